This design comes from an exercise in tuning for small area and a short achievable clock period on the open sky130 flow, not from production work. RTL that was checked went through simulation tests only; none was proved equivalent to the original. The runs stand in the order in which they began. Some may have run side by side, so a run need not build on the results above it, and the first need not be the original design. Not every run is shown, and edits may drop behaviour that the tests do not exercise. Only the layout flow was run in runs 3 to 10, 12, 19 to 21, 29, 32 and 33; the RTL was not checked for function there.

## constraint.sdc

```tcl
create_clock -name core_clock -period 8.0 [get_ports {clk}]
set_input_delay 1.6000 -clock core_clock [delete_from_list [all_inputs] [get_ports {clk}]]
set_output_delay 1.6000 -clock core_clock [all_outputs]
set_load 0.01 [all_outputs]
```

## run.sh

```bash
#!/bin/bash
# synth_recipe.tcl (not shown) runs the flow's synth.tcl, then flattens the netlist and writes it again
# the make line also repeats each setting of config.mk as NAME=value (left out here)
make -C /OpenROAD-flow-scripts/flow DESIGN_CONFIG=/design/flow/config.mk WORK_HOME=/design/flow/orfs CLKGATE_MAP_FILE= SYNTH_SCRIPT=/design/flow/synth_recipe.tcl finish
```

## config.mk

```make
export PLATFORM = sky130hd
export DESIGN_NAME = ROTATING_VECTORING
export DESIGN_NICKNAME = ROTATING_VECTORING
export VERILOG_FILES = /design/flow/design.v
export SDC_FILE = /design/flow/constraint.sdc
export NUM_CORES = 4
export LEC_CHECK = 0
export CAP_MARGIN = 20
export CORE_MARGIN = 2
export CORE_UTILIZATION = 40
export SLEW_MARGIN = 20
```

## design.v

```verilog
module ROTATING_VECTORING(clk,xi,yi,xf,yf);
 input clk;
 input [15:0]xi,yi; 
 output [15:0] xf,yf;
 wire [15:0]theta,norm;
 VECTORING first(clk,xi,yi,theta,norm);
 ROTATING second(xi,yi,theta,xf,yf,clk);
endmodule
module ROTATING(x0, y0, theta, xf, yf, clk);
  input clk;
  input [15:0] x0, y0;
  input [15:0] theta;
  output [15:0] xf, yf;
  wire [15:0] xi [0:7]; 
  wire [15:0] yi [0:7];
  reg [2:0] stage;
  wire [15:0] outangle [0:7];
  cordics r0(clk, 3'd0, x0, y0, theta, 16'd45_00, 16'd0, xi[0], yi[0], outangle[0]);
  cordics r1(clk, 3'd1, xi[0], yi[0], theta, 16'd26_57, outangle[0], xi[1], yi[1], outangle[1]);
  cordics r2(clk, 3'd2, xi[1], yi[1], theta, 16'd14_04, outangle[1], xi[2], yi[2], outangle[2]); 
  cordics r3(clk, 3'd3, xi[2], yi[2], theta, 16'd7_13, outangle[2], xi[3], yi[3], outangle[3]);
  cordics r4(clk, 3'd4, xi[3], yi[3], theta, 16'd3_58, outangle[3], xi[4], yi[4], outangle[4]);  
  cordics r5(clk, 3'd5, xi[4], yi[4], theta, 16'd1_79, outangle[4], xi[5], yi[5], outangle[5]);
  cordics r6(clk, 3'd6, xi[5], yi[5], theta, 16'd89, outangle[5], xi[6], yi[6], outangle[6]);
  cordics r7(clk, 3'd7, xi[6], yi[6], theta, 16'd44, outangle[6], xi[7], yi[7], outangle[7]);
  assign xf = xi[7];
  assign yf = yi[7];
endmodule
module cordics(clk,stage,xi,yi,theta,uangle,inangle,xf,yf,outangle);
 input clk;
 input [2:0] stage;
 input [15:0] xi,yi,theta,inangle,uangle;
 output reg [15:0] xf,yf,outangle;
 always @(posedge clk)begin
   if((inangle)>theta)begin                                    
    case({xi[15],yi[15]})
       2'b00 : begin
          xf <= xi+(yi>>stage);
            yf <= yi - (xi>>stage);
       end
       2'b01 : begin
          xf <= xi-((16'hffff-yi+1)>>stage);
          yf <= -(16'hffff-yi+1) - (xi>>stage);
       end 
      2'b10 : begin
          xf <= -(16'hffff-xi+1)+(yi>>stage);
          yf <= yi +((16'hffff-xi+1)>>stage);
       end
      2'b11 : begin 
          xf <= -(16'hffff-xi+1)-((16'hffff-yi+1)>>stage);
          yf <= -(16'hffff-yi+1) + ((16'hffff-xi+1)>>stage);
       end
    endcase
    outangle <= inangle-uangle;
   end
   else begin 
    case({xi[15],yi[15]})
       2'b00 : begin                                         
          xf <= xi-(yi>>stage);
          yf <= yi + (xi>>stage);
        end
       2'b01 : begin
            xf <= xi + ((16'hffff-yi+1)>>stage);
            yf <= -(16'hffff-yi+1) + (xi>>stage);
        end 
       2'b10 : begin
          xf <= -((16'hffff-xi+1))-(yi>>stage);
          yf <= yi - ((16'hffff-xi+1)>>stage);
        end 
       2'b11 : begin
          xf <= -(16'hffff-xi+1)+((16'hffff-yi+1)>>stage);
          yf <= -(16'hffff-yi+1) - ((16'hffff-xi+1)>>stage);
        end
    endcase
         outangle <= inangle+uangle;
   end
  end
endmodule
module VECTORING(clk, xi, yi, theta, norm);
input clk;
input [15:0] xi, yi;
output [15:0] theta, norm;
reg [2:0] stage;
wire [15:0] x [0:7];
wire [15:0] y [0:7];
wire [15:0] outangle [0:7];
   cordicvec v0(clk,3'd0,xi,yi,16'd0,x[0],y[0],outangle[0],16'd45_00);
   cordicvec v1(clk,3'd1,x[0],y[0],outangle[0],x[1],y[1],outangle[1],16'd26_57); 
   cordicvec v2(clk,3'd2,x[1],y[1],outangle[1],x[2],y[2],outangle[2],16'd14_04);
   cordicvec v3(clk,3'd3,x[2],y[2],outangle[2],x[3],y[3],outangle[3],16'd7_13);
   cordicvec v4(clk,3'd4,x[3],y[3],outangle[3],x[4],y[4],outangle[4],16'd3_58); 
   cordicvec v5(clk,3'd5,x[4],y[4],outangle[4],x[5],y[5],outangle[5],16'd1_79); 
   cordicvec v6(clk,3'd6,x[5],y[5],outangle[5],x[6],y[6],outangle[6],16'd89);
   cordicvec v7(clk,3'd7,x[6],y[6],outangle[6],x[7],y[7],outangle[7],16'd44); 
    assign norm = x[7];
    assign theta = outangle[7];
endmodule
module cordicvec (clk, stage, xi, yi, inangle, xf, yf, outangle, uangle);
input clk;
input [2:0] stage;
input [15:0] xi, yi, inangle, uangle;
output reg [15:0] xf, yf, outangle;
 always @(posedge clk)
 begin
  if (yi[15])
   begin
   case({xi[15],yi[15]})
       2'b00 : begin                               
          xf <= xi-(yi>>stage);
          yf <= yi + (xi>>stage);
        end
       2'b01 : begin
            xf <= xi + ((16'hffff-yi+1)>>stage);
            yf <= -(16'hffff-yi+1) + (xi>>stage);
        end 
       2'b10 : begin
          xf <= -((16'hffff-xi+1))-(yi>>stage);
          yf <= yi - ((16'hffff-xi+1)>>stage);
        end 
       2'b11 : begin
          xf <= -(16'hffff-xi+1)+((16'hffff-yi+1)>>stage);
          yf <= -(16'hffff-yi+1) - ((16'hffff-xi+1)>>stage);
        end
    endcase
         outangle <= inangle-uangle;
   end
     else begin                                     
    case({xi[15],yi[15]})
       2'b00 : begin
          xf <= xi+(yi>>stage);
            yf <= yi - (xi>>stage);
       end
       2'b01 : begin
          xf <= xi-((16'hffff-yi+1)>>stage);
          yf <= -(16'hffff-yi+1) - (xi>>stage);
       end 
      2'b10 : begin
          xf <= -(16'hffff-xi+1)+(yi>>stage);
          yf <= yi +((16'hffff-xi+1)>>stage);
       end
      2'b11 : begin 
          xf <= -(16'hffff-xi+1)-((16'hffff-yi+1)>>stage);
          yf <= -(16'hffff-yi+1) + ((16'hffff-xi+1)>>stage);
       end
    endcase
    outangle <= inangle+uangle;
   end
 end
 endmodule
```

==> results of run 1 <==
-- cell type report --
cell class / instances / area (sq um)
Fill cell: 30000 / 166000
Multi-Input combinational cell: 13200 / 95200
Inverter: 1376 / 5160
Antenna cell: 2 / 5.00
Clock inverter: 46 / 551
Timing Repair Buffer: 160 / 1360
Clock buffer: 114 / 2410
Sequential cell: 630 / 12600
Tap cell: 3781 / 4730
-- through the flow --
step                      cell area, sq um  utilization [%]  instances  setup WS, ns  hold WS [ns]
final                               122000             42.4      19300          1.78         0.330
after global routing                122000             42.4      19300          1.49         0.336
after CTS                           122000             42.4      19300          1.90         0.331
after detailed placement            119000             41.3      19100          1.10         0.314
after global placement              119000             41.3      19100          1.07         0.311
after floorplan                     116000                -      15900          2.20         0.310
-- worst max-delay path by stage --
stage                     start  slack, ns  cells after the start              end
after CTS                 yi[5]       1.90                     16  first.v0.yf[15]
after global placement    yi[5]       1.07                     18  first.v0.yf[15]
after global routing      xi[1]       1.49                     20  first.v0.xf[15]
after detailed placement  yi[5]       1.10                     16  first.v0.yf[15]
after floorplan           yi[4]       2.20                     17  first.v0.yf[15]
final                     yi[5]       1.78                     16  first.v0.yf[15]
-- metal layers --
metal	global-route usage, %	up-vias	wire (um)
met5	0	-	0
li1	-	53600	-
met2	40.1	2537	164000
met3	1.91	506	15500
met1	29.9	49500	159000
met4	6.41	0	9760
-- critical path, stage by stage --
cell	delay, ns
clkdlybuf4s50_1	0.68
or4_1	0.71
nor4_2	0.54
nand3_1	0.21
xnor2_2	0.38
inv_1	0.24
nor4_1	0.37
xnor2_1	0.17
ha_1	0.44
nor2_1	0.08
and3_1	0.19
a2111oi_0	0.49
xnor2_1	0.12
a21oi_1	0.16
a31oi_1	0.12
a221o_1	0.35
-- layout by cell type (no fill, tap or decap), drive strengths merged, types with 142 or more instances in the layout --
master and instances:
a211oi 142, a21o 273, a21oi 1272, dfxtp 630, ha 1811, inv 1377, nand2 1434, nand2b 177
nand3 223, nor2 1458, nor2b 199, nor3 512, o21ai 810, o21bai 284, or3 211, xnor2 1567
xor2 798
-- logic make-up (layout without fill, tap and decap cells) --
family	count (synthesis)	after routing	synth area share (%)
other	1	3	0.00324
xor gates and xnor gates	2365	2365	17.9
muxes	233	233	2.52
DFF	630	630	10.9
buffers and inverters	2072	1696	6.79
adders and majority gates	1919	1919	21.5
and+or+nand+nor	4844	4844	19.5
AOI/OAI and AO/OA	3819	3819	20.8
==> impl_metrics.json, run 1 <==
{
  "die_y_um": 542,
  "synth_area_sq_um": 116000,
  "syn_avg_cell_area_sq_um": 7.28,
  "worst_setup_path_end_kind": "flip-flop",
  "row_count": 197,
  "cts_setup_buffers": 0,
  "wl_um": 348000,
  "synth_area_leaders": "ha_1 20%, xnor2_1 12%, dfxtp_1 11%",
  "async_flop_share_pct": 0,
  "port_buffers": 64,
  "ys_types": 106,
  "fin_crit_ns": 6.22,
  "whs_path_depth": 0,
  "grt_pass1_vias": 101000,
  "r2r-start": "second.r1.xf[2]",
  "crit_path_max_fanout": 8,
  "drc_errors": 0,
  "ys_seq_elements": 630,
  "netlist_top_cells_count": "1,811 x ha_1, 1,566 x xnor2_1, 1,456 x nor2_1",
  "netlist_instances": 15900,
  "synth_area_leader_cell": "ha_1",
  "fin_skew_ns": 0.0542,
  "dieArea_sq_um": 293000,
  "hold_path.class": "reg2reg",
  "grt_max_degree": 79,
  "initial_utilization_pct": 40.2,
  "critical_path_class": "in2reg",
  "setup_tns_ns": 0,
  "grt_overflow": 0,
  "status": "no timing/DRC/antenna violations",
  "start_kind": "input port",
  "grt_pass1_wl_um": 551000,
  "setup_viol": 0,
  "cts_buffer_depth": 3,
  "gp_congestion": 0.947,
  "cts_sinks": 630,
  "yosysTopAreaCellShare_pct": 19.6,
  "whs_endpoint": "first.v2.outangle[1]",
  "cts-root-buf": "clkbuf_16",
  "tightest_slew_ns": 1.09,
  "rr_endpoint": "second.r2.xf[15]",
  "reg2reg_depth": 17,
  "drtPass1Iterations": 6,
  "rsz0062_at_grt": "no",
  "drt_first_iter_violations": 6604,
  "grtUsageTotal_pct": 22.9,
  "core-area_sq_um": 288000,
  "synth_most_common_cell": "ha_1",
  "worstPathArrival_ns": 6.84,
  "clk_pin_slew_ns": 0.06,
  "ys.flop_type": "dfxtp_1",
  "layout.nets": 17400,
  "relSlewSlack_pct": 27.4,
  "cts_buffers": 87,
  "hpwl_um": 283000,
  "syn_to_final_growth_pct": 5.55,
  "num_vias": 106000,
  "io_pins": 65,
  "fin_crit_sh_pct": 77.8,
  "vias_per_cell": 5.50,
  "ys_seq_area_share_pct": 10.9,
  "hold_viol_final": 0,
  "yosysWarnings": 4,
  "clk_latency_ns": 0.75,
  "regToRegSetupSlack_ns": 2.37,
  "min_from": "first.v1.outangle[1]",
  "synth_edf_count": 0,
  "max_cap_violations": 0,
  "tritoncts": "yes",
  "syn-num-nets": 17800,
  "layout-drive-gt1-share_pct": 3.55,
  "die_w_um": 542,
  "cts_resized": 0,
  "cts.hold.buffers_added": 0,
  "fmax_mhz": 161,
  "wire_per_inst_um": 18.0,
  "cts.htree.levels": 3,
  "critPathRequiredTime_ns": 8.62,
  "drv_slew": 0,
  "grt_antenna_before_repair": 6,
  "drtAntennaViolNets": 0
}
Power of run 1 is not shown: default switching activity piles up to over one toggle a cycle in this logic, so the estimate is an artifact.
==> run 2, diff against run 1 <==
==> design.v (replaced) <==
module ROTATING_VECTORING(clk, xi, yi, xf, yf);
  input clk;
  input [15:0] xi, yi;
  output [15:0] xf, yf;
  wire [15:0] theta;
  VECTORING first(.clk(clk), .x0(xi), .y0(yi), .theta(theta));
  ROTATING second(.clk(clk), .x0(xi), .y0(yi), .theta(theta), .xf(xf), .yf(yf));
endmodule
module tadd #(parameter S = 0) (a, b, plus, r);
  input [15:0] a, b;
  input plus;
  output [15:0] r;
  wire [15:0] sh;
  wire c;
  generate
    if (S == 0) begin : g0
      assign sh = b;
      assign c = 1'b0;
    end else begin : gs
      assign sh = {{S{b[15]}}, b[15:S]};
      assign c = b[15] & (|b[S-1:0]);
    end
  endgenerate
  assign r = a + (sh ^ {16{~plus}}) + {15'd0, c ^ ~plus};
endmodule
module ROTATING(clk, x0, y0, theta, xf, yf);
  input clk;
  input [15:0] x0, y0, theta;
  output [15:0] xf, yf;
  localparam [16*8-1:0] U = {16'd44, 16'd89, 16'd179, 16'd358, 16'd713, 16'd1404, 16'd2657, 16'd4500};
  wire [15:0] xs [0:8];
  wire [15:0] ys [0:8];
  wire [15:0] as [0:8];
  assign xs[0] = x0;
  assign ys[0] = y0;
  assign as[0] = 16'd0;
  genvar k;
  generate
    for (k = 0; k < 8; k = k + 1) begin : st
      wire d = as[k] > theta;
      wire [15:0] nx, ny;
      tadd #(k) ax(.a(xs[k]), .b(ys[k]), .plus(d), .r(nx));
      tadd #(k) ay(.a(ys[k]), .b(xs[k]), .plus(~d), .r(ny));
      reg [15:0] rx, ry, ra;
      always @(posedge clk) begin
        rx <= nx;
        ry <= ny;
        ra <= d ? as[k] - U[16*k +: 16] : as[k] + U[16*k +: 16];
      end
      assign xs[k+1] = rx;
      assign ys[k+1] = ry;
      assign as[k+1] = ra;
    end
  endgenerate
  assign xf = xs[8];
  assign yf = ys[8];
endmodule
module VECTORING(clk, x0, y0, theta);
  input clk;
  input [15:0] x0, y0;
  output [15:0] theta;
  localparam [16*8-1:0] U = {16'd44, 16'd89, 16'd179, 16'd358, 16'd713, 16'd1404, 16'd2657, 16'd4500};
  wire [15:0] xs [0:8];
  wire [15:0] ys [0:8];
  wire [15:0] as [0:8];
  assign xs[0] = x0;
  assign ys[0] = y0;
  assign as[0] = 16'd0;
  genvar k;
  generate
    for (k = 0; k < 8; k = k + 1) begin : st
      wire e = ys[k][15];
      wire [15:0] nx, ny;
      tadd #(k) ax(.a(xs[k]), .b(ys[k]), .plus(~e), .r(nx));
      tadd #(k) ay(.a(ys[k]), .b(xs[k]), .plus(e), .r(ny));
      reg [15:0] rx, ry, ra;
      always @(posedge clk) begin
        rx <= nx;
        ry <= ny;
        ra <= e ? as[k] - U[16*k +: 16] : as[k] + U[16*k +: 16];
      end
      assign xs[k+1] = rx;
      assign ys[k+1] = ry;
      assign as[k+1] = ra;
    end
  endgenerate
  assign theta = as[8];
endmodule
==> run 2 against run 1 <==
Effect of this change:
- still clean on timing, DRC and antenna
- area after synthesis is 64% lower
- final area is 62% lower
- worst hold slack worse by 0.0023 ns
- via count is 71% lower
- core utilization is 2.7 points higher
==> impl_metrics.json, run 2 <==
{
  "status": "no timing/DRC/antenna violations",
  "tritoncts": "yes",
  "num_vias": 30600,
  "layout.nets": 5398,
  "dieArea_sq_um": 107000,
  "cpPeakStageDelay_ns": 0.79,
  "die_y_um": 328,
  "wire_per_inst_um": 14.1,
  "initial_utilization_pct": 40.4,
  "io_pins": 65,
  "setup_tns_ns": 0,
  "syn_avg_cell_area_sq_um": 9.10,
  "cts_buffer_depth": 3,
  "drtPass1Iterations": 5,
  "fin_crit_ns": 5.65,
  "layout-drive-gt1-share_pct": 4.68,
  "synth_area_leader_cell": "dfxtp_1",
  "fin_crit_sh_pct": 70.6,
  "place_area_sq_um": 44200,
  "fill_cells": 9995,
  "final_area_sq_um": 46800,
  "netlist_top_cells_count": "632 x dfxtp_1, 604 x ha_1, 565 x xnor2_1",
  "crit_chain": "inv_1, ha_1, a21o_1, a21o_1, a21oi_1, o21ai_0, a21o_1, a211oi_4, buf_4, xor2_1, fa_1, fa_1, a21o_1, a21oi_1, o21ai_1, a21oi_1, o21bai_1, a211oi_1, o21ai_1, a31o_2, a21oi_1, xnor2_1",
  "drt_first_iter_violations": 1293,
  "cts_buffers": 75,
  "slowest_stage": "a211oi_4",
  "gp_congestion": 0.849,
  "fin_skew_ns": 0.0331,
  "clk_pin_slew_ns": 0.06,
  "syn_to_final_growth_pct": 11.5,
  "syn-num-nets": 5309,
  "ys_seq_area_share_pct": 30.2,
  "grt_antenna_before_repair": 1,
  "drc_errors": 0,
  "row_count": 118,
  "die_w_um": 328,
  "cts.htree.levels": 3,
  "crit_path_max_fanout": 16,
  "multi_input_area_sq_um": 27800,
  "ys_types": 90,
  "final_common_cell": "dfxtp_1",
  "core-area_sq_um": 104000,
  "fmax_mhz": 177,
  "wl_um": 86500,
  "cts.hold.buffers_added": 0,
  "netlist_instances": 4612,
  "grtUsageTotal_pct": 16.1,
  "grt_max_degree": 42,
  "hpwl_um": 69500,
  "worst_setup_path_end_kind": "flip-flop",
  "largest_reg_flops": 128,
  "rsz0062_at_grt": "no",
  "cts_setup_buffers": 0,
  "hold_path.class": "reg2reg",
  "critical_path_class": "reg2reg",
  "clk_latency_ns": 0.64,
  "async_flop_share_pct": 0,
  "yosysTopAreaCellShare_pct": 30.2,
  "ys_seq_elements": 632,
  "setup_viol": 0,
  "largestRegisters": "second.st.rx x128, second.st.ry x127, first.st.ra x107",
  "port_buffers": 64,
  "start_kind": "flip-flop",
  "cts-root-buf": "clkbuf_16",
  "vias_per_cell": 4.99,
  "synth_area_leaders": "dfxtp_1 30%, ha_1 18%, xnor2_1 12%",
  "final_cells": 6141,
  "dp.cells": 6004,
  "grt_pass1_vias": 30000,
  "critPathRequiredTime_ns": 8.57,
  "grt_overflow": 0,
  "drv_slew": 0,
  "tightest_slew_ns": 0.913,
  "synth_most_common_cell": "dfxtp_1",
  "cts_sinks": 632,
  "ys.flop_type": "dfxtp_1",
  "synth_edf_count": 0,
  "top_register": "second.st.rx",
  "synth_area_sq_um": 42000,
  "max_cap_violations": 0,
  "cts_resized": 0,
  "layout_common_cells": "627 x dfxtp_1, 604 x ha_1, 565 x xnor2_1",
  "worstPathArrival_ns": 6.22,
  "grt_pass1_wl_um": 146000,
  "drtAntennaViolNets": 0,
  "relSlewSlack_pct": 38.9,
  "diodes": 0,
  "yosysWarnings": 2,
  "register_area_sq_um": 12700,
  "hold_viol_final": 0
}
==> run 2: cell types whose count changed after synthesis, sizes merged, moves of 177 or more <==
| cell | before | now |
|---|---|---|
| a21oi | 1272 | 270 |
| ha | 1811 | 604 |
| nand2 | 1434 | 198 |
| xor2 | 798 | 238 |
| a21o | 273 | 71 |
| o21bai | 284 | 66 |
| xnor2 | 1567 | 565 |
| nor3 | 512 | 117 |
| o21ai | 810 | 261 |
| or3 | 211 | 34 |
| inv | 1369 | 333 |
| clkbuf | 588 | 31 |
| nor2 | 1458 | 384 |
==> run 2: area by class of cell <==
| type | count | area share (%) |
|---|---|---|
| Clock buffer | 90 | 4.24 |
| Multi-Input combinational cell | 3581 | 59.4 |
| Sequential cell | 632 | 27.1 |
| Timing Repair Buffer | 77 | 1.57 |
| Clock inverter | 47 | 1.33 |
| Tap cell | 1380 | 3.69 |
| Inverter | 334 | 2.69 |
==> run 2: cells by family (layout without fill, tap and decap cells) <==
group | Yosys count | after routing | share of synthesized area, %
compound gates | 1029 | 1029 | 16.1
flops | 632 | 632 | 30.2
mux | 8 | 8 | 0.194
xor+xnor | 803 | 803 | 16.8
buf+inv | 399 | 548 | 3.65
other cells | 1 | 1 | 0.00894
fa+ha+maj | 664 | 664 | 20.9
simple gates | 1076 | 1076 | 12.2
==> run 2: worst paths after layout <==
kind	start	end	slack [ns]	depth (start not counted)
hold / removal	first.st[1].ra[1]	first.st[2].ra[1]	0.33	0
setup / recovery	first.st[7].ra[9]	second.st[6].rx[14]	2.35	22
hold reg to reg	first.st[1].ra[1]	first.st[2].ra[1]	0.33	0
setup reg to reg	first.st[7].ra[9]	second.st[6].rx[14]	2.35	22
==> run 2: worst max-delay path: cells and delay by family, from the launching register on <==
family,cells,cell delay [ns]
flops,1,0.31
buf+inv,2,0.59
xor+xnor,2,0.24
compound gates,15,3.29
fa+ha+maj,3,1.16
==> run 2: per-stage QoR <==
stage               setup slack [ns]  utilization [%]  hold slack (ns)
finish                          2.35             45.1            0.328
global route                    1.94             45.1            0.329
CTS                             2.35             45.1            0.327
detailed placement              2.37             42.6            0.313
global placement                2.39             42.6            0.317
floorplan                       3.21                -            0.310
==> run 2: routing by layer <==
metal	GRT usage (%)	up-vias	share of wire (%)
li1	-	16300	-
met1	21.3	13900	49
met2	27.4	373	45
met3	2.03	122	2.9
met4	4.80	2	2.3
met5	0	-	0.018
Power of run 2 is left out for the same reason.
## Run 3: large edit since run 2, in outline
design.v: 88 -> 2555 lines; modules unchanged: 0
  ROTATING_VECTORING: edited, 8 -> 2555 lines, shown in part
  removed: tadd, ROTATING, VECTORING
==> module ROTATING_VECTORING, changes in run 3, first 22 of 2558 lines <==
@@ -2,7 +2,2554 @@
   input clk;
   input [15:0] xi, yi;
   output [15:0] xf, yf;
-  wire [15:0] theta;
-  VECTORING first(.clk(clk), .x0(xi), .y0(yi), .theta(theta));
-  ROTATING second(.clk(clk), .x0(xi), .y0(yi), .theta(theta), .xf(xf), .yf(yf));
+  function [15:0] add17;
+    input [16:0] a, b;
+    reg [16:0] s;
+    begin
+      s = a + b;
+      add17 = s[16:1];
+    end
+  endfunction
+  reg [15:0] t6;       
+  reg e7;              
+  wire [15:0] theta = e7 ? t6 - 16'd44 : t6 + 16'd44;
+  wire ad1_m = ~(1'b1);
+  wire ad1_p0 = xi[0] ^ (yi[0] ^ ad1_m);
+  wire ad1_p1 = xi[1] ^ (yi[1] ^ ad1_m);
+  wire ad1_p2 = xi[2] ^ (yi[2] ^ ad1_m);
--- a/config.mk
+++ b/config.mk
@@ -8,4 +8,5 @@
 export CAP_MARGIN = 20
 export CORE_MARGIN = 2
 export CORE_UTILIZATION = 40
+export SETUP_SLACK_MARGIN = 5
 export SLEW_MARGIN = 20
==> run 3 against run 2 <==
Effect of this change:
- still clean
- via count down 19%
- final area shrank 5.4%
- clock skew down 0.0094 ns
- area after synthesis down 16%
==> impl_metrics.json, run 3 <==
{
  "hpwl_um": 56600,
  "final_common_cell": "ha_1",
  "drc_errors": 0,
  "start_kind": "flip-flop",
  "drtAntennaViolNets": 0,
  "r2r-start": "ry6[0]",
  "hold_path.class": "reg2reg",
  "setup_viol": 0,
  "gp_congestion": 0.854,
  "synth_area_leader_cell": "dfxtp_1",
  "setup_tns_ns": 0,
  "min_from": "vE5[3]",
  "grt_overflow": 0,
  "row_count": 108,
  "syn-num-nets": 4332,
  "core-area_sq_um": 86900,
  "grt_pass1_wl_um": 127000,
  "die_w_um": 300,
  "clk_pin_slew_ns": 0.06,
  "tritoncts": "yes",
  "synth_most_common_cell": "ha_1",
  "layout.nets": 4619,
  "drv_slew": 0,
  "wire_per_inst_um": 15.3,
  "die_y_um": 300,
  "cts-root-buf": "clkbuf_16",
  "async_flop_share_pct": 0,
  "netlist_top_cells_count": "496 x ha_1, 488 x dfxtp_1, 435 x inv_1",
  "clk_latency_ns": 0.63,
  "fin_skew_ns": 0.0237,
  "relSlewSlack_pct": 35.1,
  "drtPass1Iterations": 5,
  "status": "no timing/DRC/antenna violations",
  "wl_met2_um": 38000,
  "syn_avg_cell_area_sq_um": 9.84,
  "max_cap_violations": 0,
  "syn_to_final_growth_pct": 25.9,
  "cts_buffers": 55,
  "initial_utilization_pct": 40.5,
  "grt_max_degree": 58,
  "rsz0062_at_grt": "yes",
  "cts_sinks": 488,
  "crit_path_max_fanout": 2,
  "vias_per_cell": 4.89,
  "yosysTopAreaCellShare_pct": 27.8,
  "hold_viol_final": 0,
  "num_vias": 24800,
  "synth_area_leaders": "dfxtp_1 28%, ha_1 18%, fa_1 13%",
  "crit_start": "ry6[0]",
  "io_pins": 65,
  "critPathRequiredTime_ns": 8.56,
  "netlist_instances": 3571,
  "worstPathArrival_ns": 4.51,
  "tightest_slew_ns": 0.969,
  "cts.htree.levels": 2,
  "drt_first_iter_violations": 1045,
  "fin_crit_ns": 3.95,
  "layout_common_cells": "463 x ha_1, 431 x dfxtp_1, 378 x inv_1",
  "critical_path_class": "reg2reg",
  "routed.top_layer": "met4",
  "worst_setup_path_end_kind": "flip-flop",
  "diodes": 0,
  "grt_pass1_vias": 25100,
  "grt_antenna_before_repair": 0,
  "dieArea_sq_um": 90300,
  "fin_crit_sh_pct": 49.3,
  "ys_seq_area_share_pct": 27.8,
  "ys_types": 67,
  "synth_area_sq_um": 35200,
  "ys_seq_elements": 488,
  "cts_buffer_depth": 3,
  "fmax_mhz": 253,
  "grtUsageTotal_pct": 17.1,
  "ys.flop_type": "dfxtp_1",
  "port_buffers": 64,
  "layout-drive-gt1-share_pct": 25.1,
  "yosysWarnings": 1,
  "synth_edf_count": 0,
  "wl_um": 77500,
  "dr_wl_met3_um": 2430,
  "wl_met1_um": 35100
}
-- run 3: cell count changes after synthesis, moves of 62 or more --
cell and change:
nor2_1 -259, o21ai_1 -99, xnor2_1 -278, nand3_1 -62, dfxtp_1 -144, nor2b_1 -65
inv_1 +108, nor3_1 -88, a21oi_1 -107, fa_1 +172, a21o_1 +74, ha_1 -108
-- run 3: metal layers --
layer  vias to the layer above  GRT usage [%]
met1                     11700           22.0
li1                      12600              -
met4                         0           4.74
met3                       111           2.01
met2                       367           30.2
met5                         -              0
-- run 3: path summary, 6_finish.rpt --
check             cells past startpoint  slack [ns]       to
setup / recovery                     15        4.05  rx7[14]
hold / removal                        0        0.32   vE6[3]
setup reg to reg                     15        4.05  rx7[14]
hold reg to reg                       0        0.32   vE6[3]
-- run 3: cell families after synthesis --
group | Yosys count | share of synthesized area, %
fa+ha+maj | 729 | 30.9
xor+xnor | 542 | 13.5
mux | 52 | 1.65
buf+inv | 553 | 5.94
flops | 488 | 27.8
simple gates | 483 | 6.57
compound gates | 724 | 13.7
-- run 3: timing repair --
action / 4_1_cts / 5_1_grt
buffers inserted: 177 / 75
setup endpoints to repair: 309 / 252
hold buffers: 0 / 0
gates cloned: 6 / 0
gates resized for setup: 435 / 211
pin swaps: 216 / 191
-- run 3: final cells by class --
type	count	area [sq um]
clock buffers	78	1610
clock inverters	25	274
fillers	7686	42600
inverters	438	1690
multi-input cells	2530	26000
flip-flops and latches	488	9900
well taps	1155	1450
repair buffers	345	3340
-- run 3: per-stage QoR --
stage	instances	setup slack, ns	hold WS (ns)	cell area [sq um]	utilization, %
floorplan	3571	4.01	0.310	36400	-
global placement	4698	2.97	0.311	37900	43.6
detailed placement	4698	2.91	0.312	37900	43.6
CTS	4984	3.96	0.326	42700	49.2
global route	5059	3.90	0.332	44200	50.9
finish	5059	4.05	0.321	44200	50.9
-- run 3: critical path: stages (launching register included) --
cell     delay [ns]
dfxtp_2        0.32
or4_4          0.53
o31ai_4        0.21
xnor2_2        0.15
fa_2           0.23
inv_2          0.04
fa_2           0.34
a21o_1         0.18
a21o_1         0.20
a21o_1         0.20
o311a_1        0.32
a311o_2        0.37
o31ai_4        0.19
o21a_1         0.15
fa_1           0.42
inv_1          0.06
Power of run 3 is left out for the same reason.
==> run 4, diff against run 3 <==
--- a/config.mk
+++ b/config.mk
@@ -8,5 +8,4 @@
 export CAP_MARGIN = 20
 export CORE_MARGIN = 2
 export CORE_UTILIZATION = 40
-export SETUP_SLACK_MARGIN = 5
 export SLEW_MARGIN = 20
==> run 4 against run 3 <==
Effect of this change:
- clock skew increased by 0.00071 ns
- synthesized cell count unchanged
- flip-flop and latch count unchanged
- die area unchanged
- final area decreased by 12%
- register-to-register slack got worse by 0.66 ns
- final cell count decreased by 5.1%
- critical path type unchanged
- worst setup slack got worse by 0.66 ns
- still clean
- core utilization decreased by 6.2 points
- area after synthesis unchanged
- wire length decreased by 8.0%
- first-iteration DRC count increased by 8.1%
==> impl_metrics.json, run 4 <==
{
  "grt_overflow": 0,
  "synth_edf_count": 0,
  "tightest_slew_ns": 1.00,
  "port_buffers": 64,
  "worst-path-buf-inv": 3,
  "grt_max_degree": 58,
  "drc_errors": 0,
  "hold_viol_final": 0,
  "die_y_um": 300,
  "synth_most_common_cell": "ha_1",
  "cts_buffer_depth": 3,
  "netlist_top_cells_count": "496 x ha_1, 488 x dfxtp_1, 435 x inv_1",
  "yosysWarnings": 1,
  "critPathRequiredTime_ns": 8.56,
  "final_common_cell": "ha_1",
  "fin_ws_ns": 3.39,
  "syn_avg_cell_area_sq_um": 9.84,
  "relSlewSlack_pct": 32.8,
  "async_flop_share_pct": 0,
  "grt_pass1_wl_um": 120000,
  "synth_xor_area_share_pct": 13.5,
  "layout.nets": 4359,
  "crit_top_cell": "fa_1",
  "cts_resized": 0,
  "critical_path_class": "reg2reg",
  "synth_top_family_by_area": "adder cells",
  "initial_utilization_pct": 40.5,
  "drtAntennaViolNets": 0,
  "synth-simple-area-share_pct": 6.57,
  "max_cap_violations": 0,
  "gp_congestion": 0.848,
  "syn-num-nets": 4332,
  "vias_per_cell": 4.88,
  "io_pins": 65,
  "hold_path.class": "reg2reg",
  "num_vias": 23400,
  "drv_slew": 0,
  "place_area_sq_um": 37000,
  "worstPathArrival_ns": 5.17,
  "ys_seq_area_share_pct": 27.8,
  "crit_path_max_fanout": 38,
  "status": "no timing/DRC/antenna violations",
  "synth_area_sq_um": 35200,
  "clk_latency_ns": 0.62,
  "ys_types": 67,
  "synth-compound-area-share_pct": 13.7,
  "path_delay_family": "compound AO/OA/AOI/OAI gates",
  "drt_first_iter_violations": 1130,
  "whs_path_depth": 0,
  "synth_area_leader_cell": "dfxtp_1",
  "synthAdderAreaFrac_pct": 30.9,
  "final_cells": 4799,
  "grt_antenna_before_repair": 1,
  "cts_buffers": 55,
  "core-area_sq_um": 86900,
  "crit_chain": "nor2b_1, a21oi_4, buf_4, xnor2_1, fa_1, inv_1, fa_1, a21o_1, a311o_1, a21oi_1, o21bai_1, nand4_1, nand3_1, a41oi_1, fa_1, inv_1",
  "layout_common_cells": "496 x ha_1, 480 x dfxtp_1, 435 x inv_1",
  "cpPeakStageDelay_ns": 0.90,
  "fin_skew_ns": 0.0244,
  "cts.htree.levels": 2,
  "tritoncts": "yes",
  "grtUsageTotal_pct": 16.1,
  "wire_per_inst_um": 14.9,
  "fmax_mhz": 217,
  "die_w_um": 300,
  "dp.cells": 4696,
  "worst_setup_path_end_kind": "flip-flop",
  "reg2reg_depth": 16,
  "start_kind": "flip-flop",
  "ys_seq_elements": 488,
  "row_count": 108,
  "yosysTopAreaCellShare_pct": 27.8,
  "setup_viol": 0,
  "slowest_stage": "dfxtp_2",
  "dieArea_sq_um": 90300,
  "wl_um": 71300,
  "grt_pass1_vias": 23700,
  "clk_pin_slew_ns": 0.06,
  "setup_tns_ns": 0,
  "layout-drive-gt1-share_pct": 4.34,
  "critical_path_depth": 16,
  "syn_to_final_growth_pct": 10.6,
  "rsz0062_at_grt": "no",
  "cts-root-buf": "clkbuf_16",
  "cts_sinks": 488,
  "ys.flop_type": "dfxtp_1",
  "fin_crit_sh_pct": 57.6,
  "synthMuxAreaShare_pct": 1.65,
  "cts.hold.buffers_added": 0,
  "hpwl_um": 56900,
  "drtPass1Iterations": 5,
  "final_area_sq_um": 38900,
  "fin_crit_ns": 4.61,
  "synth_area_leaders": "dfxtp_1 28%, ha_1 18%, fa_1 13%",
  "cts_setup_buffers": 0,
  "netlist_instances": 3571,
  "place_ws_ns": 2.75,
  "fill_cells": 8251
}
## run 4: changes by cell type in the layout (fill, tap and decap cells not counted), moves of 43 or more
cell	previous run	this run
fa_2	143	0
buf_6	62	0
buf_4	193	21
inv_2	48	0
inv_1	378	435
dfxtp_1	431	480
xnor2_2	43	0
xnor2_1	232	287
fa_1	89	232
clkdlybuf4s50_1	14	64
## run 4: worst reg2reg max path: cells and delay by family (launching register included)
family                     cells  cell delay, ns
AOI/OAI and AO/OA              6            1.37
DFF                            1            0.90
adders and majority gates      3            1.05
buffers and inverters          3            0.53
xor gates and xnor gates       1            0.22
and+or+nand+nor                3            0.48
## run 4: worst paths after layout
path         startpoint  endpoint  slack (ns)
min reg2reg      vE5[0]    vE6[0]        0.33
max reg2reg         ve0   vy2[14]        3.39
min              vE5[0]    vE6[0]        0.33
max                 ve0   vy2[14]        3.39
## run 4: cells by family after synthesis
kind of cell | Yosys count
AOI/OAI and AO/OA | 724
xor gates and xnor gates | 542
adders and majority gates | 729
buffers and inverters | 553
DFF | 488
muxes | 52
and+or+nand+nor | 483
## run 4: through the flow
step | utilization (%) | hold slack (ns)
global route | 44.8 | 0.328
finish | 44.8 | 0.326
detailed placement | 42.6 | 0.312
CTS | 44.8 | 0.326
floorplan | - | 0.310
global placement | 42.6 | 0.310
## run 4: cell type report
class                      count  area (sq um)  share of cell area [%]
tap                         1155          1450                    3.72
clock buffer                  74          1570                    4.03
antenna                        1          2.50                 0.00643
timing repair buffer          85           798                    2.05
multi-input combinational   2530         23300                    59.9
sequential                   488          9780                    25.1
inverter                     438          1640                    4.23
clock inverter                28           345                   0.888
## run 4: layer usage
metal | part of all wire [%] | vias to the layer above | routed length [um] | global-route usage, %
met5 | 0 | - | 0 | 0
met4 | 2.4 | 0 | 1720 | 4.33
met3 | 3.3 | 85 | 2320 | 1.99
met2 | 47 | 367 | 33300 | 27.3
met1 | 48 | 11000 | 34000 | 21.7
li1 | - | 12000 | - | -
Power of run 4 is left out for the same reason.
==> run 5: too many edits to list; what changed since run 4 <==
design.v: 2555 -> 3175 lines; modules unchanged: 0
  ROTATING_VECTORING: edited, 2555 -> 3175 lines, shown in part
==> module ROTATING_VECTORING, changes in run 5, first 22 of 995 lines <==
@@ -2,17 +2,7 @@
   input clk;
   input [15:0] xi, yi;
   output [15:0] xf, yf;
-  function [15:0] add17;
-    input [16:0] a, b;
-    reg [16:0] s;
-    begin
-      s = a + b;
-      add17 = s[16:1];
-    end
-  endfunction
-  reg [15:0] t6;       
-  reg e7;              
-  wire [15:0] theta = e7 ? t6 - 16'd44 : t6 + 16'd44;
+  reg [7:0] E;
   wire ad1_m = ~(1'b1);
   wire ad1_p0 = xi[0] ^ (yi[0] ^ ad1_m);
   wire ad1_p1 = xi[1] ^ (yi[1] ^ ad1_m);
@@ -99,7 +89,6 @@
   wire ad1_g14_7 = ad1_g14_0 | (ad1_p14 & ad1_g13_6);
   wire ad1_pp14_7 = ad1_p14 & ad1_pp13_6;
--- a/config.mk
+++ b/config.mk
@@ -8,4 +8,5 @@
 export CAP_MARGIN = 20
 export CORE_MARGIN = 2
 export CORE_UTILIZATION = 40
+export SETUP_SLACK_MARGIN = 5
 export SLEW_MARGIN = 20
==> run 5 against run 4 <==
Effect of this change:
- clock-buffer cell count shrank 2
- wire length shrank 8.2%
- final area shrank 3.4%
- die area shrank 14%
- fmax grew 20%
- area after synthesis shrank 15%
- final cell count shrank 15%
- clock skew grew 0.0098 ns
- worst setup slack gained 0.76 ns
- critical path type unchanged
- critical endpoint is now xo[15]
- highest routed layer unchanged
==> impl_metrics.json, run 5 <==
{
  "status": "no timing/DRC/antenna violations",
  "cts.hold.buffers_added": 0,
  "fin_hold_ws_ns": 0.324,
  "tritoncts": "yes",
  "grt_pass1_wl_um": 107000,
  "synth_area_leader_cell": "dfxtp_1",
  "setup_tns_ns": 0,
  "crit_start": "ry7[3]",
  "min_from": "vE6[4]",
  "crit_path_max_fanout": 2,
  "syn-num-nets": 3412,
  "fin_crit_sh_pct": 48.1,
  "whs_endpoint": "E[4]",
  "yosysWarnings": 1,
  "layout-drive-gt1-share_pct": 24.9,
  "dieArea_sq_um": 77300,
  "clk_latency_ns": 0.61,
  "fin_skew_ns": 0.0342,
  "clk_pin_slew_ns": 0.06,
  "tightest_slew_ns": 0.869,
  "final_common_cell": "dfxtp_1",
  "worstPathArrival_ns": 4.34,
  "cts_buffer_depth": 3,
  "gp_congestion": 0.874,
  "synth_edf_count": 0,
  "drt_first_iter_violations": 746,
  "layout.nets": 3665,
  "start_kind": "flip-flop",
  "row_count": 100,
  "hpwl_um": 49700,
  "drtPass1Iterations": 5,
  "r2r-start": "ry7[3]",
  "ys_seq_elements": 481,
  "netlist_instances": 2807,
  "whs_path_depth": 0,
  "rr_endpoint": "xo[15]",
  "rsz0062_at_grt": "yes",
  "worst_setup_path_end_kind": "flip-flop",
  "cts-root-buf": "clkbuf_16",
  "io_pins": 65,
  "cts.htree.levels": 2,
  "drtAntennaViolNets": 0,
  "initial_utilization_pct": 40.3,
  "ys.flop_type": "dfxtp_1",
  "reg2reg_depth": 14,
  "ys_seq_area_share_pct": 32.1,
  "regToRegSetupSlack_ns": 4.15,
  "layout_common_cells": "433 x dfxtp_1, 333 x inv_1, 324 x ha_1",
  "synth_area_sq_um": 30000,
  "drc_errors": 0,
  "num_vias": 19700,
  "grtUsageTotal_pct": 16.9,
  "async_flop_share_pct": 0,
  "wl_um": 65400,
  "die_y_um": 278,
  "diodes": 0,
  "fill_cells": 6463,
  "hold_path.class": "reg2reg",
  "hold_viol_final": 0,
  "fmax_mhz": 260,
  "max_cap_violations": 0,
  "cts_sinks": 481,
  "vias_per_cell": 4.84,
  "grt_pass1_vias": 21600,
  "ys_types": 75,
  "synth_most_common_cell": "dfxtp_1",
  "grt_overflow": 0,
  "die_w_um": 278,
  "grt_antenna_before_repair": 0,
  "fin_crit_ns": 3.85,
  "grt_max_degree": 28,
  "yosysTopAreaCellShare_pct": 32.1,
  "cts_buffers": 53,
  "port_buffers": 64,
  "wire_per_inst_um": 16.1,
  "core-area_sq_um": 74400,
  "syn_to_final_growth_pct": 25.0,
  "synth_area_leaders": "dfxtp_1 32%, fa_1 15%, ha_1 14%",
  "netlist_top_cells_count": "481 x dfxtp_1, 381 x inv_1, 341 x ha_1",
  "drv_slew": 0,
  "critPathRequiredTime_ns": 8.49,
  "syn_avg_cell_area_sq_um": 10.7,
  "relSlewSlack_pct": 42.0,
  "setup_viol": 0,
  "critical_path_class": "reg2reg"
}
[run 5: changes by cell type after synthesis, sizes merged, moves of 33 or more]
cell	previous run	this run
a21oi	162	86
and2	35	2
clkbuf	77	18
ha	496	341
inv	435	385
nand2	139	81
nor2	124	53
o21ai	145	61
[run 5: how the worst max path moves through the flow]
| stage | end | slack [ns] |
|---|---|---|
| final | xo[15] | 4.15 |
| after global routing | xo[15] | 4.05 |
| after CTS | rx7[14] | 4.11 |
| after detailed placement | vx2[13] | 3.29 |
| after global placement | vx2[13] | 3.34 |
| after floorplan | ry1[15] | 4.38 |
[run 5: per-stage QoR]
stage / instance area, sq um / setup slack, ns / cells / utilization [%]
6_report: 37500 / 4.15 / 4069 / 50.4
5_1_grt: 37500 / 4.05 / 4069 / 50.4
3_5_place_dp: 32300 / 3.29 / 3788 / 43.4
2_1_floorplan: 30900 / 4.38 / 2807 / -
4_1_cts: 36600 / 4.11 / 4017 / 49.1
3_3_place_gp: 32300 / 3.34 / 3788 / 43.4
[run 5: worst max-delay path: stages, from the launching register on]
cell and delay [ns]:
dfxtp_2 0.32, or4_4 0.54, o41ai_4 0.28, xnor2_2 0.15
fa_2 0.35, inv_2 0.06, fa_2 0.19, a21o_1 0.11
a21o_1 0.20, a2111oi_4 0.11, or3_4 0.41, a211o_1 0.29
o21a_1 0.21, fa_1 0.38, xnor2_1 0.14
[run 5: area by class of cell]
type	count	area (sq um)	share of cell area, %
Clock buffer	72	1520	4.05
Tap cell	969	1210	3.23
Multi-Input combinational cell	1879	20700	55.2
Sequential cell	481	9730	25.9
Clock inverter	23	377	1.00
Inverter	385	1470	3.91
Timing Repair Buffer	260	2530	6.74
[run 5: cells by family (layout without fill, tap and decap cells)]
kind of cell | count (synthesis) | in the layout | synth area share (%)
fa+ha+maj | 580 | 580 | 29.9
xor+xnor | 522 | 522 | 15.2
flops | 481 | 481 | 32.1
compound gates | 458 | 459 | 11.2
buf+inv | 448 | 740 | 5.81
simple gates | 292 | 292 | 4.89
mux | 26 | 26 | 0.925
[run 5: metal layers]
| metal | up-vias | wire (um) | GRT usage [%] |
|---|---|---|---|
| met5 | - | 0 | 0 |
| met1 | 9466 | 26000 | 18.7 |
| met2 | 341 | 33600 | 31.2 |
| met4 | 0 | 4120 | 9.72 |
| met3 | 176 | 1730 | 2.13 |
| li1 | 9720 | - | - |
[run 5: repair_timing]
item,in CTS,in global routing
endpoints found under the setup margin,295,223
resized for setup,372,167
pin swaps,181,129
cloned,7,0
setup buffers,127,52
Power of run 5 is left out for the same reason.
==> run 6, diff against run 5 <==
--- a/config.mk
+++ b/config.mk
@@ -8,5 +8,4 @@
 export CAP_MARGIN = 20
 export CORE_MARGIN = 2
 export CORE_UTILIZATION = 40
-export SETUP_SLACK_MARGIN = 5
 export SLEW_MARGIN = 20
==> run 6 against run 5 <==
Effect of this change:
- register-to-register slack worse by 0.77 ns
- flip-flop and latch count unchanged
- via count down 6.0%
- critical endpoint is now vx2[13]
- largest cell class unchanged
==> impl_metrics.json, run 6 <==
{
  "final_cells": 3885,
  "drc_errors": 0,
  "drtPass1Iterations": 5,
  "ys_types": 75,
  "regToRegSetupSlack_ns": 3.37,
  "worstPathArrival_ns": 5.11,
  "ys_seq_elements": 481,
  "wl_um": 59200,
  "crit_path_max_fanout": 38,
  "layout.nets": 3480,
  "max_cap_violations": 0,
  "clk_latency_ns": 0.60,
  "fin_crit_ns": 4.63,
  "worst_setup_path_end_kind": "flip-flop",
  "netlist_top_cells_count": "481 x dfxtp_1, 381 x inv_1, 341 x ha_1",
  "diodes": 0,
  "critical_path_class": "reg2reg",
  "drv_slew": 0,
  "die_w_um": 278,
  "gp_congestion": 0.879,
  "drt_first_iter_violations": 573,
  "grt_max_degree": 39,
  "grt_pass1_wl_um": 100000,
  "ys_seq_area_share_pct": 32.1,
  "cts-root-buf": "clkbuf_16",
  "fmax_mhz": 216,
  "fin_util_pct": 45.1,
  "cts_sinks": 481,
  "cts_buffer_depth": 3,
  "status": "no timing/DRC/antenna violations",
  "tritoncts": "yes",
  "fin_crit_sh_pct": 57.8,
  "yosysWarnings": 1,
  "grt_pass1_vias": 20300,
  "fin_skew_ns": 0.0299,
  "cts.htree.levels": 2,
  "drtAntennaViolNets": 0,
  "hold_path.class": "reg2reg",
  "grtUsageTotal_pct": 15.7,
  "yosysTopAreaCellShare_pct": 32.1,
  "port_buffers": 64,
  "synth_edf_count": 0,
  "critPathRequiredTime_ns": 8.48,
  "setup_tns_ns": 0,
  "die_y_um": 278,
  "ys.flop_type": "dfxtp_1",
  "synth_area_leaders": "dfxtp_1 32%, fa_1 15%, ha_1 14%",
  "cts.hold.buffers_added": 0,
  "grt_antenna_before_repair": 0,
  "syn-num-nets": 3412,
  "synth_area_leader_cell": "dfxtp_1",
  "cts_resized": 0,
  "synth_most_common_cell": "dfxtp_1",
  "cts_buffers": 54,
  "setup_viol": 0,
  "initial_utilization_pct": 40.3,
  "vias_per_cell": 4.77,
  "io_pins": 65,
  "core-area_sq_um": 74400,
  "rsz0062_at_grt": "no",
  "tightest_slew_ns": 1.11,
  "wire_per_inst_um": 15.2,
  "async_flop_share_pct": 0,
  "synth_area_sq_um": 30000,
  "relSlewSlack_pct": 25.9,
  "syn_to_final_growth_pct": 11.8,
  "dieArea_sq_um": 77300,
  "num_vias": 18500,
  "hold_viol_final": 0,
  "dp.cells": 3788,
  "grt_overflow": 0,
  "row_count": 100,
  "start_kind": "flip-flop",
  "layout-drive-gt1-share_pct": 5.42,
  "hpwl_um": 48900,
  "clk_pin_slew_ns": 0.06,
  "fill_cells": 6886,
  "final_common_cell": "dfxtp_1",
  "netlist_instances": 2807,
  "layout_common_cells": "478 x dfxtp_1, 381 x inv_1, 341 x ha_1",
  "syn_avg_cell_area_sq_um": 10.7,
  "cts_setup_buffers": 0
}
## run 6: cell counts after synthesis
Identical to the previous run, type by type.
## run 6: through the flow
stage	setup slack [ns]	instance area [sq um]	hold WS (ns)
finish	3.37	33600	0.321
global route	3.06	33600	0.328
CTS	3.34	33600	0.323
detailed placement	3.22	31700	0.312
global placement	3.38	31700	0.310
floorplan	4.19	30000	0.310
## run 6: logic make-up (layout without fill, tap and decap cells)
logic type                 count (synthesis)  count (layout)  share of synthesized area, %
AOI/OAI and AO/OA                        458             458                          11.2
xor gates and xnor gates                 522             522                          15.2
adders and majority gates                580             580                          29.9
muxes                                     26              26                         0.925
and+or+nand+nor                          292             292                          4.89
DFF                                      481             481                          32.1
buffers and inverters                    448             557                          5.81
## run 6: layer usage
| metal | track usage [%] | vias to the layer above | share of wire [%] |
|---|---|---|---|
| li1 | - | 9334 | - |
| met4 | 6.65 | 0 | 4.1 |
| met3 | 1.94 | 138 | 2.6 |
| met5 | 0 | - | 0 |
| met1 | 17.7 | 8776 | 42 |
| met2 | 29.6 | 269 | 52 |
## run 6: path summary, 6_finish.rpt
check	startpoint	to	cells past startpoint
hold / removal	vE5[3]	vE6[3]	0
setup reg to reg	ve0	vx2[13]	15
hold reg to reg	vE5[3]	vE6[3]	0
setup / recovery	ve0	vx2[13]	15
## run 6: critical path: stages, from the launching register on
cell,delay (ns)
dfxtp_2,0.31
buf_4,0.41
nor2b_1,0.16
a21oi_4,0.86
xor2_1,0.26
fa_1,0.20
inv_1,0.05
fa_1,0.39
a21o_1,0.19
a21o_1,0.23
a2111oi_4,0.42
nor2_1,0.11
nor4b_2,0.26
nor3_1,0.11
fa_1,0.38
xor2_1,0.16
## run 6: cell type report
cell class                      instances  area (sq um)  share of cell area [%]
Inverter                              385          1450                    4.31
Timing Repair Buffer                   75           723                    2.15
Multi-Input combinational cell       1878         18700                    55.6
Clock inverter                         23           368                    1.10
Sequential cell                       481          9630                    28.7
Clock buffer                           74          1530                    4.54
Tap cell                              969          1210                    3.61
Power of run 6 is left out for the same reason.
--- run 7: outline of the changes from run 6 ---
design.v: 3175 -> 3613 lines; modules unchanged: 0
  ROTATING_VECTORING: edited, 3175 -> 3613 lines, not shown
--- a/config.mk
+++ b/config.mk
@@ -8,4 +8,5 @@
 export CAP_MARGIN = 20
 export CORE_MARGIN = 2
 export CORE_UTILIZATION = 40
+export SETUP_SLACK_MARGIN = 5
 export SLEW_MARGIN = 20
==> run 7 against run 6 <==
Effect of this change:
- still clean on timing, DRC and antenna
- sequential share of layout area fell by 2.4 points
- final area grew 9.4%
- fmax grew 37%
- core utilization increased by 4.2 points
- highest routed layer unchanged
- clock skew shrank 0.015 ns
- critical path depth down 3
- critical endpoint is now vy2[15]
==> impl_metrics.json, run 7 <==
{
  "clk_latency_ns": 0.60,
  "fmax_mhz": 297,
  "synth_most_common_cell": "dfxtp_1",
  "cts.hold.buffers_added": 0,
  "synth_area_sq_um": 30200,
  "drtPass1Iterations": 5,
  "synth_area_leaders": "dfxtp_1 32%, ha_1 17%, xnor2_1 11%",
  "hold_viol_final": 0,
  "vias_per_cell": 5.02,
  "syn_avg_cell_area_sq_um": 9.48,
  "crit_path_max_fanout": 8,
  "setup_viol": 0,
  "async_flop_share_pct": 0,
  "gp_congestion": 0.845,
  "drc_errors": 0,
  "dieArea_sq_um": 77800,
  "final_common_cell": "dfxtp_1",
  "drtAntennaViolNets": 0,
  "cts-root-buf": "clkbuf_16",
  "port_buffers": 64,
  "yosysWarnings": 1,
  "critical_path_class": "reg2reg",
  "fin_crit_sh_pct": 42.1,
  "fin_crit_ns": 3.37,
  "tightest_slew_ns": 0.912,
  "reg2reg_depth": 12,
  "rsz0062_at_grt": "yes",
  "ys.flop_type": "dfxtp_1",
  "diodes": 0,
  "synth_edf_count": 0,
  "wire_per_inst_um": 15.1,
  "layout-drive-gt1-share_pct": 15.6,
  "whs_path_depth": 0,
  "grt_pass1_wl_um": 107000,
  "netlist_top_cells_count": "481 x dfxtp_1, 406 x ha_1, 382 x xnor2_1",
  "grtUsageTotal_pct": 16.6,
  "grt_antenna_before_repair": 0,
  "clk_pin_slew_ns": 0.06,
  "cts_buffers": 54,
  "min_from": "vE6[2]",
  "drt_first_iter_violations": 851,
  "max_cap_violations": 0,
  "synth_area_leader_cell": "dfxtp_1",
  "layout_common_cells": "465 x dfxtp_1, 382 x ha_1, 365 x xnor2_1",
  "syn_to_final_growth_pct": 21.6,
  "netlist_instances": 3187,
  "fin_skew_ns": 0.0154,
  "ys_types": 97,
  "grt_max_degree": 38,
  "relSlewSlack_pct": 39.0,
  "die_y_um": 279,
  "ys_seq_area_share_pct": 31.9,
  "status": "no timing/DRC/antenna violations",
  "worstPathArrival_ns": 3.85,
  "core-area_sq_um": 74600,
  "drv_slew": 0,
  "hold_path.class": "reg2reg",
  "ys_seq_elements": 481,
  "initial_utilization_pct": 40.5,
  "yosysTopAreaCellShare_pct": 31.9,
  "rr_endpoint": "vy2[15]",
  "r2r-start": "ve0",
  "row_count": 100,
  "start_kind": "flip-flop",
  "cts_sinks": 481,
  "whs_endpoint": "E[2]",
  "wl_um": 66400,
  "critPathRequiredTime_ns": 8.49,
  "hpwl_um": 48900,
  "setup_tns_ns": 0,
  "cts.htree.levels": 2,
  "die_w_um": 279,
  "layout.nets": 3860,
  "tritoncts": "yes",
  "num_vias": 22100,
  "grt_overflow": 0,
  "syn-num-nets": 3652,
  "cts_buffer_depth": 3,
  "worst_setup_path_end_kind": "flip-flop",
  "grt_pass1_vias": 21700,
  "regToRegSetupSlack_ns": 4.63,
  "io_pins": 65
}
run 7: worst max-delay path: stages (launching register included):
cell      delay, ns
dfxtp_4        0.38
buf_12         0.14
mux2_4         0.34
xnor2_4        0.14
ha_4           0.17
or4_4          0.54
o211ai_1       0.12
a21oi_2        0.08
o311ai_4       0.26
a41oi_2        0.17
o21a_1         0.24
o31a_1         0.34
a311o_1        0.32
run 7: cells by family after synthesis:
group           share of synthesized area [%]
fa+ha+maj                                19.0
xor+xnor                                 18.3
buf+inv                                  2.41
mux                                      1.54
simple gates                             13.3
flops                                    31.9
compound gates                           13.6
run 7: metrics by stage:
stage          util, %  instance area, sq um  cells  setup WS [ns]  hold WS (ns)
2_1_floorplan        -                 30700   3187           4.31         0.310
3_3_place_gp      43.1                 32200   4160           3.31         0.310
3_5_place_dp      43.1                 32200   4160           3.29         0.312
4_1_cts           47.6                 35500   4343           4.62         0.325
5_1_grt           49.3                 36700   4403           4.55         0.331
6_report          49.3                 36700   4403           4.63         0.325
run 7: routing by layer:
metal / up-vias / GRT usage [%] / part of all wire (%) / wire [um]
met3: 116 / 2.10 / 2.8 / 1850
met1: 10100 / 20.8 / 45 / 30200
met2: 299 / 29.4 / 49 / 32200
met4: 0 / 5.71 / 3.2 / 2150
met5: - / 0 / 0 / 0
li1: 11600 / - / - / -
run 7: final cells by class:
class / count / area, sq um
clock inverter: 21 / 256
sequential: 481 / 9660
fill: 6932 / 37800
tap: 969 / 1210
inverter: 119 / 514
timing repair buffer: 223 / 2240
clock buffer: 74 / 1570
multi-input combinational: 2516 / 21300
run 7: timing repair:
action | in CTS | in global routing
pin swaps | 83 | 97
endpoints found under the setup margin | 185 | 96
gates cloned | 6 | 2
gates resized for setup | 221 | 140
buffers inserted | 82 | 58
run 7: worst max path at each step:
stage          startpoint  endpoint  slack (ns)
2_1_floorplan       xi[2]   ry1[15]        4.31
3_3_place_gp        xi[0]   rx1[14]        3.31
3_5_place_dp        xi[0]   rx1[14]        3.29
4_1_cts             xi[0]   rx1[14]        4.62
5_1_grt               ve0   vy2[15]        4.55
6_report              ve0   vy2[15]        4.63
Power of run 7 is left out for the same reason.
==> run 8, diff against run 7 <==
==> design.v (replaced) <==
module ROTATING_VECTORING(clk, xi, yi, xf, yf);
  input clk;
  input [15:0] xi, yi;
  output [15:0] xf, yf;
  reg [7:0] E;
  wire ad1_m = ~(1'b1);
  wire [16:0] ad1_s = {xi, 1'b1} + {(yi[15] ^ ad1_m), (yi[14] ^ ad1_m), (yi[13] ^ ad1_m), (yi[12] ^ ad1_m), (yi[11] ^ ad1_m), (yi[10] ^ ad1_m), (yi[9] ^ ad1_m), (yi[8] ^ ad1_m), (yi[7] ^ ad1_m), (yi[6] ^ ad1_m), (yi[5] ^ ad1_m), (yi[4] ^ ad1_m), (yi[3] ^ ad1_m), (yi[2] ^ ad1_m), (yi[1] ^ ad1_m), (yi[0] ^ ad1_m), (1'b0 ^ ad1_m)};
  wire [15:0] ad1 = ad1_s[16:1];
  wire ad2_m = ~(1'b0);
  wire [16:0] ad2_s = {xi, 1'b1} + {(yi[15] ^ ad2_m), (yi[14] ^ ad2_m), (yi[13] ^ ad2_m), (yi[12] ^ ad2_m), (yi[11] ^ ad2_m), (yi[10] ^ ad2_m), (yi[9] ^ ad2_m), (yi[8] ^ ad2_m), (yi[7] ^ ad2_m), (yi[6] ^ ad2_m), (yi[5] ^ ad2_m), (yi[4] ^ ad2_m), (yi[3] ^ ad2_m), (yi[2] ^ ad2_m), (yi[1] ^ ad2_m), (yi[0] ^ ad2_m), (1'b0 ^ ad2_m)};
  wire [15:0] ad2 = ad2_s[16:1];
  wire ad3_m = ~(1'b0);
  wire [16:0] ad3_s = {yi, 1'b1} + {(xi[15] ^ ad3_m), (xi[14] ^ ad3_m), (xi[13] ^ ad3_m), (xi[12] ^ ad3_m), (xi[11] ^ ad3_m), (xi[10] ^ ad3_m), (xi[9] ^ ad3_m), (xi[8] ^ ad3_m), (xi[7] ^ ad3_m), (xi[6] ^ ad3_m), (xi[5] ^ ad3_m), (xi[4] ^ ad3_m), (xi[3] ^ ad3_m), (xi[2] ^ ad3_m), (xi[1] ^ ad3_m), (xi[0] ^ ad3_m), (1'b0 ^ ad3_m)};
  wire [15:0] ad3 = ad3_s[16:1];
  wire dn1;
  wire c0_new_n10;
  wire c0_new_n11;
  wire c0_new_n12;
  wire c0_new_n13;
  wire c0_new_n14;
  wire c0_new_n15;
  wire c0_new_n16;
  wire c0_new_n17;
  wire c0_new_n18;
  wire c0_new_n19;
  wire c0_new_n20;
  wire c0_new_n21;
  wire c0_new_n22;
  wire c0_new_n23;
  wire c0_new_n24;
  wire c0_new_n25;
  wire c0_new_n26;
  wire c0_new_n27;
  wire c0_new_n28;
  wire c0_new_n29;
  wire c0_new_n30;
  wire c0_new_n31;
  wire c0_new_n32;
  wire c0_new_n33;
  wire c0_new_n34;
  wire c0_new_n35;
  assign c0_new_n10 = (~E[2] & ~E[3]);
  assign c0_new_n11 = (E[0] & ~E[1]);
  assign c0_new_n12 = (c0_new_n10 & c0_new_n11);
  assign c0_new_n13 = (~E[0] & E[1]);
  assign c0_new_n14 = (E[3] & ~E[6]);
  assign c0_new_n15 = (~E[7] & c0_new_n14);
  assign c0_new_n16 = (c0_new_n13 & c0_new_n15);
  assign c0_new_n17 = (~c0_new_n12 & ~c0_new_n16);
  assign c0_new_n18 = (E[6] & E[7]);
  assign c0_new_n19 = (~E[3] & ~E[5]);
  assign c0_new_n20 = (~c0_new_n18 & c0_new_n19);
  assign c0_new_n21 = (E[4] & ~c0_new_n20);
  assign c0_new_n22 = (~c0_new_n17 & ~c0_new_n21);
  assign c0_new_n23 = (E[2] & E[3]);
  assign c0_new_n24 = (E[4] & c0_new_n23);
  assign c0_new_n25 = (~E[4] & ~E[5]);
  assign c0_new_n26 = (c0_new_n10 & c0_new_n25);
  assign c0_new_n27 = (~c0_new_n24 & ~c0_new_n26);
  assign c0_new_n28 = (~E[6] & ~c0_new_n27);
  assign c0_new_n29 = (c0_new_n23 & ~c0_new_n25);
  assign c0_new_n30 = (c0_new_n13 & ~c0_new_n29);
  assign c0_new_n31 = (~E[0] & ~E[1]);
  assign c0_new_n32 = (E[5] & c0_new_n31);
  assign c0_new_n33 = (c0_new_n24 & c0_new_n32);
  assign c0_new_n34 = (~c0_new_n30 & ~c0_new_n33);
  assign c0_new_n35 = (~c0_new_n28 & ~c0_new_n34);
  assign dn1 = ~((~c0_new_n22 & ~c0_new_n35));
  reg [15:0] rx1, ry1, vn1;
  reg ve0;
  reg [1:1] rd1;    
  always @(posedge clk) begin
    rx1 <= ad2;
    ry1 <= ad1;
    vn1 <= ad3;
    ve0 <= yi[15];
    rd1 <= dn1;
  end
  wire [15:0] vx1 = ve0 ? rx1 : ry1;
  wire [15:0] vy1 = ve0 ? ry1 : vn1;
  wire ve1 = ve0 ? ry1[15] : vn1[15];
  wire ad4_m = ~(~ve1);
  wire [16:0] ad4_s = {vx1, 1'b1} + {(vy1[15] ^ ad4_m), (vy1[15] ^ ad4_m), (vy1[14] ^ ad4_m), (vy1[13] ^ ad4_m), (vy1[12] ^ ad4_m), (vy1[11] ^ ad4_m), (vy1[10] ^ ad4_m), (vy1[9] ^ ad4_m), (vy1[8] ^ ad4_m), (vy1[7] ^ ad4_m), (vy1[6] ^ ad4_m), (vy1[5] ^ ad4_m), (vy1[4] ^ ad4_m), (vy1[3] ^ ad4_m), (vy1[2] ^ ad4_m), (vy1[1] ^ ad4_m), ((vy1[15] & (|vy1[0:0])) ^ ad4_m)};
  wire [15:0] ad4 = ad4_s[16:1];
  wire ad5_m = ~(ve1);
  wire [16:0] ad5_s = {vy1, 1'b1} + {(vx1[15] ^ ad5_m), (vx1[15] ^ ad5_m), (vx1[14] ^ ad5_m), (vx1[13] ^ ad5_m), (vx1[12] ^ ad5_m), (vx1[11] ^ ad5_m), (vx1[10] ^ ad5_m), (vx1[9] ^ ad5_m), (vx1[8] ^ ad5_m), (vx1[7] ^ ad5_m), (vx1[6] ^ ad5_m), (vx1[5] ^ ad5_m), (vx1[4] ^ ad5_m), (vx1[3] ^ ad5_m), (vx1[2] ^ ad5_m), (vx1[1] ^ ad5_m), ((vx1[15] & (|vx1[0:0])) ^ ad5_m)};
  wire [15:0] ad5 = ad5_s[16:1];
  reg [15:0] vx2, vy2;
  reg [1:0] vE2;    
  always @(posedge clk) begin
    vx2 <= ad4;
    vy2 <= ad5;
    vE2 <= {ve1, ve0};
  end
  wire ve2 = vy2[15];
  wire ad6_m = ~(~ve2);
  wire [16:0] ad6_s = {vx2, 1'b1} + {(vy2[15] ^ ad6_m), (vy2[15] ^ ad6_m), (vy2[15] ^ ad6_m), (vy2[14] ^ ad6_m), (vy2[13] ^ ad6_m), (vy2[12] ^ ad6_m), (vy2[11] ^ ad6_m), (vy2[10] ^ ad6_m), (vy2[9] ^ ad6_m), (vy2[8] ^ ad6_m), (vy2[7] ^ ad6_m), (vy2[6] ^ ad6_m), (vy2[5] ^ ad6_m), (vy2[4] ^ ad6_m), (vy2[3] ^ ad6_m), (vy2[2] ^ ad6_m), ((vy2[15] & (|vy2[1:0])) ^ ad6_m)};
  wire [15:0] ad6 = ad6_s[16:1];
  wire ad7_m = ~(ve2);
  wire [16:0] ad7_s = {vy2, 1'b1} + {(vx2[15] ^ ad7_m), (vx2[15] ^ ad7_m), (vx2[15] ^ ad7_m), (vx2[14] ^ ad7_m), (vx2[13] ^ ad7_m), (vx2[12] ^ ad7_m), (vx2[11] ^ ad7_m), (vx2[10] ^ ad7_m), (vx2[9] ^ ad7_m), (vx2[8] ^ ad7_m), (vx2[7] ^ ad7_m), (vx2[6] ^ ad7_m), (vx2[5] ^ ad7_m), (vx2[4] ^ ad7_m), (vx2[3] ^ ad7_m), (vx2[2] ^ ad7_m), ((vx2[15] & (|vx2[1:0])) ^ ad7_m)};
  wire [15:0] ad7 = ad7_s[16:1];
  reg [15:0] vx3, vy3;
  reg [2:0] vE3;    
  always @(posedge clk) begin
    vx3 <= ad6;
    vy3 <= ad7;
    vE3 <= {ve2, vE2};
  end
  wire ve3 = vy3[15];
  wire ad8_m = ~(~ve3);
  wire [16:0] ad8_s = {vx3, 1'b1} + {(vy3[15] ^ ad8_m), (vy3[15] ^ ad8_m), (vy3[15] ^ ad8_m), (vy3[15] ^ ad8_m), (vy3[14] ^ ad8_m), (vy3[13] ^ ad8_m), (vy3[12] ^ ad8_m), (vy3[11] ^ ad8_m), (vy3[10] ^ ad8_m), (vy3[9] ^ ad8_m), (vy3[8] ^ ad8_m), (vy3[7] ^ ad8_m), (vy3[6] ^ ad8_m), (vy3[5] ^ ad8_m), (vy3[4] ^ ad8_m), (vy3[3] ^ ad8_m), ((vy3[15] & (|vy3[2:0])) ^ ad8_m)};
  wire [15:0] ad8 = ad8_s[16:1];
  wire ad9_m = ~(ve3);
  wire [16:0] ad9_s = {vy3, 1'b1} + {(vx3[15] ^ ad9_m), (vx3[15] ^ ad9_m), (vx3[15] ^ ad9_m), (vx3[15] ^ ad9_m), (vx3[14] ^ ad9_m), (vx3[13] ^ ad9_m), (vx3[12] ^ ad9_m), (vx3[11] ^ ad9_m), (vx3[10] ^ ad9_m), (vx3[9] ^ ad9_m), (vx3[8] ^ ad9_m), (vx3[7] ^ ad9_m), (vx3[6] ^ ad9_m), (vx3[5] ^ ad9_m), (vx3[4] ^ ad9_m), (vx3[3] ^ ad9_m), ((vx3[15] & (|vx3[2:0])) ^ ad9_m)};
  wire [15:0] ad9 = ad9_s[16:1];
  reg [15:0] vx4, vy4;
  reg [3:0] vE4;    
  always @(posedge clk) begin
    vx4 <= ad8;
    vy4 <= ad9;
    vE4 <= {ve3, vE3};
  end
  wire ve4 = vy4[15];
  wire ad10_m = ~(~ve4);
  wire [16:0] ad10_s = {vx4, 1'b1} + {(vy4[15] ^ ad10_m), (vy4[15] ^ ad10_m), (vy4[15] ^ ad10_m), (vy4[15] ^ ad10_m), (vy4[15] ^ ad10_m), (vy4[14] ^ ad10_m), (vy4[13] ^ ad10_m), (vy4[12] ^ ad10_m), (vy4[11] ^ ad10_m), (vy4[10] ^ ad10_m), (vy4[9] ^ ad10_m), (vy4[8] ^ ad10_m), (vy4[7] ^ ad10_m), (vy4[6] ^ ad10_m), (vy4[5] ^ ad10_m), (vy4[4] ^ ad10_m), ((vy4[15] & (|vy4[3:0])) ^ ad10_m)};
  wire [15:0] ad10 = ad10_s[16:1];
  wire ad11_m = ~(ve4);
  wire [16:0] ad11_s = {vy4, 1'b1} + {(vx4[15] ^ ad11_m), (vx4[15] ^ ad11_m), (vx4[15] ^ ad11_m), (vx4[15] ^ ad11_m), (vx4[15] ^ ad11_m), (vx4[14] ^ ad11_m), (vx4[13] ^ ad11_m), (vx4[12] ^ ad11_m), (vx4[11] ^ ad11_m), (vx4[10] ^ ad11_m), (vx4[9] ^ ad11_m), (vx4[8] ^ ad11_m), (vx4[7] ^ ad11_m), (vx4[6] ^ ad11_m), (vx4[5] ^ ad11_m), (vx4[4] ^ ad11_m), ((vx4[15] & (|vx4[3:0])) ^ ad11_m)};
  wire [15:0] ad11 = ad11_s[16:1];
  reg [15:0] vx5, vy5;
  reg [4:0] vE5;    
  always @(posedge clk) begin
    vx5 <= ad10;
    vy5 <= ad11;
    vE5 <= {ve4, vE4};
  end
  wire ve5 = vy5[15];
  wire ad12_m = ~(~ve5);
  wire [16:0] ad12_s = {vx5, 1'b1} + {(vy5[15] ^ ad12_m), (vy5[15] ^ ad12_m), (vy5[15] ^ ad12_m), (vy5[15] ^ ad12_m), (vy5[15] ^ ad12_m), (vy5[15] ^ ad12_m), (vy5[14] ^ ad12_m), (vy5[13] ^ ad12_m), (vy5[12] ^ ad12_m), (vy5[11] ^ ad12_m), (vy5[10] ^ ad12_m), (vy5[9] ^ ad12_m), (vy5[8] ^ ad12_m), (vy5[7] ^ ad12_m), (vy5[6] ^ ad12_m), (vy5[5] ^ ad12_m), ((vy5[15] & (|vy5[4:0])) ^ ad12_m)};
  wire [15:0] ad12 = ad12_s[16:1];
  wire ad13_m = ~(ve5);
  wire [16:0] ad13_s = {vy5, 1'b1} + {(vx5[15] ^ ad13_m), (vx5[15] ^ ad13_m), (vx5[15] ^ ad13_m), (vx5[15] ^ ad13_m), (vx5[15] ^ ad13_m), (vx5[15] ^ ad13_m), (vx5[14] ^ ad13_m), (vx5[13] ^ ad13_m), (vx5[12] ^ ad13_m), (vx5[11] ^ ad13_m), (vx5[10] ^ ad13_m), (vx5[9] ^ ad13_m), (vx5[8] ^ ad13_m), (vx5[7] ^ ad13_m), (vx5[6] ^ ad13_m), (vx5[5] ^ ad13_m), ((vx5[15] & (|vx5[4:0])) ^ ad13_m)};
  wire [15:0] ad13 = ad13_s[16:1];
  reg [15:0] vx6, vy6;
  reg [5:0] vE6;    
  always @(posedge clk) begin
    vx6 <= ad12;
    vy6 <= ad13;
    vE6 <= {ve5, vE5};
  end
  wire ve6 = vy6[15];
  wire ad14_m = ~(ve6);
  wire [16:0] ad14_s = {vy6, 1'b1} + {(vx6[15] ^ ad14_m), (vx6[15] ^ ad14_m), (vx6[15] ^ ad14_m), (vx6[15] ^ ad14_m), (vx6[15] ^ ad14_m), (vx6[15] ^ ad14_m), (vx6[15] ^ ad14_m), (vx6[14] ^ ad14_m), (vx6[13] ^ ad14_m), (vx6[12] ^ ad14_m), (vx6[11] ^ ad14_m), (vx6[10] ^ ad14_m), (vx6[9] ^ ad14_m), (vx6[8] ^ ad14_m), (vx6[7] ^ ad14_m), (vx6[6] ^ ad14_m), ((vx6[15] & (|vx6[5:0])) ^ ad14_m)};
  wire [15:0] ad14 = ad14_s[16:1];
  always @(posedge clk) E <= {ad14[15], ve6, vE6};
  wire ad15_m = ~(rd1[1]);
  wire [16:0] ad15_s = {rx1, 1'b1} + {(ry1[15] ^ ad15_m), (ry1[15] ^ ad15_m), (ry1[14] ^ ad15_m), (ry1[13] ^ ad15_m), (ry1[12] ^ ad15_m), (ry1[11] ^ ad15_m), (ry1[10] ^ ad15_m), (ry1[9] ^ ad15_m), (ry1[8] ^ ad15_m), (ry1[7] ^ ad15_m), (ry1[6] ^ ad15_m), (ry1[5] ^ ad15_m), (ry1[4] ^ ad15_m), (ry1[3] ^ ad15_m), (ry1[2] ^ ad15_m), (ry1[1] ^ ad15_m), ((ry1[15] & (|ry1[0:0])) ^ ad15_m)};
  wire [15:0] ad15 = ad15_s[16:1];
  wire ad16_m = ~(~rd1[1]);
  wire [16:0] ad16_s = {ry1, 1'b1} + {(rx1[15] ^ ad16_m), (rx1[15] ^ ad16_m), (rx1[14] ^ ad16_m), (rx1[13] ^ ad16_m), (rx1[12] ^ ad16_m), (rx1[11] ^ ad16_m), (rx1[10] ^ ad16_m), (rx1[9] ^ ad16_m), (rx1[8] ^ ad16_m), (rx1[7] ^ ad16_m), (rx1[6] ^ ad16_m), (rx1[5] ^ ad16_m), (rx1[4] ^ ad16_m), (rx1[3] ^ ad16_m), (rx1[2] ^ ad16_m), (rx1[1] ^ ad16_m), ((rx1[15] & (|rx1[0:0])) ^ ad16_m)};
  wire [15:0] ad16 = ad16_s[16:1];
  reg [15:0] rx2, ry2;
  wire dn2;
  wire c1_new_n11;
  wire c1_new_n12;
  wire c1_new_n13;
  wire c1_new_n14;
  wire c1_new_n15;
  wire c1_new_n16;
  wire c1_new_n17;
  wire c1_new_n18;
  wire c1_new_n19;
  wire c1_new_n20;
  wire c1_new_n21;
  wire c1_new_n22;
  wire c1_new_n23;
  wire c1_new_n24;
  wire c1_new_n25;
  wire c1_new_n26;
  wire c1_new_n27;
  assign c1_new_n11 = (~E[6] & ~E[7]);
  assign c1_new_n12 = (E[5] & ~c1_new_n11);
  assign c1_new_n13 = (~E[4] & ~c1_new_n12);
  assign c1_new_n14 = (E[1] & E[2]);
  assign c1_new_n15 = (E[3] & c1_new_n14);
  assign c1_new_n16 = (~c1_new_n13 & c1_new_n15);
  assign c1_new_n17 = (rd1[1] & ~c1_new_n14);
  assign c1_new_n18 = (~E[1] & ~E[2]);
  assign c1_new_n19 = (~E[0] & ~c1_new_n18);
  assign c1_new_n20 = (~c1_new_n17 & c1_new_n19);
  assign c1_new_n21 = (~c1_new_n16 & c1_new_n20);
  assign c1_new_n22 = (E[6] & E[7]);
  assign c1_new_n23 = (~E[5] & ~c1_new_n22);
  assign c1_new_n24 = (E[4] & ~c1_new_n23);
  assign c1_new_n25 = (E[0] & ~E[3]);
  assign c1_new_n26 = (c1_new_n18 & c1_new_n25);
  assign c1_new_n27 = (~c1_new_n24 & c1_new_n26);
  assign dn2 = ~((~c1_new_n21 & ~c1_new_n27));
  reg [2:1] rd2;
  always @(posedge clk) begin
    rx2 <= ad15;
    ry2 <= ad16;
    rd2 <= {dn2, rd1[1:1]};
  end
  wire ad17_m = ~(rd2[2]);
  wire [16:0] ad17_s = {rx2, 1'b1} + {(ry2[15] ^ ad17_m), (ry2[15] ^ ad17_m), (ry2[15] ^ ad17_m), (ry2[14] ^ ad17_m), (ry2[13] ^ ad17_m), (ry2[12] ^ ad17_m), (ry2[11] ^ ad17_m), (ry2[10] ^ ad17_m), (ry2[9] ^ ad17_m), (ry2[8] ^ ad17_m), (ry2[7] ^ ad17_m), (ry2[6] ^ ad17_m), (ry2[5] ^ ad17_m), (ry2[4] ^ ad17_m), (ry2[3] ^ ad17_m), (ry2[2] ^ ad17_m), ((ry2[15] & (|ry2[1:0])) ^ ad17_m)};
  wire [15:0] ad17 = ad17_s[16:1];
  wire ad18_m = ~(~rd2[2]);
  wire [16:0] ad18_s = {ry2, 1'b1} + {(rx2[15] ^ ad18_m), (rx2[15] ^ ad18_m), (rx2[15] ^ ad18_m), (rx2[14] ^ ad18_m), (rx2[13] ^ ad18_m), (rx2[12] ^ ad18_m), (rx2[11] ^ ad18_m), (rx2[10] ^ ad18_m), (rx2[9] ^ ad18_m), (rx2[8] ^ ad18_m), (rx2[7] ^ ad18_m), (rx2[6] ^ ad18_m), (rx2[5] ^ ad18_m), (rx2[4] ^ ad18_m), (rx2[3] ^ ad18_m), (rx2[2] ^ ad18_m), ((rx2[15] & (|rx2[1:0])) ^ ad18_m)};
  wire [15:0] ad18 = ad18_s[16:1];
  reg [15:0] rx3, ry3;
  wire dn3;
  wire c2_new_n12;
  wire c2_new_n13;
  wire c2_new_n14;
  wire c2_new_n15;
  wire c2_new_n16;
  wire c2_new_n17;
  wire c2_new_n18;
  wire c2_new_n19;
  wire c2_new_n20;
  wire c2_new_n21;
  wire c2_new_n22;
  wire c2_new_n23;
  wire c2_new_n24;
  wire c2_new_n25;
  wire c2_new_n26;
  wire c2_new_n27;
  wire c2_new_n28;
  wire c2_new_n29;
  wire c2_new_n30;
  wire c2_new_n31;
  wire c2_new_n32;
  wire c2_new_n33;
  wire c2_new_n34;
  wire c2_new_n35;
  wire c2_new_n36;
  assign c2_new_n12 = (E[5] & E[6]);
  assign c2_new_n13 = (~E[4] & ~c2_new_n12);
  assign c2_new_n14 = (E[5] & E[7]);
  assign c2_new_n15 = (c2_new_n13 & ~c2_new_n14);
  assign c2_new_n16 = (E[2] & E[3]);
  assign c2_new_n17 = (E[1] & c2_new_n16);
  assign c2_new_n18 = (~c2_new_n15 & c2_new_n17);
  assign c2_new_n19 = (~E[2] & ~E[3]);
  assign c2_new_n20 = (~rd2[2] & ~c2_new_n19);
  assign c2_new_n21 = (E[1] & ~rd2[1]);
  assign c2_new_n22 = (~c2_new_n16 & ~c2_new_n21);
  assign c2_new_n23 = (~c2_new_n20 & c2_new_n22);
  assign c2_new_n24 = (~E[1] & rd2[1]);
  assign c2_new_n25 = (~E[0] & ~c2_new_n24);
  assign c2_new_n26 = (~c2_new_n23 & c2_new_n25);
  assign c2_new_n27 = (~c2_new_n18 & c2_new_n26);
  assign c2_new_n28 = (E[6] & E[7]);
  assign c2_new_n29 = (~E[5] & ~c2_new_n28);
  assign c2_new_n30 = (E[4] & ~c2_new_n29);
  assign c2_new_n31 = (rd2[1] & rd2[2]);
  assign c2_new_n32 = (c2_new_n13 & c2_new_n31);
  assign c2_new_n33 = (E[0] & ~E[1]);
  assign c2_new_n34 = (c2_new_n19 & c2_new_n33);
  assign c2_new_n35 = (~c2_new_n32 & c2_new_n34);
  assign c2_new_n36 = (~c2_new_n30 & c2_new_n35);
  assign dn3 = ~((~c2_new_n27 & ~c2_new_n36));
  reg [3:1] rd3;
  always @(posedge clk) begin
    rx3 <= ad17;
    ry3 <= ad18;
    rd3 <= {dn3, rd2[2:1]};
  end
  wire ad19_m = ~(rd3[3]);
  wire [16:0] ad19_s = {rx3, 1'b1} + {(ry3[15] ^ ad19_m), (ry3[15] ^ ad19_m), (ry3[15] ^ ad19_m), (ry3[15] ^ ad19_m), (ry3[14] ^ ad19_m), (ry3[13] ^ ad19_m), (ry3[12] ^ ad19_m), (ry3[11] ^ ad19_m), (ry3[10] ^ ad19_m), (ry3[9] ^ ad19_m), (ry3[8] ^ ad19_m), (ry3[7] ^ ad19_m), (ry3[6] ^ ad19_m), (ry3[5] ^ ad19_m), (ry3[4] ^ ad19_m), (ry3[3] ^ ad19_m), ((ry3[15] & (|ry3[2:0])) ^ ad19_m)};
  wire [15:0] ad19 = ad19_s[16:1];
  wire ad20_m = ~(~rd3[3]);
  wire [16:0] ad20_s = {ry3, 1'b1} + {(rx3[15] ^ ad20_m), (rx3[15] ^ ad20_m), (rx3[15] ^ ad20_m), (rx3[15] ^ ad20_m), (rx3[14] ^ ad20_m), (rx3[13] ^ ad20_m), (rx3[12] ^ ad20_m), (rx3[11] ^ ad20_m), (rx3[10] ^ ad20_m), (rx3[9] ^ ad20_m), (rx3[8] ^ ad20_m), (rx3[7] ^ ad20_m), (rx3[6] ^ ad20_m), (rx3[5] ^ ad20_m), (rx3[4] ^ ad20_m), (rx3[3] ^ ad20_m), ((rx3[15] & (|rx3[2:0])) ^ ad20_m)};
  wire [15:0] ad20 = ad20_s[16:1];
  reg [15:0] rx4, ry4;
  wire dn4;
  wire c3_new_n13;
  wire c3_new_n14;
  wire c3_new_n15;
  wire c3_new_n16;
  wire c3_new_n17;
  wire c3_new_n18;
  wire c3_new_n19;
  wire c3_new_n20;
  wire c3_new_n21;
  wire c3_new_n22;
  wire c3_new_n23;
  wire c3_new_n24;
  wire c3_new_n25;
  wire c3_new_n26;
  wire c3_new_n27;
  wire c3_new_n28;
  wire c3_new_n29;
  wire c3_new_n30;
  wire c3_new_n31;
  wire c3_new_n32;
  wire c3_new_n33;
  wire c3_new_n34;
  wire c3_new_n35;
  wire c3_new_n36;
  wire c3_new_n37;
  wire c3_new_n38;
  wire c3_new_n39;
  wire c3_new_n40;
  wire c3_new_n41;
  wire c3_new_n42;
  wire c3_new_n43;
  wire c3_new_n44;
  wire c3_new_n45;
  wire c3_new_n46;
  wire c3_new_n47;
  wire c3_new_n48;
  wire c3_new_n49;
  wire c3_new_n50;
  wire c3_new_n51;
  wire c3_new_n52;
  assign c3_new_n13 = (E[1] & E[2]);
  assign c3_new_n14 = (E[3] & c3_new_n13);
  assign c3_new_n15 = (~E[0] & ~E[4]);
  assign c3_new_n16 = (c3_new_n14 & c3_new_n15);
  assign c3_new_n17 = (~E[6] & c3_new_n16);
  assign c3_new_n18 = (~E[1] & ~E[2]);
  assign c3_new_n19 = (~E[3] & c3_new_n18);
  assign c3_new_n20 = (E[0] & c3_new_n19);
  assign c3_new_n21 = (~E[5] & c3_new_n20);
  assign c3_new_n22 = (~c3_new_n17 & ~c3_new_n21);
  assign c3_new_n23 = (~E[7] & ~c3_new_n22);
  assign c3_new_n24 = (E[5] & E[6]);
  assign c3_new_n25 = (c3_new_n19 & ~c3_new_n24);
  assign c3_new_n26 = (rd3[2] & rd3[3]);
  assign c3_new_n27 = (rd3[1] & c3_new_n26);
  assign c3_new_n28 = (~c3_new_n16 & c3_new_n27);
  assign c3_new_n29 = (~c3_new_n25 & c3_new_n28);
  assign c3_new_n30 = (E[3] & E[4]);
  assign c3_new_n31 = (rd3[3] & ~c3_new_n30);
  assign c3_new_n32 = (~E[2] & rd3[2]);
  assign c3_new_n33 = (~E[3] & ~E[4]);
  assign c3_new_n34 = (~c3_new_n32 & ~c3_new_n33);
  assign c3_new_n35 = (~c3_new_n31 & c3_new_n34);
  assign c3_new_n36 = (E[1] & ~rd3[1]);
  assign c3_new_n37 = (E[2] & ~rd3[2]);
  assign c3_new_n38 = (~E[1] & rd3[1]);
  assign c3_new_n39 = (~c3_new_n37 & ~c3_new_n38);
  assign c3_new_n40 = (~c3_new_n36 & c3_new_n39);
  assign c3_new_n41 = (~c3_new_n35 & c3_new_n40);
  assign c3_new_n42 = (~c3_new_n26 & c3_new_n38);
  assign c3_new_n43 = (~E[0] & ~c3_new_n14);
  assign c3_new_n44 = (~c3_new_n42 & c3_new_n43);
  assign c3_new_n45 = (~c3_new_n41 & c3_new_n44);
  assign c3_new_n46 = (~E[5] & c3_new_n16);
  assign c3_new_n47 = (~E[5] & ~E[6]);
  assign c3_new_n48 = (E[4] & ~c3_new_n47);
  assign c3_new_n49 = (c3_new_n20 & ~c3_new_n48);
  assign c3_new_n50 = (~c3_new_n46 & ~c3_new_n49);
  assign c3_new_n51 = (~c3_new_n45 & c3_new_n50);
  assign c3_new_n52 = (~c3_new_n29 & c3_new_n51);
  assign dn4 = ~((~c3_new_n23 & c3_new_n52));
  reg [4:1] rd4;
  always @(posedge clk) begin
    rx4 <= ad19;
    ry4 <= ad20;
    rd4 <= {dn4, rd3[3:1]};
  end
  wire ad21_m = ~(rd4[4]);
  wire [16:0] ad21_s = {rx4, 1'b1} + {(ry4[15] ^ ad21_m), (ry4[15] ^ ad21_m), (ry4[15] ^ ad21_m), (ry4[15] ^ ad21_m), (ry4[15] ^ ad21_m), (ry4[14] ^ ad21_m), (ry4[13] ^ ad21_m), (ry4[12] ^ ad21_m), (ry4[11] ^ ad21_m), (ry4[10] ^ ad21_m), (ry4[9] ^ ad21_m), (ry4[8] ^ ad21_m), (ry4[7] ^ ad21_m), (ry4[6] ^ ad21_m), (ry4[5] ^ ad21_m), (ry4[4] ^ ad21_m), ((ry4[15] & (|ry4[3:0])) ^ ad21_m)};
  wire [15:0] ad21 = ad21_s[16:1];
  wire ad22_m = ~(~rd4[4]);
  wire [16:0] ad22_s = {ry4, 1'b1} + {(rx4[15] ^ ad22_m), (rx4[15] ^ ad22_m), (rx4[15] ^ ad22_m), (rx4[15] ^ ad22_m), (rx4[15] ^ ad22_m), (rx4[14] ^ ad22_m), (rx4[13] ^ ad22_m), (rx4[12] ^ ad22_m), (rx4[11] ^ ad22_m), (rx4[10] ^ ad22_m), (rx4[9] ^ ad22_m), (rx4[8] ^ ad22_m), (rx4[7] ^ ad22_m), (rx4[6] ^ ad22_m), (rx4[5] ^ ad22_m), (rx4[4] ^ ad22_m), ((rx4[15] & (|rx4[3:0])) ^ ad22_m)};
  wire [15:0] ad22 = ad22_s[16:1];
  reg [15:0] rx5, ry5;
  wire dn5;
  wire c4_new_n14;
  wire c4_new_n15;
  wire c4_new_n16;
  wire c4_new_n17;
  wire c4_new_n18;
  wire c4_new_n19;
  wire c4_new_n20;
  wire c4_new_n21;
  wire c4_new_n22;
  wire c4_new_n23;
  wire c4_new_n24;
  wire c4_new_n25;
  wire c4_new_n26;
  wire c4_new_n27;
  wire c4_new_n28;
  wire c4_new_n29;
  wire c4_new_n30;
  wire c4_new_n31;
  wire c4_new_n32;
  wire c4_new_n33;
  wire c4_new_n34;
  wire c4_new_n35;
  wire c4_new_n36;
  wire c4_new_n37;
  wire c4_new_n38;
  wire c4_new_n39;
  wire c4_new_n40;
  wire c4_new_n41;
  wire c4_new_n42;
  wire c4_new_n43;
  wire c4_new_n44;
  wire c4_new_n45;
  wire c4_new_n46;
  wire c4_new_n47;
  wire c4_new_n48;
  wire c4_new_n49;
  wire c4_new_n50;
  wire c4_new_n51;
  wire c4_new_n52;
  wire c4_new_n53;
  wire c4_new_n54;
  wire c4_new_n55;
  wire c4_new_n56;
  wire c4_new_n57;
  wire c4_new_n58;
  wire c4_new_n59;
  wire c4_new_n60;
  wire c4_new_n61;
  wire c4_new_n62;
  wire c4_new_n63;
  wire c4_new_n64;
  wire c4_new_n65;
  wire c4_new_n66;
  wire c4_new_n67;
  wire c4_new_n68;
  wire c4_new_n69;
  wire c4_new_n70;
  wire c4_new_n71;
  wire c4_new_n72;
  wire c4_new_n73;
  wire c4_new_n74;
  wire c4_new_n75;
  wire c4_new_n76;
  wire c4_new_n77;
  wire c4_new_n78;
  wire c4_new_n79;
  assign c4_new_n14 = (rd4[1] & rd4[2]);
  assign c4_new_n15 = (rd4[3] & c4_new_n14);
  assign c4_new_n16 = (E[0] & ~E[1]);
  assign c4_new_n17 = (~E[2] & c4_new_n16);
  assign c4_new_n18 = (~E[5] & ~E[6]);
  assign c4_new_n19 = (c4_new_n17 & ~c4_new_n18);
  assign c4_new_n20 = (~E[3] & c4_new_n19);
  assign c4_new_n21 = (E[1] & E[2]);
  assign c4_new_n22 = (~E[0] & c4_new_n21);
  assign c4_new_n23 = (E[3] & c4_new_n22);
  assign c4_new_n24 = (~E[5] & c4_new_n23);
  assign c4_new_n25 = (~c4_new_n20 & ~c4_new_n24);
  assign c4_new_n26 = (~c4_new_n15 & ~c4_new_n25);
  assign c4_new_n27 = (c4_new_n17 & c4_new_n18);
  assign c4_new_n28 = (rd4[4] & c4_new_n15);
  assign c4_new_n29 = (E[2] & E[5]);
  assign c4_new_n30 = (c4_new_n28 & ~c4_new_n29);
  assign c4_new_n31 = (~c4_new_n27 & c4_new_n30);
  assign c4_new_n32 = (~c4_new_n26 & ~c4_new_n31);
  assign c4_new_n33 = (~E[4] & ~c4_new_n32);
  assign c4_new_n34 = (~E[1] & rd4[1]);
  assign c4_new_n35 = (~E[2] & rd4[2]);
  assign c4_new_n36 = (~E[0] & ~c4_new_n35);
  assign c4_new_n37 = (~c4_new_n34 & c4_new_n36);
  assign c4_new_n38 = (E[4] & ~rd4[4]);
  assign c4_new_n39 = (rd4[3] & ~c4_new_n38);
  assign c4_new_n40 = (~c4_new_n21 & ~c4_new_n39);
  assign c4_new_n41 = (c4_new_n37 & c4_new_n40);
  assign c4_new_n42 = (E[4] & E[5]);
  assign c4_new_n43 = (c4_new_n22 & ~c4_new_n42);
  assign c4_new_n44 = (~E[4] & ~E[5]);
  assign c4_new_n45 = (c4_new_n28 & ~c4_new_n44);
  assign c4_new_n46 = (~c4_new_n43 & c4_new_n45);
  assign c4_new_n47 = (~c4_new_n41 & ~c4_new_n46);
  assign c4_new_n48 = (E[3] & ~c4_new_n47);
  assign c4_new_n49 = (E[2] & ~rd4[2]);
  assign c4_new_n50 = (~E[1] & ~c4_new_n49);
  assign c4_new_n51 = (~E[0] & ~rd4[1]);
  assign c4_new_n52 = (~c4_new_n21 & c4_new_n51);
  assign c4_new_n53 = (~c4_new_n50 & c4_new_n52);
  assign c4_new_n54 = (~E[3] & c4_new_n27);
  assign c4_new_n55 = (E[5] & c4_new_n37);
  assign c4_new_n56 = (~c4_new_n54 & ~c4_new_n55);
  assign c4_new_n57 = (~E[3] & rd4[3]);
  assign c4_new_n58 = (~E[4] & rd4[4]);
  assign c4_new_n59 = (~c4_new_n57 & ~c4_new_n58);
  assign c4_new_n60 = (~c4_new_n23 & c4_new_n59);
  assign c4_new_n61 = (~c4_new_n56 & c4_new_n60);
  assign c4_new_n62 = (~c4_new_n53 & ~c4_new_n61);
  assign c4_new_n63 = (~c4_new_n48 & c4_new_n62);
  assign c4_new_n64 = (~E[5] & c4_new_n20);
  assign c4_new_n65 = (~E[4] & ~E[6]);
  assign c4_new_n66 = (c4_new_n23 & c4_new_n65);
  assign c4_new_n67 = (~c4_new_n64 & ~c4_new_n66);
  assign c4_new_n68 = (~E[7] & ~c4_new_n44);
  assign c4_new_n69 = (~c4_new_n67 & c4_new_n68);
  assign c4_new_n70 = (~c4_new_n22 & ~c4_new_n27);
  assign c4_new_n71 = (~c4_new_n14 & ~c4_new_n70);
  assign c4_new_n72 = (~c4_new_n19 & c4_new_n28);
  assign c4_new_n73 = (~rd4[3] & c4_new_n38);
  assign c4_new_n74 = (c4_new_n37 & c4_new_n73);
  assign c4_new_n75 = (~c4_new_n72 & ~c4_new_n74);
  assign c4_new_n76 = (~c4_new_n71 & c4_new_n75);
  assign c4_new_n77 = (~E[3] & ~c4_new_n76);
  assign c4_new_n78 = (~c4_new_n69 & ~c4_new_n77);
  assign c4_new_n79 = (c4_new_n63 & c4_new_n78);
  assign dn5 = ~((~c4_new_n33 & c4_new_n79));
  reg [5:1] rd5;
  always @(posedge clk) begin
    rx5 <= ad21;
    ry5 <= ad22;
    rd5 <= {dn5, rd4[4:1]};
  end
  wire ad23_m = ~(rd5[5]);
  wire [16:0] ad23_s = {rx5, 1'b1} + {(ry5[15] ^ ad23_m), (ry5[15] ^ ad23_m), (ry5[15] ^ ad23_m), (ry5[15] ^ ad23_m), (ry5[15] ^ ad23_m), (ry5[15] ^ ad23_m), (ry5[14] ^ ad23_m), (ry5[13] ^ ad23_m), (ry5[12] ^ ad23_m), (ry5[11] ^ ad23_m), (ry5[10] ^ ad23_m), (ry5[9] ^ ad23_m), (ry5[8] ^ ad23_m), (ry5[7] ^ ad23_m), (ry5[6] ^ ad23_m), (ry5[5] ^ ad23_m), ((ry5[15] & (|ry5[4:0])) ^ ad23_m)};
  wire [15:0] ad23 = ad23_s[16:1];
  wire ad24_m = ~(~rd5[5]);
  wire [16:0] ad24_s = {ry5, 1'b1} + {(rx5[15] ^ ad24_m), (rx5[15] ^ ad24_m), (rx5[15] ^ ad24_m), (rx5[15] ^ ad24_m), (rx5[15] ^ ad24_m), (rx5[15] ^ ad24_m), (rx5[14] ^ ad24_m), (rx5[13] ^ ad24_m), (rx5[12] ^ ad24_m), (rx5[11] ^ ad24_m), (rx5[10] ^ ad24_m), (rx5[9] ^ ad24_m), (rx5[8] ^ ad24_m), (rx5[7] ^ ad24_m), (rx5[6] ^ ad24_m), (rx5[5] ^ ad24_m), ((rx5[15] & (|rx5[4:0])) ^ ad24_m)};
  wire [15:0] ad24 = ad24_s[16:1];
  reg [15:0] rx6, ry6;
  wire dn6;
  wire c5_new_n15;
  wire c5_new_n16;
  wire c5_new_n17;
  wire c5_new_n18;
  wire c5_new_n19;
  wire c5_new_n20;
  wire c5_new_n21;
  wire c5_new_n22;
  wire c5_new_n23;
  wire c5_new_n24;
  wire c5_new_n25;
  wire c5_new_n26;
  wire c5_new_n27;
  wire c5_new_n28;
  wire c5_new_n29;
  wire c5_new_n30;
  wire c5_new_n31;
  wire c5_new_n32;
  wire c5_new_n33;
  wire c5_new_n34;
  wire c5_new_n35;
  wire c5_new_n36;
  wire c5_new_n37;
  wire c5_new_n38;
  wire c5_new_n39;
  wire c5_new_n40;
  wire c5_new_n41;
  wire c5_new_n42;
  wire c5_new_n43;
  wire c5_new_n44;
  wire c5_new_n45;
  wire c5_new_n46;
  wire c5_new_n47;
  wire c5_new_n48;
  wire c5_new_n49;
  wire c5_new_n50;
  wire c5_new_n51;
  wire c5_new_n52;
  wire c5_new_n53;
  wire c5_new_n54;
  wire c5_new_n55;
  wire c5_new_n56;
  wire c5_new_n57;
  wire c5_new_n58;
  wire c5_new_n59;
  wire c5_new_n60;
  wire c5_new_n61;
  wire c5_new_n62;
  wire c5_new_n63;
  wire c5_new_n64;
  wire c5_new_n65;
  wire c5_new_n66;
  wire c5_new_n67;
  wire c5_new_n68;
  wire c5_new_n69;
  wire c5_new_n70;
  wire c5_new_n71;
  wire c5_new_n72;
  wire c5_new_n73;
  wire c5_new_n74;
  wire c5_new_n75;
  wire c5_new_n76;
  wire c5_new_n77;
  wire c5_new_n78;
  wire c5_new_n79;
  wire c5_new_n80;
  wire c5_new_n81;
  wire c5_new_n82;
  wire c5_new_n83;
  assign c5_new_n15 = (~E[4] & rd5[4]);
  assign c5_new_n16 = (~E[5] & rd5[5]);
  assign c5_new_n17 = (E[6] & ~c5_new_n16);
  assign c5_new_n18 = (E[4] & ~rd5[4]);
  assign c5_new_n19 = (E[5] & ~rd5[5]);
  assign c5_new_n20 = (~c5_new_n18 & ~c5_new_n19);
  assign c5_new_n21 = (~c5_new_n17 & c5_new_n20);
  assign c5_new_n22 = (~c5_new_n15 & ~c5_new_n21);
  assign c5_new_n23 = (~rd5[4] & ~rd5[5]);
  assign c5_new_n24 = (rd5[1] & ~c5_new_n23);
  assign c5_new_n25 = (c5_new_n22 & c5_new_n24);
  assign c5_new_n26 = (~E[6] & ~E[7]);
  assign c5_new_n27 = (E[5] & ~c5_new_n26);
  assign c5_new_n28 = (~E[4] & ~c5_new_n27);
  assign c5_new_n29 = (~E[0] & E[1]);
  assign c5_new_n30 = (~c5_new_n28 & c5_new_n29);
  assign c5_new_n31 = (~c5_new_n25 & ~c5_new_n30);
  assign c5_new_n32 = (E[2] & E[3]);
  assign c5_new_n33 = (~c5_new_n31 & c5_new_n32);
  assign c5_new_n34 = (~E[1] & ~rd5[1]);
  assign c5_new_n35 = (~c5_new_n33 & ~c5_new_n34);
  assign c5_new_n36 = (~E[2] & rd5[2]);
  assign c5_new_n37 = (E[2] & ~rd5[2]);
  assign c5_new_n38 = (~E[3] & rd5[3]);
  assign c5_new_n39 = (E[3] & ~rd5[3]);
  assign c5_new_n40 = (~c5_new_n22 & ~c5_new_n39);
  assign c5_new_n41 = (~c5_new_n38 & ~c5_new_n40);
  assign c5_new_n42 = (~c5_new_n37 & ~c5_new_n41);
  assign c5_new_n43 = (~c5_new_n36 & ~c5_new_n42);
  assign c5_new_n44 = (~c5_new_n35 & ~c5_new_n43);
  assign c5_new_n45 = (~E[1] & ~E[2]);
  assign c5_new_n46 = (c5_new_n15 & c5_new_n16);
  assign c5_new_n47 = (E[3] & ~c5_new_n46);
  assign c5_new_n48 = (c5_new_n45 & ~c5_new_n47);
  assign c5_new_n49 = (rd5[1] & ~c5_new_n48);
  assign c5_new_n50 = (E[0] & ~c5_new_n49);
  assign c5_new_n51 = (~c5_new_n44 & ~c5_new_n50);
  assign c5_new_n52 = (E[4] & ~E[5]);
  assign c5_new_n53 = (E[6] & E[7]);
  assign c5_new_n54 = (c5_new_n52 & c5_new_n53);
  assign c5_new_n55 = (E[4] & E[5]);
  assign c5_new_n56 = (rd5[4] & c5_new_n55);
  assign c5_new_n57 = (E[0] & ~E[3]);
  assign c5_new_n58 = (~c5_new_n56 & c5_new_n57);
  assign c5_new_n59 = (~c5_new_n54 & c5_new_n58);
  assign c5_new_n60 = (~c5_new_n51 & ~c5_new_n59);
  assign c5_new_n61 = (rd5[2] & rd5[3]);
  assign c5_new_n62 = (c5_new_n24 & c5_new_n61);
  assign c5_new_n63 = (rd5[2] & c5_new_n46);
  assign c5_new_n64 = (~E[1] & ~c5_new_n63);
  assign c5_new_n65 = (~c5_new_n43 & ~c5_new_n64);
  assign c5_new_n66 = (E[6] & c5_new_n37);
  assign c5_new_n67 = (c5_new_n39 & c5_new_n55);
  assign c5_new_n68 = (c5_new_n66 & c5_new_n67);
  assign c5_new_n69 = (~E[4] & c5_new_n61);
  assign c5_new_n70 = (c5_new_n57 & ~c5_new_n69);
  assign c5_new_n71 = (~E[1] & ~c5_new_n70);
  assign c5_new_n72 = (~c5_new_n68 & c5_new_n71);
  assign c5_new_n73 = (~c5_new_n65 & ~c5_new_n72);
  assign c5_new_n74 = (rd5[1] & ~c5_new_n73);
  assign c5_new_n75 = (c5_new_n45 & ~c5_new_n55);
  assign c5_new_n76 = (~E[2] & ~E[6]);
  assign c5_new_n77 = (c5_new_n38 & c5_new_n76);
  assign c5_new_n78 = (c5_new_n63 & c5_new_n77);
  assign c5_new_n79 = (~E[0] & ~c5_new_n78);
  assign c5_new_n80 = (~c5_new_n75 & ~c5_new_n79);
  assign c5_new_n81 = (~c5_new_n33 & ~c5_new_n80);
  assign c5_new_n82 = (~c5_new_n74 & c5_new_n81);
  assign c5_new_n83 = (~c5_new_n62 & ~c5_new_n82);
  assign dn6 = (~c5_new_n60 & ~c5_new_n83);
  reg [6:1] rd6;
  always @(posedge clk) begin
    rx6 <= ad23;
    ry6 <= ad24;
    rd6 <= {dn6, rd5[5:1]};
  end
  wire ad25_m = ~(rd6[6]);
  wire [16:0] ad25_s = {rx6, 1'b1} + {(ry6[15] ^ ad25_m), (ry6[15] ^ ad25_m), (ry6[15] ^ ad25_m), (ry6[15] ^ ad25_m), (ry6[15] ^ ad25_m), (ry6[15] ^ ad25_m), (ry6[15] ^ ad25_m), (ry6[14] ^ ad25_m), (ry6[13] ^ ad25_m), (ry6[12] ^ ad25_m), (ry6[11] ^ ad25_m), (ry6[10] ^ ad25_m), (ry6[9] ^ ad25_m), (ry6[8] ^ ad25_m), (ry6[7] ^ ad25_m), (ry6[6] ^ ad25_m), ((ry6[15] & (|ry6[5:0])) ^ ad25_m)};
  wire [15:0] ad25 = ad25_s[16:1];
  wire ad26_m = ~(~rd6[6]);
  wire [16:0] ad26_s = {ry6, 1'b1} + {(rx6[15] ^ ad26_m), (rx6[15] ^ ad26_m), (rx6[15] ^ ad26_m), (rx6[15] ^ ad26_m), (rx6[15] ^ ad26_m), (rx6[15] ^ ad26_m), (rx6[15] ^ ad26_m), (rx6[14] ^ ad26_m), (rx6[13] ^ ad26_m), (rx6[12] ^ ad26_m), (rx6[11] ^ ad26_m), (rx6[10] ^ ad26_m), (rx6[9] ^ ad26_m), (rx6[8] ^ ad26_m), (rx6[7] ^ ad26_m), (rx6[6] ^ ad26_m), ((rx6[15] & (|rx6[5:0])) ^ ad26_m)};
  wire [15:0] ad26 = ad26_s[16:1];
  reg [15:0] rx7, ry7;
  wire dn7;
  wire c6_new_n16;
  wire c6_new_n17;
  wire c6_new_n18;
  wire c6_new_n19;
  wire c6_new_n20;
  wire c6_new_n21;
  wire c6_new_n22;
  wire c6_new_n23;
  wire c6_new_n24;
  wire c6_new_n25;
  wire c6_new_n26;
  wire c6_new_n27;
  wire c6_new_n28;
  wire c6_new_n29;
  wire c6_new_n30;
  wire c6_new_n31;
  wire c6_new_n32;
  wire c6_new_n33;
  wire c6_new_n34;
  wire c6_new_n35;
  wire c6_new_n36;
  wire c6_new_n37;
  wire c6_new_n38;
  wire c6_new_n39;
  wire c6_new_n40;
  wire c6_new_n41;
  wire c6_new_n42;
  wire c6_new_n43;
  wire c6_new_n44;
  wire c6_new_n45;
  wire c6_new_n46;
  wire c6_new_n47;
  wire c6_new_n48;
  wire c6_new_n49;
  wire c6_new_n50;
  wire c6_new_n51;
  wire c6_new_n52;
  wire c6_new_n53;
  wire c6_new_n54;
  wire c6_new_n55;
  wire c6_new_n56;
  wire c6_new_n57;
  wire c6_new_n58;
  wire c6_new_n59;
  wire c6_new_n60;
  wire c6_new_n61;
  wire c6_new_n62;
  wire c6_new_n63;
  wire c6_new_n64;
  wire c6_new_n65;
  wire c6_new_n66;
  wire c6_new_n67;
  wire c6_new_n68;
  wire c6_new_n69;
  wire c6_new_n70;
  wire c6_new_n71;
  wire c6_new_n72;
  wire c6_new_n73;
  wire c6_new_n74;
  wire c6_new_n75;
  wire c6_new_n76;
  wire c6_new_n77;
  wire c6_new_n78;
  wire c6_new_n79;
  wire c6_new_n80;
  wire c6_new_n81;
  wire c6_new_n82;
  wire c6_new_n83;
  wire c6_new_n84;
  wire c6_new_n85;
  wire c6_new_n86;
  wire c6_new_n87;
  wire c6_new_n88;
  wire c6_new_n89;
  wire c6_new_n90;
  wire c6_new_n91;
  wire c6_new_n92;
  wire c6_new_n93;
  wire c6_new_n94;
  assign c6_new_n16 = (E[2] & ~rd6[2]);
  assign c6_new_n17 = (~E[3] & rd6[3]);
  assign c6_new_n18 = (E[5] & ~rd6[5]);
  assign c6_new_n19 = (E[6] & E[7]);
  assign c6_new_n20 = (~E[6] & ~E[7]);
  assign c6_new_n21 = (~rd6[6] & ~c6_new_n20);
  assign c6_new_n22 = (~c6_new_n19 & ~c6_new_n21);
  assign c6_new_n23 = (~c6_new_n18 & c6_new_n22);
  assign c6_new_n24 = (~E[4] & rd6[4]);
  assign c6_new_n25 = (~E[5] & rd6[5]);
  assign c6_new_n26 = (~c6_new_n24 & ~c6_new_n25);
  assign c6_new_n27 = (~c6_new_n23 & c6_new_n26);
  assign c6_new_n28 = (E[3] & ~rd6[3]);
  assign c6_new_n29 = (E[4] & ~rd6[4]);
  assign c6_new_n30 = (~c6_new_n28 & ~c6_new_n29);
  assign c6_new_n31 = (~c6_new_n27 & c6_new_n30);
  assign c6_new_n32 = (~c6_new_n17 & ~c6_new_n31);
  assign c6_new_n33 = (~c6_new_n16 & ~c6_new_n32);
  assign c6_new_n34 = (~E[2] & rd6[2]);
  assign c6_new_n35 = (~E[1] & rd6[1]);
  assign c6_new_n36 = (~c6_new_n34 & ~c6_new_n35);
  assign c6_new_n37 = (~c6_new_n33 & c6_new_n36);
  assign c6_new_n38 = (rd6[6] & c6_new_n20);
  assign c6_new_n39 = (~c6_new_n18 & c6_new_n38);
  assign c6_new_n40 = (~rd6[6] & c6_new_n19);
  assign c6_new_n41 = (c6_new_n25 & ~c6_new_n40);
  assign c6_new_n42 = (~c6_new_n39 & ~c6_new_n41);
  assign c6_new_n43 = (c6_new_n24 & ~c6_new_n42);
  assign c6_new_n44 = (c6_new_n34 & c6_new_n43);
  assign c6_new_n45 = (E[2] & ~E[4]);
  assign c6_new_n46 = (E[5] & c6_new_n45);
  assign c6_new_n47 = (~c6_new_n44 & ~c6_new_n46);
  assign c6_new_n48 = (E[0] & c6_new_n40);
  assign c6_new_n49 = (~rd6[4] & ~rd6[5]);
  assign c6_new_n50 = (c6_new_n16 & c6_new_n28);
  assign c6_new_n51 = (c6_new_n49 & c6_new_n50);
  assign c6_new_n52 = (~c6_new_n22 & c6_new_n51);
  assign c6_new_n53 = (~c6_new_n48 & ~c6_new_n52);
  assign c6_new_n54 = (E[5] & ~c6_new_n53);
  assign c6_new_n55 = (E[4] & ~c6_new_n38);
  assign c6_new_n56 = (rd6[2] & rd6[3]);
  assign c6_new_n57 = (~c6_new_n55 & c6_new_n56);
  assign c6_new_n58 = (E[0] & ~c6_new_n57);
  assign c6_new_n59 = (~c6_new_n54 & ~c6_new_n58);
  assign c6_new_n60 = (c6_new_n47 & ~c6_new_n59);
  assign c6_new_n61 = (~E[0] & ~E[1]);
  assign c6_new_n62 = (~rd6[1] & ~c6_new_n61);
  assign c6_new_n63 = (~c6_new_n60 & ~c6_new_n62);
  assign c6_new_n64 = (~c6_new_n37 & c6_new_n63);
  assign c6_new_n65 = (~E[5] & ~c6_new_n19);
  assign c6_new_n66 = (E[4] & ~c6_new_n65);
  assign c6_new_n67 = (~E[3] & ~c6_new_n66);
  assign c6_new_n68 = (~E[1] & ~E[2]);
  assign c6_new_n69 = (~c6_new_n67 & c6_new_n68);
  assign c6_new_n70 = (rd6[1] & ~c6_new_n49);
  assign c6_new_n71 = (c6_new_n56 & c6_new_n70);
  assign c6_new_n72 = (~c6_new_n68 & ~c6_new_n71);
  assign c6_new_n73 = (~c6_new_n69 & ~c6_new_n72);
  assign c6_new_n74 = (c6_new_n17 & c6_new_n25);
  assign c6_new_n75 = (c6_new_n22 & c6_new_n74);
  assign c6_new_n76 = (~c6_new_n47 & c6_new_n75);
  assign c6_new_n77 = (~E[0] & ~c6_new_n76);
  assign c6_new_n78 = (E[5] & ~c6_new_n20);
  assign c6_new_n79 = (~E[4] & ~c6_new_n78);
  assign c6_new_n80 = (E[1] & E[2]);
  assign c6_new_n81 = (E[3] & c6_new_n80);
  assign c6_new_n82 = (~c6_new_n79 & c6_new_n81);
  assign c6_new_n83 = (c6_new_n77 & ~c6_new_n82);
  assign c6_new_n84 = (~c6_new_n73 & ~c6_new_n83);
  assign c6_new_n85 = (~c6_new_n64 & ~c6_new_n84);
  assign c6_new_n86 = (c6_new_n18 & c6_new_n40);
  assign c6_new_n87 = (~E[3] & ~c6_new_n86);
  assign c6_new_n88 = (~c6_new_n43 & ~c6_new_n87);
  assign c6_new_n89 = (~rd6[4] & c6_new_n42);
  assign c6_new_n90 = (c6_new_n69 & ~c6_new_n89);
  assign c6_new_n91 = (~c6_new_n88 & c6_new_n90);
  assign c6_new_n92 = (~c6_new_n77 & ~c6_new_n91);
  assign c6_new_n93 = (~c6_new_n83 & ~c6_new_n92);
  assign c6_new_n94 = (c6_new_n71 & ~c6_new_n93);
  assign dn7 = ~((~c6_new_n85 & ~c6_new_n94));
  reg [7:7] rd7;
  always @(posedge clk) begin
    rx7 <= ad25;
    ry7 <= ad26;
    rd7 <= dn7;
  end
  wire ad27_m = ~(rd7[7]);
  wire [16:0] ad27_s = {rx7, 1'b1} + {(ry7[15] ^ ad27_m), (ry7[15] ^ ad27_m), (ry7[15] ^ ad27_m), (ry7[15] ^ ad27_m), (ry7[15] ^ ad27_m), (ry7[15] ^ ad27_m), (ry7[15] ^ ad27_m), (ry7[15] ^ ad27_m), (ry7[14] ^ ad27_m), (ry7[13] ^ ad27_m), (ry7[12] ^ ad27_m), (ry7[11] ^ ad27_m), (ry7[10] ^ ad27_m), (ry7[9] ^ ad27_m), (ry7[8] ^ ad27_m), (ry7[7] ^ ad27_m), ((ry7[15] & (|ry7[6:0])) ^ ad27_m)};
  wire [15:0] ad27 = ad27_s[16:1];
  wire ad28_m = ~(~rd7[7]);
  wire [16:0] ad28_s = {ry7, 1'b1} + {(rx7[15] ^ ad28_m), (rx7[15] ^ ad28_m), (rx7[15] ^ ad28_m), (rx7[15] ^ ad28_m), (rx7[15] ^ ad28_m), (rx7[15] ^ ad28_m), (rx7[15] ^ ad28_m), (rx7[15] ^ ad28_m), (rx7[14] ^ ad28_m), (rx7[13] ^ ad28_m), (rx7[12] ^ ad28_m), (rx7[11] ^ ad28_m), (rx7[10] ^ ad28_m), (rx7[9] ^ ad28_m), (rx7[8] ^ ad28_m), (rx7[7] ^ ad28_m), ((rx7[15] & (|rx7[6:0])) ^ ad28_m)};
  wire [15:0] ad28 = ad28_s[16:1];
  reg [15:0] xo, yo;
  always @(posedge clk) begin
    xo <= ad27;
    yo <= ad28;
  end
  assign xf = xo;
  assign yf = yo;
endmodule
==> run 8 against run 7 <==
Effect of this change:
- critical path type unchanged
- area after synthesis increased by 5.2%
- clock-buffer cell count increased by 1
- fmax increased by 5.6%
- final cell count increased by 10%
- synthesized cell count increased by 8.7%
- critical endpoint is now yo[15]
- highest routed layer unchanged
==> impl_metrics.json, run 8 <==
{
  "status": "no timing/DRC/antenna violations",
  "core-area_sq_um": 78900,
  "tightest_slew_ns": 0.779,
  "syn_avg_cell_area_sq_um": 9.18,
  "clk_pin_slew_ns": 0.06,
  "drv_slew": 0,
  "dieArea_sq_um": 81800,
  "tritoncts": "yes",
  "async_flop_share_pct": 0,
  "syn_to_final_growth_pct": 24.6,
  "critPathRequiredTime_ns": 8.52,
  "crit_chain": "or4_4, o21a_1, xor2_1, fa_2, a21o_1, a21oi_2, nor2b_1, o21a_1, o311a_1, nor3_2, o31ai_1, a21oi_1, xor2_1",
  "slowest_stage": "or4_4",
  "layout_common_cells": "450 x dfxtp_1, 403 x xnor2_1, 381 x ha_1",
  "io_pins": 65,
  "die_y_um": 286,
  "yosysWarnings": 1,
  "hpwl_um": 54700,
  "fmax_mhz": 314,
  "final_common_cell": "dfxtp_1",
  "clk_latency_ns": 0.61,
  "crit_path_max_fanout": 2,
  "diodes": 0,
  "gp_congestion": 0.874,
  "worst-path-buf-inv": 0,
  "synth_most_common_cell": "dfxtp_1",
  "grt_antenna_before_repair": 0,
  "critical_path_class": "reg2reg",
  "cts.htree.levels": 2,
  "synth_area_leader_cell": "dfxtp_1",
  "grt_pass1_wl_um": 117000,
  "fin_crit_sh_pct": 39.9,
  "netlist_instances": 3464,
  "worstPathArrival_ns": 3.71,
  "wl_um": 75100,
  "rsz0062_at_grt": "yes",
  "ys_seq_area_share_pct": 30.3,
  "initial_utilization_pct": 40.3,
  "yosysTopAreaCellShare_pct": 30.3,
  "synth_area_sq_um": 31800,
  "num_vias": 24700,
  "drc_errors": 0,
  "cts_buffer_depth": 3,
  "fin_crit_ns": 3.19,
  "start_kind": "flip-flop",
  "port_buffers": 64,
  "ys_seq_elements": 481,
  "drt_first_iter_violations": 1133,
  "max_cap_violations": 0,
  "cts_sinks": 481,
  "row_count": 103,
  "grt_max_degree": 36,
  "cts-root-buf": "clkbuf_16",
  "worst_setup_path_end_kind": "flip-flop",
  "dp.cells": 4518,
  "setup_tns_ns": 0,
  "wire_per_inst_um": 15.5,
  "grtUsageTotal_pct": 17.2,
  "synth_area_leaders": "dfxtp_1 30%, ha_1 16%, xnor2_1 12%",
  "die_w_um": 286,
  "hold_viol_final": 0,
  "vias_per_cell": 5.09,
  "netlist_top_cells_count": "481 x dfxtp_1, 420 x xnor2_1, 405 x ha_1",
  "grt_overflow": 0,
  "ys_types": 83,
  "syn-num-nets": 3929,
  "final_cells": 4842,
  "layout.nets": 4213,
  "drtPass1Iterations": 6,
  "cpPeakStageDelay_ns": 0.53,
  "grt_pass1_vias": 23700,
  "relSlewSlack_pct": 48.0,
  "ys.flop_type": "dfxtp_1",
  "hold_path.class": "reg2reg",
  "fin_skew_ns": 0.0207,
  "cts_buffers": 55,
  "path_delay_family": "compound AO/OA/AOI/OAI gates",
  "setup_viol": 0,
  "layout-drive-gt1-share_pct": 18.4,
  "synth_edf_count": 0,
  "drtAntennaViolNets": 0
}
==> run 8: final timing paths <==
kind	end	startpoint	cells after the start	slack, ns
max	yo[15]	rx7[2]	13	4.81
min	vE6[3]	vE5[3]	0	0.33
max reg2reg	yo[15]	rx7[2]	13	4.81
min reg2reg	vE6[3]	vE5[3]	0	0.33
==> run 8: kinds of logic after synthesis <==
logic type	share of synthesized area (%)
AOI/OAI and AO/OA	18.2
xor gates and xnor gates	19.1
adders and majority gates	17.8
buffers and inverters	2.72
DFF	30.3
muxes	1.24
and+or+nand+nor	10.8
==> run 8: per-layer routing <==
metal / up-vias / part of all wire, % / global-route usage (%)
li1: 12800 / - / -
met1: 11300 / 44 / 20.7
met2: 420 / 49 / 30.8
met3: 153 / 3.1 / 1.93
met4: 0 / 4.0 / 7.24
met5: - / 0 / 0
==> run 8: cell type report <==
type | instances | area (sq um)
Sequential cell | 481 | 9700
Clock inverter | 26 | 390
Clock buffer | 75 | 1580
Tap cell | 1050 | 1310
Multi-Input combinational cell | 2753 | 23100
Fill cell | 7327 | 39300
Timing Repair Buffer | 300 | 2880
Inverter | 157 | 641
==> run 8: worst reg2reg max path, stage by stage, from the launching register on <==
cell     delay [ns]
dfxtp_2        0.33
or4_4          0.53
o21a_1         0.21
xor2_1         0.16
fa_2           0.36
a21o_1         0.18
a21oi_2        0.17
nor2b_1        0.07
o21a_1         0.19
o311a_1        0.33
nor3_2         0.16
o31ai_1        0.11
a21oi_1        0.15
xor2_1         0.18
==> run 8: per-stage QoR <==
step	setup slack, ns	cell area, sq um	hold slack, ns	utilization [%]
2_1_floorplan	4.62	32200	0.310	-
3_3_place_gp	3.59	33900	0.310	43.0
3_5_place_dp	3.54	33900	0.312	43.0
4_1_cts	4.80	37500	0.326	47.5
5_1_grt	4.66	39600	0.330	50.2
6_report	4.81	39600	0.325	50.2
==> run 8: timing repair <==
item	4_1_cts	5_1_grt
hold endpoints to repair	0	0
pin swaps	88	182
buffers inserted	102	109
setup endpoints to repair	168	114
gates resized for setup	243	239
hold buffers	0	0
gates cloned	5	7
Power of run 8 is left out for the same reason.
==> run 9, diff against run 8 <==
==> design.v: back to that of run 7 <==
--- a/config.mk
+++ b/config.mk
@@ -7,6 +7,6 @@
 export LEC_CHECK = 0
 export CAP_MARGIN = 20
 export CORE_MARGIN = 2
-export CORE_UTILIZATION = 40
+export CORE_UTILIZATION = 60
 export SETUP_SLACK_MARGIN = 5
 export SLEW_MARGIN = 20
==> run 9 against run 8 <==
Effect of this change:
- core utilization rose by 23 points
- clock skew fell by 0.0045 ns
- first-iteration DRC count shrank 0.26%
- wire length fell by 3.0%
- clock-buffer cell count down 11
- synthesized cell count fell by 8.0%
- area after synthesis shrank 4.9%
- via count shrank 5.3%
- critical path type is now in2reg
- highest routed layer unchanged
==> impl_metrics.json, run 9 <==
{
  "fin_crit_sh_pct": 42.1,
  "synth_most_common_cell": "dfxtp_1",
  "tightest_slew_ns": 0.977,
  "gp_congestion": 0.920,
  "cpPeakStageDelay_ns": 0.48,
  "die_y_um": 228,
  "drt_first_iter_violations": 1130,
  "fin_hold_ws_ns": 0.309,
  "layout.nets": 3874,
  "grt_antenna_before_repair": 0,
  "syn-num-nets": 3652,
  "status": "no timing/DRC/antenna violations",
  "clk_latency_ns": 0.60,
  "worst-path-buf-inv": 1,
  "ys_seq_area_share_pct": 31.9,
  "crit_top_cell": "a21oi_2",
  "slowest_stage": "or4b_1",
  "layout-drive-gt1-share_pct": 15.9,
  "hold_path.class": "reg2reg",
  "initial_utilization_pct": 60.5,
  "cts-root-buf": "clkbuf_16",
  "register_area_sq_um": 9660,
  "grt_max_degree": 38,
  "drv_slew": 0,
  "max_cap_violations": 0,
  "num_vias": 23300,
  "fmax_mhz": 297,
  "cts.hold.buffers_added": 0,
  "critPathRequiredTime_ns": 8.54,
  "setup_viol": 0,
  "cts.htree.levels": 2,
  "grt_pass1_vias": 23500,
  "wire_per_inst_um": 17.7,
  "cts_sinks": 481,
  "fin_ws_ns": 4.63,
  "fin_crit_ns": 3.37,
  "drtPass1Iterations": 6,
  "diodes": 0,
  "hpwl_um": 52800,
  "setup_tns_ns": 0,
  "final_common_cell": "dfxtp_1",
  "cts_buffer_depth": 3,
  "rsz0062_at_grt": "yes",
  "clk_pin_slew_ns": 0.06,
  "ys_types": 97,
  "syn_to_final_growth_pct": 20.5,
  "path_delay_family": "compound AO/OA/AOI/OAI gates",
  "core-area_sq_um": 50000,
  "grt_pass1_wl_um": 115000,
  "grtUsageTotal_pct": 26.4,
  "grt_overflow": 0,
  "crit_chain": "buf_12, ha_4, fa_2, a21oi_2, o21ai_1, a21oi_2, nor2_1, o21a_1, o311ai_4, a31oi_2, or4b_1, nand3_1",
  "fin_skew_ns": 0.0162,
  "die_w_um": 228,
  "synth_area_leaders": "dfxtp_1 32%, ha_1 17%, xnor2_1 11%",
  "cts_buffers": 52,
  "final_area_sq_um": 36400,
  "worstPathArrival_ns": 3.91,
  "drc_errors": 0,
  "ys_seq_elements": 481,
  "syn_avg_cell_area_sq_um": 9.48,
  "fill_cells": 3696,
  "netlist_top_cells_count": "481 x dfxtp_1, 406 x ha_1, 382 x xnor2_1",
  "synth_area_leader_cell": "dfxtp_1",
  "synth_area_sq_um": 30200,
  "vias_per_cell": 5.66,
  "layout_common_cells": "467 x dfxtp_1, 382 x ha_1, 369 x xnor2_1",
  "relSlewSlack_pct": 34.6,
  "multi_input_area_sq_um": 21200,
  "port_buffers": 64,
  "hold_viol_final": 0,
  "synth_edf_count": 0,
  "worst_setup_path_end_kind": "flip-flop",
  "io_pins": 65,
  "place_ws_ns": 3.30,
  "ys.flop_type": "dfxtp_1",
  "tritoncts": "yes",
  "netlist_instances": 3187,
  "yosysWarnings": 1,
  "drtAntennaViolNets": 0,
  "critical_path_class": "in2reg",
  "async_flop_share_pct": 0,
  "row_count": 82,
  "crit_path_max_fanout": 2,
  "wl_um": 72900,
  "yosysTopAreaCellShare_pct": 31.9,
  "start_kind": "input port",
  "place_area_sq_um": 31800,
  "dieArea_sq_um": 52200
}
-- run 9: final cells by class --
| cell class | count | area share, % |
|---|---|---|
| clock buffer | 64 | 3.86 |
| clock inverter | 32 | 1.19 |
| inverter | 119 | 1.42 |
| multi-input combinational | 2516 | 58.3 |
| sequential | 481 | 26.5 |
| tap | 672 | 2.31 |
| timing repair buffer | 239 | 6.39 |
-- run 9: per-stage QoR --
stage / util, % / instances
floorplan: - / 3187
global placement: 63.7 / 3864
detailed placement: 63.7 / 3864
CTS: 69.7 / 4031
global route: 72.9 / 4123
finish: 72.9 / 4123
-- run 9: metal layers --
metal / track usage (%) / vias up / share of wire (%)
li1: - / 11700 / -
met5: 0 / - / 0
met4: 11.6 / 0 / 4.3
met3: 3.52 / 178 / 3.4
met1: 31.2 / 11000 / 43
met2: 47.7 / 466 / 50
-- run 9: final timing paths --
path / endpoint / slack, ns / startpoint / depth (start not counted)
worst max register to register: vy2[15] / 4.64 / ve0 / 12
worst max-delay path: rx1[14] / 4.63 / xi[0] / 12
worst min-delay path: vE6[3] / 0.31 / vE5[3] / 0
worst min register to register: vE6[3] / 0.31 / vE5[3] / 0
-- run 9: cell families (layout without fill, tap and decap cells) --
| group | Yosys count | in the layout | share of synthesized area (%) |
|---|---|---|---|
| buffers and inverters | 190 | 454 | 2.41 |
| muxes | 41 | 41 | 1.54 |
| adders and majority gates | 445 | 445 | 19.0 |
| DFF | 481 | 481 | 31.9 |
| xor gates and xnor gates | 631 | 631 | 18.3 |
| and+or+nand+nor | 803 | 803 | 13.3 |
| AOI/OAI and AO/OA | 596 | 596 | 13.6 |
-- run 9: timing repair --
| item | 4_1_cts | 5_1_grt |
|---|---|---|
| endpoints found under the hold margin | 0 | 0 |
| pin swaps | 83 | 115 |
| buffers inserted | 68 | 87 |
| gates cloned | 3 | 5 |
| setup endpoints to repair | 189 | 118 |
| resized for setup | 211 | 142 |
Power of run 9 is left out for the same reason.
## Run 10: large edit since run 9, in outline
design.v: 3613 -> 3485 lines; modules unchanged: 0
  ROTATING_VECTORING: edited, 3613 -> 3485 lines, not shown
--- a/config.mk
+++ b/config.mk
@@ -5,8 +5,9 @@
 export SDC_FILE = /design/flow/constraint.sdc
 export NUM_CORES = 4
 export LEC_CHECK = 0
+export ABC_AREA = 1
 export CAP_MARGIN = 20
 export CORE_MARGIN = 2
-export CORE_UTILIZATION = 60
+export CORE_UTILIZATION = 40
 export SETUP_SLACK_MARGIN = 5
 export SLEW_MARGIN = 20
==> run 10 against run 9 <==
Effect of this change:
- worst setup slack better by 0.43 ns
- fmax grew 15%
- final cell count increased by 36%
- critical path depth shrank 1
- non-clock buffer count down 147
- synthesized cell count grew 38%
- via count up 16%
- global-route usage down 8.5 points
- worst hold slack gained 0.0079 ns
- area after synthesis increased by 11%
- highest routed layer unchanged
- core utilization down 28 points
- die area is 65% higher
==> impl_metrics.json, run 10 <==
{
  "netlist_instances": 4386,
  "path_delay_family": "compound AO/OA/AOI/OAI gates",
  "cts.hold.buffers_added": 0,
  "dieArea_sq_um": 85900,
  "cts_buffer_depth": 3,
  "fin_util_pct": 45.3,
  "rsz0062_at_grt": "yes",
  "critPathRequiredTime_ns": 8.50,
  "hpwl_um": 63500,
  "die_y_um": 293,
  "routed.top_layer": "met4",
  "ys_seq_area_share_pct": 28.5,
  "whs_path_depth": 0,
  "num_vias": 27200,
  "cts_sinks": 476,
  "rr_endpoint": "vx2[12]",
  "synth_area_sq_um": 33400,
  "max_cap_violations": 0,
  "status": "no timing/DRC/antenna violations",
  "whs_endpoint": "E[4]",
  "clk_pin_slew_ns": 0.06,
  "grt_pass1_wl_um": 127000,
  "regToRegSetupSlack_ns": 5.12,
  "drt_first_iter_violations": 1240,
  "grt_overflow": 0,
  "final_common_cell": "nand2_1",
  "dr_wl_met3_um": 2430,
  "crit_top_cell": "nand2_1",
  "crit_start": "yi[4]",
  "diodes": 0,
  "grt_pass1_vias": 26000,
  "io_pins": 65,
  "slowest_stage": "clkdlybuf4s50_1",
  "cts.htree.levels": 2,
  "wl_met1_um": 33000,
  "reg2reg_depth": 11,
  "gp_congestion": 0.894,
  "grtUsageTotal_pct": 17.9,
  "wl_met2_um": 38400,
  "synth_area_leaders": "dfxtp_1 28%, ha_1 15%, xor2_1 11%",
  "synth_edf_count": 0,
  "drtAntennaViolNets": 0,
  "syn_to_final_growth_pct": 12.7,
  "grt_max_degree": 36,
  "synth_area_leader_cell": "dfxtp_1",
  "synth_most_common_cell": "nand2_1",
  "tightest_slew_ns": 0.778,
  "syn_avg_cell_area_sq_um": 7.63,
  "wl_um": 77500,
  "fill_cells": 8304,
  "layout_common_cells": "825 x nand2_1, 502 x inv_1, 473 x dfxtp_1",
  "cts-root-buf": "clkbuf_16",
  "netlist_top_cells_count": "830 x nand2_1, 506 x inv_1, 476 x dfxtp_1",
  "setup_viol": 0,
  "die_w_um": 293,
  "tritoncts": "yes",
  "core-area_sq_um": 83200,
  "start_kind": "input port",
  "grt_antenna_before_repair": 0,
  "dp.cells": 5471,
  "final_cells": 5592,
  "fin_crit_sh_pct": 36.7,
  "ys.flop_type": "dfxtp_1",
  "worst-path-buf-inv": 2,
  "row_count": 106,
  "hold_viol_final": 0,
  "setup_tns_ns": 0,
  "relSlewSlack_pct": 46.6,
  "worstPathArrival_ns": 3.43,
  "async_flop_share_pct": 0,
  "initial_utilization_pct": 40.2,
  "fmax_mhz": 341,
  "min_from": "vE6[4]",
  "r2r-start": "ve0",
  "cts_buffers": 56,
  "fin_crit_ns": 2.93,
  "yosysTopAreaCellShare_pct": 28.5,
  "ys_types": 58,
  "vias_per_cell": 4.86,
  "wire_per_inst_um": 13.9,
  "cpPeakStageDelay_ns": 0.48,
  "yosysWarnings": 1,
  "hold_path.class": "reg2reg",
  "fin_skew_ns": 0.0387,
  "clk_latency_ns": 0.62,
  "drv_slew": 0,
  "syn-num-nets": 4836,
  "worst_setup_path_end_kind": "flip-flop",
  "crit_path_max_fanout": 8,
  "drtPass1Iterations": 5,
  "critical_path_class": "in2reg",
  "ys_seq_elements": 476,
  "port_buffers": 64,
  "crit_chain": "clkdlybuf4s50_1, inv_1, ha_4, a21oi_2, o21ai_1, a21oi_4, o21ai_2, a21oi_2, nand2_1, nand2_1, nand2_1",
  "layout-drive-gt1-share_pct": 5.12,
  "layout.nets": 4917,
  "drc_errors": 0
}
-- run 10: cell types whose count changed after synthesis, sizes merged, moves of 31 or more --
cell,delta
a21oi,+153
and3,-46
inv,+400
mux2,-31
nand2,+737
nand2b,-33
nand3,+283
nand4,+106
nor2b,-38
nor3,-44
o21a,-63
xnor2,-174
xor2,+159
-- run 10: metrics by stage --
step	instance area (sq um)	hold slack, ns	worst slack (ns)
5_1_grt	37700	0.316	4.96
2_1_floorplan	33500	0.310	4.98
3_3_place_gp	35300	0.311	4.05
4_1_cts	37400	0.312	4.94
6_report	37700	0.317	5.07
3_5_place_dp	35300	0.312	4.05
-- run 10: final cells by class --
| class | instances | area [sq um] | share of cell area [%] |
|---|---|---|---|
| clock inverters | 28 | 422 | 1.12 |
| multi-input cells | 3315 | 22000 | 58.3 |
| flip-flops and latches | 476 | 9540 | 25.3 |
| repair buffers | 92 | 833 | 2.21 |
| well taps | 1080 | 1350 | 3.59 |
| clock buffers | 75 | 1580 | 4.20 |
| inverters | 526 | 1980 | 5.25 |
-- run 10: per-layer routing --
metal  vias to the layer above  GRT usage [%]
met2                       477           33.2
li1                      14600              -
met3                       165           2.20
met4                         0           8.33
met5                         -              0
met1                     11900           20.3
-- run 10: worst max-delay path by stage --
stage	endpoint	slack [ns]	cells after the start
6_report	rx1[13]	5.07	11
3_3_place_gp	rx1[14]	4.05	12
3_5_place_dp	rx1[14]	4.05	12
4_1_cts	ry1[10]	4.94	10
5_1_grt	rx1[13]	4.96	11
2_1_floorplan	ry1[10]	4.98	10
-- run 10: cell families after synthesis --
logic type | after synthesis | share of synthesized area (%)
simple gates | 1676 | 21.7
xor+xnor | 616 | 16.2
buf+inv | 595 | 6.91
fa+ha+maj | 417 | 16.2
flops | 476 | 28.5
compound gates | 604 | 10.5
mux | 2 | 0.0636
-- run 10: repair_timing --
item	4_1_cts	5_1_grt
buffers inserted	3	15
gates resized for setup	58	52
endpoints found under the setup margin	85	36
endpoints found under the hold margin	0	0
pin swaps	3	15
-- run 10: worst reg2reg max path: cells and delay by family (launching register included) --
family	cells	cell delay (ns)
AO/OA/AOI/OAI	4	0.96
XOR/XNOR	2	0.43
adder cells (fa/ha/maj)	1	0.29
buffers and inverters	1	0.22
flip-flops	1	0.49
AND/OR/NAND/NOR	3	0.40
Power of run 10 is left out for the same reason.
## Run 11: large edit since run 10, in outline
design.v: 3485 -> 3617 lines; modules unchanged: 0
  ROTATING_VECTORING: edited, 3485 -> 3617 lines, not shown
==> run 11 against run 10 <==
Effect of this change:
- final cell count is 2.8% higher
- via count increased by 1.7%
- die area is 2.1% higher
- area after synthesis rose by 2.1%
- critical path depth fell by 1
- global-route usage about the same
- final area up 1.6%
- first-iteration DRC count is 2.7% higher
- flip-flop and latch count unchanged
- clock skew fell by 0.010 ns
==> impl_metrics.json, run 11 <==
{
  "reg2reg_depth": 11,
  "min_from": "vE6[0]",
  "synth_area_leaders": "dfxtp_1 28%, ha_1 15%, xor2_1 10%",
  "crit_chain": "clkdlybuf4s50_1, inv_1, ha_4, nand2_1, inv_1, a21oi_1, or2_2, nand3_1, a21oi_1, xnor2_1",
  "ys_seq_elements": 476,
  "critPathRequiredTime_ns": 8.48,
  "tritoncts": "yes",
  "whs_endpoint": "E[0]",
  "wl_um": 78300,
  "regToRegSetupSlack_ns": 5.15,
  "rr_endpoint": "ry3[9]",
  "diodes": 0,
  "path_delay_family": "buffers and inverters",
  "worst-path-buf-inv": 3,
  "die_w_um": 296,
  "drc_errors": 0,
  "cts_buffer_depth": 3,
  "status": "no timing/DRC/antenna violations",
  "synthAdderAreaFrac_pct": 16.4,
  "fill_cells": 8590,
  "cts.htree.levels": 2,
  "grt_max_degree": 61,
  "max_cap_violations": 0,
  "crit_path_max_fanout": 12,
  "fin_crit_ns": 2.92,
  "hold_path.class": "reg2reg",
  "whs_path_depth": 0,
  "synth-simple-area-share_pct": 22.1,
  "worstPathArrival_ns": 3.41,
  "grt_overflow": 0,
  "rsz0062_at_grt": "yes",
  "synth_top_family_by_area": "simple AND/OR/NAND/NOR gates",
  "drt_first_iter_violations": 1274,
  "grt_pass1_vias": 26500,
  "core-area_sq_um": 84900,
  "grtUsageTotal_pct": 17.9,
  "fin_skew_ns": 0.0287,
  "hpwl_um": 64400,
  "synth_xor_area_share_pct": 15.7,
  "syn_avg_cell_area_sq_um": 7.61,
  "cts-root-buf": "clkbuf_16",
  "fin_crit_sh_pct": 36.5,
  "layout-drive-gt1-share_pct": 5.39,
  "row_count": 107,
  "clk_pin_slew_ns": 0.06,
  "async_flop_share_pct": 0,
  "critical_path_class": "in2reg",
  "synth-compound-area-share_pct": 10.6,
  "synthMuxAreaShare_pct": 0.0330,
  "synth_most_common_cell": "nand2_1",
  "cpPeakStageDelay_ns": 0.50,
  "yosysTopAreaCellShare_pct": 27.9,
  "clk_latency_ns": 0.62,
  "r2r-start": "rd2[2]",
  "netlist_top_cells_count": "879 x nand2_1, 548 x inv_1, 476 x dfxtp_1",
  "fin_util_pct": 45.1,
  "hold_viol_final": 0,
  "port_buffers": 64,
  "ys.flop_type": "dfxtp_1",
  "gp_congestion": 0.889,
  "layout_common_cells": "873 x nand2_1, 543 x inv_1, 473 x dfxtp_1",
  "final_cells": 5749,
  "setup_tns_ns": 0,
  "grt_antenna_before_repair": 0,
  "netlist_instances": 4487,
  "grt_pass1_wl_um": 130000,
  "synth_edf_count": 0,
  "synth_area_sq_um": 34100,
  "drtAntennaViolNets": 0,
  "syn-num-nets": 4952,
  "syn_to_final_growth_pct": 12.1,
  "yosysWarnings": 1,
  "vias_per_cell": 4.81,
  "die_y_um": 296,
  "relSlewSlack_pct": 47.8,
  "final_common_cell": "nand2_1",
  "layout.nets": 5024,
  "ys_seq_area_share_pct": 27.9,
  "cts_sinks": 476,
  "wire_per_inst_um": 13.6,
  "ys_types": 60,
  "tightest_slew_ns": 0.783,
  "cts_buffers": 55,
  "setup_viol": 0,
  "io_pins": 65,
  "dieArea_sq_um": 87700,
  "num_vias": 27600,
  "start_kind": "input port",
  "slowest_stage": "clkdlybuf4s50_1",
  "drtPass1Iterations": 5,
  "fmax_mhz": 342,
  "worst_setup_path_end_kind": "flip-flop",
  "synth_area_leader_cell": "dfxtp_1",
  "drv_slew": 0,
  "dp.cells": 5637,
  "initial_utilization_pct": 40.2
}
-- run 11: changes by cell type after synthesis, sizes merged, moves of 5 or more --
cell / before / now
a31oi: 21 / 26
buf: 52 / 63
clkbuf: 17 / 8
ha: 391 / 406
inv: 518 / 559
nand2: 837 / 888
nand3: 355 / 338
nand4: 119 / 132
nor2: 273 / 263
o21ai: 114 / 126
xnor2: 208 / 213
xor2: 408 / 394
-- run 11: layer usage --
| layer | global-route usage [%] | routed length, um |
|---|---|---|
| met5 | 0 | 0 |
| met4 | 6.49 | 2690 |
| met3 | 1.83 | 2310 |
| met1 | 21.4 | 35400 |
| met2 | 32.8 | 38000 |
-- run 11: layout make-up --
cell class	instances	area (sq um)	share of cell area, %
clock buffers	70	1520	3.98
clock inverters	33	434	1.13
inverters	564	2120	5.54
multi-input cells	3376	22400	58.6
flip-flops and latches	476	9530	24.9
well taps	1144	1430	3.74
repair buffers	86	798	2.08
-- run 11: kinds of logic after synthesis --
group                      after synthesis
buffers and inverters                  635
DFF                                    476
xor gates and xnor gates               607
and+or+nand+nor                       1716
AOI/OAI and AO/OA                      620
adders and majority gates              432
muxes                                    1
-- run 11: through the flow --
stage	worst slack (ns)	instance area (sq um)	hold WS, ns
3_5_place_dp	4.03	36000	0.312
2_1_floorplan	4.98	34200	0.310
4_1_cts	5.00	38100	0.319
6_report	5.08	38300	0.309
3_3_place_gp	4.05	36000	0.311
5_1_grt	4.98	38300	0.323
-- run 11: how the worst max path moves through the flow --
stage / cells after the start / slack (ns) / from / endpoint
after global routing: 13 / 4.98 / xi[4] / ry1[15]
after detailed placement: 10 / 4.03 / xi[1] / rx1[9]
final: 10 / 5.08 / xi[9] / rx1[14]
after floorplan: 10 / 4.98 / xi[0] / ry1[10]
after CTS: 10 / 5.00 / xi[9] / rx1[14]
after global placement: 10 / 4.05 / xi[1] / rx1[13]
-- run 11: repair_timing --
action	CTS	global route
endpoints found under the setup margin	75	42
gates resized for setup	66	43
setup buffers	3	6
pin swaps	5	14
hold buffers	0	0
Power of run 11 is left out for the same reason.
==> run 12: too many edits to list; what changed since run 11 <==
design.v: 3617 -> 3317 lines; modules unchanged: 0
  ROTATING_VECTORING: edited, 3617 -> 3317 lines, not shown
==> run 12 against run 11 <==
Effect of this change:
- critical path type is now reg2reg
- register-to-register slack worse by 0.36 ns
- area after synthesis down 14%
- flip-flop and latch count unchanged
- first-iteration DRC count down 49%
- synthesized cell count down 33%
- still clean on timing, DRC and antenna
- global-route usage down 2.1 points
==> impl_metrics.json, run 12 <==
{
  "syn_avg_cell_area_sq_um": 9.87,
  "num_vias": 19500,
  "start_kind": "flip-flop",
  "cts_sinks": 476,
  "status": "no timing/DRC/antenna violations",
  "diodes": 0,
  "slowest_stage": "o21ai_0",
  "syn_to_final_growth_pct": 23.0,
  "critical_path_depth": 12,
  "layout-drive-gt1-share_pct": 19.6,
  "io_pins": 65,
  "vias_per_cell": 4.65,
  "r2r-start": "ve0",
  "core-area_sq_um": 73000,
  "tritoncts": "yes",
  "cts_buffers": 53,
  "crit_chain": "buf_6, o21ai_0, xor2_1, ha_1, a21o_1, a221oi_1, nand2_2, a31oi_4, o21ai_2, a21boi_2, fa_2, inv_1",
  "drtPass1Iterations": 5,
  "gp_congestion": 0.880,
  "hpwl_um": 45500,
  "synth_most_common_cell": "inv_1",
  "final_common_cell": "inv_1",
  "grt_max_degree": 32,
  "tightest_slew_ns": 0.904,
  "fin_util_pct": 49.7,
  "max_cap_violations": 0,
  "place_area_sq_um": 31200,
  "cts.htree.levels": 2,
  "fin_crit_sh_pct": 40.1,
  "fmax_mhz": 311,
  "worst-path-buf-inv": 2,
  "ys_seq_elements": 476,
  "dp.cells": 3960,
  "hold_viol_final": 0,
  "setup_viol": 0,
  "wl_um": 59900,
  "final_cells": 4206,
  "drv_slew": 0,
  "layout.nets": 3793,
  "relSlewSlack_pct": 39.1,
  "cpPeakStageDelay_ns": 0.58,
  "critical_path_class": "reg2reg",
  "wire_per_inst_um": 14.2,
  "drc_errors": 0,
  "synth_area_leader_cell": "dfxtp_1",
  "row_count": 99,
  "ys_seq_area_share_pct": 32.3,
  "rr_endpoint": "vy2[14]",
  "path_delay_family": "compound AO/OA/AOI/OAI gates",
  "cts_buffer_depth": 3,
  "port_buffers": 64,
  "crit_path_max_fanout": 16,
  "reg2reg_depth": 12,
  "drtAntennaViolNets": 0,
  "clk_pin_slew_ns": 0.06,
  "setup_tns_ns": 0,
  "critPathRequiredTime_ns": 8.54,
  "drt_first_iter_violations": 652,
  "initial_utilization_pct": 40.4,
  "grt_pass1_vias": 19900,
  "grt_pass1_wl_um": 97500,
  "netlist_top_cells_count": "488 x inv_1, 476 x dfxtp_1, 347 x ha_1",
  "ys.flop_type": "dfxtp_1",
  "fin_skew_ns": 0.0286,
  "fin_crit_ns": 3.21,
  "synth_area_sq_um": 29500,
  "netlist_instances": 2990,
  "layout_common_cells": "461 x inv_1, 440 x dfxtp_1, 331 x ha_1",
  "die_w_um": 276,
  "grtUsageTotal_pct": 15.8,
  "synth_edf_count": 0,
  "cts-root-buf": "clkbuf_16",
  "rsz0062_at_grt": "yes",
  "worstPathArrival_ns": 3.75,
  "clk_latency_ns": 0.62,
  "synth_area_leaders": "dfxtp_1 32%, ha_1 15%, fa_1 14%",
  "yosysTopAreaCellShare_pct": 32.3,
  "ys_types": 52,
  "grt_antenna_before_repair": 0,
  "yosysWarnings": 1,
  "grt_overflow": 0,
  "worst_setup_path_end_kind": "flip-flop",
  "whs_path_depth": 0,
  "final_area_sq_um": 36300,
  "die_y_um": 276,
  "whs_endpoint": "vE5[0]",
  "hold_path.class": "reg2reg",
  "cts.hold.buffers_added": 0,
  "syn-num-nets": 3580,
  "async_flop_share_pct": 0,
  "regToRegSetupSlack_ns": 4.79,
  "dieArea_sq_um": 76000,
  "min_from": "vE4[0]"
}
-- run 12: cell types whose count changed in the layout (fill, tap and decap cells not counted), sizes merged, moves of 30 or more --
cell    change
fa        +184
nor2      -182
ha         -59
inv        -71
nand4     -104
nand2     -623
a21oi     -179
buf       +128
o21bai     -36
nor3       -70
nand3     -280
xor2       -99
o21ai      -30
-- run 12: timing repair --
action                     4_1_cts  5_1_grt
setup endpoints to repair      198      148
cloned                           3        4
setup buffers                   79       61
gates resized for setup        276      212
pin swaps                       55      112
-- run 12: worst max path at each step --
stage	slack (ns)	startpoint	endpoint
after floorplan	4.84	xi[0]	ry1[14]
after global placement	3.77	ve0	vy2[14]
after detailed placement	3.77	ve0	vy2[15]
after CTS	4.81	rx6[3]	ry7[14]
after global routing	4.68	rx6[3]	ry7[14]
final	4.79	ve0	vy2[14]
-- run 12: metrics by stage --
step	setup slack (ns)	hold slack [ns]
3_3_place_gp	3.77	0.310
2_1_floorplan	4.84	0.310
4_1_cts	4.81	0.316
6_report	4.79	0.310
3_5_place_dp	3.77	0.314
5_1_grt	4.68	0.328
-- run 12: cell families (layout without fill, tap and decap cells) --
kind of cell | count (synthesis) | after routing | synth area share (%)
simple gates | 453 | 453 | 6.55
fa+ha+maj | 557 | 557 | 29.0
flops | 476 | 476 | 32.3
buf+inv | 555 | 811 | 7.44
compound gates | 415 | 416 | 8.91
xor+xnor | 534 | 534 | 15.8
-- run 12: cell type report --
class	instances	area, sq um
well taps	959	1200
inverters	492	1860
fillers	6528	36700
multi-input cells	1960	19400
repair buffers	220	2160
flip-flops and latches	476	9590
clock inverters	35	636
clock buffers	64	1440
-- run 12: per-layer routing --
layer / global-route usage, % / vias to the layer above / share of wire [%]
met5: 0 / - / 0
met4: 6.73 / 0 / 3.9
met3: 1.98 / 127 / 3.0
met2: 28.8 / 294 / 51
met1: 18.6 / 9124 / 42
li1: - / 9992 / -
Power of run 12 is left out for the same reason.
## Run 13: large edit since run 12, in outline
design.v: 3317 -> 3617 lines; modules unchanged: 0
  ROTATING_VECTORING: edited, 3317 -> 3617 lines, not shown
==> run 13 against run 12 <==
Effect of this change:
- register-to-register slack improved by 0.25 ns
- core utilization decreased by 3.1 points
- global-route usage decreased by 0.49 points
- die area increased by 3.8%
- largest cell class unchanged
- via count increased by 10%
- non-clock buffer count decreased by 91
- fmax increased by 8.3%
- final cell count increased by 11%
- worst hold slack improved by 0.010 ns
- synthesized cell count increased by 17%
==> impl_metrics.json, run 13 <==
{
  "row_count": 101,
  "worst_setup_path_end_kind": "flip-flop",
  "grt_antenna_before_repair": 0,
  "layout-drive-gt1-share_pct": 10.3,
  "drv_slew": 0,
  "cts.hold.buffers_added": 0,
  "rsz0062_at_grt": "yes",
  "die_y_um": 281,
  "final_area_sq_um": 35400,
  "relSlewSlack_pct": 54.3,
  "layout_common_cells": "538 x nand2_1, 460 x dfxtp_1, 375 x inv_1",
  "place_area_sq_um": 32300,
  "hold_path.class": "reg2reg",
  "drt_first_iter_violations": 838,
  "ys_seq_area_share_pct": 31.1,
  "crit_path_max_fanout": 3,
  "synth_area_sq_um": 30600,
  "setup_viol": 0,
  "synth_edf_count": 0,
  "syn-num-nets": 4000,
  "regToRegSetupSlack_ns": 5.04,
  "gp_congestion": 0.913,
  "cts_buffers": 53,
  "clk_pin_slew_ns": 0.06,
  "grt_pass1_wl_um": 100000,
  "whs_path_depth": 0,
  "grt_overflow": 0,
  "crit_start": "rx5[3]",
  "tritoncts": "yes",
  "final_cells": 4683,
  "reg2reg_depth": 14,
  "fill_cells": 7257,
  "crit_chain": "or4_4, o21ai_4, xor2_2, fa_2, inv_2, fa_2, nand3_2, nand2_2, nand3_2, nand2_2, nand3_2, nand2_4, fa_2, xor2_1",
  "ys_seq_elements": 476,
  "ys.flop_type": "dfxtp_1",
  "grtUsageTotal_pct": 15.3,
  "netlist_top_cells_count": "550 x nand2_1, 476 x dfxtp_1, 380 x inv_1",
  "drc_errors": 0,
  "cts_sinks": 476,
  "drtPass1Iterations": 6,
  "setup_tns_ns": 0,
  "port_buffers": 64,
  "dieArea_sq_um": 78900,
  "core-area_sq_um": 75900,
  "hpwl_um": 48300,
  "final_common_cell": "nand2_1",
  "synth_area_leaders": "dfxtp_1 31%, ha_1 15%, xor2_1 9.6%",
  "critical_path_class": "reg2reg",
  "num_vias": 21500,
  "cts_buffer_depth": 3,
  "r2r-start": "rx5[3]",
  "fin_skew_ns": 0.0344,
  "ys_types": 59,
  "cts.htree.levels": 2,
  "async_flop_share_pct": 0,
  "whs_endpoint": "E[0]",
  "grt_max_degree": 36,
  "min_from": "vE6[0]",
  "yosysTopAreaCellShare_pct": 31.1,
  "grt_pass1_vias": 21100,
  "initial_utilization_pct": 40.4,
  "diodes": 0,
  "wire_per_inst_um": 13.0,
  "multi_input_area_sq_um": 19900,
  "wl_um": 60700,
  "synth_most_common_cell": "nand2_1",
  "io_pins": 65,
  "netlist_instances": 3487,
  "cpPeakStageDelay_ns": 0.54,
  "vias_per_cell": 4.60,
  "fin_crit_ns": 2.96,
  "critPathRequiredTime_ns": 8.49,
  "max_cap_violations": 0,
  "syn_avg_cell_area_sq_um": 8.79,
  "dp.cells": 4533,
  "worstPathArrival_ns": 3.45,
  "start_kind": "flip-flop",
  "hold_viol_final": 0,
  "yosysWarnings": 1,
  "die_w_um": 281,
  "cts-root-buf": "clkbuf_16",
  "register_area_sq_um": 9560,
  "fin_hold_ws_ns": 0.320,
  "tightest_slew_ns": 0.683,
  "synth_area_leader_cell": "dfxtp_1",
  "fmax_mhz": 337,
  "syn_to_final_growth_pct": 15.5,
  "rr_endpoint": "ry6[9]",
  "slowest_stage": "or4_4",
  "clk_latency_ns": 0.61,
  "status": "no timing/DRC/antenna violations",
  "drtAntennaViolNets": 0,
  "fin_crit_sh_pct": 37.0,
  "layout.nets": 4123
}
[run 13: changes by cell type after synthesis, moves of 17 or more]
cell / previous run / this run
a221oi_1: 23 / 1
nand3_1: 58 / 223
xor2_1: 295 / 335
a21oi_1: 124 / 245
a21boi_0: 2 / 19
o21bai_1: 5 / 33
nor2_1: 75 / 167
nand4_1: 28 / 7
fa_1: 210 / 123
inv_1: 488 / 380
a21boi_1: 17 / 0
nand2_1: 264 / 550
nand2_2: 0 / 37
a31oi_1: 51 / 8
[run 13: final cells by class]
class | count | area share (%)
well taps | 1030 | 3.64
clock buffers | 69 | 4.20
repair buffers | 129 | 3.77
flip-flops and latches | 476 | 27.0
clock inverters | 29 | 1.04
inverters | 392 | 4.19
multi-input cells | 2558 | 56.2
[run 13: per-layer routing]
metal  vias to the layer above  wire [um]  global-route usage (%)
met2                       279      29000                    27.0
li1                      11500          -                       -
met5                         -          0                       0
met4                         0       1810                    5.35
met3                       106       1750                    2.05
met1                      9591      28200                    19.1
[run 13: how the worst max path moves through the flow]
stage / to / depth (start not counted)
4_1_cts: vy2[8] / 13
3_3_place_gp: vy2[8] / 15
2_1_floorplan: ry1[10] / 10
5_1_grt: ry6[9] / 14
3_5_place_dp: vy2[8] / 16
6_report: ry6[9] / 14
[run 13: cells by family (layout without fill, tap and decap cells)]
kind of cell | after synthesis | in the layout | share of synthesized area [%]
compound gates | 477 | 477 | 9.59
xor+xnor | 562 | 562 | 16.1
fa+ha+maj | 480 | 480 | 22.6
buf+inv | 453 | 619 | 6.02
flops | 476 | 476 | 31.1
mux | 1 | 1 | 0.0367
simple gates | 1038 | 1038 | 14.6
[run 13: timing repair]
item	in CTS	in global routing
endpoints found under the setup margin	102	91
gates resized for setup	102	127
buffers inserted	15	31
cloned	1	5
pin swaps	22	39
[run 13: critical path: cells and delay by family (launching register included)]
family	cells	cell delay, ns
adders and majority gates	3	0.99
and+or+nand+nor	7	0.97
xor gates and xnor gates	2	0.34
DFF	1	0.32
AOI/OAI and AO/OA	1	0.18
buffers and inverters	1	0.04
[run 13: through the flow]
stage,utilization [%],worst slack [ns]
global route,46.6,4.91
detailed placement,42.6,4.09
CTS,45.5,4.92
floorplan,-,5.00
global placement,42.6,4.16
finish,46.6,5.04
Power of run 13 is left out for the same reason.
==> run 14, diff against run 13 <==
--- a/config.mk
+++ b/config.mk
@@ -11,3 +11,4 @@
 export CORE_UTILIZATION = 40
 export SETUP_SLACK_MARGIN = 5
 export SLEW_MARGIN = 20
+export TNS_END_PERCENT = 0
==> run 14 against run 13 <==
Effect of this change:
- critical path depth fell by 13
- core utilization fell by 0.64 points
- final cell count fell by 0.45%
- via count fell by 1.3%
- critical endpoint is now yf[12]
- highest routed layer unchanged
- still clean
- fmax fell by 3.1%
- worst hold slack got worse by 0.012 ns
- first-iteration DRC count fell by 2.0%
- global-route usage fell by 0.11 points
- wire length fell by 1.6%
- sequential share of layout area rose by 0.32 points
- clock skew fell by 0.0091 ns
- die area did not move
==> impl_metrics.json, run 14 <==
{
  "status": "no timing/DRC/antenna violations",
  "layout-drive-gt1-share_pct": 8.15,
  "die_y_um": 281,
  "critPathRequiredTime_ns": 6.40,
  "cts_sinks": 476,
  "io_pins": 65,
  "async_flop_share_pct": 0,
  "max_cap_violations": 0,
  "ys_seq_area_share_pct": 31.1,
  "use_met3_pct": 1.83,
  "fin_crit_ns": 3.06,
  "register_area_sq_um": 9540,
  "worst_setup_path_end_kind": "primary output",
  "drtPass1Iterations": 7,
  "crit_chain": "clkdlybuf4s50_1",
  "wire_per_inst_um": 12.8,
  "reg2reg_depth": 14,
  "rr_endpoint": "vy2[8]",
  "hold_viol_final": 0,
  "cts.htree.levels": 2,
  "multi_input_area_sq_um": 19600,
  "fmax_mhz": 327,
  "worst-path-buf-inv": 1,
  "ys.flop_type": "dfxtp_1",
  "clk_pin_slew_ns": 0.06,
  "setup_tns_ns": 0,
  "crit_path_max_fanout": 1,
  "wl_um": 59700,
  "synth_area_sq_um": 30600,
  "fill_cells": 7341,
  "grtUsageTotal_pct": 15.2,
  "grt_max_degree": 36,
  "netlist_instances": 3487,
  "grtUsageMet1_pct": 19.0,
  "setup_viol": 0,
  "layout_common_cells": "545 x nand2_1, 470 x dfxtp_1, 379 x inv_1",
  "core-area_sq_um": 75900,
  "r2r-start": "ve0",
  "cts_buffer_depth": 3,
  "fin_crit_sh_pct": 38.2,
  "num_vias": 21200,
  "critical_path_class": "reg2out",
  "relSlewSlack_pct": 55.1,
  "syn_avg_cell_area_sq_um": 8.79,
  "tritoncts": "yes",
  "grt_pass1_wl_um": 99500,
  "whs_endpoint": "E[0]",
  "gr-usage-met2_pct": 26.9,
  "cpPeakStageDelay_ns": 0.53,
  "slowest_stage": "clkdlybuf4s50_1",
  "synth_area_leader_cell": "dfxtp_1",
  "tightest_slew_ns": 0.671,
  "rsz0062_at_grt": "yes",
  "min_from": "vE6[0]",
  "ys_seq_elements": 476,
  "diodes": 0,
  "final_common_cell": "nand2_1",
  "grt_antenna_before_repair": 0,
  "drc_errors": 0,
  "layout.nets": 4101,
  "drt_first_iter_violations": 821,
  "dieArea_sq_um": 78900,
  "worstPathArrival_ns": 1.46,
  "row_count": 101,
  "grt_overflow": 0,
  "clk_latency_ns": 0.61,
  "die_w_um": 281,
  "vias_per_cell": 4.56,
  "fin_skew_ns": 0.0254,
  "regToRegSetupSlack_ns": 5.01,
  "hpwl_um": 48300,
  "syn-num-nets": 4000,
  "start_kind": "flip-flop",
  "cts-root-buf": "clkbuf_16",
  "synth_most_common_cell": "nand2_1",
  "netlist_top_cells_count": "550 x nand2_1, 476 x dfxtp_1, 380 x inv_1",
  "whs_path_depth": 0,
  "cts.hold.buffers_added": 0,
  "port_buffers": 64,
  "drv_slew": 0,
  "hold_path.class": "reg2reg",
  "grt_pass1_vias": 20700,
  "syn_to_final_growth_pct": 13.9,
  "synth_edf_count": 0,
  "busiest_layer": "met2",
  "gp_congestion": 0.898,
  "ys_types": 59,
  "yosysTopAreaCellShare_pct": 31.1,
  "drtAntennaViolNets": 0,
  "yosysWarnings": 1,
  "path_delay_family": "buffers and inverters",
  "initial_utilization_pct": 40.4,
  "synth_area_leaders": "dfxtp_1 31%, ha_1 15%, xor2_1 9.6%",
  "cts_buffers": 53
}
==> run 14: cell count changes in the layout (fill, tap and decap cells not counted), sizes merged <==
cell / previous run / this run
buf: 59 / 38
bufbuf: 1 / 2
bufinv: 7 / 6
clkbuf: 74 / 80
clkdlybuf4s50: 26 / 59
clkinv: 18 / 13
dlygate4sd2: 36 / 1
dlymetal6s2s: 2 / 4
inv: 393 / 392
==> run 14: how the worst max path moves through the flow <==
stage	startpoint	to	slack [ns]	cells after the start
finish	yo[12]	yf[12]	4.94	1
global route	rx5[1]	ry6[9]	4.85	14
CTS	yo[12]	yf[12]	4.87	1
floorplan	yi[0]	vn1[12]	4.95	8
global placement	xi[1]	ry1[10]	4.22	10
detailed placement	xi[1]	ry1[10]	4.18	10
==> run 14: cell families after synthesis <==
| kind of cell | Yosys count | synth area share [%] |
|---|---|---|
| and+or+nand+nor | 1038 | 14.6 |
| AOI/OAI and AO/OA | 477 | 9.59 |
| xor gates and xnor gates | 562 | 16.1 |
| DFF | 476 | 31.1 |
| buffers and inverters | 453 | 6.02 |
| adders and majority gates | 480 | 22.6 |
| muxes | 1 | 0.0367 |
==> run 14: what timing repair did <==
item	4_1_cts	5_1_grt
cloned	2	3
endpoints found under the hold margin	0	0
buffers inserted	2	22
pin swaps	1	15
gates resized for setup	23	84
endpoints found under the setup margin	103	158
==> run 14: area by class of cell <==
class	count	area share (%)
multi-input combinational	2558	56.0
clock inverter	22	0.853
sequential	476	27.3
timing repair buffer	107	3.36
inverter	392	4.23
tap	1030	3.69
clock buffer	77	4.55
==> run 14: through the flow <==
step / hold slack [ns] / area, sq um / cells / setup slack, ns / util (%)
after floorplan: 0.310 / 30700 / 3487 / 4.95 / -
after global placement: 0.311 / 32300 / 4534 / 4.22 / 42.6
after detailed placement: 0.312 / 32300 / 4534 / 4.18 / 42.6
after CTS: 0.308 / 34400 / 4637 / 4.87 / 45.3
after global routing: 0.316 / 34900 / 4662 / 4.85 / 46.0
final: 0.308 / 34900 / 4662 / 4.94 / 46.0
==> run 14: routing by layer <==
| metal | vias to the layer above | wire, um |
|---|---|---|
| li1 | 11500 | - |
| met1 | 9444 | 27900 |
| met2 | 211 | 28700 |
| met3 | 98 | 1440 |
| met4 | 0 | 1650 |
| met5 | - | 0 |
==> run 14: worst reg2reg max path, delay by kind of cell, from the launching register on <==
family / cells / cell delay, ns
simple gates: 5 / 0.43
fa+ha+maj: 3 / 1.02
compound gates: 3 / 0.66
flops: 1 / 0.35
buf+inv: 2 / 0.21
xor+xnor: 1 / 0.19
Power of run 14 is left out for the same reason.
--- run 15: outline of the changes from run 14 ---
design.v: 3617 -> 3485 lines; modules unchanged: 0
  ROTATING_VECTORING: edited, 3617 -> 3485 lines, not shown
--- a/config.mk
+++ b/config.mk
@@ -11,4 +11,3 @@
 export CORE_UTILIZATION = 40
 export SETUP_SLACK_MARGIN = 5
 export SLEW_MARGIN = 20
-export TNS_END_PERCENT = 0
==> run 15 against run 14 <==
Effect of this change:
- sequential share of layout area increased by 0.074 points
- global-route usage up 0.53 points
- clock skew grew 0.0012 ns
- non-clock buffer count is 20 higher
- critical path depth increased by 13
- wire length increased by 1.7%
- final area hardly changed
- worst setup slack improved by 0.068 ns
- via count up 0.81%
- clock-buffer cell count down 11
==> impl_metrics.json, run 15 <==
{
  "relSlewSlack_pct": 49.2,
  "ys_seq_area_share_pct": 31.7,
  "row_count": 100,
  "clk_latency_ns": 0.61,
  "grtUsageTotal_pct": 15.7,
  "reg2reg_depth": 14,
  "setup_viol": 0,
  "syn_avg_cell_area_sq_um": 8.73,
  "cts_buffer_depth": 3,
  "gp_congestion": 0.895,
  "slowest_stage": "or4_4",
  "regToRegSetupSlack_ns": 5.01,
  "die_y_um": 278,
  "crit_chain": "or4_4, o21ai_2, xor2_1, fa_2, inv_2, fa_2, nand3_2, nand2_2, nand3_2, nand2_2, nand3_2, nand2_4, fa_2, xor2_1",
  "netlist_instances": 3443,
  "synth_most_common_cell": "nand2_1",
  "ys.flop_type": "dfxtp_1",
  "grt_antenna_before_repair": 0,
  "max_cap_violations": 0,
  "drt_first_iter_violations": 799,
  "core-area_sq_um": 74400,
  "diodes": 0,
  "final_area_sq_um": 34900,
  "cts_sinks": 476,
  "layout_common_cells": "555 x nand2_1, 460 x dfxtp_1, 351 x inv_1",
  "ys_types": 47,
  "critPathRequiredTime_ns": 8.49,
  "syn_to_final_growth_pct": 16.1,
  "synth_area_leader_cell": "dfxtp_1",
  "io_pins": 65,
  "ys_seq_elements": 476,
  "drtPass1Iterations": 5,
  "setup_tns_ns": 0,
  "syn-num-nets": 3941,
  "drtAntennaViolNets": 0,
  "clk_pin_slew_ns": 0.06,
  "grt_max_degree": 36,
  "place_area_sq_um": 31700,
  "start_kind": "flip-flop",
  "initial_utilization_pct": 40.4,
  "async_flop_share_pct": 0,
  "vias_per_cell": 4.68,
  "synth_area_sq_um": 30000,
  "grt_overflow": 0,
  "fin_util_pct": 46.9,
  "cpPeakStageDelay_ns": 0.53,
  "cts.htree.levels": 2,
  "num_vias": 21400,
  "synth_edf_count": 0,
  "drv_slew": 0,
  "worstPathArrival_ns": 3.48,
  "tightest_slew_ns": 0.754,
  "cts_buffers": 53,
  "whs_path_depth": 0,
  "critical_path_class": "reg2reg",
  "yosysTopAreaCellShare_pct": 31.7,
  "synth_area_leaders": "dfxtp_1 32%, ha_1 14%, xor2_1 9.9%",
  "fin_crit_ns": 2.99,
  "hold_path.class": "reg2reg",
  "dieArea_sq_um": 77300,
  "layout.nets": 4065,
  "rsz0062_at_grt": "yes",
  "yosysWarnings": 1,
  "layout-drive-gt1-share_pct": 9.95,
  "hpwl_um": 48300,
  "port_buffers": 64,
  "fill_cells": 7119,
  "wire_per_inst_um": 13.3,
  "cts-root-buf": "clkbuf_16",
  "drc_errors": 0,
  "tritoncts": "yes",
  "register_area_sq_um": 9560,
  "fmax_mhz": 334,
  "final_common_cell": "nand2_1",
  "multi_input_area_sq_um": 19500,
  "status": "no timing/DRC/antenna violations",
  "netlist_top_cells_count": "587 x nand2_1, 476 x dfxtp_1, 363 x inv_1",
  "fin_skew_ns": 0.0266,
  "grt_pass1_wl_um": 102000,
  "crit_path_max_fanout": 4,
  "wl_um": 60800,
  "fin_crit_sh_pct": 37.4,
  "grt_pass1_vias": 21100,
  "die_w_um": 278,
  "worst_setup_path_end_kind": "flip-flop",
  "hold_viol_final": 0
}
## run 15: cell count changes after synthesis, sizes merged, moves of 3 or more
cell,change
a21oi,-20
nor3,+6
inv,-21
a31oi,+4
ha,-14
o21bai,-3
buf,-4
nor2,+11
o21a,+3
o21ai,-10
xor2,+4
## run 15: layout make-up
| type | instances | area share [%] |
|---|---|---|
| Clock buffer | 66 | 4.23 |
| Clock inverter | 31 | 1.29 |
| Inverter | 370 | 3.98 |
| Multi-Input combinational cell | 2539 | 56.0 |
| Sequential cell | 476 | 27.4 |
| Tap cell | 969 | 3.47 |
| Timing Repair Buffer | 127 | 3.64 |
## run 15: cells by family after synthesis
kind of cell / after synthesis / synth area share (%)
and+or+nand+nor: 1056 / 14.6
AOI/OAI and AO/OA: 453 / 9.16
DFF: 476 / 31.7
adders and majority gates: 465 / 22.4
xor gates and xnor gates: 564 / 16.4
muxes: 1 / 0.0375
buffers and inverters: 428 / 5.62
## run 15: metrics by stage
step,cells,hold WS (ns),setup slack (ns)
after global placement,4431,0.310,4.07
after detailed placement,4431,0.312,4.00
after CTS,4552,0.327,4.97
after global routing,4578,0.334,4.90
after floorplan,3443,0.310,4.96
final,4578,0.325,5.01
## run 15: path summary, 6_finish.rpt
path                             start      to
worst min-delay path            vE6[4]    E[4]
worst min register to register  vE6[4]    E[4]
worst max-delay path            rx5[1]  ry6[9]
worst max register to register  rx5[1]  ry6[9]
## run 15: critical path, delay by kind of cell (launching register included)
| kind | cells | cell delay [ns] |
|---|---|---|
| AND/OR/NAND/NOR | 7 | 0.97 |
| buffers and inverters | 1 | 0.04 |
| XOR/XNOR | 2 | 0.36 |
| flip-flops | 1 | 0.33 |
| adder cells (fa/ha/maj) | 3 | 1.02 |
| AO/OA/AOI/OAI | 1 | 0.16 |
## run 15: routing by layer
layer / up-vias / GRT usage, % / share of wire (%) / wire length (um)
li1: 11400 / - / - / -
met1: 9566 / 19.0 / 44 / 26900
met2: 335 / 28.5 / 49 / 29800
met3: 124 / 2.06 / 3.3 / 1980
met4: 0 / 5.50 / 3.5 / 2110
met5: - / 0 / 0 / 0
## run 15: timing repair
action	in CTS	in global routing
pin swaps	24	40
hold buffers	0	0
endpoints found under the setup margin	132	94
buffers inserted	22	24
resized for setup	127	129
endpoints found under the hold margin	0	0
gates cloned	2	2
Power of run 15 is left out for the same reason.
==> run 16, diff against run 15 <==
==> design.v: back to that of run 13 <==
--- a/config.mk
+++ b/config.mk
@@ -8,6 +8,6 @@
 export ABC_AREA = 1
 export CAP_MARGIN = 20
 export CORE_MARGIN = 2
-export CORE_UTILIZATION = 40
+export CORE_UTILIZATION = 55
 export SETUP_SLACK_MARGIN = 5
 export SLEW_MARGIN = 20
==> run 16 against run 15 <==
Effect of this change:
- global-route usage increased by 7.0 points
- register-to-register slack barely moved
- critical path depth is the same
==> impl_metrics.json, run 16 <==
{
  "r2r-start": "ry5[0]",
  "layout-drive-gt1-share_pct": 9.93,
  "io_pins": 65,
  "drv_slew": 0,
  "critical_path_class": "reg2reg",
  "cpPeakStageDelay_ns": 0.54,
  "row_count": 86,
  "rsz0062_at_grt": "yes",
  "cts_sinks": 476,
  "grtUsageTotal_pct": 22.8,
  "tritoncts": "yes",
  "yosysWarnings": 1,
  "worst-path-buf-inv": 1,
  "wl_um": 64800,
  "crit_start": "ry5[0]",
  "drc_errors": 0,
  "hpwl_um": 52200,
  "syn-num-nets": 4000,
  "fin_crit_sh_pct": 37.2,
  "slowest_stage": "or4_4",
  "wire_per_inst_um": 14.7,
  "netlist_top_cells_count": "550 x nand2_1, 476 x dfxtp_1, 380 x inv_1",
  "initial_utilization_pct": 55.6,
  "die_w_um": 240,
  "synth_area_leader_cell": "dfxtp_1",
  "synth_edf_count": 0,
  "cts.htree.levels": 2,
  "layout_common_cells": "539 x nand2_1, 462 x dfxtp_1, 374 x inv_1",
  "drtPass1Iterations": 7,
  "max_cap_violations": 0,
  "synth_area_leaders": "dfxtp_1 31%, ha_1 15%, xor2_1 9.6%",
  "worst_setup_path_end_kind": "flip-flop",
  "cts_buffers": 53,
  "ys.flop_type": "dfxtp_1",
  "dieArea_sq_um": 57600,
  "syn_to_final_growth_pct": 13.8,
  "port_buffers": 64,
  "grt_antenna_before_repair": 0,
  "grt_overflow": 0,
  "core-area_sq_um": 55100,
  "setup_viol": 0,
  "cts.hold.buffers_added": 0,
  "vias_per_cell": 5.07,
  "clk_pin_slew_ns": 0.06,
  "netlist_instances": 3487,
  "drtAntennaViolNets": 0,
  "final_common_cell": "nand2_1",
  "ys_types": 59,
  "die_y_um": 240,
  "diodes": 0,
  "num_vias": 22300,
  "setup_tns_ns": 0,
  "start_kind": "flip-flop",
  "min_from": "vE6[0]",
  "cts-root-buf": "clkbuf_16",
  "fin_skew_ns": 0.0220,
  "hold_path.class": "reg2reg",
  "syn_avg_cell_area_sq_um": 8.79,
  "layout.nets": 4117,
  "critPathRequiredTime_ns": 8.48,
  "synth_area_sq_um": 30600,
  "async_flop_share_pct": 0,
  "yosysTopAreaCellShare_pct": 31.1,
  "hold_viol_final": 0,
  "drt_first_iter_violations": 963,
  "grt_pass1_wl_um": 107000,
  "relSlewSlack_pct": 53.8,
  "tightest_slew_ns": 0.691,
  "fmax_mhz": 336,
  "fill_cells": 4739,
  "path_delay_family": "simple AND/OR/NAND/NOR gates",
  "ys_seq_area_share_pct": 31.1,
  "worstPathArrival_ns": 3.45,
  "crit_chain": "or4_4, o21ai_4, xor2_2, fa_2, inv_2, fa_2, nand3_2, nand2_2, nand3_2, nand2_2, nand3_2, nand2_4, fa_2, xor2_1",
  "crit_path_max_fanout": 5,
  "synth_most_common_cell": "nand2_1",
  "grt_max_degree": 32,
  "grt_pass1_vias": 22200,
  "clk_latency_ns": 0.61,
  "status": "no timing/DRC/antenna violations",
  "fin_crit_ns": 2.98,
  "ys_seq_elements": 476,
  "gp_congestion": 0.864,
  "cts_buffer_depth": 3
}
-- run 16: changes by cell type after synthesis, sizes merged, moves of 3 or more --
cell	delta
xor2	-4
nor2	-11
o21ai	+10
nor3	-6
buf	+4
a31oi	-4
inv	+21
o21bai	+3
o21a	-3
ha	+14
a21oi	+20
-- run 16: kinds of logic (layout without fill, tap and decap cells) --
| logic type | after synthesis | after routing | synth area share, % |
|---|---|---|---|
| xor gates and xnor gates | 562 | 562 | 16.1 |
| adders and majority gates | 480 | 480 | 22.6 |
| buffers and inverters | 453 | 612 | 6.02 |
| and+or+nand+nor | 1038 | 1038 | 14.6 |
| muxes | 1 | 1 | 0.0367 |
| AOI/OAI and AO/OA | 477 | 478 | 9.59 |
| DFF | 476 | 476 | 31.1 |
-- run 16: final cells by class --
cell class              instances  area, sq um  share of cell area, %
clock inverters                24          253                  0.724
inverters                     392         1490                   4.26
multi-input cells            2559        19900                   57.1
clock buffers                  74         1520                   4.34
repair buffers                122         1220                   3.49
well taps                     748          936                   2.68
flip-flops and latches        476         9560                   27.4
-- run 16: per-layer routing --
layer	share of wire [%]	vias up	track usage (%)	wire [um]
met4	2.9	0	7.85	1910
met3	3.1	119	2.95	2030
met2	49	353	40.5	32000
li1	-	11500	-	-
met1	45	10300	28.3	28900
met5	0	-	0	0
-- run 16: what timing repair did --
action	4_1_cts	5_1_grt
hold endpoints to repair	0	0
setup buffers	15	29
cloned	3	1
resized for setup	106	115
setup endpoints to repair	115	84
pin swaps	16	39
-- run 16: final timing paths --
kind | endpoint | slack [ns] | cells past startpoint
worst max-delay path | rx6[9] | 5.02 | 14
worst min-delay path | E[0] | 0.32 | 0
worst max register to register | rx6[9] | 5.02 | 14
worst min register to register | E[0] | 0.32 | 0
-- run 16: metrics by stage --
| stage | hold slack, ns | cells | util (%) | instance area [sq um] | setup slack, ns |
|---|---|---|---|---|---|
| 2_1_floorplan | 0.310 | 3487 | - | 30700 | 5.00 |
| 3_3_place_gp | 0.311 | 4249 | 58.0 | 32000 | 4.12 |
| 3_5_place_dp | 0.312 | 4249 | 58.0 | 32000 | 4.00 |
| 4_1_cts | 0.325 | 4365 | 62.0 | 34100 | 4.97 |
| 5_1_grt | 0.321 | 4395 | 63.3 | 34900 | 4.83 |
| 6_report | 0.320 | 4395 | 63.3 | 34900 | 5.02 |
Power of run 16 is left out for the same reason.
==> run 17, diff against run 16 <==
==> design.v: back to that of run 15 <==
==> flow/run.sh (new file) <==
#!/bin/bash
# The standard layout, with timing repair aimed at a 2.7 ns clock (setup margin 5.3 ns
# on the design's 8 ns clock); constraints and clock period are the design's.
set -euo pipefail
bash standard.sh SETUP_SLACK_MARGIN=5.3 finish > standard.log 2>&1
==> standard.sh (new file) <==
#!/bin/bash
# synth_recipe.tcl (not shown) runs the flow's synth.tcl, then flattens the netlist and writes it again
# the make line also repeats each setting of config.mk as NAME=value (left out here)
make -C /OpenROAD-flow-scripts/flow DESIGN_CONFIG=/design/flow/config.mk WORK_HOME=/design/flow/orfs CLKGATE_MAP_FILE= SYNTH_SCRIPT=/design/flow/synth_recipe.tcl "${@:-finish}"
--- a/config.mk
+++ b/config.mk
@@ -8,6 +8,6 @@
 export ABC_AREA = 1
 export CAP_MARGIN = 20
 export CORE_MARGIN = 2
-export CORE_UTILIZATION = 55
+export CORE_UTILIZATION = 40
 export SETUP_SLACK_MARGIN = 5
 export SLEW_MARGIN = 20
removed: run.sh
==> run 17 against run 16 <==
Effect of this change:
- register-to-register slack improved by 0.17 ns
- final area rose by 5.9%
- core utilization fell by 14 points
- largest cell class unchanged
- global-route usage fell by 6.5 points
- fmax rose by 6.0%
- clock skew rose by 0.014 ns
- first-iteration DRC count fell by 3.7%
- still clean on timing, DRC and antenna
- clock-buffer cell count fell by 5
==> impl_metrics.json, run 17 <==
{
  "status": "no timing/DRC/antenna violations",
  "syn_to_final_growth_pct": 23.0,
  "final_common_cell": "nand2_1",
  "layout-drive-gt1-share_pct": 21.6,
  "drtPass1Iterations": 5,
  "synth_area_sq_um": 30000,
  "drtAntennaViolNets": 0,
  "hpwl_um": 48300,
  "cpPeakStageDelay_ns": 0.55,
  "syn_avg_cell_area_sq_um": 8.73,
  "num_vias": 21900,
  "fin_crit_ns": 2.81,
  "grtUsageTotal_pct": 16.3,
  "grt_pass1_vias": 21800,
  "crit_path_max_fanout": 2,
  "grt_max_degree": 31,
  "fmax_mhz": 356,
  "ys_seq_area_share_pct": 31.7,
  "critPathRequiredTime_ns": 8.48,
  "tritoncts": "yes",
  "fin_skew_ns": 0.0355,
  "ys_seq_elements": 476,
  "critical_path_class": "reg2reg",
  "die_w_um": 278,
  "wl_um": 63600,
  "setup_tns_ns": 0,
  "synth_area_leader_cell": "dfxtp_1",
  "dieArea_sq_um": 77300,
  "tightest_slew_ns": 0.655,
  "worstPathArrival_ns": 3.28,
  "diodes": 0,
  "worst-path-buf-inv": 1,
  "vias_per_cell": 4.67,
  "netlist_top_cells_count": "587 x nand2_1, 476 x dfxtp_1, 363 x inv_1",
  "layout.nets": 4175,
  "synth_area_leaders": "dfxtp_1 32%, ha_1 14%, xor2_1 9.9%",
  "cts_buffers": 52,
  "die_y_um": 278,
  "setup_viol": 0,
  "netlist_instances": 3443,
  "hold_path.class": "reg2reg",
  "core-area_sq_um": 74400,
  "synth_edf_count": 0,
  "clk_pin_slew_ns": 0.06,
  "fin_hold_ws_ns": 0.317,
  "cts.hold.buffers_added": 0,
  "clk_latency_ns": 0.60,
  "drc_errors": 0,
  "syn-num-nets": 3941,
  "regToRegSetupSlack_ns": 5.19,
  "cts_buffer_depth": 3,
  "crit_chain": "or4_4, o21ai_4, xnor2_2, fa_2, inv_2, fa_2, nand3_2, nand2_2, nand3_2, nand2_2, nand2_2, a21oi_4, fa_2",
  "cts.htree.levels": 2,
  "layout_common_cells": "481 x nand2_1, 430 x dfxtp_1, 329 x xor2_1",
  "ys_types": 47,
  "fin_crit_sh_pct": 35.1,
  "worst_setup_path_end_kind": "flip-flop",
  "start_kind": "flip-flop",
  "drt_first_iter_violations": 927,
  "synth_most_common_cell": "nand2_1",
  "grt_overflow": 0,
  "relSlewSlack_pct": 56.2,
  "gp_congestion": 0.864,
  "wire_per_inst_um": 13.6,
  "yosysWarnings": 1,
  "rsz0062_at_grt": "yes",
  "path_delay_family": "adder cells",
  "yosysTopAreaCellShare_pct": 31.7,
  "row_count": 100,
  "ys.flop_type": "dfxtp_1",
  "cts-root-buf": "clkbuf_16",
  "initial_utilization_pct": 40.4,
  "port_buffers": 64,
  "slowest_stage": "or4_4",
  "grt_pass1_wl_um": 105000,
  "hold_viol_final": 0,
  "io_pins": 65,
  "max_cap_violations": 0,
  "async_flop_share_pct": 0,
  "cts_sinks": 476,
  "grt_antenna_before_repair": 0,
  "drv_slew": 0
}
[run 17: logic make-up (layout without fill, tap and decap cells)]
logic type / Yosys count / count (layout) / synth area share, %
AND/OR/NAND/NOR: 1056 / 1056 / 14.6
XOR/XNOR: 564 / 564 / 16.4
flip-flops: 476 / 476 / 31.7
adder cells (fa/ha/maj): 465 / 465 / 22.4
AO/OA/AOI/OAI: 453 / 453 / 9.16
buffers and inverters: 428 / 701 / 5.62
multiplexers: 1 / 1 / 0.0375
[run 17: final timing paths]
| kind | from | end | depth (start not counted) |
|---|---|---|---|
| worst max register to register | vx5[1] | vy6[8] | 13 |
| worst max-delay path | vx5[1] | vy6[8] | 13 |
| worst min-delay path | vE6[2] | E[2] | 0 |
| worst min register to register | vE6[2] | E[2] | 0 |
[run 17: cell type report]
class                   count  area [sq um]
fillers                  6939         37500
multi-input cells        2539         20900
flip-flops and latches    476          9630
repair buffers            238          2090
inverters                 370          1460
clock buffers              69          1440
well taps                 969          1210
clock inverters            24           233
[run 17: per-stage QoR]
stage	setup WS (ns)	area, sq um	utilization (%)	std cells
after floorplan	5.02	30800	-	3443
after global placement	4.10	32300	43.4	4428
after detailed placement	4.05	32300	43.4	4428
after CTS	5.11	35800	48.1	4642
after global routing	5.05	36900	49.6	4685
final	5.19	36900	49.6	4685
[run 17: routing by layer]
layer	share of wire (%)	track usage, %
met1	45	20.1
met2	49	29.5
met3	2.9	2.20
met4	2.6	4.71
met5	0	0
[run 17: timing repair]
action / 4_1_cts / 5_1_grt
setup buffers: 117 / 41
gates cloned: 4 / 2
pin swaps: 117 / 115
resized for setup: 434 / 222
setup endpoints to repair: 272 / 191
Power of run 17 is left out for the same reason.
==> run 18, diff against run 17 <==
==> run.sh (new file) <==
#!/bin/bash
# synth_recipe.tcl (not shown) runs the flow's synth.tcl, then flattens the netlist and writes it again
# the make line also repeats each setting of config.mk as NAME=value (left out here)
make -C /OpenROAD-flow-scripts/flow DESIGN_CONFIG=/design/flow/config.mk WORK_HOME=/design/flow/orfs CLKGATE_MAP_FILE= SYNTH_SCRIPT=/design/flow/synth_recipe.tcl finish
--- a/config.mk
+++ b/config.mk
@@ -9,5 +9,6 @@
 export CAP_MARGIN = 20
 export CORE_MARGIN = 2
 export CORE_UTILIZATION = 40
+export PLACE_DENSITY = 0.75
 export SETUP_SLACK_MARGIN = 5
 export SLEW_MARGIN = 20
removed: flow/run.sh
removed: standard.sh
==> run 18 against run 17 <==
Effect of this change:
- wire length is 2.1% lower
- first-iteration DRC count is 4.6% lower
- area after synthesis unchanged
- final area fell by 6.0%
==> impl_metrics.json, run 18 <==
{
  "io_pins": 65,
  "cts_buffer_depth": 3,
  "fmax_mhz": 336,
  "tightest_slew_ns": 0.707,
  "drtAntennaViolNets": 0,
  "rsz0062_at_grt": "yes",
  "diodes": 0,
  "ys_seq_elements": 476,
  "synth_xor_area_share_pct": 16.4,
  "grtUsageTotal_pct": 15.6,
  "yosysTopAreaCellShare_pct": 31.7,
  "syn_avg_cell_area_sq_um": 8.73,
  "fin_util_pct": 46.7,
  "relSlewSlack_pct": 52.3,
  "synth_top_family_by_area": "adder cells",
  "layout_common_cells": "556 x nand2_1, 460 x dfxtp_1, 352 x inv_1",
  "grt_max_degree": 31,
  "wire_per_inst_um": 13.6,
  "ys_types": 47,
  "clk_pin_slew_ns": 0.06,
  "synth-simple-area-share_pct": 14.6,
  "hpwl_um": 47900,
  "max_cap_violations": 0,
  "critical_path_class": "reg2reg",
  "layout-drive-gt1-share_pct": 9.51,
  "place_ws_ns": 4.07,
  "synth_most_common_cell": "nand2_1",
  "layout.nets": 4063,
  "grt_overflow": 0,
  "grt_pass1_vias": 21800,
  "cts_sinks": 476,
  "start_kind": "flip-flop",
  "fin_crit_ns": 2.97,
  "hold_viol_final": 0,
  "die_y_um": 278,
  "gp_congestion": 0.908,
  "worstPathArrival_ns": 3.48,
  "setup_viol": 0,
  "critPathRequiredTime_ns": 8.51,
  "tritoncts": "yes",
  "grt_pass1_wl_um": 102000,
  "die_w_um": 278,
  "async_flop_share_pct": 0,
  "num_vias": 22200,
  "synth_edf_count": 0,
  "synth_area_sq_um": 30000,
  "syn-num-nets": 3941,
  "cts.hold.buffers_added": 0,
  "worst_setup_path_end_kind": "flip-flop",
  "port_buffers": 64,
  "whs_path_depth": 0,
  "drt_first_iter_violations": 884,
  "netlist_top_cells_count": "587 x nand2_1, 476 x dfxtp_1, 363 x inv_1",
  "initial_utilization_pct": 40.4,
  "drtPass1Iterations": 6,
  "cts.htree.levels": 2,
  "synthMuxAreaShare_pct": 0.0375,
  "final_common_cell": "nand2_1",
  "cts_buffers": 53,
  "hold_path.class": "reg2reg",
  "ys_seq_area_share_pct": 31.7,
  "status": "no timing/DRC/antenna violations",
  "row_count": 100,
  "setup_tns_ns": 0,
  "place_area_sq_um": 31700,
  "fin_ws_ns": 5.03,
  "drc_errors": 0,
  "reg2reg_depth": 14,
  "synthAdderAreaFrac_pct": 22.4,
  "grt_antenna_before_repair": 0,
  "cts-root-buf": "clkbuf_16",
  "crit_path_max_fanout": 3,
  "ys.flop_type": "dfxtp_1",
  "syn_to_final_growth_pct": 15.6,
  "clk_latency_ns": 0.63,
  "fin_crit_sh_pct": 37.2,
  "core-area_sq_um": 74400,
  "dieArea_sq_um": 77300,
  "synth_area_leader_cell": "dfxtp_1",
  "drv_slew": 0,
  "final_area_sq_um": 34700,
  "vias_per_cell": 4.86,
  "fin_skew_ns": 0.0252,
  "netlist_instances": 3443,
  "synth_area_leaders": "dfxtp_1 32%, ha_1 14%, xor2_1 9.9%",
  "yosysWarnings": 1,
  "synth-compound-area-share_pct": 9.16,
  "wl_um": 62300
}
-- run 18: through the flow --
stage	hold slack [ns]	instances
final	0.321	4576
after floorplan	0.310	3443
after global placement	0.310	4429
after detailed placement	0.312	4429
after CTS	0.323	4543
after global routing	0.327	4576
-- run 18: path summary, 6_finish.rpt --
| path | start | end | slack, ns |
|---|---|---|---|
| min reg2reg | vE4[2] | vE5[2] | 0.32 |
| max | ry5[1] | rx6[9] | 5.03 |
| min | vE4[2] | vE5[2] | 0.32 |
| max reg2reg | ry5[1] | rx6[9] | 5.03 |
-- run 18: final cells by class --
| cell class | instances | area [sq um] |
|---|---|---|
| Clock buffer | 70 | 1500 |
| Clock inverter | 27 | 298 |
| Fill cell | 6847 | 39700 |
| Inverter | 370 | 1390 |
| Multi-Input combinational cell | 2540 | 19600 |
| Sequential cell | 476 | 9560 |
| Tap cell | 969 | 1210 |
| Timing Repair Buffer | 124 | 1220 |
-- run 18: critical path: stages (launching register included) --
cell     delay (ns)
dfxtp_2        0.32
or4_4          0.54
o21ai_4        0.15
xor2_2         0.19
fa_2           0.23
inv_2          0.04
fa_2           0.40
nand3_2        0.08
nand2_2        0.06
nand3_2        0.09
nand2_4        0.07
nand3_4        0.08
nand2_4        0.06
fa_2           0.39
xor2_1         0.16
-- run 18: logic make-up after synthesis --
group,after synthesis
adder cells (fa/ha/maj),465
AO/OA/AOI/OAI,453
AND/OR/NAND/NOR,1056
buffers and inverters,428
multiplexers,1
XOR/XNOR,564
flip-flops,476
-- run 18: repair_timing --
action | in CTS | in global routing
resized for setup | 111 | 143
endpoints found under the setup margin | 132 | 102
pin swaps | 12 | 45
setup buffers | 14 | 32
cloned | 3 | 1
endpoints found under the hold margin | 0 | 0
-- run 18: per-layer routing --
metal  wire length (um)  track usage (%)  part of all wire (%)  vias to the layer above
met2              31700             29.7                    51                      424
li1                   -                -                     -                    11400
met5                  0                0                     0                        -
met1              26100             17.6                    42                    10200
met4               2450             6.14                   3.9                        0
met3               2060             1.96                   3.3                      146
Power of run 18 is left out for the same reason.
==> run 19, diff against run 18 <==
--- a/design.v
+++ b/design.v
@@ -38,100 +38,66 @@
   wire ad1_g15_0 = xi[15] & (yi[15] ^ ad1_m);
   wire ad1_g1_1 = ad1_g1_0 | (ad1_p1 & ad1_g0_0);
   wire ad1_pp1_1 = ad1_p1 & ad1_p0;
-  wire ad1_g2_1 = ad1_g2_0 | (ad1_p2 & ad1_g1_0);
-  wire ad1_pp2_1 = ad1_p2 & ad1_p1;
   wire ad1_g3_1 = ad1_g3_0 | (ad1_p3 & ad1_g2_0);
   wire ad1_pp3_1 = ad1_p3 & ad1_p2;
-  wire ad1_g4_1 = ad1_g4_0 | (ad1_p4 & ad1_g3_0);
-  wire ad1_pp4_1 = ad1_p4 & ad1_p3;
   wire ad1_g5_1 = ad1_g5_0 | (ad1_p5 & ad1_g4_0);
   wire ad1_pp5_1 = ad1_p5 & ad1_p4;
-  wire ad1_g6_1 = ad1_g6_0 | (ad1_p6 & ad1_g5_0);
-  wire ad1_pp6_1 = ad1_p6 & ad1_p5;
   wire ad1_g7_1 = ad1_g7_0 | (ad1_p7 & ad1_g6_0);
   wire ad1_pp7_1 = ad1_p7 & ad1_p6;
-  wire ad1_g8_1 = ad1_g8_0 | (ad1_p8 & ad1_g7_0);
-  wire ad1_pp8_1 = ad1_p8 & ad1_p7;
   wire ad1_g9_1 = ad1_g9_0 | (ad1_p9 & ad1_g8_0);
   wire ad1_pp9_1 = ad1_p9 & ad1_p8;
-  wire ad1_g10_1 = ad1_g10_0 | (ad1_p10 & ad1_g9_0);
-  wire ad1_pp10_1 = ad1_p10 & ad1_p9;
   wire ad1_g11_1 = ad1_g11_0 | (ad1_p11 & ad1_g10_0);
   wire ad1_pp11_1 = ad1_p11 & ad1_p10;
-  wire ad1_g12_1 = ad1_g12_0 | (ad1_p12 & ad1_g11_0);
-  wire ad1_pp12_1 = ad1_p12 & ad1_p11;
   wire ad1_g13_1 = ad1_g13_0 | (ad1_p13 & ad1_g12_0);
   wire ad1_pp13_1 = ad1_p13 & ad1_p12;
-  wire ad1_g14_1 = ad1_g14_0 | (ad1_p14 & ad1_g13_0);
-  wire ad1_pp14_1 = ad1_p14 & ad1_p13;
   wire ad1_g15_1 = ad1_g15_0 | (ad1_p15 & ad1_g14_0);
   wire ad1_pp15_1 = ad1_p15 & ad1_p14;
-  wire ad1_g2_2 = ad1_g2_1 | (ad1_pp2_1 & ad1_g0_0);
-  wire ad1_pp2_2 = ad1_pp2_1 & ad1_p0;
+  wire ad1_g2_2 = ad1_g2_0 | (ad1_p2 & ad1_g1_1);
+  wire ad1_pp2_2 = ad1_p2 & ad1_pp1_1;
   wire ad1_g3_2 = ad1_g3_1 | (ad1_pp3_1 & ad1_g1_1);
   wire ad1_pp3_2 = ad1_pp3_1 & ad1_pp1_1;
-  wire ad1_g4_2 = ad1_g4_1 | (ad1_pp4_1 & ad1_g2_1);
-  wire ad1_pp4_2 = ad1_pp4_1 & ad1_pp2_1;
-  wire ad1_g5_2 = ad1_g5_1 | (ad1_pp5_1 & ad1_g3_1);
-  wire ad1_pp5_2 = ad1_pp5_1 & ad1_pp3_1;
-  wire ad1_g6_2 = ad1_g6_1 | (ad1_pp6_1 & ad1_g4_1);
-  wire ad1_pp6_2 = ad1_pp6_1 & ad1_pp4_1;
+  wire ad1_g6_2 = ad1_g6_0 | (ad1_p6 & ad1_g5_1);
+  wire ad1_pp6_2 = ad1_p6 & ad1_pp5_1;
   wire ad1_g7_2 = ad1_g7_1 | (ad1_pp7_1 & ad1_g5_1);
   wire ad1_pp7_2 = ad1_pp7_1 & ad1_pp5_1;
-  wire ad1_g8_2 = ad1_g8_1 | (ad1_pp8_1 & ad1_g6_1);
-  wire ad1_pp8_2 = ad1_pp8_1 & ad1_pp6_1;
-  wire ad1_g9_2 = ad1_g9_1 | (ad1_pp9_1 & ad1_g7_1);
-  wire ad1_pp9_2 = ad1_pp9_1 & ad1_pp7_1;
-  wire ad1_g10_2 = ad1_g10_1 | (ad1_pp10_1 & ad1_g8_1);
-  wire ad1_pp10_2 = ad1_pp10_1 & ad1_pp8_1;
+  wire ad1_g10_2 = ad1_g10_0 | (ad1_p10 & ad1_g9_1);
+  wire ad1_pp10_2 = ad1_p10 & ad1_pp9_1;
   wire ad1_g11_2 = ad1_g11_1 | (ad1_pp11_1 & ad1_g9_1);
   wire ad1_pp11_2 = ad1_pp11_1 & ad1_pp9_1;
-  wire ad1_g12_2 = ad1_g12_1 | (ad1_pp12_1 & ad1_g10_1);
-  wire ad1_pp12_2 = ad1_pp12_1 & ad1_pp10_1;
-  wire ad1_g13_2 = ad1_g13_1 | (ad1_pp13_1 & ad1_g11_1);
-  wire ad1_pp13_2 = ad1_pp13_1 & ad1_pp11_1;
-  wire ad1_g14_2 = ad1_g14_1 | (ad1_pp14_1 & ad1_g12_1);
-  wire ad1_pp14_2 = ad1_pp14_1 & ad1_pp12_1;
+  wire ad1_g14_2 = ad1_g14_0 | (ad1_p14 & ad1_g13_1);
+  wire ad1_pp14_2 = ad1_p14 & ad1_pp13_1;
   wire ad1_g15_2 = ad1_g15_1 | (ad1_pp15_1 & ad1_g13_1);
   wire ad1_pp15_2 = ad1_pp15_1 & ad1_pp13_1;
-  wire ad1_g4_3 = ad1_g4_2 | (ad1_pp4_2 & ad1_g0_0);
-  wire ad1_pp4_3 = ad1_pp4_2 & ad1_p0;
-  wire ad1_g5_3 = ad1_g5_2 | (ad1_pp5_2 & ad1_g1_1);
-  wire ad1_pp5_3 = ad1_pp5_2 & ad1_pp1_1;
-  wire ad1_g6_3 = ad1_g6_2 | (ad1_pp6_2 & ad1_g2_2);
-  wire ad1_pp6_3 = ad1_pp6_2 & ad1_pp2_2;
+  wire ad1_g4_3 = ad1_g4_0 | (ad1_p4 & ad1_g3_2);
+  wire ad1_pp4_3 = ad1_p4 & ad1_pp3_2;
+  wire ad1_g5_3 = ad1_g5_1 | (ad1_pp5_1 & ad1_g3_2);
+  wire ad1_pp5_3 = ad1_pp5_1 & ad1_pp3_2;
+  wire ad1_g6_3 = ad1_g6_2 | (ad1_pp6_2 & ad1_g3_2);
+  wire ad1_pp6_3 = ad1_pp6_2 & ad1_pp3_2;
   wire ad1_g7_3 = ad1_g7_2 | (ad1_pp7_2 & ad1_g3_2);
   wire ad1_pp7_3 = ad1_pp7_2 & ad1_pp3_2;
-  wire ad1_g8_3 = ad1_g8_2 | (ad1_pp8_2 & ad1_g4_2);
-  wire ad1_pp8_3 = ad1_pp8_2 & ad1_pp4_2;
-  wire ad1_g9_3 = ad1_g9_2 | (ad1_pp9_2 & ad1_g5_2);
-  wire ad1_pp9_3 = ad1_pp9_2 & ad1_pp5_2;
-  wire ad1_g10_3 = ad1_g10_2 | (ad1_pp10_2 & ad1_g6_2);
-  wire ad1_pp10_3 = ad1_pp10_2 & ad1_pp6_2;
-  wire ad1_g11_3 = ad1_g11_2 | (ad1_pp11_2 & ad1_g7_2);
-  wire ad1_pp11_3 = ad1_pp11_2 & ad1_pp7_2;
-  wire ad1_g12_3 = ad1_g12_2 | (ad1_pp12_2 & ad1_g8_2);
-  wire ad1_pp12_3 = ad1_pp12_2 & ad1_pp8_2;
-  wire ad1_g13_3 = ad1_g13_2 | (ad1_pp13_2 & ad1_g9_2);
-  wire ad1_pp13_3 = ad1_pp13_2 & ad1_pp9_2;
-  wire ad1_g14_3 = ad1_g14_2 | (ad1_pp14_2 & ad1_g10_2);
-  wire ad1_pp14_3 = ad1_pp14_2 & ad1_pp10_2;
+  wire ad1_g12_3 = ad1_g12_0 | (ad1_p12 & ad1_g11_2);
+  wire ad1_pp12_3 = ad1_p12 & ad1_pp11_2;
+  wire ad1_g13_3 = ad1_g13_1 | (ad1_pp13_1 & ad1_g11_2);
+  wire ad1_pp13_3 = ad1_pp13_1 & ad1_pp11_2;
+  wire ad1_g14_3 = ad1_g14_2 | (ad1_pp14_2 & ad1_g11_2);
+  wire ad1_pp14_3 = ad1_pp14_2 & ad1_pp11_2;
   wire ad1_g15_3 = ad1_g15_2 | (ad1_pp15_2 & ad1_g11_2);
   wire ad1_pp15_3 = ad1_pp15_2 & ad1_pp11_2;
-  wire ad1_g8_4 = ad1_g8_3 | (ad1_pp8_3 & ad1_g0_0);
-  wire ad1_pp8_4 = ad1_pp8_3 & ad1_p0;
-  wire ad1_g9_4 = ad1_g9_3 | (ad1_pp9_3 & ad1_g1_1);
-  wire ad1_pp9_4 = ad1_pp9_3 & ad1_pp1_1;
-  wire ad1_g10_4 = ad1_g10_3 | (ad1_pp10_3 & ad1_g2_2);
-  wire ad1_pp10_4 = ad1_pp10_3 & ad1_pp2_2;
-  wire ad1_g11_4 = ad1_g11_3 | (ad1_pp11_3 & ad1_g3_2);
-  wire ad1_pp11_4 = ad1_pp11_3 & ad1_pp3_2;
-  wire ad1_g12_4 = ad1_g12_3 | (ad1_pp12_3 & ad1_g4_3);
-  wire ad1_pp12_4 = ad1_pp12_3 & ad1_pp4_3;
-  wire ad1_g13_4 = ad1_g13_3 | (ad1_pp13_3 & ad1_g5_3);
-  wire ad1_pp13_4 = ad1_pp13_3 & ad1_pp5_3;
-  wire ad1_g14_4 = ad1_g14_3 | (ad1_pp14_3 & ad1_g6_3);
-  wire ad1_pp14_4 = ad1_pp14_3 & ad1_pp6_3;
+  wire ad1_g8_4 = ad1_g8_0 | (ad1_p8 & ad1_g7_3);
+  wire ad1_pp8_4 = ad1_p8 & ad1_pp7_3;
+  wire ad1_g9_4 = ad1_g9_1 | (ad1_pp9_1 & ad1_g7_3);
+  wire ad1_pp9_4 = ad1_pp9_1 & ad1_pp7_3;
+  wire ad1_g10_4 = ad1_g10_2 | (ad1_pp10_2 & ad1_g7_3);
+  wire ad1_pp10_4 = ad1_pp10_2 & ad1_pp7_3;
+  wire ad1_g11_4 = ad1_g11_2 | (ad1_pp11_2 & ad1_g7_3);
+  wire ad1_pp11_4 = ad1_pp11_2 & ad1_pp7_3;
+  wire ad1_g12_4 = ad1_g12_3 | (ad1_pp12_3 & ad1_g7_3);
+  wire ad1_pp12_4 = ad1_pp12_3 & ad1_pp7_3;
+  wire ad1_g13_4 = ad1_g13_3 | (ad1_pp13_3 & ad1_g7_3);
+  wire ad1_pp13_4 = ad1_pp13_3 & ad1_pp7_3;
+  wire ad1_g14_4 = ad1_g14_3 | (ad1_pp14_3 & ad1_g7_3);
+  wire ad1_pp14_4 = ad1_pp14_3 & ad1_pp7_3;
   wire ad1_g15_4 = ad1_g15_3 | (ad1_pp15_3 & ad1_g7_3);
   wire ad1_pp15_4 = ad1_pp15_3 & ad1_pp7_3;
   wire [15:0] ad1 = {(ad1_p15 ^ ad1_g14_4), (ad1_p14 ^ ad1_g13_4), (ad1_p13 ^ ad1_g12_4), (ad1_p12 ^ ad1_g11_4), (ad1_p11 ^ ad1_g10_4), (ad1_p10 ^ ad1_g9_4), (ad1_p9 ^ ad1_g8_4), (ad1_p8 ^ ad1_g7_3), (ad1_p7 ^ ad1_g6_3), (ad1_p6 ^ ad1_g5_3), (ad1_p5 ^ ad1_g4_3), (ad1_p4 ^ ad1_g3_2), (ad1_p3 ^ ad1_g2_2), (ad1_p2 ^ ad1_g1_1), (ad1_p1 ^ ad1_g0_0), (ad1_p0 ^ (1'b0 ^ ad1_m))};
@@ -169,100 +135,66 @@
   wire dx_g15_0 = xi[15] & ~yi[15];
   wire dx_g1_1 = dx_g1_0 | (dx_p1 & dx_g0_0);
   wire dx_pp1_1 = dx_p1 & dx_p0;
-  wire dx_g2_1 = dx_g2_0 | (dx_p2 & dx_g1_0);
-  wire dx_pp2_1 = dx_p2 & dx_p1;
   wire dx_g3_1 = dx_g3_0 | (dx_p3 & dx_g2_0);
   wire dx_pp3_1 = dx_p3 & dx_p2;
-  wire dx_g4_1 = dx_g4_0 | (dx_p4 & dx_g3_0);
-  wire dx_pp4_1 = dx_p4 & dx_p3;
   wire dx_g5_1 = dx_g5_0 | (dx_p5 & dx_g4_0);
   wire dx_pp5_1 = dx_p5 & dx_p4;
-  wire dx_g6_1 = dx_g6_0 | (dx_p6 & dx_g5_0);
-  wire dx_pp6_1 = dx_p6 & dx_p5;
   wire dx_g7_1 = dx_g7_0 | (dx_p7 & dx_g6_0);
   wire dx_pp7_1 = dx_p7 & dx_p6;
-  wire dx_g8_1 = dx_g8_0 | (dx_p8 & dx_g7_0);
-  wire dx_pp8_1 = dx_p8 & dx_p7;
   wire dx_g9_1 = dx_g9_0 | (dx_p9 & dx_g8_0);
   wire dx_pp9_1 = dx_p9 & dx_p8;
-  wire dx_g10_1 = dx_g10_0 | (dx_p10 & dx_g9_0);
-  wire dx_pp10_1 = dx_p10 & dx_p9;
   wire dx_g11_1 = dx_g11_0 | (dx_p11 & dx_g10_0);
   wire dx_pp11_1 = dx_p11 & dx_p10;
-  wire dx_g12_1 = dx_g12_0 | (dx_p12 & dx_g11_0);
-  wire dx_pp12_1 = dx_p12 & dx_p11;
   wire dx_g13_1 = dx_g13_0 | (dx_p13 & dx_g12_0);
   wire dx_pp13_1 = dx_p13 & dx_p12;
-  wire dx_g14_1 = dx_g14_0 | (dx_p14 & dx_g13_0);
-  wire dx_pp14_1 = dx_p14 & dx_p13;
   wire dx_g15_1 = dx_g15_0 | (dx_p15 & dx_g14_0);
   wire dx_pp15_1 = dx_p15 & dx_p14;
-  wire dx_g2_2 = dx_g2_1 | (dx_pp2_1 & dx_g0_0);
-  wire dx_pp2_2 = dx_pp2_1 & dx_p0;
+  wire dx_g2_2 = dx_g2_0 | (dx_p2 & dx_g1_1);
+  wire dx_pp2_2 = dx_p2 & dx_pp1_1;
   wire dx_g3_2 = dx_g3_1 | (dx_pp3_1 & dx_g1_1);
   wire dx_pp3_2 = dx_pp3_1 & dx_pp1_1;
-  wire dx_g4_2 = dx_g4_1 | (dx_pp4_1 & dx_g2_1);
-  wire dx_pp4_2 = dx_pp4_1 & dx_pp2_1;
-  wire dx_g5_2 = dx_g5_1 | (dx_pp5_1 & dx_g3_1);
-  wire dx_pp5_2 = dx_pp5_1 & dx_pp3_1;
-  wire dx_g6_2 = dx_g6_1 | (dx_pp6_1 & dx_g4_1);
-  wire dx_pp6_2 = dx_pp6_1 & dx_pp4_1;
+  wire dx_g6_2 = dx_g6_0 | (dx_p6 & dx_g5_1);
+  wire dx_pp6_2 = dx_p6 & dx_pp5_1;
   wire dx_g7_2 = dx_g7_1 | (dx_pp7_1 & dx_g5_1);
   wire dx_pp7_2 = dx_pp7_1 & dx_pp5_1;
-  wire dx_g8_2 = dx_g8_1 | (dx_pp8_1 & dx_g6_1);
-  wire dx_pp8_2 = dx_pp8_1 & dx_pp6_1;
-  wire dx_g9_2 = dx_g9_1 | (dx_pp9_1 & dx_g7_1);
-  wire dx_pp9_2 = dx_pp9_1 & dx_pp7_1;
-  wire dx_g10_2 = dx_g10_1 | (dx_pp10_1 & dx_g8_1);
-  wire dx_pp10_2 = dx_pp10_1 & dx_pp8_1;
+  wire dx_g10_2 = dx_g10_0 | (dx_p10 & dx_g9_1);
+  wire dx_pp10_2 = dx_p10 & dx_pp9_1;
   wire dx_g11_2 = dx_g11_1 | (dx_pp11_1 & dx_g9_1);
   wire dx_pp11_2 = dx_pp11_1 & dx_pp9_1;
-  wire dx_g12_2 = dx_g12_1 | (dx_pp12_1 & dx_g10_1);
-  wire dx_pp12_2 = dx_pp12_1 & dx_pp10_1;
-  wire dx_g13_2 = dx_g13_1 | (dx_pp13_1 & dx_g11_1);
-  wire dx_pp13_2 = dx_pp13_1 & dx_pp11_1;
-  wire dx_g14_2 = dx_g14_1 | (dx_pp14_1 & dx_g12_1);
-  wire dx_pp14_2 = dx_pp14_1 & dx_pp12_1;
+  wire dx_g14_2 = dx_g14_0 | (dx_p14 & dx_g13_1);
+  wire dx_pp14_2 = dx_p14 & dx_pp13_1;
   wire dx_g15_2 = dx_g15_1 | (dx_pp15_1 & dx_g13_1);
   wire dx_pp15_2 = dx_pp15_1 & dx_pp13_1;
-  wire dx_g4_3 = dx_g4_2 | (dx_pp4_2 & dx_g0_0);
-  wire dx_pp4_3 = dx_pp4_2 & dx_p0;
-  wire dx_g5_3 = dx_g5_2 | (dx_pp5_2 & dx_g1_1);
-  wire dx_pp5_3 = dx_pp5_2 & dx_pp1_1;
-  wire dx_g6_3 = dx_g6_2 | (dx_pp6_2 & dx_g2_2);
-  wire dx_pp6_3 = dx_pp6_2 & dx_pp2_2;
+  wire dx_g4_3 = dx_g4_0 | (dx_p4 & dx_g3_2);
+  wire dx_pp4_3 = dx_p4 & dx_pp3_2;
+  wire dx_g5_3 = dx_g5_1 | (dx_pp5_1 & dx_g3_2);
+  wire dx_pp5_3 = dx_pp5_1 & dx_pp3_2;
+  wire dx_g6_3 = dx_g6_2 | (dx_pp6_2 & dx_g3_2);
+  wire dx_pp6_3 = dx_pp6_2 & dx_pp3_2;
   wire dx_g7_3 = dx_g7_2 | (dx_pp7_2 & dx_g3_2);
   wire dx_pp7_3 = dx_pp7_2 & dx_pp3_2;
-  wire dx_g8_3 = dx_g8_2 | (dx_pp8_2 & dx_g4_2);
-  wire dx_pp8_3 = dx_pp8_2 & dx_pp4_2;
-  wire dx_g9_3 = dx_g9_2 | (dx_pp9_2 & dx_g5_2);
-  wire dx_pp9_3 = dx_pp9_2 & dx_pp5_2;
-  wire dx_g10_3 = dx_g10_2 | (dx_pp10_2 & dx_g6_2);
-  wire dx_pp10_3 = dx_pp10_2 & dx_pp6_2;
-  wire dx_g11_3 = dx_g11_2 | (dx_pp11_2 & dx_g7_2);
-  wire dx_pp11_3 = dx_pp11_2 & dx_pp7_2;
-  wire dx_g12_3 = dx_g12_2 | (dx_pp12_2 & dx_g8_2);
-  wire dx_pp12_3 = dx_pp12_2 & dx_pp8_2;
-  wire dx_g13_3 = dx_g13_2 | (dx_pp13_2 & dx_g9_2);
-  wire dx_pp13_3 = dx_pp13_2 & dx_pp9_2;
-  wire dx_g14_3 = dx_g14_2 | (dx_pp14_2 & dx_g10_2);
-  wire dx_pp14_3 = dx_pp14_2 & dx_pp10_2;
+  wire dx_g12_3 = dx_g12_0 | (dx_p12 & dx_g11_2);
+  wire dx_pp12_3 = dx_p12 & dx_pp11_2;
+  wire dx_g13_3 = dx_g13_1 | (dx_pp13_1 & dx_g11_2);
+  wire dx_pp13_3 = dx_pp13_1 & dx_pp11_2;
+  wire dx_g14_3 = dx_g14_2 | (dx_pp14_2 & dx_g11_2);
+  wire dx_pp14_3 = dx_pp14_2 & dx_pp11_2;
   wire dx_g15_3 = dx_g15_2 | (dx_pp15_2 & dx_g11_2);
   wire dx_pp15_3 = dx_pp15_2 & dx_pp11_2;
-  wire dx_g8_4 = dx_g8_3 | (dx_pp8_3 & dx_g0_0);
-  wire dx_pp8_4 = dx_pp8_3 & dx_p0;
-  wire dx_g9_4 = dx_g9_3 | (dx_pp9_3 & dx_g1_1);
-  wire dx_pp9_4 = dx_pp9_3 & dx_pp1_1;
-  wire dx_g10_4 = dx_g10_3 | (dx_pp10_3 & dx_g2_2);
-  wire dx_pp10_4 = dx_pp10_3 & dx_pp2_2;
-  wire dx_g11_4 = dx_g11_3 | (dx_pp11_3 & dx_g3_2);
-  wire dx_pp11_4 = dx_pp11_3 & dx_pp3_2;
-  wire dx_g12_4 = dx_g12_3 | (dx_pp12_3 & dx_g4_3);
-  wire dx_pp12_4 = dx_pp12_3 & dx_pp4_3;
-  wire dx_g13_4 = dx_g13_3 | (dx_pp13_3 & dx_g5_3);
-  wire dx_pp13_4 = dx_pp13_3 & dx_pp5_3;
-  wire dx_g14_4 = dx_g14_3 | (dx_pp14_3 & dx_g6_3);
-  wire dx_pp14_4 = dx_pp14_3 & dx_pp6_3;
+  wire dx_g8_4 = dx_g8_0 | (dx_p8 & dx_g7_3);
+  wire dx_pp8_4 = dx_p8 & dx_pp7_3;
+  wire dx_g9_4 = dx_g9_1 | (dx_pp9_1 & dx_g7_3);
+  wire dx_pp9_4 = dx_pp9_1 & dx_pp7_3;
+  wire dx_g10_4 = dx_g10_2 | (dx_pp10_2 & dx_g7_3);
+  wire dx_pp10_4 = dx_pp10_2 & dx_pp7_3;
+  wire dx_g11_4 = dx_g11_2 | (dx_pp11_2 & dx_g7_3);
+  wire dx_pp11_4 = dx_pp11_2 & dx_pp7_3;
+  wire dx_g12_4 = dx_g12_3 | (dx_pp12_3 & dx_g7_3);
+  wire dx_pp12_4 = dx_pp12_3 & dx_pp7_3;
+  wire dx_g13_4 = dx_g13_3 | (dx_pp13_3 & dx_g7_3);
+  wire dx_pp13_4 = dx_pp13_3 & dx_pp7_3;
+  wire dx_g14_4 = dx_g14_3 | (dx_pp14_3 & dx_g7_3);
+  wire dx_pp14_4 = dx_pp14_3 & dx_pp7_3;
   wire dx_g15_4 = dx_g15_3 | (dx_pp15_3 & dx_g7_3);
   wire dx_pp15_4 = dx_pp15_3 & dx_pp7_3;
   wire [15:0] dx_0 = {(dx_p15 ^ dx_g14_4), (dx_p14 ^ dx_g13_4), (dx_p13 ^ dx_g12_4), (dx_p12 ^ dx_g11_4), (dx_p11 ^ dx_g10_4), (dx_p10 ^ dx_g9_4), (dx_p9 ^ dx_g8_4), (dx_p8 ^ dx_g7_3), (dx_p7 ^ dx_g6_3), (dx_p6 ^ dx_g5_3), (dx_p5 ^ dx_g4_3), (dx_p4 ^ dx_g3_2), (dx_p3 ^ dx_g2_2), (dx_p2 ^ dx_g1_1), (dx_p1 ^ dx_g0_0), dx_p0};
--- a/config.mk
+++ b/config.mk
@@ -9,6 +9,5 @@
 export CAP_MARGIN = 20
 export CORE_MARGIN = 2
 export CORE_UTILIZATION = 40
-export PLACE_DENSITY = 0.75
 export SETUP_SLACK_MARGIN = 5
 export SLEW_MARGIN = 20
==> run 19 against run 18 <==
Effect of this change:
- still clean
- die area hardly changed
- final area grew 0.68%
- core utilization grew 0.32 points
- sequential share of layout area is 0.19 points lower
- clock skew up 0.0061 ns
- critical endpoint is now rx1[9]
==> impl_metrics.json, run 19 <==
{
  "wl_um": 59400,
  "tightest_slew_ns": 0.659,
  "die_y_um": 278,
  "tritoncts": "yes",
  "synth_most_common_cell": "nand2_1",
  "fmax_mhz": 337,
  "io_pins": 65,
  "ys_seq_elements": 476,
  "layout_common_cells": "551 x nand2_1, 460 x dfxtp_1, 337 x inv_1",
  "relSlewSlack_pct": 55.9,
  "syn_avg_cell_area_sq_um": 8.83,
  "synth_edf_count": 0,
  "layout.nets": 4044,
  "cts_buffers": 54,
  "grtUsageTotal_pct": 15.1,
  "critical_path_class": "in2reg",
  "synth_area_leader_cell": "dfxtp_1",
  "status": "no timing/DRC/antenna violations",
  "grt_antenna_before_repair": 1,
  "setup_tns_ns": 0,
  "fin_skew_ns": 0.0314,
  "vias_per_cell": 4.60,
  "ys_seq_area_share_pct": 31.7,
  "crit_chain": "clkdlybuf4s50_1, ha_4, a21oi_4, nand2_2, nand2_4, nand2_8, fa_2, o21bai_4, xor2_1",
  "ys_types": 58,
  "netlist_instances": 3404,
  "yosysTopAreaCellShare_pct": 31.7,
  "core-area_sq_um": 74400,
  "crit_path_max_fanout": 5,
  "path_delay_family": "adder cells",
  "hold_viol_final": 0,
  "wire_per_inst_um": 13.1,
  "clk_pin_slew_ns": 0.06,
  "rsz0062_at_grt": "yes",
  "grt_pass1_vias": 20400,
  "slowest_stage": "clkdlybuf4s50_1",
  "setup_viol": 0,
  "drt_first_iter_violations": 820,
  "dieArea_sq_um": 77300,
  "initial_utilization_pct": 40.4,
  "worst-path-buf-inv": 1,
  "syn-num-nets": 3907,
  "grt_max_degree": 36,
  "start_kind": "input port",
  "final_common_cell": "nand2_1",
  "cts_buffer_depth": 3,
  "synth_area_sq_um": 30000,
  "worst_setup_path_end_kind": "flip-flop",
  "regToRegSetupSlack_ns": 5.03,
  "netlist_top_cells_count": "586 x nand2_1, 476 x dfxtp_1, 355 x inv_1",
  "gp_congestion": 0.853,
  "row_count": 100,
  "grt_overflow": 0,
  "max_cap_violations": 0,
  "layout-drive-gt1-share_pct": 10.9,
  "port_buffers": 64,
  "grt_pass1_wl_um": 98000,
  "cts-root-buf": "clkbuf_16",
  "cts.htree.levels": 2,
  "fin_crit_ns": 2.97,
  "yosysWarnings": 1,
  "fin_crit_sh_pct": 37.1,
  "cts_sinks": 476,
  "drc_errors": 0,
  "synth_area_leaders": "dfxtp_1 32%, ha_1 14%, xor2_1 9.2%",
  "drv_slew": 0,
  "num_vias": 21000,
  "ys.flop_type": "dfxtp_1",
  "worstPathArrival_ns": 3.46,
  "clk_latency_ns": 0.62,
  "async_flop_share_pct": 0,
  "critPathRequiredTime_ns": 8.49,
  "syn_to_final_growth_pct": 16.4,
  "drtAntennaViolNets": 0,
  "cpPeakStageDelay_ns": 0.53,
  "die_w_um": 278,
  "hpwl_um": 46600,
  "drtPass1Iterations": 5,
  "hold_path.class": "reg2reg"
}
==> run 19: cell types whose count changed in the layout (fill, tap and decap cells not counted), sizes merged, moves of 12 or more <==
cell	before	now
o21ai	62	48
xor2	340	316
clkdlybuf4s50	28	16
nor2	185	164
nand2	589	607
nand3	223	236
==> run 19: stage by stage <==
step           setup slack [ns]  instances  utilization [%]  cell area, sq um  hold WS [ns]
6_report                   5.03       4553             47.0             35000         0.320
5_1_grt                    4.92       4553             47.0             35000         0.334
2_1_floorplan              4.69       3404                -             30200         0.310
4_1_cts                    4.96       4512             45.9             34200         0.322
3_5_place_dp               3.73       4393             42.7             31800         0.312
3_3_place_gp               3.75       4393             42.7             31800         0.310
==> run 19: cells by family after synthesis <==
kind of cell | count (synthesis) | synth area share [%]
xor gates and xnor gates | 546 | 15.9
DFF | 476 | 31.7
and+or+nand+nor | 1058 | 15.1
buffers and inverters | 424 | 5.58
adders and majority gates | 470 | 22.8
muxes | 1 | 0.0375
AOI/OAI and AO/OA | 429 | 8.89
==> run 19: final cells by class <==
type                            count  area [sq um]
Inverter                          368          1410
Tap cell                          969          1210
Clock buffer                       68          1480
Fill cell                        7035         39500
Clock inverter                     30           479
Timing Repair Buffer              137          1380
Sequential cell                   476          9560
Multi-Input combinational cell   2504         19500
Antenna cell                        1          2.50
==> run 19: final timing paths <==
kind	start	end	depth (start not counted)
max	xi[6]	rx1[9]	9
min reg2reg	vE4[3]	vE5[3]	0
max reg2reg	vx5[3]	vy6[8]	13
min	vE4[3]	vE5[3]	0
==> run 19: worst reg2reg max path, stage by stage, from the launching register on <==
cell and delay, ns:
dfxtp_2 0.32, or4_4 0.54, o21ai_4 0.18, xnor2_2 0.10, fa_2 0.40, inv_2 0.07
fa_2 0.22, nand3_2 0.07, nand2_2 0.09, nand3_2 0.08, nand2_4 0.09, nand2_4 0.05
a21oi_4 0.17, fa_2 0.45
==> run 19: timing repair <==
| item | CTS | global route |
|---|---|---|
| pin swaps | 22 | 43 |
| setup buffers | 20 | 34 |
| resized for setup | 124 | 121 |
| hold buffers | 0 | 0 |
| setup endpoints to repair | 127 | 93 |
| gates cloned | 1 | 6 |
==> run 19: per-layer routing <==
layer	up-vias	track usage, %	share of wire, %
li1	11300	-	-
met1	9351	18.8	46
met2	230	27.2	49
met3	93	2.06	2.9
met4	0	4.21	2.3
met5	-	0	0
Power of run 19 is left out for the same reason.
==> run 20, diff against run 19 <==
--- a/design.v
+++ b/design.v
@@ -38,66 +38,100 @@
   wire ad1_g15_0 = xi[15] & (yi[15] ^ ad1_m);
   wire ad1_g1_1 = ad1_g1_0 | (ad1_p1 & ad1_g0_0);
   wire ad1_pp1_1 = ad1_p1 & ad1_p0;
+  wire ad1_g2_1 = ad1_g2_0 | (ad1_p2 & ad1_g1_0);
+  wire ad1_pp2_1 = ad1_p2 & ad1_p1;
   wire ad1_g3_1 = ad1_g3_0 | (ad1_p3 & ad1_g2_0);
   wire ad1_pp3_1 = ad1_p3 & ad1_p2;
+  wire ad1_g4_1 = ad1_g4_0 | (ad1_p4 & ad1_g3_0);
+  wire ad1_pp4_1 = ad1_p4 & ad1_p3;
   wire ad1_g5_1 = ad1_g5_0 | (ad1_p5 & ad1_g4_0);
   wire ad1_pp5_1 = ad1_p5 & ad1_p4;
+  wire ad1_g6_1 = ad1_g6_0 | (ad1_p6 & ad1_g5_0);
+  wire ad1_pp6_1 = ad1_p6 & ad1_p5;
   wire ad1_g7_1 = ad1_g7_0 | (ad1_p7 & ad1_g6_0);
   wire ad1_pp7_1 = ad1_p7 & ad1_p6;
+  wire ad1_g8_1 = ad1_g8_0 | (ad1_p8 & ad1_g7_0);
+  wire ad1_pp8_1 = ad1_p8 & ad1_p7;
   wire ad1_g9_1 = ad1_g9_0 | (ad1_p9 & ad1_g8_0);
   wire ad1_pp9_1 = ad1_p9 & ad1_p8;
+  wire ad1_g10_1 = ad1_g10_0 | (ad1_p10 & ad1_g9_0);
+  wire ad1_pp10_1 = ad1_p10 & ad1_p9;
   wire ad1_g11_1 = ad1_g11_0 | (ad1_p11 & ad1_g10_0);
   wire ad1_pp11_1 = ad1_p11 & ad1_p10;
+  wire ad1_g12_1 = ad1_g12_0 | (ad1_p12 & ad1_g11_0);
+  wire ad1_pp12_1 = ad1_p12 & ad1_p11;
   wire ad1_g13_1 = ad1_g13_0 | (ad1_p13 & ad1_g12_0);
   wire ad1_pp13_1 = ad1_p13 & ad1_p12;
+  wire ad1_g14_1 = ad1_g14_0 | (ad1_p14 & ad1_g13_0);
+  wire ad1_pp14_1 = ad1_p14 & ad1_p13;
   wire ad1_g15_1 = ad1_g15_0 | (ad1_p15 & ad1_g14_0);
   wire ad1_pp15_1 = ad1_p15 & ad1_p14;
-  wire ad1_g2_2 = ad1_g2_0 | (ad1_p2 & ad1_g1_1);
-  wire ad1_pp2_2 = ad1_p2 & ad1_pp1_1;
+  wire ad1_g2_2 = ad1_g2_1 | (ad1_pp2_1 & ad1_g0_0);
+  wire ad1_pp2_2 = ad1_pp2_1 & ad1_p0;
   wire ad1_g3_2 = ad1_g3_1 | (ad1_pp3_1 & ad1_g1_1);
   wire ad1_pp3_2 = ad1_pp3_1 & ad1_pp1_1;
-  wire ad1_g6_2 = ad1_g6_0 | (ad1_p6 & ad1_g5_1);
-  wire ad1_pp6_2 = ad1_p6 & ad1_pp5_1;
+  wire ad1_g4_2 = ad1_g4_1 | (ad1_pp4_1 & ad1_g2_1);
+  wire ad1_pp4_2 = ad1_pp4_1 & ad1_pp2_1;
+  wire ad1_g5_2 = ad1_g5_1 | (ad1_pp5_1 & ad1_g3_1);
+  wire ad1_pp5_2 = ad1_pp5_1 & ad1_pp3_1;
+  wire ad1_g6_2 = ad1_g6_1 | (ad1_pp6_1 & ad1_g4_1);
+  wire ad1_pp6_2 = ad1_pp6_1 & ad1_pp4_1;
   wire ad1_g7_2 = ad1_g7_1 | (ad1_pp7_1 & ad1_g5_1);
   wire ad1_pp7_2 = ad1_pp7_1 & ad1_pp5_1;
-  wire ad1_g10_2 = ad1_g10_0 | (ad1_p10 & ad1_g9_1);
-  wire ad1_pp10_2 = ad1_p10 & ad1_pp9_1;
+  wire ad1_g8_2 = ad1_g8_1 | (ad1_pp8_1 & ad1_g6_1);
+  wire ad1_pp8_2 = ad1_pp8_1 & ad1_pp6_1;
+  wire ad1_g9_2 = ad1_g9_1 | (ad1_pp9_1 & ad1_g7_1);
+  wire ad1_pp9_2 = ad1_pp9_1 & ad1_pp7_1;
+  wire ad1_g10_2 = ad1_g10_1 | (ad1_pp10_1 & ad1_g8_1);
+  wire ad1_pp10_2 = ad1_pp10_1 & ad1_pp8_1;
   wire ad1_g11_2 = ad1_g11_1 | (ad1_pp11_1 & ad1_g9_1);
   wire ad1_pp11_2 = ad1_pp11_1 & ad1_pp9_1;
-  wire ad1_g14_2 = ad1_g14_0 | (ad1_p14 & ad1_g13_1);
-  wire ad1_pp14_2 = ad1_p14 & ad1_pp13_1;
+  wire ad1_g12_2 = ad1_g12_1 | (ad1_pp12_1 & ad1_g10_1);
+  wire ad1_pp12_2 = ad1_pp12_1 & ad1_pp10_1;
+  wire ad1_g13_2 = ad1_g13_1 | (ad1_pp13_1 & ad1_g11_1);
+  wire ad1_pp13_2 = ad1_pp13_1 & ad1_pp11_1;
+  wire ad1_g14_2 = ad1_g14_1 | (ad1_pp14_1 & ad1_g12_1);
+  wire ad1_pp14_2 = ad1_pp14_1 & ad1_pp12_1;
   wire ad1_g15_2 = ad1_g15_1 | (ad1_pp15_1 & ad1_g13_1);
   wire ad1_pp15_2 = ad1_pp15_1 & ad1_pp13_1;
-  wire ad1_g4_3 = ad1_g4_0 | (ad1_p4 & ad1_g3_2);
-  wire ad1_pp4_3 = ad1_p4 & ad1_pp3_2;
-  wire ad1_g5_3 = ad1_g5_1 | (ad1_pp5_1 & ad1_g3_2);
-  wire ad1_pp5_3 = ad1_pp5_1 & ad1_pp3_2;
-  wire ad1_g6_3 = ad1_g6_2 | (ad1_pp6_2 & ad1_g3_2);
-  wire ad1_pp6_3 = ad1_pp6_2 & ad1_pp3_2;
+  wire ad1_g4_3 = ad1_g4_2 | (ad1_pp4_2 & ad1_g0_0);
+  wire ad1_pp4_3 = ad1_pp4_2 & ad1_p0;
+  wire ad1_g5_3 = ad1_g5_2 | (ad1_pp5_2 & ad1_g1_1);
+  wire ad1_pp5_3 = ad1_pp5_2 & ad1_pp1_1;
+  wire ad1_g6_3 = ad1_g6_2 | (ad1_pp6_2 & ad1_g2_2);
+  wire ad1_pp6_3 = ad1_pp6_2 & ad1_pp2_2;
   wire ad1_g7_3 = ad1_g7_2 | (ad1_pp7_2 & ad1_g3_2);
   wire ad1_pp7_3 = ad1_pp7_2 & ad1_pp3_2;
-  wire ad1_g12_3 = ad1_g12_0 | (ad1_p12 & ad1_g11_2);
-  wire ad1_pp12_3 = ad1_p12 & ad1_pp11_2;
-  wire ad1_g13_3 = ad1_g13_1 | (ad1_pp13_1 & ad1_g11_2);
-  wire ad1_pp13_3 = ad1_pp13_1 & ad1_pp11_2;
-  wire ad1_g14_3 = ad1_g14_2 | (ad1_pp14_2 & ad1_g11_2);
-  wire ad1_pp14_3 = ad1_pp14_2 & ad1_pp11_2;
+  wire ad1_g8_3 = ad1_g8_2 | (ad1_pp8_2 & ad1_g4_2);
+  wire ad1_pp8_3 = ad1_pp8_2 & ad1_pp4_2;
+  wire ad1_g9_3 = ad1_g9_2 | (ad1_pp9_2 & ad1_g5_2);
+  wire ad1_pp9_3 = ad1_pp9_2 & ad1_pp5_2;
+  wire ad1_g10_3 = ad1_g10_2 | (ad1_pp10_2 & ad1_g6_2);
+  wire ad1_pp10_3 = ad1_pp10_2 & ad1_pp6_2;
+  wire ad1_g11_3 = ad1_g11_2 | (ad1_pp11_2 & ad1_g7_2);
+  wire ad1_pp11_3 = ad1_pp11_2 & ad1_pp7_2;
+  wire ad1_g12_3 = ad1_g12_2 | (ad1_pp12_2 & ad1_g8_2);
+  wire ad1_pp12_3 = ad1_pp12_2 & ad1_pp8_2;
+  wire ad1_g13_3 = ad1_g13_2 | (ad1_pp13_2 & ad1_g9_2);
+  wire ad1_pp13_3 = ad1_pp13_2 & ad1_pp9_2;
+  wire ad1_g14_3 = ad1_g14_2 | (ad1_pp14_2 & ad1_g10_2);
+  wire ad1_pp14_3 = ad1_pp14_2 & ad1_pp10_2;
   wire ad1_g15_3 = ad1_g15_2 | (ad1_pp15_2 & ad1_g11_2);
   wire ad1_pp15_3 = ad1_pp15_2 & ad1_pp11_2;
-  wire ad1_g8_4 = ad1_g8_0 | (ad1_p8 & ad1_g7_3);
-  wire ad1_pp8_4 = ad1_p8 & ad1_pp7_3;
-  wire ad1_g9_4 = ad1_g9_1 | (ad1_pp9_1 & ad1_g7_3);
-  wire ad1_pp9_4 = ad1_pp9_1 & ad1_pp7_3;
-  wire ad1_g10_4 = ad1_g10_2 | (ad1_pp10_2 & ad1_g7_3);
-  wire ad1_pp10_4 = ad1_pp10_2 & ad1_pp7_3;
-  wire ad1_g11_4 = ad1_g11_2 | (ad1_pp11_2 & ad1_g7_3);
-  wire ad1_pp11_4 = ad1_pp11_2 & ad1_pp7_3;
-  wire ad1_g12_4 = ad1_g12_3 | (ad1_pp12_3 & ad1_g7_3);
-  wire ad1_pp12_4 = ad1_pp12_3 & ad1_pp7_3;
-  wire ad1_g13_4 = ad1_g13_3 | (ad1_pp13_3 & ad1_g7_3);
-  wire ad1_pp13_4 = ad1_pp13_3 & ad1_pp7_3;
-  wire ad1_g14_4 = ad1_g14_3 | (ad1_pp14_3 & ad1_g7_3);
-  wire ad1_pp14_4 = ad1_pp14_3 & ad1_pp7_3;
+  wire ad1_g8_4 = ad1_g8_3 | (ad1_pp8_3 & ad1_g0_0);
+  wire ad1_pp8_4 = ad1_pp8_3 & ad1_p0;
+  wire ad1_g9_4 = ad1_g9_3 | (ad1_pp9_3 & ad1_g1_1);
+  wire ad1_pp9_4 = ad1_pp9_3 & ad1_pp1_1;
+  wire ad1_g10_4 = ad1_g10_3 | (ad1_pp10_3 & ad1_g2_2);
+  wire ad1_pp10_4 = ad1_pp10_3 & ad1_pp2_2;
+  wire ad1_g11_4 = ad1_g11_3 | (ad1_pp11_3 & ad1_g3_2);
+  wire ad1_pp11_4 = ad1_pp11_3 & ad1_pp3_2;
+  wire ad1_g12_4 = ad1_g12_3 | (ad1_pp12_3 & ad1_g4_3);
+  wire ad1_pp12_4 = ad1_pp12_3 & ad1_pp4_3;
+  wire ad1_g13_4 = ad1_g13_3 | (ad1_pp13_3 & ad1_g5_3);
+  wire ad1_pp13_4 = ad1_pp13_3 & ad1_pp5_3;
+  wire ad1_g14_4 = ad1_g14_3 | (ad1_pp14_3 & ad1_g6_3);
+  wire ad1_pp14_4 = ad1_pp14_3 & ad1_pp6_3;
   wire ad1_g15_4 = ad1_g15_3 | (ad1_pp15_3 & ad1_g7_3);
   wire ad1_pp15_4 = ad1_pp15_3 & ad1_pp7_3;
   wire [15:0] ad1 = {(ad1_p15 ^ ad1_g14_4), (ad1_p14 ^ ad1_g13_4), (ad1_p13 ^ ad1_g12_4), (ad1_p12 ^ ad1_g11_4), (ad1_p11 ^ ad1_g10_4), (ad1_p10 ^ ad1_g9_4), (ad1_p9 ^ ad1_g8_4), (ad1_p8 ^ ad1_g7_3), (ad1_p7 ^ ad1_g6_3), (ad1_p6 ^ ad1_g5_3), (ad1_p5 ^ ad1_g4_3), (ad1_p4 ^ ad1_g3_2), (ad1_p3 ^ ad1_g2_2), (ad1_p2 ^ ad1_g1_1), (ad1_p1 ^ ad1_g0_0), (ad1_p0 ^ (1'b0 ^ ad1_m))};
@@ -135,66 +169,100 @@
   wire dx_g15_0 = xi[15] & ~yi[15];
   wire dx_g1_1 = dx_g1_0 | (dx_p1 & dx_g0_0);
   wire dx_pp1_1 = dx_p1 & dx_p0;
+  wire dx_g2_1 = dx_g2_0 | (dx_p2 & dx_g1_0);
+  wire dx_pp2_1 = dx_p2 & dx_p1;
   wire dx_g3_1 = dx_g3_0 | (dx_p3 & dx_g2_0);
   wire dx_pp3_1 = dx_p3 & dx_p2;
+  wire dx_g4_1 = dx_g4_0 | (dx_p4 & dx_g3_0);
+  wire dx_pp4_1 = dx_p4 & dx_p3;
   wire dx_g5_1 = dx_g5_0 | (dx_p5 & dx_g4_0);
   wire dx_pp5_1 = dx_p5 & dx_p4;
+  wire dx_g6_1 = dx_g6_0 | (dx_p6 & dx_g5_0);
+  wire dx_pp6_1 = dx_p6 & dx_p5;
   wire dx_g7_1 = dx_g7_0 | (dx_p7 & dx_g6_0);
   wire dx_pp7_1 = dx_p7 & dx_p6;
+  wire dx_g8_1 = dx_g8_0 | (dx_p8 & dx_g7_0);
+  wire dx_pp8_1 = dx_p8 & dx_p7;
   wire dx_g9_1 = dx_g9_0 | (dx_p9 & dx_g8_0);
   wire dx_pp9_1 = dx_p9 & dx_p8;
+  wire dx_g10_1 = dx_g10_0 | (dx_p10 & dx_g9_0);
+  wire dx_pp10_1 = dx_p10 & dx_p9;
   wire dx_g11_1 = dx_g11_0 | (dx_p11 & dx_g10_0);
   wire dx_pp11_1 = dx_p11 & dx_p10;
+  wire dx_g12_1 = dx_g12_0 | (dx_p12 & dx_g11_0);
+  wire dx_pp12_1 = dx_p12 & dx_p11;
   wire dx_g13_1 = dx_g13_0 | (dx_p13 & dx_g12_0);
   wire dx_pp13_1 = dx_p13 & dx_p12;
+  wire dx_g14_1 = dx_g14_0 | (dx_p14 & dx_g13_0);
+  wire dx_pp14_1 = dx_p14 & dx_p13;
   wire dx_g15_1 = dx_g15_0 | (dx_p15 & dx_g14_0);
   wire dx_pp15_1 = dx_p15 & dx_p14;
-  wire dx_g2_2 = dx_g2_0 | (dx_p2 & dx_g1_1);
-  wire dx_pp2_2 = dx_p2 & dx_pp1_1;
+  wire dx_g2_2 = dx_g2_1 | (dx_pp2_1 & dx_g0_0);
+  wire dx_pp2_2 = dx_pp2_1 & dx_p0;
   wire dx_g3_2 = dx_g3_1 | (dx_pp3_1 & dx_g1_1);
   wire dx_pp3_2 = dx_pp3_1 & dx_pp1_1;
-  wire dx_g6_2 = dx_g6_0 | (dx_p6 & dx_g5_1);
-  wire dx_pp6_2 = dx_p6 & dx_pp5_1;
+  wire dx_g4_2 = dx_g4_1 | (dx_pp4_1 & dx_g2_1);
+  wire dx_pp4_2 = dx_pp4_1 & dx_pp2_1;
+  wire dx_g5_2 = dx_g5_1 | (dx_pp5_1 & dx_g3_1);
+  wire dx_pp5_2 = dx_pp5_1 & dx_pp3_1;
+  wire dx_g6_2 = dx_g6_1 | (dx_pp6_1 & dx_g4_1);
+  wire dx_pp6_2 = dx_pp6_1 & dx_pp4_1;
   wire dx_g7_2 = dx_g7_1 | (dx_pp7_1 & dx_g5_1);
   wire dx_pp7_2 = dx_pp7_1 & dx_pp5_1;
-  wire dx_g10_2 = dx_g10_0 | (dx_p10 & dx_g9_1);
-  wire dx_pp10_2 = dx_p10 & dx_pp9_1;
+  wire dx_g8_2 = dx_g8_1 | (dx_pp8_1 & dx_g6_1);
+  wire dx_pp8_2 = dx_pp8_1 & dx_pp6_1;
+  wire dx_g9_2 = dx_g9_1 | (dx_pp9_1 & dx_g7_1);
+  wire dx_pp9_2 = dx_pp9_1 & dx_pp7_1;
+  wire dx_g10_2 = dx_g10_1 | (dx_pp10_1 & dx_g8_1);
+  wire dx_pp10_2 = dx_pp10_1 & dx_pp8_1;
   wire dx_g11_2 = dx_g11_1 | (dx_pp11_1 & dx_g9_1);
   wire dx_pp11_2 = dx_pp11_1 & dx_pp9_1;
-  wire dx_g14_2 = dx_g14_0 | (dx_p14 & dx_g13_1);
-  wire dx_pp14_2 = dx_p14 & dx_pp13_1;
+  wire dx_g12_2 = dx_g12_1 | (dx_pp12_1 & dx_g10_1);
+  wire dx_pp12_2 = dx_pp12_1 & dx_pp10_1;
+  wire dx_g13_2 = dx_g13_1 | (dx_pp13_1 & dx_g11_1);
+  wire dx_pp13_2 = dx_pp13_1 & dx_pp11_1;
+  wire dx_g14_2 = dx_g14_1 | (dx_pp14_1 & dx_g12_1);
+  wire dx_pp14_2 = dx_pp14_1 & dx_pp12_1;
   wire dx_g15_2 = dx_g15_1 | (dx_pp15_1 & dx_g13_1);
   wire dx_pp15_2 = dx_pp15_1 & dx_pp13_1;
-  wire dx_g4_3 = dx_g4_0 | (dx_p4 & dx_g3_2);
-  wire dx_pp4_3 = dx_p4 & dx_pp3_2;
-  wire dx_g5_3 = dx_g5_1 | (dx_pp5_1 & dx_g3_2);
-  wire dx_pp5_3 = dx_pp5_1 & dx_pp3_2;
-  wire dx_g6_3 = dx_g6_2 | (dx_pp6_2 & dx_g3_2);
-  wire dx_pp6_3 = dx_pp6_2 & dx_pp3_2;
+  wire dx_g4_3 = dx_g4_2 | (dx_pp4_2 & dx_g0_0);
+  wire dx_pp4_3 = dx_pp4_2 & dx_p0;
+  wire dx_g5_3 = dx_g5_2 | (dx_pp5_2 & dx_g1_1);
+  wire dx_pp5_3 = dx_pp5_2 & dx_pp1_1;
+  wire dx_g6_3 = dx_g6_2 | (dx_pp6_2 & dx_g2_2);
+  wire dx_pp6_3 = dx_pp6_2 & dx_pp2_2;
   wire dx_g7_3 = dx_g7_2 | (dx_pp7_2 & dx_g3_2);
   wire dx_pp7_3 = dx_pp7_2 & dx_pp3_2;
-  wire dx_g12_3 = dx_g12_0 | (dx_p12 & dx_g11_2);
-  wire dx_pp12_3 = dx_p12 & dx_pp11_2;
-  wire dx_g13_3 = dx_g13_1 | (dx_pp13_1 & dx_g11_2);
-  wire dx_pp13_3 = dx_pp13_1 & dx_pp11_2;
-  wire dx_g14_3 = dx_g14_2 | (dx_pp14_2 & dx_g11_2);
-  wire dx_pp14_3 = dx_pp14_2 & dx_pp11_2;
+  wire dx_g8_3 = dx_g8_2 | (dx_pp8_2 & dx_g4_2);
+  wire dx_pp8_3 = dx_pp8_2 & dx_pp4_2;
+  wire dx_g9_3 = dx_g9_2 | (dx_pp9_2 & dx_g5_2);
+  wire dx_pp9_3 = dx_pp9_2 & dx_pp5_2;
+  wire dx_g10_3 = dx_g10_2 | (dx_pp10_2 & dx_g6_2);
+  wire dx_pp10_3 = dx_pp10_2 & dx_pp6_2;
+  wire dx_g11_3 = dx_g11_2 | (dx_pp11_2 & dx_g7_2);
+  wire dx_pp11_3 = dx_pp11_2 & dx_pp7_2;
+  wire dx_g12_3 = dx_g12_2 | (dx_pp12_2 & dx_g8_2);
+  wire dx_pp12_3 = dx_pp12_2 & dx_pp8_2;
+  wire dx_g13_3 = dx_g13_2 | (dx_pp13_2 & dx_g9_2);
+  wire dx_pp13_3 = dx_pp13_2 & dx_pp9_2;
+  wire dx_g14_3 = dx_g14_2 | (dx_pp14_2 & dx_g10_2);
+  wire dx_pp14_3 = dx_pp14_2 & dx_pp10_2;
   wire dx_g15_3 = dx_g15_2 | (dx_pp15_2 & dx_g11_2);
   wire dx_pp15_3 = dx_pp15_2 & dx_pp11_2;
-  wire dx_g8_4 = dx_g8_0 | (dx_p8 & dx_g7_3);
-  wire dx_pp8_4 = dx_p8 & dx_pp7_3;
-  wire dx_g9_4 = dx_g9_1 | (dx_pp9_1 & dx_g7_3);
-  wire dx_pp9_4 = dx_pp9_1 & dx_pp7_3;
-  wire dx_g10_4 = dx_g10_2 | (dx_pp10_2 & dx_g7_3);
-  wire dx_pp10_4 = dx_pp10_2 & dx_pp7_3;
-  wire dx_g11_4 = dx_g11_2 | (dx_pp11_2 & dx_g7_3);
-  wire dx_pp11_4 = dx_pp11_2 & dx_pp7_3;
-  wire dx_g12_4 = dx_g12_3 | (dx_pp12_3 & dx_g7_3);
-  wire dx_pp12_4 = dx_pp12_3 & dx_pp7_3;
-  wire dx_g13_4 = dx_g13_3 | (dx_pp13_3 & dx_g7_3);
-  wire dx_pp13_4 = dx_pp13_3 & dx_pp7_3;
-  wire dx_g14_4 = dx_g14_3 | (dx_pp14_3 & dx_g7_3);
-  wire dx_pp14_4 = dx_pp14_3 & dx_pp7_3;
+  wire dx_g8_4 = dx_g8_3 | (dx_pp8_3 & dx_g0_0);
+  wire dx_pp8_4 = dx_pp8_3 & dx_p0;
+  wire dx_g9_4 = dx_g9_3 | (dx_pp9_3 & dx_g1_1);
+  wire dx_pp9_4 = dx_pp9_3 & dx_pp1_1;
+  wire dx_g10_4 = dx_g10_3 | (dx_pp10_3 & dx_g2_2);
+  wire dx_pp10_4 = dx_pp10_3 & dx_pp2_2;
+  wire dx_g11_4 = dx_g11_3 | (dx_pp11_3 & dx_g3_2);
+  wire dx_pp11_4 = dx_pp11_3 & dx_pp3_2;
+  wire dx_g12_4 = dx_g12_3 | (dx_pp12_3 & dx_g4_3);
+  wire dx_pp12_4 = dx_pp12_3 & dx_pp4_3;
+  wire dx_g13_4 = dx_g13_3 | (dx_pp13_3 & dx_g5_3);
+  wire dx_pp13_4 = dx_pp13_3 & dx_pp5_3;
+  wire dx_g14_4 = dx_g14_3 | (dx_pp14_3 & dx_g6_3);
+  wire dx_pp14_4 = dx_pp14_3 & dx_pp6_3;
   wire dx_g15_4 = dx_g15_3 | (dx_pp15_3 & dx_g7_3);
   wire dx_pp15_4 = dx_pp15_3 & dx_pp7_3;
   wire [15:0] dx_0 = {(dx_p15 ^ dx_g14_4), (dx_p14 ^ dx_g13_4), (dx_p13 ^ dx_g12_4), (dx_p12 ^ dx_g11_4), (dx_p11 ^ dx_g10_4), (dx_p10 ^ dx_g9_4), (dx_p9 ^ dx_g8_4), (dx_p8 ^ dx_g7_3), (dx_p7 ^ dx_g6_3), (dx_p6 ^ dx_g5_3), (dx_p5 ^ dx_g4_3), (dx_p4 ^ dx_g3_2), (dx_p3 ^ dx_g2_2), (dx_p2 ^ dx_g1_1), (dx_p1 ^ dx_g0_0), dx_p0};
@@ -256,12 +324,14 @@
   reg [15:0] rx1, ry1, vn1;
   reg ve0;
   reg [1:1] rd1;    
+  reg rq1;          
   always @(posedge clk) begin
     rx1 <= dx_1;
     ry1 <= ad1;
     vn1 <= (~dx_0);
     ve0 <= yi[15];
     rd1 <= dn1;
+    rq1 <= ~dn1;
   end
   wire [15:0] vx1 = ve0 ? rx1 : ry1;
   wire [15:0] vy1 = ve0 ? ry1 : vn1;
@@ -464,10 +534,12 @@
   wire [15:0] ad3 = {(ad3_p15 ^ ad3_g14_4), (ad3_p14 ^ ad3_g13_4), (ad3_p13 ^ ad3_g12_4), (ad3_p12 ^ ad3_g11_4), (ad3_p11 ^ ad3_g10_4), (ad3_p10 ^ ad3_g9_4), (ad3_p9 ^ ad3_g8_4), (ad3_p8 ^ ad3_g7_3), (ad3_p7 ^ ad3_g6_3), (ad3_p6 ^ ad3_g5_3), (ad3_p5 ^ ad3_g4_3), (ad3_p4 ^ ad3_g3_2), (ad3_p3 ^ ad3_g2_2), (ad3_p2 ^ ad3_g1_1), (ad3_p1 ^ ad3_g0_0), (ad3_p0 ^ ((vx1[15] & (|vx1[0:0])) ^ ad3_m))};
   reg [15:0] vx2, vy2;
   reg [1:0] vE2;    
+  reg vq2;    
   always @(posedge clk) begin
     vx2 <= ad2;
     vy2 <= ad3;
     vE2 <= {ve1, ve0};
+    vq2 <= ~ad3[15];
   end
   wire ve2 = vy2[15];
   wire ad4_m = ~(~ve2);
@@ -568,7 +640,7 @@
   wire ad4_g15_4 = ad4_g15_3 | (ad4_pp15_3 & ad4_g7_3);
   wire ad4_pp15_4 = ad4_pp15_3 & ad4_pp7_3;
   wire [15:0] ad4 = {(ad4_p15 ^ ad4_g14_4), (ad4_p14 ^ ad4_g13_4), (ad4_p13 ^ ad4_g12_4), (ad4_p12 ^ ad4_g11_4), (ad4_p11 ^ ad4_g10_4), (ad4_p10 ^ ad4_g9_4), (ad4_p9 ^ ad4_g8_4), (ad4_p8 ^ ad4_g7_3), (ad4_p7 ^ ad4_g6_3), (ad4_p6 ^ ad4_g5_3), (ad4_p5 ^ ad4_g4_3), (ad4_p4 ^ ad4_g3_2), (ad4_p3 ^ ad4_g2_2), (ad4_p2 ^ ad4_g1_1), (ad4_p1 ^ ad4_g0_0), (ad4_p0 ^ ((vy2[15] & (|vy2[1:0])) ^ ad4_m))};
-  wire ad5_m = ~(ve2);
+  wire ad5_m = ~(~vq2);
   wire ad5_p0 = vy2[0] ^ (vx2[2] ^ ad5_m);
   wire ad5_p1 = vy2[1] ^ (vx2[3] ^ ad5_m);
   wire ad5_p2 = vy2[2] ^ (vx2[4] ^ ad5_m);
@@ -668,10 +740,12 @@
   wire [15:0] ad5 = {(ad5_p15 ^ ad5_g14_4), (ad5_p14 ^ ad5_g13_4), (ad5_p13 ^ ad5_g12_4), (ad5_p12 ^ ad5_g11_4), (ad5_p11 ^ ad5_g10_4), (ad5_p10 ^ ad5_g9_4), (ad5_p9 ^ ad5_g8_4), (ad5_p8 ^ ad5_g7_3), (ad5_p7 ^ ad5_g6_3), (ad5_p6 ^ ad5_g5_3), (ad5_p5 ^ ad5_g4_3), (ad5_p4 ^ ad5_g3_2), (ad5_p3 ^ ad5_g2_2), (ad5_p2 ^ ad5_g1_1), (ad5_p1 ^ ad5_g0_0), (ad5_p0 ^ ((vx2[15] & (|vx2[1:0])) ^ ad5_m))};
   reg [15:0] vx3, vy3;
   reg [2:0] vE3;    
+  reg vq3;    
   always @(posedge clk) begin
     vx3 <= ad4;
     vy3 <= ad5;
     vE3 <= {ve2, vE2};
+    vq3 <= ~ad5[15];
   end
   wire ve3 = vy3[15];
   wire ad6_m = ~(~ve3);
@@ -772,7 +846,7 @@
   wire ad6_g15_4 = ad6_g15_3 | (ad6_pp15_3 & ad6_g7_3);
   wire ad6_pp15_4 = ad6_pp15_3 & ad6_pp7_3;
   wire [15:0] ad6 = {(ad6_p15 ^ ad6_g14_4), (ad6_p14 ^ ad6_g13_4), (ad6_p13 ^ ad6_g12_4), (ad6_p12 ^ ad6_g11_4), (ad6_p11 ^ ad6_g10_4), (ad6_p10 ^ ad6_g9_4), (ad6_p9 ^ ad6_g8_4), (ad6_p8 ^ ad6_g7_3), (ad6_p7 ^ ad6_g6_3), (ad6_p6 ^ ad6_g5_3), (ad6_p5 ^ ad6_g4_3), (ad6_p4 ^ ad6_g3_2), (ad6_p3 ^ ad6_g2_2), (ad6_p2 ^ ad6_g1_1), (ad6_p1 ^ ad6_g0_0), (ad6_p0 ^ ((vy3[15] & (|vy3[2:0])) ^ ad6_m))};
-  wire ad7_m = ~(ve3);
+  wire ad7_m = ~(~vq3);
   wire ad7_p0 = vy3[0] ^ (vx3[3] ^ ad7_m);
   wire ad7_p1 = vy3[1] ^ (vx3[4] ^ ad7_m);
   wire ad7_p2 = vy3[2] ^ (vx3[5] ^ ad7_m);
@@ -872,10 +946,12 @@
   wire [15:0] ad7 = {(ad7_p15 ^ ad7_g14_4), (ad7_p14 ^ ad7_g13_4), (ad7_p13 ^ ad7_g12_4), (ad7_p12 ^ ad7_g11_4), (ad7_p11 ^ ad7_g10_4), (ad7_p10 ^ ad7_g9_4), (ad7_p9 ^ ad7_g8_4), (ad7_p8 ^ ad7_g7_3), (ad7_p7 ^ ad7_g6_3), (ad7_p6 ^ ad7_g5_3), (ad7_p5 ^ ad7_g4_3), (ad7_p4 ^ ad7_g3_2), (ad7_p3 ^ ad7_g2_2), (ad7_p2 ^ ad7_g1_1), (ad7_p1 ^ ad7_g0_0), (ad7_p0 ^ ((vx3[15] & (|vx3[2:0])) ^ ad7_m))};
   reg [15:0] vx4, vy4;
   reg [3:0] vE4;    
+  reg vq4;    
   always @(posedge clk) begin
     vx4 <= ad6;
     vy4 <= ad7;
     vE4 <= {ve3, vE3};
+    vq4 <= ~ad7[15];
   end
   wire ve4 = vy4[15];
   wire ad8_m = ~(~ve4);
@@ -976,7 +1052,7 @@
   wire ad8_g15_4 = ad8_g15_3 | (ad8_pp15_3 & ad8_g7_3);
   wire ad8_pp15_4 = ad8_pp15_3 & ad8_pp7_3;
   wire [15:0] ad8 = {(ad8_p15 ^ ad8_g14_4), (ad8_p14 ^ ad8_g13_4), (ad8_p13 ^ ad8_g12_4), (ad8_p12 ^ ad8_g11_4), (ad8_p11 ^ ad8_g10_4), (ad8_p10 ^ ad8_g9_4), (ad8_p9 ^ ad8_g8_4), (ad8_p8 ^ ad8_g7_3), (ad8_p7 ^ ad8_g6_3), (ad8_p6 ^ ad8_g5_3), (ad8_p5 ^ ad8_g4_3), (ad8_p4 ^ ad8_g3_2), (ad8_p3 ^ ad8_g2_2), (ad8_p2 ^ ad8_g1_1), (ad8_p1 ^ ad8_g0_0), (ad8_p0 ^ ((vy4[15] & (|vy4[3:0])) ^ ad8_m))};
-  wire ad9_m = ~(ve4);
+  wire ad9_m = ~(~vq4);
   wire ad9_p0 = vy4[0] ^ (vx4[4] ^ ad9_m);
   wire ad9_p1 = vy4[1] ^ (vx4[5] ^ ad9_m);
   wire ad9_p2 = vy4[2] ^ (vx4[6] ^ ad9_m);
@@ -1076,10 +1152,12 @@
   wire [15:0] ad9 = {(ad9_p15 ^ ad9_g14_4), (ad9_p14 ^ ad9_g13_4), (ad9_p13 ^ ad9_g12_4), (ad9_p12 ^ ad9_g11_4), (ad9_p11 ^ ad9_g10_4), (ad9_p10 ^ ad9_g9_4), (ad9_p9 ^ ad9_g8_4), (ad9_p8 ^ ad9_g7_3), (ad9_p7 ^ ad9_g6_3), (ad9_p6 ^ ad9_g5_3), (ad9_p5 ^ ad9_g4_3), (ad9_p4 ^ ad9_g3_2), (ad9_p3 ^ ad9_g2_2), (ad9_p2 ^ ad9_g1_1), (ad9_p1 ^ ad9_g0_0), (ad9_p0 ^ ((vx4[15] & (|vx4[3:0])) ^ ad9_m))};
   reg [15:0] vx5, vy5;
   reg [4:0] vE5;    
+  reg vq5;    
   always @(posedge clk) begin
     vx5 <= ad8;
     vy5 <= ad9;
     vE5 <= {ve4, vE4};
+    vq5 <= ~ad9[15];
   end
   wire ve5 = vy5[15];
   wire ad10_m = ~(~ve5);
@@ -1180,7 +1258,7 @@
   wire ad10_g15_4 = ad10_g15_3 | (ad10_pp15_3 & ad10_g7_3);
   wire ad10_pp15_4 = ad10_pp15_3 & ad10_pp7_3;
   wire [15:0] ad10 = {(ad10_p15 ^ ad10_g14_4), (ad10_p14 ^ ad10_g13_4), (ad10_p13 ^ ad10_g12_4), (ad10_p12 ^ ad10_g11_4), (ad10_p11 ^ ad10_g10_4), (ad10_p10 ^ ad10_g9_4), (ad10_p9 ^ ad10_g8_4), (ad10_p8 ^ ad10_g7_3), (ad10_p7 ^ ad10_g6_3), (ad10_p6 ^ ad10_g5_3), (ad10_p5 ^ ad10_g4_3), (ad10_p4 ^ ad10_g3_2), (ad10_p3 ^ ad10_g2_2), (ad10_p2 ^ ad10_g1_1), (ad10_p1 ^ ad10_g0_0), (ad10_p0 ^ ((vy5[15] & (|vy5[4:0])) ^ ad10_m))};
-  wire ad11_m = ~(ve5);
+  wire ad11_m = ~(~vq5);
   wire ad11_p0 = vy5[0] ^ (vx5[5] ^ ad11_m);
   wire ad11_p1 = vy5[1] ^ (vx5[6] ^ ad11_m);
   wire ad11_p2 = vy5[2] ^ (vx5[7] ^ ad11_m);
@@ -1283,14 +1361,16 @@
   reg [15:0] vy6;
   wire [15:0] vx6 = {vx6h, 5'd0, vx6z};
   reg [5:0] vE6;    
+  reg vq6;    
   always @(posedge clk) begin
     vx6h <= ad10[15:6];
     vx6z <= |ad10[5:0];
     vy6 <= ad11;
     vE6 <= {ve5, vE5};
+    vq6 <= ~ad11[15];
   end
   wire ve6 = vy6[15];
-  wire ad12_m = ~(ve6);
+  wire ad12_m = ~(~vq6);
   wire ad12_p0 = vy6[0] ^ (vx6[6] ^ ad12_m);
   wire ad12_p1 = vy6[1] ^ (vx6[7] ^ ad12_m);
   wire ad12_p2 = vy6[2] ^ (vx6[8] ^ ad12_m);
@@ -1487,7 +1567,7 @@
   wire ad13_g15_4 = ad13_g15_3 | (ad13_pp15_3 & ad13_g7_3);
   wire ad13_pp15_4 = ad13_pp15_3 & ad13_pp7_3;
   wire [15:0] ad13 = {(ad13_p15 ^ ad13_g14_4), (ad13_p14 ^ ad13_g13_4), (ad13_p13 ^ ad13_g12_4), (ad13_p12 ^ ad13_g11_4), (ad13_p11 ^ ad13_g10_4), (ad13_p10 ^ ad13_g9_4), (ad13_p9 ^ ad13_g8_4), (ad13_p8 ^ ad13_g7_3), (ad13_p7 ^ ad13_g6_3), (ad13_p6 ^ ad13_g5_3), (ad13_p5 ^ ad13_g4_3), (ad13_p4 ^ ad13_g3_2), (ad13_p3 ^ ad13_g2_2), (ad13_p2 ^ ad13_g1_1), (ad13_p1 ^ ad13_g0_0), (ad13_p0 ^ ((ry1[15] & (|ry1[0:0])) ^ ad13_m))};
-  wire ad14_m = ~(~rd1[1]);
+  wire ad14_m = ~(rq1);
   wire ad14_p0 = ry1[0] ^ (rx1[1] ^ ad14_m);
   wire ad14_p1 = ry1[1] ^ (rx1[2] ^ ad14_m);
   wire ad14_p2 = ry1[2] ^ (rx1[3] ^ ad14_m);
@@ -1623,10 +1703,12 @@
   assign c1_new_n27 = (~c1_new_n24 & c1_new_n26);
   assign dn2 = ~((~c1_new_n21 & ~c1_new_n27));
   reg [2:1] rd2;
+  reg rq2;    
   always @(posedge clk) begin
     rx2 <= ad13;
     ry2 <= ad14;
     rd2 <= {dn2, rd1[1:1]};
+    rq2 <= ~dn2;
   end
   wire ad15_m = ~(rd2[2]);
   wire ad15_p0 = rx2[0] ^ (ry2[2] ^ ad15_m);
@@ -1726,7 +1808,7 @@
   wire ad15_g15_4 = ad15_g15_3 | (ad15_pp15_3 & ad15_g7_3);
   wire ad15_pp15_4 = ad15_pp15_3 & ad15_pp7_3;
   wire [15:0] ad15 = {(ad15_p15 ^ ad15_g14_4), (ad15_p14 ^ ad15_g13_4), (ad15_p13 ^ ad15_g12_4), (ad15_p12 ^ ad15_g11_4), (ad15_p11 ^ ad15_g10_4), (ad15_p10 ^ ad15_g9_4), (ad15_p9 ^ ad15_g8_4), (ad15_p8 ^ ad15_g7_3), (ad15_p7 ^ ad15_g6_3), (ad15_p6 ^ ad15_g5_3), (ad15_p5 ^ ad15_g4_3), (ad15_p4 ^ ad15_g3_2), (ad15_p3 ^ ad15_g2_2), (ad15_p2 ^ ad15_g1_1), (ad15_p1 ^ ad15_g0_0), (ad15_p0 ^ ((ry2[15] & (|ry2[1:0])) ^ ad15_m))};
-  wire ad16_m = ~(~rd2[2]);
+  wire ad16_m = ~(rq2);
   wire ad16_p0 = ry2[0] ^ (rx2[2] ^ ad16_m);
   wire ad16_p1 = ry2[1] ^ (rx2[3] ^ ad16_m);
   wire ad16_p2 = ry2[2] ^ (rx2[4] ^ ad16_m);
@@ -1878,10 +1960,12 @@
   assign c2_new_n36 = (~c2_new_n30 & c2_new_n35);
   assign dn3 = ~((~c2_new_n27 & ~c2_new_n36));
   reg [3:1] rd3;
+  reg rq3;    
   always @(posedge clk) begin
     rx3 <= ad15;
     ry3 <= ad16;
     rd3 <= {dn3, rd2[2:1]};
+    rq3 <= ~dn3;
   end
   wire ad17_m = ~(rd3[3]);
   wire ad17_p0 = rx3[0] ^ (ry3[3] ^ ad17_m);
@@ -1981,7 +2065,7 @@
   wire ad17_g15_4 = ad17_g15_3 | (ad17_pp15_3 & ad17_g7_3);
   wire ad17_pp15_4 = ad17_pp15_3 & ad17_pp7_3;
   wire [15:0] ad17 = {(ad17_p15 ^ ad17_g14_4), (ad17_p14 ^ ad17_g13_4), (ad17_p13 ^ ad17_g12_4), (ad17_p12 ^ ad17_g11_4), (ad17_p11 ^ ad17_g10_4), (ad17_p10 ^ ad17_g9_4), (ad17_p9 ^ ad17_g8_4), (ad17_p8 ^ ad17_g7_3), (ad17_p7 ^ ad17_g6_3), (ad17_p6 ^ ad17_g5_3), (ad17_p5 ^ ad17_g4_3), (ad17_p4 ^ ad17_g3_2), (ad17_p3 ^ ad17_g2_2), (ad17_p2 ^ ad17_g1_1), (ad17_p1 ^ ad17_g0_0), (ad17_p0 ^ ((ry3[15] & (|ry3[2:0])) ^ ad17_m))};
-  wire ad18_m = ~(~rd3[3]);
+  wire ad18_m = ~(rq3);
   wire ad18_p0 = ry3[0] ^ (rx3[3] ^ ad18_m);
   wire ad18_p1 = ry3[1] ^ (rx3[4] ^ ad18_m);
   wire ad18_p2 = ry3[2] ^ (rx3[5] ^ ad18_m);
@@ -2163,10 +2247,12 @@
   assign c3_new_n52 = (~c3_new_n29 & c3_new_n51);
   assign dn4 = ~((~c3_new_n23 & c3_new_n52));
   reg [4:1] rd4;
+  reg rq4;    
   always @(posedge clk) begin
     rx4 <= ad17;
     ry4 <= ad18;
     rd4 <= {dn4, rd3[3:1]};
+    rq4 <= ~dn4;
   end
   wire ad19_m = ~(rd4[4]);
   wire ad19_p0 = rx4[0] ^ (ry4[4] ^ ad19_m);
@@ -2266,7 +2352,7 @@
   wire ad19_g15_4 = ad19_g15_3 | (ad19_pp15_3 & ad19_g7_3);
   wire ad19_pp15_4 = ad19_pp15_3 & ad19_pp7_3;
   wire [15:0] ad19 = {(ad19_p15 ^ ad19_g14_4), (ad19_p14 ^ ad19_g13_4), (ad19_p13 ^ ad19_g12_4), (ad19_p12 ^ ad19_g11_4), (ad19_p11 ^ ad19_g10_4), (ad19_p10 ^ ad19_g9_4), (ad19_p9 ^ ad19_g8_4), (ad19_p8 ^ ad19_g7_3), (ad19_p7 ^ ad19_g6_3), (ad19_p6 ^ ad19_g5_3), (ad19_p5 ^ ad19_g4_3), (ad19_p4 ^ ad19_g3_2), (ad19_p3 ^ ad19_g2_2), (ad19_p2 ^ ad19_g1_1), (ad19_p1 ^ ad19_g0_0), (ad19_p0 ^ ((ry4[15] & (|ry4[3:0])) ^ ad19_m))};
-  wire ad20_m = ~(~rd4[4]);
+  wire ad20_m = ~(rq4);
   wire ad20_p0 = ry4[0] ^ (rx4[4] ^ ad20_m);
   wire ad20_p1 = ry4[1] ^ (rx4[5] ^ ad20_m);
   wire ad20_p2 = ry4[2] ^ (rx4[6] ^ ad20_m);
@@ -2500,10 +2586,12 @@
   assign c4_new_n79 = (c4_new_n63 & c4_new_n78);
   assign dn5 = ~((~c4_new_n33 & c4_new_n79));
   reg [5:1] rd5;
+  reg rq5;    
   always @(posedge clk) begin
     rx5 <= ad19;
     ry5 <= ad20;
     rd5 <= {dn5, rd4[4:1]};
+    rq5 <= ~dn5;
   end
   wire ad21_m = ~(rd5[5]);
   wire ad21_p0 = rx5[0] ^ (ry5[5] ^ ad21_m);
@@ -2603,7 +2691,7 @@
   wire ad21_g15_4 = ad21_g15_3 | (ad21_pp15_3 & ad21_g7_3);
   wire ad21_pp15_4 = ad21_pp15_3 & ad21_pp7_3;
   wire [15:0] ad21 = {(ad21_p15 ^ ad21_g14_4), (ad21_p14 ^ ad21_g13_4), (ad21_p13 ^ ad21_g12_4), (ad21_p12 ^ ad21_g11_4), (ad21_p11 ^ ad21_g10_4), (ad21_p10 ^ ad21_g9_4), (ad21_p9 ^ ad21_g8_4), (ad21_p8 ^ ad21_g7_3), (ad21_p7 ^ ad21_g6_3), (ad21_p6 ^ ad21_g5_3), (ad21_p5 ^ ad21_g4_3), (ad21_p4 ^ ad21_g3_2), (ad21_p3 ^ ad21_g2_2), (ad21_p2 ^ ad21_g1_1), (ad21_p1 ^ ad21_g0_0), (ad21_p0 ^ ((ry5[15] & (|ry5[4:0])) ^ ad21_m))};
-  wire ad22_m = ~(~rd5[5]);
+  wire ad22_m = ~(rq5);
   wire ad22_p0 = ry5[0] ^ (rx5[5] ^ ad22_m);
   wire ad22_p1 = ry5[1] ^ (rx5[6] ^ ad22_m);
   wire ad22_p2 = ry5[2] ^ (rx5[7] ^ ad22_m);
@@ -2843,10 +2931,12 @@
   assign c5_new_n83 = (~c5_new_n62 & ~c5_new_n82);
   assign dn6 = (~c5_new_n60 & ~c5_new_n83);
   reg [6:1] rd6;
+  reg rq6;    
   always @(posedge clk) begin
     rx6 <= ad21;
     ry6 <= ad22;
     rd6 <= {dn6, rd5[5:1]};
+    rq6 <= ~dn6;
   end
   wire ad23_m = ~(rd6[6]);
   wire ad23_p0 = rx6[0] ^ (ry6[6] ^ ad23_m);
@@ -2946,7 +3036,7 @@
   wire ad23_g15_4 = ad23_g15_3 | (ad23_pp15_3 & ad23_g7_3);
   wire ad23_pp15_4 = ad23_pp15_3 & ad23_pp7_3;
   wire [15:0] ad23 = {(ad23_p15 ^ ad23_g14_4), (ad23_p14 ^ ad23_g13_4), (ad23_p13 ^ ad23_g12_4), (ad23_p12 ^ ad23_g11_4), (ad23_p11 ^ ad23_g10_4), (ad23_p10 ^ ad23_g9_4), (ad23_p9 ^ ad23_g8_4), (ad23_p8 ^ ad23_g7_3), (ad23_p7 ^ ad23_g6_3), (ad23_p6 ^ ad23_g5_3), (ad23_p5 ^ ad23_g4_3), (ad23_p4 ^ ad23_g3_2), (ad23_p3 ^ ad23_g2_2), (ad23_p2 ^ ad23_g1_1), (ad23_p1 ^ ad23_g0_0), (ad23_p0 ^ ((ry6[15] & (|ry6[5:0])) ^ ad23_m))};
-  wire ad24_m = ~(~rd6[6]);
+  wire ad24_m = ~(rq6);
   wire ad24_p0 = ry6[0] ^ (rx6[6] ^ ad24_m);
   wire ad24_p1 = ry6[1] ^ (rx6[7] ^ ad24_m);
   wire ad24_p2 = ry6[2] ^ (rx6[8] ^ ad24_m);
@@ -3206,10 +3296,12 @@
   assign c6_new_n94 = (c6_new_n71 & ~c6_new_n93);
   assign dn7 = ~((~c6_new_n85 & ~c6_new_n94));
   reg [7:7] rd7;
+  reg rq7;    
   always @(posedge clk) begin
     rx7 <= ad23;
     ry7 <= ad24;
     rd7 <= dn7;
+    rq7 <= ~dn7;
   end
   wire ad25_m = ~(rd7[7]);
   wire ad25_p0 = rx7[0] ^ (ry7[7] ^ ad25_m);
@@ -3309,7 +3401,7 @@
   wire ad25_g15_4 = ad25_g15_3 | (ad25_pp15_3 & ad25_g7_3);
   wire ad25_pp15_4 = ad25_pp15_3 & ad25_pp7_3;
   wire [15:0] ad25 = {(ad25_p15 ^ ad25_g14_4), (ad25_p14 ^ ad25_g13_4), (ad25_p13 ^ ad25_g12_4), (ad25_p12 ^ ad25_g11_4), (ad25_p11 ^ ad25_g10_4), (ad25_p10 ^ ad25_g9_4), (ad25_p9 ^ ad25_g8_4), (ad25_p8 ^ ad25_g7_3), (ad25_p7 ^ ad25_g6_3), (ad25_p6 ^ ad25_g5_3), (ad25_p5 ^ ad25_g4_3), (ad25_p4 ^ ad25_g3_2), (ad25_p3 ^ ad25_g2_2), (ad25_p2 ^ ad25_g1_1), (ad25_p1 ^ ad25_g0_0), (ad25_p0 ^ ((ry7[15] & (|ry7[6:0])) ^ ad25_m))};
-  wire ad26_m = ~(~rd7[7]);
+  wire ad26_m = ~(rq7);
   wire ad26_p0 = ry7[0] ^ (rx7[7] ^ ad26_m);
   wire ad26_p1 = ry7[1] ^ (rx7[8] ^ ad26_m);
   wire ad26_p2 = ry7[2] ^ (rx7[9] ^ ad26_m);
==> run 20 against run 19 <==
Effect of this change:
- worst setup slack worse by 0.082 ns
- via count grew 4.1%
- die area rose by 2.3%
- final cell count rose by 3.9%
- fmax fell by 2.7%
- register-to-register slack worse by 0.08 ns
- first-iteration DRC count decreased by 11%
- core utilization is 0.34 points lower
- wire length grew 3.9%
- critical path type is now reg2reg
==> impl_metrics.json, run 20 <==
{
  "num_vias": 21800,
  "grt_pass1_wl_um": 102000,
  "yosysTopAreaCellShare_pct": 31.8,
  "vias_per_cell": 4.61,
  "ys_seq_elements": 488,
  "die_y_um": 281,
  "clk_pin_slew_ns": 0.06,
  "setup_viol": 0,
  "regToRegSetupSlack_ns": 4.95,
  "crit_start": "vx5[0]",
  "die_w_um": 281,
  "io_pins": 65,
  "crit_path_end": "vy6[9]",
  "hold_viol_final": 0,
  "drtAntennaViolNets": 0,
  "crit_path_max_fanout": 2,
  "diodes": 0,
  "cts_buffers": 53,
  "row_count": 101,
  "hold_path.class": "reg2reg",
  "hpwl_um": 49600,
  "layout_common_cells": "569 x nand2_1, 452 x dfxtp_1, 415 x inv_1",
  "cts_buffer_depth": 3,
  "synth_edf_count": 0,
  "final_cells": 4732,
  "core-area_sq_um": 76100,
  "relSlewSlack_pct": 40.9,
  "grt_pass1_vias": 21400,
  "synthAdderAreaFrac_pct": 21.9,
  "cts.htree.levels": 2,
  "fin_crit_ns": 3.05,
  "layout.nets": 4161,
  "worstPathArrival_ns": 3.52,
  "tritoncts": "yes",
  "initial_utilization_pct": 40.4,
  "ys_types": 48,
  "fin_skew_ns": 0.0182,
  "cts.hold.buffers_added": 0,
  "rsz0062_at_grt": "yes",
  "start_kind": "flip-flop",
  "r2r-start": "vx5[0]",
  "netlist_instances": 3542,
  "gp_congestion": 0.900,
  "wl_um": 61700,
  "dieArea_sq_um": 79100,
  "grtUsageTotal_pct": 15.6,
  "tightest_slew_ns": 0.880,
  "grt_overflow": 0,
  "worst_setup_path_end_kind": "flip-flop",
  "synth_area_sq_um": 30700,
  "synth_xor_area_share_pct": 16.6,
  "synthMuxAreaShare_pct": 0.0326,
  "wire_per_inst_um": 13.0,
  "synth-simple-area-share_pct": 14.4,
  "critical_path_class": "reg2reg",
  "fin_crit_sh_pct": 38.1,
  "yosysWarnings": 1,
  "port_buffers": 64,
  "status": "no timing/DRC/antenna violations",
  "cts-root-buf": "clkbuf_16",
  "max_cap_violations": 0,
  "synth_area_leaders": "dfxtp_1 32%, ha_1 14%, xor2_1 8.9%",
  "ys_seq_area_share_pct": 31.8,
  "async_flop_share_pct": 0,
  "ys.flop_type": "dfxtp_1",
  "synth_area_leader_cell": "dfxtp_1",
  "syn_avg_cell_area_sq_um": 8.68,
  "reg2reg_depth": 14,
  "grt_max_degree": 31,
  "synth-compound-area-share_pct": 8.91,
  "critPathRequiredTime_ns": 8.47,
  "drt_first_iter_violations": 727,
  "final_common_cell": "nand2_1",
  "synth_top_family_by_area": "adder cells",
  "clk_latency_ns": 0.60,
  "drc_errors": 0,
  "rr_endpoint": "vy6[9]",
  "layout-drive-gt1-share_pct": 10.3,
  "synth_most_common_cell": "nand2_1",
  "syn_to_final_growth_pct": 15.4,
  "netlist_top_cells_count": "607 x nand2_1, 488 x dfxtp_1, 429 x inv_1",
  "cts_sinks": 488,
  "drv_slew": 0,
  "fill_cells": 7377,
  "fin_hold_ws_ns": 0.321,
  "drtPass1Iterations": 8,
  "grt_antenna_before_repair": 0,
  "setup_tns_ns": 0,
  "syn-num-nets": 4040,
  "dp.cells": 4574,
  "fmax_mhz": 328
}
==> run 20: cell types whose count changed after synthesis, moves of 8 or more <==
cell,before,now
nor2_1,154,162
a31oi_1,5,14
nand2_1,586,607
inv_2,12,3
xnor2_1,230,270
dfxtp_1,476,488
nand2_2,17,3
inv_1,355,429
o21ai_0,40,55
==> run 20: worst min-delay path by stage <==
| stage | start | end | slack, ns | depth (start not counted) |
|---|---|---|---|---|
| after global placement | vE6[0] | E[0] | 0.31 | 0 |
| after global routing | vE6[2] | E[2] | 0.33 | 0 |
| final | vE4[1] | vE5[1] | 0.32 | 0 |
| after floorplan | vE6[0] | E[0] | 0.31 | 0 |
| after detailed placement | vE6[1] | E[1] | 0.31 | 0 |
| after CTS | vE4[1] | vE5[1] | 0.32 | 0 |
==> run 20: kinds of logic (layout without fill, tap and decap cells) <==
group | count (synthesis) | count (layout)
simple gates | 1062 | 1062
xor+xnor | 581 | 581
buf+inv | 497 | 657
flops | 488 | 488
fa+ha+maj | 465 | 465
compound gates | 448 | 448
mux | 1 | 1
==> run 20: repair_timing <==
action | in CTS | in global routing
pin swaps | 30 | 44
setup endpoints to repair | 185 | 133
setup buffers | 29 | 34
cloned | 1 | 0
gates resized for setup | 134 | 141
==> run 20: worst max-delay path, stage by stage, from the launching register on <==
cell      delay (ns)
dfxtp_1         0.31
or4_4           0.53
o21ai_2         0.13
xor2_1          0.09
fa_2            0.37
fa_2            0.34
nand3b_1        0.16
nand2_1         0.10
nand3_2         0.07
nand2_2         0.08
nand2_2         0.06
a21oi_4         0.14
inv_2           0.05
fa_1            0.37
xnor2_1         0.13
==> run 20: per-layer routing <==
layer	routed length, um	GRT usage [%]
met1	27400	18.7
met2	30100	28.2
met3	2090	2.18
met4	2080	5.99
met5	0	0
==> run 20: final cells by class <==
class / count / area (sq um) / share of cell area [%]
Tap cell: 1030 / 1290 / 3.63
Clock buffer: 66 / 1440 / 4.04
Sequential cell: 488 / 9850 / 27.8
Timing Repair Buffer: 131 / 1180 / 3.32
Multi-Input combinational cell: 2557 / 19800 / 55.7
Clock inverter: 28 / 358 / 1.01
Inverter: 432 / 1630 / 4.58
==> run 20: through the flow <==
step / area, sq um / util (%) / setup WS, ns
after floorplan: 30800 / - / 4.94
after global placement: 32400 / 42.6 / 3.90
after global routing: 35500 / 46.6 / 4.80
final: 35500 / 46.6 / 4.95
after detailed placement: 32400 / 42.6 / 3.86
after CTS: 34700 / 45.6 / 4.91
Power of run 20 is left out for the same reason.
==> run 21, diff against run 20 <==
--- a/config.mk
+++ b/config.mk
@@ -9,5 +9,6 @@
 export CAP_MARGIN = 20
 export CORE_MARGIN = 2
 export CORE_UTILIZATION = 40
+export PLACE_DENSITY = 0.75
 export SETUP_SLACK_MARGIN = 5
 export SLEW_MARGIN = 20
==> run 21 against run 20 <==
Effect of this change:
- still clean
- fmax down 3.4%
- worst setup slack got worse by 0.11 ns
- register-to-register slack worse by 0.11 ns
- area after synthesis unchanged
- via count up 3.6%
- critical path depth stayed put
- core utilization up 0.21 points
- final area increased by 0.46%
- worst hold slack worse by 0.0056 ns
- critical endpoint is now vy6[8]
- largest cell class unchanged
==> impl_metrics.json, run 21 <==
{
  "status": "no timing/DRC/antenna violations",
  "start_kind": "flip-flop",
  "cts-root-buf": "clkbuf_16",
  "fin_ws_ns": 4.84,
  "worst_setup_path_end_kind": "flip-flop",
  "grt_antenna_before_repair": 0,
  "r2r-start": "vx5[0]",
  "yosysTopAreaCellShare_pct": 31.8,
  "row_count": 101,
  "diodes": 0,
  "fill_cells": 7002,
  "drtPass1Iterations": 5,
  "synth_most_common_cell": "nand2_1",
  "grt_pass1_wl_um": 103000,
  "initial_utilization_pct": 40.4,
  "synth_edf_count": 0,
  "critical_path_class": "reg2reg",
  "core-area_sq_um": 76100,
  "syn-num-nets": 4040,
  "num_vias": 22600,
  "final_common_cell": "nand2_1",
  "drc_errors": 0,
  "io_pins": 65,
  "relSlewSlack_pct": 39.7,
  "crit_start": "vx5[0]",
  "fin_crit_sh_pct": 39.5,
  "grtUsageTotal_pct": 15.7,
  "fin_crit_ns": 3.16,
  "port_buffers": 64,
  "grt_overflow": 0,
  "cts.hold.buffers_added": 0,
  "synth_area_leader_cell": "dfxtp_1",
  "dieArea_sq_um": 79100,
  "setup_viol": 0,
  "synth_area_leaders": "dfxtp_1 32%, ha_1 14%, xor2_1 8.9%",
  "synth_area_sq_um": 30700,
  "hpwl_um": 49000,
  "layout-drive-gt1-share_pct": 10.6,
  "gp_congestion": 0.906,
  "cts_buffers": 53,
  "netlist_top_cells_count": "607 x nand2_1, 488 x dfxtp_1, 429 x inv_1",
  "async_flop_share_pct": 0,
  "layout.nets": 4173,
  "grt_pass1_vias": 22200,
  "drt_first_iter_violations": 945,
  "clk_pin_slew_ns": 0.06,
  "syn_to_final_growth_pct": 16.0,
  "syn_avg_cell_area_sq_um": 8.68,
  "min_from": "vE6[1]",
  "cts_buffer_depth": 3,
  "ys_seq_elements": 488,
  "place_ws_ns": 3.81,
  "ys_types": 48,
  "wire_per_inst_um": 13.3,
  "hold_viol_final": 0,
  "grt_max_degree": 32,
  "max_cap_violations": 0,
  "crit_path_max_fanout": 2,
  "cts_sinks": 488,
  "wl_um": 63200,
  "dp.cells": 4573,
  "ys_seq_area_share_pct": 31.8,
  "tritoncts": "yes",
  "die_w_um": 281,
  "die_y_um": 281,
  "hold_path.class": "reg2reg",
  "final_cells": 4749,
  "ys.flop_type": "dfxtp_1",
  "fmax_mhz": 317,
  "fin_skew_ns": 0.0226,
  "rsz0062_at_grt": "yes",
  "tightest_slew_ns": 0.898,
  "critPathRequiredTime_ns": 8.50,
  "drv_slew": 0,
  "yosysWarnings": 1,
  "cts.htree.levels": 2,
  "layout_common_cells": "570 x nand2_1, 453 x dfxtp_1, 419 x inv_1",
  "clk_latency_ns": 0.62,
  "netlist_instances": 3542,
  "vias_per_cell": 4.76,
  "drtAntennaViolNets": 0,
  "setup_tns_ns": 0,
  "worstPathArrival_ns": 3.66
}
==> run 21: cell types whose count changed in the layout (fill, tap and decap cells not counted), sizes merged <==
cell      change
buf          +12
bufbuf        -1
clkbuf        -1
clkinv        -2
clkinvlp      +4
inv           +4
o21ai         +1
==> run 21: final cells by class <==
cell class | count | area [sq um] | area share [%]
Timing Repair Buffer | 142 | 1240 | 3.49
Sequential cell | 488 | 9840 | 27.6
Inverter | 432 | 1630 | 4.56
Clock inverter | 34 | 449 | 1.26
Multi-Input combinational cell | 2558 | 19700 | 55.3
Clock buffer | 65 | 1470 | 4.13
Tap cell | 1030 | 1290 | 3.61
==> run 21: cells by family (layout without fill, tap and decap cells) <==
logic type / Yosys count / after routing / share of synthesized area [%]
and+or+nand+nor: 1062 / 1062 / 14.4
DFF: 488 / 488 / 31.8
xor gates and xnor gates: 581 / 581 / 16.6
adders and majority gates: 465 / 465 / 21.9
muxes: 1 / 1 / 0.0326
AOI/OAI and AO/OA: 448 / 449 / 8.91
buffers and inverters: 497 / 673 / 6.39
==> run 21: final timing paths <==
check	to	slack [ns]	cells after the start
worst max-delay path	vy6[8]	4.84	14
worst min-delay path	E[1]	0.32	0
worst max register to register	vy6[8]	4.84	14
worst min register to register	E[1]	0.32	0
==> run 21: critical path, stage by stage, from the launching register on <==
cell      delay (ns)
dfxtp_2         0.32
or4_4           0.53
o21ai_2         0.13
xor2_1          0.09
fa_2            0.37
fa_2            0.36
nand3b_1        0.18
nand2_2         0.09
nand3_2         0.06
nand2_2         0.10
nand2_2         0.07
a21oi_4         0.13
inv_2           0.05
fa_2            0.52
inv_1           0.03
==> run 21: per-stage QoR <==
stage / area [sq um] / hold slack (ns) / utilization [%]
after floorplan: 30800 / 0.310 / -
after global placement: 32400 / 0.311 / 42.6
after detailed placement: 32400 / 0.313 / 42.6
after CTS: 34700 / 0.324 / 45.6
after global routing: 35700 / 0.326 / 46.9
final: 35700 / 0.316 / 46.9
==> run 21: metal layers <==
layer | GRT usage [%] | vias up | wire length, um
li1 | - | 11700 | -
met1 | 18.5 | 10400 | 27200
met2 | 28.6 | 413 | 31500
met3 | 1.95 | 147 | 2120
met4 | 6.64 | 0 | 2450
met5 | 0 | - | 0
==> run 21: what timing repair did <==
action,4_1_cts,5_1_grt
gates resized for setup,102,164
setup buffers,23,53
setup endpoints to repair,185,118
pin swaps,15,50
cloned,1,0
Power of run 21 is left out for the same reason.
==> run 22, diff against run 21 <==
==> design.v: back to that of run 15 <==
--- a/config.mk
+++ b/config.mk
@@ -9,6 +9,8 @@
 export CAP_MARGIN = 20
 export CORE_MARGIN = 2
 export CORE_UTILIZATION = 40
+export CTS_BUF_LIST = sky130_fd_sc_hd__clkbuf_8
+export CTS_CLUSTER_SIZE = 30
 export PLACE_DENSITY = 0.75
 export SETUP_SLACK_MARGIN = 5
 export SLEW_MARGIN = 20
==> run 22 against run 21 <==
Effect of this change:
- worst hold slack got worse by 0.0050 ns
- wire length down 2.1%
- final cell count decreased by 2.6%
- worst setup slack better by 0.18 ns
- fmax increased by 6.2%
- die area down 2.2%
- area after synthesis down 2.3%
- final area down 2.7%
- global-route usage hardly changed
- still clean
- core utilization shrank 0.25 points
- critical endpoint is now rx6[9]
- non-clock buffer count shrank 27
==> impl_metrics.json, run 22 <==
{
  "netlist_top_cells_count": "587 x nand2_1, 476 x dfxtp_1, 363 x inv_1",
  "hpwl_um": 47900,
  "grt_pass1_vias": 22200,
  "hold_path.class": "reg2reg",
  "clk_latency_ns": 0.69,
  "hold_viol_final": 0,
  "start_kind": "flip-flop",
  "synth_area_sq_um": 30000,
  "cpPeakStageDelay_ns": 0.54,
  "rsz0062_at_grt": "yes",
  "grt_overflow": 0,
  "port_buffers": 64,
  "cts.hold.buffers_added": 0,
  "fin_crit_ns": 2.97,
  "layout_common_cells": "556 x nand2_1, 461 x dfxtp_1, 374 x inv_1",
  "max_cap_violations": 0,
  "yosysTopAreaCellShare_pct": 31.7,
  "num_vias": 22300,
  "syn-num-nets": 3941,
  "tritoncts": "yes",
  "setup_tns_ns": 0,
  "drv_slew": 0,
  "grtUsageTotal_pct": 15.7,
  "status": "no timing/DRC/antenna violations",
  "crit_chain": "or4_4, o21ai_4, xor2_2, fa_2, inv_2, fa_2, nand3_2, nand2_2, nand3_2, nand2_4, nand3_4, nand2_4, fa_2, xor2_1",
  "syn_avg_cell_area_sq_um": 8.73,
  "critical_path_class": "reg2reg",
  "fin_crit_sh_pct": 37.2,
  "ys.flop_type": "dfxtp_1",
  "tightest_slew_ns": 0.789,
  "fill_cells": 6900,
  "ys_seq_area_share_pct": 31.7,
  "synth_edf_count": 0,
  "synth_area_leaders": "dfxtp_1 32%, ha_1 14%, xor2_1 9.9%",
  "drt_first_iter_violations": 842,
  "ys_seq_elements": 476,
  "drtAntennaViolNets": 0,
  "drtPass1Iterations": 5,
  "synth_area_leader_cell": "dfxtp_1",
  "fin_skew_ns": 0.0477,
  "row_count": 100,
  "vias_per_cell": 4.82,
  "crit_top_cell": "fa_2",
  "layout.nets": 4086,
  "relSlewSlack_pct": 46.8,
  "netlist_instances": 3443,
  "dieArea_sq_um": 77300,
  "io_pins": 65,
  "cts_buffers": 85,
  "layout-drive-gt1-share_pct": 10.0,
  "yosysWarnings": 1,
  "synth_most_common_cell": "nand2_1",
  "cts.htree.levels": 3,
  "die_w_um": 278,
  "syn_to_final_growth_pct": 15.5,
  "wl_um": 61900,
  "async_flop_share_pct": 0,
  "worstPathArrival_ns": 3.53,
  "gp_congestion": 0.908,
  "worst_setup_path_end_kind": "flip-flop",
  "drc_errors": 0,
  "cts_buffer_depth": 3,
  "grt_antenna_before_repair": 1,
  "fmax_mhz": 336,
  "cts-root-buf": "clkbuf_8",
  "clk_pin_slew_ns": 0.06,
  "die_y_um": 278,
  "core-area_sq_um": 74400,
  "initial_utilization_pct": 40.4,
  "wire_per_inst_um": 13.4,
  "slowest_stage": "or4_4",
  "setup_viol": 0,
  "final_common_cell": "nand2_1",
  "cts_sinks": 476,
  "crit_path_max_fanout": 3,
  "critPathRequiredTime_ns": 8.56,
  "grt_pass1_wl_um": 102000,
  "grt_max_degree": 31,
  "ys_types": 47
}
==> run 22: changes by cell type after synthesis, sizes merged, moves of 5 or more <==
cell,delta
nor2,+19
xnor2,-46
inv,-62
clkbuf,-8
xor2,+29
nor3,+5
nand3,-5
dfxtp,-12
nand2,-21
==> run 22: cells by family (layout without fill, tap and decap cells) <==
group,count (synthesis),after routing,synth area share [%]
simple gates,1056,1056,14.6
xor+xnor,564,564,16.4
flops,476,476,31.7
fa+ha+maj,465,465,22.4
compound gates,453,454,9.16
buf+inv,428,641,5.62
mux,1,1,0.0375
other cells,0,1,0
==> run 22: cell type report <==
class                           instances  area, sq um  area share, %
Antenna cell                            1         2.50        0.00721
Clock buffer                          105         1450           4.16
Clock inverter                         51          484           1.40
Inverter                              370         1390           4.01
Multi-Input combinational cell       2540        19500           56.1
Sequential cell                       476         9560           27.6
Tap cell                              969         1210           3.49
Timing Repair Buffer                  115         1140           3.27
==> run 22: repair_timing <==
action / in CTS / in global routing
buffers inserted: 11 / 27
cloned: 3 / 0
gates resized for setup: 90 / 145
endpoints found under the hold margin: 0 / 0
pin swaps: 6 / 36
setup endpoints to repair: 110 / 92
==> run 22: through the flow <==
stage	utilization (%)	hold slack (ns)	area [sq um]	std cells	setup slack [ns]
2_1_floorplan	-	0.310	30100	3443	4.96
3_3_place_gp	42.6	0.310	31700	4429	4.06
3_5_place_dp	42.6	0.312	31700	4429	4.07
4_1_cts	45.6	0.314	34000	4599	5.00
5_1_grt	46.6	0.326	34700	4627	4.90
6_report	46.6	0.311	34700	4627	5.03
==> run 22: critical path: cells and delay by family, from the launching register on <==
family / cells / cell delay, ns
adder cells (fa/ha/maj): 3 / 1.02
flip-flops: 1 / 0.32
AO/OA/AOI/OAI: 1 / 0.17
XOR/XNOR: 2 / 0.35
buffers and inverters: 1 / 0.04
AND/OR/NAND/NOR: 7 / 0.99
==> run 22: final timing paths <==
| check | start | endpoint | slack [ns] | depth (start not counted) |
|---|---|---|---|---|
| setup / recovery | ry5[1] | rx6[9] | 5.03 | 14 |
| hold / removal | vE3[0] | vE4[0] | 0.31 | 0 |
| setup reg to reg | ry5[1] | rx6[9] | 5.03 | 14 |
| hold reg to reg | vE3[0] | vE4[0] | 0.31 | 0 |
==> run 22: layer usage <==
layer | track usage (%) | share of wire [%] | wire [um] | vias up
met5 | 0 | 0 | 0 | -
met3 | 2.53 | 3.5 | 2150 | 159
met4 | 7.03 | 4.0 | 2480 | 0
li1 | - | - | - | 11500
met1 | 17.4 | 42 | 25800 | 10200
met2 | 29.4 | 51 | 31400 | 426
Power of run 22 is left out for the same reason.
==> run 23, diff against run 22 <==
--- a/config.mk
+++ b/config.mk
@@ -9,7 +9,7 @@
 export CAP_MARGIN = 20
 export CORE_MARGIN = 2
 export CORE_UTILIZATION = 40
-export CTS_BUF_LIST = sky130_fd_sc_hd__clkbuf_8
+export CTS_CLUSTER_DIAMETER = 100
 export CTS_CLUSTER_SIZE = 30
 export PLACE_DENSITY = 0.75
 export SETUP_SLACK_MARGIN = 5
==> run 23 against run 22 <==
Effect of this change:
- flip-flop and latch count unchanged
- die area unchanged
- worst hold slack better by 0.022 ns
- fmax down 0.12%
- worst setup slack worse by 0.0037 ns
- final area down 2.7%
- first-iteration DRC count up 6.8%
- critical path type unchanged
- largest cell class unchanged
==> impl_metrics.json, run 23 <==
{
  "cts.htree.levels": 1,
  "status": "no timing/DRC/antenna violations",
  "fin_crit_ns": 2.98,
  "path_delay_family": "adder cells",
  "final_area_sq_um": 33700,
  "die_w_um": 278,
  "core-area_sq_um": 74400,
  "place_ws_ns": 4.07,
  "async_flop_share_pct": 0,
  "netlist_instances": 3443,
  "netlist_top_cells_count": "587 x nand2_1, 476 x dfxtp_1, 363 x inv_1",
  "fmax_mhz": 336,
  "syn-num-nets": 3941,
  "fill_cells": 7003,
  "cpPeakStageDelay_ns": 0.40,
  "gp_congestion": 0.908,
  "critPathRequiredTime_ns": 8.47,
  "grt_pass1_wl_um": 100000,
  "final_common_cell": "nand2_1",
  "crit_chain": "inv_2, nand2_2, o21ai_4, buf_4, xnor2_1, fa_1, inv_1, fa_1, nand3_1, nand2_1, nand3_1, nand2_1, nand3_1, nand2_2, fa_1, xor2_1",
  "hold_path.class": "reg2reg",
  "synth_area_leader_cell": "dfxtp_1",
  "setup_tns_ns": 0,
  "clk_pin_slew_ns": 0.12,
  "diodes": 0,
  "drt_first_iter_violations": 899,
  "layout_common_cells": "551 x nand2_1, 457 x dfxtp_1, 350 x inv_1",
  "yosysWarnings": 1,
  "max_cap_violations": 0,
  "wire_per_inst_um": 13.3,
  "synth-simple-area-share_pct": 14.6,
  "fin_ws_ns": 5.02,
  "synth_area_leaders": "dfxtp_1 32%, ha_1 14%, xor2_1 9.9%",
  "worst-path-buf-inv": 3,
  "tightest_slew_ns": 0.831,
  "drv_slew": 0,
  "num_vias": 21800,
  "drtPass1Iterations": 7,
  "grt_pass1_vias": 21600,
  "cts-root-buf": "clkbuf_16",
  "hpwl_um": 47900,
  "relSlewSlack_pct": 44.6,
  "die_y_um": 278,
  "row_count": 100,
  "register_area_sq_um": 9570,
  "grtUsageTotal_pct": 15.2,
  "critical_path_class": "reg2reg",
  "rr_endpoint": "vy2[9]",
  "cts_sinks": 476,
  "initial_utilization_pct": 40.4,
  "worstPathArrival_ns": 3.45,
  "multi_input_area_sq_um": 19600,
  "synth_most_common_cell": "nand2_1",
  "layout-drive-gt1-share_pct": 8.57,
  "worst_setup_path_end_kind": "flip-flop",
  "setup_viol": 0,
  "cts.hold.buffers_added": 0,
  "hold_viol_final": 0,
  "port_buffers": 64,
  "slowest_stage": "fa_1",
  "crit_path_max_fanout": 7,
  "syn_to_final_growth_pct": 12.3,
  "clk_latency_ns": 0.60,
  "drtAntennaViolNets": 0,
  "place_area_sq_um": 31700,
  "fin_hold_ws_ns": 0.333,
  "synth_top_family_by_area": "adder cells",
  "cts_buffers": 23,
  "regToRegSetupSlack_ns": 5.02,
  "ys_types": 47,
  "vias_per_cell": 4.83,
  "tritoncts": "yes",
  "yosysTopAreaCellShare_pct": 31.7,
  "layout.nets": 4032,
  "dieArea_sq_um": 77300,
  "min_from": "vE4[2]",
  "synth_xor_area_share_pct": 16.4,
  "fin_skew_ns": 0.0470,
  "syn_avg_cell_area_sq_um": 8.73,
  "cts_buffer_depth": 3,
  "whs_path_depth": 0,
  "start_kind": "flip-flop",
  "rsz0062_at_grt": "yes",
  "ys_seq_elements": 476,
  "fin_crit_sh_pct": 37.2,
  "grt_max_degree": 31,
  "synthMuxAreaShare_pct": 0.0375,
  "grt_overflow": 0,
  "whs_endpoint": "vE5[2]",
  "synthAdderAreaFrac_pct": 22.4,
  "ys.flop_type": "dfxtp_1",
  "wl_um": 60000,
  "synth_edf_count": 0,
  "synth-compound-area-share_pct": 9.16,
  "r2r-start": "ry1[15]",
  "grt_antenna_before_repair": 0,
  "drc_errors": 0,
  "ys_seq_area_share_pct": 31.7,
  "reg2reg_depth": 16,
  "synth_area_sq_um": 30000,
  "io_pins": 65
}
[run 23: layout make-up]
type / count / share of cell area (%)
inverters: 370 / 4.14
clock inverters: 12 / 0.564
multi-input cells: 2540 / 58.0
well taps: 969 / 3.59
clock buffers: 25 / 1.79
flip-flops and latches: 476 / 28.3
repair buffers: 123 / 3.58
[run 23: worst reg2reg max path, delay by kind of cell (launching register included)]
| kind | cells | cell delay [ns] |
|---|---|---|
| DFF | 1 | 0.39 |
| and+or+nand+nor | 7 | 0.67 |
| adders and majority gates | 3 | 0.99 |
| AOI/OAI and AO/OA | 1 | 0.13 |
| buffers and inverters | 3 | 0.38 |
| xor gates and xnor gates | 2 | 0.30 |
[run 23: cell families (layout without fill, tap and decap cells)]
family                     after synthesis  count (layout)
muxes                                    1               1
DFF                                    476             476
buffers and inverters                  428             530
AOI/OAI and AO/OA                      453             454
and+or+nand+nor                       1056            1056
adders and majority gates              465             465
xor gates and xnor gates               564             564
[run 23: how the worst max path moves through the flow]
stage	slack, ns	to	cells past startpoint	startpoint
after detailed placement	4.07	vy2[8]	15	ve0
final	5.02	vy2[9]	16	ry1[15]
after floorplan	4.96	ry3[9]	13	rd2[2]
after global routing	4.81	vx2[9]	16	ve0
after CTS	4.97	vy2[9]	16	rx1[15]
after global placement	4.06	rx1[15]	10	yi[10]
[run 23: metal layers]
layer	wire length, um	share of wire [%]	vias to the layer above	track usage (%)
li1	-	-	11300	-
met1	25700	43	10000	17.5
met2	30600	51	370	29.4
met3	1710	2.9	119	1.29
met4	1910	3.2	0	5.07
met5	0	0	-	0
[run 23: stage by stage]
step | util [%] | cells
2_1_floorplan | - | 3443
3_3_place_gp | 42.6 | 4429
3_5_place_dp | 42.6 | 4429
4_1_cts | 44.3 | 4490
5_1_grt | 45.3 | 4515
6_report | 45.3 | 4515
[run 23: what timing repair did]
action	4_1_cts	5_1_grt
pin swaps	18	43
gates cloned	3	0
setup endpoints to repair	135	99
resized for setup	123	143
buffers inserted	21	25
Power of run 23 is left out for the same reason.
==> run 24, diff against run 23 <==
--- a/config.mk
+++ b/config.mk
@@ -9,8 +9,7 @@
 export CAP_MARGIN = 20
 export CORE_MARGIN = 2
 export CORE_UTILIZATION = 40
-export CTS_CLUSTER_DIAMETER = 100
-export CTS_CLUSTER_SIZE = 30
+export CTS_CLUSTER_SIZE = 24
 export PLACE_DENSITY = 0.75
 export SETUP_SLACK_MARGIN = 5
 export SLEW_MARGIN = 20
==> run 24 against run 23 <==
Effect of this change:
- still clean
- via count is 1.8% higher
- die area did not move
- non-clock buffer count increased by 1
- fmax barely moved
- register-to-register slack about the same
- flip-flop and latch count unchanged
- final cell count grew 1.4%
- clock skew down 0.022 ns
- clock-buffer cell count rose by 45
- critical path type unchanged
==> impl_metrics.json, run 24 <==
{
  "status": "no timing/DRC/antenna violations",
  "async_flop_share_pct": 0,
  "relSlewSlack_pct": 52.3,
  "drt_first_iter_violations": 884,
  "synth_area_leader_cell": "dfxtp_1",
  "synth_most_common_cell": "nand2_1",
  "worst_setup_path_end_kind": "flip-flop",
  "yosysWarnings": 1,
  "cts.hold.buffers_added": 0,
  "critical_path_class": "reg2reg",
  "netlist_instances": 3443,
  "die_w_um": 278,
  "layout.nets": 4063,
  "crit_chain": "or4_4, o21ai_4, xor2_2, fa_2, inv_2, fa_2, nand3_2, nand2_2, nand3_2, nand2_4, nand3_4, nand2_4, fa_2, xor2_1",
  "ys.flop_type": "dfxtp_1",
  "rsz0062_at_grt": "yes",
  "hpwl_um": 47900,
  "wire_per_inst_um": 13.6,
  "crit_path_max_fanout": 3,
  "grt_pass1_wl_um": 102000,
  "core-area_sq_um": 74400,
  "hold_path.class": "reg2reg",
  "clk_latency_ns": 0.63,
  "cts_buffers": 53,
  "drv_slew": 0,
  "fin_hold_ws_ns": 0.321,
  "num_vias": 22200,
  "dieArea_sq_um": 77300,
  "fin_crit_ns": 2.97,
  "wl_um": 62300,
  "grt_overflow": 0,
  "die_y_um": 278,
  "row_count": 100,
  "fin_skew_ns": 0.0252,
  "crit_top_cell": "fa_2",
  "drtPass1Iterations": 6,
  "grt_antenna_before_repair": 0,
  "final_common_cell": "nand2_1",
  "cts.htree.levels": 2,
  "worst-path-buf-inv": 1,
  "grt_pass1_vias": 21800,
  "io_pins": 65,
  "vias_per_cell": 4.86,
  "syn_to_final_growth_pct": 15.6,
  "tightest_slew_ns": 0.707,
  "max_cap_violations": 0,
  "worstPathArrival_ns": 3.48,
  "clk_pin_slew_ns": 0.06,
  "drtAntennaViolNets": 0,
  "multi_input_area_sq_um": 19600,
  "start_kind": "flip-flop",
  "tritoncts": "yes",
  "yosysTopAreaCellShare_pct": 31.7,
  "cpPeakStageDelay_ns": 0.54,
  "port_buffers": 64,
  "path_delay_family": "adder cells",
  "grt_max_degree": 31,
  "netlist_top_cells_count": "587 x nand2_1, 476 x dfxtp_1, 363 x inv_1",
  "cts_buffer_depth": 3,
  "setup_tns_ns": 0,
  "ys_types": 47,
  "layout_common_cells": "556 x nand2_1, 460 x dfxtp_1, 352 x inv_1",
  "drc_errors": 0,
  "synth_area_sq_um": 30000,
  "critPathRequiredTime_ns": 8.51,
  "ys_seq_elements": 476,
  "slowest_stage": "or4_4",
  "register_area_sq_um": 9560,
  "cts-root-buf": "clkbuf_16",
  "layout-drive-gt1-share_pct": 9.51,
  "synth_edf_count": 0,
  "initial_utilization_pct": 40.4,
  "setup_viol": 0,
  "gp_congestion": 0.908,
  "fill_cells": 6847,
  "diodes": 0,
  "cts_sinks": 476,
  "syn_avg_cell_area_sq_um": 8.73,
  "hold_viol_final": 0,
  "ys_seq_area_share_pct": 31.7,
  "grtUsageTotal_pct": 15.6,
  "syn-num-nets": 3941,
  "fmax_mhz": 336,
  "fin_crit_sh_pct": 37.2,
  "synth_area_leaders": "dfxtp_1 32%, ha_1 14%, xor2_1 9.9%"
}
[run 24: cell counts after synthesis]
No cell type changed its count.
[run 24: worst paths after layout]
kind,from,endpoint,slack (ns),cells past startpoint
max,ry5[1],rx6[9],5.03,14
min,vE4[2],vE5[2],0.32,0
max reg2reg,ry5[1],rx6[9],5.03,14
min reg2reg,vE4[2],vE5[2],0.32,0
[run 24: kinds of logic (layout without fill, tap and decap cells)]
logic type	after synthesis	after routing	share of synthesized area, %
AOI/OAI and AO/OA	453	454	9.16
xor gates and xnor gates	564	564	16.4
adders and majority gates	465	465	22.4
buffers and inverters	428	591	5.62
DFF	476	476	31.7
muxes	1	1	0.0375
and+or+nand+nor	1056	1056	14.6
[run 24: timing repair]
action | 4_1_cts | 5_1_grt
pin swaps | 12 | 45
endpoints found under the setup margin | 132 | 102
buffers inserted | 14 | 32
cloned | 3 | 1
gates resized for setup | 111 | 143
[run 24: routing by layer]
metal  share of wire [%]  vias to the layer above  track usage [%]
li1                    -                    11400                -
met3                 3.3                      146             1.96
met1                  42                    10200             17.6
met5                   0                        -                0
met2                  51                      424             29.7
met4                 3.9                        0             6.14
[run 24: worst reg2reg max path, cell delays in order (launching register included)]
cell and delay, ns:
dfxtp_2 0.32, or4_4 0.54, o21ai_4 0.15, xor2_2 0.19, fa_2 0.23, inv_2 0.04
fa_2 0.40, nand3_2 0.08, nand2_2 0.06, nand3_2 0.09, nand2_4 0.07, nand3_4 0.08
nand2_4 0.06, fa_2 0.39, xor2_1 0.16
[run 24: stage by stage]
stage               setup WS (ns)  cell area [sq um]  utilization [%]  instances
finish                       5.03              34700             46.7       4576
floorplan                    4.96              30100                -       3443
detailed placement           4.07              31700             42.6       4429
global route                 4.82              34700             46.7       4576
global placement             4.06              31700             42.6       4429
CTS                          5.00              33900             45.5       4543
[run 24: cell type report]
| class | instances | share of cell area [%] |
|---|---|---|
| multi-input cells | 2540 | 56.3 |
| flip-flops and latches | 476 | 27.5 |
| clock buffers | 70 | 4.32 |
| inverters | 370 | 4.01 |
| repair buffers | 124 | 3.52 |
| well taps | 969 | 3.49 |
| clock inverters | 27 | 0.857 |
Power of run 24 is left out for the same reason.
==> run 25, diff against run 24 <==
--- a/config.mk
+++ b/config.mk
@@ -9,7 +9,8 @@
 export CAP_MARGIN = 20
 export CORE_MARGIN = 2
 export CORE_UTILIZATION = 40
-export CTS_CLUSTER_SIZE = 24
+export CTS_CLUSTER_DIAMETER = 80
+export CTS_CLUSTER_SIZE = 30
 export PLACE_DENSITY = 0.75
 export SETUP_SLACK_MARGIN = 5
 export SLEW_MARGIN = 20
==> run 25 against run 24 <==
Effect of this change:
- non-clock buffer count down 9
- sequential share of layout area up 0.74 points
- clock-buffer cell count down 42
- clock skew up 0.011 ns
- critical path type is now in2reg
- highest routed layer unchanged
==> impl_metrics.json, run 25 <==
{
  "status": "no timing/DRC/antenna violations",
  "final_common_cell": "nand2_1",
  "grt_pass1_vias": 21600,
  "wire_per_inst_um": 13.3,
  "cts-root-buf": "clkbuf_16",
  "netlist_top_cells_count": "587 x nand2_1, 476 x dfxtp_1, 363 x inv_1",
  "fin_crit_sh_pct": 37.0,
  "fmax_mhz": 337,
  "drt_first_iter_violations": 887,
  "grt_pass1_wl_um": 100000,
  "crit_path_max_fanout": 6,
  "rsz0062_at_grt": "yes",
  "io_pins": 65,
  "grt_antenna_before_repair": 0,
  "layout-drive-gt1-share_pct": 8.23,
  "crit_chain": "clkdlybuf4s50_1, ha_2, inv_2, nand2_1, nor3_1, nand4_1, nand3_2, a21oi_1, xor2_1",
  "netlist_instances": 3443,
  "fin_skew_ns": 0.0366,
  "fin_crit_ns": 2.96,
  "cts.htree.levels": 1,
  "layout.nets": 4028,
  "num_vias": 21900,
  "syn_avg_cell_area_sq_um": 8.73,
  "grt_overflow": 0,
  "die_w_um": 278,
  "final_cells": 4519,
  "clk_pin_slew_ns": 0.11,
  "synth_most_common_cell": "nand2_1",
  "yosysWarnings": 1,
  "max_cap_violations": 0,
  "diodes": 0,
  "cts.hold.buffers_added": 0,
  "layout_common_cells": "554 x nand2_1, 458 x dfxtp_1, 352 x inv_1",
  "yosysTopAreaCellShare_pct": 31.7,
  "tightest_slew_ns": 0.837,
  "worstPathArrival_ns": 3.48,
  "core-area_sq_um": 74400,
  "drv_slew": 0,
  "async_flop_share_pct": 0,
  "clk_latency_ns": 0.63,
  "start_kind": "input port",
  "ys_seq_area_share_pct": 31.7,
  "hold_viol_final": 0,
  "path_delay_family": "buffers and inverters",
  "relSlewSlack_pct": 44.2,
  "dp.cells": 4429,
  "drtAntennaViolNets": 0,
  "synth_area_leader_cell": "dfxtp_1",
  "worst_setup_path_end_kind": "flip-flop",
  "critical_path_class": "in2reg",
  "dieArea_sq_um": 77300,
  "critPathRequiredTime_ns": 8.51,
  "drtPass1Iterations": 5,
  "worst-path-buf-inv": 2,
  "grt_max_degree": 31,
  "vias_per_cell": 4.84,
  "synth_area_leaders": "dfxtp_1 32%, ha_1 14%, xor2_1 9.9%",
  "cts_sinks": 476,
  "r2r-start": "rx5[3]",
  "ys_types": 47,
  "setup_viol": 0,
  "hpwl_um": 47900,
  "row_count": 100,
  "slowest_stage": "clkdlybuf4s50_1",
  "min_from": "vE4[2]",
  "grtUsageTotal_pct": 15.3,
  "tritoncts": "yes",
  "setup_tns_ns": 0,
  "crit_start": "xi[7]",
  "syn-num-nets": 3941,
  "synth_edf_count": 0,
  "initial_utilization_pct": 40.4,
  "cts_buffer_depth": 3,
  "die_y_um": 278,
  "cpPeakStageDelay_ns": 0.52,
  "synth_area_sq_um": 30000,
  "hold_path.class": "reg2reg",
  "gp_congestion": 0.908,
  "wl_um": 60300,
  "ys.flop_type": "dfxtp_1",
  "cts_buffers": 27,
  "drc_errors": 0,
  "ys_seq_elements": 476,
  "syn_to_final_growth_pct": 12.6,
  "port_buffers": 64
}
-- run 25: layer usage --
metal	up-vias	wire length, um	global-route usage, %
met2	366	30700	29.4
met1	10000	25700	17.4
met3	119	1760	1.39
met5	-	0	0
li1	11300	-	-
met4	0	2120	5.21
-- run 25: cells by family after synthesis --
group	after synthesis	share of synthesized area (%)
AO/OA/AOI/OAI	453	9.16
adder cells (fa/ha/maj)	465	22.4
AND/OR/NAND/NOR	1056	14.6
XOR/XNOR	564	16.4
buffers and inverters	428	5.62
multiplexers	1	0.0375
flip-flops	476	31.7
-- run 25: timing repair --
action	CTS	global route
resized for setup	112	132
endpoints found under the setup margin	129	102
gates cloned	3	0
pin swaps	18	39
endpoints found under the hold margin	0	0
setup buffers	19	19
-- run 25: metrics by stage --
step | hold slack, ns | setup slack, ns | utilization [%] | instance area, sq um
2_1_floorplan | 0.310 | 4.96 | - | 30100
3_3_place_gp | 0.310 | 4.06 | 42.6 | 31700
3_5_place_dp | 0.312 | 4.07 | 42.6 | 31700
4_1_cts | 0.333 | 4.94 | 44.6 | 33200
5_1_grt | 0.338 | 4.82 | 45.4 | 33800
6_report | 0.328 | 5.04 | 45.4 | 33800
-- run 25: final timing paths --
kind                            cells past startpoint  slack, ns       to
worst max-delay path                                9       5.04  ry1[15]
worst min-delay path                                0       0.33   vE5[2]
worst max register to register                     14       5.04   ry6[9]
worst min register to register                      0       0.33   vE5[2]
-- run 25: worst register-to-register path, cell delays in order (launching register included) --
cell     delay, ns
dfxtp_2       0.33
or4_4         0.54
o21ai_4       0.18
xor2_2        0.18
fa_2          0.22
inv_2         0.04
fa_2          0.39
nand3_2       0.08
nand2_2       0.07
nand3_2       0.07
nand2_2       0.07
nand3_2       0.08
nand2_4       0.07
fa_2          0.39
xor2_1        0.14
-- run 25: cell type report --
class                           instances  area (sq um)
Clock buffer                           28           679
Clock inverter                         21           357
Fill cell                            7011         40600
Inverter                              370          1390
Multi-Input combinational cell       2540         19500
Sequential cell                       476          9560
Tap cell                              969          1210
Timing Repair Buffer                  115          1150
Power of run 25 is left out for the same reason.
==> run 26, diff against run 25 <==
--- a/config.mk
+++ b/config.mk
@@ -9,8 +9,8 @@
 export CAP_MARGIN = 20
 export CORE_MARGIN = 2
 export CORE_UTILIZATION = 40
-export CTS_CLUSTER_DIAMETER = 80
-export CTS_CLUSTER_SIZE = 30
+export CTS_CLUSTER_DIAMETER = 100
+export CTS_CLUSTER_SIZE = 24
 export PLACE_DENSITY = 0.75
 export SETUP_SLACK_MARGIN = 5
 export SLEW_MARGIN = 20
==> run 26 against run 25 <==
Effect of this change:
- highest routed layer unchanged
- area after synthesis unchanged
- global-route usage hardly changed
- first-iteration DRC count fell by 10%
- synthesized cell count unchanged
- clock-buffer cell count increased by 1
- non-clock buffer count increased by 8
- final cell count about the same
- still clean on timing, DRC and antenna
- clock skew is 0.013 ns lower
- critical endpoint is now ry6[9]
- via count hardly changed
- die area unchanged
- critical path depth is 5 higher
==> impl_metrics.json, run 26 <==
{
  "rsz0062_at_grt": "yes",
  "fill_cells": 6981,
  "netlist_top_cells_count": "587 x nand2_1, 476 x dfxtp_1, 363 x inv_1",
  "cts_buffers": 27,
  "fin_crit_sh_pct": 37.0,
  "syn_avg_cell_area_sq_um": 8.73,
  "synth_edf_count": 0,
  "drtAntennaViolNets": 0,
  "fmax_mhz": 337,
  "rr_endpoint": "ry6[9]",
  "grt_pass1_wl_um": 101000,
  "yosysTopAreaCellShare_pct": 31.7,
  "diodes": 0,
  "syn-num-nets": 3941,
  "vias_per_cell": 4.84,
  "hpwl_um": 47900,
  "row_count": 100,
  "reg2reg_depth": 14,
  "core-area_sq_um": 74400,
  "ys_seq_elements": 476,
  "fin_crit_ns": 2.96,
  "critPathRequiredTime_ns": 8.49,
  "ys_seq_area_share_pct": 31.7,
  "fin_util_pct": 45.3,
  "layout_common_cells": "553 x nand2_1, 458 x dfxtp_1, 352 x inv_1",
  "final_common_cell": "nand2_1",
  "drv_slew": 0,
  "grtUsageTotal_pct": 15.3,
  "cts.hold.buffers_added": 0,
  "ys_types": 47,
  "wire_per_inst_um": 13.4,
  "clk_latency_ns": 0.60,
  "regToRegSetupSlack_ns": 5.04,
  "tritoncts": "yes",
  "start_kind": "flip-flop",
  "drc_errors": 0,
  "synth_area_sq_um": 30000,
  "hold_path.class": "reg2reg",
  "ys.flop_type": "dfxtp_1",
  "wl_met1_um": 25600,
  "wl_met2_um": 31200,
  "netlist_instances": 3443,
  "grt_antenna_before_repair": 0,
  "gp_congestion": 0.908,
  "max_cap_violations": 0,
  "whs_endpoint": "vE5[2]",
  "cts_buffer_depth": 3,
  "die_w_um": 278,
  "grt_pass1_vias": 21700,
  "min_from": "vE4[2]",
  "clk_pin_slew_ns": 0.09,
  "hold_viol_final": 0,
  "cts-root-buf": "clkbuf_16",
  "drtPass1Iterations": 5,
  "drt_first_iter_violations": 796,
  "port_buffers": 64,
  "layout.nets": 4036,
  "synth_area_leaders": "dfxtp_1 32%, ha_1 14%, xor2_1 9.9%",
  "initial_utilization_pct": 40.4,
  "critical_path_class": "reg2reg",
  "synth_most_common_cell": "nand2_1",
  "yosysWarnings": 1,
  "layout-drive-gt1-share_pct": 8.26,
  "worst_setup_path_end_kind": "flip-flop",
  "cts_sinks": 476,
  "wl_um": 60400,
  "cts.htree.levels": 1,
  "setup_viol": 0,
  "dr_wl_met3_um": 1840,
  "tightest_slew_ns": 0.832,
  "setup_tns_ns": 0,
  "status": "no timing/DRC/antenna violations",
  "grt_overflow": 0,
  "syn_to_final_growth_pct": 12.2,
  "r2r-start": "rx5[3]",
  "io_pins": 65,
  "fin_skew_ns": 0.0236,
  "routed.top_layer": "met4",
  "grt_max_degree": 31,
  "num_vias": 21900,
  "async_flop_share_pct": 0,
  "synth_area_leader_cell": "dfxtp_1",
  "worstPathArrival_ns": 3.45,
  "fin_hold_ws_ns": 0.329,
  "die_y_um": 278,
  "crit_path_max_fanout": 2,
  "dieArea_sq_um": 77300,
  "whs_path_depth": 0,
  "relSlewSlack_pct": 44.5
}
[run 26: cell types whose count changed in the layout (fill, tap and decap cells not counted), moves of 4 or more]
cell / delta
a21oi_2: -4
buf_4: +8
clkinv_16: -5
clkinv_4: -5
a21oi_1: +4
[run 26: repair_timing]
item | CTS | global route
resized for setup | 115 | 134
setup buffers | 21 | 25
setup endpoints to repair | 132 | 98
pin swaps | 20 | 48
cloned | 3 | 0
[run 26: logic make-up (layout without fill, tap and decap cells)]
family,count (synthesis),after routing,synth area share [%]
xor gates and xnor gates,564,564,16.4
buffers and inverters,428,533,5.62
AOI/OAI and AO/OA,453,454,9.16
and+or+nand+nor,1056,1056,14.6
muxes,1,1,0.0375
DFF,476,476,31.7
adders and majority gates,465,465,22.4
[run 26: layout make-up]
class	instances	area (sq um)	area share, %
tap	969	1210	3.60
clock buffer	29	693	2.06
clock inverter	11	138	0.408
multi-input combinational	2540	19500	57.9
sequential	476	9560	28.4
inverter	370	1390	4.13
timing repair buffer	123	1210	3.60
[run 26: how the worst max path moves through the flow]
stage                 start       to  slack (ns)
CTS                  rx5[1]   ry6[9]        4.94
detailed placement      ve0   vy2[8]        4.07
finish               rx5[3]   ry6[9]        5.04
floorplan            rd2[2]   ry3[9]        4.96
global route        ry1[15]   vx2[9]        4.80
global placement     yi[10]  rx1[15]        4.06
[run 26: layer usage]
metal,up-vias,GRT usage [%]
met3,111,1.46
met2,357,29.8
met5,-,0
met4,0,4.62
li1,11400,-
met1,10100,17.5
[run 26: worst max-delay path: stages (launching register included)]
cell and delay (ns):
dfxtp_2 0.33, or4_4 0.54, o21ai_4 0.18, xor2_2 0.18
fa_2 0.22, inv_2 0.04, fa_2 0.39, nand3_2 0.08
nand2_2 0.07, nand3_2 0.07, nand2_2 0.07, nand3_2 0.08
nand2_4 0.07, fa_2 0.39, xor2_1 0.14
[run 26: stage by stage]
stage	area (sq um)	setup WS, ns	cells
floorplan	30100	4.96	3443
global placement	31700	4.06	4429
detailed placement	31700	4.07	4429
CTS	33000	4.94	4493
global route	33700	4.80	4518
finish	33700	5.04	4518
Power of run 26 is left out for the same reason.
==> run 27, diff against run 26 <==
--- a/config.mk
+++ b/config.mk
@@ -11,6 +11,6 @@
 export CORE_UTILIZATION = 40
 export CTS_CLUSTER_DIAMETER = 100
 export CTS_CLUSTER_SIZE = 24
-export PLACE_DENSITY = 0.75
+export PLACE_DENSITY = 0.85
 export SETUP_SLACK_MARGIN = 5
 export SLEW_MARGIN = 20
==> run 27 against run 26 <==
Effect of this change:
- final cell count hardly changed
- sequential share of layout area hardly changed
- clock skew is 0.0048 ns lower
- worst hold slack better by 0.0029 ns
- largest cell class unchanged
- via count is 1.7% higher
- final area hardly changed
- area after synthesis stayed put
- core utilization hardly changed
- critical endpoint is now vx2[9]
- non-clock buffer count is 6 higher
- critical path depth is 2 higher
- die area stayed put
==> impl_metrics.json, run 27 <==
{
  "die_y_um": 278,
  "syn-num-nets": 3941,
  "slowest_stage": "dfxtp_4",
  "netlist_top_cells_count": "587 x nand2_1, 476 x dfxtp_1, 363 x inv_1",
  "row_count": 100,
  "initial_utilization_pct": 40.4,
  "die_w_um": 278,
  "crit_path_max_fanout": 6,
  "syn_to_final_growth_pct": 12.2,
  "max_cap_violations": 0,
  "start_kind": "flip-flop",
  "clk_pin_slew_ns": 0.09,
  "drt_first_iter_violations": 1082,
  "port_buffers": 64,
  "cts_buffers": 25,
  "drtPass1Iterations": 5,
  "worst-path-buf-inv": 4,
  "yosysWarnings": 1,
  "setup_tns_ns": 0,
  "grt_overflow": 0,
  "fin_crit_sh_pct": 36.9,
  "cts_sinks": 476,
  "synth_edf_count": 0,
  "grt_pass1_wl_um": 101000,
  "worst_setup_path_end_kind": "flip-flop",
  "vias_per_cell": 4.92,
  "relSlewSlack_pct": 42.3,
  "status": "no timing/DRC/antenna violations",
  "layout.nets": 4040,
  "netlist_instances": 3443,
  "drc_errors": 0,
  "fmax_mhz": 338,
  "hold_path.class": "reg2reg",
  "fill_cells": 6681,
  "final_common_cell": "nand2_1",
  "num_vias": 22200,
  "synth_area_leader_cell": "dfxtp_1",
  "critPathRequiredTime_ns": 8.49,
  "synth_area_sq_um": 30000,
  "wl_um": 61200,
  "fin_ws_ns": 5.05,
  "multi_input_area_sq_um": 19600,
  "grtUsageTotal_pct": 15.3,
  "cts.htree.levels": 1,
  "ys_seq_area_share_pct": 31.7,
  "syn_avg_cell_area_sq_um": 8.73,
  "path_delay_family": "adder cells",
  "hpwl_um": 47800,
  "grt_max_degree": 31,
  "cts.hold.buffers_added": 0,
  "layout-drive-gt1-share_pct": 8.57,
  "place_ws_ns": 4.05,
  "clk_latency_ns": 0.59,
  "worstPathArrival_ns": 3.44,
  "fin_crit_ns": 2.95,
  "cts-root-buf": "clkbuf_16",
  "synth_area_leaders": "dfxtp_1 32%, ha_1 14%, xor2_1 9.9%",
  "crit_chain": "buf_4, o21ai_4, inv_2, buf_4, xor2_1, ha_1, nand3_1, nand3_2, nand3_1, nand2_2, nand2_1, nand2_1, o21a_4, inv_1, fa_1, xnor2_1",
  "ys.flop_type": "dfxtp_1",
  "drv_slew": 0,
  "grt_antenna_before_repair": 0,
  "gp_congestion": 0.956,
  "cpPeakStageDelay_ns": 0.38,
  "rsz0062_at_grt": "yes",
  "fin_skew_ns": 0.0188,
  "core-area_sq_um": 74400,
  "tightest_slew_ns": 0.865,
  "async_flop_share_pct": 0,
  "ys_seq_elements": 476,
  "register_area_sq_um": 9560,
  "grt_pass1_vias": 22100,
  "synth_most_common_cell": "nand2_1",
  "tritoncts": "yes",
  "ys_types": 47,
  "diodes": 0,
  "cts_buffer_depth": 3,
  "dieArea_sq_um": 77300,
  "setup_viol": 0,
  "hold_viol_final": 0,
  "drtAntennaViolNets": 0,
  "yosysTopAreaCellShare_pct": 31.7,
  "io_pins": 65,
  "wire_per_inst_um": 13.5,
  "layout_common_cells": "551 x nand2_1, 458 x dfxtp_1, 351 x inv_1",
  "critical_path_class": "reg2reg"
}
[run 27: cell counts after synthesis]
No cell type changed its count.
[run 27: routing by layer]
layer	wire, um	track usage (%)
met5	0	0
met4	2250	5.31
met3	2000	1.55
met2	31600	29.4
met1	25400	17.3
[run 27: cells by family (layout without fill, tap and decap cells)]
kind of cell / after synthesis / after routing / synth area share, %
and+or+nand+nor: 1056 / 1056 / 14.6
xor gates and xnor gates: 564 / 564 / 16.4
DFF: 476 / 476 / 31.7
adders and majority gates: 465 / 465 / 22.4
AOI/OAI and AO/OA: 453 / 454 / 9.16
buffers and inverters: 428 / 531 / 5.62
muxes: 1 / 1 / 0.0375
[run 27: timing repair]
| item | in CTS | in global routing |
|---|---|---|
| pin swaps | 19 | 48 |
| resized for setup | 122 | 153 |
| buffers inserted | 20 | 32 |
| setup endpoints to repair | 135 | 89 |
| gates cloned | 2 | 1 |
[run 27: cell type report]
| type | instances | share of cell area [%] |
|---|---|---|
| multi-input cells | 2540 | 58.1 |
| well taps | 969 | 3.60 |
| repair buffers | 129 | 3.71 |
| flip-flops and latches | 476 | 28.4 |
| clock buffers | 26 | 1.87 |
| clock inverters | 6 | 0.223 |
| inverters | 370 | 4.14 |
[run 27: path summary, 6_finish.rpt]
check	from	endpoint	slack, ns	cells past startpoint
max reg2reg	ve0	vx2[9]	5.05	16
max	ve0	vx2[9]	5.05	16
min	vE6[2]	E[2]	0.33	0
min reg2reg	vE6[2]	E[2]	0.33	0
[run 27: per-stage QoR]
stage | instance area, sq um | util, % | hold WS, ns | instances
2_1_floorplan | 30100 | - | 0.310 | 3443
3_3_place_gp | 31700 | 42.6 | 0.310 | 4429
3_5_place_dp | 31700 | 42.6 | 0.312 | 4429
4_1_cts | 32900 | 44.1 | 0.332 | 4483
5_1_grt | 33700 | 45.3 | 0.338 | 4516
6_report | 33700 | 45.3 | 0.332 | 4516
Power of run 27 is left out for the same reason.
==> run 28, diff against run 27 <==
--- a/config.mk
+++ b/config.mk
@@ -9,8 +9,9 @@
 export CAP_MARGIN = 20
 export CORE_MARGIN = 2
 export CORE_UTILIZATION = 40
+export CTS_BUF_LIST = sky130_fd_sc_hd__clkbuf_8 sky130_fd_sc_hd__clkbuf_16
 export CTS_CLUSTER_DIAMETER = 100
 export CTS_CLUSTER_SIZE = 24
-export PLACE_DENSITY = 0.85
+export PLACE_DENSITY = 0.75
 export SETUP_SLACK_MARGIN = 5
 export SLEW_MARGIN = 20
==> run 28 against run 27 <==
Effect of this change:
- clock-buffer cell count rose by 2
- die area did not move
- flip-flop and latch count did not move
- global-route usage about the same
- final area barely moved
- critical endpoint is now ry6[9]
- critical path type unchanged
- worst hold slack lost 0.0029 ns
- via count decreased by 1.7%
- core utilization hardly changed
- final cell count about the same
- largest cell class unchanged
==> impl_metrics.json, run 28 <==
{
  "hold_path.class": "reg2reg",
  "syn_avg_cell_area_sq_um": 8.73,
  "rsz0062_at_grt": "yes",
  "rr_endpoint": "ry6[9]",
  "final_common_cell": "nand2_1",
  "fin_skew_ns": 0.0235,
  "layout_common_cells": "553 x nand2_1, 458 x dfxtp_1, 353 x inv_1",
  "grt_antenna_before_repair": 0,
  "grtUsageTotal_pct": 15.3,
  "cts_buffers": 27,
  "status": "no timing/DRC/antenna violations",
  "start_kind": "flip-flop",
  "min_from": "vE4[2]",
  "clk_pin_slew_ns": 0.09,
  "initial_utilization_pct": 40.4,
  "num_vias": 21900,
  "wl_um": 60500,
  "grt_overflow": 0,
  "critPathRequiredTime_ns": 8.49,
  "cts-root-buf": "clkbuf_16",
  "r2r-start": "rx5[3]",
  "fin_crit_ns": 2.96,
  "drc_errors": 0,
  "ys.flop_type": "dfxtp_1",
  "die_y_um": 278,
  "dieArea_sq_um": 77300,
  "yosysTopAreaCellShare_pct": 31.7,
  "relSlewSlack_pct": 44.5,
  "whs_endpoint": "vE5[2]",
  "row_count": 100,
  "setup_tns_ns": 0,
  "drtPass1Iterations": 5,
  "worst_setup_path_end_kind": "flip-flop",
  "tightest_slew_ns": 0.832,
  "cpPeakStageDelay_ns": 0.54,
  "ys_seq_elements": 476,
  "wire_per_inst_um": 13.4,
  "max_cap_violations": 0,
  "fin_crit_sh_pct": 37.0,
  "io_pins": 65,
  "hold_viol_final": 0,
  "die_w_um": 278,
  "fin_ws_ns": 5.04,
  "async_flop_share_pct": 0,
  "netlist_top_cells_count": "587 x nand2_1, 476 x dfxtp_1, 363 x inv_1",
  "worstPathArrival_ns": 3.45,
  "fmax_mhz": 337,
  "crit_chain": "or4_4, o21ai_4, xor2_2, fa_2, inv_2, fa_2, nand3_2, nand2_2, nand3_2, nand2_2, nand3_2, nand2_4, fa_2, xor2_1",
  "drtAntennaViolNets": 0,
  "reg2reg_depth": 14,
  "crit_path_max_fanout": 2,
  "hpwl_um": 47900,
  "drt_first_iter_violations": 796,
  "cts_sinks": 476,
  "ys_seq_area_share_pct": 31.7,
  "slowest_stage": "or4_4",
  "synth_area_sq_um": 30000,
  "syn_to_final_growth_pct": 12.2,
  "grt_max_degree": 31,
  "syn-num-nets": 3941,
  "setup_viol": 0,
  "cts_buffer_depth": 3,
  "layout.nets": 4036,
  "core-area_sq_um": 74400,
  "cts.htree.levels": 1,
  "yosysWarnings": 1,
  "critical_path_class": "reg2reg",
  "ys_types": 47,
  "cts.hold.buffers_added": 0,
  "drv_slew": 0,
  "synth_edf_count": 0,
  "gp_congestion": 0.908,
  "netlist_instances": 3443,
  "synth_area_leaders": "dfxtp_1 32%, ha_1 14%, xor2_1 9.9%",
  "grt_pass1_vias": 21700,
  "diodes": 0,
  "port_buffers": 64,
  "place_ws_ns": 4.07,
  "grt_pass1_wl_um": 101000,
  "synth_most_common_cell": "nand2_1",
  "regToRegSetupSlack_ns": 5.04,
  "layout-drive-gt1-share_pct": 8.26,
  "tritoncts": "yes",
  "vias_per_cell": 4.84,
  "whs_path_depth": 0,
  "synth_area_leader_cell": "dfxtp_1",
  "clk_latency_ns": 0.61
}
## run 28: worst max path at each step
| stage | startpoint | slack, ns | endpoint |
|---|---|---|---|
| 2_1_floorplan | rd2[2] | 4.96 | ry3[9] |
| 3_3_place_gp | yi[10] | 4.06 | rx1[15] |
| 3_5_place_dp | ve0 | 4.07 | vy2[8] |
| 4_1_cts | rx5[1] | 4.94 | ry6[9] |
| 5_1_grt | ry1[15] | 4.80 | vx2[9] |
| 6_report | rx5[3] | 5.04 | ry6[9] |
## run 28: critical path: cells and delay by family, from the launching register on
family	cells	cell delay, ns
buffers and inverters	1	0.04
AND/OR/NAND/NOR	7	0.98
AO/OA/AOI/OAI	1	0.18
flip-flops	1	0.33
adder cells (fa/ha/maj)	3	1.00
XOR/XNOR	2	0.32
## run 28: kinds of logic after synthesis
group | synth area share [%]
compound gates | 9.16
mux | 0.0375
buf+inv | 5.62
fa+ha+maj | 22.4
simple gates | 14.6
xor+xnor | 16.4
flops | 31.7
## run 28: cell type report
| cell class | count | area, sq um |
|---|---|---|
| clock inverter | 12 | 141 |
| timing repair buffer | 123 | 1210 |
| multi-input combinational | 2540 | 19500 |
| inverter | 370 | 1390 |
| sequential | 476 | 9560 |
| clock buffer | 28 | 689 |
| fill | 6981 | 40700 |
| tap | 969 | 1210 |
## run 28: routing by layer
| layer | vias to the layer above | track usage, % | wire length (um) |
|---|---|---|---|
| met3 | 111 | 1.46 | 1790 |
| met2 | 345 | 29.8 | 31200 |
| met5 | - | 0 | 0 |
| met4 | 0 | 4.62 | 1810 |
| met1 | 10100 | 17.5 | 25600 |
| li1 | 11400 | - | - |
## run 28: stage by stage
| stage | utilization (%) | instances | hold WS, ns | instance area, sq um |
|---|---|---|---|---|
| floorplan | - | 3443 | 0.310 | 30100 |
| global placement | 42.6 | 4429 | 0.310 | 31700 |
| detailed placement | 42.6 | 4429 | 0.312 | 31700 |
| CTS | 44.3 | 4493 | 0.332 | 33000 |
| global route | 45.3 | 4518 | 0.337 | 33700 |
| finish | 45.3 | 4518 | 0.329 | 33700 |
## run 28: what timing repair did
action,in CTS,in global routing
buffers inserted,21,25
cloned,3,0
endpoints found under the hold margin,0,0
gates resized for setup,115,134
endpoints found under the setup margin,132,98
pin swaps,20,48
Power of run 28 is left out for the same reason.
==> run 29, diff against run 28 <==
==> design.v: back to that of run 19 <==
--- a/config.mk
+++ b/config.mk
@@ -9,7 +9,6 @@
 export CAP_MARGIN = 20
 export CORE_MARGIN = 2
 export CORE_UTILIZATION = 40
-export CTS_BUF_LIST = sky130_fd_sc_hd__clkbuf_8 sky130_fd_sc_hd__clkbuf_16
 export CTS_CLUSTER_DIAMETER = 100
 export CTS_CLUSTER_SIZE = 24
 export PLACE_DENSITY = 0.75
==> run 29 against run 28 <==
Effect of this change:
- area after synthesis is essentially flat
- fmax decreased by 0.74%
- final area down 0.17%
- worst setup slack got worse by 0.022 ns
- highest routed layer unchanged
- synthesized cell count shrank 1.1%
- sequential share of layout area increased by 0.052 points
- global-route usage shrank 0.74 points
- still clean on timing, DRC and antenna
- die area about the same
- wire length fell by 5.1%
- final cell count fell by 0.80%
- critical path type is now in2reg
- largest cell class unchanged
- register-to-register slack about the same
==> impl_metrics.json, run 29 <==
{
  "grt_overflow": 0,
  "hpwl_um": 45200,
  "final_common_cell": "nand2_1",
  "yosysWarnings": 1,
  "clk_pin_slew_ns": 0.10,
  "start_kind": "input port",
  "synth-simple-area-share_pct": 15.1,
  "synth_area_sq_um": 30000,
  "grt_pass1_vias": 20800,
  "ys.flop_type": "dfxtp_1",
  "crit_start": "xi[6]",
  "cts_buffer_depth": 3,
  "synth_top_family_by_area": "adder cells",
  "worst_setup_path_end_kind": "flip-flop",
  "syn_avg_cell_area_sq_um": 8.83,
  "num_vias": 21400,
  "initial_utilization_pct": 40.4,
  "tightest_slew_ns": 0.742,
  "yosysTopAreaCellShare_pct": 31.7,
  "fin_crit_sh_pct": 37.3,
  "vias_per_cell": 4.78,
  "reg2reg_depth": 14,
  "cts-root-buf": "clkbuf_16",
  "wl_um": 57400,
  "slowest_stage": "clkdlybuf4s50_1",
  "synth_xor_area_share_pct": 15.9,
  "critical_path_class": "in2reg",
  "synth_edf_count": 0,
  "fmax_mhz": 335,
  "path_delay_family": "adder cells",
  "dieArea_sq_um": 77300,
  "io_pins": 65,
  "ys_seq_area_share_pct": 31.7,
  "drt_first_iter_violations": 911,
  "rr_endpoint": "ry6[9]",
  "fin_crit_ns": 2.99,
  "setup_viol": 0,
  "gp_congestion": 0.890,
  "netlist_top_cells_count": "586 x nand2_1, 476 x dfxtp_1, 355 x inv_1",
  "worstPathArrival_ns": 3.46,
  "critPathRequiredTime_ns": 8.48,
  "synthAdderAreaFrac_pct": 22.8,
  "tritoncts": "yes",
  "layout-drive-gt1-share_pct": 9.37,
  "netlist_instances": 3404,
  "hold_viol_final": 0,
  "synth_area_leader_cell": "dfxtp_1",
  "synth_area_leaders": "dfxtp_1 32%, ha_1 14%, xor2_1 9.2%",
  "drv_slew": 0,
  "status": "no timing/DRC/antenna violations",
  "ys_seq_elements": 476,
  "fill_cells": 6835,
  "wire_per_inst_um": 12.8,
  "layout_common_cells": "559 x nand2_1, 455 x dfxtp_1, 337 x inv_1",
  "synth-compound-area-share_pct": 8.89,
  "cts_sinks": 476,
  "rsz0062_at_grt": "yes",
  "row_count": 100,
  "die_y_um": 278,
  "cts_buffers": 25,
  "ys_types": 58,
  "crit_path_max_fanout": 4,
  "synth_most_common_cell": "nand2_1",
  "setup_tns_ns": 0,
  "diodes": 0,
  "regToRegSetupSlack_ns": 5.04,
  "syn_to_final_growth_pct": 12.1,
  "async_flop_share_pct": 0,
  "layout.nets": 4012,
  "fin_skew_ns": 0.0208,
  "hold_path.class": "reg2reg",
  "crit_chain": "clkdlybuf4s50_1, ha_4, a21oi_4, nand2_2, nand2_4, nand2_8, fa_2, o21bai_1, xor2_1",
  "port_buffers": 64,
  "wl_met1_um": 24900,
  "grtUsageTotal_pct": 14.6,
  "core-area_sq_um": 74400,
  "cpPeakStageDelay_ns": 0.53,
  "synthMuxAreaShare_pct": 0.0375,
  "grt_pass1_wl_um": 96300,
  "cts.htree.levels": 1,
  "dr_wl_met3_um": 1830,
  "cts.hold.buffers_added": 0,
  "wl_met2_um": 28300,
  "relSlewSlack_pct": 50.0,
  "grt_antenna_before_repair": 0,
  "crit_path_end": "rx1[9]",
  "worst-path-buf-inv": 1,
  "drtPass1Iterations": 5,
  "max_cap_violations": 0,
  "syn-num-nets": 3907,
  "drtAntennaViolNets": 0,
  "critical_path_depth": 9,
  "routed.top_layer": "met4",
  "grt_max_degree": 32,
  "drc_errors": 0,
  "die_w_um": 278,
  "clk_latency_ns": 0.58,
  "r2r-start": "rx5[1]"
}
[run 29: repair_timing]
action	CTS	global route
cloned	2	2
gates resized for setup	126	130
setup endpoints to repair	144	71
buffers inserted	29	27
pin swaps	27	43
[run 29: per-stage QoR]
stage                     cell area (sq um)  hold slack, ns  cells  util, %  worst slack (ns)
after floorplan                       30200           0.310   3404        -              4.69
after global placement                31800           0.311   4391     42.7              3.78
after detailed placement              31800           0.312   4391     42.7              3.74
after CTS                             33000           0.329   4453     44.3              4.96
after global routing                  33700           0.340   4482     45.2              4.91
final                                 33700           0.331   4482     45.2              5.01
[run 29: kinds of logic after synthesis]
logic type               count (synthesis)
flip-flops                             476
buffers and inverters                  424
AND/OR/NAND/NOR                       1058
AO/OA/AOI/OAI                          429
adder cells (fa/ha/maj)                470
multiplexers                             1
XOR/XNOR                               546
[run 29: how the worst min path moves through the flow]
stage	endpoint	cells after the start	slack, ns	startpoint
final	E[5]	0	0.33	vE6[5]
after global routing	vE5[1]	0	0.34	vE4[1]
after CTS	E[4]	0	0.33	vE6[4]
after detailed placement	vE4[0]	0	0.31	vE3[0]
after global placement	vE5[2]	0	0.31	vE4[2]
after floorplan	E[0]	0	0.31	vE6[0]
[run 29: layout make-up]
class	count	area [sq um]	area share, %
clock buffers	25	626	1.86
clock inverters	6	92.6	0.275
inverters	368	1410	4.18
multi-input cells	2505	19500	57.8
flip-flops and latches	476	9570	28.4
well taps	969	1210	3.60
repair buffers	133	1290	3.83
[run 29: metal layers]
layer,vias to the layer above,global-route usage [%]
met4,0,5.52
met3,122,1.56
met2,375,27.0
li1,11200,-
met1,9755,17.2
met5,-,0
Power of run 29 is left out for the same reason.
==> run 30, diff against run 29 <==
==> design.v: back to that of run 15 <==
--- a/config.mk
+++ b/config.mk
@@ -8,7 +8,7 @@
 export ABC_AREA = 1
 export CAP_MARGIN = 20
 export CORE_MARGIN = 2
-export CORE_UTILIZATION = 40
+export CORE_UTILIZATION = 50
 export CTS_CLUSTER_DIAMETER = 100
 export CTS_CLUSTER_SIZE = 24
 export PLACE_DENSITY = 0.75
==> run 30 against run 29 <==
Effect of this change:
- still clean
- critical path depth is 5 higher
- synthesized cell count is 1.1% higher
- fmax shrank 0.25%
- largest cell class unchanged
==> impl_metrics.json, run 30 <==
{
  "grtUsageTotal_pct": 18.4,
  "cts.hold.buffers_added": 0,
  "row_count": 89,
  "status": "no timing/DRC/antenna violations",
  "fin_skew_ns": 0.0159,
  "setup_viol": 0,
  "final_common_cell": "nand2_1",
  "fin_crit_ns": 2.99,
  "gp_congestion": 0.901,
  "grt_max_degree": 36,
  "synth_area_leaders": "dfxtp_1 32%, ha_1 14%, xor2_1 9.9%",
  "ys.flop_type": "dfxtp_1",
  "rsz0062_at_grt": "yes",
  "yosysWarnings": 1,
  "synth_most_common_cell": "nand2_1",
  "fmax_mhz": 334,
  "critPathRequiredTime_ns": 8.47,
  "synth_edf_count": 0,
  "layout-drive-gt1-share_pct": 8.77,
  "die_y_um": 249,
  "start_kind": "flip-flop",
  "drtPass1Iterations": 5,
  "synth_area_leader_cell": "dfxtp_1",
  "drc_errors": 0,
  "drv_slew": 0,
  "cts-root-buf": "clkbuf_16",
  "layout_common_cells": "551 x nand2_1, 454 x dfxtp_1, 350 x inv_1",
  "fin_crit_sh_pct": 37.4,
  "diodes": 0,
  "grt_antenna_before_repair": 1,
  "crit_path_max_fanout": 5,
  "worstPathArrival_ns": 3.46,
  "grt_pass1_vias": 20800,
  "wl_um": 59600,
  "wire_per_inst_um": 13.8,
  "initial_utilization_pct": 50.7,
  "fin_ws_ns": 5.01,
  "hold_path.class": "reg2reg",
  "grt_pass1_wl_um": 97000,
  "max_cap_violations": 0,
  "cts_buffers": 25,
  "synthAdderAreaFrac_pct": 22.4,
  "drt_first_iter_violations": 986,
  "regToRegSetupSlack_ns": 5.01,
  "cts_sinks": 476,
  "fill_cells": 5187,
  "drtAntennaViolNets": 0,
  "synth_top_family_by_area": "adder cells",
  "syn_to_final_growth_pct": 11.7,
  "netlist_top_cells_count": "587 x nand2_1, 476 x dfxtp_1, 363 x inv_1",
  "async_flop_share_pct": 0,
  "tightest_slew_ns": 0.737,
  "critical_path_class": "reg2reg",
  "port_buffers": 64,
  "synth-compound-area-share_pct": 9.16,
  "ys_seq_elements": 476,
  "layout.nets": 4037,
  "place_ws_ns": 4.03,
  "grt_overflow": 0,
  "syn_avg_cell_area_sq_um": 8.73,
  "clk_latency_ns": 0.58,
  "syn-num-nets": 3941,
  "hpwl_um": 47000,
  "hold_viol_final": 0,
  "cts_buffer_depth": 3,
  "vias_per_cell": 5.02,
  "clk_pin_slew_ns": 0.09,
  "ys_seq_area_share_pct": 31.7,
  "tritoncts": "yes",
  "dieArea_sq_um": 62100,
  "io_pins": 65,
  "setup_tns_ns": 0,
  "netlist_instances": 3443,
  "core-area_sq_um": 59200,
  "cts.htree.levels": 1,
  "synthMuxAreaShare_pct": 0.0375,
  "synth_area_sq_um": 30000,
  "die_w_um": 249,
  "ys_types": 47,
  "worst_setup_path_end_kind": "flip-flop",
  "synth_xor_area_share_pct": 16.4,
  "num_vias": 21700,
  "synth-simple-area-share_pct": 14.6,
  "yosysTopAreaCellShare_pct": 31.7,
  "relSlewSlack_pct": 50.4
}
-- run 30: cell count changes in the layout (fill, tap and decap cells not counted), moves of 10 or more --
cell	before	now
clkdlybuf4s50_1	15	27
o21ai_0	30	42
xor2_1	312	338
inv_2	28	18
nand3_1	221	209
nor2_1	154	174
inv_1	337	350
-- run 30: area by class of cell --
type / count / area [sq um] / share of cell area [%]
clock inverter: 8 / 121 / 0.362
clock buffer: 25 / 626 / 1.86
multi-input combinational: 2540 / 19600 / 58.5
tap: 773 / 967 / 2.88
inverter: 370 / 1390 / 4.15
timing repair buffer: 126 / 1240 / 3.68
sequential: 476 / 9570 / 28.5
-- run 30: path summary, 6_finish.rpt --
| check | startpoint | end | depth (start not counted) |
|---|---|---|---|
| worst max register to register | rx5[1] | ry6[9] | 14 |
| worst min register to register | vE5[3] | vE6[3] | 0 |
| worst min-delay path | vE5[3] | vE6[3] | 0 |
| worst max-delay path | rx5[1] | ry6[9] | 14 |
-- run 30: metrics by stage --
| stage | cells | utilization, % | hold slack, ns | cell area [sq um] |
|---|---|---|---|---|
| floorplan | 3443 | - | 0.310 | 30100 |
| global placement | 4233 | 53.1 | 0.311 | 31500 |
| detailed placement | 4233 | 53.1 | 0.312 | 31500 |
| CTS | 4281 | 55.0 | 0.329 | 32600 |
| global route | 4318 | 56.6 | 0.338 | 33600 |
| finish | 4318 | 56.6 | 0.327 | 33600 |
-- run 30: logic make-up (layout without fill, tap and decap cells) --
group	Yosys count	count (layout)
flip-flops	476	476
adder cells (fa/ha/maj)	465	465
AND/OR/NAND/NOR	1056	1056
buffers and inverters	428	529
AO/OA/AOI/OAI	453	454
XOR/XNOR	564	564
multiplexers	1	1
-- run 30: critical path, cell delays in order, from the launching register on --
cell	delay, ns
dfxtp_2	0.34
or4_4	0.56
o21ai_4	0.18
xor2_2	0.18
fa_2	0.22
inv_2	0.04
fa_2	0.39
nand3_2	0.08
nand2_2	0.06
nand3_2	0.09
nand2_4	0.07
nand3_4	0.07
nand2_4	0.08
fa_2	0.40
xor2_1	0.14
-- run 30: per-layer routing --
layer	vias to the layer above	wire (um)	part of all wire [%]	global-route usage, %
met1	9870	25200	42	21.3
li1	11300	-	-	-
met5	-	13	0.022	0
met4	2	2360	4.0	7.06
met3	119	1730	2.9	1.59
met2	347	30200	51	34.8
-- run 30: timing repair --
action,4_1_cts,5_1_grt
gates cloned,2,2
setup buffers,13,35
resized for setup,124,163
endpoints found under the setup margin,127,101
endpoints found under the hold margin,0,0
pin swaps,17,45
Power of run 30 is left out for the same reason.
==> run 31, diff against run 30 <==
--- a/config.mk
+++ b/config.mk
@@ -8,9 +8,9 @@
 export ABC_AREA = 1
 export CAP_MARGIN = 20
 export CORE_MARGIN = 2
-export CORE_UTILIZATION = 50
-export CTS_CLUSTER_DIAMETER = 100
-export CTS_CLUSTER_SIZE = 24
+export CORE_UTILIZATION = 40
+export CTS_CLUSTER_DIAMETER = 120
+export CTS_CLUSTER_SIZE = 20
 export PLACE_DENSITY = 0.75
 export SETUP_SLACK_MARGIN = 5
 export SLEW_MARGIN = 20
==> run 31 against run 30 <==
Effect of this change:
- still clean on timing, DRC and antenna
- worst setup slack better by 0.052 ns
- core utilization fell by 11 points
- global-route usage shrank 3.2 points
- non-clock buffer count fell by 2
- die area increased by 25%
- first-iteration DRC count shrank 16%
- worst hold slack better by 0.0010 ns
- wire length rose by 1.1%
- critical path depth down 5
- via count up 0.93%
- final cell count is 4.5% higher
==> impl_metrics.json, run 31 <==
{
  "status": "no timing/DRC/antenna violations",
  "synth_area_sq_um": 30000,
  "dieArea_sq_um": 77300,
  "yosysTopAreaCellShare_pct": 31.7,
  "port_buffers": 64,
  "fin_skew_ns": 0.0418,
  "num_vias": 21900,
  "rsz0062_at_grt": "yes",
  "grt_antenna_before_repair": 0,
  "final_area_sq_um": 33700,
  "grt_pass1_wl_um": 100000,
  "tritoncts": "yes",
  "drc_errors": 0,
  "ys_seq_elements": 476,
  "worst-path-buf-inv": 2,
  "worst_setup_path_end_kind": "flip-flop",
  "critical_path_class": "in2reg",
  "ys.flop_type": "dfxtp_1",
  "relSlewSlack_pct": 46.9,
  "cts_buffer_depth": 3,
  "wire_per_inst_um": 13.3,
  "setup_viol": 0,
  "synth_edf_count": 0,
  "ys_seq_area_share_pct": 31.7,
  "cts_buffers": 28,
  "netlist_top_cells_count": "587 x nand2_1, 476 x dfxtp_1, 363 x inv_1",
  "crit_path_max_fanout": 6,
  "grt_pass1_vias": 21500,
  "final_common_cell": "nand2_1",
  "yosysWarnings": 1,
  "layout-drive-gt1-share_pct": 8.47,
  "hpwl_um": 47900,
  "cts_sinks": 476,
  "row_count": 100,
  "path_delay_family": "buffers and inverters",
  "cpPeakStageDelay_ns": 0.52,
  "gp_congestion": 0.908,
  "fin_crit_ns": 2.94,
  "fill_cells": 6991,
  "clk_pin_slew_ns": 0.09,
  "max_cap_violations": 0,
  "die_y_um": 278,
  "drt_first_iter_violations": 828,
  "initial_utilization_pct": 40.4,
  "vias_per_cell": 4.85,
  "fin_crit_sh_pct": 36.8,
  "synth_most_common_cell": "nand2_1",
  "grtUsageTotal_pct": 15.2,
  "cts-root-buf": "clkbuf_16",
  "netlist_instances": 3443,
  "start_kind": "input port",
  "place_area_sq_um": 31700,
  "setup_tns_ns": 0,
  "syn_to_final_growth_pct": 12.1,
  "wl_um": 60200,
  "grt_max_degree": 31,
  "tightest_slew_ns": 0.788,
  "hold_path.class": "reg2reg",
  "hold_viol_final": 0,
  "syn_avg_cell_area_sq_um": 8.73,
  "core-area_sq_um": 74400,
  "die_w_um": 278,
  "layout.nets": 4038,
  "cts.hold.buffers_added": 0,
  "ys_types": 47,
  "syn-num-nets": 3941,
  "fmax_mhz": 340,
  "crit_chain": "clkdlybuf4s50_1, ha_2, inv_2, nand2_1, nor3_1, nand4_1, nand3_2, a21oi_1, xor2_1",
  "worstPathArrival_ns": 3.45,
  "drv_slew": 0,
  "layout_common_cells": "549 x nand2_1, 459 x dfxtp_1, 351 x inv_1",
  "slowest_stage": "clkdlybuf4s50_1",
  "io_pins": 65,
  "clk_latency_ns": 0.61,
  "diodes": 0,
  "grt_overflow": 0,
  "critPathRequiredTime_ns": 8.51,
  "synth_area_leader_cell": "dfxtp_1",
  "async_flop_share_pct": 0,
  "drtPass1Iterations": 7,
  "drtAntennaViolNets": 0,
  "regToRegSetupSlack_ns": 5.06,
  "synth_area_leaders": "dfxtp_1 32%, ha_1 14%, xor2_1 9.9%",
  "cts.htree.levels": 1
}
==> run 31: changes by cell type in the layout (fill, tap and decap cells not counted), sizes merged, moves of 2 or more <==
cell	delta
bufinv	-2
dlygate4sd2	+3
clkinv	+2
inv	-4
==> run 31: what timing repair did <==
action / CTS / global route
gates resized for setup: 115 / 153
setup endpoints to repair: 130 / 105
pin swaps: 17 / 45
hold endpoints to repair: 0 / 0
setup buffers: 19 / 28
cloned: 3 / 0
==> run 31: routing by layer <==
metal  part of all wire, %  global-route usage (%)  up-vias
li1                      -                       -    11300
met1                    43                    17.5    10000
met2                    51                    29.4      365
met3                   2.9                    1.39      116
met4                   3.0                    4.68        0
met5                     0                       0        -
==> run 31: logic make-up after synthesis <==
logic type	count (synthesis)	share of synthesized area [%]
DFF	476	31.7
AOI/OAI and AO/OA	453	9.16
adders and majority gates	465	22.4
xor gates and xnor gates	564	16.4
and+or+nand+nor	1056	14.6
buffers and inverters	428	5.62
muxes	1	0.0375
==> run 31: cell type report <==
type / instances / area [sq um] / area share [%]
multi-input cells: 2540 / 19600 / 58.1
flip-flops and latches: 476 / 9560 / 28.4
inverters: 370 / 1400 / 4.14
well taps: 969 / 1210 / 3.60
repair buffers: 124 / 1200 / 3.55
clock buffers: 29 / 714 / 2.12
clock inverters: 3 / 41.3 / 0.123
==> run 31: path summary, 6_finish.rpt <==
path,startpoint,end,cells past startpoint
worst min register to register,vE4[2],vE5[2],0
worst min-delay path,vE4[2],vE5[2],0
worst max-delay path,xi[7],ry1[15],9
worst max register to register,rx5[3],ry6[9],14
==> run 31: per-stage QoR <==
stage	cells	hold slack, ns	util, %	setup slack (ns)
6_report	4511	0.328	45.3	5.06
5_1_grt	4511	0.335	45.3	4.93
4_1_cts	4483	0.330	44.2	5.00
3_5_place_dp	4429	0.312	42.6	4.07
3_3_place_gp	4429	0.310	42.6	4.06
2_1_floorplan	3443	0.310	-	4.96
Power of run 31 is left out for the same reason.
==> run 32, diff against run 31 <==
--- a/design.v
+++ b/design.v
@@ -736,7 +736,10 @@
   wire [15:0] ad5 = {(ad5_p15 ^ ad5_g14_4), (ad5_p14 ^ ad5_g13_4), (ad5_p13 ^ ad5_g12_4), (ad5_p12 ^ ad5_g11_4), (ad5_p11 ^ ad5_g10_4), (ad5_p10 ^ ad5_g9_4), (ad5_p9 ^ ad5_g8_4), (ad5_p8 ^ ad5_g7_3), (ad5_p7 ^ ad5_g6_3), (ad5_p6 ^ ad5_g5_3), (ad5_p5 ^ ad5_g4_3), (ad5_p4 ^ ad5_g3_2), (ad5_p3 ^ ad5_g2_2), (ad5_p2 ^ ad5_g1_1), (ad5_p1 ^ ad5_g0_0), (ad5_p0 ^ ((vx2[15] & (|vx2[1:0])) ^ ad5_m))};
   reg [15:0] vx3, vy3;
   reg [2:0] vE3;    
+  reg vzx3, vzy3;    
   always @(posedge clk) begin
+    vzx3 <= |ad4[2:0];
+    vzy3 <= |ad5[2:0];
     vx3 <= ad4;
     vy3 <= ad5;
     vE3 <= {ve2, vE2};
@@ -759,7 +762,7 @@
   wire ad6_p13 = vx3[13] ^ (vy3[15] ^ ad6_m);
   wire ad6_p14 = vx3[14] ^ (vy3[15] ^ ad6_m);
   wire ad6_p15 = vx3[15] ^ (vy3[15] ^ ad6_m);
-  wire ad6_g0_0 = (vx3[0] & (vy3[3] ^ ad6_m)) | (ad6_p0 & ((vy3[15] & (|vy3[2:0])) ^ ad6_m));
+  wire ad6_g0_0 = (vx3[0] & (vy3[3] ^ ad6_m)) | (ad6_p0 & ((vy3[15] & vzy3) ^ ad6_m));
   wire ad6_g1_0 = vx3[1] & (vy3[4] ^ ad6_m);
   wire ad6_g2_0 = vx3[2] & (vy3[5] ^ ad6_m);
   wire ad6_g3_0 = vx3[3] & (vy3[6] ^ ad6_m);
@@ -839,7 +842,7 @@
   wire ad6_pp14_4 = ad6_pp14_3 & ad6_pp7_3;
   wire ad6_g15_4 = ad6_g15_3 | (ad6_pp15_3 & ad6_g7_3);
   wire ad6_pp15_4 = ad6_pp15_3 & ad6_pp7_3;
-  wire [15:0] ad6 = {(ad6_p15 ^ ad6_g14_4), (ad6_p14 ^ ad6_g13_4), (ad6_p13 ^ ad6_g12_4), (ad6_p12 ^ ad6_g11_4), (ad6_p11 ^ ad6_g10_4), (ad6_p10 ^ ad6_g9_4), (ad6_p9 ^ ad6_g8_4), (ad6_p8 ^ ad6_g7_3), (ad6_p7 ^ ad6_g6_3), (ad6_p6 ^ ad6_g5_3), (ad6_p5 ^ ad6_g4_3), (ad6_p4 ^ ad6_g3_2), (ad6_p3 ^ ad6_g2_2), (ad6_p2 ^ ad6_g1_1), (ad6_p1 ^ ad6_g0_0), (ad6_p0 ^ ((vy3[15] & (|vy3[2:0])) ^ ad6_m))};
+  wire [15:0] ad6 = {(ad6_p15 ^ ad6_g14_4), (ad6_p14 ^ ad6_g13_4), (ad6_p13 ^ ad6_g12_4), (ad6_p12 ^ ad6_g11_4), (ad6_p11 ^ ad6_g10_4), (ad6_p10 ^ ad6_g9_4), (ad6_p9 ^ ad6_g8_4), (ad6_p8 ^ ad6_g7_3), (ad6_p7 ^ ad6_g6_3), (ad6_p6 ^ ad6_g5_3), (ad6_p5 ^ ad6_g4_3), (ad6_p4 ^ ad6_g3_2), (ad6_p3 ^ ad6_g2_2), (ad6_p2 ^ ad6_g1_1), (ad6_p1 ^ ad6_g0_0), (ad6_p0 ^ ((vy3[15] & vzy3) ^ ad6_m))};
   wire ad7_m = ~(ve3);
   wire ad7_p0 = vy3[0] ^ (vx3[3] ^ ad7_m);
   wire ad7_p1 = vy3[1] ^ (vx3[4] ^ ad7_m);
@@ -857,7 +860,7 @@
   wire ad7_p13 = vy3[13] ^ (vx3[15] ^ ad7_m);
   wire ad7_p14 = vy3[14] ^ (vx3[15] ^ ad7_m);
   wire ad7_p15 = vy3[15] ^ (vx3[15] ^ ad7_m);
-  wire ad7_g0_0 = (vy3[0] & (vx3[3] ^ ad7_m)) | (ad7_p0 & ((vx3[15] & (|vx3[2:0])) ^ ad7_m));
+  wire ad7_g0_0 = (vy3[0] & (vx3[3] ^ ad7_m)) | (ad7_p0 & ((vx3[15] & vzx3) ^ ad7_m));
   wire ad7_g1_0 = vy3[1] & (vx3[4] ^ ad7_m);
   wire ad7_g2_0 = vy3[2] & (vx3[5] ^ ad7_m);
   wire ad7_g3_0 = vy3[3] & (vx3[6] ^ ad7_m);
@@ -937,10 +940,13 @@
   wire ad7_pp14_4 = ad7_pp14_3 & ad7_pp7_3;
   wire ad7_g15_4 = ad7_g15_3 | (ad7_pp15_3 & ad7_g7_3);
   wire ad7_pp15_4 = ad7_pp15_3 & ad7_pp7_3;
-  wire [15:0] ad7 = {(ad7_p15 ^ ad7_g14_4), (ad7_p14 ^ ad7_g13_4), (ad7_p13 ^ ad7_g12_4), (ad7_p12 ^ ad7_g11_4), (ad7_p11 ^ ad7_g10_4), (ad7_p10 ^ ad7_g9_4), (ad7_p9 ^ ad7_g8_4), (ad7_p8 ^ ad7_g7_3), (ad7_p7 ^ ad7_g6_3), (ad7_p6 ^ ad7_g5_3), (ad7_p5 ^ ad7_g4_3), (ad7_p4 ^ ad7_g3_2), (ad7_p3 ^ ad7_g2_2), (ad7_p2 ^ ad7_g1_1), (ad7_p1 ^ ad7_g0_0), (ad7_p0 ^ ((vx3[15] & (|vx3[2:0])) ^ ad7_m))};
+  wire [15:0] ad7 = {(ad7_p15 ^ ad7_g14_4), (ad7_p14 ^ ad7_g13_4), (ad7_p13 ^ ad7_g12_4), (ad7_p12 ^ ad7_g11_4), (ad7_p11 ^ ad7_g10_4), (ad7_p10 ^ ad7_g9_4), (ad7_p9 ^ ad7_g8_4), (ad7_p8 ^ ad7_g7_3), (ad7_p7 ^ ad7_g6_3), (ad7_p6 ^ ad7_g5_3), (ad7_p5 ^ ad7_g4_3), (ad7_p4 ^ ad7_g3_2), (ad7_p3 ^ ad7_g2_2), (ad7_p2 ^ ad7_g1_1), (ad7_p1 ^ ad7_g0_0), (ad7_p0 ^ ((vx3[15] & vzx3) ^ ad7_m))};
   reg [15:0] vx4, vy4;
   reg [3:0] vE4;    
+  reg vzx4, vzy4;    
   always @(posedge clk) begin
+    vzx4 <= |ad6[3:0];
+    vzy4 <= |ad7[3:0];
     vx4 <= ad6;
     vy4 <= ad7;
     vE4 <= {ve3, vE3};
@@ -963,7 +969,7 @@
   wire ad8_p13 = vx4[13] ^ (vy4[15] ^ ad8_m);
   wire ad8_p14 = vx4[14] ^ (vy4[15] ^ ad8_m);
   wire ad8_p15 = vx4[15] ^ (vy4[15] ^ ad8_m);
-  wire ad8_g0_0 = (vx4[0] & (vy4[4] ^ ad8_m)) | (ad8_p0 & ((vy4[15] & (|vy4[3:0])) ^ ad8_m));
+  wire ad8_g0_0 = (vx4[0] & (vy4[4] ^ ad8_m)) | (ad8_p0 & ((vy4[15] & vzy4) ^ ad8_m));
   wire ad8_g1_0 = vx4[1] & (vy4[5] ^ ad8_m);
   wire ad8_g2_0 = vx4[2] & (vy4[6] ^ ad8_m);
   wire ad8_g3_0 = vx4[3] & (vy4[7] ^ ad8_m);
@@ -1043,7 +1049,7 @@
   wire ad8_pp14_4 = ad8_pp14_3 & ad8_pp7_3;
   wire ad8_g15_4 = ad8_g15_3 | (ad8_pp15_3 & ad8_g7_3);
   wire ad8_pp15_4 = ad8_pp15_3 & ad8_pp7_3;
-  wire [15:0] ad8 = {(ad8_p15 ^ ad8_g14_4), (ad8_p14 ^ ad8_g13_4), (ad8_p13 ^ ad8_g12_4), (ad8_p12 ^ ad8_g11_4), (ad8_p11 ^ ad8_g10_4), (ad8_p10 ^ ad8_g9_4), (ad8_p9 ^ ad8_g8_4), (ad8_p8 ^ ad8_g7_3), (ad8_p7 ^ ad8_g6_3), (ad8_p6 ^ ad8_g5_3), (ad8_p5 ^ ad8_g4_3), (ad8_p4 ^ ad8_g3_2), (ad8_p3 ^ ad8_g2_2), (ad8_p2 ^ ad8_g1_1), (ad8_p1 ^ ad8_g0_0), (ad8_p0 ^ ((vy4[15] & (|vy4[3:0])) ^ ad8_m))};
+  wire [15:0] ad8 = {(ad8_p15 ^ ad8_g14_4), (ad8_p14 ^ ad8_g13_4), (ad8_p13 ^ ad8_g12_4), (ad8_p12 ^ ad8_g11_4), (ad8_p11 ^ ad8_g10_4), (ad8_p10 ^ ad8_g9_4), (ad8_p9 ^ ad8_g8_4), (ad8_p8 ^ ad8_g7_3), (ad8_p7 ^ ad8_g6_3), (ad8_p6 ^ ad8_g5_3), (ad8_p5 ^ ad8_g4_3), (ad8_p4 ^ ad8_g3_2), (ad8_p3 ^ ad8_g2_2), (ad8_p2 ^ ad8_g1_1), (ad8_p1 ^ ad8_g0_0), (ad8_p0 ^ ((vy4[15] & vzy4) ^ ad8_m))};
   wire ad9_m = ~(ve4);
   wire ad9_p0 = vy4[0] ^ (vx4[4] ^ ad9_m);
   wire ad9_p1 = vy4[1] ^ (vx4[5] ^ ad9_m);
@@ -1061,7 +1067,7 @@
   wire ad9_p13 = vy4[13] ^ (vx4[15] ^ ad9_m);
   wire ad9_p14 = vy4[14] ^ (vx4[15] ^ ad9_m);
   wire ad9_p15 = vy4[15] ^ (vx4[15] ^ ad9_m);
-  wire ad9_g0_0 = (vy4[0] & (vx4[4] ^ ad9_m)) | (ad9_p0 & ((vx4[15] & (|vx4[3:0])) ^ ad9_m));
+  wire ad9_g0_0 = (vy4[0] & (vx4[4] ^ ad9_m)) | (ad9_p0 & ((vx4[15] & vzx4) ^ ad9_m));
   wire ad9_g1_0 = vy4[1] & (vx4[5] ^ ad9_m);
   wire ad9_g2_0 = vy4[2] & (vx4[6] ^ ad9_m);
   wire ad9_g3_0 = vy4[3] & (vx4[7] ^ ad9_m);
@@ -1141,10 +1147,13 @@
   wire ad9_pp14_4 = ad9_pp14_3 & ad9_pp7_3;
   wire ad9_g15_4 = ad9_g15_3 | (ad9_pp15_3 & ad9_g7_3);
   wire ad9_pp15_4 = ad9_pp15_3 & ad9_pp7_3;
-  wire [15:0] ad9 = {(ad9_p15 ^ ad9_g14_4), (ad9_p14 ^ ad9_g13_4), (ad9_p13 ^ ad9_g12_4), (ad9_p12 ^ ad9_g11_4), (ad9_p11 ^ ad9_g10_4), (ad9_p10 ^ ad9_g9_4), (ad9_p9 ^ ad9_g8_4), (ad9_p8 ^ ad9_g7_3), (ad9_p7 ^ ad9_g6_3), (ad9_p6 ^ ad9_g5_3), (ad9_p5 ^ ad9_g4_3), (ad9_p4 ^ ad9_g3_2), (ad9_p3 ^ ad9_g2_2), (ad9_p2 ^ ad9_g1_1), (ad9_p1 ^ ad9_g0_0), (ad9_p0 ^ ((vx4[15] & (|vx4[3:0])) ^ ad9_m))};
+  wire [15:0] ad9 = {(ad9_p15 ^ ad9_g14_4), (ad9_p14 ^ ad9_g13_4), (ad9_p13 ^ ad9_g12_4), (ad9_p12 ^ ad9_g11_4), (ad9_p11 ^ ad9_g10_4), (ad9_p10 ^ ad9_g9_4), (ad9_p9 ^ ad9_g8_4), (ad9_p8 ^ ad9_g7_3), (ad9_p7 ^ ad9_g6_3), (ad9_p6 ^ ad9_g5_3), (ad9_p5 ^ ad9_g4_3), (ad9_p4 ^ ad9_g3_2), (ad9_p3 ^ ad9_g2_2), (ad9_p2 ^ ad9_g1_1), (ad9_p1 ^ ad9_g0_0), (ad9_p0 ^ ((vx4[15] & vzx4) ^ ad9_m))};
   reg [15:0] vx5, vy5;
   reg [4:0] vE5;    
+  reg vzx5, vzy5;    
   always @(posedge clk) begin
+    vzx5 <= |ad8[4:0];
+    vzy5 <= |ad9[4:0];
     vx5 <= ad8;
     vy5 <= ad9;
     vE5 <= {ve4, vE4};
@@ -1167,7 +1176,7 @@
   wire ad10_p13 = vx5[13] ^ (vy5[15] ^ ad10_m);
   wire ad10_p14 = vx5[14] ^ (vy5[15] ^ ad10_m);
   wire ad10_p15 = vx5[15] ^ (vy5[15] ^ ad10_m);
-  wire ad10_g0_0 = (vx5[0] & (vy5[5] ^ ad10_m)) | (ad10_p0 & ((vy5[15] & (|vy5[4:0])) ^ ad10_m));
+  wire ad10_g0_0 = (vx5[0] & (vy5[5] ^ ad10_m)) | (ad10_p0 & ((vy5[15] & vzy5) ^ ad10_m));
   wire ad10_g1_0 = vx5[1] & (vy5[6] ^ ad10_m);
   wire ad10_g2_0 = vx5[2] & (vy5[7] ^ ad10_m);
   wire ad10_g3_0 = vx5[3] & (vy5[8] ^ ad10_m);
@@ -1247,7 +1256,7 @@
   wire ad10_pp14_4 = ad10_pp14_3 & ad10_pp7_3;
   wire ad10_g15_4 = ad10_g15_3 | (ad10_pp15_3 & ad10_g7_3);
   wire ad10_pp15_4 = ad10_pp15_3 & ad10_pp7_3;
-  wire [15:0] ad10 = {(ad10_p15 ^ ad10_g14_4), (ad10_p14 ^ ad10_g13_4), (ad10_p13 ^ ad10_g12_4), (ad10_p12 ^ ad10_g11_4), (ad10_p11 ^ ad10_g10_4), (ad10_p10 ^ ad10_g9_4), (ad10_p9 ^ ad10_g8_4), (ad10_p8 ^ ad10_g7_3), (ad10_p7 ^ ad10_g6_3), (ad10_p6 ^ ad10_g5_3), (ad10_p5 ^ ad10_g4_3), (ad10_p4 ^ ad10_g3_2), (ad10_p3 ^ ad10_g2_2), (ad10_p2 ^ ad10_g1_1), (ad10_p1 ^ ad10_g0_0), (ad10_p0 ^ ((vy5[15] & (|vy5[4:0])) ^ ad10_m))};
+  wire [15:0] ad10 = {(ad10_p15 ^ ad10_g14_4), (ad10_p14 ^ ad10_g13_4), (ad10_p13 ^ ad10_g12_4), (ad10_p12 ^ ad10_g11_4), (ad10_p11 ^ ad10_g10_4), (ad10_p10 ^ ad10_g9_4), (ad10_p9 ^ ad10_g8_4), (ad10_p8 ^ ad10_g7_3), (ad10_p7 ^ ad10_g6_3), (ad10_p6 ^ ad10_g5_3), (ad10_p5 ^ ad10_g4_3), (ad10_p4 ^ ad10_g3_2), (ad10_p3 ^ ad10_g2_2), (ad10_p2 ^ ad10_g1_1), (ad10_p1 ^ ad10_g0_0), (ad10_p0 ^ ((vy5[15] & vzy5) ^ ad10_m))};
   wire ad11_m = ~(ve5);
   wire ad11_p0 = vy5[0] ^ (vx5[5] ^ ad11_m);
   wire ad11_p1 = vy5[1] ^ (vx5[6] ^ ad11_m);
@@ -1265,7 +1274,7 @@
   wire ad11_p13 = vy5[13] ^ (vx5[15] ^ ad11_m);
   wire ad11_p14 = vy5[14] ^ (vx5[15] ^ ad11_m);
   wire ad11_p15 = vy5[15] ^ (vx5[15] ^ ad11_m);
-  wire ad11_g0_0 = (vy5[0] & (vx5[5] ^ ad11_m)) | (ad11_p0 & ((vx5[15] & (|vx5[4:0])) ^ ad11_m));
+  wire ad11_g0_0 = (vy5[0] & (vx5[5] ^ ad11_m)) | (ad11_p0 & ((vx5[15] & vzx5) ^ ad11_m));
   wire ad11_g1_0 = vy5[1] & (vx5[6] ^ ad11_m);
   wire ad11_g2_0 = vy5[2] & (vx5[7] ^ ad11_m);
   wire ad11_g3_0 = vy5[3] & (vx5[8] ^ ad11_m);
@@ -1345,7 +1354,7 @@
   wire ad11_pp14_4 = ad11_pp14_3 & ad11_pp7_3;
   wire ad11_g15_4 = ad11_g15_3 | (ad11_pp15_3 & ad11_g7_3);
   wire ad11_pp15_4 = ad11_pp15_3 & ad11_pp7_3;
-  wire [15:0] ad11 = {(ad11_p15 ^ ad11_g14_4), (ad11_p14 ^ ad11_g13_4), (ad11_p13 ^ ad11_g12_4), (ad11_p12 ^ ad11_g11_4), (ad11_p11 ^ ad11_g10_4), (ad11_p10 ^ ad11_g9_4), (ad11_p9 ^ ad11_g8_4), (ad11_p8 ^ ad11_g7_3), (ad11_p7 ^ ad11_g6_3), (ad11_p6 ^ ad11_g5_3), (ad11_p5 ^ ad11_g4_3), (ad11_p4 ^ ad11_g3_2), (ad11_p3 ^ ad11_g2_2), (ad11_p2 ^ ad11_g1_1), (ad11_p1 ^ ad11_g0_0), (ad11_p0 ^ ((vx5[15] & (|vx5[4:0])) ^ ad11_m))};
+  wire [15:0] ad11 = {(ad11_p15 ^ ad11_g14_4), (ad11_p14 ^ ad11_g13_4), (ad11_p13 ^ ad11_g12_4), (ad11_p12 ^ ad11_g11_4), (ad11_p11 ^ ad11_g10_4), (ad11_p10 ^ ad11_g9_4), (ad11_p9 ^ ad11_g8_4), (ad11_p8 ^ ad11_g7_3), (ad11_p7 ^ ad11_g6_3), (ad11_p6 ^ ad11_g5_3), (ad11_p5 ^ ad11_g4_3), (ad11_p4 ^ ad11_g3_2), (ad11_p3 ^ ad11_g2_2), (ad11_p2 ^ ad11_g1_1), (ad11_p1 ^ ad11_g0_0), (ad11_p0 ^ ((vx5[15] & vzx5) ^ ad11_m))};
   reg [15:6] vx6h;
   reg vx6z;
   reg [15:0] vy6;
@@ -1946,7 +1955,10 @@
   assign c2_new_n36 = (~c2_new_n30 & c2_new_n35);
   assign dn3 = ~((~c2_new_n27 & ~c2_new_n36));
   reg [3:1] rd3;
+  reg rzx3, rzy3;    
   always @(posedge clk) begin
+    rzx3 <= |ad15[2:0];
+    rzy3 <= |ad16[2:0];
     rx3 <= ad15;
     ry3 <= ad16;
     rd3 <= {dn3, rd2[2:1]};
@@ -1968,7 +1980,7 @@
   wire ad17_p13 = rx3[13] ^ (ry3[15] ^ ad17_m);
   wire ad17_p14 = rx3[14] ^ (ry3[15] ^ ad17_m);
   wire ad17_p15 = rx3[15] ^ (ry3[15] ^ ad17_m);
-  wire ad17_g0_0 = (rx3[0] & (ry3[3] ^ ad17_m)) | (ad17_p0 & ((ry3[15] & (|ry3[2:0])) ^ ad17_m));
+  wire ad17_g0_0 = (rx3[0] & (ry3[3] ^ ad17_m)) | (ad17_p0 & ((ry3[15] & rzy3) ^ ad17_m));
   wire ad17_g1_0 = rx3[1] & (ry3[4] ^ ad17_m);
   wire ad17_g2_0 = rx3[2] & (ry3[5] ^ ad17_m);
   wire ad17_g3_0 = rx3[3] & (ry3[6] ^ ad17_m);
@@ -2048,7 +2060,7 @@
   wire ad17_pp14_4 = ad17_pp14_3 & ad17_pp7_3;
   wire ad17_g15_4 = ad17_g15_3 | (ad17_pp15_3 & ad17_g7_3);
   wire ad17_pp15_4 = ad17_pp15_3 & ad17_pp7_3;
-  wire [15:0] ad17 = {(ad17_p15 ^ ad17_g14_4), (ad17_p14 ^ ad17_g13_4), (ad17_p13 ^ ad17_g12_4), (ad17_p12 ^ ad17_g11_4), (ad17_p11 ^ ad17_g10_4), (ad17_p10 ^ ad17_g9_4), (ad17_p9 ^ ad17_g8_4), (ad17_p8 ^ ad17_g7_3), (ad17_p7 ^ ad17_g6_3), (ad17_p6 ^ ad17_g5_3), (ad17_p5 ^ ad17_g4_3), (ad17_p4 ^ ad17_g3_2), (ad17_p3 ^ ad17_g2_2), (ad17_p2 ^ ad17_g1_1), (ad17_p1 ^ ad17_g0_0), (ad17_p0 ^ ((ry3[15] & (|ry3[2:0])) ^ ad17_m))};
+  wire [15:0] ad17 = {(ad17_p15 ^ ad17_g14_4), (ad17_p14 ^ ad17_g13_4), (ad17_p13 ^ ad17_g12_4), (ad17_p12 ^ ad17_g11_4), (ad17_p11 ^ ad17_g10_4), (ad17_p10 ^ ad17_g9_4), (ad17_p9 ^ ad17_g8_4), (ad17_p8 ^ ad17_g7_3), (ad17_p7 ^ ad17_g6_3), (ad17_p6 ^ ad17_g5_3), (ad17_p5 ^ ad17_g4_3), (ad17_p4 ^ ad17_g3_2), (ad17_p3 ^ ad17_g2_2), (ad17_p2 ^ ad17_g1_1), (ad17_p1 ^ ad17_g0_0), (ad17_p0 ^ ((ry3[15] & rzy3) ^ ad17_m))};
   wire ad18_m = ~(~rd3[3]);
   wire ad18_p0 = ry3[0] ^ (rx3[3] ^ ad18_m);
   wire ad18_p1 = ry3[1] ^ (rx3[4] ^ ad18_m);
@@ -2066,7 +2078,7 @@
   wire ad18_p13 = ry3[13] ^ (rx3[15] ^ ad18_m);
   wire ad18_p14 = ry3[14] ^ (rx3[15] ^ ad18_m);
   wire ad18_p15 = ry3[15] ^ (rx3[15] ^ ad18_m);
-  wire ad18_g0_0 = (ry3[0] & (rx3[3] ^ ad18_m)) | (ad18_p0 & ((rx3[15] & (|rx3[2:0])) ^ ad18_m));
+  wire ad18_g0_0 = (ry3[0] & (rx3[3] ^ ad18_m)) | (ad18_p0 & ((rx3[15] & rzx3) ^ ad18_m));
   wire ad18_g1_0 = ry3[1] & (rx3[4] ^ ad18_m);
   wire ad18_g2_0 = ry3[2] & (rx3[5] ^ ad18_m);
   wire ad18_g3_0 = ry3[3] & (rx3[6] ^ ad18_m);
@@ -2146,7 +2158,7 @@
   wire ad18_pp14_4 = ad18_pp14_3 & ad18_pp7_3;
   wire ad18_g15_4 = ad18_g15_3 | (ad18_pp15_3 & ad18_g7_3);
   wire ad18_pp15_4 = ad18_pp15_3 & ad18_pp7_3;
-  wire [15:0] ad18 = {(ad18_p15 ^ ad18_g14_4), (ad18_p14 ^ ad18_g13_4), (ad18_p13 ^ ad18_g12_4), (ad18_p12 ^ ad18_g11_4), (ad18_p11 ^ ad18_g10_4), (ad18_p10 ^ ad18_g9_4), (ad18_p9 ^ ad18_g8_4), (ad18_p8 ^ ad18_g7_3), (ad18_p7 ^ ad18_g6_3), (ad18_p6 ^ ad18_g5_3), (ad18_p5 ^ ad18_g4_3), (ad18_p4 ^ ad18_g3_2), (ad18_p3 ^ ad18_g2_2), (ad18_p2 ^ ad18_g1_1), (ad18_p1 ^ ad18_g0_0), (ad18_p0 ^ ((rx3[15] & (|rx3[2:0])) ^ ad18_m))};
+  wire [15:0] ad18 = {(ad18_p15 ^ ad18_g14_4), (ad18_p14 ^ ad18_g13_4), (ad18_p13 ^ ad18_g12_4), (ad18_p12 ^ ad18_g11_4), (ad18_p11 ^ ad18_g10_4), (ad18_p10 ^ ad18_g9_4), (ad18_p9 ^ ad18_g8_4), (ad18_p8 ^ ad18_g7_3), (ad18_p7 ^ ad18_g6_3), (ad18_p6 ^ ad18_g5_3), (ad18_p5 ^ ad18_g4_3), (ad18_p4 ^ ad18_g3_2), (ad18_p3 ^ ad18_g2_2), (ad18_p2 ^ ad18_g1_1), (ad18_p1 ^ ad18_g0_0), (ad18_p0 ^ ((rx3[15] & rzx3) ^ ad18_m))};
   reg [15:0] rx4, ry4;
   wire dn4;
   wire c3_new_n13;
@@ -2231,7 +2243,10 @@
   assign c3_new_n52 = (~c3_new_n29 & c3_new_n51);
   assign dn4 = ~((~c3_new_n23 & c3_new_n52));
   reg [4:1] rd4;
+  reg rzx4, rzy4;    
   always @(posedge clk) begin
+    rzx4 <= |ad17[3:0];
+    rzy4 <= |ad18[3:0];
     rx4 <= ad17;
     ry4 <= ad18;
     rd4 <= {dn4, rd3[3:1]};
@@ -2253,7 +2268,7 @@
   wire ad19_p13 = rx4[13] ^ (ry4[15] ^ ad19_m);
   wire ad19_p14 = rx4[14] ^ (ry4[15] ^ ad19_m);
   wire ad19_p15 = rx4[15] ^ (ry4[15] ^ ad19_m);
-  wire ad19_g0_0 = (rx4[0] & (ry4[4] ^ ad19_m)) | (ad19_p0 & ((ry4[15] & (|ry4[3:0])) ^ ad19_m));
+  wire ad19_g0_0 = (rx4[0] & (ry4[4] ^ ad19_m)) | (ad19_p0 & ((ry4[15] & rzy4) ^ ad19_m));
   wire ad19_g1_0 = rx4[1] & (ry4[5] ^ ad19_m);
   wire ad19_g2_0 = rx4[2] & (ry4[6] ^ ad19_m);
   wire ad19_g3_0 = rx4[3] & (ry4[7] ^ ad19_m);
@@ -2333,7 +2348,7 @@
   wire ad19_pp14_4 = ad19_pp14_3 & ad19_pp7_3;
   wire ad19_g15_4 = ad19_g15_3 | (ad19_pp15_3 & ad19_g7_3);
   wire ad19_pp15_4 = ad19_pp15_3 & ad19_pp7_3;
-  wire [15:0] ad19 = {(ad19_p15 ^ ad19_g14_4), (ad19_p14 ^ ad19_g13_4), (ad19_p13 ^ ad19_g12_4), (ad19_p12 ^ ad19_g11_4), (ad19_p11 ^ ad19_g10_4), (ad19_p10 ^ ad19_g9_4), (ad19_p9 ^ ad19_g8_4), (ad19_p8 ^ ad19_g7_3), (ad19_p7 ^ ad19_g6_3), (ad19_p6 ^ ad19_g5_3), (ad19_p5 ^ ad19_g4_3), (ad19_p4 ^ ad19_g3_2), (ad19_p3 ^ ad19_g2_2), (ad19_p2 ^ ad19_g1_1), (ad19_p1 ^ ad19_g0_0), (ad19_p0 ^ ((ry4[15] & (|ry4[3:0])) ^ ad19_m))};
+  wire [15:0] ad19 = {(ad19_p15 ^ ad19_g14_4), (ad19_p14 ^ ad19_g13_4), (ad19_p13 ^ ad19_g12_4), (ad19_p12 ^ ad19_g11_4), (ad19_p11 ^ ad19_g10_4), (ad19_p10 ^ ad19_g9_4), (ad19_p9 ^ ad19_g8_4), (ad19_p8 ^ ad19_g7_3), (ad19_p7 ^ ad19_g6_3), (ad19_p6 ^ ad19_g5_3), (ad19_p5 ^ ad19_g4_3), (ad19_p4 ^ ad19_g3_2), (ad19_p3 ^ ad19_g2_2), (ad19_p2 ^ ad19_g1_1), (ad19_p1 ^ ad19_g0_0), (ad19_p0 ^ ((ry4[15] & rzy4) ^ ad19_m))};
   wire ad20_m = ~(~rd4[4]);
   wire ad20_p0 = ry4[0] ^ (rx4[4] ^ ad20_m);
   wire ad20_p1 = ry4[1] ^ (rx4[5] ^ ad20_m);
@@ -2351,7 +2366,7 @@
   wire ad20_p13 = ry4[13] ^ (rx4[15] ^ ad20_m);
   wire ad20_p14 = ry4[14] ^ (rx4[15] ^ ad20_m);
   wire ad20_p15 = ry4[15] ^ (rx4[15] ^ ad20_m);
-  wire ad20_g0_0 = (ry4[0] & (rx4[4] ^ ad20_m)) | (ad20_p0 & ((rx4[15] & (|rx4[3:0])) ^ ad20_m));
+  wire ad20_g0_0 = (ry4[0] & (rx4[4] ^ ad20_m)) | (ad20_p0 & ((rx4[15] & rzx4) ^ ad20_m));
   wire ad20_g1_0 = ry4[1] & (rx4[5] ^ ad20_m);
   wire ad20_g2_0 = ry4[2] & (rx4[6] ^ ad20_m);
   wire ad20_g3_0 = ry4[3] & (rx4[7] ^ ad20_m);
@@ -2431,7 +2446,7 @@
   wire ad20_pp14_4 = ad20_pp14_3 & ad20_pp7_3;
   wire ad20_g15_4 = ad20_g15_3 | (ad20_pp15_3 & ad20_g7_3);
   wire ad20_pp15_4 = ad20_pp15_3 & ad20_pp7_3;
-  wire [15:0] ad20 = {(ad20_p15 ^ ad20_g14_4), (ad20_p14 ^ ad20_g13_4), (ad20_p13 ^ ad20_g12_4), (ad20_p12 ^ ad20_g11_4), (ad20_p11 ^ ad20_g10_4), (ad20_p10 ^ ad20_g9_4), (ad20_p9 ^ ad20_g8_4), (ad20_p8 ^ ad20_g7_3), (ad20_p7 ^ ad20_g6_3), (ad20_p6 ^ ad20_g5_3), (ad20_p5 ^ ad20_g4_3), (ad20_p4 ^ ad20_g3_2), (ad20_p3 ^ ad20_g2_2), (ad20_p2 ^ ad20_g1_1), (ad20_p1 ^ ad20_g0_0), (ad20_p0 ^ ((rx4[15] & (|rx4[3:0])) ^ ad20_m))};
+  wire [15:0] ad20 = {(ad20_p15 ^ ad20_g14_4), (ad20_p14 ^ ad20_g13_4), (ad20_p13 ^ ad20_g12_4), (ad20_p12 ^ ad20_g11_4), (ad20_p11 ^ ad20_g10_4), (ad20_p10 ^ ad20_g9_4), (ad20_p9 ^ ad20_g8_4), (ad20_p8 ^ ad20_g7_3), (ad20_p7 ^ ad20_g6_3), (ad20_p6 ^ ad20_g5_3), (ad20_p5 ^ ad20_g4_3), (ad20_p4 ^ ad20_g3_2), (ad20_p3 ^ ad20_g2_2), (ad20_p2 ^ ad20_g1_1), (ad20_p1 ^ ad20_g0_0), (ad20_p0 ^ ((rx4[15] & rzx4) ^ ad20_m))};
   reg [15:0] rx5, ry5;
   wire dn5;
   wire c4_new_n14;
@@ -2568,7 +2583,10 @@
   assign c4_new_n79 = (c4_new_n63 & c4_new_n78);
   assign dn5 = ~((~c4_new_n33 & c4_new_n79));
   reg [5:1] rd5;
+  reg rzx5, rzy5;    
   always @(posedge clk) begin
+    rzx5 <= |ad19[4:0];
+    rzy5 <= |ad20[4:0];
     rx5 <= ad19;
     ry5 <= ad20;
     rd5 <= {dn5, rd4[4:1]};
@@ -2590,7 +2608,7 @@
   wire ad21_p13 = rx5[13] ^ (ry5[15] ^ ad21_m);
   wire ad21_p14 = rx5[14] ^ (ry5[15] ^ ad21_m);
   wire ad21_p15 = rx5[15] ^ (ry5[15] ^ ad21_m);
-  wire ad21_g0_0 = (rx5[0] & (ry5[5] ^ ad21_m)) | (ad21_p0 & ((ry5[15] & (|ry5[4:0])) ^ ad21_m));
+  wire ad21_g0_0 = (rx5[0] & (ry5[5] ^ ad21_m)) | (ad21_p0 & ((ry5[15] & rzy5) ^ ad21_m));
   wire ad21_g1_0 = rx5[1] & (ry5[6] ^ ad21_m);
   wire ad21_g2_0 = rx5[2] & (ry5[7] ^ ad21_m);
   wire ad21_g3_0 = rx5[3] & (ry5[8] ^ ad21_m);
@@ -2670,7 +2688,7 @@
   wire ad21_pp14_4 = ad21_pp14_3 & ad21_pp7_3;
   wire ad21_g15_4 = ad21_g15_3 | (ad21_pp15_3 & ad21_g7_3);
   wire ad21_pp15_4 = ad21_pp15_3 & ad21_pp7_3;
-  wire [15:0] ad21 = {(ad21_p15 ^ ad21_g14_4), (ad21_p14 ^ ad21_g13_4), (ad21_p13 ^ ad21_g12_4), (ad21_p12 ^ ad21_g11_4), (ad21_p11 ^ ad21_g10_4), (ad21_p10 ^ ad21_g9_4), (ad21_p9 ^ ad21_g8_4), (ad21_p8 ^ ad21_g7_3), (ad21_p7 ^ ad21_g6_3), (ad21_p6 ^ ad21_g5_3), (ad21_p5 ^ ad21_g4_3), (ad21_p4 ^ ad21_g3_2), (ad21_p3 ^ ad21_g2_2), (ad21_p2 ^ ad21_g1_1), (ad21_p1 ^ ad21_g0_0), (ad21_p0 ^ ((ry5[15] & (|ry5[4:0])) ^ ad21_m))};
+  wire [15:0] ad21 = {(ad21_p15 ^ ad21_g14_4), (ad21_p14 ^ ad21_g13_4), (ad21_p13 ^ ad21_g12_4), (ad21_p12 ^ ad21_g11_4), (ad21_p11 ^ ad21_g10_4), (ad21_p10 ^ ad21_g9_4), (ad21_p9 ^ ad21_g8_4), (ad21_p8 ^ ad21_g7_3), (ad21_p7 ^ ad21_g6_3), (ad21_p6 ^ ad21_g5_3), (ad21_p5 ^ ad21_g4_3), (ad21_p4 ^ ad21_g3_2), (ad21_p3 ^ ad21_g2_2), (ad21_p2 ^ ad21_g1_1), (ad21_p1 ^ ad21_g0_0), (ad21_p0 ^ ((ry5[15] & rzy5) ^ ad21_m))};
   wire ad22_m = ~(~rd5[5]);
   wire ad22_p0 = ry5[0] ^ (rx5[5] ^ ad22_m);
   wire ad22_p1 = ry5[1] ^ (rx5[6] ^ ad22_m);
@@ -2688,7 +2706,7 @@
   wire ad22_p13 = ry5[13] ^ (rx5[15] ^ ad22_m);
   wire ad22_p14 = ry5[14] ^ (rx5[15] ^ ad22_m);
   wire ad22_p15 = ry5[15] ^ (rx5[15] ^ ad22_m);
-  wire ad22_g0_0 = (ry5[0] & (rx5[5] ^ ad22_m)) | (ad22_p0 & ((rx5[15] & (|rx5[4:0])) ^ ad22_m));
+  wire ad22_g0_0 = (ry5[0] & (rx5[5] ^ ad22_m)) | (ad22_p0 & ((rx5[15] & rzx5) ^ ad22_m));
   wire ad22_g1_0 = ry5[1] & (rx5[6] ^ ad22_m);
   wire ad22_g2_0 = ry5[2] & (rx5[7] ^ ad22_m);
   wire ad22_g3_0 = ry5[3] & (rx5[8] ^ ad22_m);
@@ -2768,7 +2786,7 @@
   wire ad22_pp14_4 = ad22_pp14_3 & ad22_pp7_3;
   wire ad22_g15_4 = ad22_g15_3 | (ad22_pp15_3 & ad22_g7_3);
   wire ad22_pp15_4 = ad22_pp15_3 & ad22_pp7_3;
-  wire [15:0] ad22 = {(ad22_p15 ^ ad22_g14_4), (ad22_p14 ^ ad22_g13_4), (ad22_p13 ^ ad22_g12_4), (ad22_p12 ^ ad22_g11_4), (ad22_p11 ^ ad22_g10_4), (ad22_p10 ^ ad22_g9_4), (ad22_p9 ^ ad22_g8_4), (ad22_p8 ^ ad22_g7_3), (ad22_p7 ^ ad22_g6_3), (ad22_p6 ^ ad22_g5_3), (ad22_p5 ^ ad22_g4_3), (ad22_p4 ^ ad22_g3_2), (ad22_p3 ^ ad22_g2_2), (ad22_p2 ^ ad22_g1_1), (ad22_p1 ^ ad22_g0_0), (ad22_p0 ^ ((rx5[15] & (|rx5[4:0])) ^ ad22_m))};
+  wire [15:0] ad22 = {(ad22_p15 ^ ad22_g14_4), (ad22_p14 ^ ad22_g13_4), (ad22_p13 ^ ad22_g12_4), (ad22_p12 ^ ad22_g11_4), (ad22_p11 ^ ad22_g10_4), (ad22_p10 ^ ad22_g9_4), (ad22_p9 ^ ad22_g8_4), (ad22_p8 ^ ad22_g7_3), (ad22_p7 ^ ad22_g6_3), (ad22_p6 ^ ad22_g5_3), (ad22_p5 ^ ad22_g4_3), (ad22_p4 ^ ad22_g3_2), (ad22_p3 ^ ad22_g2_2), (ad22_p2 ^ ad22_g1_1), (ad22_p1 ^ ad22_g0_0), (ad22_p0 ^ ((rx5[15] & rzx5) ^ ad22_m))};
   reg [15:0] rx6, ry6;
   wire dn6;
   wire c5_new_n15;
@@ -2911,7 +2929,10 @@
   assign c5_new_n83 = (~c5_new_n62 & ~c5_new_n82);
   assign dn6 = (~c5_new_n60 & ~c5_new_n83);
   reg [6:1] rd6;
+  reg rzx6, rzy6;    
   always @(posedge clk) begin
+    rzx6 <= |ad21[5:0];
+    rzy6 <= |ad22[5:0];
     rx6 <= ad21;
     ry6 <= ad22;
     rd6 <= {dn6, rd5[5:1]};
@@ -2933,7 +2954,7 @@
   wire ad23_p13 = rx6[13] ^ (ry6[15] ^ ad23_m);
   wire ad23_p14 = rx6[14] ^ (ry6[15] ^ ad23_m);
   wire ad23_p15 = rx6[15] ^ (ry6[15] ^ ad23_m);
-  wire ad23_g0_0 = (rx6[0] & (ry6[6] ^ ad23_m)) | (ad23_p0 & ((ry6[15] & (|ry6[5:0])) ^ ad23_m));
+  wire ad23_g0_0 = (rx6[0] & (ry6[6] ^ ad23_m)) | (ad23_p0 & ((ry6[15] & rzy6) ^ ad23_m));
   wire ad23_g1_0 = rx6[1] & (ry6[7] ^ ad23_m);
   wire ad23_g2_0 = rx6[2] & (ry6[8] ^ ad23_m);
   wire ad23_g3_0 = rx6[3] & (ry6[9] ^ ad23_m);
@@ -3013,7 +3034,7 @@
   wire ad23_pp14_4 = ad23_pp14_3 & ad23_pp7_3;
   wire ad23_g15_4 = ad23_g15_3 | (ad23_pp15_3 & ad23_g7_3);
   wire ad23_pp15_4 = ad23_pp15_3 & ad23_pp7_3;
-  wire [15:0] ad23 = {(ad23_p15 ^ ad23_g14_4), (ad23_p14 ^ ad23_g13_4), (ad23_p13 ^ ad23_g12_4), (ad23_p12 ^ ad23_g11_4), (ad23_p11 ^ ad23_g10_4), (ad23_p10 ^ ad23_g9_4), (ad23_p9 ^ ad23_g8_4), (ad23_p8 ^ ad23_g7_3), (ad23_p7 ^ ad23_g6_3), (ad23_p6 ^ ad23_g5_3), (ad23_p5 ^ ad23_g4_3), (ad23_p4 ^ ad23_g3_2), (ad23_p3 ^ ad23_g2_2), (ad23_p2 ^ ad23_g1_1), (ad23_p1 ^ ad23_g0_0), (ad23_p0 ^ ((ry6[15] & (|ry6[5:0])) ^ ad23_m))};
+  wire [15:0] ad23 = {(ad23_p15 ^ ad23_g14_4), (ad23_p14 ^ ad23_g13_4), (ad23_p13 ^ ad23_g12_4), (ad23_p12 ^ ad23_g11_4), (ad23_p11 ^ ad23_g10_4), (ad23_p10 ^ ad23_g9_4), (ad23_p9 ^ ad23_g8_4), (ad23_p8 ^ ad23_g7_3), (ad23_p7 ^ ad23_g6_3), (ad23_p6 ^ ad23_g5_3), (ad23_p5 ^ ad23_g4_3), (ad23_p4 ^ ad23_g3_2), (ad23_p3 ^ ad23_g2_2), (ad23_p2 ^ ad23_g1_1), (ad23_p1 ^ ad23_g0_0), (ad23_p0 ^ ((ry6[15] & rzy6) ^ ad23_m))};
   wire ad24_m = ~(~rd6[6]);
   wire ad24_p0 = ry6[0] ^ (rx6[6] ^ ad24_m);
   wire ad24_p1 = ry6[1] ^ (rx6[7] ^ ad24_m);
@@ -3031,7 +3052,7 @@
   wire ad24_p13 = ry6[13] ^ (rx6[15] ^ ad24_m);
   wire ad24_p14 = ry6[14] ^ (rx6[15] ^ ad24_m);
   wire ad24_p15 = ry6[15] ^ (rx6[15] ^ ad24_m);
-  wire ad24_g0_0 = (ry6[0] & (rx6[6] ^ ad24_m)) | (ad24_p0 & ((rx6[15] & (|rx6[5:0])) ^ ad24_m));
+  wire ad24_g0_0 = (ry6[0] & (rx6[6] ^ ad24_m)) | (ad24_p0 & ((rx6[15] & rzx6) ^ ad24_m));
   wire ad24_g1_0 = ry6[1] & (rx6[7] ^ ad24_m);
   wire ad24_g2_0 = ry6[2] & (rx6[8] ^ ad24_m);
   wire ad24_g3_0 = ry6[3] & (rx6[9] ^ ad24_m);
@@ -3111,7 +3132,7 @@
   wire ad24_pp14_4 = ad24_pp14_3 & ad24_pp7_3;
   wire ad24_g15_4 = ad24_g15_3 | (ad24_pp15_3 & ad24_g7_3);
   wire ad24_pp15_4 = ad24_pp15_3 & ad24_pp7_3;
-  wire [15:0] ad24 = {(ad24_p15 ^ ad24_g14_4), (ad24_p14 ^ ad24_g13_4), (ad24_p13 ^ ad24_g12_4), (ad24_p12 ^ ad24_g11_4), (ad24_p11 ^ ad24_g10_4), (ad24_p10 ^ ad24_g9_4), (ad24_p9 ^ ad24_g8_4), (ad24_p8 ^ ad24_g7_3), (ad24_p7 ^ ad24_g6_3), (ad24_p6 ^ ad24_g5_3), (ad24_p5 ^ ad24_g4_3), (ad24_p4 ^ ad24_g3_2), (ad24_p3 ^ ad24_g2_2), (ad24_p2 ^ ad24_g1_1), (ad24_p1 ^ ad24_g0_0), (ad24_p0 ^ ((rx6[15] & (|rx6[5:0])) ^ ad24_m))};
+  wire [15:0] ad24 = {(ad24_p15 ^ ad24_g14_4), (ad24_p14 ^ ad24_g13_4), (ad24_p13 ^ ad24_g12_4), (ad24_p12 ^ ad24_g11_4), (ad24_p11 ^ ad24_g10_4), (ad24_p10 ^ ad24_g9_4), (ad24_p9 ^ ad24_g8_4), (ad24_p8 ^ ad24_g7_3), (ad24_p7 ^ ad24_g6_3), (ad24_p6 ^ ad24_g5_3), (ad24_p5 ^ ad24_g4_3), (ad24_p4 ^ ad24_g3_2), (ad24_p3 ^ ad24_g2_2), (ad24_p2 ^ ad24_g1_1), (ad24_p1 ^ ad24_g0_0), (ad24_p0 ^ ((rx6[15] & rzx6) ^ ad24_m))};
   reg [15:0] rx7, ry7;
   wire dn7;
   wire c6_new_n16;
@@ -3274,7 +3295,10 @@
   assign c6_new_n94 = (c6_new_n71 & ~c6_new_n93);
   assign dn7 = ~((~c6_new_n85 & ~c6_new_n94));
   reg [7:7] rd7;
+  reg rzx7, rzy7;    
   always @(posedge clk) begin
+    rzx7 <= |ad23[6:0];
+    rzy7 <= |ad24[6:0];
     rx7 <= ad23;
     ry7 <= ad24;
     rd7 <= dn7;
@@ -3296,7 +3320,7 @@
   wire ad25_p13 = rx7[13] ^ (ry7[15] ^ ad25_m);
   wire ad25_p14 = rx7[14] ^ (ry7[15] ^ ad25_m);
   wire ad25_p15 = rx7[15] ^ (ry7[15] ^ ad25_m);
-  wire ad25_g0_0 = (rx7[0] & (ry7[7] ^ ad25_m)) | (ad25_p0 & ((ry7[15] & (|ry7[6:0])) ^ ad25_m));
+  wire ad25_g0_0 = (rx7[0] & (ry7[7] ^ ad25_m)) | (ad25_p0 & ((ry7[15] & rzy7) ^ ad25_m));
   wire ad25_g1_0 = rx7[1] & (ry7[8] ^ ad25_m);
   wire ad25_g2_0 = rx7[2] & (ry7[9] ^ ad25_m);
   wire ad25_g3_0 = rx7[3] & (ry7[10] ^ ad25_m);
@@ -3376,7 +3400,7 @@
   wire ad25_pp14_4 = ad25_pp14_3 & ad25_pp7_3;
   wire ad25_g15_4 = ad25_g15_3 | (ad25_pp15_3 & ad25_g7_3);
   wire ad25_pp15_4 = ad25_pp15_3 & ad25_pp7_3;
-  wire [15:0] ad25 = {(ad25_p15 ^ ad25_g14_4), (ad25_p14 ^ ad25_g13_4), (ad25_p13 ^ ad25_g12_4), (ad25_p12 ^ ad25_g11_4), (ad25_p11 ^ ad25_g10_4), (ad25_p10 ^ ad25_g9_4), (ad25_p9 ^ ad25_g8_4), (ad25_p8 ^ ad25_g7_3), (ad25_p7 ^ ad25_g6_3), (ad25_p6 ^ ad25_g5_3), (ad25_p5 ^ ad25_g4_3), (ad25_p4 ^ ad25_g3_2), (ad25_p3 ^ ad25_g2_2), (ad25_p2 ^ ad25_g1_1), (ad25_p1 ^ ad25_g0_0), (ad25_p0 ^ ((ry7[15] & (|ry7[6:0])) ^ ad25_m))};
+  wire [15:0] ad25 = {(ad25_p15 ^ ad25_g14_4), (ad25_p14 ^ ad25_g13_4), (ad25_p13 ^ ad25_g12_4), (ad25_p12 ^ ad25_g11_4), (ad25_p11 ^ ad25_g10_4), (ad25_p10 ^ ad25_g9_4), (ad25_p9 ^ ad25_g8_4), (ad25_p8 ^ ad25_g7_3), (ad25_p7 ^ ad25_g6_3), (ad25_p6 ^ ad25_g5_3), (ad25_p5 ^ ad25_g4_3), (ad25_p4 ^ ad25_g3_2), (ad25_p3 ^ ad25_g2_2), (ad25_p2 ^ ad25_g1_1), (ad25_p1 ^ ad25_g0_0), (ad25_p0 ^ ((ry7[15] & rzy7) ^ ad25_m))};
   wire ad26_m = ~(~rd7[7]);
   wire ad26_p0 = ry7[0] ^ (rx7[7] ^ ad26_m);
   wire ad26_p1 = ry7[1] ^ (rx7[8] ^ ad26_m);
@@ -3394,7 +3418,7 @@
   wire ad26_p13 = ry7[13] ^ (rx7[15] ^ ad26_m);
   wire ad26_p14 = ry7[14] ^ (rx7[15] ^ ad26_m);
   wire ad26_p15 = ry7[15] ^ (rx7[15] ^ ad26_m);
-  wire ad26_g0_0 = (ry7[0] & (rx7[7] ^ ad26_m)) | (ad26_p0 & ((rx7[15] & (|rx7[6:0])) ^ ad26_m));
+  wire ad26_g0_0 = (ry7[0] & (rx7[7] ^ ad26_m)) | (ad26_p0 & ((rx7[15] & rzx7) ^ ad26_m));
   wire ad26_g1_0 = ry7[1] & (rx7[8] ^ ad26_m);
   wire ad26_g2_0 = ry7[2] & (rx7[9] ^ ad26_m);
   wire ad26_g3_0 = ry7[3] & (rx7[10] ^ ad26_m);
@@ -3474,7 +3498,7 @@
   wire ad26_pp14_4 = ad26_pp14_3 & ad26_pp7_3;
   wire ad26_g15_4 = ad26_g15_3 | (ad26_pp15_3 & ad26_g7_3);
   wire ad26_pp15_4 = ad26_pp15_3 & ad26_pp7_3;
-  wire [15:0] ad26 = {(ad26_p15 ^ ad26_g14_4), (ad26_p14 ^ ad26_g13_4), (ad26_p13 ^ ad26_g12_4), (ad26_p12 ^ ad26_g11_4), (ad26_p11 ^ ad26_g10_4), (ad26_p10 ^ ad26_g9_4), (ad26_p9 ^ ad26_g8_4), (ad26_p8 ^ ad26_g7_3), (ad26_p7 ^ ad26_g6_3), (ad26_p6 ^ ad26_g5_3), (ad26_p5 ^ ad26_g4_3), (ad26_p4 ^ ad26_g3_2), (ad26_p3 ^ ad26_g2_2), (ad26_p2 ^ ad26_g1_1), (ad26_p1 ^ ad26_g0_0), (ad26_p0 ^ ((rx7[15] & (|rx7[6:0])) ^ ad26_m))};
+  wire [15:0] ad26 = {(ad26_p15 ^ ad26_g14_4), (ad26_p14 ^ ad26_g13_4), (ad26_p13 ^ ad26_g12_4), (ad26_p12 ^ ad26_g11_4), (ad26_p11 ^ ad26_g10_4), (ad26_p10 ^ ad26_g9_4), (ad26_p9 ^ ad26_g8_4), (ad26_p8 ^ ad26_g7_3), (ad26_p7 ^ ad26_g6_3), (ad26_p6 ^ ad26_g5_3), (ad26_p5 ^ ad26_g4_3), (ad26_p4 ^ ad26_g3_2), (ad26_p3 ^ ad26_g2_2), (ad26_p2 ^ ad26_g1_1), (ad26_p1 ^ ad26_g0_0), (ad26_p0 ^ ((rx7[15] & rzx7) ^ ad26_m))};
   reg [15:0] xo, yo;
   always @(posedge clk) begin
     xo <= ad25;
--- a/config.mk
+++ b/config.mk
@@ -9,8 +9,8 @@
 export CAP_MARGIN = 20
 export CORE_MARGIN = 2
 export CORE_UTILIZATION = 40
-export CTS_CLUSTER_DIAMETER = 120
-export CTS_CLUSTER_SIZE = 20
+export CTS_CLUSTER_DIAMETER = 100
+export CTS_CLUSTER_SIZE = 24
 export PLACE_DENSITY = 0.75
 export SETUP_SLACK_MARGIN = 5
 export SLEW_MARGIN = 20
==> run 32 against run 31 <==
Effect of this change:
- clock skew shrank 0.027 ns
- worst setup slack improved by 0.0013 ns
- final area is 4.8% higher
- fmax is essentially flat
- clock-buffer cell count down 3
- wire length increased by 6.6%
- critical path type unchanged
- still clean
- area after synthesis grew 3.8%
- die area is 3.7% higher
- global-route usage rose by 0.24 points
==> impl_metrics.json, run 32 <==
{
  "netlist_top_cells_count": "667 x nand2_1, 539 x inv_1, 492 x dfxtp_1",
  "syn-num-nets": 4202,
  "clk_pin_slew_ns": 0.09,
  "die_w_um": 283,
  "synth_area_sq_um": 31200,
  "fill_cells": 7316,
  "final_area_sq_um": 35300,
  "cts_buffer_depth": 3,
  "drv_slew": 0,
  "port_buffers": 64,
  "fin_skew_ns": 0.0146,
  "final_common_cell": "nand2_1",
  "synth_edf_count": 0,
  "layout-drive-gt1-share_pct": 8.34,
  "grt_pass1_wl_um": 106000,
  "synth_most_common_cell": "nand2_1",
  "synth_area_leaders": "dfxtp_1 32%, ha_1 14%, nand2_1 8.0%",
  "critical_path_class": "in2reg",
  "gp_congestion": 0.898,
  "diodes": 0,
  "grt_max_degree": 33,
  "drtPass1Iterations": 7,
  "yosysTopAreaCellShare_pct": 31.6,
  "ys_seq_elements": 492,
  "grt_antenna_before_repair": 0,
  "worstPathArrival_ns": 3.42,
  "cts-root-buf": "clkbuf_16",
  "final_cells": 4877,
  "grt_overflow": 0,
  "tritoncts": "yes",
  "rsz0062_at_grt": "yes",
  "wire_per_inst_um": 13.2,
  "fin_crit_sh_pct": 36.8,
  "cts_sinks": 492,
  "setup_viol": 0,
  "cts.hold.buffers_added": 0,
  "layout_common_cells": "635 x nand2_1, 525 x inv_1, 477 x dfxtp_1",
  "hold_path.class": "reg2reg",
  "fmax_mhz": 340,
  "place_area_sq_um": 32900,
  "dp.cells": 4758,
  "synth_area_leader_cell": "dfxtp_1",
  "die_y_um": 283,
  "io_pins": 65,
  "fin_crit_ns": 2.94,
  "core-area_sq_um": 77300,
  "wl_um": 64100,
  "ys_seq_area_share_pct": 31.6,
  "drtAntennaViolNets": 0,
  "fin_util_pct": 45.7,
  "max_cap_violations": 0,
  "initial_utilization_pct": 40.3,
  "status": "no timing/DRC/antenna violations",
  "layout.nets": 4331,
  "cts.htree.levels": 1,
  "drt_first_iter_violations": 1104,
  "dieArea_sq_um": 80200,
  "setup_tns_ns": 0,
  "drc_errors": 0,
  "grt_pass1_vias": 22800,
  "ys_types": 62,
  "yosysWarnings": 1,
  "netlist_instances": 3704,
  "worst_setup_path_end_kind": "flip-flop",
  "grtUsageTotal_pct": 15.5,
  "syn_to_final_growth_pct": 13.3,
  "critPathRequiredTime_ns": 8.48,
  "start_kind": "input port",
  "ys.flop_type": "dfxtp_1",
  "row_count": 102,
  "tightest_slew_ns": 0.717,
  "clk_latency_ns": 0.58,
  "crit_path_max_fanout": 6,
  "cts_buffers": 25,
  "regToRegSetupSlack_ns": 5.09,
  "relSlewSlack_pct": 51.7,
  "vias_per_cell": 4.73,
  "hpwl_um": 49500,
  "syn_avg_cell_area_sq_um": 8.42,
  "num_vias": 23100,
  "hold_viol_final": 0,
  "async_flop_share_pct": 0
}
==> run 32: cell families (layout without fill, tap and decap cells) <==
kind of cell / count (synthesis) / count (layout) / synth area share, %
flip-flops: 492 / 492 / 31.6
AO/OA/AOI/OAI: 449 / 449 / 8.64
buffers and inverters: 604 / 737 / 7.70
multiplexers: 4 / 4 / 0.132
adder cells (fa/ha/maj): 465 / 465 / 21.6
AND/OR/NAND/NOR: 1159 / 1159 / 15.4
XOR/XNOR: 531 / 531 / 14.9
==> run 32: per-layer routing <==
| metal | share of wire (%) | GRT usage [%] | up-vias |
|---|---|---|---|
| met5 | 0 | 0 | - |
| met4 | 2.8 | 4.71 | 0 |
| met3 | 2.8 | 1.61 | 115 |
| met2 | 51 | 29.2 | 364 |
| met1 | 43 | 18.2 | 10600 |
| li1 | - | - | 12000 |
==> run 32: metrics by stage <==
stage	setup WS [ns]	hold slack (ns)
6_report	5.06	0.321
5_1_grt	4.95	0.336
4_1_cts	4.98	0.326
3_5_place_dp	4.12	0.312
3_3_place_gp	4.18	0.310
2_1_floorplan	4.99	0.310
==> run 32: layout make-up <==
class / count / area (sq um) / share of cell area [%]
multi-input combinational: 2608 / 19700 / 55.9
inverter: 544 / 2050 / 5.81
tap: 1040 / 1300 / 3.68
timing repair buffer: 162 / 1660 / 4.70
clock inverter: 5 / 46.3 / 0.131
sequential: 492 / 9890 / 28.0
clock buffer: 26 / 639 / 1.81
==> run 32: path summary, 6_finish.rpt <==
check / cells past startpoint / start / to
min reg2reg: 0 / vE6[2] / E[2]
min: 0 / vE6[2] / E[2]
max: 10 / xi[3] / rx1[14]
max reg2reg: 18 / rd5[5] / ry6[8]
==> run 32: timing repair <==
action / in CTS / in global routing
endpoints found under the setup margin: 237 / 94
setup buffers: 25 / 55
pin swaps: 13 / 32
cloned: 5 / 3
gates resized for setup: 138 / 138
==> run 32: critical path, cell delays in order <==
cell,delay (ns)
clkdlybuf4s50_1,0.56
ha_4,0.27
a21o_2,0.20
nand3_1,0.06
nand2_1,0.08
nor2_2,0.22
o21ai_2,0.12
nand3_1,0.09
nand2_1,0.07
xor2_1,0.14
Power of run 32 is left out for the same reason.
==> run 33, diff against run 32 <==
--- a/design.v
+++ b/design.v
@@ -532,7 +532,10 @@
   wire [15:0] ad3 = {(ad3_p15 ^ ad3_g14_4), (ad3_p14 ^ ad3_g13_4), (ad3_p13 ^ ad3_g12_4), (ad3_p12 ^ ad3_g11_4), (ad3_p11 ^ ad3_g10_4), (ad3_p10 ^ ad3_g9_4), (ad3_p9 ^ ad3_g8_4), (ad3_p8 ^ ad3_g7_3), (ad3_p7 ^ ad3_g6_3), (ad3_p6 ^ ad3_g5_3), (ad3_p5 ^ ad3_g4_3), (ad3_p4 ^ ad3_g3_2), (ad3_p3 ^ ad3_g2_2), (ad3_p2 ^ ad3_g1_1), (ad3_p1 ^ ad3_g0_0), (ad3_p0 ^ ((vx1[15] & (|vx1[0:0])) ^ ad3_m))};
   reg [15:0] vx2, vy2;
   reg [1:0] vE2;    
+  reg vzx2, vzy2;    
   always @(posedge clk) begin
+    vzx2 <= |ad2[1:0];
+    vzy2 <= |ad3[1:0];
     vx2 <= ad2;
     vy2 <= ad3;
     vE2 <= {ve1, ve0};
@@ -555,7 +558,7 @@
   wire ad4_p13 = vx2[13] ^ (vy2[15] ^ ad4_m);
   wire ad4_p14 = vx2[14] ^ (vy2[15] ^ ad4_m);
   wire ad4_p15 = vx2[15] ^ (vy2[15] ^ ad4_m);
-  wire ad4_g0_0 = (vx2[0] & (vy2[2] ^ ad4_m)) | (ad4_p0 & ((vy2[15] & (|vy2[1:0])) ^ ad4_m));
+  wire ad4_g0_0 = (vx2[0] & (vy2[2] ^ ad4_m)) | (ad4_p0 & ((vy2[15] & vzy2) ^ ad4_m));
   wire ad4_g1_0 = vx2[1] & (vy2[3] ^ ad4_m);
   wire ad4_g2_0 = vx2[2] & (vy2[4] ^ ad4_m);
   wire ad4_g3_0 = vx2[3] & (vy2[5] ^ ad4_m);
@@ -635,7 +638,7 @@
   wire ad4_pp14_4 = ad4_pp14_3 & ad4_pp7_3;
   wire ad4_g15_4 = ad4_g15_3 | (ad4_pp15_3 & ad4_g7_3);
   wire ad4_pp15_4 = ad4_pp15_3 & ad4_pp7_3;
-  wire [15:0] ad4 = {(ad4_p15 ^ ad4_g14_4), (ad4_p14 ^ ad4_g13_4), (ad4_p13 ^ ad4_g12_4), (ad4_p12 ^ ad4_g11_4), (ad4_p11 ^ ad4_g10_4), (ad4_p10 ^ ad4_g9_4), (ad4_p9 ^ ad4_g8_4), (ad4_p8 ^ ad4_g7_3), (ad4_p7 ^ ad4_g6_3), (ad4_p6 ^ ad4_g5_3), (ad4_p5 ^ ad4_g4_3), (ad4_p4 ^ ad4_g3_2), (ad4_p3 ^ ad4_g2_2), (ad4_p2 ^ ad4_g1_1), (ad4_p1 ^ ad4_g0_0), (ad4_p0 ^ ((vy2[15] & (|vy2[1:0])) ^ ad4_m))};
+  wire [15:0] ad4 = {(ad4_p15 ^ ad4_g14_4), (ad4_p14 ^ ad4_g13_4), (ad4_p13 ^ ad4_g12_4), (ad4_p12 ^ ad4_g11_4), (ad4_p11 ^ ad4_g10_4), (ad4_p10 ^ ad4_g9_4), (ad4_p9 ^ ad4_g8_4), (ad4_p8 ^ ad4_g7_3), (ad4_p7 ^ ad4_g6_3), (ad4_p6 ^ ad4_g5_3), (ad4_p5 ^ ad4_g4_3), (ad4_p4 ^ ad4_g3_2), (ad4_p3 ^ ad4_g2_2), (ad4_p2 ^ ad4_g1_1), (ad4_p1 ^ ad4_g0_0), (ad4_p0 ^ ((vy2[15] & vzy2) ^ ad4_m))};
   wire ad5_m = ~(ve2);
   wire ad5_p0 = vy2[0] ^ (vx2[2] ^ ad5_m);
   wire ad5_p1 = vy2[1] ^ (vx2[3] ^ ad5_m);
@@ -653,7 +656,7 @@
   wire ad5_p13 = vy2[13] ^ (vx2[15] ^ ad5_m);
   wire ad5_p14 = vy2[14] ^ (vx2[15] ^ ad5_m);
   wire ad5_p15 = vy2[15] ^ (vx2[15] ^ ad5_m);
-  wire ad5_g0_0 = (vy2[0] & (vx2[2] ^ ad5_m)) | (ad5_p0 & ((vx2[15] & (|vx2[1:0])) ^ ad5_m));
+  wire ad5_g0_0 = (vy2[0] & (vx2[2] ^ ad5_m)) | (ad5_p0 & ((vx2[15] & vzx2) ^ ad5_m));
   wire ad5_g1_0 = vy2[1] & (vx2[3] ^ ad5_m);
   wire ad5_g2_0 = vy2[2] & (vx2[4] ^ ad5_m);
   wire ad5_g3_0 = vy2[3] & (vx2[5] ^ ad5_m);
@@ -733,7 +736,7 @@
   wire ad5_pp14_4 = ad5_pp14_3 & ad5_pp7_3;
   wire ad5_g15_4 = ad5_g15_3 | (ad5_pp15_3 & ad5_g7_3);
   wire ad5_pp15_4 = ad5_pp15_3 & ad5_pp7_3;
-  wire [15:0] ad5 = {(ad5_p15 ^ ad5_g14_4), (ad5_p14 ^ ad5_g13_4), (ad5_p13 ^ ad5_g12_4), (ad5_p12 ^ ad5_g11_4), (ad5_p11 ^ ad5_g10_4), (ad5_p10 ^ ad5_g9_4), (ad5_p9 ^ ad5_g8_4), (ad5_p8 ^ ad5_g7_3), (ad5_p7 ^ ad5_g6_3), (ad5_p6 ^ ad5_g5_3), (ad5_p5 ^ ad5_g4_3), (ad5_p4 ^ ad5_g3_2), (ad5_p3 ^ ad5_g2_2), (ad5_p2 ^ ad5_g1_1), (ad5_p1 ^ ad5_g0_0), (ad5_p0 ^ ((vx2[15] & (|vx2[1:0])) ^ ad5_m))};
+  wire [15:0] ad5 = {(ad5_p15 ^ ad5_g14_4), (ad5_p14 ^ ad5_g13_4), (ad5_p13 ^ ad5_g12_4), (ad5_p12 ^ ad5_g11_4), (ad5_p11 ^ ad5_g10_4), (ad5_p10 ^ ad5_g9_4), (ad5_p9 ^ ad5_g8_4), (ad5_p8 ^ ad5_g7_3), (ad5_p7 ^ ad5_g6_3), (ad5_p6 ^ ad5_g5_3), (ad5_p5 ^ ad5_g4_3), (ad5_p4 ^ ad5_g3_2), (ad5_p3 ^ ad5_g2_2), (ad5_p2 ^ ad5_g1_1), (ad5_p1 ^ ad5_g0_0), (ad5_p0 ^ ((vx2[15] & vzx2) ^ ad5_m))};
   reg [15:0] vx3, vy3;
   reg [2:0] vE3;    
   reg vzx3, vzy3;    
@@ -1700,7 +1703,10 @@
   assign c1_new_n27 = (~c1_new_n24 & c1_new_n26);
   assign dn2 = ~((~c1_new_n21 & ~c1_new_n27));
   reg [2:1] rd2;
+  reg rzx2, rzy2;    
   always @(posedge clk) begin
+    rzx2 <= |ad13[1:0];
+    rzy2 <= |ad14[1:0];
     rx2 <= ad13;
     ry2 <= ad14;
     rd2 <= {dn2, rd1[1:1]};
@@ -1722,7 +1728,7 @@
   wire ad15_p13 = rx2[13] ^ (ry2[15] ^ ad15_m);
   wire ad15_p14 = rx2[14] ^ (ry2[15] ^ ad15_m);
   wire ad15_p15 = rx2[15] ^ (ry2[15] ^ ad15_m);
-  wire ad15_g0_0 = (rx2[0] & (ry2[2] ^ ad15_m)) | (ad15_p0 & ((ry2[15] & (|ry2[1:0])) ^ ad15_m));
+  wire ad15_g0_0 = (rx2[0] & (ry2[2] ^ ad15_m)) | (ad15_p0 & ((ry2[15] & rzy2) ^ ad15_m));
   wire ad15_g1_0 = rx2[1] & (ry2[3] ^ ad15_m);
   wire ad15_g2_0 = rx2[2] & (ry2[4] ^ ad15_m);
   wire ad15_g3_0 = rx2[3] & (ry2[5] ^ ad15_m);
@@ -1802,7 +1808,7 @@
   wire ad15_pp14_4 = ad15_pp14_3 & ad15_pp7_3;
   wire ad15_g15_4 = ad15_g15_3 | (ad15_pp15_3 & ad15_g7_3);
   wire ad15_pp15_4 = ad15_pp15_3 & ad15_pp7_3;
-  wire [15:0] ad15 = {(ad15_p15 ^ ad15_g14_4), (ad15_p14 ^ ad15_g13_4), (ad15_p13 ^ ad15_g12_4), (ad15_p12 ^ ad15_g11_4), (ad15_p11 ^ ad15_g10_4), (ad15_p10 ^ ad15_g9_4), (ad15_p9 ^ ad15_g8_4), (ad15_p8 ^ ad15_g7_3), (ad15_p7 ^ ad15_g6_3), (ad15_p6 ^ ad15_g5_3), (ad15_p5 ^ ad15_g4_3), (ad15_p4 ^ ad15_g3_2), (ad15_p3 ^ ad15_g2_2), (ad15_p2 ^ ad15_g1_1), (ad15_p1 ^ ad15_g0_0), (ad15_p0 ^ ((ry2[15] & (|ry2[1:0])) ^ ad15_m))};
+  wire [15:0] ad15 = {(ad15_p15 ^ ad15_g14_4), (ad15_p14 ^ ad15_g13_4), (ad15_p13 ^ ad15_g12_4), (ad15_p12 ^ ad15_g11_4), (ad15_p11 ^ ad15_g10_4), (ad15_p10 ^ ad15_g9_4), (ad15_p9 ^ ad15_g8_4), (ad15_p8 ^ ad15_g7_3), (ad15_p7 ^ ad15_g6_3), (ad15_p6 ^ ad15_g5_3), (ad15_p5 ^ ad15_g4_3), (ad15_p4 ^ ad15_g3_2), (ad15_p3 ^ ad15_g2_2), (ad15_p2 ^ ad15_g1_1), (ad15_p1 ^ ad15_g0_0), (ad15_p0 ^ ((ry2[15] & rzy2) ^ ad15_m))};
   wire ad16_m = ~(~rd2[2]);
   wire ad16_p0 = ry2[0] ^ (rx2[2] ^ ad16_m);
   wire ad16_p1 = ry2[1] ^ (rx2[3] ^ ad16_m);
@@ -1820,7 +1826,7 @@
   wire ad16_p13 = ry2[13] ^ (rx2[15] ^ ad16_m);
   wire ad16_p14 = ry2[14] ^ (rx2[15] ^ ad16_m);
   wire ad16_p15 = ry2[15] ^ (rx2[15] ^ ad16_m);
-  wire ad16_g0_0 = (ry2[0] & (rx2[2] ^ ad16_m)) | (ad16_p0 & ((rx2[15] & (|rx2[1:0])) ^ ad16_m));
+  wire ad16_g0_0 = (ry2[0] & (rx2[2] ^ ad16_m)) | (ad16_p0 & ((rx2[15] & rzx2) ^ ad16_m));
   wire ad16_g1_0 = ry2[1] & (rx2[3] ^ ad16_m);
   wire ad16_g2_0 = ry2[2] & (rx2[4] ^ ad16_m);
   wire ad16_g3_0 = ry2[3] & (rx2[5] ^ ad16_m);
@@ -1900,7 +1906,7 @@
   wire ad16_pp14_4 = ad16_pp14_3 & ad16_pp7_3;
   wire ad16_g15_4 = ad16_g15_3 | (ad16_pp15_3 & ad16_g7_3);
   wire ad16_pp15_4 = ad16_pp15_3 & ad16_pp7_3;
-  wire [15:0] ad16 = {(ad16_p15 ^ ad16_g14_4), (ad16_p14 ^ ad16_g13_4), (ad16_p13 ^ ad16_g12_4), (ad16_p12 ^ ad16_g11_4), (ad16_p11 ^ ad16_g10_4), (ad16_p10 ^ ad16_g9_4), (ad16_p9 ^ ad16_g8_4), (ad16_p8 ^ ad16_g7_3), (ad16_p7 ^ ad16_g6_3), (ad16_p6 ^ ad16_g5_3), (ad16_p5 ^ ad16_g4_3), (ad16_p4 ^ ad16_g3_2), (ad16_p3 ^ ad16_g2_2), (ad16_p2 ^ ad16_g1_1), (ad16_p1 ^ ad16_g0_0), (ad16_p0 ^ ((rx2[15] & (|rx2[1:0])) ^ ad16_m))};
+  wire [15:0] ad16 = {(ad16_p15 ^ ad16_g14_4), (ad16_p14 ^ ad16_g13_4), (ad16_p13 ^ ad16_g12_4), (ad16_p12 ^ ad16_g11_4), (ad16_p11 ^ ad16_g10_4), (ad16_p10 ^ ad16_g9_4), (ad16_p9 ^ ad16_g8_4), (ad16_p8 ^ ad16_g7_3), (ad16_p7 ^ ad16_g6_3), (ad16_p6 ^ ad16_g5_3), (ad16_p5 ^ ad16_g4_3), (ad16_p4 ^ ad16_g3_2), (ad16_p3 ^ ad16_g2_2), (ad16_p2 ^ ad16_g1_1), (ad16_p1 ^ ad16_g0_0), (ad16_p0 ^ ((rx2[15] & rzx2) ^ ad16_m))};
   reg [15:0] rx3, ry3;
   wire dn3;
   wire c2_new_n12;
==> run 33 against run 32 <==
Effect of this change:
- clock skew barely moved
- core utilization rose by 0.72 points
- clock-buffer cell count rose by 4
- sequential share of layout area fell by 0.28 points
- fmax fell by 1.7%
- area after synthesis rose by 0.74%
- critical path depth rose by 8
- global-route usage barely moved
- register-to-register slack got worse by 0.08 ns
- worst hold slack improved by 0.011 ns
- highest routed layer unchanged
==> impl_metrics.json, run 33 <==
{
  "row_count": 102,
  "reg2reg_depth": 18,
  "min_from": "vE4[3]",
  "vias_per_cell": 4.76,
  "synth_area_leader_cell": "dfxtp_1",
  "crit_chain": "buf_12, nand2_4, inv_2, or2_4, nand2_2, o21ai_2, fa_2, fa_2, inv_2, nand3_2, nand2_2, nand3_2, nand2_2, nand3_2, nand2_2, inv_2, fa_2, inv_2",
  "multi_input_area_sq_um": 19900,
  "final_common_cell": "nand2_1",
  "status": "no timing/DRC/antenna violations",
  "grt_max_degree": 32,
  "drtAntennaViolNets": 0,
  "synth_area_leaders": "dfxtp_1 32%, ha_1 14%, nand2_1 9.0%",
  "hold_viol_final": 0,
  "clk_latency_ns": 0.59,
  "netlist_instances": 3803,
  "cts_buffers": 26,
  "syn_to_final_growth_pct": 14.6,
  "layout.nets": 4448,
  "whs_path_depth": 0,
  "netlist_top_cells_count": "755 x nand2_1, 568 x inv_1, 496 x dfxtp_1",
  "drtPass1Iterations": 5,
  "rsz0062_at_grt": "yes",
  "ys_seq_elements": 496,
  "gp_congestion": 0.881,
  "r2r-start": "rd6[6]",
  "place_area_sq_um": 33100,
  "setup_viol": 0,
  "synth_area_sq_um": 31400,
  "layout-drive-gt1-share_pct": 9.35,
  "hold_path.class": "reg2reg",
  "final_area_sq_um": 36000,
  "async_flop_share_pct": 0,
  "num_vias": 23800,
  "yosysTopAreaCellShare_pct": 31.6,
  "grtUsageTotal_pct": 15.4,
  "start_kind": "flip-flop",
  "tightest_slew_ns": 0.759,
  "cts.hold.buffers_added": 0,
  "ys_seq_area_share_pct": 31.6,
  "drc_errors": 0,
  "grt_pass1_wl_um": 106000,
  "relSlewSlack_pct": 48.8,
  "wire_per_inst_um": 13.1,
  "port_buffers": 64,
  "dieArea_sq_um": 80800,
  "tritoncts": "yes",
  "slowest_stage": "fa_2",
  "syn-num-nets": 4301,
  "grt_antenna_before_repair": 0,
  "max_cap_violations": 0,
  "syn_avg_cell_area_sq_um": 8.26,
  "synth_edf_count": 0,
  "ys.flop_type": "dfxtp_1",
  "drv_slew": 0,
  "critical_path_class": "reg2reg",
  "yosysWarnings": 1,
  "regToRegSetupSlack_ns": 5.01,
  "cts.htree.levels": 1,
  "setup_tns_ns": 0,
  "cts_sinks": 496,
  "cpPeakStageDelay_ns": 0.56,
  "fmax_mhz": 334,
  "rr_endpoint": "ry7[8]",
  "fin_crit_sh_pct": 37.4,
  "grt_pass1_vias": 22900,
  "die_w_um": 284,
  "io_pins": 65,
  "worstPathArrival_ns": 3.48,
  "final_cells": 4999,
  "drt_first_iter_violations": 1185,
  "whs_endpoint": "vE5[3]",
  "fill_cells": 7324,
  "hpwl_um": 49300,
  "core-area_sq_um": 77600,
  "register_area_sq_um": 9980,
  "cts-root-buf": "clkbuf_16",
  "path_delay_family": "adder cells",
  "initial_utilization_pct": 40.5,
  "worst-path-buf-inv": 5,
  "cts_buffer_depth": 3,
  "clk_pin_slew_ns": 0.09,
  "layout_common_cells": "717 x nand2_1, 549 x inv_1, 480 x dfxtp_1",
  "grt_overflow": 0,
  "dp.cells": 4859,
  "critPathRequiredTime_ns": 8.49,
  "fin_crit_ns": 2.99,
  "die_y_um": 284,
  "worst_setup_path_end_kind": "flip-flop",
  "wl_um": 65600,
  "fin_skew_ns": 0.0150,
  "ys_types": 50,
  "synth_most_common_cell": "nand2_1",
  "crit_path_max_fanout": 8
}
run 33: cell count changes after synthesis, sizes merged, moves of 5 or more:
cell / delta
nand2: +87
inv: +26
xor2: -16
nand3: +14
a21oi: -10
or2: +9
nor2: -8
xnor2: -7
buf: -5
run 33: metrics by stage:
stage | setup slack [ns] | hold slack (ns) | utilization (%)
3_3_place_gp | 4.08 | 0.310 | 42.7
3_5_place_dp | 4.01 | 0.312 | 42.7
2_1_floorplan | 4.91 | 0.310 | -
5_1_grt | 4.88 | 0.335 | 46.4
4_1_cts | 4.98 | 0.329 | 44.9
6_report | 5.01 | 0.332 | 46.4
run 33: routing by layer:
| layer | up-vias | track usage (%) | part of all wire [%] |
|---|---|---|---|
| met3 | 136 | 1.63 | 3.0 |
| met4 | 0 | 5.84 | 3.8 |
| met1 | 10900 | 18.5 | 44 |
| met2 | 451 | 28.2 | 49 |
| met5 | - | 0 | 0 |
| li1 | 12300 | - | - |
run 33: layout make-up:
cell class / instances / share of cell area (%)
Antenna cell: 1 / 0.00695
Sequential cell: 496 / 27.7
Clock buffer: 30 / 1.96
Multi-Input combinational cell: 2678 / 55.3
Clock inverter: 6 / 0.250
Tap cell: 1040 / 3.61
Inverter: 570 / 5.96
Timing Repair Buffer: 178 / 5.18
run 33: worst max-delay path by stage:
stage	to	depth (start not counted)	start
finish	ry7[8]	18	rd6[6]
global route	ry7[8]	18	rd6[6]
global placement	vy2[8]	18	ve0
detailed placement	vy2[9]	18	ve0
floorplan	rzx6	13	rd5[5]
CTS	ry2[9]	16	rd1
run 33: logic make-up after synthesis:
| group | count (synthesis) | share of synthesized area, % |
|---|---|---|
| XOR/XNOR | 508 | 14.2 |
| AND/OR/NAND/NOR | 1268 | 16.7 |
| flip-flops | 496 | 31.6 |
| multiplexers | 2 | 0.0677 |
| AO/OA/AOI/OAI | 435 | 8.16 |
| adder cells (fa/ha/maj) | 465 | 21.4 |
| buffers and inverters | 629 | 7.88 |
run 33: repair_timing:
item                                    CTS  global route
pin swaps                                18            41
setup buffers                            32            60
resized for setup                       166           159
endpoints found under the setup margin  249            81
gates cloned                              5             6
Power of run 33 is left out for the same reason.
==> run 34, diff against run 33 <==
==> design.v: back to that of run 15 <==
--- a/config.mk
+++ b/config.mk
@@ -11,6 +11,7 @@
 export CORE_UTILIZATION = 40
 export CTS_CLUSTER_DIAMETER = 100
 export CTS_CLUSTER_SIZE = 24
+export GPL_ROUTABILITY_DRIVEN = 0
 export PLACE_DENSITY = 0.75
 export SETUP_SLACK_MARGIN = 5
 export SLEW_MARGIN = 20
==> run 34 against run 33 <==
Effect of this change:
- via count decreased by 9.2%
- area after synthesis decreased by 4.4%
- critical endpoint is now ry1[10]
- flip-flop and latch count decreased by 20
- largest cell class unchanged
- still clean
- die area decreased by 4.3%
==> impl_metrics.json, run 34 <==
{
  "crit_path_max_fanout": 8,
  "die_w_um": 278,
  "clk_latency_ns": 0.59,
  "dp.cells": 4429,
  "grt_antenna_before_repair": 0,
  "synth_top_family_by_area": "adder cells",
  "fin_util_pct": 45.0,
  "rsz0062_at_grt": "yes",
  "synth_xor_area_share_pct": 16.4,
  "drtPass1Iterations": 6,
  "crit_path_end": "ry1[10]",
  "fin_crit_sh_pct": 37.6,
  "hold_path.class": "reg2reg",
  "tritoncts": "yes",
  "wire_per_inst_um": 12.7,
  "cts-root-buf": "clkbuf_16",
  "ys_seq_area_share_pct": 31.7,
  "tightest_slew_ns": 0.709,
  "syn-num-nets": 3941,
  "r2r-start": "vx5[1]",
  "reg2reg_depth": 13,
  "cts_buffers": 24,
  "cpPeakStageDelay_ns": 0.48,
  "drv_slew": 0,
  "place_area_sq_um": 31700,
  "layout-drive-gt1-share_pct": 7.86,
  "grt_pass1_wl_um": 96700,
  "io_pins": 65,
  "num_vias": 21600,
  "critPathRequiredTime_ns": 8.49,
  "worstPathArrival_ns": 3.50,
  "yosysWarnings": 1,
  "hpwl_um": 45900,
  "netlist_top_cells_count": "587 x nand2_1, 476 x dfxtp_1, 363 x inv_1",
  "cts.htree.levels": 1,
  "vias_per_cell": 4.80,
  "worst_setup_path_end_kind": "flip-flop",
  "cts_buffer_depth": 3,
  "fmax_mhz": 333,
  "fin_skew_ns": 0.0333,
  "initial_utilization_pct": 40.4,
  "grt_overflow": 0,
  "die_y_um": 278,
  "synthAdderAreaFrac_pct": 22.4,
  "syn_avg_cell_area_sq_um": 8.73,
  "max_cap_violations": 0,
  "synth-compound-area-share_pct": 9.16,
  "synth_area_leader_cell": "dfxtp_1",
  "setup_tns_ns": 0,
  "fill_cells": 6967,
  "drc_errors": 0,
  "final_cells": 4504,
  "cts_sinks": 476,
  "ys.flop_type": "dfxtp_1",
  "synth_area_sq_um": 30000,
  "start_kind": "input port",
  "row_count": 100,
  "grt_max_degree": 36,
  "port_buffers": 64,
  "synth_area_leaders": "dfxtp_1 32%, ha_1 14%, xor2_1 9.9%",
  "async_flop_share_pct": 0,
  "yosysTopAreaCellShare_pct": 31.7,
  "grtUsageTotal_pct": 14.6,
  "hold_viol_final": 0,
  "drt_first_iter_violations": 888,
  "synthMuxAreaShare_pct": 0.0375,
  "clk_pin_slew_ns": 0.09,
  "relSlewSlack_pct": 52.2,
  "crit_chain": "clkdlybuf4s50_1, inv_1, ha_4, buf_4, o31ai_4, nand2_1, nand2_2, nand2_1, nand2_2, a21oi_2, xor2_1",
  "synth-simple-area-share_pct": 14.6,
  "regToRegSetupSlack_ns": 5.06,
  "ys_seq_elements": 476,
  "wl_um": 57300,
  "slowest_stage": "clkdlybuf4s50_1",
  "netlist_instances": 3443,
  "layout.nets": 4029,
  "ys_types": 47,
  "setup_viol": 0,
  "rr_endpoint": "vy6[8]",
  "status": "no timing/DRC/antenna violations",
  "layout_common_cells": "557 x nand2_1, 458 x dfxtp_1, 353 x inv_1",
  "crit_start": "yi[2]",
  "diodes": 0,
  "fin_crit_ns": 3.01,
  "grt_pass1_vias": 21300,
  "drtAntennaViolNets": 0,
  "cts.hold.buffers_added": 0,
  "core-area_sq_um": 74400,
  "final_area_sq_um": 33500,
  "final_common_cell": "nand2_1",
  "synth_most_common_cell": "nand2_1",
  "syn_to_final_growth_pct": 11.4,
  "synth_edf_count": 0,
  "critical_path_class": "in2reg",
  "dieArea_sq_um": 77300
}
run 34: repair_timing:
| action | CTS | global route |
|---|---|---|
| pin swaps | 20 | 34 |
| endpoints found under the setup margin | 118 | 106 |
| resized for setup | 109 | 136 |
| gates cloned | 2 | 0 |
| setup buffers | 18 | 25 |
run 34: routing by layer:
| metal | vias to the layer above | part of all wire (%) | routed length, um | GRT usage [%] |
|---|---|---|---|---|
| met4 | 0 | 3.3 | 1870 | 4.78 |
| li1 | 11300 | - | - | - |
| met3 | 129 | 3.6 | 2060 | 1.42 |
| met2 | 430 | 50 | 28700 | 27.6 |
| met1 | 9758 | 43 | 24600 | 17.2 |
| met5 | - | 0 | 0 | 0 |
run 34: how the worst min path moves through the flow:
stage / end / cells after the start / start / slack [ns]
5_1_grt: vE4[2] / 0 / vE3[2] / 0.34
3_3_place_gp: E[2] / 0 / vE6[2] / 0.31
4_1_cts: E[2] / 0 / vE6[2] / 0.33
2_1_floorplan: E[0] / 0 / vE6[0] / 0.31
6_report: vE4[1] / 0 / vE3[1] / 0.33
3_5_place_dp: vE6[4] / 0 / vE5[4] / 0.31
run 34: cells by family (layout without fill, tap and decap cells):
logic type / after synthesis / in the layout
buffers and inverters: 428 / 519
AOI/OAI and AO/OA: 453 / 454
xor gates and xnor gates: 564 / 564
and+or+nand+nor: 1056 / 1056
DFF: 476 / 476
adders and majority gates: 465 / 465
muxes: 1 / 1
run 34: final cells by class:
type	instances	area, sq um	area share, %
Sequential cell	476	9560	28.6
Tap cell	969	1210	3.62
Clock inverter	5	53.8	0.161
Timing Repair Buffer	119	1130	3.39
Inverter	370	1390	4.15
Clock buffer	25	604	1.81
Multi-Input combinational cell	2540	19500	58.3
run 34: critical path, delay by kind of cell:
family	cells	cell delay, ns
buf+inv	3	0.70
fa+ha+maj	1	0.28
compound gates	2	0.39
simple gates	4	0.38
xor+xnor	1	0.15
run 34: metrics by stage:
stage / hold WS, ns / setup WS [ns]
2_1_floorplan: 0.310 / 4.96
3_3_place_gp: 0.311 / 4.15
3_5_place_dp: 0.312 / 4.07
4_1_cts: 0.332 / 4.92
5_1_grt: 0.338 / 4.87
6_report: 0.331 / 4.99
Power of run 34 is left out for the same reason.
==> run 35, diff against run 34 <==
--- a/config.mk
+++ b/config.mk
@@ -11,7 +11,7 @@
 export CORE_UTILIZATION = 40
 export CTS_CLUSTER_DIAMETER = 100
 export CTS_CLUSTER_SIZE = 24
-export GPL_ROUTABILITY_DRIVEN = 0
 export PLACE_DENSITY = 0.75
 export SETUP_SLACK_MARGIN = 5
 export SLEW_MARGIN = 20
+export TNS_END_PERCENT = 50
==> run 35 against run 34 <==
Effect of this change:
- clock skew decreased by 0.0052 ns
- die area unchanged
- core utilization increased by 0.31 points
- synthesized cell count unchanged
- global-route usage increased by 0.45 points
- final area increased by 0.70%
- flip-flop and latch count unchanged
- via count decreased by 0.12%
- fmax decreased by 0.51%
- wire length increased by 3.5%
- worst hold slack got worse by 0.0016 ns
- critical endpoint is now yf[2]
- largest cell class unchanged
==> impl_metrics.json, run 35 <==
{
  "layout_common_cells": "552 x nand2_1, 462 x dfxtp_1, 351 x inv_1",
  "start_kind": "flip-flop",
  "grt_max_degree": 31,
  "num_vias": 21600,
  "wl_um": 59300,
  "drt_first_iter_violations": 789,
  "ys_types": 47,
  "cts.hold.buffers_added": 0,
  "layout-drive-gt1-share_pct": 8.03,
  "yosysTopAreaCellShare_pct": 31.7,
  "initial_utilization_pct": 40.4,
  "fin_crit_ns": 3.02,
  "grt_antenna_before_repair": 0,
  "cts_sinks": 476,
  "ys_seq_elements": 476,
  "clk_pin_slew_ns": 0.09,
  "synth_edf_count": 0,
  "status": "no timing/DRC/antenna violations",
  "diodes": 0,
  "critPathRequiredTime_ns": 6.40,
  "drtPass1Iterations": 4,
  "use_met3_pct": 1.47,
  "wire_per_inst_um": 13.2,
  "regToRegSetupSlack_ns": 5.05,
  "slowest_stage": "clkdlybuf4s50_1",
  "layout.nets": 4030,
  "crit_path_max_fanout": 1,
  "synth_most_common_cell": "nand2_1",
  "cts-root-buf": "clkbuf_16",
  "die_y_um": 278,
  "cts_buffer_depth": 3,
  "grtUsageTotal_pct": 15.1,
  "tightest_slew_ns": 0.884,
  "critical_path_class": "reg2out",
  "synth_area_leaders": "dfxtp_1 32%, ha_1 14%, xor2_1 9.9%",
  "syn_to_final_growth_pct": 12.2,
  "crit_chain": "clkdlybuf4s50_1",
  "tritoncts": "yes",
  "register_area_sq_um": 9560,
  "ys_seq_area_share_pct": 31.7,
  "fin_crit_sh_pct": 37.8,
  "worst-path-buf-inv": 1,
  "fill_cells": 6952,
  "port_buffers": 64,
  "hold_path.class": "reg2reg",
  "fin_skew_ns": 0.0282,
  "multi_input_area_sq_um": 19600,
  "grtUsageMet1_pct": 17.4,
  "netlist_instances": 3443,
  "busiest_layer": "met2",
  "path_delay_family": "buffers and inverters",
  "cts.htree.levels": 1,
  "die_w_um": 278,
  "async_flop_share_pct": 0,
  "core-area_sq_um": 74400,
  "dieArea_sq_um": 77300,
  "setup_tns_ns": 0,
  "synth_area_leader_cell": "dfxtp_1",
  "synth_area_sq_um": 30000,
  "gr-usage-met2_pct": 28.8,
  "rsz0062_at_grt": "yes",
  "relSlewSlack_pct": 40.7,
  "clk_latency_ns": 0.59,
  "syn_avg_cell_area_sq_um": 8.73,
  "gp_congestion": 0.920,
  "setup_viol": 0,
  "fmax_mhz": 331,
  "row_count": 100,
  "yosysWarnings": 1,
  "worstPathArrival_ns": 1.42,
  "ys.flop_type": "dfxtp_1",
  "io_pins": 65,
  "grt_overflow": 0,
  "drc_errors": 0,
  "netlist_top_cells_count": "587 x nand2_1, 476 x dfxtp_1, 363 x inv_1",
  "cpPeakStageDelay_ns": 0.53,
  "cts_buffers": 25,
  "grt_pass1_wl_um": 99000,
  "drv_slew": 0,
  "final_common_cell": "nand2_1",
  "hpwl_um": 47400,
  "hold_viol_final": 0,
  "grt_pass1_vias": 21400,
  "syn-num-nets": 3941,
  "drtAntennaViolNets": 0,
  "worst_setup_path_end_kind": "primary output",
  "vias_per_cell": 4.79,
  "max_cap_violations": 0
}
run 35: cell counts after synthesis:
No cell type changed its count.
run 35: through the flow:
stage	util, %	cells	worst slack (ns)	cell area [sq um]	hold WS (ns)
global route	45.3	4506	4.89	33700	0.329
detailed placement	42.6	4429	4.03	31700	0.312
global placement	42.6	4429	4.05	31700	0.311
floorplan	-	3443	4.96	30100	0.310
CTS	44.2	4482	4.92	32900	0.328
finish	45.3	4506	4.98	33700	0.330
run 35: timing repair:
action	in CTS	in global routing
setup endpoints to repair	130	134
gates resized for setup	89	153
pin swaps	17	48
cloned	3	0
setup buffers	18	24
run 35: per-layer routing:
metal | wire [um] | part of all wire (%)
met1 | 25500 | 43
met2 | 30100 | 51
met3 | 1740 | 2.9
met4 | 1890 | 3.2
met5 | 0 | 0
run 35: logic make-up after synthesis:
| group | after synthesis | share of synthesized area [%] |
|---|---|---|
| and+or+nand+nor | 1056 | 14.6 |
| xor gates and xnor gates | 564 | 16.4 |
| DFF | 476 | 31.7 |
| adders and majority gates | 465 | 22.4 |
| AOI/OAI and AO/OA | 453 | 9.16 |
| buffers and inverters | 428 | 5.62 |
| muxes | 1 | 0.0375 |
run 35: path summary, 6_finish.rpt:
check             startpoint     end  depth (start not counted)
setup / recovery       yo[2]   yf[2]                          1
hold / removal        vE3[1]  vE4[1]                          0
setup reg to reg      ry5[1]  rx6[9]                         14
hold reg to reg       vE3[1]  vE4[1]                          0
run 35: final cells by class:
| type | instances | area share [%] |
|---|---|---|
| Tap cell | 969 | 3.60 |
| Sequential cell | 476 | 28.4 |
| Clock inverter | 7 | 0.290 |
| Multi-Input combinational cell | 2540 | 58.1 |
| Timing Repair Buffer | 119 | 3.66 |
| Clock buffer | 25 | 1.86 |
| Inverter | 370 | 4.14 |
Power of run 35 is left out for the same reason.

what the ideal ports hide:
In the flow no input, the clock included, has a driving cell. The finished layouts below were timed again as built, in two steps.
Step 1 sets driving cells, clkbuf_16 on the clock port and buf_2 on the other inputs (assumed; they add their load-dependent delay and slew).
Step 2 adds t to the input delays and takes it off the output delays; t is the mean of the earliest and latest rising clock arrival at the registers after step 1. Input paths then give back, and output paths get back, about the clock's delay inside the block.
Slacks: no drivers / after step 1 / after step 2; pairs: no drivers / after step 1.
run	t (ns)	setup slack, ns	worst setup path at the end	worst slew at a driven data input, ns	pins driven straight from the clock port
run 1	0.827	1.779 / 1.849 / 1.022	input to register	0.06	1
run 2	0.696	2.355 / 2.355 / 2.355	register to register	0.08	1
run 3	0.674	4.053 / 4.053 / 3.731	input to register	0.08	1
run 4	0.672	3.390 / 3.389 / 2.717	input to register	0.12	1
run 5	0.653	4.148 / 4.148 / 4.071	input to register	0.07	1
run 6	0.655	3.374 / 3.374 / 3.262	input to register	0.04	1
run 7	0.652	4.633 / 4.633 / 4.024	input to register	0.06	1
run 8	0.662	4.811 / 4.811 / 4.245	input to register	0.05	1
run 9	0.655	4.635 / 4.637 / 3.983	input to register	0.06	1
run 10	0.664	5.066 / 5.086 / 4.441	input to register	0.04	1
run 11	0.665	5.080 / 5.121 / 4.455	input to register	0.04	1
run 12	0.659	4.790 / 4.790 / 4.403	input to register	0.03	1
run 13	0.661	5.036 / 5.036 / 4.448	input to register	0.03	1
run 14	0.663	4.943 / 4.881 / 4.348	input to register	0.03	1
run 15	0.654	5.010 / 5.010 / 4.432	input to register	0.05	1
run 16	0.655	5.024 / 5.024 / 4.463	input to register	0.04	1
run 17	0.650	5.192 / 5.192 / 4.728	input to register	0.04	1
run 18	0.672	5.025 / 5.025 / 4.444	input to register	0.03	1
run 19	0.663	5.032 / 5.033 / 4.402	input to register	0.06	1
run 20	0.659	4.950 / 4.950 / 4.425	input to register	0.04	1
run 21	0.669	4.843 / 4.843 / 4.459	input to register	0.04	1
run 22	0.724	5.027 / 5.027 / 4.366	input to register	0.03	1
run 23	0.640	5.023 / 5.023 / 4.486	input to register	0.03	1
run 24	0.672	5.025 / 5.025 / 4.444	input to register	0.03	1
run 25	0.667	5.037 / 5.040 / 4.407	input to register	0.03	1
run 26	0.653	5.036 / 5.036 / 4.453	input to register	0.03	1
run 27	0.633	5.046 / 5.046 / 4.448	input to register	0.04	1
run 28	0.653	5.036 / 5.036 / 4.453	input to register	0.03	1
run 29	0.625	5.014 / 5.039 / 4.426	input to register	0.04	1
run 30	0.625	5.007 / 5.007 / 4.447	input to register	0.04	1
run 31	0.655	5.059 / 5.065 / 4.441	input to register	0.03	1
run 32	0.641	5.060 / 5.088 / 4.462	input to register	0.05	1
run 33	0.640	5.009 / 5.009 / 4.410	input to register	0.03	1
run 34	0.630	4.993 / 5.026 / 4.396	input to register	0.03	1
run 35	0.627	4.978 / 4.922 / 4.423	input to register	0.03	1
After both steps every run listed still meets setup and hold. For run 1, which loses most, drivers alone change the setup slack by +0.070 ns; drivers and shift together by -0.757 ns.
